Source: an optimization exercise on an open RTL-to-GDS flow (aim: small area, a short achievable clock period and few clock cycles per item). Production flows keep margins and buffers that such runs may drop.
At most, simulation tests tie the RTL to the original design; equivalence was not proved.
Order is by start time. A run may have started before the one above it ended, and the first run may already hold edits.
Not every run is shown, and edits may drop behaviour that the tests do not exercise.
Function not checked in runs 2 to 4, 12, 13, 15, 19 to 22, 24 to 26, 34 to 37, 39, 41, 49 and 50: the RTL went through the layout flow alone.
Power is estimated from default activity; no workload was simulated.

<file path="flow/run.sh">
#!/bin/bash
# synth_recipe.tcl (not shown) runs the flow's synth.tcl, then flattens the netlist and writes it again
# the make line also repeats each setting of config.mk as NAME=value (left out here)
make -C /OpenROAD-flow-scripts/flow DESIGN_CONFIG=/design/flow/config.mk WORK_HOME=/design/flow/orfs CLKGATE_MAP_FILE= SYNTH_SCRIPT=/design/flow/synth_recipe.tcl finish
</file>
<file path="flow/design.v">
module comparator 
#(
  parameter DATA_WIDTH  = 16,
  parameter BINARY_TREE = 1,
  parameter NUM_INPUTS  = 16
)
(
  input  logic [NUM_INPUTS-1:0][DATA_WIDTH-1 : 0] cmp_ip,
  output logic [$clog2(NUM_INPUTS)-1 :0]  out
);
  generate if (BINARY_TREE == 0) begin
    always_comb begin
      out      = '0;
      for (int i =0; i < NUM_INPUTS; ++i) begin
        if (cmp_ip[i] > cmp_ip[out]) begin
          out      = i;
        end
      end
    end
  end else begin
    logic [$clog2(NUM_INPUTS)-1 : 0] out_stg[$clog2(NUM_INPUTS) + 1][NUM_INPUTS];
    logic [DATA_WIDTH-1 : 0]         cmp_stg[$clog2(NUM_INPUTS) + 1][NUM_INPUTS];
    always_comb begin
      for (int i = 0; i < NUM_INPUTS; i++) begin
        cmp_stg[0][i]  = cmp_ip[i];
        out_stg[0][i]  = i;
      end
      for (int i = 0;i < $clog2(NUM_INPUTS); i++) begin
        for (int j = 0;j < NUM_INPUTS; ++j) begin
          out_stg[i+1][j]    = 'X;
          cmp_stg[i+1][j]    = 'X;
        end
      end
      for (int i = 0;i < $clog2(NUM_INPUTS); i++) begin
        for (int j = 0;j < (NUM_INPUTS/2**i); j= j+2) begin
          if (cmp_stg[i][j] > cmp_stg[i][j+1]) begin
            out_stg[i+1][j/2]    = out_stg[i][j];
            cmp_stg[i+1][j/2]    = cmp_stg[i][j];
          end else begin
            out_stg[i+1][j/2]    = out_stg[i][j+1];
            cmp_stg[i+1][j/2]    = cmp_stg[i][j+1];
          end
        end
      end
      out   = out_stg[$clog2(NUM_INPUTS)][0];
    end
  end
  endgenerate
endmodule
module argmax16 (
  input  logic         clk,
  input  logic         rstn,        
  input  logic         in_valid,
  input  logic [255:0] in_data,     
  output logic         out_valid,
  output logic [3:0]   out_idx
);
  logic [255:0] data_q;
  logic         valid_q;
  logic [3:0]   idx_c;
  always_ff @(posedge clk or negedge rstn) begin
    if (!rstn) begin
      valid_q   <= 1'b0;
      out_valid <= 1'b0;
    end else begin
      valid_q   <= in_valid;
      out_valid <= valid_q;
    end
  end
  always_ff @(posedge clk) begin
    data_q  <= in_data;
    out_idx <= idx_c;
  end
  comparator #(
    .DATA_WIDTH  (16),
    .BINARY_TREE (1),
    .NUM_INPUTS  (16)
  ) u_cmp (
    .cmp_ip (data_q),
    .out    (idx_c)
  );
endmodule
</file>
<file path="flow/config.mk">
export PLATFORM = sky130hd
export DESIGN_NAME = argmax16
export DESIGN_NICKNAME = argmax16
export VERILOG_FILES = /design/flow/design.v
export SDC_FILE = /design/flow/constraint.sdc
export NUM_CORES = 4
export LEC_CHECK = 0
export CAP_MARGIN = 20
export CORE_MARGIN = 2
export CORE_UTILIZATION = 40
export SLEW_MARGIN = 20
</file>
<file path="flow/constraint.sdc">
create_clock -name core_clock -period 8.5 [get_ports {clk}]
set_input_delay 1.7000 -clock core_clock [delete_from_list [all_inputs] [get_ports {clk}]]
set_output_delay 1.7000 -clock core_clock [all_outputs]
set_load 0.01 [all_outputs]
</file>
==> summary.md, run 1 <==
| Metric | Value |
|---|---|
| Status | `complete, no violations` |
| Worst min path class | `reg2reg` |
| Largest net degree at the start of global routing | `36` |
| Worst slew pin tran | `921 ps` |
| #FFs+latches synth | `262` |
| Iteration-0 DRC Markers | `772` |
| DRC viols | `0` |
| Leak pwr | `8.12 nW` |
| Clock period minus worst slack | `7790 ps` |
| Total die area | `0.0361 mm2` |
| Die height | `190 um` |
| Worst-skew pair later-pin latency | `570 ps` |
| DRT antenna net count | `0` |
| DR WL/cell | `18.3 um` |
| Sw frac | `0.353` |
| Final hold vios | `0` |
| Hold Path Cell Cnt | `0` |
| Fin worst setup slack | `706 ps` |
| Worst setup path class | `reg2reg` |
| Yosys cell types | `55` |
| Via density | `5.23` |
| Worst Path Buf+Inv | `4` |
| Worst path arrival time | `8280 ps` |
| Clock Skews | `14.1 ps` |
| Final setup fails | `0` |
| Worst slack at placement | `62.5 ps` |
| Critical Path Sink Type | `register` |
| Final wirelength | `40000 um` |
| Setup TNS | `0 ps` |
| GPL Wtd Cong | `0.962` |
| CTS Root Cell | `clkbuf_16` |
| Worst Path Required | `8980 ps` |
| CP most frequent cell | `a21o_1` |
| Crit Path Max Fanout | `35` |
| Reg2reg path depth | `34` |
| Commonest non-fill, non-tap cell in the layout | `clkdlybuf4s50_1` |
| Max incr delay on CP | `570 ps` |
| Reg clk slew, reported paths | `70 ps` |
| Die W | `190 um` |
| Fin crit share | `0.917` |
| Mapped Cells | `1434` |
| F_max | `128 MHz` |
| Initial Util | `0.403` |
| Hold Path Sink | `out_valid` |
| Slowest CP cell | `a211oi_1` |
| VDD IR-drop max | `0.158 mV` |
| Syn_nets | `1933` |
| Ys async rst share | `0.00763` |
| Worst r2r dst | `out_idx[0]` |
| Final net count | `2213` |
| Slew margin rel. | `0.380` |
| CP top delay family | `compound AO/OA/AOI/OAI gates` |
| Mapped Area | `0.0138 mm2` |
| Num CTS Buffers | `29` |
| Initial antenna violation count | `1` |
| Boundary pin count | `264` |
| Pwr dens | `238 mW/mm2` |
| # diodes | `0` |
| PortBufs | `263` |
| Core Region | `0.0343 mm2` |
| Global-route wire length before repair | `61400 um` |
| Seq pwr share | `0.316` |
| Crit start category | `register` |
| CTS tree | `built` |
| GRT Util Overall | `0.218` |
| Hold_sp | `valid_q` |
| Post-Syn Area per Cell | `9.64 um2` |
| # fillers | `3173` |
| R2r setup slk | `710 ps` |
| Synthesis Warnings | `4` |
| Switching Power | `1.51 mW` |
| CTS HTree Levels | `1` |
| P_int | `2.77 mW` |
| Post-synthesis sequential area ratio | `0.380` |
| FP Rows | `68` |
| Share of cells above drive strength 1 | `0.0986` |
| Congestion Overflow GR | `0` |
| Number of max-slew violations in the final report | `0` |
| Post-synth top flop | `dfxtp_1` |
| EDFF count, synth | `0` |
| Vias in the first global route | `11.5k` |
| Reg2reg start | `data_q[145]` |
| Comb pwr share | `0.397` |
| CTS sink count | `262` |
| Most frequent cells in the layout | `clkdlybuf4s50_1, dfxtp_1, ha_1` |
| Final HPWL DP | `32600 um` |
| Clock power frac | `0.287` |
| Hold Buf Count CTS | `0` |
| Detailed Routing Iterations Pass 1 | `5` |
| Max cap viols | `0` |
| Clock tree buffer depth | `3` |
| Area Growth Syn to Fin | `30.3%` |
| Routed vias | `11.5k` |
| RSZ-0062 raised after global routing | `false` |
==> Yosys cell counts (2+ instances only) <==
cell type,number,area share
buf_6,5,0.0041
a2bb2oi_1,5,0.0032
or2_2,4,0.0018
a2111o_1,2,0.0016
o211ai_1,27,0.015
o21a_1,2,0.0011
o22ai_1,16,0.0072
clkbuf_1,21,0.0057
mux2_2,40,0.033
a22o_1,4,0.0025
nand4_1,54,0.024
buf_2,13,0.0047
nor2b_1,17,0.0077
inv_1,140,0.038
nor2_1,46,0.012
a21oi_1,154,0.056
nor3_1,13,0.0047
or4_1,3,0.0016
mux2_4,9,0.0098
a211oi_1,11,0.0060
a21boi_0,9,0.0049
a221oi_2,6,0.0065
a22oi_1,11,0.0060
a221oi_1,17,0.011
mux2i_1,42,0.030
nand3_1,35,0.013
a21o_1,16,0.0087
nand2b_1,16,0.0072
o31ai_1,7,0.0038
dfxtp_1,260,0.38
nand2_1,82,0.022
a2111oi_0,4,0.0025
and2_1,2,0.00090
a21oi_2,20,0.013
dfrtp_1,2,0.0036
ha_1,240,0.22
o21ai_0,54,0.020
buf_1,3,0.00081
nor4_1,6,0.0027
==> power by group through the flow <==
stage / clock network [mW] / logic (mW) / registers, mW
2_1_floorplan: 0 / 1.12 / 1.37
3_3_place_gp: 0 / 1.62 / 1.38
3_5_place_dp: 0 / 1.65 / 1.38
4_1_cts: 1.26 / 1.66 / 1.35
5_1_grt: 1.31 / 1.89 / 1.36
6_report: 1.23 / 1.70 / 1.35
==> through the flow <==
step / hold WS (ps) / util / cell area [um2] / power (mW) / instances
final: 367 / 0.526 / 18000 / 4.28 / 2190
after global placement: 341 / 0.497 / 17000 / 2.99 / 2137
after global routing: 383 / 0.526 / 18000 / 4.56 / 2190
after detailed placement: 343 / 0.497 / 17000 / 3.03 / 2137
after CTS: 370 / 0.524 / 18000 / 4.28 / 2189
after floorplan: 331 / - / 13800 / 2.48 / 1434
==> cells by family after synthesis <==
kind of cell	after synthesis	synth area share
buf+inv	183	0.0539
simple gates	284	0.102
fa+ha+maj	240	0.217
flops	262	0.380
compound gates	373	0.173
mux	92	0.0738
==> flip-flops by register name (all words and copies together), names as in the netlist <==
name,flops
out_valid,1
valid_q,1
data_q,256
out_idx,4
==> cell type report <==
| cell class | instances | area [um2] | share of cell area |
|---|---|---|---|
| repair buffers | 292 | 2860 | 0.159 |
| multi-input cells | 989 | 7870 | 0.437 |
| clock buffers | 36 | 782 | 0.0434 |
| inverters | 140 | 526 | 0.0292 |
| well taps | 455 | 569 | 0.0316 |
| clock inverters | 16 | 155 | 0.00861 |
| flip-flops and latches | 262 | 5260 | 0.292 |
==> worst max path at each step <==
| stage | slack, ps | startpoint | cells past startpoint | to |
|---|---|---|---|---|
| floorplan | 1310 | data_q[81] | 39 | out_idx[0] |
| global placement | 160 | data_q[49] | 33 | out_idx[0] |
| detailed placement | 60 | data_q[49] | 33 | out_idx[0] |
| CTS | 50 | data_q[49] | 33 | out_idx[0] |
| global route | 10 | data_q[87] | 36 | out_idx[0] |
| finish | 710 | data_q[145] | 34 | out_idx[0] |
==> timing repair <==
| action | CTS | global route |
|---|---|---|
| buffers inserted | 0 | 1 |
| endpoints found under the setup margin | 0 | 4 |
| gates resized for setup | 0 | 10 |
==> routing by layer <==
| metal | wire, um | up-vias | GRT usage |
|---|---|---|---|
| li1 | - | 5774 | - |
| met1 | 19700 | 5241 | 0.314 |
| met2 | 16400 | 380 | 0.330 |
| met3 | 2970 | 56 | 0.0417 |
| met4 | 902 | 2 | 0.0596 |
| met5 | 11 | - | 0 |
Testbench counts, summed over its fixed seeds: cycles 8,208, items 8,192.
==> inputs of run 2 (changes only) <==
==> flow/design.v (replaced) <==
module comparator #(
  parameter int DW = 16
) (
  input  logic [DW-1:0] a_val,
  input  logic [3:0]    a_idx,
  input  logic [DW-1:0] b_val,
  input  logic [3:0]    b_idx,
  output logic [DW-1:0] o_val,
  output logic [3:0]    o_idx
);
  logic a_wins;
  assign a_wins = a_val > b_val;
  assign o_val  = a_wins ? a_val : b_val;
  assign o_idx  = a_wins ? a_idx : b_idx;
endmodule
module argmax16 #(
  parameter int CUT = 2
) (
  input  logic         clk,
  input  logic         rstn,        
  input  logic         in_valid,
  input  logic [255:0] in_data,     
  output logic         out_valid,
  output logic [3:0]   out_idx
);
  logic [15:0] val [5][16];
  logic [3:0]  idx [5][16];
  logic [15:0] val_r [5][16];
  logic [3:0]  idx_r [5][16];
  always_ff @(posedge clk or negedge rstn) begin
    if (!rstn) out_valid <= 1'b0;
    else       out_valid <= in_valid;
  end
  for (genvar i = 0; i < 16; i++) begin : g_in
    assign val_r[0][i] = in_data[16*i +: 16];
    assign idx_r[0][i] = 4'(i);
  end
  for (genvar l = 0; l < 4; l++) begin : g_lvl
    for (genvar j = 0; j < (8 >> l); j++) begin : g_node
      comparator #(.DW(16)) u_node (
        .a_val (val_r[l][2*j]),   .a_idx (idx_r[l][2*j]),
        .b_val (val_r[l][2*j+1]), .b_idx (idx_r[l][2*j+1]),
        .o_val (val[l+1][j]),     .o_idx (idx[l+1][j])
      );
      if (l + 1 == CUT) begin : g_reg
        if (CUT < 4) begin : g_v
          always_ff @(posedge clk) val_r[l+1][j] <= val[l+1][j];
        end
        always_ff @(posedge clk) idx_r[l+1][j] <= idx[l+1][j];
      end else begin : g_wire
        assign val_r[l+1][j] = val[l+1][j];
        assign idx_r[l+1][j] = idx[l+1][j];
      end
    end
  end
  assign out_idx = idx_r[4][0];
endmodule
==> run 2 against run 1 <==
Hold slack better by 1100 ps; worst setup slack better by 630 ps; sequential power down 61%; highest routed layer is now met4; flip-flop and latch count down 189; final area down 18%; critical path depth down 17; clock power down 69%; via count up 3.1%; first-iteration DRC count up 1.0%; combinational power down 5%; sequential share of layout area down 19 points.
==> summary.md, run 2 <==
| Metric | Value |
|---|---|
| Post-synthesis sequential area ratio | `0.126` |
| Most frequent cells in the layout | `clkdlybuf4s50_1, ha_1, inv_1` |
| P_int | `1.43 mW` |
| EDFF count, synth | `0` |
| Seq. cell area | `0.00147 mm2` |
| CP Launch Point | `val_r[33][14]` |
| Max reg flops | `64` |
| Critical Path Sink Type | `output pin` |
| Global-route wire length before repair | `58300 um` |
| GPL Wtd Cong | `0.857` |
| Top-count cell post-synth | `ha_1` |
| Initial Util | `0.405` |
| Syn_nets | `1998` |
| Comb pwr share | `0.640` |
| Worst slew pin tran | `1050 ps` |
| CTS HTree Levels | `3` |
| GRT Util Overall | `0.234` |
| Switching Power | `1.08 mW` |
| Post-Synth Simple-Gate Area | `0.181` |
| Worst path arrival time | `5470 ps` |
| Crit path capture | `out_idx[1]` |
| CTS Root Cell | `clkbuf_16` |
| FP Rows | `62` |
| Worst Path Required | `6800 ps` |
| Mapped Area | `0.0116 mm2` |
| Final HPWL DP | `30100 um` |
| CTS sink count | `73` |
| Largest regs | `val_r (64), idx_r (8), out_valid (1)` |
| Fin util | `0.517` |
| Area Growth Syn to Fin | `27.6%` |
| Final setup fails | `0` |
| Top post-synthesis cells by area | `ha_1, dfxtp_1, mux2i_1, inv_1, nand2_1` |
| Final net count | `2216` |
| Worst min path class | `in2async` |
| Yosys cell types | `68` |
| Fin crit share | `0.843` |
| Synth cell count leaders | `ha_1, inv_1, nand2_1, mux2i_1, a21oi_1` |
| Setup TNS | `0 ps` |
| Max cap viols | `0` |
| Post-Syn Area per Cell | `7.74 um2` |
| Synthesis Warnings | `19` |
| # diodes | `0` |
| Crit start category | `register` |
| Clock power frac | `0.151` |
| Top cell type's share of synthesized area | `0.259` |
| DR WL/cell | `17.2 um` |
| Iteration-0 DRC Markers | `780` |
| Final wirelength | `36300 um` |
| Detailed Routing Iterations Pass 1 | `5` |
| Clock tree buffer depth | `2` |
| DRT antenna net count | `0` |
| PortBufs | `263` |
| Number of max-slew violations in the final report | `0` |
| Pwr dens | `170 mW/mm2` |
| Hold Buf Count CTS | `0` |
| Routed vias | `11.8k` |
| Footprint of the multi-input gates | `0.00898 mm2` |
| Reg clk slew, reported paths | `60 ps` |
| Sw frac | `0.432` |
| Mapped Cells | `1499` |
| Vias in the first global route | `11.5k` |
| Cell taking the most area after synthesis | `ha_1` |
| Post-cts sizing count | `0` |
| Slew margin rel. | `0.298` |
| CTS tree | `built` |
| Mux contribution to synthesized area | `0.103` |
| Via density | `5.61` |
| Clock period minus worst slack | `7170 ps` |
| Total die area | `0.0304 mm2` |
| Synth Area in Compound Gates | `0.227` |
| Top reg by flops | `val_r` |
| Commonest non-fill, non-tap cell in the layout | `clkdlybuf4s50_1` |
| Ys async rst share | `0.0137` |
| Post-synth top flop | `dfxtp_1` |
| Boundary pin count | `264` |
| Largest family of logic cells by synthesized area | `adder cells` |
| Status | `complete, no violations` |
| VDD IR-drop max | `0.129 mV` |
| Leak pwr | `7.14 nW` |
| F_max | `140 MHz` |
| Die W | `174 um` |
| Post-CTS setup buffer count | `0` |
| Fin worst setup slack | `1330 ps` |
| Core Region | `0.0286 mm2` |
| Num CTS Buffers | `9` |
| Share of cells above drive strength 1 | `0.0412` |
| Congestion Overflow GR | `0` |
| Largest net degree at the start of global routing | `36` |
| Initial antenna violation count | `0` |
| Post-Synth Adder-Cell Area | `0.259` |
| Final hold vios | `0` |
| #FFs+latches synth | `73` |
| Die height | `174 um` |
| # fillers | `2729` |
| RSZ-0062 raised after global routing | `false` |
| DRC viols | `0` |
| Worst setup path class | `reg2out` |
| Crit Path Max Fanout | `23` |
| Worst slack at placement | `1520 ps` |
| Seq pwr share | `0.209` |
| Area share of xor/xnor cells in the synthesized design | `0` |
run 2: cell types whose count changed after synthesis, moves of 39 or more:
cell	change
nand2_1	+40
dfxtp_1	-188
mux2_2	-39
a21oi_1	-77
inv_1	+82
mux2i_1	+76
run 2: critical path, stage by stage, from the launching register on:
cell	delay [ps]
dfxtp_1	340
inv_1	80
ha_1	320
nand4_1	160
nor4_1	450
a21boi_0	230
o31a_1	660
buf_4	320
nand2_1	70
o21ai_0	120
ha_1	320
a21oi_1	160
o21ai_0	110
a221o_1	330
nor3_1	330
nor2_1	200
a22oi_1	330
clkdlybuf4s50_1	600
run 2: power groups by stage:
stage | Clock, mW | Combinational, mW | Sequential, mW
6_report | 0.380 | 1.61 | 0.525
5_1_grt | 0.404 | 1.81 | 0.534
4_1_cts | 0.389 | 1.61 | 0.523
3_5_place_dp | 0 | 1.60 | 0.527
3_3_place_gp | 0 | 1.56 | 0.530
2_1_floorplan | 0 | 1.09 | 0.489
run 2: worst min path at each step:
stage / startpoint / to / slack (ps) / depth (start not counted)
finish: rstn / out_valid / 1500 / 1
global route: rstn / out_valid / 1490 / 1
CTS: rstn / out_valid / 1480 / 1
detailed placement: rstn / out_valid / 1850 / 1
global placement: rstn / out_valid / 1850 / 1
floorplan: rstn / out_valid / 1400 / 0
run 2: through the flow:
step / power, mW / instances / hold WS (ps) / cell area (um2)
2_1_floorplan: 1.58 / 1499 / 1400 / 11600
3_3_place_gp: 2.09 / 2090 / 1850 / 14500
3_5_place_dp: 2.13 / 2090 / 1850 / 14500
4_1_cts: 2.52 / 2106 / 1480 / 14800
5_1_grt: 2.74 / 2106 / 1490 / 14800
6_report: 2.51 / 2106 / 1500 / 14800
run 2: final cells by class:
| cell class | count | area share |
|---|---|---|
| clock buffers | 10 | 0.0155 |
| clock inverters | 6 | 0.00439 |
| inverters | 222 | 0.0563 |
| multi-input cells | 1132 | 0.607 |
| flip-flops and latches | 73 | 0.0990 |
| well taps | 384 | 0.0324 |
| repair buffers | 279 | 0.186 |
run 2: routing by layer:
metal / track usage / part of all wire
met5: 0 / 0
met4: 0.0518 / 0.020
met3: 0.0254 / 0.045
met2: 0.393 / 0.46
met1: 0.321 / 0.47
run 2: cells by family (layout without fill, tap and decap cells):
family	Yosys count	in the layout
AO/OA/AOI/OAI	372	372
adder cells (fa/ha/maj)	240	240
buffers and inverters	294	517
flip-flops	73	73
multiplexers	119	119
AND/OR/NAND/NOR	401	401
==> inputs of run 3 (changes only) <==
==> flow/flow/run.sh (new file) <==
#!/bin/bash
# Standard ORFS layout, with the port buffers made of sky130 buf cells
# instead of the delay buffer buffer_ports picks by default.
set -e
export BUFFER_PORTS_ARGS="-buffer_cell sky130_fd_sc_hd__buf_2"
bash standard.sh > standard.log 2>&1
==> flow/standard.sh (new file) <==
#!/bin/bash
# synth_recipe.tcl (not shown) runs the flow's synth.tcl, then flattens the netlist and writes it again
# the make line also repeats each setting of config.mk as NAME=value (left out here)
make -C /OpenROAD-flow-scripts/flow DESIGN_CONFIG=/design/flow/config.mk WORK_HOME=/design/flow/orfs CLKGATE_MAP_FILE= SYNTH_SCRIPT=/design/flow/synth_recipe.tcl "${@:-finish}"
removed: flow/run.sh
==> run 3 against run 2 <==
Final area down 8.8%; synthesized cell count unchanged; core utilization down 4.5 points; highest routed layer unchanged.
==> summary.md, run 3 <==
| Metric | Value |
|---|---|
| GPL Wtd Cong | `0.900` |
| DP Cell Count | `2086` |
| Iteration-0 DRC Markers | `714` |
| Crit start category | `register` |
| F_max | `151 MHz` |
| Core Region | `0.0286 mm2` |
| Worst slew pin tran | `1140 ps` |
| Final HPWL DP | `29100 um` |
| GRT Util Overall | `0.231` |
| Area share of xor/xnor cells in the synthesized design | `0` |
| Vias in the first global route | `11.6k` |
| Most frequent cells in the layout | `buf_2, ha_1, inv_1` |
| Ys async rst share | `0.0137` |
| Number of max-slew violations in the final report | `0` |
| Slowest CP cell | `nor2_2` |
| Max cap viols | `0` |
| Initial antenna violation count | `0` |
| Area Growth Syn to Fin | `16.4%` |
| Detailed Routing Iterations Pass 1 | `5` |
| Synthesis Warnings | `19` |
| Routed vias | `11.8k` |
| Post-Syn Area per Cell | `7.74 um2` |
| Die W | `174 um` |
| Post-CTS setup buffer count | `0` |
| Sw frac | `0.445` |
| CTS Root Cell | `clkbuf_16` |
| Congestion Overflow GR | `0` |
| Global-route wire length before repair | `57900 um` |
| # fillers | `2832` |
| Worst path arrival time | `4940 ps` |
| Boundary pin count | `264` |
| Final wirelength | `35300 um` |
| Synth cell count leaders | `ha_1, inv_1, nand2_1, mux2i_1, a21oi_1` |
| Max reg flops | `64` |
| Largest net degree at the start of global routing | `36` |
| Yosys cell types | `68` |
| Final hold vios | `0` |
| Power Total | `2.47 mW` |
| Reg clk slew, reported paths | `70 ps` |
| Clock tree buffer depth | `2` |
| CTS sink count | `73` |
| Fin util | `0.472` |
| Mapped Cells | `1499` |
| P_int | `1.37 mW` |
| Worst setup path class | `reg2out` |
| Share of cells above drive strength 1 | `0.194` |
| Top post-synthesis cells by area | `ha_1, dfxtp_1, mux2i_1, inv_1, nand2_1` |
| Comb pwr share | `0.614` |
| Top-count cell post-synth | `ha_1` |
| Hold Buf Count CTS | `0` |
| Via density | `5.62` |
| CP Launch Point | `val_r[35][11]` |
| Hold WS | `1120 ps` |
| Post-Synth Adder-Cell Area | `0.259` |
| DRT antenna net count | `0` |
| RSZ-0062 raised after global routing | `false` |
| PortBufs | `263` |
| Initial Util | `0.405` |
| Total die area | `0.0304 mm2` |
| DR WL/cell | `16.8 um` |
| #FFs+latches synth | `73` |
| Leak pwr | `7.15 nW` |
| Crit Path Max Fanout | `17` |
| Post-Synth Simple-Gate Area | `0.181` |
| Pwr dens | `183 mW/mm2` |
| Footprint of the multi-input gates | `0.00898 mm2` |
| Cell taking the most area after synthesis | `ha_1` |
| Final setup fails | `0` |
| CTS tree | `built` |
| Slew margin rel. | `0.242` |
| CP Cell Sequence | `inv_1 -> ha_1 -> and4_1 -> nand3b_1 -> a21o_1 -> o211a_1 -> nor2_2 -> mux2i_1 -> ha_1 -> a21oi_1 -> nand2_1 -> a221o_1 -> nor3_1 -> nor2_1 -> mux2i_1 -> buf_2` |
| Setup TNS | `0 ps` |
| Largest family of logic cells by synthesized area | `adder cells` |
| Worst min path class | `in2async` |
| VDD IR-drop max | `0.102 mV` |
| Status | `complete, no violations` |
| Synth Area in Compound Gates | `0.227` |
| EDFF count, synth | `0` |
| Top reg by flops | `val_r` |
| Num CTS Buffers | `9` |
| Die height | `174 um` |
| Post-route insts no fill | `2103` |
| Clock period minus worst slack | `6640 ps` |
| Switching Power | `1.10 mW` |
| Syn_nets | `1998` |
| Fin crit share | `0.781` |
| Seq. cell area | `0.00147 mm2` |
| DRC viols | `0` |
| Post-synthesis sequential area ratio | `0.126` |
| # diodes | `0` |
| Largest regs | `val_r (64), idx_r (8), out_valid (1)` |
| Worst Path Required | `6800 ps` |
| Max incr delay on CP | `860 ps` |
| Final net count | `2213` |
| Mux contribution to synthesized area | `0.103` |
| Post-cts sizing count | `0` |
| CTS HTree Levels | `3` |
| Critical Path Sink Type | `output pin` |
| Seq pwr share | `0.211` |
| Post-synth top flop | `dfxtp_1` |
| Top cell type's share of synthesized area | `0.259` |
| Mapped Area | `0.0116 mm2` |
| Commonest non-fill, non-tap cell in the layout | `buf_2` |
| FP Rows | `62` |
| Clock power frac | `0.175` |
==> run 3: cell counts after synthesis <==
Identical to the previous run, type by type.
==> run 3: worst max path at each step <==
stage,to,depth (start not counted)
6_report,out_idx[2],16
5_1_grt,val_r[33][13],16
2_1_floorplan,val_r[34][8],18
3_5_place_dp,val_r[33][13],15
3_3_place_gp,val_r[33][13],15
4_1_cts,out_idx[2],14
==> run 3: through the flow <==
stage                     setup slack, ps  instance area [um2]
after floorplan                      3220                11600
after global placement               1720                13200
after detailed placement             1710                13200
after CTS                            1860                13500
after global routing                 1690                13500
final                                1860                13500
==> run 3: power by group through the flow <==
stage	combinational [mW]	sequential, mW	clock (mW)
finish	1.51	0.521	0.432
global route	1.72	0.531	0.457
global placement	1.47	0.529	0
CTS	1.51	0.521	0.445
floorplan	1.09	0.489	0
detailed placement	1.50	0.526	0
==> run 3: layout make-up <==
type	count	area share
multi-input cells	1132	0.665
flip-flops and latches	73	0.109
repair buffers	276	0.105
inverters	222	0.0617
well taps	384	0.0356
clock buffers	10	0.0177
clock inverters	6	0.00704
==> run 3: logic make-up (layout without fill, tap and decap cells) <==
| family | count (synthesis) | after routing |
|---|---|---|
| mux | 119 | 119 |
| buf+inv | 294 | 514 |
| compound gates | 372 | 372 |
| fa+ha+maj | 240 | 240 |
| flops | 73 | 73 |
| simple gates | 401 | 401 |
==> run 3: metal layers <==
metal,track usage,vias to the layer above,part of all wire
met3,0.0232,51,0.049
met2,0.383,353,0.45
met1,0.313,5443,0.47
met4,0.0784,0,0.026
li1,-,5967,-
met5,0,-,0
==> run 3: worst max-delay path, delay by kind of cell, from the launching register on <==
kind / cells / cell delay, ps
buffers and inverters: 2 / 260
multiplexers: 2 / 690
AO/OA/AOI/OAI: 4 / 870
AND/OR/NAND/NOR: 6 / 1740
flip-flops: 1 / 400
adder cells (fa/ha/maj): 2 / 620
==> inputs of run 4 (changes only) <==
--- a/flow/design.v
+++ b/flow/design.v
@@ -10,10 +10,14 @@
 );
   logic a_wins;
-  assign a_wins = a_val > b_val;
+  always_comb begin
+    a_wins = 1'b0;
+    for (int i = 0; i < DW; i++)
+      a_wins = (a_val[i] & ~b_val[i]) | ((a_val[i] | ~b_val[i]) & a_wins);
+  end
   assign o_val  = a_wins ? a_val : b_val;
   assign o_idx  = a_wins ? a_idx : b_idx;
 endmodule
 module argmax16 #(
-  parameter int CUT = 2
+  parameter int CUT = 3
 ) (
   input  logic         clk,
==> flow/run.sh (new file) <==
#!/bin/bash
# synth_recipe.tcl (not shown) runs the flow's synth.tcl, then flattens the netlist and writes it again
# the make line also repeats each setting of config.mk as NAME=value (left out here)
make -C /OpenROAD-flow-scripts/flow DESIGN_CONFIG=/design/flow/config.mk WORK_HOME=/design/flow/orfs CLKGATE_MAP_FILE= SYNTH_SCRIPT=/design/flow/synth_recipe.tcl finish
removed: flow/flow/run.sh
removed: flow/standard.sh
==> run 4 against run 3 <==
Clock power down 52%; via count down 16%; first-iteration DRC count down 15%; die area down 26%; largest power group unchanged; core utilization up 8.6 points; worst setup slack worse by 1300 ps; sequential share of layout area down 4.1 points; final area down 13%; cell count down 18%.
==> summary.md, run 4 <==
| Metric | Value |
|---|---|
| Crit Path Max Fanout | `20` |
| Status | `complete, no violations` |
| Worst Path Required | `8660 ps` |
| Final net count | `1711` |
| Max reg flops | `32` |
| Sw frac | `0.427` |
| # diodes | `0` |
| Via density | `5.73` |
| PortBufs | `263` |
| Synthesis Warnings | `12` |
| DRT antenna net count | `0` |
| Slew margin rel. | `0.351` |
| GPL Wtd Cong | `0.962` |
| Share of cells above drive strength 1 | `0.0923` |
| Hold WS | `1570 ps` |
| Worst setup path class | `in2reg` |
| CTS sink count | `39` |
| Final HPWL DP | `25000 um` |
| Iteration-0 DRC Markers | `608` |
| Max incr delay on CP | `570 ps` |
| Total die area | `0.0226 mm2` |
| Largest regs | `val_r (32), idx_r (6), out_valid (1)` |
| DP Cell Count | `1720` |
| Comb pwr share | `0.726` |
| Commonest non-fill, non-tap cell in the layout | `clkdlybuf4s50_1` |
| Crit start category | `input port` |
| Number of max-slew violations in the final report | `0` |
| Critical Path Sink Type | `register` |
| Final setup fails | `0` |
| Top-count cell post-synth | `inv_1` |
| Largest net degree at the start of global routing | `29` |
| Synth cell count leaders | `inv_1, mux2i_1, nor2_1, nand2_1, a21oi_1` |
| #FFs+latches synth | `39` |
| VDD IR-drop max | `0.121 mV` |
| Vias in the first global route | `9387` |
| Syn_nets | `1452` |
| Leak pwr | `4.99 nW` |
| FP Rows | `53` |
| Initial antenna violation count | `0` |
| Final hold vios | `0` |
| Num CTS Buffers | `5` |
| Post-synth top flop | `dfxtp_1` |
| Post-cts sizing count | `0` |
| Fin crit share | `0.929` |
| Seq pwr share | `0.165` |
| Initial Util | `0.408` |
| Setup TNS | `0 ps` |
| P_int | `1.08 mW` |
| Die W | `150 um` |
| Post-route insts no fill | `1727` |
| Ys async rst share | `0.0256` |
| Post-CTS setup buffer count | `0` |
| DRC viols | `0` |
| Switching Power | `806 uW` |
| DR WL/cell | `17.0 um` |
| GRT Util Overall | `0.249` |
| CTS Root Cell | `clkbuf_16` |
| Global-route wire length before repair | `46200 um` |
| Post-synthesis sequential area ratio | `0.0917` |
| Mapped Cells | `1193` |
| Boundary pin count | `264` |
| Power Total | `1.89 mW` |
| Congestion Overflow GR | `0` |
| Cell taking the most area after synthesis | `mux2i_1` |
| EDFF count, synth | `0` |
| Final wirelength | `29400 um` |
| Clock tree buffer depth | `2` |
| Clock period minus worst slack | `7890 ps` |
| CTS tree | `built` |
| Max cap viols | `0` |
| Top reg by flops | `val_r` |
| RSZ-0062 raised after global routing | `false` |
| Worst path arrival time | `8060 ps` |
| Top post-synthesis cells by area | `mux2i_1, dfxtp_1, inv_1, mux2_2, maj3_1` |
| Area Growth Syn to Fin | `36.7%` |
| Mapped Area | `0.00857 mm2` |
| Worst min path class | `in2async` |
| Top cell type's share of synthesized area | `0.128` |
| Routed vias | `9898` |
| CP Cell Sequence | `clkdlybuf4s50_1 -> nor2b_1 -> or4_1 -> a211oi_1 -> nand2_1 -> o221ai_2 -> buf_4 -> mux2_1 -> a21oi_1 -> a221oi_1 -> a211oi_2 -> o31ai_2 -> o21ai_4 -> buf_4 -> mux2i_1 -> maj3_2 -> and3b_1 -> nand4b_1 -> a31oi_1 -> a211oi_1 -> maj3_2 -> mux2_1` |
| Clock power frac | `0.109` |
| Most frequent cells in the layout | `clkdlybuf4s50_1, inv_1, mux2i_1` |
| Detailed Routing Iterations Pass 1 | `7` |
| Core Region | `0.0210 mm2` |
| F_max | `127 MHz` |
| Post-Syn Area per Cell | `7.19 um2` |
| Hold Buf Count CTS | `0` |
| Worst slew pin tran | `967 ps` |
| CTS HTree Levels | `2` |
| Fin util | `0.558` |
| Yosys cell types | `93` |
| Slowest CP cell | `maj3_2` |
| Reg clk slew, reported paths | `60 ps` |
| Die height | `150 um` |
| Pwr dens | `161 mW/mm2` |
[run 4: cell types whose count changed after synthesis, sizes merged, moves of 43 or more]
cell	change
nand4	-56
nand2	-43
inv	-61
mux2	+56
maj3	+61
ha	-240
nand2b	+43
[run 4: metal layers]
metal	routed length (um)	share of wire	global-route usage
met2	14800	0.50	0.462
met5	0	0	0
met4	454	0.015	0.0443
met3	1470	0.050	0.0191
met1	12700	0.43	0.315
[run 4: cells by family (layout without fill, tap and decap cells)]
logic type | count (synthesis) | count (layout) | share of synthesized area
flip-flops | 39 | 39 | 0.0917
adder cells (fa/ha/maj) | 61 | 61 | 0.0746
AO/OA/AOI/OAI | 361 | 361 | 0.314
buffers and inverters | 192 | 451 | 0.0912
multiplexers | 167 | 167 | 0.205
AND/OR/NAND/NOR | 373 | 373 | 0.224
[run 4: through the flow]
step / area (um2) / setup slack [ps]
floorplan: 8570 / 1510
global placement: 11600 / 411
detailed placement: 11600 / 413
CTS: 11700 / 582
global route: 11700 / 183
finish: 11700 / 605
[run 4: power by group through the flow]
| stage | clock [mW] | combinational, mW | sequential (mW) |
|---|---|---|---|
| after floorplan | 0 | 0.950 | 0.299 |
| after global placement | 0 | 1.36 | 0.314 |
| after detailed placement | 0 | 1.36 | 0.311 |
| after CTS | 0.210 | 1.37 | 0.311 |
| after global routing | 0.217 | 1.50 | 0.318 |
| final | 0.206 | 1.37 | 0.310 |
[run 4: cell type report]
type	count	area, um2
clock buffer	5	125
clock inverter	2	37.5
fill	2066	9300
inverter	161	604
multi-input combinational	962	7040
sequential	39	786
tap	275	344
timing repair buffer	283	2780
[run 4: final timing paths]
path,end,slack [ps],start,cells past startpoint
max,val_r[48][1],610,in_data[125],22
min in group core_clock,out_valid,1870,in_valid,1
max in group asynchronous,out_valid,6840,rstn,1
min,out_valid,1570,rstn,1
[run 4: critical path, delay by kind of cell]
family / cells / cell delay [ps]
mux: 3 / 1120
fa+ha+maj: 2 / 830
simple gates: 5 / 1070
buf+inv: 3 / 1000
compound gates: 9 / 2300
==> inputs of run 5 (changes only) <==
==> flow/design.v (replaced) <==
module comparator #(
  parameter int DW = 16,
  parameter int IW = 2
) (
  input  logic [3:0][DW-1:0] val,
  input  logic [3:0][IW-1:0] idx,
  output logic [DW-1:0]      o_val,
  output logic [IW+1:0]      o_idx
);
  logic gt01, gt02, gt03, gt12, gt13, gt23;
  logic [3:0] win;
  function automatic logic greater(input logic [DW-1:0] a, input logic [DW-1:0] b);
    logic c;
    c = 1'b0;
    for (int k = 0; k < DW; k++) c = (a[k] & ~b[k]) | ((a[k] | ~b[k]) & c);
    greater = c;
  endfunction
  assign gt01 = greater(val[0], val[1]);
  assign gt02 = greater(val[0], val[2]);
  assign gt03 = greater(val[0], val[3]);
  assign gt12 = greater(val[1], val[2]);
  assign gt13 = greater(val[1], val[3]);
  assign gt23 = greater(val[2], val[3]);
  assign win[0] =  gt01 &  gt02 &  gt03;
  assign win[1] = ~gt01 &  gt12 &  gt13;
  assign win[2] = ~gt02 & ~gt12 &  gt23;
  assign win[3] = ~gt03 & ~gt13 & ~gt23;
  always_comb begin
    o_val = '0;
    for (int i = 0; i < 4; i++) o_val |= {DW{win[i]}} & val[i];
  end
  assign o_idx[IW+1] = win[3] | win[2];
  assign o_idx[IW]   = win[3] | win[1];
  always_comb begin
    o_idx[IW-1:0] = '0;
    for (int i = 0; i < 4; i++) o_idx[IW-1:0] |= {IW{win[i]}} & idx[i];
  end
endmodule
module argmax16 #(
  parameter bit REG_MID = 1    
) (
  input  logic         clk,
  input  logic         rstn,        
  input  logic         in_valid,
  input  logic [255:0] in_data,     
  output logic         out_valid,
  output logic [3:0]   out_idx
);
  logic [3:0][15:0] gval, gval_q;    
  logic [3:0][1:0]  gidx, gidx_q;    
  logic [3:0]       idx_c;
  logic [3:0][3:0]  gx;              
  logic [15:0]      unused_val;
  always_ff @(posedge clk or negedge rstn) begin
    if (!rstn) out_valid <= 1'b0;
    else       out_valid <= in_valid;
  end
  for (genvar g = 0; g < 4; g++) begin : g_grp
    comparator #(.DW(16), .IW(1)) u_grp (
      .val   (in_data[64*g +: 64]),
      .idx   ('0),
      .o_val (gval[g]),
      .o_idx (gx[g][2:0])
    );
    assign gx[g][3] = 1'b0;
    assign gidx[g]  = gx[g][2:1];
  end
  comparator #(.DW(16), .IW(2)) u_top (
    .val   (gval_q),
    .idx   (gidx_q),
    .o_val (unused_val),
    .o_idx (idx_c)
  );
  if (REG_MID) begin : g_mid
    always_ff @(posedge clk) begin
      gval_q <= gval;
      gidx_q <= gidx;
    end
    assign out_idx = idx_c;
  end else begin : g_out
    assign gval_q = gval;
    assign gidx_q = gidx;
    always_ff @(posedge clk) out_idx <= idx_c;
  end
endmodule
==> flow/flow/run.sh (new file) <==
#!/bin/bash
# Standard ORFS layout, with the port buffers made of sky130 buf cells
# instead of the delay buffer buffer_ports picks by default.
set -e
export BUFFER_PORTS_ARGS="-buffer_cell sky130_fd_sc_hd__buf_2"
bash standard.sh > standard.log 2>&1
==> flow/standard.sh (new file) <==
#!/bin/bash
# synth_recipe.tcl (not shown) runs the flow's synth.tcl, then flattens the netlist and writes it again
# the make line also repeats each setting of config.mk as NAME=value (left out here)
make -C /OpenROAD-flow-scripts/flow DESIGN_CONFIG=/design/flow/config.mk WORK_HOME=/design/flow/orfs CLKGATE_MAP_FILE= SYNTH_SCRIPT=/design/flow/synth_recipe.tcl "${@:-finish}"
removed: flow/run.sh
==> run 5 against run 4 <==
Cell count rose by 30%; critical path depth fell by 12; final area rose by 14%; sequential share of layout area rose by 4.3 points; combinational power fell by 29%; critical path type is now reg2out; critical endpoint is now out_idx[0]; largest power group unchanged.
==> summary.md, run 5 <==
| Metric | Value |
|---|---|
| Worst slew pin tran | `1070 ps` |
| Pwr dens | `140 mW/mm2` |
| Via density | `6.43` |
| Post-Layout Inst Area | `0.0134 mm2` |
| Crit Path Max Fanout | `4` |
| CP Cell Sequence | `inv_1 -> maj3_1 -> a221o_1 -> a2111oi_1 -> o22ai_1 -> a2111oi_0 -> a211oi_1 -> or3b_1 -> o221ai_1 -> buf_2` |
| Reg clk slew, reported paths | `50 ps` |
| Slew margin rel. | `0.281` |
| Most frequent cells in the layout | `buf_2, inv_1, maj3_1` |
| CTS tree | `built` |
| Final wirelength | `45600 um` |
| Post-synthesis sequential area ratio | `0.128` |
| Hold Buf Count CTS | `0` |
| GPL Wtd Cong | `0.972` |
| Top post-synthesis cells by area | `dfxtp_1, maj3_1, inv_1, nand2b_1, nor2b_1` |
| Post-cts sizing count | `0` |
| EDFF count, synth | `0` |
| Top-count cell post-synth | `inv_1` |
| Initial antenna violation count | `0` |
| Num CTS Buffers | `9` |
| Leak pwr | `5.51 nW` |
| Setup TNS | `0 ps` |
| Syn_nets | `1889` |
| CP top delay family | `compound AO/OA/AOI/OAI gates` |
| Max incr delay on CP | `770 ps` |
| DRT antenna net count | `0` |
| Post-Syn Area per Cell | `7.03 um2` |
| Final hold vios | `0` |
| Seq. cell area | `0.00147 mm2` |
| Met2 usage | `0.473` |
| Clock period minus worst slack | `5370 ps` |
| Ys async rst share | `0.0137` |
| Max reg flops | `64` |
| Largest net degree at the start of global routing | `19` |
| Status | `complete, no violations` |
| PortBufs | `263` |
| Fin crit share | `0.632` |
| Max cap viols | `0` |
| Mapped Area | `0.0115 mm2` |
| Largest regs | `gval_q (64), gidx_q (8), out_valid (1)` |
| Top reg by flops | `gval_q` |
| Detailed Routing Iterations Pass 1 | `8` |
| Routed vias | `14.4k` |
| CTS HTree Levels | `3` |
| Global-route wire length before repair | `71600 um` |
| Die height | `173 um` |
| Crit start category | `register` |
| DRC viols | `0` |
| Placed inst area | `0.0130 mm2` |
| Number of max-slew violations in the final report | `0` |
| Final net count | `2117` |
| Mapped Cells | `1630` |
| Post-CTS setup buffer count | `0` |
| Commonest non-fill, non-tap cell in the layout | `buf_2` |
| Vias in the first global route | `13.4k` |
| Top cell type's share of synthesized area | `0.126` |
| CTS sink count | `73` |
| Top Usage Layer GRT | `met2` |
| CTS Root Cell | `clkbuf_16` |
| Synthesis Warnings | `3` |
| Boundary pin count | `264` |
| # fillers | `2879` |
| Footprint of the multi-input gates | `0.00885 mm2` |
| FP Rows | `61` |
| Met3 usage | `0.0259` |
| Die W | `173 um` |
| Critical Path Sink Type | `output pin` |
| Worst setup path class | `reg2out` |
| Final setup fails | `0` |
| Iteration-0 DRC Markers | `1799` |
| Worst Path Buf+Inv | `2` |
| RSZ-0062 raised after global routing | `false` |
| Yosys cell types | `91` |
| Synth cell count leaders | `inv_1, maj3_1, nand2_1, nand2b_1, nor2_1` |
| VDD IR-drop max | `0.0913 mV` |
| DR WL/cell | `20.3 um` |
| Routing usage on met1 | `0.399` |
| Clock tree buffer depth | `2` |
| Worst min path class | `in2async` |
| # diodes | `0` |
| Worst Path Required | `6800 ps` |
| Final HPWL DP | `36500 um` |
| Share of cells above drive strength 1 | `0.171` |
| Total die area | `0.0300 mm2` |
| Congestion Overflow GR | `0` |
| Cell taking the most area after synthesis | `dfxtp_1` |
| Slowest CP cell | `a2111oi_1` |
| Area Growth Syn to Fin | `16.4%` |
| Worst path arrival time | `3670 ps` |
| #FFs+latches synth | `73` |
| Core Region | `0.0280 mm2` |
| GRT Util Overall | `0.288` |
| F_max | `186 MHz` |
| Post-synth top flop | `dfxtp_1` |
| Initial Util | `0.409` |
[run 5: cell count changes after synthesis, moves of 27 or more]
cell | previous run | this run
nand3_1 | 27 | 66
o2111ai_1 | 2 | 46
mux2i_1 | 110 | 0
inv_1 | 161 | 245
o22ai_1 | 26 | 68
dfxtp_1 | 38 | 72
mux2_2 | 46 | 1
maj3_1 | 38 | 133
nor2b_1 | 45 | 72
nand2_1 | 79 | 117
a221o_1 | 2 | 34
nand2b_1 | 45 | 92
[run 5: cell families after synthesis]
| family | count (synthesis) | share of synthesized area |
|---|---|---|
| AOI/OAI and AO/OA | 578 | 0.388 |
| DFF | 73 | 0.128 |
| and+or+nand+nor | 542 | 0.257 |
| adders and majority gates | 140 | 0.123 |
| muxes | 1 | 0.000982 |
| buffers and inverters | 296 | 0.103 |
[run 5: per-layer routing]
metal | vias to the layer above | wire length, um
met2 | 779 | 20800
met1 | 6796 | 20000
met5 | - | 0
met4 | 0 | 1050
li1 | 6752 | -
met3 | 79 | 3680
[run 5: where the power goes]
group / total (mW) / internal, mW / leakage (nW) / switching, mW
clock: 0.380 / 0.235 / 0.144 / 0.145
sequential: 0.512 / 0.412 / 0.612 / 0.101
combinational: 0.972 / 0.402 / 4.75 / 0.570
[run 5: final cells by class]
class | count | share of cell area
Timing Repair Buffer | 267 | 0.101
Clock buffer | 13 | 0.0187
Tap cell | 378 | 0.0354
Multi-Input combinational cell | 1261 | 0.663
Sequential cell | 73 | 0.110
Inverter | 246 | 0.0692
Clock inverter | 3 | 0.00300
[run 5: how the worst max path moves through the flow]
stage                           start          to  slack (ps)  depth (start not counted)
after detailed placement  in_data[74]  gval_q[31]        3430                         10
after CTS                   gval_q[3]  out_idx[0]        3190                         10
final                       gval_q[3]  out_idx[0]        3130                         10
after global routing       gval_q[12]  out_idx[1]        2940                         10
after floorplan            gval_q[50]  out_idx[0]        4140                          9
after global placement     in_data[9]   gval_q[2]        3420                         10
[run 5: metrics by stage]
stage / cells / total power [mW] / utilization / setup WS, ps / hold slack (ps)
floorplan: 1630 / 1.12 / - / 4140 / 1400
global placement: 2224 / 1.46 / 0.465 / 3420 / 1470
detailed placement: 2225 / 1.47 / 0.466 / 3430 / 1480
CTS: 2241 / 1.85 / 0.476 / 3190 / 1100
global route: 2241 / 1.98 / 0.477 / 2940 / 1110
finish: 2241 / 1.86 / 0.477 / 3130 / 1120
Testbench counts for the RTL of run 5, summed over its fixed seeds: cycles 8,200, items 8,192.
==> inputs of run 6 (changes only) <==
==> flow/flow/run.sh (replaced) <==
#!/bin/bash
# Standard ORFS layout, with the port buffers made of sky130 buf cells
# instead of the delay buffer buffer_ports picks by default.
set -e
export BUFFER_PORTS_ARGS="-buffer_cell sky130_fd_sc_hd__buf_1"
bash standard.sh > standard.log 2>&1
==> run 6 against run 5 <==
Sequential share of layout area increased by 0.24 points; clock power up about 10%; power increased by 1.1%; critical endpoint is now out_idx[1]; cell count unchanged; clock-buffer cell count is 2 lower; hold slack worse by 12 ps; final area shrank 2.1%; non-clock buffer count did not move; die area unchanged; combinational power shrank 2%; critical path type unchanged; sequential power is essentially flat; flip-flop and latch count unchanged.
==> summary.md, run 6 <==
| Metric | Value |
|---|---|
| Synth cell count leaders | `inv_1, maj3_1, nand2_1, nand2b_1, nor2_1` |
| Top post-synthesis cells by area | `dfxtp_1, maj3_1, inv_1, nand2b_1, nor2b_1` |
| Routed vias | `14.4k` |
| Syn_nets | `1889` |
| Reg clk slew, reported paths | `60 ps` |
| Comb pwr share | `0.506` |
| Crit start category | `register` |
| Worst min path class | `in2async` |
| Post-Layout Inst Area | `0.0131 mm2` |
| CTS sink count | `73` |
| Post-synthesis sequential area ratio | `0.128` |
| Initial antenna violation count | `0` |
| Most frequent cells in the layout | `buf_1, inv_1, maj3_1` |
| Seq pwr share | `0.272` |
| Worst path arrival time | `3680 ps` |
| Boundary pin count | `264` |
| Setup TNS | `0 ps` |
| DRT antenna net count | `0` |
| RSZ-0062 raised after global routing | `false` |
| Clock power frac | `0.223` |
| Final wirelength | `45800 um` |
| Top reg by flops | `gval_q` |
| GRT Util Overall | `0.293` |
| Fin crit share | `0.633` |
| Initial Util | `0.409` |
| Post-cts sizing count | `0` |
| Top cell type's share of synthesized area | `0.126` |
| Final setup fails | `0` |
| CTS Root Cell | `clkbuf_16` |
| Max reg flops | `64` |
| Placed inst area | `0.0127 mm2` |
| VDD IR-drop max | `0.0994 mV` |
| PortBufs | `263` |
| Share of cells above drive strength 1 | `0.0306` |
| Area Growth Syn to Fin | `14.0%` |
| Sw frac | `0.436` |
| Crit Path Max Fanout | `4` |
| Ys async rst share | `0.0137` |
| Number of max-slew violations in the final report | `0` |
| Pwr dens | `144 mW/mm2` |
| Largest net degree at the start of global routing | `19` |
| Clock tree buffer depth | `2` |
| GPL Wtd Cong | `0.970` |
| Commonest non-fill, non-tap cell in the layout | `buf_1` |
| Num CTS Buffers | `9` |
| Global-route wire length before repair | `73100 um` |
| P_int | `1.06 mW` |
| Mapped Area | `0.0115 mm2` |
| DR WL/cell | `20.4 um` |
| DRC viols | `0` |
| Congestion Overflow GR | `0` |
| Final net count | `2117` |
| Total die area | `0.0300 mm2` |
| Hold Buf Count CTS | `0` |
| CTS HTree Levels | `3` |
| Detailed Routing Iterations Pass 1 | `6` |
| Post-CTS setup buffer count | `0` |
| F_max | `186 MHz` |
| #FFs+latches synth | `73` |
| Final hold vios | `0` |
| Die W | `173 um` |
| Top-count cell post-synth | `inv_1` |
| Via density | `6.43` |
| Critical Path Sink Type | `output pin` |
| Switching Power | `821 uW` |
| Iteration-0 DRC Markers | `1578` |
| # diodes | `0` |
| Cell taking the most area after synthesis | `dfxtp_1` |
| Status | `complete, no violations` |
| Clock period minus worst slack | `5380 ps` |
| Worst Path Required | `6800 ps` |
| Synthesis Warnings | `3` |
| CTS tree | `built` |
| Worst setup path class | `reg2out` |
| Die height | `173 um` |
| Core Region | `0.0280 mm2` |
| Max cap viols | `0` |
| FP Rows | `61` |
| Slew margin rel. | `0.337` |
| Final HPWL DP | `36500 um` |
| Worst slew pin tran | `987 ps` |
| Largest regs | `gval_q (64), gidx_q (8), out_valid (1)` |
| Mapped Cells | `1630` |
| Vias in the first global route | `13.6k` |
| Leak pwr | `4.80 nW` |
| Power Total | `1.88 mW` |
| Post-Syn Area per Cell | `7.03 um2` |
| EDFF count, synth | `0` |
| Post-synth top flop | `dfxtp_1` |
| Yosys cell types | `91` |
==> run 6: metal layers <==
| metal | wire length [um] | up-vias | GRT usage |
|---|---|---|---|
| met3 | 3530 | 89 | 0.0382 |
| li1 | - | 6749 | - |
| met2 | 20800 | 780 | 0.478 |
| met5 | 0 | - | 0 |
| met1 | 20300 | 6782 | 0.402 |
| met4 | 1170 | 0 | 0.0862 |
==> run 6: area by class of cell <==
| cell class | instances | area (um2) |
|---|---|---|
| clock buffers | 11 | 253 |
| clock inverters | 5 | 77.6 |
| fillers | 3013 | 14900 |
| inverters | 246 | 923 |
| multi-input cells | 1261 | 8860 |
| flip-flops and latches | 73 | 1470 |
| well taps | 378 | 473 |
| repair buffers | 267 | 1020 |
==> run 6: path summary, 6_finish.rpt <==
kind	startpoint	end	slack, ps
setup / recovery	gval_q[3]	out_idx[1]	3120
hold / removal	rstn	out_valid	1110
max in group asynchronous	rstn	out_valid	7300
min in group core_clock	in_valid	out_valid	1450
==> run 6: stage by stage <==
stage	hold slack, ps	cells	worst slack, ps	utilization
2_1_floorplan	1400	1630	4140	-
3_3_place_gp	1460	2225	3280	0.454
3_5_place_dp	1460	2225	3280	0.454
4_1_cts	1090	2241	3120	0.466
5_1_grt	1090	2241	2820	0.466
6_report	1110	2241	3120	0.466
==> run 6: logic make-up (layout without fill, tap and decap cells) <==
family,Yosys count,in the layout,share of synthesized area
AOI/OAI and AO/OA,578,578,0.388
and+or+nand+nor,542,542,0.257
buffers and inverters,296,529,0.103
adders and majority gates,140,140,0.123
DFF,73,73,0.128
muxes,1,1,0.000982
==> run 6: power by group through the flow <==
stage | clock network (mW) | logic, mW | registers, mW
after floorplan | 0 | 0.650 | 0.466
after global placement | 0 | 0.925 | 0.518
after detailed placement | 0 | 0.930 | 0.515
after CTS | 0.428 | 0.936 | 0.510
after global routing | 0.442 | 1.05 | 0.518
final | 0.419 | 0.953 | 0.512
==> run 6: worst max-delay path, stage by stage, from the launching register on <==
cell	delay [ps]
dfxtp_1	380
inv_1	110
maj3_1	360
a221o_1	270
a2111oi_1	730
o22ai_1	190
a2111oi_0	330
a211oi_1	160
or3b_1	420
o221ai_1	190
buf_1	210
==> inputs of run 7 (changes only) <==
==> flow/flow/run.sh (replaced) <==
#!/bin/bash
# Standard ORFS layout, with the port buffers made of sky130 buf cells
# instead of the delay buffer buffer_ports picks by default.
set -e
export BUFFER_PORTS_ARGS="-buffer_cell sky130_fd_sc_hd__buf_2"
bash standard.sh > standard.log 2>&1
--- a/flow/config.mk
+++ b/flow/config.mk
@@ -9,3 +9,4 @@
 export CORE_MARGIN = 2
 export CORE_UTILIZATION = 40
+export SETUP_SLACK_MARGIN = 4
 export SLEW_MARGIN = 20
==> run 7 against run 6 <==
Via count is 0.32% higher; non-clock buffer count grew 11; clock-buffer cell count is 2 higher; critical path type unchanged; largest power group unchanged.
==> summary.md, run 7 <==
| Metric | Value |
|---|---|
| Status | `complete, no violations` |
| Share of cells above drive strength 1 | `0.204` |
| Placed inst area | `0.0130 mm2` |
| CTS tree | `built` |
| Slowest CP cell | `a2111oi_4` |
| DR WL/cell | `20.4 um` |
| Die W | `173 um` |
| EDFF count, synth | `0` |
| Post-synthesis sequential area ratio | `0.128` |
| Post-synth top flop | `dfxtp_1` |
| Boundary pin count | `264` |
| CP Cell Sequence | `nor2b_4 -> maj3_2 -> a221o_1 -> a2111oi_4 -> o22ai_2 -> a2111oi_4 -> a211oi_2 -> or3b_1 -> o221ai_1 -> buf_2` |
| Initial Util | `0.409` |
| DRC viols | `0` |
| Worst setup path class | `reg2out` |
| Setup TNS | `0 ps` |
| RSZ-0062 raised after global routing | `true` |
| DP Cell Count | `2225` |
| Power Total | `1.99 mW` |
| Final net count | `2128` |
| Cell taking the most area after synthesis | `dfxtp_1` |
| Synth cell count leaders | `inv_1, maj3_1, nand2_1, nand2b_1, nor2_1` |
| Max incr delay on CP | `420 ps` |
| CP top delay family | `compound AO/OA/AOI/OAI gates` |
| Max reg flops | `64` |
| Yosys cell types | `91` |
| Synthesis Warnings | `3` |
| Crit start category | `register` |
| Worst path arrival time | `3040 ps` |
| Number of max-slew violations in the final report | `0` |
| # fillers | `2839` |
| Final HPWL DP | `36500 um` |
| Largest regs | `gval_q (64), gidx_q (8), out_valid (1)` |
| Mapped Cells | `1630` |
| Final wirelength | `45900 um` |
| Post-Layout Inst Area | `0.0137 mm2` |
| DRT antenna net count | `0` |
| Iteration-0 DRC Markers | `1893` |
| Num CTS Buffers | `9` |
| Top reg by flops | `gval_q` |
| Ys async rst share | `0.0137` |
| CP most frequent cell | `a2111oi_4` |
| Congestion Overflow GR | `0` |
| Global-route wire length before repair | `72000 um` |
| Die height | `173 um` |
| CTS Root Cell | `clkbuf_16` |
| CTS sink count | `73` |
| Worst slack at placement | `3430 ps` |
| F_max | `211 MHz` |
| Detailed Routing Iterations Pass 1 | `8` |
| Syn_nets | `1889` |
| PortBufs | `263` |
| Worst slew pin tran | `1060 ps` |
| Fin util | `0.489` |
| Fin crit share | `0.557` |
| Hold Buf Count CTS | `0` |
| Mapped Area | `0.0115 mm2` |
| Clock period minus worst slack | `4740 ps` |
| Clock tree buffer depth | `2` |
| Pwr dens | `145 mW/mm2` |
| Routed vias | `14.4k` |
| Final hold vios | `0` |
| Worst Path Required | `6800 ps` |
| Seq. cell area | `0.00150 mm2` |
| Commonest non-fill, non-tap cell in the layout | `buf_2` |
| Final setup fails | `0` |
| Crit Path Max Fanout | `2` |
| Reg clk slew, reported paths | `60 ps` |
| #FFs+latches synth | `73` |
| Initial antenna violation count | `0` |
| Largest net degree at the start of global routing | `19` |
| Total die area | `0.0300 mm2` |
| # diodes | `0` |
| Hold WS | `1120 ps` |
| Top post-synthesis cells by area | `dfxtp_1, maj3_1, inv_1, nand2b_1, nor2b_1` |
| VDD IR-drop max | `0.0950 mV` |
| Top-count cell post-synth | `inv_1` |
| Slew margin rel. | `0.289` |
| Most frequent cells in the layout | `buf_2, inv_1, maj3_1` |
| Via density | `6.41` |
| Leak pwr | `5.63 nW` |
| CTS HTree Levels | `3` |
| Critical Path Sink Type | `output pin` |
| Post-route insts no fill | `2252` |
| Worst Path Buf+Inv | `1` |
| FP Rows | `61` |
| Footprint of the multi-input gates | `0.00904 mm2` |
| Vias in the first global route | `13.5k` |
| Core Region | `0.0280 mm2` |
| Fin worst setup slack | `3760 ps` |
| Area Growth Syn to Fin | `19.5%` |
| Max cap viols | `0` |
| Post-Syn Area per Cell | `7.03 um2` |
| GPL Wtd Cong | `0.972` |
| GRT Util Overall | `0.289` |
| Top cell type's share of synthesized area | `0.126` |
| Worst min path class | `in2async` |
## run 7: cell count changes in the layout (fill, tap and decap cells not counted), moves of 3 or more
cell and delta:
a2111oi_0 -3, buf_1 -263, buf_2 +261, buf_4 +6, buf_6 +5, clkbuf_1 +3, dfxtp_1 -18, dfxtp_2 +14
dfxtp_4 +4, maj3_1 -12, maj3_2 +12, o21ai_0 -3
## run 7: per-layer routing
layer,share of wire,track usage,up-vias
met2,0.46,0.479,759
met5,0,0,-
met4,0.022,0.0823,0
li1,-,-,6773
met3,0.077,0.0261,78
met1,0.44,0.400,6836
## run 7: logic make-up after synthesis
family / synth area share
adders and majority gates: 0.123
AOI/OAI and AO/OA: 0.388
DFF: 0.128
muxes: 0.000982
buffers and inverters: 0.103
and+or+nand+nor: 0.257
## run 7: where the power goes
part           switching [mW]  internal (mW)  total (mW)  leakage, nW
Sequential              0.104          0.416       0.521        0.618
Clock                   0.146          0.235       0.381        0.144
Combinational           0.616          0.469        1.09         4.87
Total                   0.867           1.12        1.99         5.63
## run 7: repair_timing
action                                  4_1_cts  5_1_grt
endpoints found under the setup margin       33       54
setup buffers                                 9        2
resized for setup                            60       21
pin swaps                                    18       15
## run 7: final cells by class
| type | count | share of cell area |
|---|---|---|
| clock buffers | 13 | 0.0183 |
| inverters | 246 | 0.0674 |
| clock inverters | 3 | 0.00292 |
| multi-input cells | 1261 | 0.660 |
| repair buffers | 278 | 0.108 |
| well taps | 378 | 0.0345 |
| flip-flops and latches | 73 | 0.109 |
## run 7: how the worst max path moves through the flow
| stage | startpoint | endpoint | slack [ps] | cells after the start |
|---|---|---|---|---|
| after floorplan | gval_q[50] | out_idx[0] | 4140 | 9 |
| after global placement | in_data[9] | gval_q[2] | 3420 | 10 |
| after detailed placement | in_data[74] | gval_q[31] | 3430 | 10 |
| after CTS | gval_q[50] | out_idx[0] | 3730 | 10 |
| after global routing | gval_q[50] | out_idx[1] | 3670 | 10 |
| final | gval_q[50] | out_idx[0] | 3760 | 10 |
==> inputs of run 8 (changes only) <==
--- a/flow/config.mk
+++ b/flow/config.mk
@@ -9,4 +9,4 @@
 export CORE_MARGIN = 2
 export CORE_UTILIZATION = 40
-export SETUP_SLACK_MARGIN = 4
+export SETUP_SLACK_MARGIN = 5
 export SLEW_MARGIN = 20
==> run 8 against run 7 <==
Die area stayed put; non-clock buffer count is 92 higher; critical path depth is 1 higher; clock-buffer cell count is 3 lower; flip-flop and latch count stayed put; via count is 8.6% higher; combinational power is 25% higher; wire length is 13% higher; critical path type unchanged.
==> summary.md, run 8 <==
| Metric | Value |
|---|---|
| Status | `complete, no violations` |
| Die W | `173 um` |
| #FFs+latches synth | `73` |
| Top post-synthesis cells by area | `dfxtp_1, maj3_1, inv_1, nand2b_1, nor2b_1` |
| Clock period minus worst slack | `4750 ps` |
| Post-synth top flop | `dfxtp_1` |
| Footprint of the multi-input gates | `0.0109 mm2` |
| Initial Util | `0.409` |
| Final net count | `2232` |
| Top cell type's share of synthesized area | `0.126` |
| Share of cells above drive strength 1 | `0.398` |
| Largest net degree at the start of global routing | `21` |
| Critical Path Sink Type | `output pin` |
| Worst slew pin tran | `1040 ps` |
| CP Cell Sequence | `nor2b_4 -> maj3_2 -> a221o_1 -> a2111oi_2 -> buf_4 -> nor2_2 -> a2111oi_4 -> a211oi_2 -> or3b_4 -> o221ai_2 -> buf_2` |
| EDFF count, synth | `0` |
| Yosys cell types | `91` |
| Post-synthesis sequential area ratio | `0.128` |
| CTS tree | `built` |
| Final hold vios | `0` |
| Top reg by flops | `gval_q` |
| DRT antenna net count | `0` |
| Worst Path Required | `6800 ps` |
| Fin crit share | `0.559` |
| Boundary pin count | `264` |
| Via density | `6.66` |
| Reg clk slew, reported paths | `60 ps` |
| Post-Synth Adder-Cell Area | `0.123` |
| Core Region | `0.0280 mm2` |
| Worst min path class | `in2async` |
| CTS Root Cell | `clkbuf_16` |
| Syn_nets | `1889` |
| Synth cell count leaders | `inv_1, maj3_1, nand2_1, nand2b_1, nor2_1` |
| Die height | `173 um` |
| Post-Syn Area per Cell | `7.03 um2` |
| Detailed Routing Iterations Pass 1 | `8` |
| Post-Layout Inst Area | `0.0168 mm2` |
| Max cap viols | `0` |
| Mapped Area | `0.0115 mm2` |
| PortBufs | `263` |
| CTS HTree Levels | `3` |
| Vias in the first global route | `14.8k` |
| # fillers | `2575` |
| Synthesis Warnings | `3` |
| # diodes | `0` |
| Final wirelength | `52000 um` |
| CP Launch Point | `gval_q[50]` |
| Ys async rst share | `0.0137` |
| Num CTS Buffers | `9` |
| Slowest CP cell | `or3b_4` |
| Setup TNS | `0 ps` |
| Seq. cell area | `0.00150 mm2` |
| VDD IR-drop max | `0.109 mV` |
| Max incr delay on CP | `400 ps` |
| Iteration-0 DRC Markers | `1801` |
| Pwr dens | `133 mW/mm2` |
| Crit Path Max Fanout | `2` |
| Number of max-slew violations in the final report | `0` |
| Final setup fails | `0` |
| Commonest non-fill, non-tap cell in the layout | `inv_1` |
| Max reg flops | `64` |
| GPL Wtd Cong | `0.958` |
| Top-count cell post-synth | `inv_1` |
| Clock tree buffer depth | `2` |
| Leak pwr | `6.80 nW` |
| Mapped Cells | `1630` |
| Area Growth Syn to Fin | `46.5%` |
| Crit start category | `register` |
| Post-Synth Simple-Gate Area | `0.257` |
| Slew margin rel. | `0.305` |
| DR WL/cell | `22.1 um` |
| Synth Area in Compound Gates | `0.388` |
| Largest family of logic cells by synthesized area | `compound AO/OA/AOI/OAI gates` |
| Total die area | `0.0300 mm2` |
| F_max | `210 MHz` |
| Mux contribution to synthesized area | `0.000982` |
| CTS sink count | `73` |
| Placed inst area | `0.0135 mm2` |
| DRC viols | `0` |
| Worst path arrival time | `3050 ps` |
| Fin util | `0.600` |
| Area share of xor/xnor cells in the synthesized design | `0` |
| FP Rows | `61` |
| Cell taking the most area after synthesis | `dfxtp_1` |
| Routed vias | `15.7k` |
| GRT Util Overall | `0.321` |
| Worst setup path class | `reg2out` |
| Final HPWL DP | `36800 um` |
| RSZ-0062 raised after global routing | `true` |
| Most frequent cells in the layout | `inv_1, buf_2, nand2_1` |
| Largest regs | `gval_q (64), gidx_q (8), out_valid (1)` |
| Global-route wire length before repair | `80000 um` |
| Initial antenna violation count | `0` |
| Congestion Overflow GR | `0` |
-- run 8: cell counts after synthesis --
No cell type changed its count.
-- run 8: worst max-delay path by stage --
| stage | slack, ps | end |
|---|---|---|
| 2_1_floorplan | 4370 | out_idx[0] |
| 3_3_place_gp | 3760 | gval_q[14] |
| 3_5_place_dp | 3760 | gval_q[14] |
| 4_1_cts | 3750 | out_idx[0] |
| 5_1_grt | 3640 | out_idx[0] |
| 6_report | 3750 | out_idx[0] |
-- run 8: metrics by stage --
step                      setup slack, ps  hold WS, ps  power, mW  instances
final                                3750         1120       2.23       2356
after global placement               3760         1470       1.52       2221
after detailed placement             3760         1480       1.52       2221
after global routing                 3640         1110       2.35       2356
after CTS                            3750         1110       2.13       2334
after floorplan                      4370         1400       1.19       1630
-- run 8: repair_timing --
action,4_1_cts,5_1_grt
setup buffers,80,20
endpoints found under the hold margin,0,0
resized for setup,321,192
gates cloned,17,1
endpoints found under the setup margin,76,76
hold buffers,0,0
pin swaps,200,144
-- run 8: power by group --
part	leakage (nW)	internal (mW)	switching (mW)
Sequential	0.617	0.416	0.102
Clock	0.121	0.198	0.150
Combinational	6.06	0.618	0.746
Total	6.80	1.23	0.999
-- run 8: routing by layer --
metal / routed length (um) / vias to the layer above / global-route usage
met5: 0 / - / 0
met4: 1980 / 0 / 0.128
met3: 4980 / 179 / 0.0454
met2: 23900 / 1019 / 0.519
met1: 21100 / 7470 / 0.429
li1: - / 7027 / -
-- run 8: logic make-up (layout without fill, tap and decap cells) --
family | Yosys count | after routing
compound gates | 578 | 582
mux | 1 | 1
simple gates | 542 | 548
flops | 73 | 73
buf+inv | 296 | 632
fa+ha+maj | 140 | 142
-- run 8: area by class of cell --
class                   instances  area share
multi-input cells            1273       0.648
repair buffers                370       0.162
flip-flops and latches         73      0.0892
inverters                     246      0.0565
clock inverters                 6     0.00261
clock buffers                  10      0.0136
well taps                     378      0.0282
-- run 8: critical path: cells and delay by family, from the launching register on --
family                     cells  cell delay (ps)
AOI/OAI and AO/OA              5             1170
adders and majority gates      1              280
DFF                            1              340
and+or+nand+nor                3              570
buffers and inverters          2              350
==> inputs of run 9 (changes only) <==
==> flow/flow/run.sh (replaced) <==
#!/bin/bash
# Standard ORFS layout, with the port buffers made of sky130 buf cells
# instead of the delay buffer buffer_ports picks by default.
set -e
export BUFFER_PORTS_ARGS="-buffer_cell sky130_fd_sc_hd__buf_1"
bash standard.sh > standard.log 2>&1
==> run 9 against run 8 <==
Worst setup slack better by 18 ps; sequential power hardly changed; non-clock buffer count is 32 higher; via count is 0.34% higher; clock power is 3% higher; largest cell class unchanged; combinational power is 3% higher; area after synthesis stayed put; still clean on timing, DRC and antenna; critical path depth stayed put; die area stayed put; cell count is 1.2% higher.
==> summary.md, run 9 <==
| Metric | Value |
|---|---|
| Status | `complete, no violations` |
| Num CTS Buffers | `9` |
| DR WL/cell | `22.1 um` |
| Commonest non-fill, non-tap cell in the layout | `inv_1` |
| Clock period minus worst slack | `4730 ps` |
| Initial Util | `0.409` |
| Congestion Overflow GR | `0` |
| Max incr delay on CP | `430 ps` |
| Fin worst setup slack | `3770 ps` |
| PortBufs | `263` |
| Largest net degree at the start of global routing | `21` |
| Worst setup path class | `reg2out` |
| GRT Util Overall | `0.326` |
| Iteration-0 DRC Markers | `2037` |
| Clock tree buffer depth | `2` |
| Core Region | `0.0280 mm2` |
| Boundary pin count | `264` |
| CTS tree | `built` |
| CP Cell Sequence | `nor2b_4 -> maj3_2 -> a221o_1 -> a2111oi_2 -> buf_4 -> nor2_4 -> a2111oi_4 -> a211oi_2 -> or3b_4 -> o221ai_2 -> buf_2` |
| Post-synthesis sequential area ratio | `0.128` |
| Worst slew pin tran | `966 ps` |
| CTS sink count | `73` |
| DRC viols | `0` |
| DRT antenna net count | `0` |
| Critical Path Sink Type | `output pin` |
| Yosys cell types | `91` |
| Share of cells above drive strength 1 | `0.342` |
| Routed vias | `15.7k` |
| Mapped Cells | `1630` |
| Top-count cell post-synth | `inv_1` |
| Die W | `173 um` |
| Hold Buf Count CTS | `0` |
| #FFs+latches synth | `73` |
| CTS Root Cell | `clkbuf_16` |
| Synth cell count leaders | `inv_1, maj3_1, nand2_1, nand2b_1, nor2_1` |
| Max cap viols | `0` |
| Post-Syn Area per Cell | `7.03 um2` |
| Leak pwr | `6.66 nW` |
| Die height | `173 um` |
| Largest regs | `gval_q (64), gidx_q (8), out_valid (1)` |
| Initial antenna violation count | `0` |
| Post-synth top flop | `dfxtp_1` |
| Final hold vios | `0` |
| Crit start category | `register` |
| Final wirelength | `52700 um` |
| Max reg flops | `64` |
| F_max | `211 MHz` |
| Synthesis Warnings | `3` |
| Cell taking the most area after synthesis | `dfxtp_1` |
| GPL Wtd Cong | `0.975` |
| Slowest CP cell | `or3b_4` |
| Worst Path Required | `6800 ps` |
| Ys async rst share | `0.0137` |
| Worst path arrival time | `3030 ps` |
| # diodes | `0` |
| FP Rows | `61` |
| Worst min path class | `in2async` |
| RSZ-0062 raised after global routing | `true` |
| Setup TNS | `0 ps` |
| Via density | `6.60` |
| Pwr dens | `134 mW/mm2` |
| Total die area | `0.0300 mm2` |
| Vias in the first global route | `14.8k` |
| Worst slack at placement | `3690 ps` |
| EDFF count, synth | `0` |
| Fin crit share | `0.557` |
| CTS HTree Levels | `3` |
| Top post-synthesis cells by area | `dfxtp_1, maj3_1, inv_1, nand2b_1, nor2b_1` |
| Mapped Area | `0.0115 mm2` |
| Detailed Routing Iterations Pass 1 | `12` |
| Final net count | `2261` |
| Most frequent cells in the layout | `inv_1, buf_1, buf_4` |
| Top reg by flops | `gval_q` |
| Area Growth Syn to Fin | `48.8%` |
| VDD IR-drop max | `0.0968 mV` |
| Global-route wire length before repair | `80700 um` |
| Crit Path Max Fanout | `3` |
| Number of max-slew violations in the final report | `0` |
| Final setup fails | `0` |
| Reg clk slew, reported paths | `60 ps` |
| Top cell type's share of synthesized area | `0.126` |
| Final HPWL DP | `36900 um` |
| Syn_nets | `1889` |
| Slew margin rel. | `0.352` |
-- run 9: layout make-up --
type                            instances  area, um2
Fill cell                            2549      10900
Timing Repair Buffer                  402       3010
Inverter                              246        952
Multi-Input combinational cell       1270      10900
Clock inverter                          3       15.0
Sequential cell                        73       1510
Tap cell                              378        473
Clock buffer                           13        260
-- run 9: per-layer routing --
metal,part of all wire,wire length [um],vias to the layer above,global-route usage
li1,-,-,7074,-
met3,0.10,5410,215,0.0480
met2,0.46,24100,1081,0.537
met5,0,0,-,0
met4,0.041,2180,0,0.133
met1,0.40,21000,7378,0.427
-- run 9: worst paths after layout --
| path | from | to | slack [ps] |
|---|---|---|---|
| max | gval_q[50] | out_idx[1] | 3770 |
| min in group core_clock | in_valid | out_valid | 1450 |
| max in group asynchronous | rstn | out_valid | 7300 |
| min | rstn | out_valid | 1100 |
-- run 9: cells by family after synthesis --
kind of cell,count (synthesis),synth area share
AOI/OAI and AO/OA,578,0.388
and+or+nand+nor,542,0.257
buffers and inverters,296,0.103
adders and majority gates,140,0.123
DFF,73,0.128
muxes,1,0.000982
-- run 9: metrics by stage --
stage	cell area [um2]	hold WS, ps	instances	total power [mW]	util
2_1_floorplan	12100	1400	1630	1.19	-
3_3_place_gp	13200	1460	2221	1.50	0.470
3_5_place_dp	13200	1460	2221	1.50	0.470
4_1_cts	16100	1090	2367	2.17	0.576
5_1_grt	17100	1110	2385	2.40	0.609
6_report	17100	1100	2385	2.28	0.609
-- run 9: power breakdown --
part | internal [mW] | total, mW | leakage [nW] | switching (mW)
clock network | 0.212 | 0.358 | 0.139 | 0.146
logic | 0.649 | 1.40 | 5.90 | 0.751
registers | 0.417 | 0.522 | 0.619 | 0.104
-- run 9: critical path, delay by kind of cell (launching register included) --
family	cells	cell delay, ps
buf+inv	2	370
compound gates	5	1140
simple gates	3	580
fa+ha+maj	1	280
flops	1	320
-- run 9: timing repair --
item | 4_1_cts | 5_1_grt
pin swaps | 200 | 132
setup buffers | 115 | 18
cloned | 15 | 0
gates resized for setup | 466 | 208
endpoints found under the setup margin | 76 | 76
hold endpoints to repair | 0 | 0
==> inputs of run 10 (changes only) <==
--- a/flow/config.mk
+++ b/flow/config.mk
@@ -9,4 +9,4 @@
 export CORE_MARGIN = 2
 export CORE_UTILIZATION = 40
-export SETUP_SLACK_MARGIN = 5
+export SETUP_SLACK_MARGIN = 3.5
 export SLEW_MARGIN = 20
==> run 10 against run 9 <==
Non-clock buffer count fell by 134; sequential share of layout area rose by 2.4 points; area after synthesis did not move; power fell by 15%; flip-flop and latch count did not move; cell count fell by 6.0%; largest cell class unchanged; largest power group unchanged; highest routed layer unchanged.
==> summary.md, run 10 <==
| Metric | Value |
|---|---|
| Status | `complete, no violations` |
| CTS Root Cell | `clkbuf_16` |
| # diodes | `0` |
| Worst path arrival time | `3220 ps` |
| Initial Util | `0.409` |
| Core Region | `0.0280 mm2` |
| FP Rows | `61` |
| Routed vias | `14.4k` |
| DRC viols | `0` |
| Worst min path class | `in2async` |
| Worst setup path class | `reg2out` |
| CTS tree | `built` |
| Slowest CP cell | `o311ai_0` |
| Top-count cell post-synth | `inv_1` |
| CTS sink count | `73` |
| Num CTS Buffers | `9` |
| CP Cell Sequence | `nor2_1 -> maj3_1 -> maj3_1 -> o311ai_0 -> o2111ai_1 -> o211ai_1 -> nand3b_1 -> o221ai_2 -> buf_2` |
| CTS HTree Levels | `3` |
| RSZ-0062 raised after global routing | `false` |
| Post-Layout Inst Area | `0.0132 mm2` |
| Fin crit share | `0.578` |
| Yosys cell types | `91` |
| Clock period minus worst slack | `4920 ps` |
| Largest net degree at the start of global routing | `19` |
| Mapped Area | `0.0115 mm2` |
| Ys async rst share | `0.0137` |
| CP top delay family | `compound AO/OA/AOI/OAI gates` |
| Post-Syn Area per Cell | `7.03 um2` |
| #FFs+latches synth | `73` |
| Top post-synthesis cells by area | `dfxtp_1, maj3_1, inv_1, nand2b_1, nor2b_1` |
| Worst Path Buf+Inv | `1` |
| Detailed Routing Iterations Pass 1 | `8` |
| Power Total | `1.93 mW` |
| Critical Path Sink Type | `output pin` |
| Max incr delay on CP | `670 ps` |
| VDD IR-drop max | `0.102 mV` |
| Total die area | `0.0300 mm2` |
| F_max | `203 MHz` |
| Die height | `173 um` |
| Congestion Overflow GR | `0` |
| Hold WS | `1100 ps` |
| Synthesis Warnings | `3` |
| DRT antenna net count | `0` |
| Syn_nets | `1889` |
| Crit start category | `register` |
| Leak pwr | `4.83 nW` |
| EDFF count, synth | `0` |
| Commonest non-fill, non-tap cell in the layout | `buf_1` |
| GPL Wtd Cong | `0.970` |
| Pwr dens | `146 mW/mm2` |
| Cell taking the most area after synthesis | `dfxtp_1` |
| Final HPWL DP | `36500 um` |
| Slew margin rel. | `0.338` |
| Mapped Cells | `1630` |
| Die W | `173 um` |
| Area Growth Syn to Fin | `14.8%` |
| Max cap viols | `0` |
| Post-synth top flop | `dfxtp_1` |
| Synth cell count leaders | `inv_1, maj3_1, nand2_1, nand2b_1, nor2_1` |
| Max reg flops | `64` |
| Crit Path Max Fanout | `4` |
| Iteration-0 DRC Markers | `1633` |
| Worst Path Required | `6800 ps` |
| DR WL/cell | `20.5 um` |
| Number of max-slew violations in the final report | `0` |
| Hold Buf Count CTS | `0` |
| Most frequent cells in the layout | `buf_1, inv_1, maj3_1` |
| Via density | `6.42` |
| Initial antenna violation count | `0` |
| Vias in the first global route | `13.6k` |
| Final wirelength | `46000 um` |
| Reg clk slew, reported paths | `60 ps` |
| # fillers | `2990` |
| Final net count | `2118` |
| Final setup fails | `0` |
| Global-route wire length before repair | `73100 um` |
| Placed inst area | `0.0127 mm2` |
| Top cell type's share of synthesized area | `0.126` |
| Fin util | `0.470` |
| Final hold vios | `0` |
| Largest regs | `gval_q (64), gidx_q (8), out_valid (1)` |
| Clock tree buffer depth | `2` |
| Worst slew pin tran | `985 ps` |
| Share of cells above drive strength 1 | `0.0413` |
| Post-synthesis sequential area ratio | `0.128` |
| GRT Util Overall | `0.293` |
| PortBufs | `263` |
| Boundary pin count | `264` |
| CP most frequent cell | `maj3_1` |
| Top reg by flops | `gval_q` |
| Setup TNS | `0 ps` |
## run 10: cell counts after synthesis
Identical to the previous run, type by type.
## run 10: cell type report
class	count	area, um2	area share
timing repair buffer	268	1030	0.0780
multi-input combinational	1261	8940	0.679
sequential	73	1470	0.112
tap	378	473	0.0359
clock inverter	5	77.6	0.00589
inverter	246	923	0.0701
clock buffer	11	253	0.0192
## run 10: per-layer routing
| metal | global-route usage | up-vias | wire, um |
|---|---|---|---|
| li1 | - | 6756 | - |
| met1 | 0.402 | 6736 | 20300 |
| met2 | 0.478 | 810 | 20700 |
| met3 | 0.0390 | 98 | 3710 |
| met4 | 0.0862 | 0 | 1220 |
| met5 | 0 | - | 0 |
## run 10: cell families after synthesis
family,share of synthesized area
AOI/OAI and AO/OA,0.388
adders and majority gates,0.123
buffers and inverters,0.103
DFF,0.128
muxes,0.000982
and+or+nand+nor,0.257
## run 10: repair_timing
item / 4_1_cts / 5_1_grt
resized for setup: 5 / 19
setup endpoints to repair: 2 / 2
pin swaps: 1 / 8
buffers inserted: 0 / 1
hold endpoints to repair: 0 / 0
## run 10: metrics by stage
stage | setup slack [ps] | instances
after global placement | 3280 | 2225
after detailed placement | 3280 | 2225
after floorplan | 4140 | 1630
final | 3580 | 2242
after CTS | 3540 | 2241
after global routing | 3390 | 2242
## run 10: power by group
part / internal [mW] / leakage [nW] / total, mW / switching [mW]
sequential: 0.413 / 0.613 / 0.516 / 0.103
combinational: 0.399 / 4.05 / 0.991 / 0.592
clock: 0.272 / 0.162 / 0.420 / 0.148
total: 1.08 / 4.83 / 1.93 / 0.843
## run 10: worst max-delay path by stage
stage          cells after the start   startpoint          to
6_report                           9   gval_q[35]  out_idx[0]
3_3_place_gp                      10  in_data[42]  gval_q[12]
3_5_place_dp                      10  in_data[42]   gval_q[4]
2_1_floorplan                      9   gval_q[50]  out_idx[0]
5_1_grt                           10   gval_q[11]  out_idx[1]
4_1_cts                           10   gval_q[50]  out_idx[1]
==> inputs of run 11 (changes only) <==
--- a/flow/config.mk
+++ b/flow/config.mk
@@ -9,4 +9,4 @@
 export CORE_MARGIN = 2
 export CORE_UTILIZATION = 40
-export SETUP_SLACK_MARGIN = 3.5
+export SETUP_SLACK_MARGIN = 4
 export SLEW_MARGIN = 20
==> run 11 against run 10 <==
Critical path depth up 2; final area rose by 2.8%; worst setup slack improved by 110 ps; still clean on timing, DRC and antenna.
==> summary.md, run 11 <==
| Metric | Value |
|---|---|
| Yosys cell types | `91` |
| Pwr dens | `151 mW/mm2` |
| Top post-synthesis cells by area | `dfxtp_1, maj3_1, inv_1, nand2b_1, nor2b_1` |
| Leak pwr | `4.98 nW` |
| Largest net degree at the start of global routing | `19` |
| Worst setup path class | `reg2out` |
| Top cell type's share of synthesized area | `0.126` |
| Setup TNS | `0 ps` |
| Via density | `6.41` |
| GPL Wtd Cong | `0.970` |
| CTS HTree Levels | `3` |
| DR WL/cell | `20.5 um` |
| VDD IR-drop max | `0.102 mV` |
| Final net count | `2135` |
| # fillers | `2949` |
| Final wirelength | `46300 um` |
| Placed inst area | `0.0127 mm2` |
| Area Growth Syn to Fin | `18.1%` |
| Global-route wire length before repair | `73500 um` |
| Status | `complete, no violations` |
| Switching Power | `890 uW` |
| Most frequent cells in the layout | `buf_1, inv_1, maj3_1` |
| Fin crit share | `0.565` |
| Footprint of the multi-input gates | `0.00910 mm2` |
| Worst slew pin tran | `819 ps` |
| Congestion Overflow GR | `0` |
| GRT Util Overall | `0.295` |
| Top reg by flops | `gval_q` |
| Number of max-slew violations in the final report | `0` |
| Mapped Cells | `1630` |
| Slew margin rel. | `0.454` |
| DRC viols | `0` |
| Post-synth top flop | `dfxtp_1` |
| FP Rows | `61` |
| Ys async rst share | `0.0137` |
| Clock power frac | `0.205` |
| Max reg flops | `64` |
| P_int | `1.15 mW` |
| Reg clk slew, reported paths | `60 ps` |
| PortBufs | `263` |
| Critical Path Sink Type | `output pin` |
| Die height | `173 um` |
| Clock tree buffer depth | `2` |
| Met1 WL | `20500 um` |
| Met3 routed WL | `3530 um` |
| # diodes | `0` |
| Highest metal used | `met4` |
| Post-Syn Area per Cell | `7.03 um2` |
| Final setup fails | `0` |
| Worst Path Required | `6800 ps` |
| Post-Layout Inst Area | `0.0135 mm2` |
| #FFs+latches synth | `73` |
| Share of cells above drive strength 1 | `0.0739` |
| Comb pwr share | `0.540` |
| Cell taking the most area after synthesis | `dfxtp_1` |
| Num CTS Buffers | `9` |
| Core Region | `0.0280 mm2` |
| Seq pwr share | `0.255` |
| Syn_nets | `1889` |
| Iteration-0 DRC Markers | `1558` |
| Synth cell count leaders | `inv_1, maj3_1, nand2_1, nand2b_1, nor2_1` |
| F_max | `208 MHz` |
| RSZ-0062 raised after global routing | `true` |
| Top-count cell post-synth | `inv_1` |
| Initial antenna violation count | `0` |
| Initial Util | `0.409` |
| Crit start category | `register` |
| Clock period minus worst slack | `4800 ps` |
| Commonest non-fill, non-tap cell in the layout | `buf_1` |
| Boundary pin count | `264` |
| Largest regs | `gval_q (64), gidx_q (8), out_valid (1)` |
| Post-synthesis sequential area ratio | `0.128` |
| CTS sink count | `73` |
| Vias in the first global route | `13.7k` |
| EDFF count, synth | `0` |
| Hold Buf Count CTS | `0` |
| Synthesis Warnings | `3` |
| Worst path arrival time | `3100 ps` |
| CTS tree | `built` |
| Die W | `173 um` |
| Sw frac | `0.436` |
| Max cap viols | `0` |
| CTS Root Cell | `clkbuf_16` |
| Met2 WL | `21000 um` |
| Routed vias | `14.5k` |
| Final HPWL DP | `36500 um` |
| Hold WS | `1110 ps` |
| Seq. cell area | `0.00150 mm2` |
| Final hold vios | `0` |
| Worst min path class | `in2async` |
| Detailed Routing Iterations Pass 1 | `7` |
| DRT antenna net count | `0` |
| Total die area | `0.0300 mm2` |
| Fin util | `0.483` |
| Crit Path Max Fanout | `6` |
| Mapped Area | `0.0115 mm2` |
run 11: cell counts after synthesis:
No cell type changed its count.
run 11: power groups by stage:
stage          sequential, mW  clock, mW  combinational (mW)
2_1_floorplan           0.466          0               0.650
5_1_grt                 0.526      0.442                1.19
6_report                0.521      0.418                1.10
3_5_place_dp            0.515          0               0.930
4_1_cts                 0.514      0.428                1.03
3_3_place_gp            0.518          0               0.925
run 11: metal layers:
layer  global-route usage  vias up
li1                     -     6788
met1                0.403     6809
met2                0.480      781
met3               0.0388      101
met4               0.0925        0
met5                    0        -
run 11: worst paths after layout:
kind                             from         end  cells past startpoint
min in group core_clock      in_valid   out_valid                      1
hold / removal                   rstn   out_valid                      1
max in group asynchronous        rstn   out_valid                      1
setup / recovery           gval_q[10]  out_idx[1]                     11
run 11: kinds of logic after synthesis:
logic type | synth area share
multiplexers | 0.000982
adder cells (fa/ha/maj) | 0.123
AND/OR/NAND/NOR | 0.257
buffers and inverters | 0.103
flip-flops | 0.128
AO/OA/AOI/OAI | 0.388
run 11: what timing repair did:
item | CTS | global route
cloned | 0 | 0
pin swaps | 17 | 22
resized for setup | 55 | 37
endpoints found under the setup margin | 37 | 73
setup buffers | 5 | 13
run 11: worst max-delay path, stage by stage, from the launching register on:
cell	delay, ps
dfxtp_1	460
inv_1	60
a222oi_1	350
o21ai_1	200
a2111oi_4	440
nor2_2	110
a2111oi_4	290
a211oi_2	80
buf_4	170
a32oi_1	300
o221ai_2	140
buf_2	170
run 11: cell type report:
cell class	instances	share of cell area
Sequential cell	73	0.111
Clock inverter	5	0.00573
Multi-Input combinational cell	1261	0.672
Inverter	246	0.0682
Clock buffer	11	0.0187
Tap cell	378	0.0349
Timing Repair Buffer	285	0.0892
run 11: stage by stage:
step	setup WS [ps]	power, mW	cells
after floorplan	4140	1.12	1630
after CTS	3740	1.97	2246
after global routing	3450	2.16	2259
final	3700	2.04	2259
after global placement	3280	1.44	2225
after detailed placement	3280	1.44	2225
==> inputs of run 12 (changes only) <==
==> flow/design.v (replaced) <==
module comparator #(
  parameter int DW = 16
) (
  input  logic [DW-1:0] a,
  input  logic [DW-1:0] b,
  output logic          gt
);
  always_comb begin
    gt = 1'b0;
    for (int k = 0; k < DW; k++) gt = (a[k] & ~b[k]) | ((a[k] | ~b[k]) & gt);
  end
endmodule
module argmax4_tree #(
  parameter int DW = 16
) (
  input  logic [3:0][DW-1:0] val,
  output logic [DW-1:0]      o_val,
  output logic [1:0]         o_idx
);
  logic          lo_a, hi_a, top_a;    
  logic [DW-1:0] lo_v, hi_v;
  comparator #(.DW(DW)) u_lo  (.a(val[0]), .b(val[1]), .gt(lo_a));
  comparator #(.DW(DW)) u_hi  (.a(val[2]), .b(val[3]), .gt(hi_a));
  assign lo_v = lo_a ? val[0] : val[1];
  assign hi_v = hi_a ? val[2] : val[3];
  comparator #(.DW(DW)) u_top (.a(lo_v), .b(hi_v), .gt(top_a));
  assign o_val = top_a ? lo_v : hi_v;
  assign o_idx = top_a ? {1'b0, ~lo_a} : {1'b1, ~hi_a};
endmodule
module argmax4_flat #(
  parameter int DW = 16
) (
  input  logic [3:0][DW-1:0] val,
  output logic [3:0]         win
);
  logic gt01, gt02, gt03, gt12, gt13, gt23;    
  comparator #(.DW(DW)) u01 (.a(val[0]), .b(val[1]), .gt(gt01));
  comparator #(.DW(DW)) u02 (.a(val[0]), .b(val[2]), .gt(gt02));
  comparator #(.DW(DW)) u03 (.a(val[0]), .b(val[3]), .gt(gt03));
  comparator #(.DW(DW)) u12 (.a(val[1]), .b(val[2]), .gt(gt12));
  comparator #(.DW(DW)) u13 (.a(val[1]), .b(val[3]), .gt(gt13));
  comparator #(.DW(DW)) u23 (.a(val[2]), .b(val[3]), .gt(gt23));
  assign win[0] =  gt01 &  gt02 &  gt03;
  assign win[1] = ~gt01 &  gt12 &  gt13;
  assign win[2] = ~gt02 & ~gt12 &  gt23;
  assign win[3] = ~gt03 & ~gt13 & ~gt23;
endmodule
module argmax16 (
  input  logic         clk,
  input  logic         rstn,        
  input  logic         in_valid,
  input  logic [255:0] in_data,     
  output logic         out_valid,
  output logic [3:0]   out_idx
);
  logic [3:0][15:0] gval, gval_q;    
  logic [3:0][1:0]  gidx, gidx_q;    
  logic [3:0]       win;             
  always_ff @(posedge clk or negedge rstn) begin
    if (!rstn) out_valid <= 1'b0;
    else       out_valid <= in_valid;
  end
  for (genvar g = 0; g < 4; g++) begin : g_grp
    argmax4_tree #(.DW(16)) u_grp (
      .val   (in_data[64*g +: 64]),
      .o_val (gval[g]),
      .o_idx (gidx[g])
    );
  end
  always_ff @(posedge clk) begin
    gval_q <= gval;
    gidx_q <= gidx;
  end
  argmax4_flat #(.DW(16)) u_top (
    .val (gval_q),
    .win (win)
  );
  always_comb begin
    out_idx[3] = win[3] | win[2];
    out_idx[2] = win[3] | win[1];
    out_idx[1:0] = '0;
    for (int g = 0; g < 4; g++) out_idx[1:0] |= {2{win[g]}} & gidx_q[g];
  end
endmodule
==> run 12 against run 11 <==
Still clean; sequential share of layout area increased by 0.45 points; global-route usage shrank 4.6 points; area after synthesis down 21%; maximum frequency is 15% lower; flip-flop and latch count stayed put; clock power shrank about 10%; critical path depth up 5; worst setup slack worse by 830 ps; combinational power is 21% higher; critical path type unchanged.
==> summary.md, run 12 <==
| Metric | Value |
|---|---|
| Final setup fails | `0` |
| Mapped Cells | `1244` |
| Yosys cell types | `83` |
| # fillers | `2032` |
| Cell taking the most area after synthesis | `dfxtp_1` |
| Clock tree buffer depth | `2` |
| Post-Syn Area per Cell | `7.26 um2` |
| Boundary pin count | `264` |
| Clock period minus worst slack | `5630 ps` |
| Post-synth top flop | `dfxtp_1` |
| Core Region | `0.0220 mm2` |
| Footprint of the multi-input gates | `0.00785 mm2` |
| Worst Path Required | `6800 ps` |
| Vias in the first global route | `10.0k` |
| Leak pwr | `5.51 nW` |
| CP Cell Sequence | `o21ai_1 -> a222oi_1 -> a221oi_1 -> a211o_1 -> a221oi_2 -> nor2_1 -> maj3_2 -> maj3_2 -> o2111a_1 -> nor4_2 -> o221ai_1 -> maj3_2 -> nor3b_4 -> a22oi_2 -> o211ai_1 -> buf_2` |
| Top cell type's share of synthesized area | `0.160` |
| Final wirelength | `31700 um` |
| Placed inst area | `0.0105 mm2` |
| Worst path arrival time | `3930 ps` |
| Congestion Overflow GR | `0` |
| Largest regs | `gval_q (64), gidx_q (8), out_valid (1)` |
| DP Cell Count | `1768` |
| CTS sink count | `73` |
| Final hold vios | `0` |
| Worst slew pin tran | `929 ps` |
| CTS HTree Levels | `3` |
| GPL Wtd Cong | `0.905` |
| #FFs+latches synth | `73` |
| Most frequent cells in the layout | `buf_1, inv_1, nand2_1` |
| Num CTS Buffers | `9` |
| Post-route insts no fill | `1894` |
| Worst min path class | `in2async` |
| Die height | `154 um` |
| Largest net degree at the start of global routing | `18` |
| Crit Path Max Fanout | `4` |
| Critical Path Sink Type | `output pin` |
| Area Growth Syn to Fin | `42.9%` |
| Synthesis Warnings | `2` |
| Post-synthesis sequential area ratio | `0.162` |
| Commonest non-fill, non-tap cell in the layout | `buf_1` |
| Max cap viols | `0` |
| Reg clk slew, reported paths | `60 ps` |
| Final net count | `1868` |
| Initial antenna violation count | `0` |
| Mapped Area | `0.00903 mm2` |
| DRT antenna net count | `0` |
| VDD IR-drop max | `0.130 mV` |
| Worst setup path class | `reg2out` |
| CTS Root Cell | `clkbuf_16` |
| Number of max-slew violations in the final report | `0` |
| # diodes | `0` |
| Final HPWL DP | `23900 um` |
| Post-Layout Inst Area | `0.0129 mm2` |
| Syn_nets | `1503` |
| DRC viols | `0` |
| Fin util | `0.587` |
| Crit start category | `register` |
| Iteration-0 DRC Markers | `607` |
| Slew margin rel. | `0.381` |
| F_max | `178 MHz` |
| Share of cells above drive strength 1 | `0.244` |
| Fin crit share | `0.662` |
| CTS tree | `built` |
| Top post-synthesis cells by area | `dfxtp_1, mux2i_1, inv_1, maj3_1, o21ai_0` |
| EDFF count, synth | `0` |
| RSZ-0062 raised after global routing | `true` |
| DR WL/cell | `16.8 um` |
| Total die area | `0.0238 mm2` |
| Hold Buf Count CTS | `0` |
| Max incr delay on CP | `400 ps` |
| Initial Util | `0.411` |
| PortBufs | `263` |
| GRT Util Overall | `0.249` |
| Setup TNS | `0 ps` |
| Via density | `5.58` |
| Ys async rst share | `0.0137` |
| Detailed Routing Iterations Pass 1 | `8` |
| Seq. cell area | `0.00149 mm2` |
| Synth cell count leaders | `inv_1, mux2i_1, nand2_1, nor2_1, o21ai_0` |
| Top-count cell post-synth | `inv_1` |
| Hold WS | `1110 ps` |
| Slowest CP cell | `dfxtp_4` |
| Max reg flops | `64` |
| FP Rows | `54` |
| Die W | `154 um` |
| Pwr dens | `174 mW/mm2` |
| CP most frequent cell | `maj3_2` |
| Routed vias | `10.6k` |
| Top reg by flops | `gval_q` |
| Global-route wire length before repair | `48800 um` |
| Status | `complete, no violations` |
[run 12: logic make-up (layout without fill, tap and decap cells)]
logic type | after synthesis | after routing | share of synthesized area
AOI/OAI and AO/OA | 386 | 386 | 0.309
muxes | 128 | 128 | 0.146
buffers and inverters | 211 | 579 | 0.0940
adders and majority gates | 73 | 75 | 0.0815
and+or+nand+nor | 373 | 373 | 0.208
DFF | 73 | 73 | 0.162
[run 12: per-stage QoR]
stage	total power, mW	setup slack, ps
2_1_floorplan	1.26	2960
4_1_cts	2.15	2860
3_5_place_dp	1.52	2000
6_report	2.25	2870
5_1_grt	2.39	2590
3_3_place_gp	1.51	2060
[run 12: final timing paths]
kind / startpoint / to / slack (ps) / cells past startpoint
worst min-delay path: rstn / out_valid / 1110 / 1
max in group asynchronous: rstn / out_valid / 7280 / 1
min in group core_clock: in_valid / out_valid / 1460 / 1
worst max-delay path: gval_q[33] / out_idx[0] / 2870 / 16
[run 12: where the power goes]
part | switching, mW | internal [mW] | total [mW]
Clock | 0.145 | 0.230 | 0.375
Sequential | 0.105 | 0.432 | 0.537
Combinational | 0.668 | 0.666 | 1.33
[run 12: per-layer routing]
metal,vias to the layer above,share of wire,global-route usage
li1,5291,-,-
met1,4921,0.44,0.314
met2,323,0.49,0.440
met3,39,0.053,0.0319
met4,0,0.019,0.0819
met5,-,0,0
[run 12: area by class of cell]
type | instances | share of cell area
multi-input combinational | 962 | 0.608
timing repair buffer | 373 | 0.171
sequential | 73 | 0.115
inverter | 190 | 0.0553
tap | 280 | 0.0272
clock buffer | 13 | 0.0217
clock inverter | 3 | 0.00165
[run 12: timing repair]
item                       in CTS  in global routing
pin swaps                      91                 68
setup endpoints to repair      70                 70
gates cloned                    7                  0
hold endpoints to repair        0                  0
gates resized for setup       193                107
buffers inserted               82                 21
[run 12: worst max-delay path: cells and delay by family (launching register included)]
| kind | cells | cell delay, ps |
|---|---|---|
| adders and majority gates | 3 | 990 |
| AOI/OAI and AO/OA | 9 | 1560 |
| DFF | 1 | 400 |
| and+or+nand+nor | 3 | 470 |
| buffers and inverters | 1 | 170 |
==> inputs of run 13 (changes only) <==
--- a/flow/config.mk
+++ b/flow/config.mk
@@ -9,4 +9,4 @@
 export CORE_MARGIN = 2
 export CORE_UTILIZATION = 40
-export SETUP_SLACK_MARGIN = 4
+export SETUP_SLACK_MARGIN = 2
 export SLEW_MARGIN = 20
==> run 13 against run 12 <==
Global-route usage decreased by 2.5 points; highest routed layer unchanged; via count decreased by 5.1%; final area decreased by 17%; synthesized cell count unchanged.
==> summary.md, run 13 <==
| Metric | Value |
|---|---|
| Clock period minus worst slack | `6220 ps` |
| Footprint of the multi-input gates | `0.00676 mm2` |
| Post-Syn Area per Cell | `7.26 um2` |
| GPL Wtd Cong | `0.939` |
| Ys async rst share | `0.0137` |
| Slew margin rel. | `0.464` |
| Top post-synthesis cells by area | `dfxtp_1, mux2i_1, inv_1, maj3_1, o21ai_0` |
| Most frequent cells in the layout | `buf_1, inv_1, mux2i_1` |
| Critical Path Sink Type | `register` |
| Syn_nets | `1503` |
| Vias in the first global route | `9423` |
| # fillers | `2216` |
| Post-Layout Inst Area | `0.0108 mm2` |
| Detailed Routing Iterations Pass 1 | `7` |
| Final net count | `1779` |
| Die W | `154 um` |
| Post-synth top flop | `dfxtp_1` |
| Routed vias | `10.0k` |
| Worst min path class | `in2async` |
| Worst path arrival time | `6470 ps` |
| CTS HTree Levels | `3` |
| Setup TNS | `0 ps` |
| Cell taking the most area after synthesis | `dfxtp_1` |
| Largest net degree at the start of global routing | `22` |
| Leak pwr | `4.64 nW` |
| GRT Util Overall | `0.224` |
| Number of max-slew violations in the final report | `0` |
| DRC viols | `0` |
| #FFs+latches synth | `73` |
| Area Growth Syn to Fin | `19.3%` |
| Global-route wire length before repair | `44700 um` |
| Die height | `154 um` |
| Reg clk slew, reported paths | `60 ps` |
| Final setup fails | `0` |
| Num CTS Buffers | `9` |
| Max incr delay on CP | `590 ps` |
| Top reg by flops | `gval_q` |
| CTS sink count | `73` |
| Commonest non-fill, non-tap cell in the layout | `buf_1` |
| Placed inst area | `0.0103 mm2` |
| # diodes | `0` |
| CTS tree | `built` |
| Crit start category | `input port` |
| Slowest CP cell | `maj3_2` |
| Via density | `5.56` |
| Mapped Area | `0.00903 mm2` |
| Fin crit share | `0.731` |
| Seq. cell area | `0.00147 mm2` |
| Congestion Overflow GR | `0` |
| Top cell type's share of synthesized area | `0.160` |
| Final hold vios | `0` |
| Iteration-0 DRC Markers | `626` |
| CTS Root Cell | `clkbuf_16` |
| Post-synthesis sequential area ratio | `0.162` |
| DRT antenna net count | `0` |
| Max cap viols | `0` |
| Worst slew pin tran | `804 ps` |
| Yosys cell types | `83` |
| CP Cell Sequence | `buf_1 -> nand2b_1 -> maj3_1 -> a21oi_1 -> o32ai_2 -> o31ai_1 -> maj3_2 -> mux2_4 -> a31o_1 -> a31oi_1 -> o221a_2 -> o31ai_2 -> maj3_1 -> a222oi_1 -> nor3_2 -> o211ai_4 -> mux2i_1` |
| Share of cells above drive strength 1 | `0.0591` |
| CP most frequent cell | `maj3_1` |
| Worst Path Required | `8750 ps` |
| VDD IR-drop max | `0.122 mV` |
| Worst setup path class | `in2reg` |
| Initial Util | `0.411` |
| Core Region | `0.0220 mm2` |
| Largest regs | `gval_q (64), gidx_q (8), out_valid (1)` |
| Final HPWL DP | `23300 um` |
| Synthesis Warnings | `2` |
| DR WL/cell | `15.3 um` |
| EDFF count, synth | `0` |
| RSZ-0062 raised after global routing | `false` |
| PortBufs | `263` |
| F_max | `161 MHz` |
| CP Launch Point | `in_data[208]` |
| Power Total | `1.90 mW` |
| Status | `complete, no violations` |
| Pwr dens | `177 mW/mm2` |
| Mapped Cells | `1244` |
| Crit Path Max Fanout | `20` |
| Boundary pin count | `264` |
| Synth cell count leaders | `inv_1, mux2i_1, nand2_1, nor2_1, o21ai_0` |
| Initial antenna violation count | `0` |
| Final wirelength | `27600 um` |
| FP Rows | `54` |
| Top-count cell post-synth | `inv_1` |
| Clock tree buffer depth | `2` |
| Total die area | `0.0238 mm2` |
| Max reg flops | `64` |
[run 13: changes by cell type in the layout (fill, tap and decap cells not counted), sizes merged]
cell      change
buf          -74
clkinvlp      -1
bufinv        +2
maj3          -2
clkbuf       -14
inv           -1
[run 13: worst paths after layout]
kind,end,cells after the start
setup / recovery,gval_q[57],17
hold / removal,out_valid,1
max in group asynchronous,out_valid,1
min in group core_clock,out_valid,1
[run 13: metrics by stage]
stage	hold slack, ps	setup WS, ps	utilization	instances
5_1_grt	1100	2000	0.490	1804
6_report	1120	2280	0.490	1804
4_1_cts	1100	2060	0.482	1784
3_5_place_dp	1460	1590	0.468	1769
2_1_floorplan	1400	2770	-	1244
3_3_place_gp	1460	1640	0.468	1769
[run 13: area by class of cell]
cell class | count | share of cell area
Multi-Input combinational cell | 960 | 0.627
Sequential cell | 73 | 0.136
Timing Repair Buffer | 286 | 0.109
Inverter | 190 | 0.0662
Tap cell | 280 | 0.0325
Clock buffer | 12 | 0.0229
Clock inverter | 3 | 0.00604
[run 13: cell families (layout without fill, tap and decap cells)]
logic type | Yosys count | in the layout | share of synthesized area
AOI/OAI and AO/OA | 386 | 386 | 0.309
and+or+nand+nor | 373 | 373 | 0.208
buffers and inverters | 211 | 491 | 0.0940
muxes | 128 | 128 | 0.146
adders and majority gates | 73 | 73 | 0.0815
DFF | 73 | 73 | 0.162
[run 13: worst max-delay path, delay by kind of cell]
kind | cells | cell delay (ps)
compound gates | 9 | 2440
fa+ha+maj | 3 | 1290
mux | 2 | 630
simple gates | 2 | 270
buf+inv | 1 | 110
[run 13: power breakdown]
part	internal (mW)	leakage (nW)	total, mW	switching, mW
Clock	0.263	0.153	0.399	0.136
Sequential	0.428	0.618	0.527	0.0987
Combinational	0.442	3.87	0.978	0.536
[run 13: timing repair]
item	CTS	global route
gates resized for setup	2	6
endpoints found under the setup margin	3	36
pin swaps	0	4
setup buffers	0	20
hold buffers	0	0
[run 13: per-layer routing]
layer  part of all wire  global-route usage
met1               0.46               0.294
met2               0.47               0.393
met3              0.053              0.0263
met4              0.014              0.0525
met5                  0                   0
==> inputs of run 14 (changes only) <==
==> flow/design.v (replaced) <==
module comparator #(
  parameter int DW = 16,
  parameter int IW = 2
) (
  input  logic [3:0][DW-1:0] val,
  input  logic [3:0][IW-1:0] idx,
  output logic [DW-1:0]      o_val,
  output logic [IW+1:0]      o_idx
);
  logic gt01, gt02, gt03, gt12, gt13, gt23;
  logic [3:0] win;
  function automatic logic greater(input logic [DW-1:0] a, input logic [DW-1:0] b);
    logic c;
    c = 1'b0;
    for (int k = 0; k < DW; k++) c = (a[k] & ~b[k]) | ((a[k] | ~b[k]) & c);
    greater = c;
  endfunction
  assign gt01 = greater(val[0], val[1]);
  assign gt02 = greater(val[0], val[2]);
  assign gt03 = greater(val[0], val[3]);
  assign gt12 = greater(val[1], val[2]);
  assign gt13 = greater(val[1], val[3]);
  assign gt23 = greater(val[2], val[3]);
  assign win[0] =  gt01 &  gt02 &  gt03;
  assign win[1] = ~gt01 &  gt12 &  gt13;
  assign win[2] = ~gt02 & ~gt12 &  gt23;
  assign win[3] = ~gt03 & ~gt13 & ~gt23;
  always_comb begin
    o_val = '0;
    for (int i = 0; i < 4; i++) o_val |= {DW{win[i]}} & val[i];
  end
  assign o_idx[IW+1] = win[3] | win[2];
  assign o_idx[IW]   = win[3] | win[1];
  always_comb begin
    o_idx[IW-1:0] = '0;
    for (int i = 0; i < 4; i++) o_idx[IW-1:0] |= {IW{win[i]}} & idx[i];
  end
endmodule
module argmax16 #(
  parameter bit REG_MID = 1    
) (
  input  logic         clk,
  input  logic         rstn,        
  input  logic         in_valid,
  input  logic [255:0] in_data,     
  output logic         out_valid,
  output logic [3:0]   out_idx
);
  logic [3:0][15:0] gval, gval_q;    
  logic [3:0][1:0]  gidx, gidx_q;    
  logic [3:0]       idx_c;
  logic [3:0][3:0]  gx;              
  logic [15:0]      unused_val;
  always_ff @(posedge clk or negedge rstn) begin
    if (!rstn) out_valid <= 1'b0;
    else       out_valid <= in_valid;
  end
  for (genvar g = 0; g < 4; g++) begin : g_grp
    comparator #(.DW(16), .IW(1)) u_grp (
      .val   (in_data[64*g +: 64]),
      .idx   ('0),
      .o_val (gval[g]),
      .o_idx (gx[g][2:0])
    );
    assign gx[g][3] = 1'b0;
    assign gidx[g]  = gx[g][2:1];
  end
  comparator #(.DW(16), .IW(2)) u_top (
    .val   (gval_q),
    .idx   (gidx_q),
    .o_val (unused_val),
    .o_idx (idx_c)
  );
  if (REG_MID) begin : g_mid
    always_ff @(posedge clk) begin
      gval_q <= gval;
      gidx_q <= gidx;
    end
    assign out_idx = idx_c;
  end else begin : g_out
    assign gval_q = gval;
    assign gidx_q = gidx;
    always_ff @(posedge clk) out_idx <= idx_c;
  end
endmodule
--- a/flow/config.mk
+++ b/flow/config.mk
@@ -9,4 +9,4 @@
 export CORE_MARGIN = 2
 export CORE_UTILIZATION = 40
-export SETUP_SLACK_MARGIN = 2
+export SETUP_SLACK_MARGIN = 3
 export SLEW_MARGIN = 20
==> run 14 against run 13 <==
Maximum frequency increased by 23%; worst setup slack better by 1100 ps; core utilization shrank 2.3 points; clock-buffer cell count shrank 1; critical path depth shrank 7; first-iteration DRC count is 150% higher; critical endpoint is now out_idx[1]; via count increased by 43%; largest power group unchanged; synthesized cell count up 31%; area after synthesis grew 27%; largest cell class unchanged; hold slack worse by 9.8 ps; final area rose by 21%; die area increased by 26%.
==> summary.md, run 14 <==
| Metric | Value |
|---|---|
| Synth cell count leaders | `inv_1, maj3_1, nand2_1, nand2b_1, nor2_1` |
| Post-Layout Inst Area | `0.0131 mm2` |
| Worst slack at placement | `3280 ps` |
| DRC viols | `0` |
| Hold WS | `1110 ps` |
| Mapped Cells | `1630` |
| Final hold vios | `0` |
| Total die area | `0.0300 mm2` |
| Hold Buf Count CTS | `0` |
| Worst setup path class | `reg2out` |
| Num CTS Buffers | `9` |
| Iteration-0 DRC Markers | `1557` |
| Top reg by flops | `gval_q` |
| PortBufs | `263` |
| Post-cts sizing count | `0` |
| Worst slew pin tran | `978 ps` |
| Post-Syn Area per Cell | `7.03 um2` |
| Number of max-slew violations in the final report | `0` |
| GRT Util Overall | `0.293` |
| Post-route insts no fill | `2241` |
| Global-route wire length before repair | `73100 um` |
| Boundary pin count | `264` |
| Crit start category | `register` |
| Crit Path Max Fanout | `4` |
| Fin crit share | `0.596` |
| F_max | `197 MHz` |
| Initial antenna violation count | `0` |
| Setup TNS | `0 ps` |
| CP top delay family | `compound AO/OA/AOI/OAI gates` |
| VDD IR-drop max | `0.0991 mV` |
| Worst path arrival time | `3370 ps` |
| Power Total | `1.89 mW` |
| Reg clk slew, reported paths | `60 ps` |
| Pwr dens | `144 mW/mm2` |
| Vias in the first global route | `13.6k` |
| Initial Util | `0.409` |
| Most frequent cells in the layout | `buf_1, inv_1, maj3_1` |
| DRT antenna net count | `0` |
| Worst Path Required | `6800 ps` |
| RSZ-0062 raised after global routing | `false` |
| Ys async rst share | `0.0137` |
| Synthesis Warnings | `3` |
| GPL Wtd Cong | `0.970` |
| Placed inst area | `0.0127 mm2` |
| Slew margin rel. | `0.343` |
| Commonest non-fill, non-tap cell in the layout | `buf_1` |
| #FFs+latches synth | `73` |
| Largest net degree at the start of global routing | `19` |
| Top-count cell post-synth | `inv_1` |
| Worst min path class | `in2async` |
| Critical Path Sink Type | `output pin` |
| Final wirelength | `45700 um` |
| FP Rows | `61` |
| Top post-synthesis cells by area | `dfxtp_1, maj3_1, inv_1, nand2b_1, nor2b_1` |
| Clock tree buffer depth | `2` |
| EDFF count, synth | `0` |
| Worst Path Buf+Inv | `2` |
| Die height | `173 um` |
| Fin util | `0.467` |
| Fin worst setup slack | `3430 ps` |
| CTS tree | `built` |
| CP Cell Sequence | `inv_1 -> maj3_1 -> a221o_1 -> a2111oi_4 -> o22ai_1 -> a2111oi_0 -> a211oi_1 -> or3b_1 -> o221ai_1 -> buf_1` |
| Max cap viols | `0` |
| Detailed Routing Iterations Pass 1 | `8` |
| Leak pwr | `4.80 nW` |
| # diodes | `0` |
| Congestion Overflow GR | `0` |
| Syn_nets | `1889` |
| Largest regs | `gval_q (64), gidx_q (8), out_valid (1)` |
| Die W | `173 um` |
| CTS HTree Levels | `3` |
| Status | `complete, no violations` |
| Cell taking the most area after synthesis | `dfxtp_1` |
| Final setup fails | `0` |
| Clock period minus worst slack | `5070 ps` |
| Max reg flops | `64` |
| Yosys cell types | `91` |
| Via density | `6.41` |
| Slowest CP cell | `a2111oi_4` |
| Routed vias | `14.4k` |
| Post-synthesis sequential area ratio | `0.128` |
| Post-CTS setup buffer count | `0` |
| DR WL/cell | `20.4 um` |
| Max incr delay on CP | `440 ps` |
| Share of cells above drive strength 1 | `0.0311` |
| DP Cell Count | `2225` |
| Final net count | `2117` |
| Final HPWL DP | `36500 um` |
| Top cell type's share of synthesized area | `0.126` |
| CTS Root Cell | `clkbuf_16` |
| # fillers | `3010` |
| Post-synth top flop | `dfxtp_1` |
| CTS sink count | `73` |
| Mapped Area | `0.0115 mm2` |
| Core Region | `0.0280 mm2` |
| Area Growth Syn to Fin | `14.1%` |
[run 14: how the worst max path moves through the flow]
stage	from	cells after the start	slack, ps	endpoint
detailed placement	in_data[42]	10	3280	gval_q[4]
floorplan	gval_q[50]	9	4140	out_idx[0]
CTS	gval_q[50]	10	3120	out_idx[1]
finish	gval_q[3]	10	3430	out_idx[1]
global route	gval_q[12]	10	3060	out_idx[1]
global placement	in_data[42]	10	3280	gval_q[12]
[run 14: power breakdown]
part | switching (mW) | internal, mW | total, mW
clock network | 0.146 | 0.272 | 0.418
registers | 0.100 | 0.412 | 0.512
logic | 0.577 | 0.383 | 0.960
total | 0.824 | 1.07 | 1.89
[run 14: cell type report]
type	instances	area, um2	share of cell area
multi-input cells	1261	8870	0.678
flip-flops and latches	73	1470	0.112
inverters	246	923	0.0706
clock inverters	5	77.6	0.00593
well taps	378	473	0.0361
repair buffers	267	1020	0.0777
clock buffers	11	253	0.0193
[run 14: cell families (layout without fill, tap and decap cells)]
| group | count (synthesis) | count (layout) | share of synthesized area |
|---|---|---|---|
| AND/OR/NAND/NOR | 542 | 542 | 0.257 |
| AO/OA/AOI/OAI | 578 | 578 | 0.388 |
| buffers and inverters | 296 | 529 | 0.103 |
| adder cells (fa/ha/maj) | 140 | 140 | 0.123 |
| multiplexers | 1 | 1 | 0.000982 |
| flip-flops | 73 | 73 | 0.128 |
[run 14: metal layers]
metal / GRT usage / wire [um] / vias to the layer above
met1: 0.402 / 20400 / 6776
met5: 0 / 0 / -
met4: 0.0862 / 1130 / 0
met3: 0.0382 / 3420 / 84
li1: - / - / 6752
met2: 0.478 / 20700 / 758
Testbench counts for the RTL of run 14, summed over its fixed seeds: cycles 8,200, items 8,192.
==> inputs of run 15 (changes only) <==
==> flow/design.v (replaced) <==
module comparator #(
  parameter int LB = 12
) (
  input  logic [3:0][LB-1:0] val,
  input  logic [3:0]         cand,
  output logic [3:0]         win,
  output logic [LB-1:0]      o_val
);
  function automatic logic greater(input logic [LB-1:0] a, input logic [LB-1:0] b);
    logic c;
    c = 1'b0;
    for (int k = 0; k < LB; k++) c = (a[k] & ~b[k]) | ((a[k] | ~b[k]) & c);
    greater = c;
  endfunction
  logic [3:0][3:0] beats;        
  always_comb begin
    beats = '0;
    for (int i = 0; i < 4; i++)
      for (int j = i + 1; j < 4; j++) begin
        beats[i][j] = greater(val[i], val[j]);
        beats[j][i] = ~beats[i][j];
      end
    for (int i = 0; i < 4; i++) begin
      win[i] = cand[i];
      for (int j = 0; j < 4; j++)
        if (j != i) win[i] = win[i] & (~cand[j] | beats[i][j]);
    end
    o_val = '0;
    for (int i = 0; i < 4; i++) o_val |= {LB{win[i]}} & val[i];
  end
endmodule
module argmax16 #(
  parameter int HB = 4
) (
  input  logic         clk,
  input  logic         rstn,        
  input  logic         in_valid,
  input  logic [255:0] in_data,     
  output logic         out_valid,
  output logic [3:0]   out_idx
);
  localparam int LB = 16 - HB;
  logic [15:0]         cand;             
  logic [15:0]         hbit;
  logic                any;
  logic [3:0][LB-1:0]  glow, glow_q;     
  logic [3:0][1:0]     gidx, gidx_q;     
  logic [3:0]          gc, gc_q;         
  logic [3:0][3:0]     gwin;
  logic [3:0]          win;
  logic [LB-1:0]       unused_val;
  always_ff @(posedge clk or negedge rstn) begin
    if (!rstn) out_valid <= 1'b0;
    else       out_valid <= in_valid;
  end
  always_comb begin
    cand = '1;
    for (int k = 15; k >= LB; k--) begin
      for (int i = 0; i < 16; i++) hbit[i] = in_data[16*i + k];
      any  = |(cand & hbit);
      cand = cand & (hbit | {16{~any}});
    end
  end
  for (genvar g = 0; g < 4; g++) begin : g_grp
    comparator #(.LB(LB)) u_grp (
      .val   ({in_data[64*g+48 +: LB], in_data[64*g+32 +: LB],
               in_data[64*g+16 +: LB], in_data[64*g +: LB]}),
      .cand  (cand[4*g +: 4]),
      .win   (gwin[g]),
      .o_val (glow[g])
    );
    assign gc[g]      = |cand[4*g +: 4];
    assign gidx[g][1] = gwin[g][3] | gwin[g][2];
    assign gidx[g][0] = gwin[g][3] | gwin[g][1];
  end
  always_ff @(posedge clk) begin
    glow_q <= glow;
    gidx_q <= gidx;
    gc_q   <= gc;
  end
  comparator #(.LB(LB)) u_top (
    .val   (glow_q),
    .cand  (gc_q),
    .win   (win),
    .o_val (unused_val)
  );
  always_comb begin
    out_idx[3] = win[3] | win[2];
    out_idx[2] = win[3] | win[1];
    out_idx[1:0] = '0;
    for (int g = 0; g < 4; g++) out_idx[1:0] |= {2{win[g]}} & gidx_q[g];
  end
endmodule
--- a/flow/config.mk
+++ b/flow/config.mk
@@ -8,5 +8,5 @@
 export CAP_MARGIN = 20
 export CORE_MARGIN = 2
-export CORE_UTILIZATION = 40
-export SETUP_SLACK_MARGIN = 3
+export CORE_UTILIZATION = 55
+export SETUP_SLACK_MARGIN = 4
 export SLEW_MARGIN = 20
==> run 15 against run 14 <==
Still clean; worst setup slack lost 1900 ps; sequential share of layout area is 1.5 points lower; global-route usage up 12 points; highest routed layer is now met5.
==> summary.md, run 15 <==
| Metric | Value |
|---|---|
| Vias in the first global route | `10.8k` |
| Max cap viols | `0` |
| Fin worst setup slack | `1490 ps` |
| Final wirelength | `41400 um` |
| Die W | `130 um` |
| Synth cell count leaders | `inv_1, maj3_1, o21ai_0, nand2_1, nor2_1` |
| Synthesis Warnings | `2` |
| Initial antenna violation count | `1` |
| DRT antenna net count | `0` |
| Clock power frac | `0.218` |
| Post-synth top flop | `dfxtp_1` |
| #FFs+latches synth | `61` |
| Crit Path Max Fanout | `7` |
| Switching Power | `652 uW` |
| Most frequent cells in the layout | `buf_1, inv_1, maj3_1` |
| Via density | `6.86` |
| VDD IR-drop max | `0.116 mV` |
| Largest regs | `glow_q (48), gidx_q (8), gc_q (4)` |
| Share of cells above drive strength 1 | `0.228` |
| Clock period minus worst slack | `7010 ps` |
| Top-count cell post-synth | `inv_1` |
| Global-route wire length before repair | `55200 um` |
| Final HPWL DP | `24500 um` |
| Leak pwr | `4.84 nW` |
| Area Growth Syn to Fin | `45.7%` |
| Post-synthesis sequential area ratio | `0.141` |
| Slew margin rel. | `0.433` |
| Top post-synthesis cells by area | `maj3_1, dfxtp_1, inv_1, o21ai_0, a221o_1` |
| Top cell type's share of synthesized area | `0.180` |
| Clock tree buffer depth | `2` |
| CTS HTree Levels | `3` |
| # fillers | `1035` |
| EDFF count, synth | `0` |
| Seq pwr share | `0.235` |
| Final hold vios | `0` |
| Hold Buf Count CTS | `0` |
| DRC viols | `0` |
| Detailed Routing Iterations Pass 1 | `9` |
| CTS Root Cell | `clkbuf_16` |
| Num CTS Buffers | `9` |
| Status | `complete, no violations` |
| Core Region | `0.0157 mm2` |
| Cell taking the most area after synthesis | `maj3_1` |
| CTS sink count | `61` |
| Routed vias | `12.4k` |
| Max reg flops | `48` |
| Reg clk slew, reported paths | `60 ps` |
| Boundary pin count | `264` |
| PortBufs | `263` |
| Largest net degree at the start of global routing | `15` |
| GRT Util Overall | `0.410` |
| Syn_nets | `1479` |
| RSZ-0062 raised after global routing | `true` |
| Critical Path Sink Type | `register` |
| Worst setup path class | `in2reg` |
| Pwr dens | `123 mW/mm2` |
| FP Rows | `46` |
| Initial Util | `0.555` |
| Iteration-0 DRC Markers | `1902` |
| Final setup fails | `0` |
| Total die area | `0.0169 mm2` |
| Footprint of the multi-input gates | `0.00777 mm2` |
| Seq. cell area | `0.00124 mm2` |
| Worst min path class | `in2async` |
| Sw frac | `0.417` |
| Mapped Cells | `1220` |
| DR WL/cell | `22.9 um` |
| Worst slack at placement | `1220 ps` |
| Final net count | `1845` |
| Mapped Area | `0.00872 mm2` |
| P_int | `912 uW` |
| GPL Wtd Cong | `0.984` |
| Number of max-slew violations in the final report | `0` |
| Worst Path Required | `8720 ps` |
| Crit start category | `input port` |
| Worst path arrival time | `7230 ps` |
| Ys async rst share | `0.0164` |
| Worst slew pin tran | `841 ps` |
| Die height | `130 um` |
| CTS tree | `built` |
| Commonest non-fill, non-tap cell in the layout | `buf_1` |
| Congestion Overflow GR | `0` |
| Comb pwr share | `0.547` |
| Fin crit share | `0.824` |
| Post-Syn Area per Cell | `7.15 um2` |
| F_max | `143 MHz` |
| Top reg by flops | `glow_q` |
| Setup TNS | `0 ps` |
| Yosys cell types | `69` |
[run 15: cell types whose count changed after synthesis, moves of 24 or more]
cell / change
nand2_1: -41
o2111ai_1: -36
nand3_1: -55
maj3_1: +24
nand2b_1: -60
inv_1: -40
nor2b_1: -41
[run 15: repair_timing]
item,CTS,global route
pin swaps,130,44
resized for setup,271,77
cloned,17,1
buffers inserted,77,16
endpoints found under the setup margin,64,64
[run 15: cells by family (layout without fill, tap and decap cells)]
logic type | after synthesis | count (layout) | synth area share
fa+ha+maj | 173 | 173 | 0.201
other cells | 0 | 1 | 0
simple gates | 279 | 282 | 0.159
compound gates | 468 | 469 | 0.390
flops | 61 | 61 | 0.141
buf+inv | 239 | 606 | 0.109
[run 15: metal layers]
layer,track usage,wire length (um),up-vias
met3,0.0947,5280,340
met1,0.497,14900,5611
li1,-,-,5407
met5,0,14,-
met4,0.279,3630,2
met2,0.647,17600,1045
[run 15: worst max-delay path by stage]
stage,end,start,depth (start not counted)
after global placement,glow_q[35],in_data[63],19
after detailed placement,glow_q[30],in_data[15],19
final,glow_q[35],in_data[127],24
after floorplan,out_idx[0],glow_q[24],14
after CTS,out_idx[0],glow_q[0],15
after global routing,glow_q[11],in_data[127],21
[run 15: through the flow]
step                power [mW]  area (um2)  cells  hold WS, ps   util
global placement         0.964       10100   1680         1460  0.645
global route              1.62       12700   1807         1110  0.808
floorplan                0.771        8960   1220         1400      -
CTS                       1.45       12200   1790         1100  0.775
detailed placement       0.968       10100   1680         1470  0.645
finish                    1.56       12700   1808         1110  0.808
[run 15: worst max-delay path: stages]
cell and delay, ps:
buf_8 100, nor4_4 50, and4_4 240, buf_8 140
o21ai_2 160, nand4_1 200, nor4_4 460, buf_6 240
buf_4 150, o221ai_4 120, o2111ai_4 120, nor4_4 80
buf_4 170, buf_6 120, o211ai_1 600, o2111ai_2 470
buf_4 290, or4_4 620, buf_12 180, a21oi_4 150
nor2b_2 260, a2111oi_4 70, buf_4 210, a211o_1 300
[run 15: area by class of cell]
class | instances | area share
clock buffer | 11 | 0.0191
clock inverter | 5 | 0.00217
inverter | 205 | 0.0606
antenna | 1 | 0.000197
timing repair buffer | 385 | 0.187
tap | 216 | 0.0213
sequential | 61 | 0.0975
multi-input combinational | 924 | 0.612
[run 15: power groups by stage]
stage	logic, mW	clock network [mW]	registers [mW]
6_report	0.856	0.340	0.368
4_1_cts	0.750	0.339	0.362
3_3_place_gp	0.597	0	0.367
5_1_grt	0.901	0.347	0.369
2_1_floorplan	0.422	0	0.349
3_5_place_dp	0.601	0	0.367
==> inputs of run 16 (changes only) <==
==> flow/design.v (replaced) <==
module comparator #(
  parameter int DW = 16,
  parameter int IW = 2
) (
  input  logic [3:0][DW-1:0] val,
  input  logic [3:0][IW-1:0] idx,
  output logic [DW-1:0]      o_val,
  output logic [IW+1:0]      o_idx
);
  logic gt01, gt02, gt03, gt12, gt13, gt23;
  logic [3:0] win;
  function automatic logic greater(input logic [DW-1:0] a, input logic [DW-1:0] b);
    logic c;
    c = 1'b0;
    for (int k = 0; k < DW; k++) c = (a[k] & ~b[k]) | ((a[k] | ~b[k]) & c);
    greater = c;
  endfunction
  assign gt01 = greater(val[0], val[1]);
  assign gt02 = greater(val[0], val[2]);
  assign gt03 = greater(val[0], val[3]);
  assign gt12 = greater(val[1], val[2]);
  assign gt13 = greater(val[1], val[3]);
  assign gt23 = greater(val[2], val[3]);
  assign win[0] =  gt01 &  gt02 &  gt03;
  assign win[1] = ~gt01 &  gt12 &  gt13;
  assign win[2] = ~gt02 & ~gt12 &  gt23;
  assign win[3] = ~gt03 & ~gt13 & ~gt23;
  always_comb begin
    o_val = '0;
    for (int i = 0; i < 4; i++) o_val |= {DW{win[i]}} & val[i];
  end
  assign o_idx[IW+1] = win[3] | win[2];
  assign o_idx[IW]   = win[3] | win[1];
  always_comb begin
    o_idx[IW-1:0] = '0;
    for (int i = 0; i < 4; i++) o_idx[IW-1:0] |= {IW{win[i]}} & idx[i];
  end
endmodule
module argmax16 #(
  parameter bit REG_MID = 1    
) (
  input  logic         clk,
  input  logic         rstn,        
  input  logic         in_valid,
  input  logic [255:0] in_data,     
  output logic         out_valid,
  output logic [3:0]   out_idx
);
  logic [3:0][15:0] gval, gval_q;    
  logic [3:0][1:0]  gidx, gidx_q;    
  logic [3:0]       idx_c;
  logic [3:0][3:0]  gx;              
  logic [15:0]      unused_val;
  always_ff @(posedge clk or negedge rstn) begin
    if (!rstn) out_valid <= 1'b0;
    else       out_valid <= in_valid;
  end
  for (genvar g = 0; g < 4; g++) begin : g_grp
    comparator #(.DW(16), .IW(1)) u_grp (
      .val   (in_data[64*g +: 64]),
      .idx   ('0),
      .o_val (gval[g]),
      .o_idx (gx[g][2:0])
    );
    assign gx[g][3] = 1'b0;
    assign gidx[g]  = gx[g][2:1];
  end
  comparator #(.DW(16), .IW(2)) u_top (
    .val   (gval_q),
    .idx   (gidx_q),
    .o_val (unused_val),
    .o_idx (idx_c)
  );
  if (REG_MID) begin : g_mid
    always_ff @(posedge clk) begin
      gval_q <= gval;
      gidx_q <= gidx;
    end
    assign out_idx = idx_c;
  end else begin : g_out
    assign gval_q = gval;
    assign gidx_q = gidx;
    always_ff @(posedge clk) out_idx <= idx_c;
  end
endmodule
==> run 16 against run 15 <==
Still clean; global-route usage fell by 3.9 points; synthesized cell count grew 34%; worst setup slack improved by 2300 ps; hold slack better by 15 ps; clock power increased by 21%; final area is 4.2% higher; wire length rose by 4.3%; non-clock buffer count down 111; combinational power rose by 23%; area after synthesis rose by 32%; via count grew 18%; critical endpoint is now out_idx[0].
==> summary.md, run 16 <==
| Metric | Value |
|---|---|
| Largest net degree at the start of global routing | `19` |
| Post-synth top flop | `dfxtp_1` |
| F_max | `210 MHz` |
| FP Rows | `52` |
| VDD IR-drop max | `0.0763 mV` |
| CTS tree | `built` |
| Final setup fails | `0` |
| Worst path arrival time | `3050 ps` |
| Max cap viols | `0` |
| Synthesis Warnings | `3` |
| P_int | `1.12 mW` |
| Congestion Overflow GR | `0` |
| Fin util | `0.650` |
| Post-Syn Area per Cell | `7.03 um2` |
| Worst min path class | `in2async` |
| Post-route insts no fill | `2139` |
| Reg clk slew, reported paths | `50 ps` |
| Final wirelength | `43200 um` |
| Final net count | `2124` |
| Iteration-0 DRC Markers | `1899` |
| Final hold vios | `0` |
| Top-count cell post-synth | `inv_1` |
| Total die area | `0.0220 mm2` |
| Setup TNS | `0 ps` |
| Initial Util | `0.563` |
| Top reg by flops | `gval_q` |
| DRT antenna net count | `0` |
| DP Cell Count | `2117` |
| CTS sink count | `73` |
| Fin crit share | `0.559` |
| Clock period minus worst slack | `4750 ps` |
| Max reg flops | `64` |
| Worst slack at placement | `3490 ps` |
| RSZ-0062 raised after global routing | `true` |
| Seq pwr share | `0.262` |
| Die height | `148 um` |
| Critical Path Sink Type | `output pin` |
| Fin worst setup slack | `3750 ps` |
| Crit start category | `register` |
| Vias in the first global route | `13.1k` |
| Final HPWL DP | `34000 um` |
| Detailed Routing Iterations Pass 1 | `8` |
| Status | `complete, no violations` |
| Worst Path Required | `6800 ps` |
| Most frequent cells in the layout | `buf_1, inv_1, maj3_1` |
| Crit Path Max Fanout | `2` |
| Pwr dens | `149 mW/mm2` |
| # fillers | `1934` |
| # diodes | `0` |
| GPL Wtd Cong | `0.994` |
| Post-synthesis sequential area ratio | `0.128` |
| CTS Root Cell | `clkbuf_16` |
| Largest regs | `gval_q (64), gidx_q (8), out_valid (1)` |
| Share of cells above drive strength 1 | `0.0674` |
| Mapped Cells | `1630` |
| #FFs+latches synth | `73` |
| Leak pwr | `4.91 nW` |
| DR WL/cell | `20.2 um` |
| Hold Buf Count CTS | `0` |
| Top cell type's share of synthesized area | `0.126` |
| Boundary pin count | `264` |
| Syn_nets | `1889` |
| Worst slew pin tran | `800 ps` |
| Core Region | `0.0204 mm2` |
| Number of max-slew violations in the final report | `0` |
| Slew margin rel. | `0.466` |
| Commonest non-fill, non-tap cell in the layout | `buf_1` |
| CTS HTree Levels | `3` |
| Routed vias | `14.6k` |
| Footprint of the multi-input gates | `0.00904 mm2` |
| EDFF count, synth | `0` |
| Synth cell count leaders | `inv_1, maj3_1, nand2_1, nand2b_1, nor2_1` |
| Switching Power | `856 uW` |
| Clock tree buffer depth | `2` |
| PortBufs | `263` |
| GRT Util Overall | `0.371` |
| Top post-synthesis cells by area | `dfxtp_1, maj3_1, inv_1, nand2b_1, nor2b_1` |
| Num CTS Buffers | `9` |
| Yosys cell types | `91` |
| Cell taking the most area after synthesis | `dfxtp_1` |
| Initial antenna violation count | `0` |
| Ys async rst share | `0.0137` |
| Worst setup path class | `reg2out` |
| Hold WS | `1120 ps` |
| Area Growth Syn to Fin | `15.4%` |
| Comb pwr share | `0.530` |
| Via density | `6.82` |
| Seq. cell area | `0.00150 mm2` |
| Mapped Area | `0.0115 mm2` |
| Sw frac | `0.433` |
| Clock power frac | `0.208` |
| Die W | `148 um` |
| DRC viols | `0` |
| Global-route wire length before repair | `67500 um` |
## run 16: cell count changes after synthesis, moves of 14 or more
cell       delta
a32oi_1      +18
a222oi_1     +18
inv_1        +40
o21ai_0      -23
nand2_1      +41
a211oi_1     +14
nor2b_1      +41
maj3_1       -24
nand3_1      +55
o2111ai_1    +36
nand2b_1     +60
## run 16: area by class of cell
class,instances,share of cell area
multi-input combinational,1261,0.683
sequential,73,0.113
timing repair buffer,274,0.0836
inverter,246,0.0698
tap,270,0.0255
clock buffer,11,0.0191
clock inverter,4,0.00577
## run 16: through the flow
step	cell area (um2)	total power [mW]
3_3_place_gp	12600	1.42
2_1_floorplan	11500	1.12
5_1_grt	13200	2.08
4_1_cts	13000	1.90
6_report	13200	1.97
3_5_place_dp	12600	1.43
## run 16: worst max-delay path by stage
stage / startpoint / to / slack [ps] / depth (start not counted)
after global routing: gval_q[50] / out_idx[0] / 3670 / 11
after detailed placement: in_data[74] / gval_q[31] / 3490 / 10
after CTS: gval_q[50] / out_idx[0] / 3780 / 10
final: gval_q[50] / out_idx[0] / 3750 / 10
after global placement: in_data[107] / gval_q[20] / 3530 / 10
after floorplan: gval_q[50] / out_idx[0] / 4140 / 9
## run 16: worst max-delay path, stage by stage, from the launching register on
cell       delay, ps
dfxtp_2          330
nor2b_4          120
maj3_2           290
a221o_1          310
a2111oi_4        440
nor2_1            90
a2111oi_2        320
a211oi_2          90
or3b_4           410
o221ai_2         150
buf_2            160
## run 16: power by group through the flow
stage	Combinational [mW]	Sequential (mW)	Clock, mW
2_1_floorplan	0.650	0.466	0
3_3_place_gp	0.910	0.510	0
3_5_place_dp	0.918	0.511	0
4_1_cts	0.977	0.510	0.415
5_1_grt	1.13	0.522	0.431
6_report	1.05	0.518	0.410
## run 16: logic make-up after synthesis
logic type | Yosys count | share of synthesized area
adders and majority gates | 140 | 0.123
muxes | 1 | 0.000982
AOI/OAI and AO/OA | 578 | 0.388
buffers and inverters | 296 | 0.103
and+or+nand+nor | 542 | 0.257
DFF | 73 | 0.128
## run 16: routing by layer
metal,global-route usage,vias up,part of all wire
li1,-,6762,-
met1,0.508,6758,0.41
met2,0.611,940,0.45
met3,0.0497,121,0.11
met4,0.102,0,0.030
met5,0,-,0
## run 16: repair_timing
action                                  CTS  global route
buffers inserted                          1             6
endpoints found under the setup margin   36            73
gates resized for setup                  42            41
pin swaps                                16            23
Testbench counts for the RTL of run 16, summed over its fixed seeds: cycles 8,200, items 8,192.
==> inputs of run 17 (changes only) <==
--- a/flow/config.mk
+++ b/flow/config.mk
@@ -8,5 +8,5 @@
 export CAP_MARGIN = 20
 export CORE_MARGIN = 2
-export CORE_UTILIZATION = 55
+export CORE_UTILIZATION = 62
 export SETUP_SLACK_MARGIN = 4
 export SLEW_MARGIN = 20
==> run 17 against run 16 <==
Wire length shrank 1.4%; via count is 2.7% higher; hold slack worse by 7.0 ps; critical endpoint is now out_idx[1]; non-clock buffer count is 2 higher; first-iteration DRC count grew 24%; power decreased by 0.13%; final area about the same; cell count is 1.8% lower; die area down 11%; clock power down 6.1%.
==> summary.md, run 17 <==
| Metric | Value |
|---|---|
| Worst min path class | `in2async` |
| Routed vias | `15.0k` |
| Ys async rst share | `0.0137` |
| DRC viols | `0` |
| EDFF count, synth | `0` |
| Final net count | `2126` |
| Critical Path Sink Type | `output pin` |
| Largest regs | `gval_q (64), gidx_q (8), out_valid (1)` |
| Worst setup path class | `reg2out` |
| Yosys cell types | `91` |
| VDD IR-drop max | `0.126 mV` |
| Crit Path Max Fanout | `6` |
| Max cap viols | `0` |
| GRT Util Overall | `0.408` |
| Final setup fails | `0` |
| Synthesis Warnings | `3` |
| Via density | `7.13` |
| Detailed Routing Iterations Pass 1 | `9` |
| Worst Path Required | `6800 ps` |
| DR WL/cell | `20.3 um` |
| FP Rows | `49` |
| Final HPWL DP | `32900 um` |
| Setup TNS | `0 ps` |
| #FFs+latches synth | `73` |
| Reg clk slew, reported paths | `60 ps` |
| Fin worst setup slack | `3800 ps` |
| CTS sink count | `73` |
| Boundary pin count | `264` |
| Worst path arrival time | `3000 ps` |
| Slew margin rel. | `0.319` |
| Cell taking the most area after synthesis | `dfxtp_1` |
| Leak pwr | `4.91 nW` |
| Clock tree buffer depth | `2` |
| Num CTS Buffers | `9` |
| Die W | `140 um` |
| CTS tree | `built` |
| # diodes | `0` |
| F_max | `213 MHz` |
| Worst slack at placement | `3220 ps` |
| Top post-synthesis cells by area | `dfxtp_1, maj3_1, inv_1, nand2b_1, nor2b_1` |
| Worst slew pin tran | `1010 ps` |
| Post-Layout Inst Area | `0.0132 mm2` |
| Mapped Area | `0.0115 mm2` |
| Crit start category | `register` |
| Post-synthesis sequential area ratio | `0.128` |
| Initial antenna violation count | `1` |
| Initial Util | `0.636` |
| Seq. cell area | `0.00150 mm2` |
| DRT antenna net count | `0` |
| Syn_nets | `1889` |
| Most frequent cells in the layout | `buf_1, inv_1, maj3_1` |
| Post-Syn Area per Cell | `7.03 um2` |
| Top reg by flops | `gval_q` |
| Final wirelength | `42600 um` |
| Vias in the first global route | `13.5k` |
| PortBufs | `263` |
| # fillers | `1532` |
| Number of max-slew violations in the final report | `0` |
| Share of cells above drive strength 1 | `0.0673` |
| Hold Buf Count CTS | `0` |
| Status | `complete, no violations` |
| RSZ-0062 raised after global routing | `true` |
| Total die area | `0.0196 mm2` |
| CTS HTree Levels | `3` |
| Clock period minus worst slack | `4700 ps` |
| Max reg flops | `64` |
| CTS Root Cell | `clkbuf_16` |
| Commonest non-fill, non-tap cell in the layout | `buf_1` |
| Top-count cell post-synth | `inv_1` |
| Congestion Overflow GR | `0` |
| Placed inst area | `0.0125 mm2` |
| Area Growth Syn to Fin | `15.4%` |
| Die height | `140 um` |
| Largest net degree at the start of global routing | `19` |
| Synth cell count leaders | `inv_1, maj3_1, nand2_1, nand2b_1, nor2_1` |
| GPL Wtd Cong | `1.02` |
| Global-route wire length before repair | `67600 um` |
| Top cell type's share of synthesized area | `0.126` |
| Core Region | `0.0180 mm2` |
| Footprint of the multi-input gates | `0.00911 mm2` |
| Final hold vios | `0` |
| Post-synth top flop | `dfxtp_1` |
| Pwr dens | `149 mW/mm2` |
| Fin crit share | `0.553` |
| Mapped Cells | `1630` |
| Iteration-0 DRC Markers | `2351` |
## run 17: cell counts after synthesis
Identical to the previous run, type by type.
## run 17: final timing paths
| path | from | end | slack [ps] | cells past startpoint |
|---|---|---|---|---|
| max | gval_q[10] | out_idx[1] | 3800 | 10 |
| min | rstn | out_valid | 1110 | 1 |
| max in group asynchronous | rstn | out_valid | 7290 | 1 |
| min in group core_clock | in_valid | out_valid | 1460 | 1 |
## run 17: final cells by class
| class | instances | area share |
|---|---|---|
| flip-flops and latches | 73 | 0.113 |
| well taps | 229 | 0.0217 |
| multi-input cells | 1261 | 0.688 |
| inverters | 246 | 0.0698 |
| clock inverters | 6 | 0.00492 |
| clock buffers | 10 | 0.0181 |
| repair buffers | 276 | 0.0838 |
## run 17: power by group
| part | leakage, nW | internal [mW] | switching, mW |
|---|---|---|---|
| combinational | 4.15 | 0.444 | 0.625 |
| sequential | 0.618 | 0.416 | 0.102 |
| clock | 0.149 | 0.235 | 0.149 |
## run 17: critical path, cell delays in order, from the launching register on
cell       delay [ps]
dfxtp_1           460
inv_1              70
a222oi_1          320
o21ai_1           210
a2111oi_4         390
nor2_2            100
a2111oi_4         300
a211oi_2           80
or3b_4            400
o221ai_2          170
buf_2             170
## run 17: metrics by stage
stage | std cells | hold WS [ps] | total power, mW | util
floorplan | 1630 | 1400 | 1.12 | -
global placement | 2075 | 1460 | 1.41 | 0.694
detailed placement | 2075 | 1470 | 1.42 | 0.694
CTS | 2094 | 1110 | 1.88 | 0.721
global route | 2101 | 1120 | 2.07 | 0.734
finish | 2101 | 1110 | 1.97 | 0.734
## run 17: logic make-up (layout without fill, tap and decap cells)
group	Yosys count	after routing	share of synthesized area
compound gates	578	578	0.388
flops	73	73	0.128
fa+ha+maj	140	140	0.123
buf+inv	296	538	0.103
simple gates	542	542	0.257
mux	1	1	0.000982
## run 17: repair_timing
action | CTS | global route
gates resized for setup | 46 | 39
pin swaps | 16 | 18
endpoints found under the hold margin | 0 | 0
buffers inserted | 3 | 7
setup endpoints to repair | 35 | 71
## run 17: metal layers
| metal | up-vias | wire, um | GRT usage |
|---|---|---|---|
| li1 | 6763 | - | - |
| met1 | 6793 | 16600 | 0.546 |
| met2 | 1211 | 19000 | 0.650 |
| met3 | 208 | 5280 | 0.0735 |
| met4 | 2 | 1760 | 0.164 |
| met5 | - | 11 | 0 |
==> inputs of run 18 (changes only) <==
--- a/flow/config.mk
+++ b/flow/config.mk
@@ -8,5 +8,6 @@
 export CAP_MARGIN = 20
 export CORE_MARGIN = 2
-export CORE_UTILIZATION = 62
+export CORE_UTILIZATION = 55
+export CTS_BUF_LIST = sky130_fd_sc_hd__clkbuf_4 sky130_fd_sc_hd__clkbuf_8
 export SETUP_SLACK_MARGIN = 4
 export SLEW_MARGIN = 20
==> run 18 against run 17 <==
Clock power decreased by about 20%; wire length increased by 1.4%; sequential power barely moved; critical path type unchanged; largest cell class unchanged.
==> summary.md, run 18 <==
| Metric | Value |
|---|---|
| Worst setup path class | `reg2out` |
| Post-Synth Adder-Cell Area | `0.123` |
| PortBufs | `263` |
| DRC viols | `0` |
| Top-count cell post-synth | `inv_1` |
| Worst min path class | `in2async` |
| Critical Path Sink Type | `output pin` |
| Vias in the first global route | `13.2k` |
| Die height | `148 um` |
| Routed vias | `14.6k` |
| F_max | `210 MHz` |
| RSZ-0062 raised after global routing | `true` |
| Largest regs | `gval_q (64), gidx_q (8), out_valid (1)` |
| Post-synthesis sequential area ratio | `0.128` |
| # diodes | `0` |
| Area share of xor/xnor cells in the synthesized design | `0` |
| Boundary pin count | `264` |
| Worst Path Required | `6800 ps` |
| Largest net degree at the start of global routing | `19` |
| CTS tree | `built` |
| Mapped Area | `0.0115 mm2` |
| Post-Syn Area per Cell | `7.03 um2` |
| CTS HTree Levels | `3` |
| Crit Path Max Fanout | `2` |
| Post-Synth Simple-Gate Area | `0.257` |
| Most frequent cells in the layout | `buf_1, inv_1, maj3_1` |
| Status | `complete, no violations` |
| Initial Util | `0.563` |
| CP Cell Sequence | `nor2b_4 -> maj3_2 -> a221o_1 -> a2111oi_4 -> nor2_1 -> a2111oi_2 -> a211oi_2 -> or3b_4 -> o221ai_2 -> buf_2` |
| Max incr delay on CP | `430 ps` |
| Syn_nets | `1889` |
| Initial antenna violation count | `0` |
| Synthesis Warnings | `3` |
| Slew margin rel. | `0.473` |
| Iteration-0 DRC Markers | `1814` |
| Final setup fails | `0` |
| FP Rows | `52` |
| Worst slack at placement | `3490 ps` |
| CTS sink count | `73` |
| Top reg by flops | `gval_q` |
| Top cell type's share of synthesized area | `0.126` |
| GRT Util Overall | `0.372` |
| Clock tree buffer depth | `2` |
| Global-route wire length before repair | `67600 um` |
| Synth cell count leaders | `inv_1, maj3_1, nand2_1, nand2b_1, nor2_1` |
| Total die area | `0.0220 mm2` |
| Fin crit share | `0.561` |
| # fillers | `1946` |
| Commonest non-fill, non-tap cell in the layout | `buf_1` |
| Post-synth top flop | `dfxtp_1` |
| Area Growth Syn to Fin | `14.4%` |
| Final HPWL DP | `34000 um` |
| Max reg flops | `64` |
| Die W | `148 um` |
| Worst slew pin tran | `790 ps` |
| Num CTS Buffers | `9` |
| Clock period minus worst slack | `4770 ps` |
| Setup TNS | `0 ps` |
| Final net count | `2124` |
| Leak pwr | `4.85 nW` |
| Mapped Cells | `1630` |
| Slowest CP cell | `a2111oi_4` |
| DRT antenna net count | `0` |
| Fin util | `0.644` |
| Crit start category | `register` |
| Share of cells above drive strength 1 | `0.0615` |
| Top post-synthesis cells by area | `dfxtp_1, maj3_1, inv_1, nand2b_1, nor2b_1` |
| Via density | `6.81` |
| Ys async rst share | `0.0137` |
| Congestion Overflow GR | `0` |
| GPL Wtd Cong | `0.994` |
| Mux contribution to synthesized area | `0.000982` |
| Core Region | `0.0204 mm2` |
| Worst path arrival time | `3070 ps` |
| VDD IR-drop max | `0.0758 mV` |
| Fin worst setup slack | `3730 ps` |
| Detailed Routing Iterations Pass 1 | `8` |
| Max cap viols | `0` |
| EDFF count, synth | `0` |
| Final hold vios | `0` |
| Synth Area in Compound Gates | `0.388` |
| Yosys cell types | `91` |
| Cell taking the most area after synthesis | `dfxtp_1` |
| Final wirelength | `43200 um` |
| CTS Root Cell | `clkbuf_8` |
| #FFs+latches synth | `73` |
| DR WL/cell | `20.2 um` |
| Number of max-slew violations in the final report | `0` |
| Pwr dens | `142 mW/mm2` |
| Reg clk slew, reported paths | `70 ps` |
| Largest family of logic cells by synthesized area | `compound AO/OA/AOI/OAI gates` |
-- run 18: layout make-up --
type	count	area [um2]	area share
inverters	246	923	0.0704
clock buffers	11	151	0.0115
clock inverters	4	76.3	0.00582
well taps	270	338	0.0258
multi-input cells	1261	9030	0.689
flip-flops and latches	73	1490	0.114
repair buffers	274	1100	0.0839
-- run 18: critical path: cells and delay by family, from the launching register on --
family	cells	cell delay (ps)
AOI/OAI and AO/OA	5	1290
adders and majority gates	1	280
buffers and inverters	1	160
DFF	1	340
and+or+nand+nor	3	620
-- run 18: what timing repair did --
action / CTS / global route
setup endpoints to repair: 36 / 72
hold buffers: 0 / 0
pin swaps: 16 / 13
cloned: 0 / 0
setup buffers: 5 / 2
gates resized for setup: 45 / 26
-- run 18: through the flow --
| stage | area, um2 | instances | hold slack, ps | power, mW |
|---|---|---|---|---|
| 3_3_place_gp | 12600 | 2117 | 1460 | 1.42 |
| 2_1_floorplan | 11500 | 1630 | 1400 | 1.12 |
| 4_1_cts | 13000 | 2137 | 1090 | 1.81 |
| 3_5_place_dp | 12600 | 2117 | 1470 | 1.43 |
| 6_report | 13100 | 2139 | 1100 | 1.87 |
| 5_1_grt | 13100 | 2139 | 1080 | 1.98 |
-- run 18: power breakdown --
part	internal (mW)	switching [mW]	leakage (nW)
Combinational	0.426	0.616	4.12
Clock	0.180	0.128	0.112
Sequential	0.415	0.101	0.617
-- run 18: logic make-up (layout without fill, tap and decap cells) --
logic type	Yosys count	in the layout
buffers and inverters	296	535
DFF	73	73
and+or+nand+nor	542	542
adders and majority gates	140	140
muxes	1	1
AOI/OAI and AO/OA	578	578
-- run 18: worst paths after layout --
path,end,slack (ps),startpoint,depth (start not counted)
min,out_valid,1100,rstn,1
max,out_idx[0],3730,gval_q[50],10
max in group asynchronous,out_valid,7300,rstn,1
min in group core_clock,out_valid,1450,in_valid,1
-- run 18: per-layer routing --
metal / vias up / part of all wire / routed length, um / global-route usage
met3: 99 / 0.11 / 4710 / 0.0567
met1: 6732 / 0.41 / 17600 / 0.506
met5: - / 0 / 0 / 0
met4: 0 / 0.030 / 1300 / 0.117
li1: 6761 / - / - / -
met2: 974 / 0.45 / 19600 / 0.606
==> inputs of run 19 (changes only) <==
--- a/flow/design.v
+++ b/flow/design.v
@@ -1,5 +1,6 @@
 module comparator #(
   parameter int DW = 16,
-  parameter int IW = 2
+  parameter int IW = 2,
+  parameter int HB = 2
 ) (
   input  logic [3:0][DW-1:0] val,
@@ -8,22 +9,37 @@
   output logic [IW+1:0]      o_idx
 );
-  logic gt01, gt02, gt03, gt12, gt13, gt23;
-  logic [3:0] win;
-  function automatic logic greater(input logic [DW-1:0] a, input logic [DW-1:0] b);
+  localparam int LB = DW - HB;
+  function automatic logic greater(input logic [LB-1:0] a, input logic [LB-1:0] b);
     logic c;
     c = 1'b0;
-    for (int k = 0; k < DW; k++) c = (a[k] & ~b[k]) | ((a[k] | ~b[k]) & c);
+    for (int k = 0; k < LB; k++) c = (a[k] & ~b[k]) | ((a[k] | ~b[k]) & c);
     greater = c;
   endfunction
-  assign gt01 = greater(val[0], val[1]);
-  assign gt02 = greater(val[0], val[2]);
-  assign gt03 = greater(val[0], val[3]);
-  assign gt12 = greater(val[1], val[2]);
-  assign gt13 = greater(val[1], val[3]);
-  assign gt23 = greater(val[2], val[3]);
-  assign win[0] =  gt01 &  gt02 &  gt03;
-  assign win[1] = ~gt01 &  gt12 &  gt13;
-  assign win[2] = ~gt02 & ~gt12 &  gt23;
-  assign win[3] = ~gt03 & ~gt13 & ~gt23;
+  logic [3:0] cand;              
+  logic       any;
+  logic [3:0] bits;
+  logic [3:0][3:0] beats;        
+  logic [3:0] win;
+  always_comb begin
+    cand = 4'b1111;
+    for (int k = DW - 1; k >= LB; k--) begin
+      for (int i = 0; i < 4; i++) bits[i] = val[i][k];
+      any  = |(cand & bits);
+      cand = cand & (bits | {4{~any}});
+    end
+  end
+  always_comb begin
+    beats = '0;
+    for (int i = 0; i < 4; i++)
+      for (int j = i + 1; j < 4; j++) begin
+        beats[i][j] = greater(val[i][LB-1:0], val[j][LB-1:0]);
+        beats[j][i] = ~beats[i][j];
+      end
+    for (int i = 0; i < 4; i++) begin
+      win[i] = cand[i];
+      for (int j = 0; j < 4; j++)
+        if (j != i) win[i] = win[i] & (~cand[j] | beats[i][j]);
+    end
+  end
   always_comb begin
     o_val = '0;
--- a/flow/config.mk
+++ b/flow/config.mk
@@ -9,5 +9,4 @@
 export CORE_MARGIN = 2
 export CORE_UTILIZATION = 55
-export CTS_BUF_LIST = sky130_fd_sc_hd__clkbuf_4 sky130_fd_sc_hd__clkbuf_8
 export SETUP_SLACK_MARGIN = 4
 export SLEW_MARGIN = 20
==> run 19 against run 18 <==
Flip-flop and latch count unchanged; first-iteration DRC count fell by 30%; power rose by 1.9%; clock-buffer cell count is 1 lower; combinational power shrank 9%; clock power rose by 43%; cell count decreased by 5.8%; die area fell by 8.7%; area after synthesis fell by 8.9%; largest cell class unchanged; highest routed layer unchanged.
==> summary.md, run 19 <==
| Metric | Value |
|---|---|
| Status | `complete, no violations` |
| Final HPWL DP | `28700 um` |
| Top post-synthesis cells by area | `dfxtp_1, maj3_1, inv_1, nand2_1, a222oi_1` |
| Met3 usage | `0.0432` |
| Congestion Overflow GR | `0` |
| Mapped Area | `0.0104 mm2` |
| F_max | `203 MHz` |
| Largest net degree at the start of global routing | `18` |
| Detailed Routing Iterations Pass 1 | `7` |
| Area Growth Syn to Fin | `18.9%` |
| DP Cell Count | `1983` |
| DR WL/cell | `18.1 um` |
| Clock period minus worst slack | `4920 ps` |
| PortBufs | `263` |
| Max cap viols | `0` |
| Post-Layout Inst Area | `0.0124 mm2` |
| Total die area | `0.0201 mm2` |
| Die W | `142 um` |
| Number of max-slew violations in the final report | `0` |
| Final setup fails | `0` |
| Met2 WL | `17300 um` |
| Crit Path Max Fanout | `3` |
| Sw frac | `0.412` |
| Top Usage Layer GRT | `met2` |
| Fin crit share | `0.579` |
| RSZ-0062 raised after global routing | `true` |
| # diodes | `0` |
| Slew margin rel. | `0.405` |
| Routed vias | `13.2k` |
| Iteration-0 DRC Markers | `1261` |
| VDD IR-drop max | `0.112 mV` |
| Most frequent cells in the layout | `buf_1, inv_1, nand2_1` |
| Clock power frac | `0.232` |
| Fin util | `0.666` |
| Critical Path Sink Type | `output pin` |
| FP Rows | `50` |
| CP Cell Sequence | `nor2b_4 -> maj3_2 -> maj3_2 -> maj3_2 -> maj3_2 -> a21oi_2 -> o21ai_1 -> maj3_2 -> a221oi_4 -> nand4_1 -> nand3_2 -> buf_6` |
| Core Region | `0.0186 mm2` |
| Global-route wire length before repair | `57200 um` |
| CP most frequent cell | `maj3_2` |
| Switching Power | `783 uW` |
| Initial antenna violation count | `0` |
| EDFF count, synth | `0` |
| Post-Syn Area per Cell | `6.91 um2` |
| CTS Root Cell | `clkbuf_16` |
| Worst slack at placement | `3270 ps` |
| Slowest CP cell | `maj3_2` |
| Fin worst setup slack | `3580 ps` |
| Max reg flops | `64` |
| Largest regs | `gval_q (64), gidx_q (8), out_valid (1)` |
| Pwr dens | `153 mW/mm2` |
| Vias in the first global route | `11.6k` |
| #FFs+latches synth | `73` |
| Post-synth top flop | `dfxtp_1` |
| Crit start category | `register` |
| CTS sink count | `73` |
| Worst min path class | `in2async` |
| Highest metal used | `met4` |
| Yosys cell types | `84` |
| Worst Path Required | `6800 ps` |
| Clock tree buffer depth | `2` |
| GPL Wtd Cong | `0.966` |
| Synthesis Warnings | `3` |
| Num CTS Buffers | `9` |
| DRC viols | `0` |
| DRT antenna net count | `0` |
| Top reg by flops | `gval_q` |
| GRT Util Overall | `0.340` |
| Top cell type's share of synthesized area | `0.138` |
| Post-route insts no fill | `2014` |
| Met1 WL | `15600 um` |
| Mapped Cells | `1511` |
| Boundary pin count | `264` |
| Post-synthesis sequential area ratio | `0.140` |
| Met2 usage | `0.587` |
| Share of cells above drive strength 1 | `0.0719` |
| Ys async rst share | `0.0137` |
| Hold Buf Count CTS | `0` |
| Comb pwr share | `0.500` |
| Final hold vios | `0` |
| Initial Util | `0.560` |
| Setup TNS | `0 ps` |
| Final wirelength | `36500 um` |
| CTS HTree Levels | `3` |
| Routing usage on met1 | `0.445` |
| P_int | `1.12 mW` |
| Worst path arrival time | `3220 ps` |
| Via density | `6.57` |
| Die height | `142 um` |
| CTS tree | `built` |
| Top-count cell post-synth | `inv_1` |
| Max incr delay on CP | `340 ps` |
| Leak pwr | `4.90 nW` |
| Final net count | `2034` |
| Cell taking the most area after synthesis | `dfxtp_1` |
| Placed inst area | `0.0116 mm2` |
| Commonest non-fill, non-tap cell in the layout | `buf_1` |
| Synth cell count leaders | `inv_1, nand2_1, maj3_1, nor2_1, o21ai_0` |
| Reg clk slew, reported paths | `60 ps` |
| Worst slew pin tran | `870 ps` |
| Seq pwr share | `0.268` |
| Worst setup path class | `reg2out` |
| Met3 routed WL | `2770 um` |
| Syn_nets | `1770` |
-- run 19: cell types whose count changed in the layout (fill, tap and decap cells not counted), moves of 19 or more --
cell and change:
o2111ai_1 -35, o21ai_0 +24, nor2b_1 -37, a222oi_1 +19
nand2b_1 -51, nor2_1 +33, nand3_1 -49
-- run 19: timing repair --
item	in CTS	in global routing
gates cloned	0	2
endpoints found under the setup margin	52	66
gates resized for setup	29	43
pin swaps	21	27
buffers inserted	5	8
-- run 19: stage by stage --
step / hold slack (ps) / power (mW)
after floorplan: 1400 / 1.07
after global placement: 1460 / 1.34
after detailed placement: 1460 / 1.35
after CTS: 1110 / 1.83
after global routing: 1120 / 2.01
final: 1120 / 1.90
-- run 19: cells by family after synthesis --
| family | count (synthesis) | synth area share |
|---|---|---|
| simple gates | 420 | 0.192 |
| compound gates | 605 | 0.436 |
| flops | 73 | 0.140 |
| buf+inv | 281 | 0.104 |
| fa+ha+maj | 132 | 0.128 |
-- run 19: layout make-up --
| type | count | area, um2 |
|---|---|---|
| fill | 1781 | 6220 |
| clock buffer | 10 | 239 |
| timing repair buffer | 279 | 1170 |
| multi-input combinational | 1159 | 8180 |
| tap | 234 | 293 |
| inverter | 253 | 950 |
| clock inverter | 6 | 113 |
| sequential | 73 | 1470 |
-- run 19: how the worst max path moves through the flow --
stage,start,end,slack [ps],cells after the start
floorplan,gval_q[32],out_idx[0],4030,11
global placement,in_data[239],gval_q[59],3410,12
detailed placement,in_data[240],gval_q[59],3270,12
CTS,gval_q[0],out_idx[1],3560,12
global route,gval_q[0],out_idx[1],3460,12
finish,gval_q[0],out_idx[1],3580,12
-- run 19: worst max-delay path: cells and delay by family, from the launching register on --
| family | cells | cell delay [ps] |
|---|---|---|
| adder cells (fa/ha/maj) | 5 | 1530 |
| AND/OR/NAND/NOR | 3 | 390 |
| AO/OA/AOI/OAI | 3 | 530 |
| flip-flops | 1 | 330 |
| buffers and inverters | 1 | 100 |
-- run 19: power by group through the flow --
stage / Sequential, mW / Combinational, mW / Clock [mW]
3_3_place_gp: 0.509 / 0.833 / 0
2_1_floorplan: 0.464 / 0.604 / 0
5_1_grt: 0.515 / 1.04 / 0.460
3_5_place_dp: 0.506 / 0.843 / 0
4_1_cts: 0.503 / 0.888 / 0.444
6_report: 0.509 / 0.951 / 0.441
==> inputs of run 20 (changes only) <==
--- a/flow/design.v
+++ b/flow/design.v
@@ -2,5 +2,5 @@
   parameter int DW = 16,
   parameter int IW = 2,
-  parameter int HB = 2
+  parameter int HB = 1
 ) (
   input  logic [3:0][DW-1:0] val,
==> run 20 against run 19 <==
Largest power group unchanged; non-clock buffer count increased by 7; area after synthesis increased by 7.4%; core utilization decreased by 0.48 points; maximum frequency increased by 3.6%; critical path depth decreased by 2; via count increased by 4.9%.
==> summary.md, run 20 <==
| Metric | Value |
|---|---|
| Status | `complete, no violations` |
| Final HPWL DP | `31600 um` |
| Detailed Routing Iterations Pass 1 | `7` |
| Power Total | `1.99 mW` |
| Die height | `147 um` |
| Clock tree buffer depth | `2` |
| Worst setup path class | `reg2out` |
| DR WL/cell | `18.8 um` |
| Post-Synth Simple-Gate Area | `0.242` |
| Crit start category | `register` |
| Clock power frac | `0.192` |
| GPL Wtd Cong | `1.06` |
| Final wirelength | `40000 um` |
| Placed inst area | `0.0124 mm2` |
| Switching Power | `858 uW` |
| # fillers | `1840` |
| Crit Path Max Fanout | `4` |
| RSZ-0062 raised after global routing | `true` |
| Largest family of logic cells by synthesized area | `compound AO/OA/AOI/OAI gates` |
| Total die area | `0.0216 mm2` |
| Final hold vios | `0` |
| Post-synth top flop | `dfxtp_1` |
| Mapped Area | `0.0112 mm2` |
| Top-count cell post-synth | `inv_1` |
| Setup TNS | `0 ps` |
| Worst Path Required | `6800 ps` |
| Vias in the first global route | `12.7k` |
| Seq. cell area | `0.00150 mm2` |
| Max incr delay on CP | `400 ps` |
| Critical Path Sink Type | `output pin` |
| Global-route wire length before repair | `63900 um` |
| Largest net degree at the start of global routing | `18` |
| Synth Area in Compound Gates | `0.401` |
| Fin crit share | `0.559` |
| Clock period minus worst slack | `4750 ps` |
| Via density | `6.52` |
| Yosys cell types | `88` |
| Fin util | `0.662` |
| GRT Util Overall | `0.356` |
| Iteration-0 DRC Markers | `1456` |
| F_max | `211 MHz` |
| #FFs+latches synth | `73` |
| Worst min path class | `in2async` |
| Area share of xor/xnor cells in the synthesized design | `0` |
| Initial antenna violation count | `1` |
| Worst path arrival time | `3050 ps` |
| Top post-synthesis cells by area | `dfxtp_1, maj3_1, inv_1, nand2b_1, a221o_1` |
| Final net count | `2112` |
| Sw frac | `0.432` |
| Initial Util | `0.558` |
| Synth cell count leaders | `inv_1, maj3_1, nand2_1, nor2_1, nand2b_1` |
| CP Cell Sequence | `nand2b_1 -> maj3_1 -> a221oi_4 -> nor4_4 -> nor4_1 -> nor3_2 -> o21a_1 -> o311a_4 -> a221o_1 -> buf_2` |
| Final setup fails | `0` |
| Top cell type's share of synthesized area | `0.128` |
| Top reg by flops | `gval_q` |
| FP Rows | `52` |
| Commonest non-fill, non-tap cell in the layout | `buf_1` |
| Routed vias | `13.9k` |
| EDFF count, synth | `0` |
| Post-Layout Inst Area | `0.0133 mm2` |
| DRT antenna net count | `0` |
| P_int | `1.13 mW` |
| Max cap viols | `0` |
| VDD IR-drop max | `0.111 mV` |
| Post-synthesis sequential area ratio | `0.131` |
| Number of max-slew violations in the final report | `0` |
| Seq pwr share | `0.267` |
| Num CTS Buffers | `9` |
| Max reg flops | `64` |
| Ys async rst share | `0.0137` |
| Largest regs | `gval_q (64), gidx_q (8), out_valid (1)` |
| Die W | `147 um` |
| CTS sink count | `73` |
| Hold Buf Count CTS | `0` |
| Cell taking the most area after synthesis | `dfxtp_1` |
| Reg clk slew, reported paths | `60 ps` |
| CTS tree | `built` |
| Congestion Overflow GR | `0` |
| Boundary pin count | `264` |
| Worst slew pin tran | `753 ps` |
| Mapped Cells | `1590` |
| Most frequent cells in the layout | `buf_1, inv_1, maj3_1` |
| Comb pwr share | `0.541` |
| Post-Syn Area per Cell | `7.06 um2` |
| CTS Root Cell | `clkbuf_16` |
| Share of cells above drive strength 1 | `0.0829` |
| Area Growth Syn to Fin | `18.5%` |
| Footprint of the multi-input gates | `0.00899 mm2` |
| Syn_nets | `1849` |
| Synthesis Warnings | `3` |
| Slew margin rel. | `0.494` |
| Pwr dens | `149 mW/mm2` |
| PortBufs | `263` |
| Mux contribution to synthesized area | `0` |
| DRC viols | `0` |
| Post-Synth Adder-Cell Area | `0.133` |
| Slowest CP cell | `nor4_1` |
| Leak pwr | `5.12 nW` |
| Core Region | `0.0201 mm2` |
| CTS HTree Levels | `3` |
==> run 20: worst max-delay path: cells and delay by family, from the launching register on <==
kind	cells	cell delay, ps
compound gates	4	1030
simple gates	4	760
fa+ha+maj	1	390
flops	1	360
buf+inv	1	140
==> run 20: cell families after synthesis <==
kind of cell / count (synthesis)
AOI/OAI and AO/OA: 582
and+or+nand+nor: 518
buffers and inverters: 270
adders and majority gates: 147
DFF: 73
==> run 20: layout make-up <==
type,instances,area share
Sequential cell,73,0.113
Clock buffer,9,0.0169
Antenna cell,1,0.000188
Inverter,236,0.0666
Timing Repair Buffer,286,0.0964
Multi-Input combinational cell,1247,0.676
Tap cell,270,0.0254
Clock inverter,6,0.00527
==> run 20: worst max-delay path by stage <==
stage | startpoint | endpoint | slack [ps]
after floorplan | gval_q[40] | out_idx[0] | 4030
after global placement | in_data[88] | gval_q[31] | 3470
after detailed placement | in_data[166] | gval_q[44] | 3380
after CTS | gval_q[16] | out_idx[0] | 3800
after global routing | gval_q[6] | out_idx[0] | 3680
final | gval_q[16] | out_idx[0] | 3750
==> run 20: power by group through the flow <==
stage	Clock [mW]	Sequential (mW)	Combinational, mW
2_1_floorplan	0	0.473	0.662
3_3_place_gp	0	0.524	0.904
3_5_place_dp	0	0.523	0.918
4_1_cts	0.384	0.523	0.993
5_1_grt	0.397	0.537	1.17
6_report	0.381	0.531	1.08
==> run 20: layer usage <==
metal	GRT usage	wire [um]
met2	0.608	18900
met4	0.104	961
met5	0	0
met3	0.0528	3220
met1	0.467	16900
==> run 20: what timing repair did <==
item                                    in CTS  in global routing
gates resized for setup                     61                 42
buffers inserted                             9                  8
gates cloned                                 0                  0
endpoints found under the setup margin      69                 67
pin swaps                                   28                 20
==> run 20: metrics by stage <==
| stage | setup WS, ps | std cells | hold slack, ps |
|---|---|---|---|
| 2_1_floorplan | 4030 | 1590 | 1400 |
| 3_3_place_gp | 3470 | 2095 | 1460 |
| 3_5_place_dp | 3380 | 2095 | 1470 |
| 4_1_cts | 3800 | 2119 | 1100 |
| 5_1_grt | 3680 | 2127 | 1100 |
| 6_report | 3750 | 2128 | 1110 |
==> inputs of run 21 (changes only) <==
--- a/flow/design.v
+++ b/flow/design.v
@@ -2,5 +2,5 @@
   parameter int DW = 16,
   parameter int IW = 2,
-  parameter int HB = 1
+  parameter int HB = 4
 ) (
   input  logic [3:0][DW-1:0] val,
==> run 21 against run 20 <==
Flip-flop and latch count is the same; via count shrank 1.0%; combinational power grew 11%; maximum frequency shrank 4.8%; critical endpoint unchanged.
==> summary.md, run 21 <==
| Metric | Value |
|---|---|
| GPL Wtd Cong | `0.938` |
| Congestion Overflow GR | `0` |
| EDFF count, synth | `0` |
| Worst Path Required | `6800 ps` |
| Top cell type's share of synthesized area | `0.129` |
| FP Rows | `52` |
| DR WL/cell | `18.2 um` |
| Largest regs | `gval_q (64), gidx_q (8), out_valid (1)` |
| Die height | `146 um` |
| CTS HTree Levels | `3` |
| Via density | `6.48` |
| Most frequent cells in the layout | `buf_1, inv_1, nand2_1` |
| # diodes | `0` |
| Seq pwr share | `0.254` |
| Yosys cell types | `102` |
| Number of max-slew violations in the final report | `0` |
| Area Growth Syn to Fin | `22.7%` |
| Commonest non-fill, non-tap cell in the layout | `buf_1` |
| CTS sink count | `73` |
| Routed vias | `13.7k` |
| Synthesis Warnings | `3` |
| Top reg by flops | `gval_q` |
| Mapped Area | `0.0111 mm2` |
| Routing usage on met1 | `0.442` |
| Detailed Routing Iterations Pass 1 | `6` |
| Clock tree buffer depth | `2` |
| Sw frac | `0.433` |
| Ys async rst share | `0.0137` |
| Comb pwr share | `0.554` |
| Hold WS | `1100 ps` |
| Top-count cell post-synth | `inv_1` |
| Initial antenna violation count | `0` |
| Critical Path Sink Type | `output pin` |
| RSZ-0062 raised after global routing | `true` |
| Post-synth top flop | `dfxtp_1` |
| Crit start category | `register` |
| GRT Util Overall | `0.331` |
| Hold Buf Count CTS | `0` |
| Power Total | `2.17 mW` |
| Post-Layout Inst Area | `0.0137 mm2` |
| Core Region | `0.0200 mm2` |
| F_max | `200 MHz` |
| Iteration-0 DRC Markers | `1003` |
| #FFs+latches synth | `73` |
| Total die area | `0.0214 mm2` |
| Vias in the first global route | `12.2k` |
| CTS tree | `built` |
| Fin util | `0.682` |
| Top post-synthesis cells by area | `dfxtp_1, maj3_1, inv_1, nand2_1, nor2_1` |
| DRC viols | `0` |
| # fillers | `1810` |
| Clock period minus worst slack | `4990 ps` |
| Boundary pin count | `264` |
| VDD IR-drop max | `0.143 mV` |
| Met2 usage | `0.572` |
| Num CTS Buffers | `9` |
| Final HPWL DP | `29400 um` |
| Mapped Cells | `1566` |
| Final wirelength | `38600 um` |
| Clock power frac | `0.192` |
| PortBufs | `263` |
| Seq. cell area | `0.00151 mm2` |
| Pwr dens | `158 mW/mm2` |
| Switching Power | `938 uW` |
| Met3 usage | `0.0309` |
| Post-synthesis sequential area ratio | `0.132` |
| CTS Root Cell | `clkbuf_16` |
| Fin crit share | `0.587` |
| Max reg flops | `64` |
| Syn_nets | `1825` |
| Status | `complete, no violations` |
| Leak pwr | `5.34 nW` |
| DRT antenna net count | `0` |
| Final net count | `2104` |
| Crit Path Max Fanout | `7` |
| Footprint of the multi-input gates | `0.00936 mm2` |
| Worst setup path class | `reg2out` |
| Placed inst area | `0.0123 mm2` |
| Setup TNS | `0 ps` |
| Max cap viols | `0` |
| Global-route wire length before repair | `59500 um` |
| Worst min path class | `in2async` |
| Die W | `146 um` |
| Reg clk slew, reported paths | `60 ps` |
| Final setup fails | `0` |
| Largest net degree at the start of global routing | `15` |
| Share of cells above drive strength 1 | `0.141` |
| Worst path arrival time | `3290 ps` |
| Synth cell count leaders | `inv_1, nand2_1, nor2_1, maj3_1, a21oi_1` |
| Initial Util | `0.556` |
| P_int | `1.23 mW` |
| Top Usage Layer GRT | `met2` |
| Slew margin rel. | `0.481` |
| Cell taking the most area after synthesis | `dfxtp_1` |
| Post-Syn Area per Cell | `7.12 um2` |
| Final hold vios | `0` |
| Worst slew pin tran | `759 ps` |
==> run 21: cell count changes after synthesis, sizes merged, moves of 23 or more <==
cell and delta:
nand2b -37, a22o -23, o22ai -23, a221o -23
nor2b -32, inv -29
==> run 21: layout make-up <==
type | instances | area share
clock buffers | 11 | 0.0178
clock inverters | 5 | 0.00576
inverters | 206 | 0.0565
multi-input cells | 1251 | 0.684
flip-flops and latches | 73 | 0.110
well taps | 270 | 0.0247
repair buffers | 304 | 0.100
==> run 21: stage by stage <==
stage               cells  worst slack (ps)
global route         2120              3410
global placement     2065              3200
CTS                  2103              3480
detailed placement   2065              3090
floorplan            1566              4020
finish               2120              3510
==> run 21: worst max-delay path, cell delays in order, from the launching register on <==
cell and delay, ps:
dfxtp_4 370, nor3_1 190, o22ai_1 120, a2111o_1 490, buf_4 170, a31o_4 220
a31o_4 260, a21oi_2 120, o21ai_2 90, or2_4 250, a32o_1 250, a221o_1 270
buf_6 140
==> run 21: worst max path at each step <==
| stage | cells after the start | end | start | slack (ps) |
|---|---|---|---|---|
| floorplan | 10 | out_idx[0] | gval_q[5] | 4020 |
| global placement | 12 | gval_q[0] | in_data[47] | 3200 |
| detailed placement | 12 | gval_q[3] | in_data[47] | 3090 |
| CTS | 11 | out_idx[0] | gval_q[15] | 3480 |
| global route | 13 | out_idx[0] | gval_q[15] | 3410 |
| finish | 12 | out_idx[0] | gval_q[31] | 3510 |
==> run 21: cell families after synthesis <==
family / after synthesis / synth area share
fa+ha+maj: 127 / 0.115
compound gates: 612 / 0.437
buf+inv: 242 / 0.0883
flops: 73 / 0.132
simple gates: 512 / 0.228
==> run 21: power groups by stage <==
stage,clock network (mW),logic [mW],registers [mW]
global route,0.431,1.30,0.553
CTS,0.418,1.09,0.541
detailed placement,0,1.01,0.541
global placement,0,1.00,0.544
floorplan,0,0.755,0.487
finish,0.416,1.20,0.550
==> run 21: timing repair <==
| action | in CTS | in global routing |
|---|---|---|
| pin swaps | 24 | 45 |
| gates resized for setup | 78 | 119 |
| setup endpoints to repair | 58 | 60 |
| buffers inserted | 22 | 17 |
==> run 21: per-layer routing <==
| metal | share of wire | wire, um |
|---|---|---|
| met3 | 0.072 | 2770 |
| met2 | 0.48 | 18400 |
| met1 | 0.43 | 16500 |
| met4 | 0.024 | 939 |
| met5 | 0 | 0 |
==> inputs of run 22 (changes only) <==
--- a/flow/design.v
+++ b/flow/design.v
@@ -2,5 +2,5 @@
   parameter int DW = 16,
   parameter int IW = 2,
-  parameter int HB = 4
+  parameter int HB = 2
 ) (
   input  logic [3:0][DW-1:0] val,
@@ -16,15 +16,14 @@
     greater = c;
   endfunction
-  logic [3:0] cand;              
-  logic       any;
-  logic [3:0] bits;
+  logic [3:0]      cand;         
+  logic [3:0]      bits;
   logic [3:0][3:0] beats;        
-  logic [3:0] win;
+  logic [3:0]      win;
   always_comb begin
     cand = 4'b1111;
     for (int k = DW - 1; k >= LB; k--) begin
       for (int i = 0; i < 4; i++) bits[i] = val[i][k];
-      any  = |(cand & bits);
-      cand = cand & (bits | {4{~any}});
+      o_val[k] = |(cand & bits);
+      cand = cand & (bits | {4{~o_val[k]}});
     end
   end
@@ -43,6 +42,6 @@
   end
   always_comb begin
-    o_val = '0;
-    for (int i = 0; i < 4; i++) o_val |= {DW{win[i]}} & val[i];
+    o_val[LB-1:0] = '0;
+    for (int i = 0; i < 4; i++) o_val[LB-1:0] |= {LB{win[i]}} & val[i][LB-1:0];
   end
   assign o_idx[IW+1] = win[3] | win[2];
@@ -54,5 +53,7 @@
 endmodule
 module argmax16 #(
-  parameter bit REG_MID = 1    
+  parameter bit REG_MID = 1,   
+  parameter int HBG     = 3,   
+  parameter int HBT     = 3    
 ) (
   input  logic         clk,
@@ -73,5 +74,5 @@
   end
   for (genvar g = 0; g < 4; g++) begin : g_grp
-    comparator #(.DW(16), .IW(1)) u_grp (
+    comparator #(.DW(16), .IW(1), .HB(HBG)) u_grp (
       .val   (in_data[64*g +: 64]),
       .idx   ('0),
@@ -82,5 +83,5 @@
     assign gidx[g]  = gx[g][2:1];
   end
-  comparator #(.DW(16), .IW(2)) u_top (
+  comparator #(.DW(16), .IW(2), .HB(HBT)) u_top (
     .val   (gval_q),
     .idx   (gidx_q),
==> run 22 against run 21 <==
Die area fell by 0.26%; maximum frequency grew 2.7%; clock-buffer cell count decreased by 1; critical endpoint unchanged; largest cell class unchanged.
==> summary.md, run 22 <==
| Metric | Value |
|---|---|
| Yosys cell types | `90` |
| CP Cell Sequence | `inv_1 -> maj3_2 -> nor4b_2 -> a31oi_1 -> and3_1 -> maj3_2 -> nor3_1 -> nor2_1 -> a22oi_2 -> o211ai_1 -> buf_2` |
| Synthesis Warnings | `3` |
| Max reg flops | `64` |
| VDD IR-drop max | `0.115 mV` |
| Final hold vios | `0` |
| Mapped Area | `0.0111 mm2` |
| Placed inst area | `0.0123 mm2` |
| Mapped Cells | `1585` |
| Share of cells above drive strength 1 | `0.0959` |
| Core Region | `0.0200 mm2` |
| EDFF count, synth | `0` |
| #FFs+latches synth | `73` |
| Boundary pin count | `264` |
| Largest net degree at the start of global routing | `16` |
| Setup TNS | `0 ps` |
| Post-route insts no fill | `2116` |
| CTS tree | `built` |
| Clock period minus worst slack | `4860 ps` |
| Worst min path class | `in2async` |
| Hold Buf Count CTS | `0` |
| Reg clk slew, reported paths | `60 ps` |
| Post-Layout Inst Area | `0.0132 mm2` |
| Commonest non-fill, non-tap cell in the layout | `buf_1` |
| Pwr dens | `151 mW/mm2` |
| Fin util | `0.659` |
| Crit Path Max Fanout | `6` |
| F_max | `206 MHz` |
| GRT Util Overall | `0.350` |
| Critical Path Sink Type | `output pin` |
| Number of max-slew violations in the final report | `0` |
| Final net count | `2100` |
| DRC viols | `0` |
| Worst Path Buf+Inv | `2` |
| Post-Syn Area per Cell | `7.01 um2` |
| # diodes | `0` |
| Most frequent cells in the layout | `buf_1, inv_1, nor2_1` |
| Final wirelength | `39600 um` |
| Final HPWL DP | `30600 um` |
| Total die area | `0.0214 mm2` |
| GPL Wtd Cong | `1.00` |
| CTS sink count | `73` |
| PortBufs | `263` |
| DP Cell Count | `2081` |
| Status | `complete, no violations` |
| CP most frequent cell | `maj3_2` |
| Via density | `6.64` |
| CP top delay family | `simple AND/OR/NAND/NOR gates` |
| CTS HTree Levels | `3` |
| Top cell type's share of synthesized area | `0.130` |
| Num CTS Buffers | `9` |
| Congestion Overflow GR | `0` |
| Max cap viols | `0` |
| Die height | `146 um` |
| Final setup fails | `0` |
| Area Growth Syn to Fin | `18.8%` |
| Power Total | `1.99 mW` |
| Vias in the first global route | `12.6k` |
| Crit start category | `register` |
| Post-synthesis sequential area ratio | `0.132` |
| Ys async rst share | `0.0137` |
| Top-count cell post-synth | `inv_1` |
| Global-route wire length before repair | `63000 um` |
| Slew margin rel. | `0.272` |
| Initial Util | `0.555` |
| DRT antenna net count | `0` |
| Worst slew pin tran | `1090 ps` |
| Top post-synthesis cells by area | `dfxtp_1, maj3_1, inv_1, nand2b_1, nor2b_1` |
| Syn_nets | `1844` |
| Fin crit share | `0.572` |
| Top reg by flops | `gval_q` |
| Iteration-0 DRC Markers | `1155` |
| Routed vias | `14.0k` |
| Die W | `146 um` |
| FP Rows | `52` |
| Worst Path Required | `6800 ps` |
| Detailed Routing Iterations Pass 1 | `9` |
| RSZ-0062 raised after global routing | `true` |
| Worst setup path class | `reg2out` |
| Worst path arrival time | `3160 ps` |
| Cell taking the most area after synthesis | `dfxtp_1` |
| Max incr delay on CP | `390 ps` |
| Clock tree buffer depth | `2` |
| CTS Root Cell | `clkbuf_16` |
| Largest regs | `gval_q (64), gidx_q (8), out_valid (1)` |
| Post-synth top flop | `dfxtp_1` |
| DR WL/cell | `18.7 um` |
| Slowest CP cell | `dfxtp_2` |
| Synth cell count leaders | `inv_1, maj3_1, nor2_1, nand2_1, o21ai_0` |
| Initial antenna violation count | `0` |
| Leak pwr | `5.01 nW` |
## run 22: stage by stage
| stage | hold WS [ps] | worst slack [ps] |
|---|---|---|
| 4_1_cts | 1100 | 3740 |
| 3_5_place_dp | 1460 | 3600 |
| 5_1_grt | 1100 | 3550 |
| 3_3_place_gp | 1460 | 3650 |
| 6_report | 1110 | 3640 |
| 2_1_floorplan | 1400 | 4210 |
## run 22: cell families after synthesis
family	count (synthesis)	synth area share
compound gates	610	0.418
fa+ha+maj	132	0.120
buf+inv	247	0.0871
flops	73	0.132
simple gates	523	0.243
## run 22: final cells by class
class / instances / area, um2
Clock buffer: 10 / 239
Clock inverter: 6 / 50.0
Fill cell: 1951 / 6830
Inverter: 207 / 777
Multi-Input combinational cell: 1265 / 9070
Sequential cell: 73 / 1530
Tap cell: 270 / 338
Timing Repair Buffer: 285 / 1200
## run 22: worst max path at each step
stage | from | end | slack [ps] | cells past startpoint
3_5_place_dp | in_data[207] | gval_q[48] | 3600 | 11
4_1_cts | gval_q[57] | out_idx[0] | 3740 | 10
5_1_grt | gval_q[27] | out_idx[0] | 3550 | 11
2_1_floorplan | gval_q[16] | out_idx[0] | 4210 | 10
3_3_place_gp | in_data[207] | gval_q[53] | 3650 | 10
6_report | gval_q[27] | out_idx[0] | 3640 | 11
## run 22: power by group
part / switching, mW / internal, mW / total [mW]
clock: 0.158 / 0.208 / 0.367
sequential: 0.107 / 0.419 / 0.526
combinational: 0.626 / 0.471 / 1.10
total: 0.891 / 1.10 / 1.99
## run 22: per-layer routing
| metal | track usage | part of all wire | wire length, um | vias up |
|---|---|---|---|---|
| met3 | 0.0397 | 0.081 | 3210 | 100 |
| li1 | - | - | - | 6621 |
| met5 | 0 | 0 | 0 | - |
| met1 | 0.464 | 0.42 | 16600 | 6589 |
| met4 | 0.105 | 0.028 | 1130 | 0 |
| met2 | 0.598 | 0.47 | 18700 | 732 |
## run 22: timing repair
action	CTS	global route
buffers inserted	9	10
endpoints found under the setup margin	18	59
gates resized for setup	81	44
pin swaps	27	30
hold endpoints to repair	0	0
==> inputs of run 23 (changes only) <==
--- a/flow/design.v
+++ b/flow/design.v
@@ -2,5 +2,5 @@
   parameter int DW = 16,
   parameter int IW = 2,
-  parameter int HB = 2
+  parameter int HB = 3
 ) (
   input  logic [3:0][DW-1:0] val,
@@ -16,14 +16,15 @@
     greater = c;
   endfunction
-  logic [3:0]      cand;         
-  logic [3:0]      bits;
+  logic [3:0] cand;              
+  logic       any;
+  logic [3:0] bits;
   logic [3:0][3:0] beats;        
-  logic [3:0]      win;
+  logic [3:0] win;
   always_comb begin
     cand = 4'b1111;
     for (int k = DW - 1; k >= LB; k--) begin
       for (int i = 0; i < 4; i++) bits[i] = val[i][k];
-      o_val[k] = |(cand & bits);
-      cand = cand & (bits | {4{~o_val[k]}});
+      any  = |(cand & bits);
+      cand = cand & (bits | {4{~any}});
     end
   end
@@ -42,6 +43,6 @@
   end
   always_comb begin
-    o_val[LB-1:0] = '0;
-    for (int i = 0; i < 4; i++) o_val[LB-1:0] |= {LB{win[i]}} & val[i][LB-1:0];
+    o_val = '0;
+    for (int i = 0; i < 4; i++) o_val |= {DW{win[i]}} & val[i];
   end
   assign o_idx[IW+1] = win[3] | win[2];
@@ -53,7 +54,5 @@
 endmodule
 module argmax16 #(
-  parameter bit REG_MID = 1,   
-  parameter int HBG     = 3,   
-  parameter int HBT     = 3    
+  parameter bit REG_MID = 1    
 ) (
   input  logic         clk,
@@ -74,5 +73,5 @@
   end
   for (genvar g = 0; g < 4; g++) begin : g_grp
-    comparator #(.DW(16), .IW(1), .HB(HBG)) u_grp (
+    comparator #(.DW(16), .IW(1)) u_grp (
       .val   (in_data[64*g +: 64]),
       .idx   ('0),
@@ -83,5 +82,5 @@
     assign gidx[g]  = gx[g][2:1];
   end
-  comparator #(.DW(16), .IW(2), .HB(HBT)) u_top (
+  comparator #(.DW(16), .IW(2)) u_top (
     .val   (gval_q),
     .idx   (gidx_q),
==> run 23 against run 22 <==
Wire length down 9.5%; maximum frequency up 2.8%; die area down 5.7%; combinational power down 13%; final area down 7.2%; first-iteration DRC count down 4.6%; area after synthesis down 5.9%; power down 6.4%; highest routed layer unchanged; hold slack worse by 2.1 ps; critical path type unchanged; sequential share of layout area up 0.61 points; via count down 6.5%; worst setup slack better by 130 ps.
==> summary.md, run 23 <==
| Metric | Value |
|---|---|
| Clock period minus worst slack | `4730 ps` |
| FP Rows | `50` |
| Vias in the first global route | `11.7k` |
| Final setup fails | `0` |
| Top reg by flops | `gval_q` |
| CP Cell Sequence | `nor2b_4 -> maj3_2 -> maj3_2 -> maj3_2 -> maj3_2 -> a2111oi_4 -> a211oi_2 -> nor2_1 -> nor2_2 -> a221o_1 -> buf_6` |
| CTS tree | `built` |
| Mapped Area | `0.0105 mm2` |
| # fillers | `1770` |
| DRC viols | `0` |
| Detailed Routing Iterations Pass 1 | `7` |
| Num CTS Buffers | `9` |
| Crit start category | `register` |
| Ys async rst share | `0.0137` |
| Max cap viols | `0` |
| #FFs+latches synth | `73` |
| Routed vias | `13.1k` |
| Largest net degree at the start of global routing | `16` |
| Max reg flops | `64` |
| RSZ-0062 raised after global routing | `true` |
| Yosys cell types | `75` |
| Top cell type's share of synthesized area | `0.138` |
| PortBufs | `263` |
| Boundary pin count | `264` |
| Congestion Overflow GR | `0` |
| Status | `complete, no violations` |
| Initial antenna violation count | `0` |
| Mapped Cells | `1492` |
| Setup TNS | `0 ps` |
| Die height | `142 um` |
| Worst slew pin tran | `641 ps` |
| Footprint of the multi-input gates | `0.00825 mm2` |
| Final wirelength | `35900 um` |
| Cell taking the most area after synthesis | `dfxtp_1` |
| # diodes | `0` |
| CTS Root Cell | `clkbuf_16` |
| Worst setup path class | `reg2out` |
| Fin util | `0.655` |
| Die W | `142 um` |
| Share of cells above drive strength 1 | `0.0650` |
| Pwr dens | `152 mW/mm2` |
| Fin crit share | `0.556` |
| Clock tree buffer depth | `2` |
| Commonest non-fill, non-tap cell in the layout | `buf_1` |
| Post-Syn Area per Cell | `7.01 um2` |
| DRT antenna net count | `0` |
| Slew margin rel. | `0.571` |
| GRT Util Overall | `0.340` |
| Largest regs | `gval_q (64), gidx_q (8), out_valid (1)` |
| Final hold vios | `0` |
| DR WL/cell | `18.0 um` |
| Final net count | `2007` |
| CP most frequent cell | `maj3_2` |
| Reg clk slew, reported paths | `60 ps` |
| CTS sink count | `73` |
| Syn_nets | `1751` |
| Core Region | `0.0187 mm2` |
| Seq. cell area | `0.00149 mm2` |
| Area Growth Syn to Fin | `17.1%` |
| GPL Wtd Cong | `0.972` |
| Top post-synthesis cells by area | `dfxtp_1, maj3_1, inv_1, o21ai_0, a221o_1` |
| Post-synthesis sequential area ratio | `0.140` |
| Max incr delay on CP | `360 ps` |
| Initial Util | `0.559` |
| Top-count cell post-synth | `inv_1` |
| Slowest CP cell | `dfxtp_4` |
| EDFF count, synth | `0` |
| Critical Path Sink Type | `output pin` |
| Synth cell count leaders | `inv_1, maj3_1, nand2_1, nor2_1, o21ai_0` |
| Crit Path Max Fanout | `4` |
| CTS HTree Levels | `3` |
| Worst min path class | `in2async` |
| Final HPWL DP | `28700 um` |
| Post-synth top flop | `dfxtp_1` |
| Worst Path Required | `6800 ps` |
| Worst path arrival time | `3030 ps` |
| Total die area | `0.0201 mm2` |
| Iteration-0 DRC Markers | `1102` |
| Synthesis Warnings | `3` |
| Global-route wire length before repair | `57400 um` |
| Leak pwr | `4.71 nW` |
| F_max | `211 MHz` |
| Number of max-slew violations in the final report | `0` |
| VDD IR-drop max | `0.0986 mV` |
| Via density | `6.61` |
| Most frequent cells in the layout | `buf_1, inv_1, maj3_1` |
[run 23: changes by cell type after synthesis, sizes merged, moves of 12 or more]
| cell | previous run | this run |
|---|---|---|
| o211ai | 37 | 13 |
| a2bb2o | 12 | 0 |
| nor2 | 117 | 99 |
| nand3 | 25 | 49 |
| nand2b | 79 | 53 |
| nor3 | 52 | 34 |
| nand4 | 25 | 5 |
| a22oi | 34 | 16 |
| buf | 19 | 6 |
[run 23: area by class of cell]
class / instances / share of cell area
clock buffers: 10 / 0.0195
inverters: 208 / 0.0637
flip-flops and latches: 73 / 0.122
repair buffers: 277 / 0.0929
multi-input cells: 1179 / 0.673
clock inverters: 6 / 0.00551
well taps: 234 / 0.0239
[run 23: worst max-delay path by stage]
| stage | startpoint | endpoint | slack, ps |
|---|---|---|---|
| after CTS | gval_q[54] | out_idx[1] | 3660 |
| after global routing | gval_q[54] | out_idx[0] | 3650 |
| after floorplan | in_data[48] | gval_q[10] | 4020 |
| after global placement | in_data[102] | gval_q[23] | 3450 |
| final | gval_q[54] | out_idx[1] | 3770 |
| after detailed placement | in_data[67] | gval_q[20] | 3430 |
[run 23: routing by layer]
metal  wire length (um)  up-vias  global-route usage
li1                   -     6279                   -
met1              15400     6153               0.450
met2              17000      631               0.583
met3               2580       70              0.0333
met4                807        0               0.107
met5                  0        -                   0
[run 23: where the power goes]
group          internal (mW)  leakage (nW)  switching, mW
Sequential             0.415         0.617         0.0994
Clock                  0.235         0.145          0.152
Combinational          0.420          3.95          0.540
Total                   1.07          4.71          0.792
[run 23: critical path, delay by kind of cell (launching register included)]
kind	cells	cell delay (ps)
buffers and inverters	1	140
and+or+nand+nor	3	330
DFF	1	360
AOI/OAI and AO/OA	3	620
adders and majority gates	4	1230
[run 23: what timing repair did]
item,in CTS,in global routing
resized for setup,41,33
setup endpoints to repair,39,59
hold buffers,0,0
setup buffers,4,3
pin swaps,14,16
[run 23: through the flow]
stage                     total power [mW]  cell area [um2]  cells  setup slack (ps)  hold slack, ps
after floorplan                       1.09            10500   1492              4020            1400
after global placement                1.37            11700   1964              3450            1460
after detailed placement              1.38            11700   1964              3430            1470
after CTS                             1.82            12100   1984              3660            1100
after global routing                  1.97            12300   1987              3650            1100
final                                 1.86            12300   1987              3770            1100
[run 23: cells by family after synthesis]
| family | synth area share |
|---|---|
| AO/OA/AOI/OAI | 0.426 |
| AND/OR/NAND/NOR | 0.214 |
| flip-flops | 0.140 |
| buffers and inverters | 0.0876 |
| adder cells (fa/ha/maj) | 0.132 |
Testbench counts for the RTL of run 23, summed over its fixed seeds: cycles 8,200, items 8,192.
==> inputs of run 24 (changes only) <==
==> flow/design.v (replaced) <==
module comparator #(
  parameter int LB = 12
) (
  input  logic [3:0][LB-1:0] val,
  input  logic [3:0]         cand,
  output logic [3:0]         win,
  output logic [LB-1:0]      o_val
);
  function automatic logic greater(input logic [LB-1:0] a, input logic [LB-1:0] b);
    logic c;
    c = 1'b0;
    for (int k = 0; k < LB; k++) c = (a[k] & ~b[k]) | ((a[k] | ~b[k]) & c);
    greater = c;
  endfunction
  logic [3:0][3:0] beats;        
  always_comb begin
    beats = '0;
    for (int i = 0; i < 4; i++)
      for (int j = i + 1; j < 4; j++) begin
        beats[i][j] = greater(val[i], val[j]);
        beats[j][i] = ~beats[i][j];
      end
    for (int i = 0; i < 4; i++) begin
      win[i] = cand[i];
      for (int j = 0; j < 4; j++)
        if (j != i) win[i] = win[i] & (~cand[j] | beats[i][j]);
    end
    o_val = '0;
    for (int i = 0; i < 4; i++) o_val |= {LB{win[i]}} & val[i];
  end
endmodule
module argmax16 #(
  parameter int HB = 3
) (
  input  logic         clk,
  input  logic         rstn,        
  input  logic         in_valid,
  input  logic [255:0] in_data,     
  output logic         out_valid,
  output logic [3:0]   out_idx
);
  localparam int LB = 16 - HB;
  logic [15:0]         cand;             
  logic [15:0]         hbit;
  logic                any;
  logic [3:0][LB-1:0]  glow, glow_q;     
  logic [3:0][1:0]     gidx, gidx_q;     
  logic [3:0]          gc, gc_q;         
  logic [3:0][3:0]     gwin;
  logic [3:0]          win;
  logic [LB-1:0]       unused_val;
  always_ff @(posedge clk or negedge rstn) begin
    if (!rstn) out_valid <= 1'b0;
    else       out_valid <= in_valid;
  end
  always_comb begin
    cand = '1;
    for (int k = 15; k >= LB; k--) begin
      for (int i = 0; i < 16; i++) hbit[i] = in_data[16*i + k];
      any  = |(cand & hbit);
      cand = cand & (hbit | {16{~any}});
    end
  end
  for (genvar g = 0; g < 4; g++) begin : g_grp
    comparator #(.LB(LB)) u_grp (
      .val   ({in_data[64*g+48 +: LB], in_data[64*g+32 +: LB],
               in_data[64*g+16 +: LB], in_data[64*g +: LB]}),
      .cand  (cand[4*g +: 4]),
      .win   (gwin[g]),
      .o_val (glow[g])
    );
    assign gc[g]      = |cand[4*g +: 4];
    assign gidx[g][1] = gwin[g][3] | gwin[g][2];
    assign gidx[g][0] = gwin[g][3] | gwin[g][1];
  end
  always_ff @(posedge clk) begin
    glow_q <= glow;
    gidx_q <= gidx;
    gc_q   <= gc;
  end
  comparator #(.LB(LB)) u_top (
    .val   (glow_q),
    .cand  (gc_q),
    .win   (win),
    .o_val (unused_val)
  );
  always_comb begin
    out_idx[3] = win[3] | win[2];
    out_idx[2] = win[3] | win[1];
    out_idx[1:0] = '0;
    for (int g = 0; g < 4; g++) out_idx[1:0] |= {2{win[g]}} & gidx_q[g];
  end
endmodule
==> run 24 against run 23 <==
Worst setup slack worse by 1000 ps; non-clock buffer count increased by 101; synthesized cell count rose by 2.0%; power down 6.0%; via count is 15% higher; sequential share of layout area fell by 2.9 points; wire length increased by 33%; die area shrank 0.29%; critical endpoint is now glow_q[31].
==> summary.md, run 24 <==
| Metric | Value |
|---|---|
| Detailed Routing Iterations Pass 1 | `8` |
| Synth cell count leaders | `inv_1, nand2_1, nor2_1, maj3_1, o21ai_0` |
| Final hold vios | `0` |
| Clock tree buffer depth | `2` |
| Setup TNS | `0 ps` |
| CTS HTree Levels | `3` |
| CTS tree | `built` |
| Ys async rst share | `0.0154` |
| Worst slew pin tran | `934 ps` |
| Top-count cell post-synth | `inv_1` |
| DRT antenna net count | `0` |
| Die height | `142 um` |
| Leak pwr | `5.44 nW` |
| DRC viols | `0` |
| Worst min path class | `in2async` |
| Initial antenna violation count | `0` |
| F_max | `174 MHz` |
| Final HPWL DP | `31000 um` |
| Crit Path Max Fanout | `7` |
| CTS sink count | `65` |
| Worst Path Buf+Inv | `7` |
| Vias in the first global route | `13.1k` |
| Congestion Overflow GR | `0` |
| Num CTS Buffers | `9` |
| Status | `complete, no violations` |
| Slew margin rel. | `0.371` |
| Post-synthesis sequential area ratio | `0.125` |
| Top cell type's share of synthesized area | `0.123` |
| Cell taking the most area after synthesis | `dfxtp_1` |
| FP Rows | `50` |
| GPL Wtd Cong | `0.975` |
| Post-route insts no fill | `2110` |
| Hold Buf Count CTS | `0` |
| Top reg by flops | `glow_q` |
| Core Region | `0.0186 mm2` |
| #FFs+latches synth | `65` |
| # fillers | `1401` |
| Via density | `7.17` |
| Syn_nets | `1781` |
| Final net count | `2130` |
| CTS Root Cell | `clkbuf_16` |
| CP Cell Sequence | `buf_1 -> or4_4 -> buf_6 -> o41ai_4 -> a22oi_2 -> and4_4 -> buf_4 -> a31oi_4 -> o22ai_2 -> nor4_4 -> buf_4 -> a21oi_2 -> nor3_4 -> buf_12 -> a2111oi_4 -> buf_4 -> buf_6 -> a32oi_2 -> o211ai_1` |
| Max cap viols | `0` |
| Total die area | `0.0201 mm2` |
| Clock period minus worst slack | `5740 ps` |
| Die W | `142 um` |
| CP top delay family | `simple AND/OR/NAND/NOR gates` |
| Reg clk slew, reported paths | `50 ps` |
| Pwr dens | `123 mW/mm2` |
| Worst Path Required | `8710 ps` |
| # diodes | `0` |
| Synthesis Warnings | `2` |
| Post-synth top flop | `dfxtp_1` |
| RSZ-0062 raised after global routing | `true` |
| Mapped Cells | `1522` |
| Crit start category | `input port` |
| Share of cells above drive strength 1 | `0.174` |
| Iteration-0 DRC Markers | `1800` |
| Most frequent cells in the layout | `buf_1, inv_1, nand2_1` |
| PortBufs | `263` |
| Critical Path Sink Type | `register` |
| Final wirelength | `47700 um` |
| GRT Util Overall | `0.406` |
| Routed vias | `15.1k` |
| Largest net degree at the start of global routing | `17` |
| Initial Util | `0.560` |
| Number of max-slew violations in the final report | `0` |
| Slowest CP cell | `or4_4` |
| Largest regs | `glow_q (52), gidx_q (8), gc_q (4)` |
| Worst path arrival time | `5950 ps` |
| CP most frequent cell | `buf_4` |
| Mapped Area | `0.0104 mm2` |
| Post-Syn Area per Cell | `6.85 um2` |
| Commonest non-fill, non-tap cell in the layout | `buf_1` |
| EDFF count, synth | `0` |
| Area Growth Syn to Fin | `36.1%` |
| Yosys cell types | `80` |
| Max incr delay on CP | `610 ps` |
| Final setup fails | `0` |
| VDD IR-drop max | `0.0931 mV` |
| Worst setup path class | `in2reg` |
| Fin crit share | `0.676` |
| DR WL/cell | `22.6 um` |
| Max reg flops | `52` |
| Global-route wire length before repair | `67000 um` |
| Top post-synthesis cells by area | `dfxtp_1, maj3_1, inv_1, nand2_1, o21ai_0` |
| DP Cell Count | `1971` |
| Boundary pin count | `264` |
-- run 24: cell count changes after synthesis, moves of 14 or more --
| cell | previous run | this run |
|---|---|---|
| a22o_1 | 41 | 15 |
| nor2b_1 | 61 | 47 |
| a221o_1 | 44 | 16 |
| a22oi_1 | 16 | 31 |
| a31oi_1 | 21 | 40 |
| a32oi_1 | 4 | 30 |
| maj3_1 | 134 | 90 |
| a222oi_1 | 27 | 8 |
| o21ai_0 | 98 | 80 |
| nand2_1 | 102 | 172 |
| o211ai_1 | 13 | 38 |
-- run 24: what timing repair did --
action / in CTS / in global routing
gates cloned: 8 / 5
resized for setup: 121 / 116
pin swaps: 88 / 62
endpoints found under the setup margin: 68 / 68
buffers inserted: 58 / 52
-- run 24: per-stage QoR --
step                      hold slack (ps)  total power [mW]  utilization  worst slack (ps)  instance area, um2
after detailed placement             1470              1.07        0.627              1030               11700
after global routing                 1110              1.82        0.761              2760               14200
after global placement               1460              1.07        0.627              1290               11700
final                                1110              1.75        0.761              2760               14200
after CTS                            1110              1.62        0.709              3350               13200
after floorplan                      1400             0.852            -              3100               10700
-- run 24: how the worst max path moves through the flow --
| stage | end | from | slack, ps | depth (start not counted) |
|---|---|---|---|---|
| 4_1_cts | glow_q[40] | in_data[239] | 3350 | 16 |
| 2_1_floorplan | glow_q[49] | in_data[63] | 3100 | 17 |
| 3_5_place_dp | glow_q[8] | in_data[143] | 1030 | 12 |
| 3_3_place_gp | glow_q[37] | in_data[143] | 1290 | 13 |
| 6_report | glow_q[31] | in_data[95] | 2760 | 19 |
| 5_1_grt | glow_q[31] | in_data[111] | 2760 | 19 |
-- run 24: cell families (layout without fill, tap and decap cells) --
kind of cell,count (synthesis),after routing,share of synthesized area
flops,65,65,0.125
compound gates,603,607,0.444
fa+ha+maj,90,90,0.0864
simple gates,514,519,0.247
buf+inv,250,595,0.0977
-- run 24: final cells by class --
class	count	area, um2	share of cell area
multi-input cells	1216	9270	0.653
repair buffers	378	2200	0.155
flip-flops and latches	65	1320	0.0932
inverters	201	754	0.0532
well taps	234	293	0.0206
clock buffers	10	229	0.0161
clock inverters	6	130	0.00917
-- run 24: where the power goes --
part	switching, mW	internal (mW)
logic	0.516	0.367
clock network	0.145	0.315
registers	0.0636	0.344
-- run 24: metal layers --
metal	wire length (um)	vias to the layer above	track usage
met1	16900	6865	0.502
li1	-	6639	-
met4	3360	0	0.161
met2	21400	1266	0.683
met5	0	-	0
met3	6040	354	0.0965
==> inputs of run 25 (changes only) <==
==> flow/design.v (replaced) <==
module comparator #(
  parameter int DW = 16,
  parameter int IW = 2,
  parameter int HB = 3
) (
  input  logic [3:0][DW-1:0] val,
  input  logic [3:0][IW-1:0] idx,
  output logic [DW-1:0]      o_val,
  output logic [IW+1:0]      o_idx
);
  localparam int LB = DW - HB;
  function automatic logic greater(input logic [LB-1:0] a, input logic [LB-1:0] b);
    logic c;
    c = 1'b0;
    for (int k = 0; k < LB; k++) c = (a[k] & ~b[k]) | ((a[k] | ~b[k]) & c);
    greater = c;
  endfunction
  logic [3:0] cand;              
  logic       any;
  logic [3:0] bits;
  logic [3:0][3:0] beats;        
  logic [3:0] win;
  always_comb begin
    cand = 4'b1111;
    for (int k = DW - 1; k >= LB; k--) begin
      for (int i = 0; i < 4; i++) bits[i] = val[i][k];
      any  = |(cand & bits);
      cand = cand & (bits | {4{~any}});
    end
  end
  always_comb begin
    beats = '0;
    for (int i = 0; i < 4; i++)
      for (int j = i + 1; j < 4; j++) begin
        beats[i][j] = greater(val[i][LB-1:0], val[j][LB-1:0]);
        beats[j][i] = ~beats[i][j];
      end
    for (int i = 0; i < 4; i++) begin
      win[i] = cand[i];
      for (int j = 0; j < 4; j++)
        if (j != i) win[i] = win[i] & (~cand[j] | beats[i][j]);
    end
  end
  always_comb begin
    o_val = '0;
    for (int i = 0; i < 4; i++) o_val |= {DW{win[i]}} & val[i];
  end
  assign o_idx[IW+1] = win[3] | win[2];
  assign o_idx[IW]   = win[3] | win[1];
  always_comb begin
    o_idx[IW-1:0] = '0;
    for (int i = 0; i < 4; i++) o_idx[IW-1:0] |= {IW{win[i]}} & idx[i];
  end
endmodule
module argmax16 #(
  parameter bit REG_MID = 1,   
  parameter int HBG     = 3,   
  parameter int HBT     = 2    
) (
  input  logic         clk,
  input  logic         rstn,        
  input  logic         in_valid,
  input  logic [255:0] in_data,     
  output logic         out_valid,
  output logic [3:0]   out_idx
);
  logic [3:0][15:0] gval, gval_q;    
  logic [3:0][1:0]  gidx, gidx_q;    
  logic [3:0]       idx_c;
  logic [3:0][3:0]  gx;              
  logic [15:0]      unused_val;
  always_ff @(posedge clk or negedge rstn) begin
    if (!rstn) out_valid <= 1'b0;
    else       out_valid <= in_valid;
  end
  for (genvar g = 0; g < 4; g++) begin : g_grp
    comparator #(.DW(16), .IW(1), .HB(HBG)) u_grp (
      .val   (in_data[64*g +: 64]),
      .idx   ('0),
      .o_val (gval[g]),
      .o_idx (gx[g][2:0])
    );
    assign gx[g][3] = 1'b0;
    assign gidx[g]  = gx[g][2:1];
  end
  comparator #(.DW(16), .IW(2), .HB(HBT)) u_top (
    .val   (gval_q),
    .idx   (gidx_q),
    .o_val (unused_val),
    .o_idx (idx_c)
  );
  if (REG_MID) begin : g_mid
    always_ff @(posedge clk) begin
      gval_q <= gval;
      gidx_q <= gidx;
    end
    assign out_idx = idx_c;
  end else begin : g_out
    assign gval_q = gval;
    assign gidx_q = gidx;
    always_ff @(posedge clk) out_idx <= idx_c;
  end
endmodule
==> run 25 against run 24 <==
Cell count decreased by 0.47%; core utilization is 11 points lower; maximum frequency up 26%; largest power group unchanged.
==> summary.md, run 25 <==
| Metric | Value |
|---|---|
| Area Growth Syn to Fin | `16.4%` |
| Top post-synthesis cells by area | `dfxtp_1, maj3_1, inv_1, o21ai_0, a221o_1` |
| Worst min path class | `in2async` |
| Final wirelength | `40900 um` |
| Top-count cell post-synth | `inv_1` |
| Slowest CP cell | `maj3_2` |
| Levels on crit path | `10` |
| Leak pwr | `4.73 nW` |
| Post-route insts no fill | `2100` |
| DRT antenna net count | `0` |
| GRT Util Overall | `0.364` |
| EDFF count, synth | `0` |
| Detailed Routing Iterations Pass 1 | `6` |
| Number of max-slew violations in the final report | `0` |
| PortBufs | `263` |
| Final net count | `2089` |
| Largest regs | `gval_q (64), gidx_q (8), out_valid (1)` |
| Initial Util | `0.563` |
| Share of cells above drive strength 1 | `0.0714` |
| Post-Syn Area per Cell | `6.96 um2` |
| Vias in the first global route | `13.0k` |
| Synth cell count leaders | `inv_1, maj3_1, nor2_1, o21ai_0, nand2_1` |
| DR WL/cell | `19.5 um` |
| Synthesis Warnings | `3` |
| Met2 usage | `0.601` |
| Max cap viols | `0` |
| Top reg by flops | `gval_q` |
| Final setup fails | `0` |
| Crit start category | `register` |
| Fin worst setup slack | `3950 ps` |
| Congestion Overflow GR | `0` |
| Slew margin rel. | `0.392` |
| Ys async rst share | `0.0137` |
| F_max | `220 MHz` |
| Reg clk slew, reported paths | `60 ps` |
| Mapped Cells | `1586` |
| Mux contribution to synthesized area | `0` |
| Final hold vios | `0` |
| Routing usage on met1 | `0.486` |
| DRC viols | `0` |
| Max incr delay on CP | `340 ps` |
| Syn_nets | `1845` |
| Area share of xor/xnor cells in the synthesized design | `0` |
| CP top delay family | `adder cells` |
| Cell taking the most area after synthesis | `dfxtp_1` |
| Largest net degree at the start of global routing | `21` |
| Pwr dens | `153 mW/mm2` |
| CTS HTree Levels | `3` |
| Most frequent cells in the layout | `buf_1, inv_1, maj3_1` |
| Hold WS | `1110 ps` |
| Core Region | `0.0196 mm2` |
| Yosys cell types | `82` |
| RSZ-0062 raised after global routing | `true` |
| Post-Synth Simple-Gate Area | `0.215` |
| Fin util | `0.656` |
| Num CTS Buffers | `9` |
| Commonest non-fill, non-tap cell in the layout | `buf_1` |
| Crit Path Max Fanout | `3` |
| Post-synthesis sequential area ratio | `0.133` |
| Top cell type's share of synthesized area | `0.131` |
| FP Rows | `51` |
| Iteration-0 DRC Markers | `1632` |
| DP Cell Count | `2078` |
| Clock period minus worst slack | `4550 ps` |
| Worst slack at placement | `3560 ps` |
| Largest family of logic cells by synthesized area | `compound AO/OA/AOI/OAI gates` |
| Setup TNS | `0 ps` |
| VDD IR-drop max | `0.100 mV` |
| GPL Wtd Cong | `0.978` |
| Worst setup path class | `reg2out` |
| Global-route wire length before repair | `65500 um` |
| #FFs+latches synth | `73` |
| Worst slew pin tran | `908 ps` |
| Max reg flops | `64` |
| Status | `complete, no violations` |
| Top Usage Layer GRT | `met2` |
| Synth Area in Compound Gates | `0.448` |
| Fin crit share | `0.536` |
| Die W | `146 um` |
| CTS tree | `built` |
| Post-Synth Adder-Cell Area | `0.110` |
| CTS Root Cell | `clkbuf_16` |
| CP Cell Sequence | `nand2b_4 -> maj3_2 -> maj3_2 -> maj3_2 -> a21oi_4 -> o32ai_2 -> o21ai_2 -> a32oi_2 -> o211ai_1 -> buf_2` |
| Via density | `6.80` |
| Worst Path Required | `6800 ps` |
| Hold Buf Count CTS | `0` |
| CTS sink count | `73` |
| Clock tree buffer depth | `2` |
| Routed vias | `14.3k` |
| Boundary pin count | `264` |
| Mapped Area | `0.0110 mm2` |
| CP most frequent cell | `maj3_2` |
| Initial antenna violation count | `0` |
| Critical Path Sink Type | `output pin` |
| Post-synth top flop | `dfxtp_1` |
| Worst path arrival time | `2850 ps` |
| # diodes | `0` |
| Total die area | `0.0212 mm2` |
| Worst Path Buf+Inv | `1` |
| Met3 usage | `0.0586` |
| Final HPWL DP | `32000 um` |
| Die height | `146 um` |
[run 25: layer usage]
metal | share of wire | wire length (um)
met5 | 0 | 0
met4 | 0.030 | 1240
met3 | 0.10 | 4280
met2 | 0.46 | 18700
met1 | 0.41 | 16600
[run 25: cell type report]
type                            instances  area (um2)
Tap cell                              265         332
Fill cell                            1910        6750
Inverter                              224         841
Multi-Input combinational cell       1247        8800
Sequential cell                        73        1500
Timing Repair Buffer                  275        1090
Clock buffer                           10         239
Clock inverter                          6        40.0
[run 25: per-stage QoR]
step	cell area, um2	total power [mW]
3_5_place_dp	12200	1.47
4_1_cts	12700	1.89
6_report	12800	1.97
3_3_place_gp	12200	1.46
2_1_floorplan	11000	1.15
5_1_grt	12800	2.09
[run 25: cells by family after synthesis]
logic type      after synthesis
buf+inv                     266
simple gates                465
fa+ha+maj                   121
compound gates              661
flops                        73
[run 25: worst paths after layout]
check                           start         end  slack, ps
max                        gval_q[32]  out_idx[0]       3950
min                              rstn   out_valid       1110
max in group asynchronous        rstn   out_valid       7290
min in group core_clock      in_valid   out_valid       1460
[run 25: power breakdown]
group	leakage [nW]	total, mW	switching, mW	internal (mW)
combinational	3.97	1.07	0.637	0.437
clock	0.139	0.359	0.154	0.206
sequential	0.618	0.537	0.116	0.422
[run 25: what timing repair did]
| item | in CTS | in global routing |
|---|---|---|
| pin swaps | 16 | 20 |
| setup buffers | 1 | 5 |
| cloned | 0 | 0 |
| setup endpoints to repair | 20 | 58 |
| gates resized for setup | 47 | 40 |
==> inputs of run 26 (changes only) <==
--- a/flow/design.v
+++ b/flow/design.v
@@ -56,5 +56,5 @@
   parameter bit REG_MID = 1,   
   parameter int HBG     = 3,   
-  parameter int HBT     = 2    
+  parameter int HBT     = 4    
 ) (
   input  logic         clk,
==> run 26 against run 25 <==
Wire length is 13% lower; area after synthesis shrank 6.7%; critical path depth up 1; highest routed layer unchanged; flip-flop and latch count did not move; die area fell by 6.6%; critical path type unchanged; clock power is 9.7% higher.
==> summary.md, run 26 <==
| Metric | Value |
|---|---|
| Total die area | `0.0198 mm2` |
| Max incr delay on CP | `570 ps` |
| Iteration-0 DRC Markers | `1128` |
| Core Region | `0.0185 mm2` |
| Hold WS | `1110 ps` |
| Most frequent cells in the layout | `buf_1, inv_1, maj3_1` |
| Die height | `141 um` |
| Largest net degree at the start of global routing | `16` |
| Synthesis Warnings | `3` |
| Via density | `6.49` |
| RSZ-0062 raised after global routing | `true` |
| Synth cell count leaders | `inv_1, maj3_1, nor2_1, nand2_1, o21ai_0` |
| Crit Path Max Fanout | `3` |
| Slowest CP cell | `or4b_4` |
| Critical Path Sink Type | `output pin` |
| Max reg flops | `64` |
| Share of cells above drive strength 1 | `0.102` |
| Area Growth Syn to Fin | `21.7%` |
| Final wirelength | `35500 um` |
| Final setup fails | `0` |
| Top-count cell post-synth | `inv_1` |
| CTS sink count | `73` |
| Slew margin rel. | `0.619` |
| Top post-synthesis cells by area | `dfxtp_1, maj3_1, inv_1, nor2_1, o21ai_0` |
| Initial Util | `0.556` |
| Leak pwr | `4.74 nW` |
| Ys async rst share | `0.0137` |
| Max cap viols | `0` |
| Post-synth top flop | `dfxtp_1` |
| VDD IR-drop max | `0.135 mV` |
| Yosys cell types | `95` |
| Syn_nets | `1732` |
| Final hold vios | `0` |
| Die W | `141 um` |
| Post-Syn Area per Cell | `6.98 um2` |
| #FFs+latches synth | `73` |
| Worst Path Buf+Inv | `1` |
| Crit start category | `register` |
| FP Rows | `50` |
| Worst min path class | `in2async` |
| Initial antenna violation count | `0` |
| Clock tree buffer depth | `2` |
| CTS tree | `built` |
| Mapped Cells | `1473` |
| Number of max-slew violations in the final report | `0` |
| Routed vias | `12.9k` |
| DRT antenna net count | `0` |
| Worst slew pin tran | `571 ps` |
| Setup TNS | `0 ps` |
| Worst setup path class | `reg2out` |
| Cell taking the most area after synthesis | `dfxtp_1` |
| CP most frequent cell | `o41ai_4` |
| Vias in the first global route | `11.8k` |
| # diodes | `0` |
| CP Cell Sequence | `nor2b_4 -> o21a_1 -> or4b_4 -> o32a_1 -> o2111a_2 -> o41ai_4 -> o41ai_4 -> o2111a_1 -> a22oi_2 -> o221ai_1 -> buf_2` |
| CTS Root Cell | `clkbuf_16` |
| Post-route insts no fill | `1992` |
| CP top delay family | `compound AO/OA/AOI/OAI gates` |
| Final net count | `2012` |
| Top reg by flops | `gval_q` |
| Worst path arrival time | `3270 ps` |
| PortBufs | `263` |
| Fin crit share | `0.585` |
| Post-synthesis sequential area ratio | `0.143` |
| DP Cell Count | `1950` |
| DRC viols | `0` |
| Clock period minus worst slack | `4970 ps` |
| Boundary pin count | `264` |
| Worst Path Required | `6800 ps` |
| Pwr dens | `150 mW/mm2` |
| Congestion Overflow GR | `0` |
| CTS HTree Levels | `3` |
| Fin util | `0.676` |
| Hold Buf Count CTS | `0` |
| EDFF count, synth | `0` |
| Power Total | `1.88 mW` |
| Mapped Area | `0.0103 mm2` |
| Status | `complete, no violations` |
| Top cell type's share of synthesized area | `0.140` |
| Reg clk slew, reported paths | `60 ps` |
| F_max | `201 MHz` |
| Detailed Routing Iterations Pass 1 | `6` |
| GRT Util Overall | `0.342` |
| Largest regs | `gval_q (64), gidx_q (8), out_valid (1)` |
| Final HPWL DP | `27700 um` |
| Global-route wire length before repair | `57300 um` |
| GPL Wtd Cong | `0.956` |
| DR WL/cell | `17.8 um` |
| Commonest non-fill, non-tap cell in the layout | `buf_1` |
| Num CTS Buffers | `9` |
-- run 26: final cells by class --
cell class / instances / area, um2
Multi-Input combinational cell: 1166 / 8300
Fill cell: 1700 / 6000
Sequential cell: 73 / 1520
Timing Repair Buffer: 290 / 1290
Inverter: 213 / 800
Tap cell: 234 / 293
Clock buffer: 10 / 239
Clock inverter: 6 / 72.6
-- run 26: final timing paths --
kind                             from          to  slack, ps  cells past startpoint
worst max-delay path       gval_q[46]  out_idx[1]       3530                     11
max in group asynchronous        rstn   out_valid       7300                      1
worst min-delay path             rstn   out_valid       1110                      1
min in group core_clock      in_valid   out_valid       1450                      1
-- run 26: per-layer routing --
layer	vias to the layer above	global-route usage	share of wire
li1	6195	-	-
met5	-	0	0
met4	0	0.0705	0.017
met3	53	0.0445	0.085
met2	684	0.577	0.46
met1	6002	0.468	0.44
-- run 26: where the power goes --
part / internal, mW / leakage, nW / switching [mW]
registers: 0.414 / 0.619 / 0.0843
logic: 0.435 / 3.97 / 0.555
clock network: 0.239 / 0.150 / 0.155
-- run 26: per-stage QoR --
| stage | cell area (um2) | setup WS (ps) |
|---|---|---|
| floorplan | 10300 | 4020 |
| global placement | 11500 | 3280 |
| detailed placement | 11500 | 3170 |
| CTS | 12300 | 3610 |
| global route | 12500 | 3390 |
| finish | 12500 | 3530 |
-- run 26: timing repair --
action,4_1_cts,5_1_grt
setup buffers,19,7
endpoints found under the setup margin,44,65
gates resized for setup,90,42
pin swaps,34,13
-- run 26: kinds of logic after synthesis --
kind of cell | count (synthesis) | synth area share
AO/OA/AOI/OAI | 557 | 0.404
AND/OR/NAND/NOR | 464 | 0.223
buffers and inverters | 234 | 0.0884
adder cells (fa/ha/maj) | 145 | 0.143
flip-flops | 73 | 0.143
==> inputs of run 27 (changes only) <==
--- a/flow/design.v
+++ b/flow/design.v
@@ -54,7 +54,5 @@
 endmodule
 module argmax16 #(
-  parameter bit REG_MID = 1,   
-  parameter int HBG     = 3,   
-  parameter int HBT     = 4    
+  parameter bit REG_MID = 1    
 ) (
   input  logic         clk,
@@ -75,5 +73,5 @@
   end
   for (genvar g = 0; g < 4; g++) begin : g_grp
-    comparator #(.DW(16), .IW(1), .HB(HBG)) u_grp (
+    comparator #(.DW(16), .IW(1)) u_grp (
       .val   (in_data[64*g +: 64]),
       .idx   ('0),
@@ -84,5 +82,5 @@
     assign gidx[g]  = gx[g][2:1];
   end
-  comparator #(.DW(16), .IW(2), .HB(HBT)) u_top (
+  comparator #(.DW(16), .IW(2)) u_top (
     .val   (gval_q),
     .idx   (gidx_q),
--- a/flow/config.mk
+++ b/flow/config.mk
@@ -9,4 +9,5 @@
 export CORE_MARGIN = 2
 export CORE_UTILIZATION = 55
+export CTS_BUF_LIST = sky130_fd_sc_hd__clkbuf_4 sky130_fd_sc_hd__clkbuf_8
 export SETUP_SLACK_MARGIN = 4
 export SLEW_MARGIN = 20
==> run 27 against run 26 <==
Still clean on timing, DRC and antenna; hold slack got worse by 34 ps; sequential power grew 3%; flip-flop and latch count unchanged; first-iteration DRC count grew 6.8%; non-clock buffer count decreased by 13; global-route usage shrank 0.39 points; sequential share of layout area increased by 0.18 points; combinational power shrank 2.7%; clock power fell by 29%; via count is 1.4% higher; largest cell class unchanged.
==> summary.md, run 27 <==
| Metric | Value |
|---|---|
| Final HPWL DP | `28700 um` |
| Yosys cell types | `75` |
| Worst min path class | `in2async` |
| Worst path arrival time | `3040 ps` |
| Clock tree buffer depth | `2` |
| Number of max-slew violations in the final report | `0` |
| Crit Path Max Fanout | `4` |
| Final net count | `2007` |
| # diodes | `0` |
| Initial Util | `0.559` |
| Slowest CP cell | `dfxtp_4` |
| CTS Root Cell | `clkbuf_8` |
| Area Growth Syn to Fin | `16.3%` |
| Post-route insts no fill | `1987` |
| Post-CTS setup buffer count | `2` |
| Cell taking the most area after synthesis | `dfxtp_1` |
| Fin crit share | `0.557` |
| Mapped Area | `0.0105 mm2` |
| Hold WS | `1070 ps` |
| Worst setup path class | `reg2out` |
| Syn_nets | `1751` |
| Met2 usage | `0.581` |
| EDFF count, synth | `0` |
| P_int | `982 uW` |
| Final setup fails | `0` |
| Sw frac | `0.441` |
| Global-route wire length before repair | `57100 um` |
| CP Cell Sequence | `nor2b_4 -> maj3_2 -> maj3_2 -> maj3_2 -> maj3_2 -> a2111oi_4 -> a211oi_2 -> nor2_1 -> nor2_2 -> a221o_1 -> buf_6` |
| Boundary pin count | `264` |
| Status | `complete, no violations` |
| Iteration-0 DRC Markers | `1205` |
| DRT antenna net count | `0` |
| Switching Power | `776 uW` |
| Clock period minus worst slack | `4740 ps` |
| Post-cts sizing count | `41` |
| Slew margin rel. | `0.464` |
| DRC viols | `0` |
| PortBufs | `263` |
| Share of cells above drive strength 1 | `0.0650` |
| Top reg by flops | `gval_q` |
| Largest net degree at the start of global routing | `16` |
| FP Rows | `50` |
| CTS tree | `built` |
| DP Cell Count | `1964` |
| GPL Wtd Cong | `0.972` |
| Pwr dens | `144 mW/mm2` |
| CTS HTree Levels | `3` |
| RSZ-0062 raised after global routing | `true` |
| Reg clk slew, reported paths | `80 ps` |
| Worst Path Required | `6800 ps` |
| Post-synthesis sequential area ratio | `0.140` |
| # fillers | `1787` |
| Max cap viols | `0` |
| Top Usage Layer GRT | `met2` |
| Die W | `142 um` |
| Max reg flops | `64` |
| Post-Syn Area per Cell | `7.01 um2` |
| Seq. cell area | `0.00150 mm2` |
| Clock power frac | `0.160` |
| Most frequent cells in the layout | `buf_1, inv_1, maj3_1` |
| Leak pwr | `4.66 nW` |
| Num CTS Buffers | `9` |
| Critical Path Sink Type | `output pin` |
| CP top delay family | `adder cells` |
| Top-count cell post-synth | `inv_1` |
| Met3 usage | `0.0347` |
| F_max | `211 MHz` |
| Total die area | `0.0201 mm2` |
| Final wirelength | `35800 um` |
| Mapped Cells | `1492` |
| GRT Util Overall | `0.338` |
| Seq pwr share | `0.292` |
| Comb pwr share | `0.548` |
| Routed vias | `13.1k` |
| Top post-synthesis cells by area | `dfxtp_1, maj3_1, inv_1, o21ai_0, a221o_1` |
| Worst slew pin tran | `783 ps` |
| Largest regs | `gval_q (64), gidx_q (8), out_valid (1)` |
| Initial antenna violation count | `0` |
| Post-synth top flop | `dfxtp_1` |
| Detailed Routing Iterations Pass 1 | `8` |
| Ys async rst share | `0.0137` |
| Final hold vios | `0` |
| Synthesis Warnings | `3` |
| CP most frequent cell | `maj3_2` |
| #FFs+latches synth | `73` |
| Worst Path Buf+Inv | `1` |
| Via density | `6.60` |
| CTS sink count | `73` |
| VDD IR-drop max | `0.0962 mV` |
| Setup TNS | `0 ps` |
| Congestion Overflow GR | `0` |
| Hold Buf Count CTS | `0` |
| Crit start category | `register` |
| Synth cell count leaders | `inv_1, maj3_1, nand2_1, nor2_1, o21ai_0` |
| Routing usage on met1 | `0.448` |
| Footprint of the multi-input gates | `0.00825 mm2` |
| Top cell type's share of synthesized area | `0.138` |
| DR WL/cell | `18.0 um` |
| Die height | `142 um` |
| Core Region | `0.0187 mm2` |
| Max incr delay on CP | `360 ps` |
| Vias in the first global route | `11.7k` |
| Commonest non-fill, non-tap cell in the layout | `buf_1` |
[run 27: cell count changes after synthesis, sizes merged, moves of 10 or more]
cell / before / now
a22oi: 47 / 16
nor2: 129 / 99
nand3: 20 / 49
a221o: 17 / 44
a22o: 14 / 41
o221ai: 47 / 22
clkbuf: 8 / 26
o2111ai: 14 / 24
[run 27: power by group through the flow]
| stage | clock network [mW] | logic [mW] | registers, mW |
|---|---|---|---|
| finish | 0.281 | 0.963 | 0.514 |
| global route | 0.301 | 1.06 | 0.520 |
| CTS | 0.287 | 0.925 | 0.508 |
| detailed placement | 0 | 0.871 | 0.512 |
| global placement | 0 | 0.861 | 0.514 |
| floorplan | 0 | 0.623 | 0.464 |
[run 27: layout make-up]
type / instances / area share
clock buffers: 10 / 0.0113
clock inverters: 6 / 0.00555
well taps: 234 / 0.0241
multi-input cells: 1179 / 0.678
repair buffers: 277 / 0.0943
flip-flops and latches: 73 / 0.123
inverters: 208 / 0.0644
[run 27: routing by layer]
layer | part of all wire | vias up | wire (um)
li1 | - | 6273 | -
met1 | 0.43 | 6123 | 15200
met2 | 0.48 | 640 | 17000
met3 | 0.076 | 85 | 2720
met4 | 0.023 | 0 | 826
met5 | 0 | - | 0
[run 27: stage by stage]
| step | power (mW) | util | setup WS, ps | instance area, um2 |
|---|---|---|---|---|
| 3_5_place_dp | 1.38 | 0.623 | 3430 | 11700 |
| 2_1_floorplan | 1.09 | - | 4020 | 10500 |
| 3_3_place_gp | 1.37 | 0.623 | 3450 | 11700 |
| 6_report | 1.76 | 0.651 | 3760 | 12200 |
| 4_1_cts | 1.72 | 0.643 | 3620 | 12000 |
| 5_1_grt | 1.88 | 0.651 | 3620 | 12200 |
[run 27: cell families after synthesis]
group | after synthesis | share of synthesized area
AOI/OAI and AO/OA | 592 | 0.426
and+or+nand+nor | 449 | 0.214
buffers and inverters | 240 | 0.0876
adders and majority gates | 138 | 0.132
DFF | 73 | 0.140
[run 27: how the worst max path moves through the flow]
| stage | end | cells past startpoint | slack, ps | from |
|---|---|---|---|---|
| 2_1_floorplan | gval_q[10] | 11 | 4020 | in_data[48] |
| 3_3_place_gp | gval_q[23] | 11 | 3450 | in_data[102] |
| 3_5_place_dp | gval_q[20] | 11 | 3430 | in_data[67] |
| 4_1_cts | out_idx[1] | 11 | 3620 | gval_q[54] |
| 5_1_grt | out_idx[0] | 11 | 3620 | gval_q[31] |
| 6_report | out_idx[1] | 11 | 3760 | gval_q[54] |
Testbench counts for the RTL of run 27, summed over its fixed seeds: cycles 8,200, items 8,192.
==> inputs of run 28 (changes only) <==
--- a/flow/config.mk
+++ b/flow/config.mk
@@ -9,5 +9,7 @@
 export CORE_MARGIN = 2
 export CORE_UTILIZATION = 55
-export CTS_BUF_LIST = sky130_fd_sc_hd__clkbuf_4 sky130_fd_sc_hd__clkbuf_8
+export CTS_BUF_LIST = sky130_fd_sc_hd__clkbuf_8 sky130_fd_sc_hd__clkbuf_16
+export CTS_CLUSTER_DIAMETER = 150
+export CTS_CLUSTER_SIZE = 40
 export SETUP_SLACK_MARGIN = 4
 export SLEW_MARGIN = 20
==> run 28 against run 27 <==
Maximum frequency increased by 0.13%; via count about the same; power increased by 5.9%; area after synthesis unchanged; core utilization increased by 0.45 points; largest power group unchanged; die area unchanged; sequential power about the same; clock power increased by 38%.
==> summary.md, run 28 <==
| Metric | Value |
|---|---|
| Status | `complete, no violations` |
| Setup TNS | `0 ps` |
| Worst min path class | `in2async` |
| FP Rows | `50` |
| CP Cell Sequence | `nor2b_4 -> maj3_2 -> maj3_2 -> maj3_2 -> maj3_2 -> a2111oi_4 -> a211oi_2 -> nor2_1 -> nor2_2 -> a221o_1 -> buf_6` |
| EDFF count, synth | `0` |
| Clock period minus worst slack | `4730 ps` |
| Mapped Area | `0.0105 mm2` |
| Seq. cell area | `0.00149 mm2` |
| Fin crit share | `0.556` |
| Post-synth top flop | `dfxtp_1` |
| Die W | `142 um` |
| Top post-synthesis cells by area | `dfxtp_1, maj3_1, inv_1, o21ai_0, a221o_1` |
| Post-synthesis sequential area ratio | `0.140` |
| DR WL/cell | `18.0 um` |
| CTS HTree Levels | `3` |
| Ys async rst share | `0.0137` |
| # fillers | `1770` |
| Die height | `142 um` |
| Largest regs | `gval_q (64), gidx_q (8), out_valid (1)` |
| Worst Path Buf+Inv | `1` |
| Initial Util | `0.559` |
| Synthesis Warnings | `3` |
| RSZ-0062 raised after global routing | `true` |
| Final hold vios | `0` |
| Commonest non-fill, non-tap cell in the layout | `buf_1` |
| Final net count | `2007` |
| Area Growth Syn to Fin | `17.1%` |
| #FFs+latches synth | `73` |
| CP most frequent cell | `maj3_2` |
| Critical Path Sink Type | `output pin` |
| Via density | `6.61` |
| Most frequent cells in the layout | `buf_1, inv_1, maj3_1` |
| Cell taking the most area after synthesis | `dfxtp_1` |
| Worst path arrival time | `3030 ps` |
| Boundary pin count | `264` |
| Footprint of the multi-input gates | `0.00825 mm2` |
| Crit start category | `register` |
| Max reg flops | `64` |
| Max cap viols | `0` |
| Top cell type's share of synthesized area | `0.138` |
| Iteration-0 DRC Markers | `1102` |
| Mapped Cells | `1492` |
| Worst Path Required | `6800 ps` |
| Post-Syn Area per Cell | `7.01 um2` |
| Crit Path Max Fanout | `4` |
| DRC viols | `0` |
| Worst slew pin tran | `641 ps` |
| Power Total | `1.86 mW` |
| Number of max-slew violations in the final report | `0` |
| Slowest CP cell | `dfxtp_4` |
| Reg clk slew, reported paths | `60 ps` |
| DRT antenna net count | `0` |
| Final setup fails | `0` |
| Largest net degree at the start of global routing | `16` |
| Final HPWL DP | `28700 um` |
| Num CTS Buffers | `9` |
| DP Cell Count | `1964` |
| Yosys cell types | `75` |
| Syn_nets | `1751` |
| Congestion Overflow GR | `0` |
| Core Region | `0.0187 mm2` |
| Top-count cell post-synth | `inv_1` |
| CTS tree | `built` |
| GPL Wtd Cong | `0.972` |
| CP Launch Point | `gval_q[54]` |
| Max incr delay on CP | `360 ps` |
| Final wirelength | `35900 um` |
| Post-route insts no fill | `1987` |
| PortBufs | `263` |
| Total die area | `0.0201 mm2` |
| F_max | `211 MHz` |
| VDD IR-drop max | `0.0986 mV` |
| CTS Root Cell | `clkbuf_16` |
| CP top delay family | `adder cells` |
| Top reg by flops | `gval_q` |
| Detailed Routing Iterations Pass 1 | `7` |
| GRT Util Overall | `0.340` |
| Pwr dens | `152 mW/mm2` |
| Leak pwr | `4.71 nW` |
| Routed vias | `13.1k` |
| Clock tree buffer depth | `2` |
| Global-route wire length before repair | `57400 um` |
| Vias in the first global route | `11.7k` |
| Synth cell count leaders | `inv_1, maj3_1, nand2_1, nor2_1, o21ai_0` |
| CTS sink count | `73` |
| Share of cells above drive strength 1 | `0.0650` |
| # diodes | `0` |
| Slew margin rel. | `0.571` |
| Initial antenna violation count | `0` |
| Worst setup path class | `reg2out` |
-- run 28: cell counts after synthesis --
No cell type changed its count.
-- run 28: kinds of logic after synthesis --
group           share of synthesized area
fa+ha+maj                           0.132
buf+inv                            0.0876
flops                               0.140
simple gates                        0.214
compound gates                      0.426
-- run 28: metrics by stage --
stage / area [um2] / util / setup slack, ps / hold slack, ps
floorplan: 10500 / - / 4020 / 1400
global placement: 11700 / 0.623 / 3450 / 1460
detailed placement: 11700 / 0.623 / 3430 / 1470
global route: 12300 / 0.655 / 3650 / 1100
finish: 12300 / 0.655 / 3770 / 1100
CTS: 12100 / 0.649 / 3660 / 1100
-- run 28: where the power goes --
group	switching [mW]	internal (mW)	total (mW)
Combinational	0.540	0.420	0.960
Clock	0.152	0.235	0.388
Sequential	0.0994	0.415	0.514
-- run 28: worst paths after layout --
check                              to  cells after the start
hold / removal              out_valid                      1
max in group asynchronous   out_valid                      1
setup / recovery           out_idx[1]                     11
min in group core_clock     out_valid                      1
-- run 28: cell type report --
class / instances / area share
clock buffers: 10 / 0.0195
clock inverters: 6 / 0.00551
inverters: 208 / 0.0637
multi-input cells: 1179 / 0.673
flip-flops and latches: 73 / 0.122
well taps: 234 / 0.0239
repair buffers: 277 / 0.0929
-- run 28: per-layer routing --
layer	track usage	wire length, um	vias up
li1	-	-	6279
met1	0.450	15400	6153
met2	0.583	17000	631
met3	0.0333	2580	70
met4	0.107	807	0
met5	0	0	-
-- run 28: repair_timing --
item                                   CTS  global route
setup buffers                            4             3
setup endpoints to repair               39            59
resized for setup                       41            33
hold buffers                             0             0
pin swaps                               14            16
endpoints found under the hold margin    0             0
==> inputs of run 29 (changes only) <==
--- a/flow/config.mk
+++ b/flow/config.mk
@@ -9,7 +9,5 @@
 export CORE_MARGIN = 2
 export CORE_UTILIZATION = 55
-export CTS_BUF_LIST = sky130_fd_sc_hd__clkbuf_8 sky130_fd_sc_hd__clkbuf_16
-export CTS_CLUSTER_DIAMETER = 150
-export CTS_CLUSTER_SIZE = 40
-export SETUP_SLACK_MARGIN = 4
+export SETUP_SLACK_MARGIN = 5
 export SLEW_MARGIN = 20
+export TNS_END_PERCENT = 10
==> run 29 against run 28 <==
Die area is the same; sequential share of layout area shrank 0.66 points; non-clock buffer count grew 20; worst setup slack gained 0.68 ps; largest cell class unchanged; clock power is essentially flat; combinational power grew 8%; via count grew 2.1%.
==> summary.md, run 29 <==
| Metric | Value |
|---|---|
| Status | `complete, no violations` |
| FP Rows | `50` |
| Worst min path class | `in2async` |
| Congestion Overflow GR | `0` |
| Synthesis Warnings | `3` |
| Worst setup path class | `reg2out` |
| Initial Util | `0.559` |
| Mapped Area | `0.0105 mm2` |
| Reg clk slew, reported paths | `60 ps` |
| Max cap viols | `0` |
| Final wirelength | `37500 um` |
| Detailed Routing Iterations Pass 1 | `9` |
| Post-Syn Area per Cell | `7.01 um2` |
| Worst Path Required | `6800 ps` |
| Commonest non-fill, non-tap cell in the layout | `buf_1` |
| CTS Root Cell | `clkbuf_16` |
| Final hold vios | `0` |
| GPL Wtd Cong | `0.977` |
| Routed vias | `13.4k` |
| Final setup fails | `0` |
| Synth cell count leaders | `inv_1, maj3_1, nand2_1, nor2_1, o21ai_0` |
| Die W | `142 um` |
| Initial antenna violation count | `0` |
| Iteration-0 DRC Markers | `1115` |
| Fin crit share | `0.556` |
| #FFs+latches synth | `73` |
| CTS sink count | `73` |
| Crit Path Max Fanout | `4` |
| Clock period minus worst slack | `4730 ps` |
| Largest regs | `gval_q (64), gidx_q (8), out_valid (1)` |
| Final net count | `2028` |
| Yosys cell types | `75` |
| Mapped Cells | `1492` |
| Number of max-slew violations in the final report | `0` |
| Slew margin rel. | `0.348` |
| Top reg by flops | `gval_q` |
| Setup TNS | `0 ps` |
| CTS tree | `built` |
| Crit start category | `register` |
| Global-route wire length before repair | `57700 um` |
| Ys async rst share | `0.0137` |
| Top-count cell post-synth | `inv_1` |
| Area Growth Syn to Fin | `23.9%` |
| Post-route insts no fill | `2008` |
| Num CTS Buffers | `9` |
| RSZ-0062 raised after global routing | `true` |
| Critical Path Sink Type | `output pin` |
| Post-synthesis sequential area ratio | `0.140` |
| Worst path arrival time | `3030 ps` |
| Core Region | `0.0187 mm2` |
| DRT antenna net count | `0` |
| DP Cell Count | `1964` |
| Cell taking the most area after synthesis | `dfxtp_1` |
| DR WL/cell | `18.7 um` |
| Die height | `142 um` |
| Pwr dens | `150 mW/mm2` |
| Most frequent cells in the layout | `buf_1, inv_1, maj3_1` |
| Clock tree buffer depth | `2` |
| Vias in the first global route | `12.0k` |
| # fillers | `1664` |
| CTS HTree Levels | `3` |
| Top post-synthesis cells by area | `dfxtp_1, maj3_1, inv_1, o21ai_0, a221o_1` |
| Final HPWL DP | `28600 um` |
| Hold Buf Count CTS | `0` |
| DRC viols | `0` |
| Boundary pin count | `264` |
| Max reg flops | `64` |
| # diodes | `0` |
| Via density | `6.68` |
| Leak pwr | `5.04 nW` |
| Top cell type's share of synthesized area | `0.138` |
| VDD IR-drop max | `0.0930 mV` |
| Total die area | `0.0201 mm2` |
| Share of cells above drive strength 1 | `0.129` |
| Largest net degree at the start of global routing | `16` |
| F_max | `211 MHz` |
| Syn_nets | `1751` |
| PortBufs | `263` |
| Post-synth top flop | `dfxtp_1` |
| EDFF count, synth | `0` |
| GRT Util Overall | `0.344` |
| Worst slew pin tran | `978 ps` |
run 29: final timing paths:
check / start / end / slack (ps) / cells past startpoint
setup / recovery: gval_q[9] / out_idx[1] / 3770 / 11
hold / removal: rstn / out_valid / 1120 / 1
max in group asynchronous: rstn / out_valid / 7290 / 1
min in group core_clock: in_valid / out_valid / 1470 / 1
run 29: critical path, stage by stage (launching register included):
cell and delay (ps):
dfxtp_4 370, inv_4 40, a222oi_1 410, o211ai_1 150
o31a_1 290, a21o_1 190, maj3_2 330, o2111ai_2 180
a31oi_2 70, a22o_1 250, a221o_1 270, buf_6 130
run 29: per-layer routing:
| layer | up-vias | share of wire | global-route usage |
|---|---|---|---|
| li1 | 6335 | - | - |
| met1 | 6236 | 0.42 | 0.446 |
| met2 | 727 | 0.48 | 0.595 |
| met3 | 107 | 0.080 | 0.0397 |
| met4 | 0 | 0.028 | 0.112 |
| met5 | - | 0 | 0 |
run 29: layout make-up:
class | instances | area (um2) | share of cell area
multi-input combinational | 1180 | 8660 | 0.668
clock buffer | 10 | 239 | 0.0184
sequential | 73 | 1490 | 0.115
inverter | 208 | 783 | 0.0604
clock inverter | 6 | 72.6 | 0.00560
tap | 234 | 293 | 0.0226
timing repair buffer | 297 | 1430 | 0.110
run 29: power by group:
| group | switching [mW] | internal, mW |
|---|---|---|
| Sequential | 0.103 | 0.415 |
| Combinational | 0.571 | 0.466 |
| Clock | 0.148 | 0.238 |
run 29: through the flow:
| step | hold WS, ps | util | power (mW) | setup WS [ps] | instance area, um2 |
|---|---|---|---|---|---|
| floorplan | 1400 | - | 1.09 | 4110 | 10500 |
| global placement | 1460 | 0.624 | 1.37 | 3460 | 11700 |
| detailed placement | 1470 | 0.624 | 1.38 | 3370 | 11700 |
| CTS | 1110 | 0.658 | 1.84 | 3690 | 12300 |
| global route | 1110 | 0.693 | 2.06 | 3600 | 13000 |
| finish | 1120 | 0.693 | 1.94 | 3770 | 13000 |
run 29: logic make-up after synthesis:
logic type	count (synthesis)	synth area share
flip-flops	73	0.140
buffers and inverters	240	0.0876
AND/OR/NAND/NOR	449	0.214
AO/OA/AOI/OAI	592	0.426
adder cells (fa/ha/maj)	138	0.132
run 29: what timing repair did:
item | in CTS | in global routing
cloned | 1 | 3
setup endpoints to repair | 64 | 64
gates resized for setup | 72 | 145
pin swaps | 29 | 49
setup buffers | 8 | 16
==> inputs of run 30 (changes only) <==
--- a/flow/config.mk
+++ b/flow/config.mk
@@ -9,5 +9,5 @@
 export CORE_MARGIN = 2
 export CORE_UTILIZATION = 55
-export SETUP_SLACK_MARGIN = 5
+export SETUP_SLACK_MARGIN = 4.5
 export SLEW_MARGIN = 20
 export TNS_END_PERCENT = 10
==> run 30 against run 29 <==
Area after synthesis did not move; maximum frequency about the same; largest power group unchanged; first-iteration DRC count decreased by 2.4%; clock power hardly changed; flip-flop and latch count unchanged; clock-buffer cell count unchanged; wire length is 2.0% lower; hold slack got worse by 0.72 ps; critical path depth did not move; power shrank 1.1%.
==> summary.md, run 30 <==
| Metric | Value |
|---|---|
| P_int | `1.11 mW` |
| Final hold vios | `0` |
| EDFF count, synth | `0` |
| Comb pwr share | `0.529` |
| Status | `complete, no violations` |
| Post-Syn Area per Cell | `7.01 um2` |
| Crit Path Max Fanout | `4` |
| Sw frac | `0.423` |
| Clock period minus worst slack | `4730 ps` |
| # diodes | `0` |
| Worst Path Required | `6800 ps` |
| DRC viols | `0` |
| Top reg by flops | `gval_q` |
| Mapped Area | `0.0105 mm2` |
| Max cap viols | `0` |
| Synth Area in Compound Gates | `0.426` |
| Top cell type's share of synthesized area | `0.138` |
| FP Rows | `50` |
| Power Total | `1.92 mW` |
| Post-Layout Inst Area | `0.0127 mm2` |
| Total die area | `0.0201 mm2` |
| Fin crit share | `0.556` |
| Synth cell count leaders | `inv_1, maj3_1, nand2_1, nor2_1, o21ai_0` |
| Vias in the first global route | `12.0k` |
| Initial antenna violation count | `0` |
| Reg clk slew, reported paths | `60 ps` |
| Global-route wire length before repair | `57700 um` |
| Mux contribution to synthesized area | `0` |
| Clock tree buffer depth | `2` |
| Synthesis Warnings | `3` |
| Leak pwr | `4.94 nW` |
| Congestion Overflow GR | `0` |
| Final net count | `2020` |
| Yosys cell types | `75` |
| Initial Util | `0.559` |
| Pwr dens | `151 mW/mm2` |
| Ys async rst share | `0.0137` |
| PortBufs | `263` |
| Clock power frac | `0.201` |
| Post-Synth Simple-Gate Area | `0.214` |
| Final setup fails | `0` |
| Top-count cell post-synth | `inv_1` |
| GRT Util Overall | `0.344` |
| Worst path arrival time | `3030 ps` |
| Mapped Cells | `1492` |
| Share of cells above drive strength 1 | `0.112` |
| Core Region | `0.0187 mm2` |
| DP Cell Count | `1964` |
| Area Growth Syn to Fin | `21.8%` |
| Detailed Routing Iterations Pass 1 | `8` |
| Post-synthesis sequential area ratio | `0.140` |
| Hold Buf Count CTS | `0` |
| Slew margin rel. | `0.352` |
| Setup TNS | `0 ps` |
| RSZ-0062 raised after global routing | `true` |
| Worst slack at placement | `3370 ps` |
| Iteration-0 DRC Markers | `1088` |
| Worst min path class | `in2async` |
| Seq pwr share | `0.269` |
| Crit start category | `register` |
| Switching Power | `812 uW` |
| Largest net degree at the start of global routing | `16` |
| Most frequent cells in the layout | `buf_1, inv_1, maj3_1` |
| Final HPWL DP | `28600 um` |
| Num CTS Buffers | `9` |
| Placed inst area | `0.0117 mm2` |
| Worst setup path class | `reg2out` |
| Critical Path Sink Type | `output pin` |
| DR WL/cell | `18.4 um` |
| F_max | `212 MHz` |
| Die W | `142 um` |
| Area share of xor/xnor cells in the synthesized design | `0` |
| Number of max-slew violations in the final report | `0` |
| Hold WS | `1120 ps` |
| CTS HTree Levels | `3` |
| DRT antenna net count | `0` |
| Final wirelength | `36800 um` |
| Cell taking the most area after synthesis | `dfxtp_1` |
| Post-route insts no fill | `2000` |
| Largest family of logic cells by synthesized area | `compound AO/OA/AOI/OAI gates` |
| CTS sink count | `73` |
| Commonest non-fill, non-tap cell in the layout | `buf_1` |
| Boundary pin count | `264` |
| #FFs+latches synth | `73` |
| Post-synth top flop | `dfxtp_1` |
| Top post-synthesis cells by area | `dfxtp_1, maj3_1, inv_1, o21ai_0, a221o_1` |
| # fillers | `1716` |
| Die height | `142 um` |
| CTS Root Cell | `clkbuf_16` |
| Fin util | `0.681` |
| VDD IR-drop max | `0.0926 mV` |
| Post-Synth Adder-Cell Area | `0.132` |
| Syn_nets | `1751` |
| Worst slew pin tran | `971 ps` |
| Max reg flops | `64` |
| Largest regs | `gval_q (64), gidx_q (8), out_valid (1)` |
| Routed vias | `13.2k` |
| CTS tree | `built` |
| Via density | `6.60` |
| GPL Wtd Cong | `0.977` |
| Fin worst setup slack | `3770 ps` |
-- run 30: cell counts after synthesis --
No cell type changed its count.
-- run 30: area by class of cell --
type / count / area (um2) / share of cell area
clock inverters: 6 / 72.6 / 0.00570
clock buffers: 10 / 239 / 0.0188
flip-flops and latches: 73 / 1490 / 0.117
inverters: 208 / 783 / 0.0615
repair buffers: 289 / 1330 / 0.105
well taps: 234 / 293 / 0.0230
multi-input cells: 1180 / 8530 / 0.669
-- run 30: critical path, stage by stage (launching register included) --
cell,delay (ps)
dfxtp_4,370
inv_4,40
a222oi_1,420
o211ai_1,150
o31a_1,300
a21o_1,190
maj3_2,330
o2111ai_2,180
a31oi_2,70
a22o_1,250
a221o_1,270
buf_6,130
-- run 30: worst paths after layout --
path,from,endpoint,cells past startpoint
max,gval_q[9],out_idx[1],11
max in group asynchronous,rstn,out_valid,1
min,rstn,out_valid,1
min in group core_clock,in_valid,out_valid,1
-- run 30: repair_timing --
| action | in CTS | in global routing |
|---|---|---|
| resized for setup | 72 | 93 |
| setup buffers | 8 | 8 |
| endpoints found under the setup margin | 64 | 64 |
| pin swaps | 29 | 34 |
| gates cloned | 1 | 3 |
-- run 30: power by group through the flow --
stage          sequential, mW  clock (mW)  combinational [mW]
3_3_place_gp            0.515           0               0.860
5_1_grt                 0.523       0.405                1.11
3_5_place_dp            0.513           0               0.870
6_report                0.517       0.387                1.02
4_1_cts                 0.509       0.393               0.941
2_1_floorplan           0.464           0               0.624
-- run 30: routing by layer --
metal	GRT usage	part of all wire	up-vias	routed length (um)
li1	-	-	6320	-
met1	0.446	0.43	6146	15700
met2	0.595	0.47	639	17400
met3	0.0397	0.074	95	2720
met4	0.112	0.026	0	946
met5	0	0	-	0
-- run 30: kinds of logic (layout without fill, tap and decap cells) --
kind of cell | count (synthesis) | in the layout
adder cells (fa/ha/maj) | 138 | 138
buffers and inverters | 240 | 513
AO/OA/AOI/OAI | 592 | 592
AND/OR/NAND/NOR | 449 | 450
flip-flops | 73 | 73
==> inputs of run 31 (changes only) <==
==> flow/design.v (replaced) <==
module comparator #(
  parameter int DW = 16,
  parameter int HB = 3
) (
  input  logic [3:0][DW-1:0] val,
  output logic [3:0]         win,
  output logic [DW-1:0]      o_val
);
  localparam int LB = DW - HB;
  function automatic logic greater(input logic [LB-1:0] a, input logic [LB-1:0] b);
    logic c;
    c = 1'b0;
    for (int k = 0; k < LB; k++) c = (a[k] & ~b[k]) | ((a[k] | ~b[k]) & c);
    greater = c;
  endfunction
  logic [3:0]      cand;         
  logic            any;
  logic [3:0]      bits;
  logic [3:0][3:0] beats;        
  always_comb begin
    cand = 4'b1111;
    for (int k = DW - 1; k >= LB; k--) begin
      for (int i = 0; i < 4; i++) bits[i] = val[i][k];
      any  = |(cand & bits);
      cand = cand & (bits | {4{~any}});
    end
  end
  always_comb begin
    beats = '0;
    for (int i = 0; i < 4; i++)
      for (int j = i + 1; j < 4; j++) begin
        beats[i][j] = greater(val[i][LB-1:0], val[j][LB-1:0]);
        beats[j][i] = ~beats[i][j];
      end
    for (int i = 0; i < 4; i++) begin
      win[i] = cand[i];
      for (int j = 0; j < 4; j++)
        if (j != i) win[i] = win[i] & (~cand[j] | beats[i][j]);
    end
  end
  always_comb begin
    o_val = '0;
    for (int i = 0; i < 4; i++) o_val |= {DW{win[i]}} & val[i];
  end
endmodule
module argmax16 #(
  parameter int HBG = 3,    
  parameter int HBT = 3     
) (
  input  logic         clk,
  input  logic         rstn,        
  input  logic         in_valid,
  input  logic [255:0] in_data,     
  output logic         out_valid,
  output logic [3:0]   out_idx
);
  logic             valid_q;
  logic [3:0][15:0] gval, gval_q;    
  logic [3:0][3:0]  gwin;            
  logic [3:0][1:0]  gidx, gidx_q;    
  logic [3:0]       win;             
  logic [15:0]      unused_val;
  logic [3:0]       idx_c;
  always_ff @(posedge clk or negedge rstn) begin
    if (!rstn) begin
      valid_q   <= 1'b0;
      out_valid <= 1'b0;
    end else begin
      valid_q   <= in_valid;
      out_valid <= valid_q;
    end
  end
  for (genvar g = 0; g < 4; g++) begin : g_grp
    comparator #(.DW(16), .HB(HBG)) u_grp (
      .val   (in_data[64*g +: 64]),
      .win   (gwin[g]),
      .o_val (gval[g])
    );
    assign gidx[g][1] = gwin[g][3] | gwin[g][2];
    assign gidx[g][0] = gwin[g][3] | gwin[g][1];
  end
  always_ff @(posedge clk) begin
    gval_q <= gval;
    gidx_q <= gidx;
  end
  comparator #(.DW(16), .HB(HBT)) u_top (
    .val   (gval_q),
    .win   (win),
    .o_val (unused_val)
  );
  always_comb begin
    idx_c[3] = win[3] | win[2];
    idx_c[2] = win[3] | win[1];
    idx_c[1:0] = '0;
    for (int g = 0; g < 4; g++) idx_c[1:0] |= {2{win[g]}} & gidx_q[g];
  end
  always_ff @(posedge clk) out_idx <= idx_c;
endmodule
--- a/flow/config.mk
+++ b/flow/config.mk
@@ -9,5 +9,5 @@
 export CORE_MARGIN = 2
 export CORE_UTILIZATION = 55
-export SETUP_SLACK_MARGIN = 4.5
+export CTS_BUF_LIST = sky130_fd_sc_hd__clkbuf_4 sky130_fd_sc_hd__clkbuf_8
+export SETUP_SLACK_MARGIN = 4
 export SLEW_MARGIN = 20
-export TNS_END_PERCENT = 10
==> run 31 against run 30 <==
Critical path depth unchanged; combinational power decreased by 12%; sequential power increased by 5.2%; worst setup slack improved by 330 ps; flip-flop and latch count increased by 5; final area decreased by 5.1%; area after synthesis increased by 1.0%; cell count decreased by 0.65%; wire length decreased by 1.6%; synthesized cell count increased by 0.34%; first-iteration DRC count decreased by 8.5%; clock-buffer cell count unchanged.
==> summary.md, run 31 <==
| Metric | Value |
|---|---|
| DR WL/cell | `18.2 um` |
| CP Cell Sequence | `buf_1 -> inv_1 -> a222oi_1 -> a21boi_0 -> a2111oi_0 -> a2111oi_0 -> o21ai_0 -> o211ai_1 -> o21ba_2 -> a22o_1 -> a221o_1` |
| Detailed Routing Iterations Pass 1 | `6` |
| Iteration-0 DRC Markers | `995` |
| Global-route wire length before repair | `57100 um` |
| Congestion Overflow GR | `0` |
| FP Rows | `50` |
| Fin crit share | `0.517` |
| Pwr dens | `144 mW/mm2` |
| Worst min path class | `reg2reg` |
| Core Region | `0.0188 mm2` |
| Reg clk slew, reported paths | `90 ps` |
| F_max | `227 MHz` |
| Fin worst setup slack | `4100 ps` |
| Die W | `143 um` |
| Slew margin rel. | `0.402` |
| Commonest non-fill, non-tap cell in the layout | `buf_1` |
| R2r setup slk | `5400 ps` |
| EDFF count, synth | `0` |
| Clock tree buffer depth | `2` |
| Crit start category | `input port` |
| Routed vias | `13.1k` |
| Num CTS Buffers | `9` |
| CTS HTree Levels | `3` |
| Die height | `143 um` |
| Worst slew pin tran | `874 ps` |
| Crit Path Max Fanout | `14` |
| Mapped Area | `0.0106 mm2` |
| Status | `complete, no violations` |
| Worst Path Required | `8750 ps` |
| Synthesis Warnings | `2` |
| Most frequent cells in the layout | `buf_1, inv_1, maj3_1` |
| Share of cells above drive strength 1 | `0.0405` |
| Syn_nets | `1756` |
| Max cap viols | `0` |
| Total die area | `0.0203 mm2` |
| Ys async rst share | `0.0256` |
| DRC viols | `0` |
| Worst-skew pair later-pin latency | `380 ps` |
| Worst setup path class | `in2reg` |
| CP most frequent cell | `a2111oi_0` |
| Worst slack at placement | `3390 ps` |
| Final hold vios | `0` |
| Top cell type's share of synthesized area | `0.144` |
| Post-route insts no fill | `1987` |
| Clock period minus worst slack | `4400 ps` |
| CTS sink count | `78` |
| GRT Util Overall | `0.339` |
| Top reg by flops | `gval_q` |
| Initial antenna violation count | `0` |
| Synth cell count leaders | `inv_1, maj3_1, nand2_1, nor2_1, o21ai_0` |
| Via density | `6.60` |
| Clock Skews | `8.40 ps` |
| # fillers | `1881` |
| Largest net degree at the start of global routing | `16` |
| Leak pwr | `4.63 nW` |
| CTS Root Cell | `clkbuf_8` |
| # diodes | `0` |
| Hold Buf Count CTS | `0` |
| Critical Path Sink Type | `register` |
| Final wirelength | `36200 um` |
| Setup TNS | `0 ps` |
| Final net count | `2007` |
| Post-synth top flop | `dfxtp_1` |
| PortBufs | `263` |
| RSZ-0062 raised after global routing | `false` |
| Yosys cell types | `75` |
| Area Growth Syn to Fin | `14.3%` |
| Top post-synthesis cells by area | `dfxtp_1, maj3_1, inv_1, o21ai_0, a221o_1` |
| Initial Util | `0.563` |
| DRT antenna net count | `0` |
| Final HPWL DP | `29200 um` |
| Hold WS | `369 ps` |
| Final setup fails | `0` |
| Post-Syn Area per Cell | `7.06 um2` |
| #FFs+latches synth | `78` |
| Worst path arrival time | `4640 ps` |
| CTS tree | `built` |
| Post-synthesis sequential area ratio | `0.149` |
| Max reg flops | `64` |
| VDD IR-drop max | `0.0780 mV` |
| Top-count cell post-synth | `inv_1` |
| DP Cell Count | `1969` |
| Number of max-slew violations in the final report | `0` |
| Largest regs | `gval_q (64), gidx_q (8), out_idx (4)` |
| Vias in the first global route | `11.9k` |
| GPL Wtd Cong | `0.991` |
| Mapped Cells | `1497` |
| Boundary pin count | `264` |
| Slowest CP cell | `a2111oi_0` |
| Max incr delay on CP | `780 ps` |
| Cell taking the most area after synthesis | `dfxtp_1` |
| Power Total | `1.74 mW` |
run 31: cell count changes after synthesis:
| cell | change |
|---|---|
| dfxtp_1 | +4 |
| dfrtp_1 | +1 |
run 31: cells by family after synthesis:
group,share of synthesized area
compound gates,0.422
simple gates,0.212
fa+ha+maj,0.131
buf+inv,0.0868
flops,0.149
run 31: metrics by stage:
step	area, um2	utilization
finish	12100	0.644
CTS	12000	0.639
floorplan	10600	-
detailed placement	11800	0.627
global placement	11800	0.627
global route	12100	0.644
run 31: per-layer routing:
layer | track usage | share of wire | wire length [um] | vias to the layer above
met2 | 0.586 | 0.47 | 17100 | 675
li1 | - | - | - | 6279
met5 | 0 | 0 | 0 | -
met4 | 0.109 | 0.027 | 969 | 0
met1 | 0.433 | 0.42 | 15400 | 6063
met3 | 0.0503 | 0.075 | 2720 | 90
run 31: repair_timing:
item,in CTS,in global routing
resized for setup,2,14
pin swaps,1,3
buffers inserted,0,2
endpoints found under the setup margin,25,54
run 31: where the power goes:
part           internal [mW]  switching (mW)
clock network          0.145           0.147
registers              0.443           0.101
logic                  0.385           0.515
total                  0.973           0.763
run 31: cell type report:
type,instances,area (um2),area share
well taps,234,293,0.0242
repair buffers,272,1080,0.0893
clock buffers,10,138,0.0114
flip-flops and latches,78,1570,0.130
clock inverters,6,70.1,0.00580
inverters,208,781,0.0646
multi-input cells,1179,8150,0.675
run 31: critical path, delay by kind of cell:
kind / cells / cell delay, ps
compound gates: 9 / 2600
buf+inv: 2 / 330
run 31: worst paths after layout:
| path | endpoint | from | depth (start not counted) |
|---|---|---|---|
| setup / recovery | gval_q[36] | in_data[163] | 11 |
| hold / removal | out_valid | valid_q | 0 |
| setup reg to reg | out_idx[1] | gval_q[23] | 10 |
| hold reg to reg | out_valid | valid_q | 0 |
| max in group asynchronous | valid_q | rstn | 1 |
| min in group asynchronous | out_valid | rstn | 1 |
Testbench counts for the RTL of run 31, summed over its fixed seeds: cycles 8,208, items 8,192.
==> inputs of run 32 (changes only) <==
--- a/flow/config.mk
+++ b/flow/config.mk
@@ -10,4 +10,4 @@
 export CORE_UTILIZATION = 55
 export CTS_BUF_LIST = sky130_fd_sc_hd__clkbuf_4 sky130_fd_sc_hd__clkbuf_8
-export SETUP_SLACK_MARGIN = 4
+export SETUP_SLACK_MARGIN = 4.6
 export SLEW_MARGIN = 20
==> run 32 against run 31 <==
Non-clock buffer count is 41 higher; sequential share of layout area fell by 1.4 points; combinational power rose by 18%; clock-buffer cell count is 1 lower; critical path depth did not move; register-to-register slack worse by 40 ps; via count up 4.0%; critical path type unchanged; synthesized cell count unchanged; clock power shrank 7.5%.
==> summary.md, run 32 <==
| Metric | Value |
|---|---|
| Crit start category | `input port` |
| DRT antenna net count | `0` |
| Final hold vios | `0` |
| Largest net degree at the start of global routing | `17` |
| Top cell type's share of synthesized area | `0.144` |
| Num CTS Buffers | `9` |
| Final setup fails | `0` |
| DR WL/cell | `19.1 um` |
| Cell taking the most area after synthesis | `dfxtp_1` |
| Synth Area in Compound Gates | `0.422` |
| Hold_sp | `valid_q` |
| Hold WS | `360 ps` |
| CP most frequent cell | `maj3_2` |
| Top post-synthesis cells by area | `dfxtp_1, maj3_1, inv_1, o21ai_0, a221o_1` |
| Final wirelength | `38900 um` |
| F_max | `240 MHz` |
| Via density | `6.71` |
| Reg2reg path depth | `10` |
| R2r setup slk | `5360 ps` |
| GRT Util Overall | `0.356` |
| Most frequent cells in the layout | `inv_1, buf_1, maj3_1` |
| Placed inst area | `0.0120 mm2` |
| Post-synthesis sequential area ratio | `0.149` |
| Post-synth top flop | `dfxtp_1` |
| Top-count cell post-synth | `inv_1` |
| Core Region | `0.0188 mm2` |
| Hold Path Sink | `out_valid` |
| Post-Syn Area per Cell | `7.06 um2` |
| Max reg flops | `64` |
| Fin crit share | `0.491` |
| RSZ-0062 raised after global routing | `true` |
| DRC viols | `0` |
| Area Growth Syn to Fin | `27.9%` |
| CP Cell Sequence | `buf_1 -> nor2b_1 -> maj3_2 -> a21oi_1 -> a221oi_1 -> or4_1 -> maj3_2 -> maj3_2 -> o211a_4 -> a22o_1 -> a221o_1` |
| Final net count | `2051` |
| CTS sink count | `78` |
| Boundary pin count | `264` |
| Iteration-0 DRC Markers | `1152` |
| GPL Wtd Cong | `0.952` |
| Slew margin rel. | `0.613` |
| Global-route wire length before repair | `60200 um` |
| Post-Layout Inst Area | `0.0135 mm2` |
| Pwr dens | `138 mW/mm2` |
| CTS Root Cell | `clkbuf_8` |
| CTS tree | `built` |
| Largest regs | `gval_q (64), gidx_q (8), out_idx (4)` |
| Post-Synth Adder-Cell Area | `0.131` |
| Initial antenna violation count | `0` |
| Worst path arrival time | `4450 ps` |
| PortBufs | `263` |
| #FFs+latches synth | `78` |
| Mapped Area | `0.0106 mm2` |
| CTS HTree Levels | `3` |
| Syn_nets | `1756` |
| Max incr delay on CP | `530 ps` |
| Share of cells above drive strength 1 | `0.174` |
| Status | `complete, no violations` |
| Critical Path Sink Type | `register` |
| Worst slew pin tran | `580 ps` |
| Ys async rst share | `0.0256` |
| Hold Path Cell Cnt | `0` |
| Setup TNS | `0 ps` |
| EDFF count, synth | `0` |
| Congestion Overflow GR | `0` |
| Power Total | `1.87 mW` |
| CP Launch Point | `in_data[55]` |
| Mapped Cells | `1497` |
| Reg clk slew, reported paths | `100 ps` |
| Vias in the first global route | `12.6k` |
| Worst Path Required | `8770 ps` |
| Clock Skews | `17.8 ps` |
| Worst-skew pair later-pin latency | `390 ps` |
| Post-Synth Simple-Gate Area | `0.212` |
| Synthesis Warnings | `2` |
| Area share of xor/xnor cells in the synthesized design | `0` |
| Worst setup path class | `in2reg` |
| FP Rows | `50` |
| Max cap viols | `0` |
| Reg2reg start | `gval_q[23]` |
| Largest family of logic cells by synthesized area | `compound AO/OA/AOI/OAI gates` |
| Detailed Routing Iterations Pass 1 | `6` |
| Mux contribution to synthesized area | `0` |
| # diodes | `0` |
| Crit Path Max Fanout | `7` |
| Clock period minus worst slack | `4180 ps` |
| Top reg by flops | `gval_q` |
| Die W | `143 um` |
| Number of max-slew violations in the final report | `0` |
| Slowest CP cell | `or4_1` |
| Leak pwr | `5.29 nW` |
| Yosys cell types | `75` |
| Die height | `143 um` |
| Worst r2r dst | `out_idx[1]` |
| Synth cell count leaders | `inv_1, maj3_1, nand2_1, nor2_1, o21ai_0` |
| Routed vias | `13.6k` |
| Worst min path class | `reg2reg` |
| Initial Util | `0.563` |
| Clock tree buffer depth | `2` |
| Final HPWL DP | `29000 um` |
| VDD IR-drop max | `0.0807 mV` |
| Total die area | `0.0203 mm2` |
[run 32: cell counts after synthesis]
No cell type changed its count.
[run 32: worst max-delay path by stage]
| stage | cells after the start | to | slack [ps] |
|---|---|---|---|
| finish | 11 | gval_q[0] | 4320 |
| global route | 10 | gval_q[4] | 4230 |
| CTS | 11 | gval_q[0] | 4360 |
| detailed placement | 11 | gval_q[10] | 3520 |
| global placement | 11 | gval_q[5] | 3560 |
| floorplan | 11 | gval_q[10] | 4110 |
[run 32: metal layers]
| layer | routed length, um | share of wire | up-vias | GRT usage |
|---|---|---|---|---|
| li1 | - | - | 6402 | - |
| met5 | 0 | 0 | - | 0 |
| met4 | 1400 | 0.036 | 0 | 0.132 |
| met1 | 16000 | 0.41 | 6323 | 0.449 |
| met2 | 18300 | 0.47 | 765 | 0.614 |
| met3 | 3180 | 0.082 | 143 | 0.0526 |
[run 32: through the flow]
stage,util,std cells,worst slack (ps)
after floorplan,-,1497,4110
after detailed placement,0.638,1964,3520
after global placement,0.638,1964,3560
after global routing,0.720,2031,4230
final,0.720,2031,4320
after CTS,0.685,2005,4360
[run 32: cell families (layout without fill, tap and decap cells)]
| kind of cell | after synthesis | count (layout) |
|---|---|---|
| AO/OA/AOI/OAI | 592 | 594 |
| AND/OR/NAND/NOR | 449 | 450 |
| buffers and inverters | 240 | 537 |
| adder cells (fa/ha/maj) | 138 | 138 |
| flip-flops | 78 | 78 |
[run 32: what timing repair did]
item,4_1_cts,5_1_grt
setup buffers,22,23
hold buffers,0,0
gates cloned,3,3
setup endpoints to repair,59,58
gates resized for setup,123,124
endpoints found under the hold margin,0,0
pin swaps,28,63
[run 32: report_power, final]
group | internal (mW) | leakage, nW | switching [mW] | total, mW
Sequential | 0.443 | 0.660 | 0.101 | 0.544
Combinational | 0.474 | 4.53 | 0.583 | 1.06
Clock | 0.112 | 0.0927 | 0.158 | 0.270
[run 32: layout make-up]
cell class                 instances  area [um2]
clock buffer                       9         124
inverter                         208         781
fill                            1593        5250
timing repair buffer             313        1700
sequential                        78        1570
multi-input combinational       1182        8990
clock inverter                     7        62.6
tap                              234         293
[run 32: worst max-delay path: cells and delay by family]
kind,cells,cell delay (ps)
compound gates,5,960
simple gates,2,680
fa+ha+maj,3,1000
buf+inv,1,110
==> inputs of run 33 (changes only) <==
--- a/flow/config.mk
+++ b/flow/config.mk
@@ -10,4 +10,4 @@
 export CORE_UTILIZATION = 55
 export CTS_BUF_LIST = sky130_fd_sc_hd__clkbuf_4 sky130_fd_sc_hd__clkbuf_8
-export SETUP_SLACK_MARGIN = 4.6
+export SETUP_SLACK_MARGIN = 4.3
 export SLEW_MARGIN = 20
==> run 33 against run 32 <==
Critical path depth unchanged; register-to-register slack improved by 20 ps; wire length down 5.7%; clock power increased by 28%; global-route usage shrank 1.8 points; first-iteration DRC count decreased by 6.3%; non-clock buffer count is 33 lower; area after synthesis did not move; combinational power is 12% lower; synthesized cell count did not move; final area down 7.5%; largest power group unchanged.
==> summary.md, run 33 <==
| Metric | Value |
|---|---|
| RSZ-0062 raised after global routing | `true` |
| Total die area | `0.0203 mm2` |
| Area share of xor/xnor cells in the synthesized design | `0` |
| CTS Root Cell | `clkbuf_8` |
| Clock period minus worst slack | `4230 ps` |
| Largest net degree at the start of global routing | `16` |
| # diodes | `0` |
| Top reg by flops | `gval_q` |
| Area Growth Syn to Fin | `18.3%` |
| Worst-skew pair later-pin latency | `380 ps` |
| Switching Power | `783 uW` |
| Top post-synthesis cells by area | `dfxtp_1, maj3_1, inv_1, o21ai_0, a221o_1` |
| Largest family of logic cells by synthesized area | `compound AO/OA/AOI/OAI gates` |
| Max reg flops | `64` |
| FP Rows | `50` |
| Pwr dens | `146 mW/mm2` |
| #FFs+latches synth | `78` |
| Post-Synth Simple-Gate Area | `0.212` |
| Syn_nets | `1756` |
| Crit Path Max Fanout | `7` |
| Boundary pin count | `264` |
| Status | `complete, no violations` |
| DR WL/cell | `18.3 um` |
| Die W | `143 um` |
| Post-synthesis sequential area ratio | `0.149` |
| Ys async rst share | `0.0256` |
| Worst Path Required | `8760 ps` |
| Post-Synth Adder-Cell Area | `0.131` |
| Vias in the first global route | `11.8k` |
| Mapped Area | `0.0106 mm2` |
| Final net count | `2017` |
| Top cell type's share of synthesized area | `0.144` |
| Congestion Overflow GR | `0` |
| CTS tree | `built` |
| Initial antenna violation count | `0` |
| # fillers | `1767` |
| Reg clk slew, reported paths | `90 ps` |
| Synth Area in Compound Gates | `0.422` |
| Clock Skews | `11.2 ps` |
| Setup TNS | `0 ps` |
| Max cap viols | `0` |
| Fin crit share | `0.498` |
| Most frequent cells in the layout | `buf_1, inv_1, maj3_1` |
| Worst slew pin tran | `627 ps` |
| GPL Wtd Cong | `0.969` |
| PortBufs | `263` |
| Synth cell count leaders | `inv_1, maj3_1, nand2_1, nor2_1, o21ai_0` |
| Comb pwr share | `0.511` |
| Seq pwr share | `0.299` |
| GRT Util Overall | `0.338` |
| Initial Util | `0.563` |
| Detailed Routing Iterations Pass 1 | `7` |
| Routed vias | `13.3k` |
| Die height | `143 um` |
| Largest regs | `gval_q (64), gidx_q (8), out_idx (4)` |
| Synthesis Warnings | `2` |
| Commonest non-fill, non-tap cell in the layout | `buf_1` |
| Sw frac | `0.429` |
| Clock tree buffer depth | `2` |
| Worst min path class | `reg2reg` |
| Final wirelength | `36600 um` |
| DRC viols | `0` |
| Cell taking the most area after synthesis | `dfxtp_1` |
| Share of cells above drive strength 1 | `0.0834` |
| Top-count cell post-synth | `inv_1` |
| P_int | `1.04 mW` |
| Post-Syn Area per Cell | `7.06 um2` |
| Fin worst setup slack | `4270 ps` |
| Global-route wire length before repair | `56900 um` |
| CTS HTree Levels | `3` |
| Worst slack at placement | `3550 ps` |
| Crit start category | `input port` |
| Clock power frac | `0.189` |
| F_max | `236 MHz` |
| EDFF count, synth | `0` |
| Post-synth top flop | `dfxtp_1` |
| Num CTS Buffers | `9` |
| Worst path arrival time | `4490 ps` |
| Final setup fails | `0` |
| Number of max-slew violations in the final report | `0` |
| Final hold vios | `0` |
| Leak pwr | `4.84 nW` |
| Mapped Cells | `1497` |
| VDD IR-drop max | `0.0953 mV` |
| Final HPWL DP | `28900 um` |
| Yosys cell types | `75` |
| CTS sink count | `78` |
| Slew margin rel. | `0.571` |
| Via density | `6.65` |
| Critical Path Sink Type | `register` |
| Mux contribution to synthesized area | `0` |
| Worst setup path class | `in2reg` |
| Core Region | `0.0188 mm2` |
| Iteration-0 DRC Markers | `1079` |
| DRT antenna net count | `0` |
run 33: cell counts after synthesis:
Identical to the previous run, type by type.
run 33: path summary, 6_finish.rpt:
check,startpoint,to,slack [ps],depth (start not counted)
max,in_data[48],gval_q[4],4270,11
min,valid_q,out_valid,370,0
max reg2reg,gval_q[23],out_idx[1],5380,10
min reg2reg,valid_q,out_valid,370,0
max in group asynchronous,rstn,out_valid,7300,1
min in group asynchronous,rstn,out_valid,1080,1
run 33: timing repair:
item | CTS | global route
setup endpoints to repair | 50 | 57
pin swaps | 5 | 16
gates cloned | 1 | 2
hold buffers | 0 | 0
setup buffers | 4 | 5
gates resized for setup | 18 | 86
run 33: power groups by stage:
stage          Clock, mW  Sequential, mW  Combinational, mW
3_3_place_gp           0           0.551              0.852
4_1_cts            0.349           0.542              0.885
3_5_place_dp           0           0.548              0.863
2_1_floorplan          0           0.504              0.617
6_report           0.346           0.547              0.934
5_1_grt            0.364           0.554               1.02
run 33: final cells by class:
class                      instances  area (um2)  share of cell area
clock inverter                     7         121             0.00970
timing repair buffer             280        1190              0.0951
sequential                        78        1570               0.126
inverter                         208         781              0.0624
clock buffer                       9         124             0.00990
multi-input combinational       1181        8430               0.674
tap                              234         293              0.0234
run 33: worst max-delay path, cell delays in order:
cell	delay, ps
buf_8	100
nand2b_4	120
a221o_1	300
o221ai_2	160
a21oi_1	100
or4_1	490
maj3_2	320
maj3_2	370
o211a_4	310
a22o_1	240
a221o_1	260
run 33: logic make-up after synthesis:
group,Yosys count
AO/OA/AOI/OAI,592
adder cells (fa/ha/maj),138
buffers and inverters,240
flip-flops,78
AND/OR/NAND/NOR,449
run 33: metal layers:
| layer | GRT usage | vias to the layer above | part of all wire |
|---|---|---|---|
| li1 | - | 6334 | - |
| met1 | 0.435 | 6140 | 0.42 |
| met2 | 0.572 | 696 | 0.47 |
| met3 | 0.0456 | 112 | 0.083 |
| met4 | 0.133 | 0 | 0.033 |
| met5 | 0 | - | 0 |
run 33: stage by stage:
step | hold slack (ps) | cell area (um2) | utilization | total power [mW] | std cells
detailed placement | 351 | 11800 | 0.629 | 1.41 | 1969
global route | 384 | 12500 | 0.666 | 1.94 | 1997
CTS | 371 | 12200 | 0.649 | 1.78 | 1990
finish | 369 | 12500 | 0.666 | 1.83 | 1997
floorplan | 331 | 10600 | - | 1.12 | 1497
global placement | 345 | 11800 | 0.629 | 1.40 | 1969
==> inputs of run 34 (changes only) <==
--- a/flow/design.v
+++ b/flow/design.v
@@ -45,5 +45,5 @@
 endmodule
 module argmax16 #(
-  parameter int HBG = 3,    
+  parameter int HBG = 2,    
   parameter int HBT = 3     
 ) (
==> run 34 against run 33 <==
Highest routed layer is now met5; hold slack worse by 8.2 ps; sequential power down 3%; global-route usage decreased by 1.8 points; still clean; non-clock buffer count shrank 13; via count is 0.86% lower; clock power down about 20%; synthesized cell count is 3.1% higher.
==> summary.md, run 34 <==
| Metric | Value |
|---|---|
| Boundary pin count | `264` |
| Max reg flops | `64` |
| FP Rows | `51` |
| Hold Path Cell Cnt | `0` |
| Post-Syn Area per Cell | `7.08 um2` |
| # diodes | `0` |
| DR WL/cell | `17.6 um` |
| Mapped Cells | `1544` |
| VDD IR-drop max | `0.0715 mV` |
| Leak pwr | `4.90 nW` |
| Iteration-0 DRC Markers | `1117` |
| Top reg by flops | `gval_q` |
| Worst path arrival time | `4410 ps` |
| EDFF count, synth | `0` |
| Syn_nets | `1803` |
| Worst min path class | `reg2reg` |
| Crit Path Max Fanout | `8` |
| Number of max-slew violations in the final report | `0` |
| Num CTS Buffers | `9` |
| Setup TNS | `0 ps` |
| Top-count cell post-synth | `inv_1` |
| Fin crit share | `0.491` |
| Final HPWL DP | `28900 um` |
| Crit start category | `input port` |
| Worst Path Required | `8740 ps` |
| Top Usage Layer GRT | `met2` |
| Congestion Overflow GR | `0` |
| Top post-synthesis cells by area | `dfxtp_1, maj3_1, inv_1, nand2b_1, nand2_1` |
| Cell taking the most area after synthesis | `dfxtp_1` |
| CP top delay family | `compound AO/OA/AOI/OAI gates` |
| Synthesis Warnings | `3` |
| GRT Util Overall | `0.320` |
| CTS HTree Levels | `3` |
| Reg clk slew, reported paths | `70 ps` |
| Slowest CP cell | `maj3_1` |
| Ys async rst share | `0.0256` |
| CTS Root Cell | `clkbuf_8` |
| Area Growth Syn to Fin | `15.3%` |
| Post-synth top flop | `dfxtp_1` |
| Final wirelength | `36200 um` |
| Most frequent cells in the layout | `buf_1, inv_1, maj3_1` |
| Critical Path Sink Type | `register` |
| Worst-skew pair later-pin latency | `370 ps` |
| F_max | `240 MHz` |
| Detailed Routing Iterations Pass 1 | `9` |
| CP most frequent cell | `o21ai_1` |
| Routed vias | `13.2k` |
| Reg2reg path depth | `10` |
| Slew margin rel. | `0.404` |
| Die W | `145 um` |
| Share of cells above drive strength 1 | `0.0563` |
| Met3 usage | `0.0393` |
| Levels on crit path | `11` |
| Mapped Area | `0.0109 mm2` |
| Initial antenna violation count | `1` |
| Synth cell count leaders | `inv_1, maj3_1, nand2_1, nor2_1, nand2b_1` |
| Vias in the first global route | `11.9k` |
| Initial Util | `0.562` |
| Top cell type's share of synthesized area | `0.139` |
| DRC viols | `0` |
| #FFs+latches synth | `78` |
| Worst Path Buf+Inv | `1` |
| Max cap viols | `0` |
| Pwr dens | `136 mW/mm2` |
| Status | `complete, no violations` |
| Total die area | `0.0210 mm2` |
| RSZ-0062 raised after global routing | `false` |
| Clock period minus worst slack | `4170 ps` |
| Max incr delay on CP | `360 ps` |
| CTS sink count | `78` |
| Final setup fails | `0` |
| DRT antenna net count | `0` |
| Fin util | `0.648` |
| Commonest non-fill, non-tap cell in the layout | `buf_1` |
| Via density | `6.40` |
| Routing usage on met1 | `0.422` |
| Core Region | `0.0195 mm2` |
| Clock tree buffer depth | `2` |
| CTS tree | `built` |
| Global-route wire length before repair | `57700 um` |
| Largest net degree at the start of global routing | `18` |
| Post-synthesis sequential area ratio | `0.144` |
| Die height | `145 um` |
| PortBufs | `263` |
| GPL Wtd Cong | `0.955` |
| Largest regs | `gval_q (64), gidx_q (8), out_idx (4)` |
| Yosys cell types | `87` |
| Clock Skews | `14.6 ps` |
| Met2 usage | `0.561` |
| Final hold vios | `0` |
| Worst setup path class | `in2reg` |
| Worst slew pin tran | `884 ps` |
| Final net count | `2047` |
| CP Cell Sequence | `buf_1 -> nand2b_1 -> maj3_2 -> maj3_1 -> a222oi_1 -> a2bb2oi_1 -> o21ai_1 -> o21ai_1 -> a221o_2 -> o32ai_2 -> a211o_1` |
## run 34: report_power, final
group | internal, mW | switching (mW)
Sequential | 0.442 | 0.0886
Combinational | 0.390 | 0.514
Clock | 0.147 | 0.131
## run 34: final timing paths
check	from	end	slack [ps]
hold reg to reg	valid_q	out_valid	360
min in group asynchronous	rstn	valid_q	1110
max in group asynchronous	rstn	out_valid	7260
setup reg to reg	gval_q[49]	out_idx[0]	5460
setup / recovery	in_data[228]	gval_q[48]	4330
hold / removal	valid_q	out_valid	360
## run 34: timing repair
| item | CTS | global route |
|---|---|---|
| hold buffers | 0 | 0 |
| gates resized for setup | 5 | 50 |
| buffers inserted | 1 | 2 |
| gates cloned | 0 | 4 |
| endpoints found under the setup margin | 40 | 65 |
| pin swaps | 1 | 9 |
## run 34: metrics by stage
stage / cell area, um2 / total power, mW / cells / hold slack (ps) / setup WS (ps)
after floorplan: 10900 / 1.11 / 1544 / 331 / 4310
after global placement: 12100 / 1.37 / 2035 / 343 / 3830
after detailed placement: 12100 / 1.39 / 2035 / 340 / 3830
after CTS: 12300 / 1.67 / 2052 / 363 / 4300
after global routing: 12600 / 1.84 / 2058 / 383 / 4280
final: 12600 / 1.71 / 2058 / 361 / 4330
## run 34: layout make-up
cell class	instances	area, um2
clock buffer	11	145
clock inverter	5	58.8
fill	1914	6860
inverter	221	830
multi-input combinational	1211	8630
sequential	78	1570
tap	265	332
timing repair buffer	267	1030
## run 34: cells by family after synthesis
kind of cell,after synthesis,synth area share
compound gates,597,0.412
simple gates,461,0.213
buf+inv,259,0.0921
fa+ha+maj,149,0.139
flops,78,0.144
## run 34: worst register-to-register path: cells and delay by family (launching register included)
family | cells | cell delay (ps)
AND/OR/NAND/NOR | 1 | 110
flip-flops | 1 | 410
adder cells (fa/ha/maj) | 4 | 1380
buffers and inverters | 1 | 70
AO/OA/AOI/OAI | 4 | 1000
## run 34: layer usage
metal	up-vias	share of wire
li1	6398	-
met1	6097	0.44
met2	611	0.47
met3	60	0.073
met4	2	0.014
met5	-	0.00036
==> inputs of run 35 (changes only) <==
--- a/flow/design.v
+++ b/flow/design.v
@@ -44,7 +44,27 @@
   end
 endmodule
+module argmax4_tree #(
+  parameter int DW = 16
+) (
+  input  logic [3:0][DW-1:0] val,
+  output logic [1:0]         pos
+);
+  function automatic logic greater(input logic [DW-1:0] a, input logic [DW-1:0] b);
+    logic c;
+    c = 1'b0;
+    for (int k = 0; k < DW; k++) c = (a[k] & ~b[k]) | ((a[k] | ~b[k]) & c);
+    greater = c;
+  endfunction
+  logic          lo_a, hi_a, top_a;    
+  logic [DW-1:0] lo_v, hi_v;
+  assign lo_a  = greater(val[0], val[1]);
+  assign hi_a  = greater(val[2], val[3]);
+  assign lo_v  = lo_a ? val[0] : val[1];
+  assign hi_v  = hi_a ? val[2] : val[3];
+  assign top_a = greater(lo_v, hi_v);
+  assign pos   = top_a ? {1'b0, ~lo_a} : {1'b1, ~hi_a};
+endmodule
 module argmax16 #(
-  parameter int HBG = 2,    
-  parameter int HBT = 3     
+  parameter int HBG = 3     
 ) (
   input  logic         clk,
@@ -59,6 +79,5 @@
   logic [3:0][3:0]  gwin;            
   logic [3:0][1:0]  gidx, gidx_q;    
-  logic [3:0]       win;             
-  logic [15:0]      unused_val;
+  logic [1:0]       gpos;            
   logic [3:0]       idx_c;
   always_ff @(posedge clk or negedge rstn) begin
@@ -84,15 +103,9 @@
     gidx_q <= gidx;
   end
-  comparator #(.DW(16), .HB(HBT)) u_top (
-    .val   (gval_q),
-    .win   (win),
-    .o_val (unused_val)
+  argmax4_tree #(.DW(16)) u_top (
+    .val (gval_q),
+    .pos (gpos)
   );
-  always_comb begin
-    idx_c[3] = win[3] | win[2];
-    idx_c[2] = win[3] | win[1];
-    idx_c[1:0] = '0;
-    for (int g = 0; g < 4; g++) idx_c[1:0] |= {2{win[g]}} & gidx_q[g];
-  end
+  assign idx_c = {gpos, gidx_q[gpos]};
   always_ff @(posedge clk) out_idx <= idx_c;
 endmodule
==> run 35 against run 34 <==
Still clean on timing, DRC and antenna; via count increased by 1.7%; area after synthesis down 5.9%; non-clock buffer count grew 69; global-route usage rose by 2.3 points; flip-flop and latch count is the same; combinational power increased by 27%; clock skew grew 2.9 ps; largest cell class unchanged; highest routed layer is now met4.
==> summary.md, run 35 <==
| Metric | Value |
|---|---|
| Hold_sp | `valid_q` |
| Hold Buf Count CTS | `0` |
| #FFs+latches synth | `78` |
| Num CTS Buffers | `9` |
| Detailed Routing Iterations Pass 1 | `8` |
| Vias in the first global route | `11.9k` |
| Top-count cell post-synth | `inv_1` |
| Area share of xor/xnor cells in the synthesized design | `0` |
| DRC viols | `0` |
| Clock period minus worst slack | `4720 ps` |
| Worst slack at placement | `3190 ps` |
| Via density | `6.49` |
| DR WL/cell | `18.5 um` |
| Top post-synthesis cells by area | `dfxtp_1, maj3_1, inv_1, nand2_1, nor2_1` |
| Worst slew pin tran | `874 ps` |
| Mapped Cells | `1509` |
| Clock tree buffer depth | `2` |
| CP top delay family | `adder cells` |
| Clock Skews | `17.5 ps` |
| Crit Path Max Fanout | `6` |
| Footprint of the multi-input gates | `0.00909 mm2` |
| Seq. cell area | `0.00157 mm2` |
| Post-Layout Inst Area | `0.0138 mm2` |
| Post-Synth Adder-Cell Area | `0.127` |
| Final wirelength | `38100 um` |
| CP Cell Sequence | `buf_8 -> nor2b_4 -> maj3_2 -> maj3_2 -> maj3_2 -> a221o_1 -> maj3_2 -> maj3_2 -> maj3_2 -> o21bai_4 -> a2111o_1 -> a31oi_4 -> a222oi_1 -> nand2_1` |
| Post-synth top flop | `dfxtp_1` |
| Reg2reg path depth | `13` |
| Iteration-0 DRC Markers | `1247` |
| GRT Util Overall | `0.343` |
| Post-route insts no fill | `2063` |
| Slew margin rel. | `0.410` |
| Setup TNS | `0 ps` |
| R2r setup slk | `4550 ps` |
| EDFF count, synth | `0` |
| Commonest non-fill, non-tap cell in the layout | `buf_1` |
| Final setup fails | `0` |
| Largest family of logic cells by synthesized area | `compound AO/OA/AOI/OAI gates` |
| Routed vias | `13.4k` |
| Largest net degree at the start of global routing | `20` |
| Die W | `141 um` |
| Slowest CP cell | `a222oi_1` |
| Top cell type's share of synthesized area | `0.148` |
| Ys async rst share | `0.0256` |
| CP Launch Point | `in_data[0]` |
| CTS tree | `built` |
| GPL Wtd Cong | `0.957` |
| Synthesis Warnings | `3` |
| Worst r2r dst | `out_idx[2]` |
| Total die area | `0.0198 mm2` |
| Yosys cell types | `79` |
| FP Rows | `50` |
| Final net count | `2083` |
| Largest regs | `gval_q (64), gidx_q (8), out_idx (4)` |
| DP Cell Count | `1973` |
| Reg2reg start | `gval_q[40]` |
| Worst path arrival time | `5000 ps` |
| Post-synthesis sequential area ratio | `0.153` |
| F_max | `212 MHz` |
| Synth Area in Compound Gates | `0.367` |
| Fin worst setup slack | `3780 ps` |
| Global-route wire length before repair | `57400 um` |
| Initial Util | `0.556` |
| VDD IR-drop max | `0.0876 mV` |
| Initial antenna violation count | `0` |
| Placed inst area | `0.0116 mm2` |
| Post-Syn Area per Cell | `6.82 um2` |
| CTS sink count | `78` |
| PortBufs | `263` |
| Worst min path class | `reg2reg` |
| CTS Root Cell | `clkbuf_8` |
| Synth cell count leaders | `inv_1, nand2_1, nor2_1, maj3_1, a21oi_1` |
| Critical Path Sink Type | `register` |
| Worst-skew pair later-pin latency | `390 ps` |
| RSZ-0062 raised after global routing | `true` |
| Final HPWL DP | `26500 um` |
| Max incr delay on CP | `390 ps` |
| Area Growth Syn to Fin | `34.4%` |
| Number of max-slew violations in the final report | `0` |
| # fillers | `1467` |
| Pwr dens | `143 mW/mm2` |
| CP most frequent cell | `maj3_2` |
| Worst setup path class | `in2reg` |
| Congestion Overflow GR | `0` |
| Hold Path Sink | `out_valid` |
| Crit start category | `input port` |
| CTS HTree Levels | `3` |
| Worst Path Buf+Inv | `1` |
| Top reg by flops | `gval_q` |
| Reg clk slew, reported paths | `100 ps` |
| Max reg flops | `64` |
| Mapped Area | `0.0103 mm2` |
| Hold Path Cell Cnt | `0` |
| Post-Synth Simple-Gate Area | `0.230` |
| Status | `complete, no violations` |
| DRT antenna net count | `0` |
| Power Total | `1.98 mW` |
| Syn_nets | `1768` |
| Most frequent cells in the layout | `buf_1, inv_1, nand2_1` |
| Cell taking the most area after synthesis | `dfxtp_1` |
| Max cap viols | `0` |
| Final hold vios | `0` |
| Worst Path Required | `8780 ps` |
| Mux contribution to synthesized area | `0.0304` |
| Core Region | `0.0185 mm2` |
| Fin crit share | `0.555` |
| Die height | `141 um` |
| Share of cells above drive strength 1 | `0.226` |
| Boundary pin count | `264` |
| # diodes | `0` |
| Leak pwr | `5.52 nW` |
## run 35: worst max-delay path by stage
stage / slack (ps) / depth (start not counted) / end
after floorplan: 3630 / 14 / gval_q[10]
after detailed placement: 3190 / 14 / gval_q[2]
after CTS: 3820 / 14 / gval_q[11]
after global routing: 3670 / 14 / gval_q[2]
after global placement: 3250 / 14 / gval_q[0]
final: 3780 / 14 / gval_q[10]
## run 35: area by class of cell
class / count / share of cell area
Timing Repair Buffer: 336 / 0.135
Inverter: 210 / 0.0581
Clock buffer: 9 / 0.00895
Clock inverter: 7 / 0.00579
Multi-Input combinational cell: 1189 / 0.657
Sequential cell: 78 / 0.114
Tap cell: 234 / 0.0212
## run 35: logic make-up (layout without fill, tap and decap cells)
group | count (synthesis) | in the layout
AOI/OAI and AO/OA | 516 | 521
muxes | 30 | 30
DFF | 78 | 78
and+or+nand+nor | 509 | 509
adders and majority gates | 129 | 129
buffers and inverters | 247 | 562
## run 35: through the flow
stage	hold WS, ps	utilization
floorplan	331	-
global placement	342	0.629
detailed placement	353	0.629
CTS	377	0.687
global route	384	0.747
finish	370	0.747
## run 35: power breakdown
part | switching (mW) | internal, mW | leakage (nW) | total [mW]
combinational | 0.644 | 0.510 | 4.77 | 1.15
clock | 0.163 | 0.139 | 0.0968 | 0.302
sequential | 0.0715 | 0.448 | 0.659 | 0.520
total | 0.878 | 1.10 | 5.52 | 1.98
## run 35: worst register-to-register path: stages, from the launching register on
cell and delay [ps]:
dfxtp_1 440, nor2b_1 80, maj3_1 350, and2_1 170, nor4_2 390, a211o_1 230
and3_4 380, mux2_1 390, nor3_1 210, o21ai_1 80, a211o_1 300, a211o_1 300
maj3_2 360, a22oi_1 190
## run 35: what timing repair did
action                     CTS  global route
setup buffers               28            36
cloned                       5             5
gates resized for setup    133           230
setup endpoints to repair   66            65
hold endpoints to repair     0             0
pin swaps                   67           120
## run 35: metal layers
layer,global-route usage,routed length (um),vias to the layer above
li1,-,-,6300
met1,0.468,16200,6233
met2,0.563,17500,740
met3,0.0581,3440,113
met4,0.0884,1020,0
met5,0,0,-
==> inputs of run 36 (changes only) <==
--- a/flow/design.v
+++ b/flow/design.v
@@ -44,27 +44,7 @@
   end
 endmodule
-module argmax4_tree #(
-  parameter int DW = 16
-) (
-  input  logic [3:0][DW-1:0] val,
-  output logic [1:0]         pos
-);
-  function automatic logic greater(input logic [DW-1:0] a, input logic [DW-1:0] b);
-    logic c;
-    c = 1'b0;
-    for (int k = 0; k < DW; k++) c = (a[k] & ~b[k]) | ((a[k] | ~b[k]) & c);
-    greater = c;
-  endfunction
-  logic          lo_a, hi_a, top_a;    
-  logic [DW-1:0] lo_v, hi_v;
-  assign lo_a  = greater(val[0], val[1]);
-  assign hi_a  = greater(val[2], val[3]);
-  assign lo_v  = lo_a ? val[0] : val[1];
-  assign hi_v  = hi_a ? val[2] : val[3];
-  assign top_a = greater(lo_v, hi_v);
-  assign pos   = top_a ? {1'b0, ~lo_a} : {1'b1, ~hi_a};
-endmodule
 module argmax16 #(
-  parameter int HBG = 3     
+  parameter int HBG = 4,    
+  parameter int HBT = 3     
 ) (
   input  logic         clk,
@@ -79,5 +59,6 @@
   logic [3:0][3:0]  gwin;            
   logic [3:0][1:0]  gidx, gidx_q;    
-  logic [1:0]       gpos;            
+  logic [3:0]       win;             
+  logic [15:0]      unused_val;
   logic [3:0]       idx_c;
   always_ff @(posedge clk or negedge rstn) begin
@@ -103,9 +84,15 @@
     gidx_q <= gidx;
   end
-  argmax4_tree #(.DW(16)) u_top (
-    .val (gval_q),
-    .pos (gpos)
+  comparator #(.DW(16), .HB(HBT)) u_top (
+    .val   (gval_q),
+    .win   (win),
+    .o_val (unused_val)
   );
-  assign idx_c = {gpos, gidx_q[gpos]};
+  always_comb begin
+    idx_c[3] = win[3] | win[2];
+    idx_c[2] = win[3] | win[1];
+    idx_c[1:0] = '0;
+    for (int g = 0; g < 4; g++) idx_c[1:0] |= {2{win[g]}} & gidx_q[g];
+  end
   always_ff @(posedge clk) out_idx <= idx_c;
 endmodule
==> run 36 against run 35 <==
Still clean; power is 1.2% higher; cell count up 3.1%; maximum frequency grew 5.9%; die area increased by 3.9%; sequential power rose by 9.2%; final area is 1.7% higher; via count rose by 6.3%; worst setup slack improved by 260 ps; first-iteration DRC count increased by 14%; critical path type unchanged; critical endpoint is now gval_q[37]; largest cell class unchanged; highest routed layer unchanged.
==> summary.md, run 36 <==
| Metric | Value |
|---|---|
| Status | `complete, no violations` |
| Synth cell count leaders | `inv_1, nand2_1, nor2_1, maj3_1, a21oi_1` |
| Synthesis Warnings | `3` |
| Largest net degree at the start of global routing | `16` |
| Clock period minus worst slack | `4460 ps` |
| Hold Buf Count CTS | `0` |
| Total die area | `0.0206 mm2` |
| Commonest non-fill, non-tap cell in the layout | `buf_1` |
| Reg clk slew, reported paths | `90 ps` |
| CTS Root Cell | `clkbuf_8` |
| Global-route wire length before repair | `59100 um` |
| CTS tree | `built` |
| Mapped Cells | `1538` |
| Max cap viols | `0` |
| DRC viols | `0` |
| Most frequent cells in the layout | `buf_1, inv_1, nand2_1` |
| VDD IR-drop max | `0.0683 mV` |
| Area Growth Syn to Fin | `31.4%` |
| Pwr dens | `142 mW/mm2` |
| Switching Power | `901 uW` |
| PortBufs | `263` |
| Final hold vios | `0` |
| Post-Layout Inst Area | `0.0141 mm2` |
| Slew margin rel. | `0.596` |
| Initial Util | `0.556` |
| Comb pwr share | `0.584` |
| Worst path arrival time | `4770 ps` |
| Top cell type's share of synthesized area | `0.142` |
| Seq pwr share | `0.284` |
| DR WL/cell | `19.2 um` |
| CTS sink count | `78` |
| Leak pwr | `5.53 nW` |
| Cell taking the most area after synthesis | `dfxtp_1` |
| GRT Util Overall | `0.347` |
| # fillers | `1616` |
| RSZ-0062 raised after global routing | `true` |
| Crit start category | `input port` |
| Worst slack at placement | `3210 ps` |
| Via density | `6.69` |
| Crit Path Max Fanout | `6` |
| Worst Path Required | `8810 ps` |
| Boundary pin count | `264` |
| Post-Syn Area per Cell | `6.96 um2` |
| Fin crit share | `0.524` |
| Placed inst area | `0.0120 mm2` |
| Top-count cell post-synth | `inv_1` |
| Setup TNS | `0 ps` |
| Post-synthesis sequential area ratio | `0.147` |
| Clock tree buffer depth | `2` |
| Worst slew pin tran | `591 ps` |
| Critical Path Sink Type | `register` |
| P_int | `1.10 mW` |
| Final net count | `2116` |
| Clock power frac | `0.132` |
| Die W | `144 um` |
| Num CTS Buffers | `9` |
| Die height | `144 um` |
| Initial antenna violation count | `0` |
| Syn_nets | `1797` |
| Mapped Area | `0.0107 mm2` |
| GPL Wtd Cong | `1.04` |
| Detailed Routing Iterations Pass 1 | `6` |
| Fin util | `0.730` |
| Routed vias | `14.2k` |
| Ys async rst share | `0.0256` |
| DP Cell Count | `2040` |
| #FFs+latches synth | `78` |
| Top reg by flops | `gval_q` |
| Hold WS | `365 ps` |
| Power Total | `2.00 mW` |
| Final HPWL DP | `29000 um` |
| Worst min path class | `reg2reg` |
| FP Rows | `51` |
| Core Region | `0.0193 mm2` |
| Yosys cell types | `83` |
| Final wirelength | `40900 um` |
| Post-route insts no fill | `2127` |
| Largest regs | `gval_q (64), gidx_q (8), out_idx (4)` |
| Share of cells above drive strength 1 | `0.173` |
| Post-synth top flop | `dfxtp_1` |
| Worst-skew pair later-pin latency | `370 ps` |
| Clock Skews | `9.95 ps` |
| Max reg flops | `64` |
| Fin worst setup slack | `4040 ps` |
| Iteration-0 DRC Markers | `1420` |
| CTS HTree Levels | `3` |
| Vias in the first global route | `12.4k` |
| Sw frac | `0.451` |
| Congestion Overflow GR | `0` |
| DRT antenna net count | `0` |
| Top post-synthesis cells by area | `dfxtp_1, maj3_1, inv_1, nand2b_1, a221o_1` |
| Worst setup path class | `in2reg` |
| Number of max-slew violations in the final report | `0` |
| EDFF count, synth | `0` |
| Final setup fails | `0` |
| # diodes | `0` |
| F_max | `224 MHz` |
run 36: cell types whose count changed after synthesis, moves of 12 or more:
cell | before | now
nand2_1 | 192 | 115
mux2i_1 | 20 | 0
o2111ai_1 | 27 | 12
a221o_1 | 18 | 44
a22o_1 | 6 | 32
o32ai_1 | 0 | 12
maj3_1 | 116 | 99
nand2b_1 | 53 | 74
run 36: routing by layer:
layer	routed length, um	track usage	share of wire
met1	16400	0.446	0.40
met5	0	0	0
met2	19400	0.591	0.47
met3	3550	0.0447	0.087
met4	1560	0.128	0.038
run 36: kinds of logic after synthesis:
| group | share of synthesized area |
|---|---|
| AOI/OAI and AO/OA | 0.433 |
| buffers and inverters | 0.0854 |
| and+or+nand+nor | 0.237 |
| DFF | 0.147 |
| adders and majority gates | 0.0978 |
run 36: power groups by stage:
| stage | combinational (mW) | clock [mW] | sequential, mW |
|---|---|---|---|
| final | 1.17 | 0.264 | 0.568 |
| after global routing | 1.26 | 0.288 | 0.573 |
| after CTS | 1.02 | 0.268 | 0.562 |
| after detailed placement | 0.946 | 0 | 0.568 |
| after global placement | 0.936 | 0 | 0.569 |
| after floorplan | 0.691 | 0 | 0.519 |
run 36: what timing repair did:
action	CTS	global route
gates resized for setup	104	215
setup endpoints to repair	55	55
pin swaps	41	86
setup buffers	27	41
cloned	1	2
run 36: worst max-delay path, cell delays in order:
cell	delay, ps
buf_8	90
nor2b_4	110
maj3_2	300
a221oi_2	250
nor2_1	90
maj3_2	320
maj3_2	310
maj3_2	310
a211o_1	310
a221o_2	440
buf_6	160
o32ai_2	210
a221o_1	160
run 36: final timing paths:
kind,from,end,slack [ps],cells after the start
worst max-delay path,in_data[160],gval_q[37],4040,13
worst min-delay path,valid_q,out_valid,360,0
worst max register to register,gval_q[32],out_idx[1],5090,11
worst min register to register,valid_q,out_valid,360,0
max in group asynchronous,rstn,out_valid,7280,1
min in group asynchronous,rstn,valid_q,1100,1
run 36: area by class of cell:
| type | instances | area (um2) | share of cell area |
|---|---|---|---|
| Clock buffer | 12 | 159 | 0.0113 |
| Timing Repair Buffer | 334 | 1810 | 0.129 |
| Inverter | 211 | 796 | 0.0566 |
| Tap cell | 265 | 332 | 0.0236 |
| Multi-Input combinational cell | 1223 | 9370 | 0.666 |
| Clock inverter | 4 | 30.0 | 0.00213 |
| Sequential cell | 78 | 1570 | 0.112 |
==> inputs of run 37 (changes only) <==
==> flow/design.v (replaced) <==
module comparator #(
  parameter int DW = 16,
  parameter int HB = 3
) (
  input  logic [3:0][DW-1:0]  val,
  output logic [3:0]          win,
  output logic [HB-1:0]       o_high,
  output logic [DW-HB-1:0]    o_low
);
  localparam int LB = DW - HB;
  function automatic logic greater(input logic [LB-1:0] a, input logic [LB-1:0] b);
    logic c;
    c = 1'b0;
    for (int k = 0; k < LB; k++) c = (a[k] & ~b[k]) | ((a[k] | ~b[k]) & c);
    greater = c;
  endfunction
  logic [3:0]      cand;         
  logic [3:0]      bits;
  logic [3:0][3:0] beats;        
  always_comb begin
    cand = 4'b1111;
    for (int k = HB - 1; k >= 0; k--) begin
      for (int i = 0; i < 4; i++) bits[i] = val[i][LB + k];
      o_high[k] = |(cand & bits);
      cand = cand & (bits | {4{~o_high[k]}});
    end
  end
  always_comb begin
    beats = '0;
    for (int i = 0; i < 4; i++)
      for (int j = i + 1; j < 4; j++) begin
        beats[i][j] = greater(val[i][LB-1:0], val[j][LB-1:0]);
        beats[j][i] = ~beats[i][j];
      end
    for (int i = 0; i < 4; i++) begin
      win[i] = cand[i];
      for (int j = 0; j < 4; j++)
        if (j != i) win[i] = win[i] & (~cand[j] | beats[i][j]);
    end
  end
  always_comb begin
    o_low = '0;
    for (int i = 0; i < 4; i++) o_low |= {LB{win[i]}} & val[i][LB-1:0];
  end
endmodule
module argmax4_tree #(
  parameter int DW = 13
) (
  input  logic [3:0][DW-1:0] val,
  input  logic [3:0]         flag,
  output logic [1:0]         pos
);
  function automatic logic greater(input logic [DW-1:0] a, input logic [DW-1:0] b);
    logic c;
    c = 1'b0;
    for (int k = 0; k < DW; k++) c = (a[k] & ~b[k]) | ((a[k] | ~b[k]) & c);
    greater = c;
  endfunction
  logic          lo_a, hi_a, top_a;    
  logic [DW-1:0] lo_v, hi_v;
  logic          lo_f, hi_f;
  assign lo_a  = flag[0] & (~flag[1] | greater(val[0], val[1]));
  assign hi_a  = flag[2] & (~flag[3] | greater(val[2], val[3]));
  assign lo_v  = lo_a ? val[0] : val[1];
  assign hi_v  = hi_a ? val[2] : val[3];
  assign lo_f  = flag[0] | flag[1];
  assign hi_f  = flag[2] | flag[3];
  assign top_a = lo_f & (~hi_f | greater(lo_v, hi_v));
  assign pos   = top_a ? {1'b0, ~lo_a} : {1'b1, ~hi_a};
endmodule
module argmax16 #(
  parameter int HB = 3      
) (
  input  logic         clk,
  input  logic         rstn,        
  input  logic         in_valid,
  input  logic [255:0] in_data,     
  output logic         out_valid,
  output logic [3:0]   out_idx
);
  localparam int LB = 16 - HB;
  logic                valid_q;
  logic [3:0][HB-1:0]  ghigh;             
  logic [3:0][LB-1:0]  glow, glow_q;      
  logic [3:0][3:0]     gwin;              
  logic [3:0][1:0]     gidx, gidx_q;      
  logic [3:0]          gflag, gflag_q;    
  logic [3:0]          hbits;
  logic                hany;
  logic [1:0]          gpos;              
  always_ff @(posedge clk or negedge rstn) begin
    if (!rstn) begin
      valid_q   <= 1'b0;
      out_valid <= 1'b0;
    end else begin
      valid_q   <= in_valid;
      out_valid <= valid_q;
    end
  end
  for (genvar g = 0; g < 4; g++) begin : g_grp
    comparator #(.DW(16), .HB(HB)) u_grp (
      .val    (in_data[64*g +: 64]),
      .win    (gwin[g]),
      .o_high (ghigh[g]),
      .o_low  (glow[g])
    );
    assign gidx[g][1] = gwin[g][3] | gwin[g][2];
    assign gidx[g][0] = gwin[g][3] | gwin[g][1];
  end
  always_comb begin
    gflag = 4'b1111;
    for (int k = HB - 1; k >= 0; k--) begin
      for (int g = 0; g < 4; g++) hbits[g] = ghigh[g][k];
      hany  = |(gflag & hbits);
      gflag = gflag & (hbits | {4{~hany}});
    end
  end
  always_ff @(posedge clk) begin
    glow_q  <= glow;
    gidx_q  <= gidx;
    gflag_q <= gflag;
  end
  argmax4_tree #(.DW(LB)) u_top (
    .val  (glow_q),
    .flag (gflag_q),
    .pos  (gpos)
  );
  always_ff @(posedge clk) out_idx <= {gpos, gidx_q[gpos]};
endmodule
==> run 37 against run 36 <==
Hold slack better by 0.97 ps; power decreased by 6.9%; highest routed layer unchanged; via count down 0.13%; largest power group unchanged; flip-flop and latch count fell by 8; sequential power down 17%; die area rose by 3.1%; critical endpoint is now glow_q[4].
==> summary.md, run 37 <==
| Metric | Value |
|---|---|
| Met2 usage | `0.595` |
| Met2 WL | `18600 um` |
| CTS sink count | `70` |
| Num CTS Buffers | `9` |
| Max cap viols | `0` |
| Top cell type's share of synthesized area | `0.123` |
| Final setup fails | `0` |
| Cell taking the most area after synthesis | `dfxtp_1` |
| Final hold vios | `0` |
| Slew margin rel. | `0.494` |
| Reg2reg start | `glow_q[10]` |
| Initial Util | `0.564` |
| CTS HTree Levels | `3` |
| Congestion Overflow GR | `0` |
| Core Region | `0.0196 mm2` |
| DP Cell Count | `2117` |
| Initial antenna violation count | `0` |
| Met1 WL | `16200 um` |
| GPL Wtd Cong | `0.975` |
| VDD IR-drop max | `0.0916 mV` |
| Largest regs | `glow_q (52), gidx_q (8)` |
| Slowest CP cell | `maj3_2` |
| Post-route insts no fill | `2167` |
| Post-Syn Area per Cell | `6.78 um2` |
| Worst setup path class | `in2reg` |
| Crit Path Max Fanout | `11` |
| Met3 usage | `0.0420` |
| Critical Path Sink Type | `register` |
| PortBufs | `263` |
| Hold Path Cell Cnt | `0` |
| Reg clk slew, reported paths | `80 ps` |
| Detailed Routing Iterations Pass 1 | `6` |
| GRT Util Overall | `0.342` |
| Post-Layout Inst Area | `0.0136 mm2` |
| Yosys cell types | `93` |
| Post-synth top flop | `dfxtp_1` |
| Hold_sp | `valid_q` |
| Routing usage on met1 | `0.444` |
| Top reg by flops | `glow_q` |
| Mapped Area | `0.0111 mm2` |
| Worst Path Required | `8730 ps` |
| Reg2reg path depth | `11` |
| Max reg flops | `52` |
| Worst slew pin tran | `752 ps` |
| Die W | `146 um` |
| Final wirelength | `38800 um` |
| Top post-synthesis cells by area | `dfxtp_1, maj3_1, inv_1, a21oi_1, nand2_1` |
| Clock period minus worst slack | `4410 ps` |
| # fillers | `1775` |
| #FFs+latches synth | `70` |
| DRC viols | `0` |
| Most frequent cells in the layout | `buf_1, inv_1, nand2_1` |
| Mapped Cells | `1629` |
| Sw frac | `0.454` |
| Hold Path Sink | `out_valid` |
| CTS Root Cell | `clkbuf_8` |
| Syn_nets | `1888` |
| F_max | `227 MHz` |
| Comb pwr share | `0.610` |
| Fin crit share | `0.519` |
| DRT antenna net count | `0` |
| P_int | `1.02 mW` |
| Die height | `146 um` |
| R2r setup slk | `4810 ps` |
| Clock tree buffer depth | `2` |
| Synth cell count leaders | `inv_1, nand2_1, nor2_1, a21oi_1, maj3_1` |
| Number of max-slew violations in the final report | `0` |
| Area Growth Syn to Fin | `22.7%` |
| Worst path arrival time | `4640 ps` |
| Boundary pin count | `264` |
| Leak pwr | `5.22 nW` |
| Top-count cell post-synth | `inv_1` |
| Iteration-0 DRC Markers | `1232` |
| EDFF count, synth | `0` |
| Power Total | `1.86 mW` |
| Total die area | `0.0212 mm2` |
| Clock power frac | `0.137` |
| Global-route wire length before repair | `62600 um` |
| CTS tree | `built` |
| Status | `complete, no violations` |
| Met3 routed WL | `2790 um` |
| Switching Power | `845 uW` |
| Setup TNS | `0 ps` |
| Commonest non-fill, non-tap cell in the layout | `buf_1` |
| Top Usage Layer GRT | `met2` |
| Worst r2r dst | `out_idx[0]` |
| Placed inst area | `0.0124 mm2` |
| Seq pwr share | `0.253` |
| Clock Skews | `7.65 ps` |
| Max incr delay on CP | `340 ps` |
| Final HPWL DP | `30100 um` |
| Pwr dens | `137 mW/mm2` |
| Largest net degree at the start of global routing | `25` |
| Hold Buf Count CTS | `0` |
| Synthesis Warnings | `3` |
| Post-synthesis sequential area ratio | `0.128` |
| Share of cells above drive strength 1 | `0.128` |
| Highest metal used | `met4` |
| DR WL/cell | `17.9 um` |
| CP Cell Sequence | `buf_8 -> nand2b_4 -> maj3_2 -> maj3_2 -> maj3_2 -> a211o_1 -> maj3_2 -> a2111oi_4 -> or4b_4 -> nor3b_4 -> buf_12 -> a22o_1 -> a221o_1` |
| # diodes | `0` |
| CP most frequent cell | `maj3_2` |
| Hold WS | `366 ps` |
| FP Rows | `51` |
| Crit start category | `input port` |
| Ys async rst share | `0.0286` |
| Routed vias | `14.2k` |
| Worst-skew pair later-pin latency | `350 ps` |
| RSZ-0062 raised after global routing | `true` |
| Vias in the first global route | `12.9k` |
| Via density | `6.56` |
| Worst min path class | `reg2reg` |
| Final net count | `2156` |
## run 37: cell types whose count changed after synthesis, moves of 11 or more
| cell | change |
|---|---|
| o21ai_1 | +14 |
| a22o_1 | -14 |
| o21ai_0 | +15 |
| nand2_1 | +17 |
| o22ai_1 | -18 |
| nand3_1 | +17 |
| a2bb2oi_1 | +11 |
| o211ai_1 | +26 |
| a2bb2o_1 | +11 |
| a22oi_1 | -18 |
| clkbuf_1 | +16 |
| a221o_1 | -18 |
| a21oi_1 | +29 |
## run 37: worst max-delay path, delay by kind of cell
kind,cells,cell delay (ps)
and+or+nand+nor,3,370
AOI/OAI and AO/OA,4,1090
adders and majority gates,4,1250
buffers and inverters,2,240
## run 37: how the worst max path moves through the flow
stage / cells after the start / startpoint / end
after detailed placement: 12 / in_data[15] / glow_q[11]
after global routing: 13 / in_data[48] / glow_q[4]
after CTS: 13 / in_data[48] / glow_q[4]
final: 13 / in_data[48] / glow_q[4]
after floorplan: 12 / in_data[48] / glow_q[11]
after global placement: 12 / in_data[143] / glow_q[36]
## run 37: cell type report
class	count	area (um2)	share of cell area
clock buffers	13	173	0.0127
clock inverters	3	17.5	0.00129
inverters	203	762	0.0562
multi-input cells	1310	9390	0.692
flip-flops and latches	70	1410	0.104
well taps	265	332	0.0244
repair buffers	303	1480	0.109
## run 37: power by group through the flow
stage               logic, mW  registers, mW  clock network, mW
floorplan               0.742          0.451                  0
global placement        0.996          0.476                  0
detailed placement       1.01          0.476                  0
CTS                      1.06          0.470              0.259
global route             1.24          0.476              0.274
finish                   1.14          0.472              0.255
## run 37: logic make-up after synthesis
| group | Yosys count | share of synthesized area |
|---|---|---|
| AND/OR/NAND/NOR | 542 | 0.250 |
| multiplexers | 8 | 0.00781 |
| adder cells (fa/ha/maj) | 104 | 0.0951 |
| buffers and inverters | 249 | 0.0876 |
| AO/OA/AOI/OAI | 656 | 0.431 |
| flip-flops | 70 | 0.128 |
## run 37: through the flow
| stage | worst slack (ps) | util |
|---|---|---|
| final | 4090 | 0.692 |
| after global routing | 4030 | 0.692 |
| after CTS | 4130 | 0.668 |
| after detailed placement | 3370 | 0.635 |
| after global placement | 3460 | 0.635 |
| after floorplan | 3980 | - |
## run 37: repair_timing
action                     CTS  global route
setup buffers               24             6
setup endpoints to repair   60            63
pin swaps                   19            31
gates resized for setup     52           105
cloned                       2             2
==> inputs of run 38 (changes only) <==
--- a/flow/design.v
+++ b/flow/design.v
@@ -44,10 +44,10 @@
   end
 endmodule
-module argmax4_tree #(
+module argmax4_flat #(
   parameter int DW = 13
 ) (
   input  logic [3:0][DW-1:0] val,
   input  logic [3:0]         flag,
-  output logic [1:0]         pos
+  output logic [3:0]         win
 );
   function automatic logic greater(input logic [DW-1:0] a, input logic [DW-1:0] b);
@@ -57,15 +57,18 @@
     greater = c;
   endfunction
-  logic          lo_a, hi_a, top_a;    
-  logic [DW-1:0] lo_v, hi_v;
-  logic          lo_f, hi_f;
-  assign lo_a  = flag[0] & (~flag[1] | greater(val[0], val[1]));
-  assign hi_a  = flag[2] & (~flag[3] | greater(val[2], val[3]));
-  assign lo_v  = lo_a ? val[0] : val[1];
-  assign hi_v  = hi_a ? val[2] : val[3];
-  assign lo_f  = flag[0] | flag[1];
-  assign hi_f  = flag[2] | flag[3];
-  assign top_a = lo_f & (~hi_f | greater(lo_v, hi_v));
-  assign pos   = top_a ? {1'b0, ~lo_a} : {1'b1, ~hi_a};
+  logic [3:0][3:0] beats;        
+  always_comb begin
+    beats = '0;
+    for (int i = 0; i < 4; i++)
+      for (int j = i + 1; j < 4; j++) begin
+        beats[i][j] = greater(val[i], val[j]);
+        beats[j][i] = ~beats[i][j];
+      end
+    for (int i = 0; i < 4; i++) begin
+      win[i] = flag[i];
+      for (int j = 0; j < 4; j++)
+        if (j != i) win[i] = win[i] & (~flag[j] | beats[i][j]);
+    end
+  end
 endmodule
 module argmax16 #(
@@ -88,5 +91,6 @@
   logic [3:0]          hbits;
   logic                hany;
-  logic [1:0]          gpos;              
+  logic [3:0]          win;               
+  logic [3:0]          idx_c;
   always_ff @(posedge clk or negedge rstn) begin
     if (!rstn) begin
@@ -121,9 +125,15 @@
     gflag_q <= gflag;
   end
-  argmax4_tree #(.DW(LB)) u_top (
+  argmax4_flat #(.DW(LB)) u_top (
     .val  (glow_q),
     .flag (gflag_q),
-    .pos  (gpos)
+    .win  (win)
   );
-  always_ff @(posedge clk) out_idx <= {gpos, gidx_q[gpos]};
+  always_comb begin
+    idx_c[3] = win[3] | win[2];
+    idx_c[2] = win[3] | win[1];
+    idx_c[1:0] = '0;
+    for (int g = 0; g < 4; g++) idx_c[1:0] |= {2{win[g]}} & gidx_q[g];
+  end
+  always_ff @(posedge clk) out_idx <= idx_c;
 endmodule
==> run 38 against run 37 <==
Critical path depth decreased by 2; cell count decreased by 9.2%; sequential share of layout area increased by 1.3 points; register-to-register slack improved by 610 ps; worst setup slack improved by 250 ps; sequential power increased by 8.1%; final area decreased by 11%; clock skew increased by 1.1 ps; area after synthesis decreased by 6.2%; clock power decreased by 2%; die area decreased by 6.1%; critical endpoint is now glow_q[19]; largest cell class unchanged.
==> summary.md, run 38 <==
| Metric | Value |
|---|---|
| Cell taking the most area after synthesis | `dfxtp_1` |
| Crit path capture | `glow_q[19]` |
| Clock tree buffer depth | `2` |
| Top reg by flops | `glow_q` |
| DRT antenna net count | `0` |
| Crit start category | `input port` |
| DRC viols | `0` |
| Mapped Cells | `1480` |
| Slowest CP cell | `o41a_1` |
| Iteration-0 DRC Markers | `1082` |
| Hold Buf Count CTS | `0` |
| Synth cell count leaders | `inv_1, maj3_1, nand2_1, nor2_1, a21oi_1` |
| Top post-synthesis cells by area | `dfxtp_1, maj3_1, inv_1, nand2b_1, a221o_1` |
| CTS tree | `built` |
| Largest net degree at the start of global routing | `16` |
| Reg2reg path depth | `10` |
| Routed vias | `12.9k` |
| Seq. cell area | `0.00141 mm2` |
| Initial antenna violation count | `0` |
| F_max | `241 MHz` |
| Worst slew pin tran | `685 ps` |
| GPL Wtd Cong | `1.01` |
| Post-synth top flop | `dfxtp_1` |
| Worst slack at placement | `3400 ps` |
| R2r setup slk | `5420 ps` |
| CP top delay family | `compound AO/OA/AOI/OAI gates` |
| Max incr delay on CP | `420 ps` |
| Total die area | `0.0200 mm2` |
| Critical Path Sink Type | `register` |
| Reg clk slew, reported paths | `80 ps` |
| Top-count cell post-synth | `inv_1` |
| Synthesis Warnings | `3` |
| CTS HTree Levels | `3` |
| Slew margin rel. | `0.542` |
| GRT Util Overall | `0.342` |
| Largest regs | `glow_q (52), gidx_q (8)` |
| Global-route wire length before repair | `56400 um` |
| Detailed Routing Iterations Pass 1 | `7` |
| Die height | `141 um` |
| Max reg flops | `52` |
| # fillers | `1792` |
| Area Growth Syn to Fin | `16.3%` |
| Number of max-slew violations in the final report | `0` |
| Reg2reg start | `glow_q[26]` |
| Footprint of the multi-input gates | `0.00826 mm2` |
| Worst Path Buf+Inv | `3` |
| Worst min path class | `reg2reg` |
| Worst Path Required | `8770 ps` |
| Yosys cell types | `86` |
| CTS sink count | `70` |
| RSZ-0062 raised after global routing | `true` |
| Mapped Area | `0.0104 mm2` |
| Final HPWL DP | `28400 um` |
| FP Rows | `50` |
| Worst r2r dst | `out_idx[0]` |
| Vias in the first global route | `11.5k` |
| Commonest non-fill, non-tap cell in the layout | `buf_1` |
| Crit Path Max Fanout | `15` |
| Initial Util | `0.558` |
| Levels on crit path | `11` |
| Share of cells above drive strength 1 | `0.0692` |
| Clock period minus worst slack | `4160 ps` |
| Top cell type's share of synthesized area | `0.131` |
| Boundary pin count | `264` |
| Clock Skews | `8.75 ps` |
| Final wirelength | `36400 um` |
| Syn_nets | `1739` |
| Most frequent cells in the layout | `buf_1, inv_1, maj3_1` |
| Core Region | `0.0186 mm2` |
| Max cap viols | `0` |
| Worst-skew pair later-pin latency | `390 ps` |
| CP Launch Point | `in_data[106]` |
| Final hold vios | `0` |
| Congestion Overflow GR | `0` |
| CP most frequent cell | `maj3_2` |
| CTS Root Cell | `clkbuf_8` |
| PortBufs | `263` |
| Final setup fails | `0` |
| Die W | `141 um` |
| Worst setup path class | `in2reg` |
| Pwr dens | `140 mW/mm2` |
| DR WL/cell | `18.5 um` |
| # diodes | `0` |
| EDFF count, synth | `0` |
| Num CTS Buffers | `9` |
| Status | `complete, no violations` |
| Via density | `6.54` |
| Fin crit share | `0.489` |
| Worst path arrival time | `4430 ps` |
| VDD IR-drop max | `0.0830 mV` |
| Leak pwr | `4.58 nW` |
| CP Cell Sequence | `buf_1 -> inv_2 -> maj3_1 -> maj3_2 -> a211o_1 -> o41a_1 -> maj3_2 -> nor2_4 -> a211oi_4 -> buf_12 -> a221o_1` |
| #FFs+latches synth | `70` |
| Post-Syn Area per Cell | `7.00 um2` |
| Fin util | `0.649` |
| Post-synthesis sequential area ratio | `0.136` |
| Ys async rst share | `0.0286` |
| Fin worst setup slack | `4340 ps` |
| Final net count | `1988` |
| Setup TNS | `0 ps` |
## run 38: cell count changes after synthesis, moves of 12 or more
cell      change
a21o_1       -12
a21oi_1      -31
a221o_1      +19
a22o_1       +23
a2bb2o_1     -12
clkbuf_1     -12
maj3_1       +23
nand2_1      -22
nand3_1      -23
nor2_1       -34
nor2b_1      +24
o211ai_1     -24
o21ai_0      -35
## run 38: how the worst min path moves through the flow
stage,slack (ps),start,depth (start not counted),end
4_1_cts,370,valid_q,0,out_valid
6_report,360,valid_q,0,out_valid
3_5_place_dp,340,valid_q,0,out_valid
5_1_grt,370,valid_q,0,out_valid
2_1_floorplan,330,valid_q,0,out_valid
3_3_place_gp,340,valid_q,0,out_valid
## run 38: metrics by stage
stage | instance area, um2 | instances | hold slack, ps | power (mW)
3_5_place_dp | 11500 | 1939 | 338 | 1.36
3_3_place_gp | 11500 | 1939 | 340 | 1.36
5_1_grt | 12100 | 1968 | 371 | 1.79
2_1_floorplan | 10400 | 1480 | 331 | 1.08
6_report | 12100 | 1968 | 365 | 1.68
4_1_cts | 11800 | 1958 | 366 | 1.64
## run 38: cell type report
cell class                 count  area share
tap                          234      0.0243
clock buffer                  11      0.0120
inverter                     209      0.0651
sequential                    70       0.117
timing repair buffer         275      0.0940
multi-input combinational   1164       0.685
clock inverter                 5     0.00208
## run 38: cells by family after synthesis
logic type               count (synthesis)  synth area share
buffers and inverters                  249            0.0939
AO/OA/AOI/OAI                          580             0.420
adder cells (fa/ha/maj)                133             0.130
flip-flops                              70             0.136
AND/OR/NAND/NOR                        448             0.220
## run 38: what timing repair did
action | 4_1_cts | 5_1_grt
resized for setup | 20 | 41
setup endpoints to repair | 56 | 63
pin swaps | 9 | 15
cloned | 1 | 2
buffers inserted | 2 | 8
## run 38: worst register-to-register path: stages, from the launching register on
cell	delay [ps]
dfxtp_1	390
nand2b_1	180
maj3_1	370
o221ai_1	160
o311ai_0	170
maj3_1	390
o21ai_0	340
a21oi_1	120
a211oi_1	490
a22oi_1	230
o211ai_1	150
## run 38: report_power, final
part / switching, mW / leakage (nW) / total, mW / internal, mW
clock network: 0.136 / 0.0961 / 0.250 / 0.114
logic: 0.527 / 3.89 / 0.922 / 0.395
registers: 0.103 / 0.594 / 0.510 / 0.407
total: 0.765 / 4.58 / 1.68 / 0.916
## run 38: per-layer routing
layer	up-vias	routed length [um]	global-route usage
met5	-	0	0
met3	81	3520	0.0692
met2	679	16500	0.562
met1	5955	15400	0.449
li1	6147	-	-
met4	0	977	0.112
Testbench counts for the RTL of run 38, summed over its fixed seeds: cycles 8,208, items 8,192.
==> inputs of run 39 (changes only) <==
--- a/flow/design.v
+++ b/flow/design.v
@@ -73,5 +73,5 @@
 endmodule
 module argmax16 #(
-  parameter int HB = 3      
+  parameter int HB = 2      
 ) (
   input  logic         clk,
==> run 39 against run 38 <==
Still clean on timing, DRC and antenna; clock skew decreased by 1.8 ps; critical path type unchanged; clock power increased by 5%; first-iteration DRC count increased by 89%.
==> summary.md, run 39 <==
| Metric | Value |
|---|---|
| Status | `complete, no violations` |
| Die W | `146 um` |
| Routing usage on met1 | `0.491` |
| Boundary pin count | `264` |
| Top reg by flops | `glow_q` |
| Leak pwr | `4.91 nW` |
| Worst slew pin tran | `799 ps` |
| Detailed Routing Iterations Pass 1 | `11` |
| Via density | `6.73` |
| Worst Path Required | `8840 ps` |
| Worst setup path class | `in2reg` |
| Worst path arrival time | `4540 ps` |
| Top-count cell post-synth | `inv_1` |
| Final HPWL DP | `32300 um` |
| Critical Path Sink Type | `register` |
| Post-cts sizing count | `18` |
| Most frequent cells in the layout | `buf_1, inv_1, maj3_1` |
| Congestion Overflow GR | `0` |
| Num CTS Buffers | `9` |
| Area Growth Syn to Fin | `16.5%` |
| Worst r2r dst | `out_idx[0]` |
| Largest regs | `glow_q (56), gidx_q (8)` |
| Top cell type's share of synthesized area | `0.130` |
| DRT antenna net count | `0` |
| Total die area | `0.0212 mm2` |
| Iteration-0 DRC Markers | `2050` |
| VDD IR-drop max | `0.0874 mV` |
| Mapped Cells | `1617` |
| Met2 usage | `0.583` |
| Post-synthesis sequential area ratio | `0.135` |
| Initial antenna violation count | `0` |
| Worst min path class | `reg2reg` |
| F_max | `238 MHz` |
| Initial Util | `0.564` |
| DP Cell Count | `2108` |
| CTS Root Cell | `clkbuf_8` |
| Fin crit share | `0.494` |
| Global-route wire length before repair | `65200 um` |
| PortBufs | `263` |
| Synth cell count leaders | `inv_1, maj3_1, nand2_1, nor2_1, o21ai_0` |
| GPL Wtd Cong | `1.02` |
| Largest net degree at the start of global routing | `17` |
| Syn_nets | `1876` |
| Final hold vios | `0` |
| Final net count | `2126` |
| Cell taking the most area after synthesis | `dfxtp_1` |
| CTS HTree Levels | `3` |
| Commonest non-fill, non-tap cell in the layout | `buf_1` |
| Reg2reg path depth | `9` |
| Max reg flops | `56` |
| Worst-skew pair later-pin latency | `380 ps` |
| Top post-synthesis cells by area | `dfxtp_1, maj3_1, inv_1, o21ai_0, nand2_1` |
| Reg2reg start | `glow_q[42]` |
| Hold_sp | `valid_q` |
| Hold Path Sink | `out_valid` |
| Final setup fails | `0` |
| Max cap viols | `0` |
| Setup TNS | `0 ps` |
| Crit start category | `input port` |
| # diodes | `0` |
| Top Usage Layer GRT | `met2` |
| Crit Path Max Fanout | `7` |
| Post-route insts no fill | `2137` |
| Hold Path Cell Cnt | `0` |
| Reg clk slew, reported paths | `90 ps` |
| Pwr dens | `136 mW/mm2` |
| Number of max-slew violations in the final report | `0` |
| DR WL/cell | `19.4 um` |
| Yosys cell types | `75` |
| CP Launch Point | `in_data[0]` |
| Clock Skews | `6.92 ps` |
| Slew margin rel. | `0.453` |
| DRC viols | `0` |
| Share of cells above drive strength 1 | `0.0620` |
| EDFF count, synth | `0` |
| CTS tree | `built` |
| Synthesis Warnings | `3` |
| Hold Buf Count CTS | `0` |
| Final wirelength | `41400 um` |
| Vias in the first global route | `13.1k` |
| Die height | `146 um` |
| Ys async rst share | `0.0270` |
| Post-Syn Area per Cell | `6.83 um2` |
| R2r setup slk | `5490 ps` |
| RSZ-0062 raised after global routing | `true` |
| Routed vias | `14.4k` |
| FP Rows | `51` |
| Clock period minus worst slack | `4200 ps` |
| Clock tree buffer depth | `2` |
| Met3 usage | `0.0708` |
| Power Total | `1.75 mW` |
| Mapped Area | `0.0111 mm2` |
| CTS sink count | `74` |
| Post-CTS setup buffer count | `2` |
| GRT Util Overall | `0.365` |
| Post-synth top flop | `dfxtp_1` |
| Core Region | `0.0196 mm2` |
| #FFs+latches synth | `74` |
-- run 39: changes by cell type in the layout (fill, tap and decap cells not counted), moves of 19 or more --
| cell | before | now |
|---|---|---|
| a221o_1 | 45 | 10 |
| a222oi_1 | 21 | 44 |
| a22o_1 | 41 | 9 |
| inv_1 | 205 | 239 |
| nor2_1 | 87 | 109 |
| o21ai_0 | 49 | 92 |
| o21ai_1 | 27 | 8 |
-- run 39: metrics by stage --
| step | setup slack [ps] | hold WS [ps] | util | instance area (um2) |
|---|---|---|---|---|
| detailed placement | 3470 | 341 | 0.626 | 12300 |
| global route | 4240 | 376 | 0.657 | 12900 |
| global placement | 3450 | 341 | 0.625 | 12200 |
| CTS | 4310 | 373 | 0.641 | 12600 |
| floorplan | 4300 | 331 | - | 11100 |
| finish | 4300 | 374 | 0.657 | 12900 |
-- run 39: worst max-delay path by stage --
stage	slack, ps	end	cells past startpoint
2_1_floorplan	4300	glow_q[35]	11
3_3_place_gp	3450	glow_q[22]	10
3_5_place_dp	3470	glow_q[24]	10
4_1_cts	4310	glow_q[40]	11
5_1_grt	4240	glow_q[7]	10
6_report	4300	glow_q[1]	10
-- run 39: routing by layer --
metal	part of all wire	vias up	wire length (um)
met2	0.45	967	18600
li1	-	6713	-
met5	0	-	0
met4	0.031	0	1270
met1	0.41	6567	16900
met3	0.11	130	4690
-- run 39: where the power goes --
| part | internal (mW) | total [mW] | switching [mW] |
|---|---|---|---|
| clock | 0.114 | 0.263 | 0.148 |
| sequential | 0.425 | 0.533 | 0.108 |
| combinational | 0.393 | 0.958 | 0.565 |
-- run 39: layout make-up --
class | count | area, um2
timing repair buffer | 282 | 1160
tap | 265 | 332
sequential | 74 | 1490
fill | 1910 | 6720
multi-input combinational | 1261 | 8810
clock buffer | 10 | 138
clock inverter | 6 | 41.3
inverter | 239 | 897
-- run 39: cell families (layout without fill, tap and decap cells) --
kind of cell | after synthesis | after routing | share of synthesized area
buffers and inverters | 283 | 537 | 0.0979
AOI/OAI and AO/OA | 609 | 610 | 0.408
adders and majority gates | 140 | 140 | 0.127
and+or+nand+nor | 511 | 511 | 0.231
DFF | 74 | 74 | 0.135
-- run 39: worst max-delay path, stage by stage --
cell and delay, ps:
clkbuf_2 120, nor2b_4 130, maj3_2 310, maj3_2 310, maj3_2 340, a211o_1 370
maj3_2 330, a2111o_2 610, o32ai_2 170, a221o_1 140
==> inputs of run 40 (changes only) <==
--- a/flow/design.v
+++ b/flow/design.v
@@ -73,5 +73,5 @@
 endmodule
 module argmax16 #(
-  parameter int HB = 2      
+  parameter int HB = 3      
 ) (
   input  logic         clk,
--- a/flow/config.mk
+++ b/flow/config.mk
@@ -10,4 +10,4 @@
 export CORE_UTILIZATION = 55
 export CTS_BUF_LIST = sky130_fd_sc_hd__clkbuf_4 sky130_fd_sc_hd__clkbuf_8
-export SETUP_SLACK_MARGIN = 4.3
+export SETUP_SLACK_MARGIN = 4.6
 export SLEW_MARGIN = 20
==> run 40 against run 39 <==
Hold slack worse by 2.7 ps; worst setup slack better by 170 ps; clock-buffer cell count increased by 1; combinational power is 9% higher; synthesized cell count fell by 8.5%; global-route usage down 0.74 points; clock skew rose by 6.9 ps; area after synthesis down 6.2%; register-to-register slack improved by 60 ps; critical path depth rose by 1; core utilization rose by 6.1 points; largest power group unchanged.
==> summary.md, run 40 <==
| Metric | Value |
|---|---|
| Final hold vios | `0` |
| # diodes | `0` |
| Number of max-slew violations in the final report | `0` |
| Synthesis Warnings | `3` |
| Die height | `141 um` |
| Syn_nets | `1739` |
| EDFF count, synth | `0` |
| Total die area | `0.0200 mm2` |
| Hold Path Sink | `out_valid` |
| Pwr dens | `142 mW/mm2` |
| Final setup fails | `0` |
| Die W | `141 um` |
| # fillers | `1624` |
| GRT Util Overall | `0.357` |
| Iteration-0 DRC Markers | `1257` |
| VDD IR-drop max | `0.0800 mV` |
| GPL Wtd Cong | `0.975` |
| Post-synth top flop | `dfxtp_1` |
| Final net count | `2025` |
| Clock tree buffer depth | `2` |
| Clock Skews | `13.8 ps` |
| Hold WS | `372 ps` |
| Worst-skew pair later-pin latency | `380 ps` |
| Vias in the first global route | `12.0k` |
| Max reg flops | `52` |
| Post-synthesis sequential area ratio | `0.136` |
| Final HPWL DP | `28200 um` |
| Initial antenna violation count | `0` |
| Yosys cell types | `86` |
| Boundary pin count | `264` |
| #FFs+latches synth | `70` |
| Congestion Overflow GR | `0` |
| Cell taking the most area after synthesis | `dfxtp_1` |
| PortBufs | `263` |
| Initial Util | `0.558` |
| Core Region | `0.0186 mm2` |
| Status | `complete, no violations` |
| CTS tree | `built` |
| Reg clk slew, reported paths | `80 ps` |
| Power Total | `1.89 mW` |
| Reg2reg start | `glow_q[0]` |
| DRC viols | `0` |
| Post-Layout Inst Area | `0.0133 mm2` |
| Top post-synthesis cells by area | `dfxtp_1, maj3_1, inv_1, nand2b_1, a221o_1` |
| Worst setup path class | `in2reg` |
| Final wirelength | `38400 um` |
| Hold_sp | `valid_q` |
| Worst slew pin tran | `690 ps` |
| F_max | `248 MHz` |
| Max cap viols | `0` |
| DRT antenna net count | `0` |
| Footprint of the multi-input gates | `0.00901 mm2` |
| Commonest non-fill, non-tap cell in the layout | `inv_1` |
| Most frequent cells in the layout | `inv_1, buf_1, nand2_1` |
| Crit Path Max Fanout | `7` |
| Top cell type's share of synthesized area | `0.131` |
| Placed inst area | `0.0116 mm2` |
| Share of cells above drive strength 1 | `0.190` |
| Fin crit share | `0.474` |
| Global-route wire length before repair | `59000 um` |
| RSZ-0062 raised after global routing | `true` |
| Top reg by flops | `glow_q` |
| Mapped Cells | `1480` |
| Routed vias | `13.3k` |
| Mapped Area | `0.0104 mm2` |
| Num CTS Buffers | `9` |
| Detailed Routing Iterations Pass 1 | `8` |
| Ys async rst share | `0.0286` |
| Critical Path Sink Type | `register` |
| Via density | `6.62` |
| R2r setup slk | `5550 ps` |
| Post-Syn Area per Cell | `7.00 um2` |
| Seq. cell area | `0.00141 mm2` |
| Worst min path class | `reg2reg` |
| Area Growth Syn to Fin | `28.7%` |
| DR WL/cell | `19.2 um` |
| FP Rows | `50` |
| Hold Path Cell Cnt | `0` |
| Worst Path Required | `8750 ps` |
| Worst path arrival time | `4280 ps` |
| Clock period minus worst slack | `4030 ps` |
| CTS sink count | `70` |
| CTS Root Cell | `clkbuf_8` |
| Top-count cell post-synth | `inv_1` |
| Synth cell count leaders | `inv_1, maj3_1, nand2_1, nor2_1, a21oi_1` |
| Worst r2r dst | `out_idx[0]` |
| Setup TNS | `0 ps` |
| Reg2reg path depth | `10` |
| Largest regs | `glow_q (52), gidx_q (8)` |
| Slew margin rel. | `0.536` |
| CTS HTree Levels | `3` |
| Largest net degree at the start of global routing | `15` |
| Leak pwr | `5.21 nW` |
| Crit start category | `input port` |
run 40: changes by cell type after synthesis, sizes merged, moves of 14 or more:
| cell | previous run | this run |
|---|---|---|
| a22o | 9 | 41 |
| a222oi | 44 | 21 |
| o221ai | 47 | 32 |
| a32oi | 18 | 4 |
| inv | 239 | 209 |
| nand2 | 125 | 110 |
| nor2 | 110 | 89 |
| a221o | 18 | 45 |
| o21ai | 101 | 79 |
| o32ai | 15 | 1 |
| nand3 | 38 | 21 |
run 40: kinds of logic (layout without fill, tap and decap cells):
logic type,after synthesis,in the layout,synth area share
compound gates,580,585,0.420
fa+ha+maj,133,133,0.130
buf+inv,249,534,0.0939
flops,70,70,0.136
simple gates,448,449,0.220
run 40: worst max-delay path: stages:
cell and delay [ps]:
buf_8 100, nor2b_4 110, maj3_2 290, maj3_2 290, maj3_2 330, o41ai_4 240
maj3_2 280, a21oi_4 90, o2111a_2 330, a22o_1 230, a221o_1 280
run 40: cell type report:
type / instances / area share
inverters: 209 / 0.0590
multi-input cells: 1167 / 0.675
well taps: 234 / 0.0219
flip-flops and latches: 70 / 0.106
clock inverters: 5 / 0.00788
repair buffers: 309 / 0.119
clock buffers: 11 / 0.0113
run 40: how the worst max path moves through the flow:
stage | from | to | slack [ps] | depth (start not counted)
floorplan | in_data[247] | glow_q[48] | 4360 | 12
global placement | in_data[7] | glow_q[12] | 3790 | 11
detailed placement | in_data[7] | glow_q[10] | 3760 | 11
CTS | in_data[64] | glow_q[15] | 4500 | 11
global route | in_data[95] | glow_q[15] | 4450 | 11
finish | in_data[64] | glow_q[18] | 4470 | 11
run 40: timing repair:
action                                  in CTS  in global routing
hold buffers                                 0                  0
endpoints found under the setup margin      64                 61
buffers inserted                            19                 23
gates cloned                                 7                  2
pin swaps                                   33                 70
gates resized for setup                    106                156
run 40: metal layers:
layer  up-vias  GRT usage  share of wire
li1       6255          -              -
met1      6166      0.477           0.42
met2       752      0.566           0.45
met3       103     0.0742          0.097
met4         0      0.139          0.034
met5         -          0              0
run 40: through the flow:
stage	std cells	util	setup WS, ps
after global placement	1938	0.627	3790
after CTS	1980	0.677	4500
after detailed placement	1938	0.627	3760
after floorplan	1480	-	4360
after global routing	2005	0.718	4450
final	2005	0.718	4470
run 40: power breakdown:
| group | internal [mW] | switching, mW | total (mW) |
|---|---|---|---|
| Sequential | 0.407 | 0.0976 | 0.505 |
| Clock | 0.211 | 0.133 | 0.344 |
| Combinational | 0.462 | 0.582 | 1.04 |
Testbench counts for the RTL of run 40, summed over its fixed seeds: cycles 8,208, items 8,192.
==> inputs of run 41 (changes only) <==
--- a/flow/design.v
+++ b/flow/design.v
@@ -73,5 +73,5 @@
 endmodule
 module argmax16 #(
-  parameter int HB = 3      
+  parameter int HB = 4      
 ) (
   input  logic         clk,
--- a/flow/config.mk
+++ b/flow/config.mk
@@ -10,4 +10,4 @@
 export CORE_UTILIZATION = 55
 export CTS_BUF_LIST = sky130_fd_sc_hd__clkbuf_4 sky130_fd_sc_hd__clkbuf_8
-export SETUP_SLACK_MARGIN = 4.6
+export SETUP_SLACK_MARGIN = 4.3
 export SLEW_MARGIN = 20
==> run 41 against run 40 <==
Flip-flop and latch count fell by 4; final area is 7.6% higher; sequential share of layout area down 1.3 points; area after synthesis grew 1.9%; highest routed layer unchanged; sequential power decreased by 1%.
==> summary.md, run 41 <==
| Metric | Value |
|---|---|
| Status | `complete, no violations` |
| Num CTS Buffers | `9` |
| Pwr dens | `141 mW/mm2` |
| Critical Path Sink Type | `register` |
| # diodes | `0` |
| Via density | `6.84` |
| CTS tree | `built` |
| Leak pwr | `5.49 nW` |
| Clock tree buffer depth | `2` |
| Congestion Overflow GR | `0` |
| Commonest non-fill, non-tap cell in the layout | `buf_1` |
| Final net count | `2070` |
| # fillers | `1474` |
| Crit start category | `input port` |
| Mapped Area | `0.0106 mm2` |
| F_max | `222 MHz` |
| Synthesis Warnings | `3` |
| Clock Skews | `7.46 ps` |
| Crit Path Max Fanout | `5` |
| CTS HTree Levels | `3` |
| Setup TNS | `0 ps` |
| Slew margin rel. | `0.482` |
| Worst-skew pair later-pin latency | `350 ps` |
| Worst path arrival time | `4780 ps` |
| Post-Syn Area per Cell | `7.16 um2` |
| Clock period minus worst slack | `4500 ps` |
| Top post-synthesis cells by area | `dfxtp_1, maj3_1, inv_1, nand2_1, nor2_1` |
| Area Growth Syn to Fin | `36.0%` |
| Post-synth top flop | `dfxtp_1` |
| Met2 WL | `19700 um` |
| DRC viols | `0` |
| Iteration-0 DRC Markers | `1697` |
| Top cell type's share of synthesized area | `0.121` |
| Initial Util | `0.563` |
| Cell taking the most area after synthesis | `dfxtp_1` |
| Max reg flops | `48` |
| Worst min path class | `reg2reg` |
| Final hold vios | `0` |
| Max incr delay on CP | `570 ps` |
| Post-synthesis sequential area ratio | `0.126` |
| GPL Wtd Cong | `0.991` |
| CP most frequent cell | `buf_4` |
| Most frequent cells in the layout | `buf_1, inv_1, nand2_1` |
| Core Region | `0.0188 mm2` |
| Met1 WL | `16000 um` |
| DR WL/cell | `20.1 um` |
| Met3 routed WL | `3860 um` |
| Die height | `143 um` |
| Reg clk slew, reported paths | `70 ps` |
| Slowest CP cell | `or4b_4` |
| DRT antenna net count | `0` |
| Mapped Cells | `1474` |
| RSZ-0062 raised after global routing | `true` |
| Syn_nets | `1733` |
| Highest metal used | `met4` |
| GRT Util Overall | `0.356` |
| Initial antenna violation count | `0` |
| Top-count cell post-synth | `inv_1` |
| Post-Layout Inst Area | `0.0144 mm2` |
| Fin crit share | `0.529` |
| Final setup fails | `0` |
| Die W | `143 um` |
| Yosys cell types | `97` |
| Ys async rst share | `0.0303` |
| #FFs+latches synth | `66` |
| Final HPWL DP | `28400 um` |
| Synth cell count leaders | `inv_1, nand2_1, maj3_1, nor2_1, o21ai_0` |
| FP Rows | `50` |
| Final wirelength | `41200 um` |
| Largest net degree at the start of global routing | `14` |
| Number of max-slew violations in the final report | `0` |
| Top reg by flops | `glow_q` |
| Largest regs | `glow_q (48), gidx_q (8)` |
| CTS Root Cell | `clkbuf_8` |
| Global-route wire length before repair | `59900 um` |
| CP Cell Sequence | `buf_12 -> or4b_4 -> nand2_4 -> a211oi_4 -> a21o_1 -> buf_6 -> a21boi_4 -> a32oi_1 -> a41oi_2 -> buf_4 -> o32ai_4 -> buf_4 -> a2111oi_0 -> or3_1` |
| Max cap viols | `0` |
| Routed vias | `14.0k` |
| Worst Path Required | `8790 ps` |
| VDD IR-drop max | `0.0875 mV` |
| Fin util | `0.765` |
| Boundary pin count | `264` |
| Worst slew pin tran | `758 ps` |
| EDFF count, synth | `0` |
| Vias in the first global route | `12.2k` |
| CTS sink count | `66` |
| Placed inst area | `0.0119 mm2` |
| Share of cells above drive strength 1 | `0.223` |
| Total die area | `0.0203 mm2` |
| Worst setup path class | `in2reg` |
| Detailed Routing Iterations Pass 1 | `9` |
| PortBufs | `263` |
==> run 41: path summary, 6_finish.rpt <==
| kind | startpoint | end | slack, ps | cells past startpoint |
|---|---|---|---|---|
| max | in_data[95] | glow_q[23] | 4000 | 14 |
| min | valid_q | out_valid | 350 | 0 |
| max reg2reg | glow_q[36] | out_idx[0] | 5300 | 11 |
| min reg2reg | valid_q | out_valid | 350 | 0 |
| max in group asynchronous | rstn | valid_q | 7200 | 1 |
| min in group asynchronous | rstn | out_valid | 1140 | 1 |
==> run 41: logic make-up after synthesis <==
group,synth area share
AOI/OAI and AO/OA,0.454
and+or+nand+nor,0.220
buffers and inverters,0.0891
adders and majority gates,0.111
DFF,0.126
==> run 41: per-stage QoR <==
| step | setup WS (ps) | std cells | power, mW | hold slack (ps) |
|---|---|---|---|---|
| floorplan | 4040 | 1474 | 1.18 | 331 |
| global placement | 3200 | 1936 | 1.45 | 335 |
| detailed placement | 3180 | 1936 | 1.46 | 340 |
| CTS | 4230 | 2012 | 1.87 | 355 |
| global route | 3940 | 2050 | 2.13 | 382 |
| finish | 4000 | 2050 | 2.02 | 354 |
==> run 41: critical path, delay by kind of cell <==
family	cells	cell delay, ps
AOI/OAI and AO/OA	7	1590
buffers and inverters	4	620
and+or+nand+nor	3	870
==> run 41: metal layers <==
metal  GRT usage  up-vias
met5           0        -
li1            -     6406
met2       0.608      933
met4       0.108        0
met1       0.472     6517
met3      0.0387      160
==> run 41: power breakdown <==
part | switching [mW] | total [mW] | internal (mW)
clock | 0.113 | 0.278 | 0.166
combinational | 0.675 | 1.24 | 0.568
sequential | 0.103 | 0.498 | 0.395
==> run 41: final cells by class <==
class / count / area, um2 / area share
repair buffers: 359 / 2110 / 0.147
multi-input cells: 1177 / 9670 / 0.673
well taps: 234 / 293 / 0.0204
flip-flops and latches: 66 / 1330 / 0.0927
inverters: 198 / 743 / 0.0518
clock inverters: 2 / 35.0 / 0.00244
clock buffers: 14 / 180 / 0.0125
==> run 41: what timing repair did <==
action                     in CTS  in global routing
hold buffers                    0                  0
setup buffers                  56                 32
gates resized for setup       154                192
gates cloned                    4                  6
pin swaps                      84                 90
setup endpoints to repair      60                 60
==> inputs of run 42 (changes only) <==
--- a/flow/design.v
+++ b/flow/design.v
@@ -73,5 +73,5 @@
 endmodule
 module argmax16 #(
-  parameter int HB = 4      
+  parameter int HB = 3      
 ) (
   input  logic         clk,
--- a/flow/config.mk
+++ b/flow/config.mk
@@ -10,4 +10,4 @@
 export CORE_UTILIZATION = 55
 export CTS_BUF_LIST = sky130_fd_sc_hd__clkbuf_4 sky130_fd_sc_hd__clkbuf_8
-export SETUP_SLACK_MARGIN = 4.3
+export SETUP_SLACK_MARGIN = 4.15
 export SLEW_MARGIN = 20
==> run 42 against run 41 <==
Still clean; first-iteration DRC count fell by 24%; worst setup slack improved by 220 ps; register-to-register slack gained 130 ps; clock power shrank 5%; critical path type unchanged; critical endpoint is now glow_q[16].
==> summary.md, run 42 <==
| Metric | Value |
|---|---|
| Status | `complete, no violations` |
| Die height | `141 um` |
| Reg2reg start | `glow_q[26]` |
| Vias in the first global route | `11.5k` |
| VDD IR-drop max | `0.0677 mV` |
| Synth Area in Compound Gates | `0.420` |
| Mapped Area | `0.0104 mm2` |
| GPL Wtd Cong | `1.03` |
| Synthesis Warnings | `3` |
| P_int | `934 uW` |
| Pwr dens | `141 mW/mm2` |
| Hold Path Cell Cnt | `0` |
| Worst slew pin tran | `1020 ps` |
| Slew margin rel. | `0.313` |
| Worst-skew pair later-pin latency | `360 ps` |
| Hold Path Sink | `out_valid` |
| Core Region | `0.0186 mm2` |
| Hold_sp | `valid_q` |
| CTS HTree Levels | `3` |
| Seq pwr share | `0.304` |
| #FFs+latches synth | `70` |
| Leak pwr | `4.51 nW` |
| Worst r2r dst | `out_idx[0]` |
| Boundary pin count | `264` |
| Iteration-0 DRC Markers | `1293` |
| Clock period minus worst slack | `4280 ps` |
| Final hold vios | `0` |
| EDFF count, synth | `0` |
| Top reg by flops | `glow_q` |
| Top cell type's share of synthesized area | `0.131` |
| Largest regs | `glow_q (52), gidx_q (8)` |
| Clock power frac | `0.158` |
| Largest net degree at the start of global routing | `16` |
| F_max | `234 MHz` |
| Final wirelength | `35700 um` |
| Clock tree buffer depth | `2` |
| Crit start category | `input port` |
| Max reg flops | `52` |
| Area share of xor/xnor cells in the synthesized design | `0` |
| Final net count | `1983` |
| Worst min path class | `reg2reg` |
| Power Total | `1.67 mW` |
| Area Growth Syn to Fin | `14.7%` |
| # fillers | `1778` |
| Mux contribution to synthesized area | `0` |
| Comb pwr share | `0.538` |
| RSZ-0062 raised after global routing | `true` |
| Critical Path Sink Type | `register` |
| Top-count cell post-synth | `inv_1` |
| Final setup fails | `0` |
| Post-Synth Simple-Gate Area | `0.220` |
| DRT antenna net count | `0` |
| PortBufs | `263` |
| Via density | `6.55` |
| Post-route insts no fill | `1963` |
| Reg2reg path depth | `10` |
| Global-route wire length before repair | `56500 um` |
| Sw frac | `0.441` |
| Yosys cell types | `86` |
| Post-Synth Adder-Cell Area | `0.130` |
| # diodes | `0` |
| CTS tree | `built` |
| Post-synth top flop | `dfxtp_1` |
| Share of cells above drive strength 1 | `0.0486` |
| Initial antenna violation count | `0` |
| Post-synthesis sequential area ratio | `0.136` |
| CTS Root Cell | `clkbuf_8` |
| Largest family of logic cells by synthesized area | `compound AO/OA/AOI/OAI gates` |
| Setup TNS | `0 ps` |
| Die W | `141 um` |
| FP Rows | `50` |
| Syn_nets | `1739` |
| Post-Syn Area per Cell | `7.00 um2` |
| Detailed Routing Iterations Pass 1 | `10` |
| Reg clk slew, reported paths | `70 ps` |
| Max cap viols | `0` |
| Commonest non-fill, non-tap cell in the layout | `buf_1` |
| Num CTS Buffers | `9` |
| Mapped Cells | `1480` |
| Initial Util | `0.558` |
| DR WL/cell | `18.2 um` |
| Final HPWL DP | `28500 um` |
| Worst setup path class | `in2reg` |
| Fin crit share | `0.503` |
| Hold Buf Count CTS | `0` |
| CTS sink count | `70` |
| Cell taking the most area after synthesis | `dfxtp_1` |
| Total die area | `0.0200 mm2` |
| DP Cell Count | `1939` |
| Routed vias | `12.9k` |
| Synth cell count leaders | `inv_1, maj3_1, nand2_1, nor2_1, a21oi_1` |
| DRC viols | `0` |
| Crit Path Max Fanout | `6` |
| Clock Skews | `10.9 ps` |
| Number of max-slew violations in the final report | `0` |
| Congestion Overflow GR | `0` |
| GRT Util Overall | `0.339` |
| R2r setup slk | `5430 ps` |
| Top post-synthesis cells by area | `dfxtp_1, maj3_1, inv_1, nand2b_1, a221o_1` |
| Ys async rst share | `0.0286` |
| Fin util | `0.640` |
| Switching Power | `737 uW` |
| Worst path arrival time | `4530 ps` |
| Worst Path Required | `8750 ps` |
| Most frequent cells in the layout | `buf_1, inv_1, maj3_1` |
==> run 42: cell types whose count changed in the layout (fill, tap and decap cells not counted), moves of 17 or more <==
cell	before	now
buf_1	220	261
buf_6	18	0
a22o_1	16	41
nand2b_1	47	73
a32oi_1	21	4
buf_4	75	8
a21oi_1	57	80
o21ai_0	69	51
o21ai_1	8	27
maj3_1	100	118
nor2b_1	43	67
==> run 42: power by group through the flow <==
stage	Combinational [mW]	Clock (mW)	Sequential (mW)
final	0.899	0.264	0.509
after global routing	0.985	0.282	0.515
after CTS	0.866	0.270	0.505
after detailed placement	0.851	0	0.510
after global placement	0.842	0	0.514
after floorplan	0.612	0	0.467
==> run 42: area by class of cell <==
cell class                      count  area, um2  area share
Tap cell                          234        293      0.0246
Multi-Input combinational cell   1162       8130       0.684
Clock buffer                       16        195      0.0164
Sequential cell                    70       1410       0.119
Timing Repair Buffer              272       1070      0.0900
Inverter                          209        785      0.0660
==> run 42: worst max-delay path: stages <==
cell      delay, ps
clkbuf_2        130
nor2b_1         150
maj3_2          320
maj3_2          320
maj3_2          350
o41ai_4         320
maj3_2          250
a21oi_2          90
o2111a_1        360
a22o_1          280
a221o_1         250
==> run 42: worst max-delay path by stage <==
stage	slack [ps]	cells past startpoint	end	startpoint
after floorplan	4230	11	glow_q[23]	in_data[64]
after global placement	3350	11	glow_q[28]	in_data[191]
after detailed placement	3380	11	glow_q[28]	in_data[191]
after CTS	4160	11	glow_q[17]	in_data[64]
after global routing	4150	11	glow_q[12]	in_data[31]
final	4220	11	glow_q[16]	in_data[64]
==> run 42: stage by stage <==
stage,worst slack [ps],hold slack [ps],cell area (um2)
after floorplan,4230,331,10400
after global placement,3350,342,11500
after detailed placement,3380,342,11500
after CTS,4160,371,11700
after global routing,4150,375,11900
final,4220,367,11900
==> run 42: layer usage <==
metal / part of all wire / routed length (um) / up-vias / GRT usage
met5: 0 / 0 / - / 0
met4: 0.023 / 818 / 0 / 0.0979
met3: 0.091 / 3250 / 78 / 0.0449
met2: 0.46 / 16300 / 699 / 0.561
met1: 0.43 / 15300 / 5952 / 0.462
li1: - / - / 6138 / -
==> run 42: cells by family after synthesis <==
kind of cell | Yosys count
buf+inv | 249
compound gates | 580
flops | 70
fa+ha+maj | 133
simple gates | 448
==> run 42: repair_timing <==
item / CTS / global route
setup endpoints to repair: 56 / 57
hold endpoints to repair: 0 / 0
buffers inserted: 3 / 4
pin swaps: 2 / 5
cloned: 0 / 1
gates resized for setup: 9 / 20
Testbench counts for the RTL of run 42, summed over its fixed seeds: cycles 8,208, items 8,192.
==> inputs of run 43 (changes only) <==
--- a/flow/config.mk
+++ b/flow/config.mk
@@ -8,6 +8,6 @@
 export CAP_MARGIN = 20
 export CORE_MARGIN = 2
-export CORE_UTILIZATION = 55
+export CORE_UTILIZATION = 62
 export CTS_BUF_LIST = sky130_fd_sc_hd__clkbuf_4 sky130_fd_sc_hd__clkbuf_8
-export SETUP_SLACK_MARGIN = 4.15
+export SETUP_SLACK_MARGIN = 4.3
 export SLEW_MARGIN = 20
==> run 43 against run 42 <==
Hold slack lost 9.4 ps; core utilization up 9.8 points; sequential share of layout area fell by 0.25 points; non-clock buffer count grew 10; still clean; via count grew 3.9%.
==> summary.md, run 43 <==
| Metric | Value |
|---|---|
| Hold Buf Count CTS | `0` |
| Worst min path class | `reg2reg` |
| P_int | `946 uW` |
| CTS HTree Levels | `3` |
| VDD IR-drop max | `0.0865 mV` |
| Largest net degree at the start of global routing | `16` |
| Leak pwr | `4.62 nW` |
| Reg2reg start | `glow_q[32]` |
| Area Growth Syn to Fin | `17.2%` |
| Seq. cell area | `0.00141 mm2` |
| Mapped Cells | `1480` |
| Crit start category | `input port` |
| F_max | `236 MHz` |
| CTS tree | `built` |
| Hold_sp | `valid_q` |
| Footprint of the multi-input gates | `0.00829 mm2` |
| Setup TNS | `0 ps` |
| Commonest non-fill, non-tap cell in the layout | `buf_1` |
| Seq pwr share | `0.298` |
| Comb pwr share | `0.549` |
| Final net count | `1995` |
| Iteration-0 DRC Markers | `1591` |
| Share of cells above drive strength 1 | `0.0724` |
| GRT Util Overall | `0.387` |
| Top reg by flops | `glow_q` |
| Pwr dens | `141 mW/mm2` |
| Routed vias | `13.4k` |
| RSZ-0062 raised after global routing | `true` |
| CP Launch Point | `in_data[137]` |
| Status | `complete, no violations` |
| Max reg flops | `52` |
| Post-Syn Area per Cell | `7.00 um2` |
| Fin worst setup slack | `4270 ps` |
| PortBufs | `263` |
| EDFF count, synth | `0` |
| Worst setup path class | `in2reg` |
| Syn_nets | `1739` |
| CTS Root Cell | `clkbuf_8` |
| Worst slew pin tran | `710 ps` |
| Detailed Routing Iterations Pass 1 | `7` |
| Via density | `6.82` |
| Critical Path Sink Type | `register` |
| Number of max-slew violations in the final report | `0` |
| Max cap viols | `0` |
| Post-synth top flop | `dfxtp_1` |
| CP Cell Sequence | `buf_1 -> nor2b_1 -> maj3_1 -> maj3_1 -> maj3_1 -> o21bai_1 -> a221oi_1 -> nand2_1 -> a31oi_1 -> a2bb2oi_1 -> a221o_1` |
| Yosys cell types | `86` |
| DRC viols | `0` |
| Core Region | `0.0165 mm2` |
| FP Rows | `47` |
| Met3 usage | `0.0837` |
| Max incr delay on CP | `450 ps` |
| CP most frequent cell | `maj3_1` |
| GPL Wtd Cong | `0.989` |
| Slowest CP cell | `a221oi_1` |
| # diodes | `0` |
| Crit Path Max Fanout | `7` |
| Clock period minus worst slack | `4230 ps` |
| Final HPWL DP | `28000 um` |
| Final setup fails | `0` |
| Ys async rst share | `0.0286` |
| Congestion Overflow GR | `0` |
| Clock tree buffer depth | `2` |
| Met2 usage | `0.637` |
| Worst Path Required | `8830 ps` |
| Slew margin rel. | `0.522` |
| Initial antenna violation count | `1` |
| Worst path arrival time | `4560 ps` |
| Top-count cell post-synth | `inv_1` |
| Mapped Area | `0.0104 mm2` |
| Num CTS Buffers | `9` |
| Most frequent cells in the layout | `buf_1, inv_1, maj3_1` |
| Global-route wire length before repair | `57500 um` |
| Final hold vios | `0` |
| Post-synthesis sequential area ratio | `0.136` |
| Reg clk slew, reported paths | `80 ps` |
| Final wirelength | `36900 um` |
| Clock Skews | `12.5 ps` |
| Vias in the first global route | `11.9k` |
| Switching Power | `769 uW` |
| Top post-synthesis cells by area | `dfxtp_1, maj3_1, inv_1, nand2b_1, a221o_1` |
| Die W | `133 um` |
| Top Usage Layer GRT | `met2` |
| Initial Util | `0.629` |
| Sw frac | `0.448` |
| Cell taking the most area after synthesis | `dfxtp_1` |
| #FFs+latches synth | `70` |
| DRT antenna net count | `0` |
| Worst slack at placement | `3390 ps` |
| Largest regs | `glow_q (52), gidx_q (8)` |
| # fillers | `1461` |
| Synth cell count leaders | `inv_1, maj3_1, nand2_1, nor2_1, a21oi_1` |
| Synthesis Warnings | `3` |
| CTS sink count | `70` |
| Boundary pin count | `264` |
| Fin crit share | `0.498` |
| Total die area | `0.0178 mm2` |
| Clock power frac | `0.153` |
| Worst-skew pair later-pin latency | `380 ps` |
| DR WL/cell | `18.8 um` |
| Top cell type's share of synthesized area | `0.131` |
| Die height | `133 um` |
| Routing usage on met1 | `0.501` |
[run 43: cells by family after synthesis]
group / after synthesis / synth area share
adders and majority gates: 133 / 0.130
DFF: 70 / 0.136
and+or+nand+nor: 448 / 0.220
buffers and inverters: 249 / 0.0939
AOI/OAI and AO/OA: 580 / 0.420
[run 43: worst paths after layout]
kind                       slack, ps  depth (start not counted)          to
setup reg to reg                5420                         10  out_idx[1]
min in group asynchronous       1080                          1     valid_q
max in group asynchronous       7300                          1   out_valid
hold / removal                   360                          0   out_valid
setup / recovery                4270                         11  glow_q[38]
hold reg to reg                  360                          0   out_valid
[run 43: what timing repair did]
action / in CTS / in global routing
pin swaps: 3 / 11
resized for setup: 16 / 45
cloned: 1 / 4
buffers inserted: 4 / 11
endpoints found under the setup margin: 58 / 63
[run 43: power by group through the flow]
stage / Combinational (mW) / Clock [mW] / Sequential, mW
5_1_grt: 1.02 / 0.279 / 0.514
4_1_cts: 0.878 / 0.261 / 0.503
2_1_floorplan: 0.617 / 0 / 0.467
3_5_place_dp: 0.854 / 0 / 0.508
6_report: 0.941 / 0.262 / 0.511
3_3_place_gp: 0.837 / 0 / 0.510
[run 43: area by class of cell]
| cell class | instances | area share |
|---|---|---|
| clock buffer | 15 | 0.0149 |
| clock inverter | 1 | 0.000412 |
| timing repair buffer | 282 | 0.0988 |
| multi-input combinational | 1164 | 0.682 |
| tap | 220 | 0.0227 |
| inverter | 209 | 0.0646 |
| sequential | 70 | 0.116 |
[run 43: routing by layer]
layer / vias up / wire (um)
met5: - / 16
met4: 2 / 1370
met3: 152 / 4360
met1: 6130 / 14500
met2: 913 / 16700
li1: 6172 / -
[run 43: worst max-delay path, delay by kind of cell]
family	cells	cell delay (ps)
buffers and inverters	1	180
AOI/OAI and AO/OA	5	1190
adders and majority gates	3	1120
and+or+nand+nor	2	350
[run 43: metrics by stage]
step / hold slack, ps / cell area, um2 / total power [mW] / utilization / instances
6_report: 358 / 12100 / 1.71 / 0.737 / 1961
5_1_grt: 372 / 12100 / 1.82 / 0.737 / 1961
4_1_cts: 358 / 11800 / 1.64 / 0.718 / 1946
3_5_place_dp: 340 / 11500 / 1.36 / 0.697 / 1925
3_3_place_gp: 339 / 11500 / 1.35 / 0.697 / 1925
2_1_floorplan: 331 / 10400 / 1.08 / - / 1480
==> inputs of run 44 (changes only) <==
--- a/flow/config.mk
+++ b/flow/config.mk
@@ -8,6 +8,7 @@
 export CAP_MARGIN = 20
 export CORE_MARGIN = 2
-export CORE_UTILIZATION = 62
+export CORE_UTILIZATION = 55
 export CTS_BUF_LIST = sky130_fd_sc_hd__clkbuf_4 sky130_fd_sc_hd__clkbuf_8
 export SETUP_SLACK_MARGIN = 4.3
 export SLEW_MARGIN = 20
+export TNS_END_PERCENT = 50
==> run 44 against run 43 <==
Maximum frequency up 1.4%; sequential power is essentially flat; first-iteration DRC count decreased by 30%; final area fell by 0.43%.
==> summary.md, run 44 <==
| Metric | Value |
|---|---|
| Status | `complete, no violations` |
| Reg clk slew, reported paths | `80 ps` |
| Max cap viols | `0` |
| CTS Root Cell | `clkbuf_8` |
| Congestion Overflow GR | `0` |
| Fin util | `0.651` |
| CTS HTree Levels | `3` |
| Detailed Routing Iterations Pass 1 | `8` |
| Final setup fails | `0` |
| Worst slack at placement | `3400 ps` |
| Slowest CP cell | `maj3_2` |
| DR WL/cell | `18.5 um` |
| P_int | `920 uW` |
| Switching Power | `764 uW` |
| Clock Skews | `8.05 ps` |
| Final HPWL DP | `28400 um` |
| Vias in the first global route | `11.5k` |
| Worst setup path class | `in2reg` |
| Seq pwr share | `0.302` |
| Cell taking the most area after synthesis | `dfxtp_1` |
| Initial Util | `0.558` |
| Crit Path Max Fanout | `7` |
| Post-synth top flop | `dfxtp_1` |
| Global-route wire length before repair | `56200 um` |
| Power Total | `1.68 mW` |
| Clock period minus worst slack | `4180 ps` |
| FP Rows | `50` |
| Iteration-0 DRC Markers | `1113` |
| Share of cells above drive strength 1 | `0.0702` |
| CP top delay family | `adder cells` |
| Die height | `141 um` |
| GPL Wtd Cong | `1.01` |
| Via density | `6.51` |
| GRT Util Overall | `0.340` |
| CP most frequent cell | `maj3_2` |
| Syn_nets | `1739` |
| Critical Path Sink Type | `register` |
| Setup TNS | `0 ps` |
| Max incr delay on CP | `350 ps` |
| Final net count | `1991` |
| DP Cell Count | `1939` |
| Initial antenna violation count | `0` |
| Ys async rst share | `0.0286` |
| CTS tree | `built` |
| Max reg flops | `52` |
| Top-count cell post-synth | `inv_1` |
| Crit start category | `input port` |
| Synthesis Warnings | `3` |
| Total die area | `0.0200 mm2` |
| Mapped Area | `0.0104 mm2` |
| # diodes | `0` |
| Boundary pin count | `264` |
| Leak pwr | `4.60 nW` |
| Comb pwr share | `0.549` |
| Worst min path class | `reg2reg` |
| Slew margin rel. | `0.527` |
| Worst Path Buf+Inv | `1` |
| # fillers | `1786` |
| Die W | `141 um` |
| Worst slew pin tran | `708 ps` |
| Area Growth Syn to Fin | `16.7%` |
| Clock power frac | `0.149` |
| VDD IR-drop max | `0.0830 mV` |
| Yosys cell types | `86` |
| Post-Syn Area per Cell | `7.00 um2` |
| DRC viols | `0` |
| Num CTS Buffers | `9` |
| Final wirelength | `36400 um` |
| Most frequent cells in the layout | `buf_1, inv_1, maj3_1` |
| Sw frac | `0.454` |
| PortBufs | `263` |
| Largest regs | `glow_q (52), gidx_q (8)` |
| CP Cell Sequence | `buf_8 -> nor2b_4 -> maj3_2 -> maj3_2 -> maj3_2 -> o41ai_4 -> maj3_2 -> a21oi_4 -> o2111a_2 -> a22o_1 -> a221o_1` |
| Post-route insts no fill | `1971` |
| DRT antenna net count | `0` |
| Post-synthesis sequential area ratio | `0.136` |
| Fin worst setup slack | `4320 ps` |
| Top reg by flops | `glow_q` |
| Final hold vios | `0` |
| Core Region | `0.0186 mm2` |
| Worst path arrival time | `4440 ps` |
| Mapped Cells | `1480` |
| F_max | `239 MHz` |
| Worst-skew pair later-pin latency | `390 ps` |
| Routed vias | `12.8k` |
| Commonest non-fill, non-tap cell in the layout | `buf_1` |
| Seq. cell area | `0.00141 mm2` |
| CTS sink count | `70` |
| Synth cell count leaders | `inv_1, maj3_1, nand2_1, nor2_1, a21oi_1` |
| Largest net degree at the start of global routing | `16` |
| #FFs+latches synth | `70` |
| Worst Path Required | `8770 ps` |
| Pwr dens | `139 mW/mm2` |
| Top post-synthesis cells by area | `dfxtp_1, maj3_1, inv_1, nand2b_1, a221o_1` |
| Fin crit share | `0.491` |
| RSZ-0062 raised after global routing | `true` |
| Footprint of the multi-input gates | `0.00825 mm2` |
| Number of max-slew violations in the final report | `0` |
| Top cell type's share of synthesized area | `0.131` |
| Clock tree buffer depth | `2` |
| EDFF count, synth | `0` |
==> run 44: cell counts after synthesis <==
Identical to the previous run, type by type.
==> run 44: final timing paths <==
path / from / to / slack (ps) / depth (start not counted)
max in group asynchronous: rstn / out_valid / 7300 / 1
max: in_data[64] / glow_q[19] / 4320 / 11
max reg2reg: glow_q[26] / out_idx[0] / 5420 / 10
min in group asynchronous: rstn / valid_q / 1070 / 1
min: valid_q / out_valid / 370 / 0
min reg2reg: valid_q / out_valid / 370 / 0
==> run 44: per-layer routing <==
layer | GRT usage | vias to the layer above | routed length (um)
met4 | 0.111 | 0 | 1090
li1 | - | 6151 | -
met2 | 0.558 | 663 | 16400
met5 | 0 | - | 0
met1 | 0.449 | 5921 | 15400
met3 | 0.0692 | 93 | 3580
==> run 44: area by class of cell <==
cell class                      instances  share of cell area
Clock buffer                           11              0.0120
Clock inverter                          5             0.00207
Inverter                              209              0.0649
Multi-Input combinational cell       1163               0.682
Sequential cell                        70               0.117
Tap cell                              234              0.0242
Timing Repair Buffer                  279              0.0979
==> run 44: power groups by stage <==
stage               logic, mW  registers, mW  clock network (mW)
global route             1.01          0.515               0.265
floorplan               0.617          0.467                   0
global placement        0.845          0.511                   0
finish                  0.924          0.509               0.251
detailed placement      0.856          0.509                   0
CTS                     0.873          0.503               0.255
==> run 44: metrics by stage <==
stage	instance area, um2	hold slack [ps]
2_1_floorplan	10400	331
3_3_place_gp	11500	340
3_5_place_dp	11500	338
4_1_cts	11800	366
5_1_grt	12100	371
6_report	12100	365
==> run 44: cell families (layout without fill, tap and decap cells) <==
logic type / Yosys count / in the layout / synth area share
simple gates: 448 / 449 / 0.220
fa+ha+maj: 133 / 133 / 0.130
flops: 70 / 70 / 0.136
buf+inv: 249 / 504 / 0.0939
compound gates: 580 / 581 / 0.420
==> run 44: repair_timing <==
| item | in CTS | in global routing |
|---|---|---|
| resized for setup | 11 | 53 |
| endpoints found under the setup margin | 56 | 63 |
| endpoints found under the hold margin | 0 | 0 |
| buffers inserted | 2 | 12 |
| pin swaps | 2 | 24 |
| hold buffers | 0 | 0 |
| gates cloned | 0 | 2 |
==> inputs of run 45 (changes only) <==
--- a/flow/config.mk
+++ b/flow/config.mk
@@ -10,5 +10,5 @@
 export CORE_UTILIZATION = 55
 export CTS_BUF_LIST = sky130_fd_sc_hd__clkbuf_4 sky130_fd_sc_hd__clkbuf_8
+export GPL_ROUTABILITY_DRIVEN = 0
 export SETUP_SLACK_MARGIN = 4.3
 export SLEW_MARGIN = 20
-export TNS_END_PERCENT = 50
==> run 45 against run 44 <==
Sequential share of layout area is 0.12 points lower; flip-flop and latch count is the same; clock skew is 9.6 ps higher; clock-buffer cell count is 1 lower; core utilization is 0.67 points higher; maximum frequency is essentially flat; non-clock buffer count rose by 5; largest cell class unchanged.
==> summary.md, run 45 <==
| Metric | Value |
|---|---|
| Status | `complete, no violations` |
| Top-count cell post-synth | `inv_1` |
| Reg clk slew, reported paths | `90 ps` |
| Max reg flops | `52` |
| Routed vias | `13.1k` |
| VDD IR-drop max | `0.0821 mV` |
| Num CTS Buffers | `9` |
| Worst Path Required | `8740 ps` |
| Synth cell count leaders | `inv_1, maj3_1, nand2_1, nor2_1, a21oi_1` |
| Initial antenna violation count | `0` |
| Commonest non-fill, non-tap cell in the layout | `buf_1` |
| Via density | `6.61` |
| Yosys cell types | `86` |
| Reg2reg start | `glow_q[0]` |
| Final HPWL DP | `28300 um` |
| Synth Area in Compound Gates | `0.420` |
| Final net count | `1996` |
| Hold_sp | `valid_q` |
| PortBufs | `263` |
| Core Region | `0.0186 mm2` |
| Clock period minus worst slack | `4170 ps` |
| RSZ-0062 raised after global routing | `true` |
| Die height | `141 um` |
| Post-synthesis sequential area ratio | `0.136` |
| #FFs+latches synth | `70` |
| CTS HTree Levels | `3` |
| Share of cells above drive strength 1 | `0.0792` |
| Worst-skew pair later-pin latency | `380 ps` |
| Worst min path class | `reg2reg` |
| Worst setup path class | `in2reg` |
| EDFF count, synth | `0` |
| Reg2reg path depth | `10` |
| CP Cell Sequence | `buf_8 -> nor2b_4 -> maj3_2 -> maj3_2 -> maj3_2 -> o41ai_4 -> maj3_2 -> a21oi_4 -> o2111a_2 -> a22o_1 -> a221o_1` |
| Hold Path Sink | `out_valid` |
| Max cap viols | `0` |
| CTS tree | `built` |
| Post-Layout Inst Area | `0.0122 mm2` |
| Hold Path Cell Cnt | `0` |
| R2r setup slk | `5430 ps` |
| Global-route wire length before repair | `56800 um` |
| Power Total | `1.69 mW` |
| GRT Util Overall | `0.341` |
| Area Growth Syn to Fin | `17.9%` |
| Critical Path Sink Type | `register` |
| Clock Skews | `17.6 ps` |
| Initial Util | `0.558` |
| Total die area | `0.0200 mm2` |
| Clock tree buffer depth | `2` |
| Leak pwr | `4.67 nW` |
| DRC viols | `0` |
| Cell taking the most area after synthesis | `dfxtp_1` |
| Most frequent cells in the layout | `buf_1, inv_1, maj3_1` |
| Final hold vios | `0` |
| Final wirelength | `36200 um` |
| Fin crit share | `0.491` |
| Max incr delay on CP | `350 ps` |
| Worst slack at placement | `3430 ps` |
| Number of max-slew violations in the final report | `0` |
| CTS sink count | `70` |
| Crit Path Max Fanout | `7` |
| Fin worst setup slack | `4330 ps` |
| Post-Synth Simple-Gate Area | `0.220` |
| Area share of xor/xnor cells in the synthesized design | `0` |
| Post-synth top flop | `dfxtp_1` |
| F_max | `240 MHz` |
| Slew margin rel. | `0.526` |
| Placed inst area | `0.0115 mm2` |
| Top cell type's share of synthesized area | `0.131` |
| Post-Synth Adder-Cell Area | `0.130` |
| Largest family of logic cells by synthesized area | `compound AO/OA/AOI/OAI gates` |
| Iteration-0 DRC Markers | `1329` |
| Pwr dens | `139 mW/mm2` |
| Mapped Cells | `1480` |
| DP Cell Count | `1939` |
| Worst r2r dst | `out_idx[1]` |
| Detailed Routing Iterations Pass 1 | `7` |
| Hold Buf Count CTS | `0` |
| Syn_nets | `1739` |
| DR WL/cell | `18.3 um` |
| DRT antenna net count | `0` |
| FP Rows | `50` |
| # diodes | `0` |
| Setup TNS | `0 ps` |
| Ys async rst share | `0.0286` |
| # fillers | `1810` |
| Worst slew pin tran | `705 ps` |
| Largest net degree at the start of global routing | `16` |
| Vias in the first global route | `11.6k` |
| Top post-synthesis cells by area | `dfxtp_1, maj3_1, inv_1, nand2b_1, a221o_1` |
| Final setup fails | `0` |
| Crit start category | `input port` |
| Mux contribution to synthesized area | `0` |
| Slowest CP cell | `maj3_2` |
| Worst path arrival time | `4420 ps` |
| Mapped Area | `0.0104 mm2` |
| Largest regs | `glow_q (52), gidx_q (8)` |
| Post-route insts no fill | `1976` |
| CTS Root Cell | `clkbuf_8` |
| Top reg by flops | `glow_q` |
| Boundary pin count | `264` |
| Fin util | `0.657` |
| Synthesis Warnings | `3` |
| CP most frequent cell | `maj3_2` |
| Post-Syn Area per Cell | `7.00 um2` |
| Die W | `141 um` |
| Hold WS | `362 ps` |
| Congestion Overflow GR | `0` |
## run 45: cell count changes in the layout (fill, tap and decap cells not counted), moves of 2 or more
cell      change
buf_1         -6
clkinv_4      +2
buf_12        +2
clkbuf_2      +6
## run 45: worst max path at each step
stage	start	end	cells past startpoint
after global placement	in_data[191]	glow_q[28]	11
after global routing	in_data[31]	glow_q[12]	11
after floorplan	in_data[247]	glow_q[48]	12
final	in_data[64]	glow_q[18]	11
after CTS	in_data[32]	glow_q[3]	11
after detailed placement	in_data[191]	glow_q[37]	11
## run 45: final cells by class
type / count / area [um2] / share of cell area
sequential: 70 / 1410 / 0.116
inverter: 209 / 785 / 0.0642
clock buffer: 10 / 138 / 0.0113
timing repair buffer: 284 / 1250 / 0.103
tap: 234 / 293 / 0.0240
multi-input combinational: 1163 / 8300 / 0.679
clock inverter: 6 / 37.5 / 0.00307
## run 45: logic make-up after synthesis
group,count (synthesis)
DFF,70
adders and majority gates,133
and+or+nand+nor,448
buffers and inverters,249
AOI/OAI and AO/OA,580
## run 45: report_power, final
part | leakage, nW | internal, mW | total, mW | switching (mW)
Clock | 0.0958 | 0.113 | 0.245 | 0.133
Combinational | 3.98 | 0.408 | 0.941 | 0.533
Sequential | 0.594 | 0.407 | 0.508 | 0.101
Total | 4.67 | 0.928 | 1.69 | 0.766
## run 45: routing by layer
layer,GRT usage,vias up,wire length [um]
li1,-,6167,-
met1,0.467,6077,15700
met2,0.557,715,16400
met3,0.0483,94,3170
met4,0.105,0,991
met5,0,-,0
## run 45: timing repair
| item | 4_1_cts | 5_1_grt |
|---|---|---|
| setup buffers | 5 | 13 |
| resized for setup | 20 | 60 |
| cloned | 2 | 1 |
| pin swaps | 4 | 26 |
| endpoints found under the setup margin | 57 | 63 |
## run 45: critical path: cells and delay by family
family	cells	cell delay, ps
compound gates	5	1250
fa+ha+maj	4	1240
buf+inv	1	100
simple gates	1	110
==> inputs of run 46 (changes only) <==
--- a/flow/config.mk
+++ b/flow/config.mk
@@ -8,7 +8,6 @@
 export CAP_MARGIN = 20
 export CORE_MARGIN = 2
-export CORE_UTILIZATION = 55
+export CORE_UTILIZATION = 48
 export CTS_BUF_LIST = sky130_fd_sc_hd__clkbuf_4 sky130_fd_sc_hd__clkbuf_8
-export GPL_ROUTABILITY_DRIVEN = 0
 export SETUP_SLACK_MARGIN = 4.3
 export SLEW_MARGIN = 20
==> run 46 against run 45 <==
Area after synthesis stayed put; wire length is 4.3% higher; highest routed layer unchanged; core utilization is 7.4 points lower; hold slack better by 13 ps.
==> summary.md, run 46 <==
| Metric | Value |
|---|---|
| Hold WS | `375 ps` |
| Worst min path class | `reg2reg` |
| Leak pwr | `4.68 nW` |
| Worst path arrival time | `4410 ps` |
| CTS Root Cell | `clkbuf_8` |
| Die W | `151 um` |
| Yosys cell types | `86` |
| DP Cell Count | `1980` |
| Routed vias | `12.9k` |
| EDFF count, synth | `0` |
| Area Growth Syn to Fin | `18.8%` |
| Initial antenna violation count | `0` |
| Clock tree buffer depth | `2` |
| DR WL/cell | `18.7 um` |
| Final setup fails | `0` |
| Num CTS Buffers | `9` |
| Number of max-slew violations in the final report | `0` |
| Die height | `151 um` |
| Post-route insts no fill | `2017` |
| DRT antenna net count | `0` |
| Post-Layout Inst Area | `0.0123 mm2` |
| Met2 usage | `0.513` |
| Mapped Area | `0.0104 mm2` |
| Met3 usage | `0.0425` |
| Max reg flops | `52` |
| DRC viols | `0` |
| Largest net degree at the start of global routing | `16` |
| Post-Syn Area per Cell | `7.00 um2` |
| RSZ-0062 raised after global routing | `true` |
| Synth cell count leaders | `inv_1, maj3_1, nand2_1, nor2_1, a21oi_1` |
| Worst Path Required | `8750 ps` |
| CTS sink count | `70` |
| Share of cells above drive strength 1 | `0.0804` |
| Top post-synthesis cells by area | `dfxtp_1, maj3_1, inv_1, nand2b_1, a221o_1` |
| Final HPWL DP | `29600 um` |
| Boundary pin count | `264` |
| #FFs+latches synth | `70` |
| Core Region | `0.0211 mm2` |
| Crit start category | `input port` |
| Final wirelength | `37800 um` |
| Commonest non-fill, non-tap cell in the layout | `buf_1` |
| Setup TNS | `0 ps` |
| Syn_nets | `1739` |
| # diodes | `0` |
| Critical Path Sink Type | `register` |
| Top-count cell post-synth | `inv_1` |
| # fillers | `2139` |
| Synthesis Warnings | `3` |
| Slew margin rel. | `0.506` |
| Top cell type's share of synthesized area | `0.131` |
| Placed inst area | `0.0116 mm2` |
| GRT Util Overall | `0.312` |
| GPL Wtd Cong | `1.02` |
| Final hold vios | `0` |
| VDD IR-drop max | `0.116 mV` |
| PortBufs | `263` |
| Global-route wire length before repair | `58000 um` |
| Fin crit share | `0.490` |
| Clock period minus worst slack | `4160 ps` |
| Cell taking the most area after synthesis | `dfxtp_1` |
| CTS HTree Levels | `3` |
| Congestion Overflow GR | `0` |
| Worst setup path class | `in2reg` |
| Total die area | `0.0228 mm2` |
| Final net count | `1996` |
| Status | `complete, no violations` |
| Largest regs | `glow_q (52), gidx_q (8)` |
| FP Rows | `53` |
| Initial Util | `0.491` |
| Iteration-0 DRC Markers | `1021` |
| F_max | `240 MHz` |
| Post-synthesis sequential area ratio | `0.136` |
| Worst-skew pair later-pin latency | `370 ps` |
| Post-synth top flop | `dfxtp_1` |
| Via density | `6.37` |
| Pwr dens | `146 mW/mm2` |
| Top reg by flops | `glow_q` |
| Crit Path Max Fanout | `7` |
| Reg clk slew, reported paths | `90 ps` |
| Detailed Routing Iterations Pass 1 | `6` |
| Worst slew pin tran | `734 ps` |
| Clock Skews | `11.4 ps` |
| Routing usage on met1 | `0.432` |
| Ys async rst share | `0.0286` |
| Top Usage Layer GRT | `met2` |
| Mapped Cells | `1480` |
| Vias in the first global route | `11.5k` |
| Most frequent cells in the layout | `buf_1, inv_1, maj3_1` |
| Max cap viols | `0` |
| CTS tree | `built` |
==> run 46: cell counts after synthesis <==
Identical to the previous run, type by type.
==> run 46: where the power goes <==
part / leakage [nW] / internal, mW / switching [mW]
sequential: 0.594 / 0.407 / 0.104
clock: 0.122 / 0.211 / 0.135
combinational: 3.96 / 0.406 / 0.533
==> run 46: repair_timing <==
action	CTS	global route
gates resized for setup	14	54
buffers inserted	6	13
gates cloned	0	2
hold buffers	0	0
pin swaps	4	11
setup endpoints to repair	57	62
==> run 46: through the flow <==
step / power [mW] / setup slack [ps] / util
global placement: 1.37 / 3440 / 0.548
global route: 1.91 / 4200 / 0.584
CTS: 1.74 / 4290 / 0.567
finish: 1.80 / 4340 / 0.584
floorplan: 1.08 / 4300 / -
detailed placement: 1.37 / 3450 / 0.548
==> run 46: cell type report <==
cell class                      instances  area [um2]  area share
Tap cell                              275         344      0.0279
Inverter                              209         785      0.0637
Clock inverter                          5         105     0.00854
Clock buffer                           11         151      0.0123
Timing Repair Buffer                  284        1240       0.101
Multi-Input combinational cell       1163        8270       0.672
Sequential cell                        70        1410       0.115
==> run 46: cell families after synthesis <==
group | after synthesis | share of synthesized area
fa+ha+maj | 133 | 0.130
flops | 70 | 0.136
compound gates | 580 | 0.420
simple gates | 448 | 0.220
buf+inv | 249 | 0.0939
==> run 46: final timing paths <==
check                            startpoint  cells after the start         end  slack, ps
worst max-delay path            in_data[64]                     11  glow_q[17]       4340
worst min-delay path                valid_q                      0   out_valid        370
worst max register to register   glow_q[32]                     10  out_idx[1]       5440
worst min register to register      valid_q                      0   out_valid        370
max in group asynchronous              rstn                      1     valid_q       7270
min in group asynchronous              rstn                      1   out_valid       1100
==> run 46: metal layers <==
layer  share of wire  vias up
li1                -     6158
met1            0.44     5980
met2            0.45      651
met3           0.086       65
met4           0.022        0
met5               0        -
==> run 46: critical path: stages <==
cell and delay, ps:
clkbuf_2 120, nor2b_1 150, maj3_2 310, maj3_2 310
maj3_2 330, o41ai_4 240, maj3_2 270, a21oi_2 100
o2111a_2 340, a22o_1 280, a221o_1 260
==> inputs of run 47 (changes only) <==
--- a/flow/config.mk
+++ b/flow/config.mk
@@ -8,6 +8,6 @@
 export CAP_MARGIN = 20
 export CORE_MARGIN = 2
-export CORE_UTILIZATION = 48
+export CORE_UTILIZATION = 55
 export CTS_BUF_LIST = sky130_fd_sc_hd__clkbuf_4 sky130_fd_sc_hd__clkbuf_8
-export SETUP_SLACK_MARGIN = 4.3
+export SETUP_SLACK_MARGIN = 4.4
 export SLEW_MARGIN = 20
==> run 47 against run 46 <==
Register-to-register slack improved by 50 ps; worst setup slack improved by 90 ps; hold slack got worse by 15 ps; clock-buffer cell count rose by 3; wire length fell by 3.7%; combinational power rose by 1%; largest cell class unchanged.
==> summary.md, run 47 <==
| Metric | Value |
|---|---|
| Most frequent cells in the layout | `buf_1, inv_1, maj3_1` |
| Clock period minus worst slack | `4070 ps` |
| CTS HTree Levels | `3` |
| Critical Path Sink Type | `register` |
| Worst min path class | `reg2reg` |
| Worst slew pin tran | `660 ps` |
| Status | `complete, no violations` |
| Hold WS | `359 ps` |
| Met3 routed WL | `3260 um` |
| Met1 WL | `15500 um` |
| Core Region | `0.0186 mm2` |
| Worst Path Buf+Inv | `3` |
| Ys async rst share | `0.0286` |
| Pwr dens | `138 mW/mm2` |
| Placed inst area | `0.0116 mm2` |
| Vias in the first global route | `11.5k` |
| Die W | `141 um` |
| Total die area | `0.0200 mm2` |
| Worst setup path class | `in2reg` |
| Die height | `141 um` |
| Synthesis Warnings | `3` |
| Number of max-slew violations in the final report | `0` |
| Final HPWL DP | `28400 um` |
| F_max | `246 MHz` |
| Worst-skew pair later-pin latency | `370 ps` |
| RSZ-0062 raised after global routing | `true` |
| DRC viols | `0` |
| DRT antenna net count | `0` |
| Final setup fails | `0` |
| VDD IR-drop max | `0.0761 mV` |
| Num CTS Buffers | `9` |
| Highest metal used | `met4` |
| CTS sink count | `70` |
| Hold Buf Count CTS | `0` |
| Clock tree buffer depth | `2` |
| Clock Skews | `14.0 ps` |
| Worst path arrival time | `4300 ps` |
| Boundary pin count | `264` |
| Top post-synthesis cells by area | `dfxtp_1, maj3_1, inv_1, nand2b_1, a221o_1` |
| Post-Syn Area per Cell | `7.00 um2` |
| Top-count cell post-synth | `inv_1` |
| Post-synth top flop | `dfxtp_1` |
| Commonest non-fill, non-tap cell in the layout | `buf_1` |
| Leak pwr | `4.75 nW` |
| Final wirelength | `36400 um` |
| #FFs+latches synth | `70` |
| Crit Path Max Fanout | `5` |
| Worst slack at placement | `3640 ps` |
| Synth cell count leaders | `inv_1, maj3_1, nand2_1, nor2_1, a21oi_1` |
| Final net count | `2000` |
| Reg clk slew, reported paths | `70 ps` |
| Routed vias | `12.9k` |
| Fin util | `0.666` |
| Share of cells above drive strength 1 | `0.102` |
| # fillers | `1738` |
| Syn_nets | `1739` |
| Detailed Routing Iterations Pass 1 | `6` |
| Yosys cell types | `86` |
| Slew margin rel. | `0.556` |
| Global-route wire length before repair | `56700 um` |
| Mapped Area | `0.0104 mm2` |
| Slowest CP cell | `maj3_1` |
| Mapped Cells | `1480` |
| Fin crit share | `0.479` |
| CTS tree | `built` |
| Iteration-0 DRC Markers | `1380` |
| CTS Root Cell | `clkbuf_8` |
| Congestion Overflow GR | `0` |
| Largest net degree at the start of global routing | `16` |
| Via density | `6.53` |
| # diodes | `0` |
| Fin worst setup slack | `4430 ps` |
| Initial Util | `0.558` |
| DR WL/cell | `18.4 um` |
| Top cell type's share of synthesized area | `0.131` |
| Met2 WL | `16400 um` |
| Worst Path Required | `8730 ps` |
| Post-synthesis sequential area ratio | `0.136` |
| Max incr delay on CP | `370 ps` |
| FP Rows | `50` |
| EDFF count, synth | `0` |
| Post-Layout Inst Area | `0.0124 mm2` |
| Crit start category | `input port` |
| R2r setup slk | `5490 ps` |
| Setup TNS | `0 ps` |
| Final hold vios | `0` |
| Max cap viols | `0` |
| Area Growth Syn to Fin | `19.4%` |
| Top reg by flops | `glow_q` |
| CP top delay family | `compound AO/OA/AOI/OAI gates` |
| Largest regs | `glow_q (52), gidx_q (8)` |
| GRT Util Overall | `0.343` |
| Initial antenna violation count | `0` |
| Max reg flops | `52` |
| Cell taking the most area after synthesis | `dfxtp_1` |
| CP Cell Sequence | `buf_2 -> inv_2 -> nand2_1 -> maj3_1 -> maj3_1 -> a41o_1 -> maj3_2 -> o221a_1 -> a21boi_4 -> buf_6 -> a22o_1 -> a221o_1` |
| PortBufs | `263` |
| CP most frequent cell | `maj3_1` |
| GPL Wtd Cong | `1.01` |
## run 47: cell type report
cell class	count	area (um2)	area share
Inverter	209	785	0.0634
Multi-Input combinational cell	1164	8420	0.681
Tap cell	234	293	0.0237
Sequential cell	70	1410	0.114
Timing Repair Buffer	287	1280	0.104
Clock inverter	1	5.00	0.000405
Clock buffer	14	174	0.0141
## run 47: worst reg2reg max path, cell delays in order, from the launching register on
cell      delay [ps]
dfxtp_1          360
nor2b_1          150
maj3_1           390
a221oi_1         380
a211oi_1         140
o22ai_1          180
nand3_1          100
maj3_1           360
maj3_1           400
a21o_1           230
o221ai_1         200
## run 47: path summary, 6_finish.rpt
check                             startpoint  depth (start not counted)    endpoint
worst max-delay path            in_data[229]                         12  glow_q[47]
worst min-delay path                 valid_q                          0   out_valid
worst max register to register     glow_q[0]                         10  out_idx[1]
worst min register to register       valid_q                          0   out_valid
max in group asynchronous               rstn                          1     valid_q
min in group asynchronous               rstn                          1   out_valid
## run 47: routing by layer
| metal | vias to the layer above | track usage |
|---|---|---|
| met2 | 674 | 0.546 |
| met1 | 5961 | 0.463 |
| met5 | - | 0 |
| met3 | 105 | 0.0621 |
| met4 | 0 | 0.132 |
| li1 | 6178 | - |
## run 47: per-stage QoR
step                      std cells  power, mW
after floorplan                1480       1.09
after detailed placement       1938       1.37
after global routing           1979       1.82
after global placement         1938       1.36
after CTS                      1966       1.66
final                          1979       1.71
## run 47: cell families after synthesis
family	count (synthesis)	synth area share
buffers and inverters	249	0.0939
AND/OR/NAND/NOR	448	0.220
adder cells (fa/ha/maj)	133	0.130
flip-flops	70	0.136
AO/OA/AOI/OAI	580	0.420
## run 47: timing repair
item                                    4_1_cts  5_1_grt
buffers inserted                             12       10
cloned                                        1        3
endpoints found under the setup margin       60       62
pin swaps                                     6       18
gates resized for setup                      27       77
hold endpoints to repair                      0        0
## run 47: power breakdown
group | switching, mW | total, mW | internal, mW
combinational | 0.539 | 0.953 | 0.414
clock | 0.122 | 0.252 | 0.130
sequential | 0.100 | 0.508 | 0.407
total | 0.761 | 1.71 | 0.951
==> inputs of run 48 (changes only) <==
==> flow/flow/run.sh (replaced) <==
#!/bin/bash
# Standard ORFS layout, with the port buffers made of sky130 buf cells
# instead of the delay buffer buffer_ports picks by default.
set -e
export BUFFER_PORTS_ARGS="-buffer_cell sky130_fd_sc_hd__buf_2"
bash standard.sh > standard.log 2>&1
--- a/flow/config.mk
+++ b/flow/config.mk
@@ -10,4 +10,4 @@
 export CORE_UTILIZATION = 55
 export CTS_BUF_LIST = sky130_fd_sc_hd__clkbuf_4 sky130_fd_sc_hd__clkbuf_8
-export SETUP_SLACK_MARGIN = 4.4
+export SETUP_SLACK_MARGIN = 4.3
 export SLEW_MARGIN = 20
==> run 48 against run 47 <==
Flip-flop and latch count unchanged; wire length down 0.12%; cell count down 0.25%; clock skew down 0.91 ps; highest routed layer unchanged; area after synthesis unchanged; core utilization up 0.57 points; largest power group unchanged; largest cell class unchanged; sequential share of layout area down 0.097 points; final area up 0.86%; global-route usage down 0.54 points; worst setup slack worse by 110 ps; combinational power down 0.5%; still clean.
==> summary.md, run 48 <==
| Metric | Value |
|---|---|
| Status | `complete, no violations` |
| Post-Synth Adder-Cell Area | `0.130` |
| Post-synthesis sequential area ratio | `0.136` |
| Met3 routed WL | `3270 um` |
| Clock period minus worst slack | `4180 ps` |
| Largest family of logic cells by synthesized area | `compound AO/OA/AOI/OAI gates` |
| VDD IR-drop max | `0.0842 mV` |
| Number of max-slew violations in the final report | `0` |
| Setup TNS | `0 ps` |
| Reg2reg start | `glow_q[26]` |
| Footprint of the multi-input gates | `0.00825 mm2` |
| Total die area | `0.0200 mm2` |
| Slew margin rel. | `0.501` |
| Initial Util | `0.558` |
| CP Cell Sequence | `buf_2 -> nand2b_1 -> maj3_1 -> a21boi_0 -> a221oi_1 -> a21oi_1 -> maj3_2 -> o221a_1 -> nor2b_4 -> buf_12 -> a22o_1 -> a221o_1` |
| Met1 WL | `15600 um` |
| Synthesis Warnings | `3` |
| CTS sink count | `70` |
| Detailed Routing Iterations Pass 1 | `6` |
| Largest net degree at the start of global routing | `16` |
| Worst-skew pair later-pin latency | `360 ps` |
| Final setup fails | `0` |
| PortBufs | `263` |
| DR WL/cell | `18.4 um` |
| Boundary pin count | `264` |
| Top reg by flops | `glow_q` |
| CTS HTree Levels | `3` |
| Final HPWL DP | `28200 um` |
| Top post-synthesis cells by area | `dfxtp_1, maj3_1, inv_1, nand2b_1, a221o_1` |
| Met2 WL | `16700 um` |
| Num CTS Buffers | `9` |
| Max incr delay on CP | `380 ps` |
| Max cap viols | `0` |
| Synth Area in Compound Gates | `0.420` |
| Most frequent cells in the layout | `buf_2, inv_1, maj3_1` |
| #FFs+latches synth | `70` |
| RSZ-0062 raised after global routing | `true` |
| Worst Path Required | `8750 ps` |
| Leak pwr | `5.33 nW` |
| Global-route wire length before repair | `56400 um` |
| Power Total | `1.78 mW` |
| Critical Path Sink Type | `register` |
| EDFF count, synth | `0` |
| Cell taking the most area after synthesis | `dfxtp_1` |
| Top-count cell post-synth | `inv_1` |
| Final net count | `1994` |
| Post-Synth Simple-Gate Area | `0.220` |
| Ys async rst share | `0.0286` |
| Final hold vios | `0` |
| Core Region | `0.0186 mm2` |
| Post-synth top flop | `dfxtp_1` |
| DRT antenna net count | `0` |
| # diodes | `0` |
| Worst slew pin tran | `748 ps` |
| Yosys cell types | `86` |
| Iteration-0 DRC Markers | `1330` |
| Crit start category | `input port` |
| CTS tree | `built` |
| Commonest non-fill, non-tap cell in the layout | `buf_2` |
| Fin util | `0.671` |
| Worst setup path class | `in2reg` |
| Worst path arrival time | `4420 ps` |
| Vias in the first global route | `11.4k` |
| FP Rows | `50` |
| F_max | `239 MHz` |
| Area Growth Syn to Fin | `20.4%` |
| Share of cells above drive strength 1 | `0.213` |
| Mux contribution to synthesized area | `0` |
| DRC viols | `0` |
| Seq. cell area | `0.00141 mm2` |
| Synth cell count leaders | `inv_1, maj3_1, nand2_1, nor2_1, a21oi_1` |
| Congestion Overflow GR | `0` |
| Mapped Area | `0.0104 mm2` |
| Slowest CP cell | `maj3_1` |
| Post-Syn Area per Cell | `7.00 um2` |
| Area share of xor/xnor cells in the synthesized design | `0` |
| Die W | `141 um` |
| Via density | `6.56` |
| Crit Path Max Fanout | `14` |
| Largest regs | `glow_q (52), gidx_q (8)` |
| CP Launch Point | `in_data[183]` |
| Clock tree buffer depth | `2` |
| Hold_sp | `valid_q` |
| Initial antenna violation count | `0` |
| Mapped Cells | `1480` |
| Hold Buf Count CTS | `0` |
| GRT Util Overall | `0.338` |
| GPL Wtd Cong | `1.01` |
| Max reg flops | `52` |
| Routed vias | `13.0k` |
| Syn_nets | `1739` |
| CTS Root Cell | `clkbuf_8` |
| Die height | `141 um` |
| # fillers | `1731` |
| Pwr dens | `143 mW/mm2` |
| Worst min path class | `reg2reg` |
| Top cell type's share of synthesized area | `0.131` |
| Highest metal used | `met4` |
| Reg clk slew, reported paths | `80 ps` |
| Clock Skews | `13.1 ps` |
| Final wirelength | `36300 um` |
| Hold WS | `362 ps` |
| Fin crit share | `0.491` |
## run 48: cell counts after synthesis
Identical to the previous run, type by type.
## run 48: where the power goes
part | switching (mW) | leakage [nW] | internal, mW
Combinational | 0.528 | 4.61 | 0.420
Clock | 0.128 | 0.123 | 0.192
Sequential | 0.102 | 0.594 | 0.407
Total | 0.759 | 5.33 | 1.02
## run 48: per-stage QoR
stage | cells | area [um2] | setup slack, ps
after floorplan | 1480 | 10400 | 4300
after global placement | 1939 | 11800 | 3520
after detailed placement | 1939 | 11800 | 3480
after CTS | 1963 | 12200 | 4300
final | 1974 | 12500 | 4320
after global routing | 1974 | 12500 | 4280
## run 48: final timing paths
| kind | end | slack (ps) | cells after the start |
|---|---|---|---|
| setup reg to reg | out_idx[0] | 5450 | 10 |
| max in group asynchronous | out_valid | 7300 | 1 |
| setup / recovery | glow_q[32] | 4320 | 12 |
| min in group asynchronous | valid_q | 1110 | 1 |
| hold reg to reg | out_valid | 360 | 0 |
| hold / removal | out_valid | 360 | 0 |
## run 48: critical path: cells and delay by family
family / cells / cell delay, ps
compound gates: 6 / 1400
fa+ha+maj: 2 / 740
buf+inv: 2 / 290
simple gates: 2 / 300
## run 48: metal layers
metal	GRT usage	vias up
met3	0.0459	72
met2	0.561	683
li1	-	6168
met4	0.0889	0
met1	0.462	6027
met5	0	-
## run 48: repair_timing
item,4_1_cts,5_1_grt
gates resized for setup,9,35
buffers inserted,8,9
setup endpoints to repair,56,61
pin swaps,3,18
cloned,0,2
## run 48: final cells by class
cell class                 instances  share of cell area
multi-input combinational       1163               0.661
timing repair buffer             282               0.120
sequential                        70               0.113
inverter                         209              0.0629
tap                              234              0.0235
clock buffer                      13              0.0138
clock inverter                     3             0.00522
## run 48: cells by family (layout without fill, tap and decap cells)
family / count (synthesis) / in the layout
simple gates: 448 / 448
compound gates: 580 / 582
fa+ha+maj: 133 / 133
buf+inv: 249 / 507
flops: 70 / 70
==> inputs of run 49 (changes only) <==
--- a/flow/design.v
+++ b/flow/design.v
@@ -45,5 +45,6 @@
 endmodule
 module argmax4_flat #(
-  parameter int DW = 13
+  parameter int DW = 13,
+  parameter int HB = 3
 ) (
   input  logic [3:0][DW-1:0] val,
@@ -51,22 +52,34 @@
   output logic [3:0]         win
 );
-  function automatic logic greater(input logic [DW-1:0] a, input logic [DW-1:0] b);
+  localparam int LB = DW - HB;
+  function automatic logic greater(input logic [LB-1:0] a, input logic [LB-1:0] b);
     logic c;
     c = 1'b0;
-    for (int k = 0; k < DW; k++) c = (a[k] & ~b[k]) | ((a[k] | ~b[k]) & c);
+    for (int k = 0; k < LB; k++) c = (a[k] & ~b[k]) | ((a[k] | ~b[k]) & c);
     greater = c;
   endfunction
+  logic [3:0]      cand;         
+  logic            any;
+  logic [3:0]      bits;
   logic [3:0][3:0] beats;        
+  always_comb begin
+    cand = flag;
+    for (int k = DW - 1; k >= LB; k--) begin
+      for (int i = 0; i < 4; i++) bits[i] = val[i][k];
+      any  = |(cand & bits);
+      cand = cand & (bits | {4{~any}});
+    end
+  end
   always_comb begin
     beats = '0;
     for (int i = 0; i < 4; i++)
       for (int j = i + 1; j < 4; j++) begin
-        beats[i][j] = greater(val[i], val[j]);
+        beats[i][j] = greater(val[i][LB-1:0], val[j][LB-1:0]);
         beats[j][i] = ~beats[i][j];
       end
     for (int i = 0; i < 4; i++) begin
-      win[i] = flag[i];
+      win[i] = cand[i];
       for (int j = 0; j < 4; j++)
-        if (j != i) win[i] = win[i] & (~flag[j] | beats[i][j]);
+        if (j != i) win[i] = win[i] & (~cand[j] | beats[i][j]);
     end
   end
==> flow/flow/run.sh (replaced) <==
#!/bin/bash
# Standard ORFS layout, with the port buffers made of sky130 buf cells
# instead of the delay buffer buffer_ports picks by default.
set -e
export BUFFER_PORTS_ARGS="-buffer_cell sky130_fd_sc_hd__buf_1"
bash standard.sh > standard.log 2>&1
==> run 49 against run 48 <==
Non-clock buffer count rose by 10; clock skew barely moved; global-route usage rose by 1.8 points; maximum frequency rose by 0.55%; flip-flop and latch count did not move; sequential share of layout area barely moved; first-iteration DRC count rose by 19%; final area fell by 0.16%; via count rose by 2.6%; worst setup slack improved by 23 ps; critical path type unchanged; area after synthesis fell by 0.83%; critical path depth did not move; largest cell class unchanged.
==> summary.md, run 49 <==
| Metric | Value |
|---|---|
| Fin crit share | `0.489` |
| Reg clk slew, reported paths | `70 ps` |
| Boundary pin count | `264` |
| Seq pwr share | `0.269` |
| Status | `complete, no violations` |
| Syn_nets | `1737` |
| Worst slack at placement | `3370 ps` |
| CTS tree | `built` |
| Post-Layout Inst Area | `0.0125 mm2` |
| Setup TNS | `0 ps` |
| Largest net degree at the start of global routing | `16` |
| FP Rows | `49` |
| Mux contribution to synthesized area | `0` |
| Top post-synthesis cells by area | `dfxtp_1, maj3_1, inv_1, nand2_1, o21ai_0` |
| Final hold vios | `0` |
| Clock period minus worst slack | `4150 ps` |
| Synth Area in Compound Gates | `0.436` |
| #FFs+latches synth | `70` |
| RSZ-0062 raised after global routing | `true` |
| CTS Root Cell | `clkbuf_8` |
| EDFF count, synth | `0` |
| Initial Util | `0.566` |
| Final net count | `2005` |
| Slew margin rel. | `0.539` |
| Mapped Area | `0.0103 mm2` |
| Top reg by flops | `glow_q` |
| Via density | `6.71` |
| CTS sink count | `70` |
| VDD IR-drop max | `0.0877 mV` |
| Critical Path Sink Type | `register` |
| Routed vias | `13.3k` |
| Global-route wire length before repair | `59200 um` |
| Iteration-0 DRC Markers | `1578` |
| Clock power frac | `0.202` |
| Worst min path class | `reg2reg` |
| Worst path arrival time | `4390 ps` |
| Hold Path Cell Cnt | `0` |
| Post-synthesis sequential area ratio | `0.137` |
| F_max | `241 MHz` |
| Reg2reg path depth | `10` |
| Largest regs | `glow_q (52), gidx_q (8)` |
| Clock Skews | `13.2 ps` |
| Post-Syn Area per Cell | `6.95 um2` |
| Worst-skew pair later-pin latency | `370 ps` |
| Pwr dens | `147 mW/mm2` |
| Final wirelength | `38100 um` |
| Synthesis Warnings | `3` |
| Mapped Cells | `1478` |
| Comb pwr share | `0.528` |
| Cell taking the most area after synthesis | `dfxtp_1` |
| Num CTS Buffers | `9` |
| Top cell type's share of synthesized area | `0.132` |
| Synth cell count leaders | `inv_1, maj3_1, nand2_1, nor2_1, o21ai_0` |
| Worst Path Required | `8740 ps` |
| Crit start category | `input port` |
| Yosys cell types | `80` |
| Post-synth top flop | `dfxtp_1` |
| Crit Path Max Fanout | `7` |
| Core Region | `0.0181 mm2` |
| Fin util | `0.686` |
| Area Growth Syn to Fin | `21.2%` |
| DRC viols | `0` |
| CTS HTree Levels | `3` |
| Final setup fails | `0` |
| Ys async rst share | `0.0286` |
| Share of cells above drive strength 1 | `0.102` |
| Largest family of logic cells by synthesized area | `compound AO/OA/AOI/OAI gates` |
| Sw frac | `0.432` |
| Top-count cell post-synth | `inv_1` |
| Switching Power | `790 uW` |
| Worst slew pin tran | `686 ps` |
| Initial antenna violation count | `0` |
| Hold Buf Count CTS | `0` |
| DRT antenna net count | `0` |
| P_int | `1.04 mW` |
| Placed inst area | `0.0114 mm2` |
| DR WL/cell | `19.3 um` |
| Post-Synth Adder-Cell Area | `0.117` |
| Max cap viols | `0` |
| Final HPWL DP | `29300 um` |
| PortBufs | `263` |
| Most frequent cells in the layout | `buf_1, inv_1, nand2_1` |
| Leak pwr | `4.60 nW` |
| GRT Util Overall | `0.355` |
| Vias in the first global route | `12.0k` |
| Post-Synth Simple-Gate Area | `0.218` |
| Die W | `141 um` |
| Area share of xor/xnor cells in the synthesized design | `0` |
| Congestion Overflow GR | `0` |
| Fin worst setup slack | `4350 ps` |
| Clock tree buffer depth | `2` |
| GPL Wtd Cong | `1.01` |
| Commonest non-fill, non-tap cell in the layout | `buf_1` |
| Die height | `141 um` |
| Detailed Routing Iterations Pass 1 | `6` |
| Max reg flops | `52` |
| Number of max-slew violations in the final report | `0` |
| Total die area | `0.0198 mm2` |
| Worst setup path class | `in2reg` |
| # diodes | `0` |
[run 49: worst paths after layout]
kind | start | end | slack [ps]
min in group asynchronous | rstn | out_valid | 1120
worst min-delay path | valid_q | out_valid | 360
max in group asynchronous | rstn | out_valid | 7260
worst max-delay path | in_data[176] | glow_q[37] | 4350
worst max register to register | gflag_q[0] | out_idx[1] | 5200
worst min register to register | valid_q | out_valid | 360
[run 49: logic make-up (layout without fill, tap and decap cells)]
kind of cell,Yosys count,count (layout)
compound gates,593,596
fa+ha+maj,119,119
buf+inv,242,512
flops,70,70
simple gates,454,454
[run 49: area by class of cell]
type	count	area, um2
repair buffers	292	1300
multi-input cells	1169	8410
flip-flops and latches	70	1410
well taps	229	287
clock buffers	11	151
inverters	204	766
fillers	1661	5690
clock inverters	5	129
[run 49: critical path, stage by stage]
cell	delay, ps
buf_1	150
nor3b_2	200
o22ai_1	110
maj3_2	320
maj3_2	310
maj3_2	330
a21o_1	210
a211oi_2	290
a2111oi_4	90
buf_4	190
a22o_1	220
a221o_1	260
[run 49: power groups by stage]
stage	clock network [mW]	logic, mW	registers [mW]
2_1_floorplan	0	0.606	0.458
3_3_place_gp	0	0.844	0.495
3_5_place_dp	0	0.855	0.494
4_1_cts	0.372	0.893	0.488
5_1_grt	0.387	1.05	0.499
6_report	0.370	0.967	0.493
[run 49: what timing repair did]
action	in CTS	in global routing
gates cloned	0	4
endpoints found under the setup margin	58	62
pin swaps	15	36
buffers inserted	13	11
gates resized for setup	26	91
[run 49: metal layers]
metal | GRT usage | share of wire
met1 | 0.478 | 0.42
met2 | 0.598 | 0.47
met3 | 0.0557 | 0.096
met4 | 0.0874 | 0.020
met5 | 0 | 0
[run 49: stage by stage]
stage	hold slack [ps]	power (mW)	instances
3_5_place_dp	338	1.35	1936
5_1_grt	384	1.94	1980
4_1_cts	363	1.75	1965
6_report	362	1.83	1980
3_3_place_gp	344	1.34	1936
2_1_floorplan	331	1.06	1478
==> inputs of run 50 (changes only) <==
--- a/flow/config.mk
+++ b/flow/config.mk
@@ -10,4 +10,4 @@
 export CORE_UTILIZATION = 55
 export CTS_BUF_LIST = sky130_fd_sc_hd__clkbuf_4 sky130_fd_sc_hd__clkbuf_8
-export SETUP_SLACK_MARGIN = 4.3
+export SETUP_SLACK_MARGIN = 4.4
 export SLEW_MARGIN = 20
==> run 50 against run 49 <==
Still clean; wire length is 2.3% higher; cell count is 0.45% higher; maximum frequency is 1.5% higher; area after synthesis stayed put; critical path type unchanged; highest routed layer unchanged.
==> summary.md, run 50 <==
| Metric | Value |
|---|---|
| R2r setup slk | `5300 ps` |
| Num CTS Buffers | `9` |
| Crit start category | `input port` |
| CP Cell Sequence | `buf_1 -> nor2b_1 -> maj3_1 -> maj3_1 -> maj3_2 -> o31ai_4 -> o2111ai_2 -> a21oi_2 -> nor3_2 -> buf_4 -> a22oi_1 -> o211ai_1` |
| GRT Util Overall | `0.357` |
| Mapped Area | `0.0103 mm2` |
| Clock tree buffer depth | `2` |
| Commonest non-fill, non-tap cell in the layout | `buf_1` |
| Reg2reg start | `gflag_q[0]` |
| Mapped Cells | `1478` |
| Initial Util | `0.566` |
| RSZ-0062 raised after global routing | `true` |
| Top cell type's share of synthesized area | `0.132` |
| Vias in the first global route | `12.0k` |
| Top Usage Layer GRT | `met2` |
| Synth cell count leaders | `inv_1, maj3_1, nand2_1, nor2_1, o21ai_0` |
| Boundary pin count | `264` |
| Synthesis Warnings | `3` |
| Fin crit share | `0.481` |
| Reg clk slew, reported paths | `70 ps` |
| Final wirelength | `39000 um` |
| Clock Skews | `14.2 ps` |
| Routed vias | `13.5k` |
| F_max | `244 MHz` |
| EDFF count, synth | `0` |
| Largest net degree at the start of global routing | `16` |
| Congestion Overflow GR | `0` |
| Final HPWL DP | `29200 um` |
| GPL Wtd Cong | `1.03` |
| Top-count cell post-synth | `inv_1` |
| Die W | `141 um` |
| # fillers | `1623` |
| Worst Path Buf+Inv | `2` |
| Detailed Routing Iterations Pass 1 | `7` |
| Die height | `141 um` |
| Worst Path Required | `8730 ps` |
| Post-Layout Inst Area | `0.0128 mm2` |
| CTS Root Cell | `clkbuf_8` |
| Largest regs | `glow_q (52), gidx_q (8)` |
| PortBufs | `263` |
| Top post-synthesis cells by area | `dfxtp_1, maj3_1, inv_1, nand2_1, o21ai_0` |
| Post-route insts no fill | `1989` |
| Critical Path Sink Type | `register` |
| Worst-skew pair later-pin latency | `370 ps` |
| Worst r2r dst | `out_idx[1]` |
| Hold WS | `360 ps` |
| Fin worst setup slack | `4410 ps` |
| Post-synth top flop | `dfxtp_1` |
| Top reg by flops | `glow_q` |
| Worst slew pin tran | `723 ps` |
| Hold Path Cell Cnt | `0` |
| Pwr dens | `139 mW/mm2` |
| Power Total | `1.78 mW` |
| FP Rows | `49` |
| DR WL/cell | `19.6 um` |
| DRC viols | `0` |
| Leak pwr | `4.74 nW` |
| Clock period minus worst slack | `4090 ps` |
| Post-Syn Area per Cell | `6.95 um2` |
| CP most frequent cell | `maj3_1` |
| Yosys cell types | `80` |
| Max incr delay on CP | `370 ps` |
| Reg2reg path depth | `10` |
| Most frequent cells in the layout | `buf_1, inv_1, nand2_1` |
| Hold_sp | `valid_q` |
| Share of cells above drive strength 1 | `0.135` |
| Max cap viols | `0` |
| Ys async rst share | `0.0286` |
| CTS tree | `built` |
| Total die area | `0.0198 mm2` |
| Met2 usage | `0.595` |
| Final net count | `2012` |
| Core Region | `0.0181 mm2` |
| Setup TNS | `0 ps` |
| Post-synthesis sequential area ratio | `0.137` |
| VDD IR-drop max | `0.0801 mV` |
| DP Cell Count | `1936` |
| Met3 usage | `0.0605` |
| Worst slack at placement | `3530 ps` |
| Area Growth Syn to Fin | `24.2%` |
| Worst min path class | `reg2reg` |
| Initial antenna violation count | `1` |
| Hold Path Sink | `out_valid` |
| CP top delay family | `adder cells` |
| CP Launch Point | `in_data[208]` |
| Slowest CP cell | `maj3_1` |
| #FFs+latches synth | `70` |
| Worst setup path class | `in2reg` |
| Routing usage on met1 | `0.477` |
| CTS sink count | `70` |
| Max reg flops | `52` |
| Crit Path Max Fanout | `6` |
| Placed inst area | `0.0115 mm2` |
| Worst path arrival time | `4320 ps` |
| CTS HTree Levels | `3` |
| Number of max-slew violations in the final report | `0` |
| Cell taking the most area after synthesis | `dfxtp_1` |
| Syn_nets | `1737` |
| Final setup fails | `0` |
| Slew margin rel. | `0.512` |
| DRT antenna net count | `0` |
| Via density | `6.77` |
| Global-route wire length before repair | `59300 um` |
| Status | `complete, no violations` |
| Iteration-0 DRC Markers | `1514` |
| Final hold vios | `0` |
| Fin util | `0.703` |
==> run 50: cell counts after synthesis <==
Identical to the previous run, type by type.
==> run 50: worst max-delay path by stage <==
stage / slack (ps) / cells past startpoint / endpoint
final: 4410 / 12 / glow_q[49]
after global routing: 4350 / 12 / glow_q[34]
after CTS: 4380 / 12 / glow_q[40]
after detailed placement: 3530 / 11 / glow_q[34]
after global placement: 3630 / 11 / glow_q[18]
after floorplan: 4400 / 11 / glow_q[33]
==> run 50: cells by family (layout without fill, tap and decap cells) <==
kind of cell	after synthesis	after routing	synth area share
AO/OA/AOI/OAI	593	596	0.436
AND/OR/NAND/NOR	454	454	0.218
buffers and inverters	242	519	0.0913
adder cells (fa/ha/maj)	119	119	0.117
flip-flops	70	70	0.137
other	0	2	0
==> run 50: metal layers <==
layer  share of wire  vias to the layer above
met4           0.029                        0
met1            0.41                     6244
met3           0.099                      125
li1                -                     6256
met5               0                        -
met2            0.46                      840
==> run 50: layout make-up <==
type | instances | area [um2] | area share
multi-input cells | 1169 | 8650 | 0.678
repair buffers | 299 | 1430 | 0.112
flip-flops and latches | 70 | 1410 | 0.111
inverters | 204 | 766 | 0.0600
well taps | 229 | 287 | 0.0225
clock buffers | 13 | 166 | 0.0130
clock inverters | 3 | 42.5 | 0.00333
diodes | 2 | 5.00 | 0.000392
==> run 50: timing repair <==
item | 4_1_cts | 5_1_grt
pin swaps | 15 | 63
hold buffers | 0 | 0
cloned | 2 | 4
gates resized for setup | 42 | 149
endpoints found under the setup margin | 61 | 64
buffers inserted | 15 | 14
==> run 50: power by group <==
group	switching [mW]	internal [mW]
clock	0.127	0.158
sequential	0.0914	0.405
combinational	0.585	0.412
==> run 50: worst reg2reg max path, cell delays in order, from the launching register on <==
cell and delay (ps):
dfxtp_1 340, a222oi_1 620, a21oi_1 240, a311o_1 410, nor3b_2 240, nor3_1 80
o21ai_0 280, inv_1 100, a221oi_1 460, a22o_1 260, a221o_1 110
==> inputs of run 51 (changes only) <==
--- a/flow/design.v
+++ b/flow/design.v
@@ -45,6 +45,5 @@
 endmodule
 module argmax4_flat #(
-  parameter int DW = 13,
-  parameter int HB = 3
+  parameter int DW = 13
 ) (
   input  logic [3:0][DW-1:0] val,
@@ -52,34 +51,22 @@
   output logic [3:0]         win
 );
-  localparam int LB = DW - HB;
-  function automatic logic greater(input logic [LB-1:0] a, input logic [LB-1:0] b);
+  function automatic logic greater(input logic [DW-1:0] a, input logic [DW-1:0] b);
     logic c;
     c = 1'b0;
-    for (int k = 0; k < LB; k++) c = (a[k] & ~b[k]) | ((a[k] | ~b[k]) & c);
+    for (int k = 0; k < DW; k++) c = (a[k] & ~b[k]) | ((a[k] | ~b[k]) & c);
     greater = c;
   endfunction
-  logic [3:0]      cand;         
-  logic            any;
-  logic [3:0]      bits;
   logic [3:0][3:0] beats;        
-  always_comb begin
-    cand = flag;
-    for (int k = DW - 1; k >= LB; k--) begin
-      for (int i = 0; i < 4; i++) bits[i] = val[i][k];
-      any  = |(cand & bits);
-      cand = cand & (bits | {4{~any}});
-    end
-  end
   always_comb begin
     beats = '0;
     for (int i = 0; i < 4; i++)
       for (int j = i + 1; j < 4; j++) begin
-        beats[i][j] = greater(val[i][LB-1:0], val[j][LB-1:0]);
+        beats[i][j] = greater(val[i], val[j]);
         beats[j][i] = ~beats[i][j];
       end
     for (int i = 0; i < 4; i++) begin
-      win[i] = cand[i];
+      win[i] = flag[i];
       for (int j = 0; j < 4; j++)
-        if (j != i) win[i] = win[i] & (~cand[j] | beats[i][j]);
+        if (j != i) win[i] = win[i] & (~flag[j] | beats[i][j]);
     end
   end
--- a/flow/config.mk
+++ b/flow/config.mk
@@ -10,4 +10,5 @@
 export CORE_UTILIZATION = 55
 export CTS_BUF_LIST = sky130_fd_sc_hd__clkbuf_4 sky130_fd_sc_hd__clkbuf_8
-export SETUP_SLACK_MARGIN = 4.4
+export PLACE_DENSITY = 0.75
+export SETUP_SLACK_MARGIN = 4.3
 export SLEW_MARGIN = 20
==> run 51 against run 50 <==
Die area rose by 0.82%; wire length fell by 7.0%; largest cell class unchanged; area after synthesis rose by 0.84%; maximum frequency fell by 2.2%; hold slack improved by 14 ps; sequential share of layout area rose by 0.44 points; largest power group unchanged; clock-buffer cell count fell by 2.
==> summary.md, run 51 <==
| Metric | Value |
|---|---|
| GRT Util Overall | `0.339` |
| Hold_sp | `valid_q` |
| Post-route insts no fill | `1976` |
| Post-Synth Simple-Gate Area | `0.220` |
| FP Rows | `50` |
| Syn_nets | `1739` |
| Crit Path Max Fanout | `7` |
| Num CTS Buffers | `9` |
| Critical Path Sink Type | `register` |
| Footprint of the multi-input gates | `0.00833 mm2` |
| Fin crit share | `0.492` |
| Synthesis Warnings | `3` |
| RSZ-0062 raised after global routing | `true` |
| Final hold vios | `0` |
| Routed vias | `12.9k` |
| Iteration-0 DRC Markers | `1278` |
| Synth cell count leaders | `inv_1, maj3_1, nand2_1, nor2_1, a21oi_1` |
| Post-Synth Adder-Cell Area | `0.130` |
| # fillers | `1754` |
| Worst path arrival time | `4420 ps` |
| Die height | `141 um` |
| Core Region | `0.0186 mm2` |
| Hold Buf Count CTS | `0` |
| Initial Util | `0.558` |
| CTS tree | `built` |
| Top cell type's share of synthesized area | `0.131` |
| Commonest non-fill, non-tap cell in the layout | `buf_1` |
| Detailed Routing Iterations Pass 1 | `6` |
| Worst Path Required | `8740 ps` |
| Clock Skews | `7.45 ps` |
| # diodes | `0` |
| Final setup fails | `0` |
| Yosys cell types | `86` |
| Max cap viols | `0` |
| Final HPWL DP | `28400 um` |
| CTS HTree Levels | `3` |
| Reg clk slew, reported paths | `80 ps` |
| Mux contribution to synthesized area | `0` |
| EDFF count, synth | `0` |
| DP Cell Count | `1939` |
| Worst slack at placement | `3410 ps` |
| CTS sink count | `70` |
| Area Growth Syn to Fin | `18.4%` |
| Largest family of logic cells by synthesized area | `compound AO/OA/AOI/OAI gates` |
| Clock period minus worst slack | `4180 ps` |
| Worst-skew pair later-pin latency | `370 ps` |
| Synth Area in Compound Gates | `0.420` |
| CP Launch Point | `in_data[197]` |
| Seq. cell area | `0.00141 mm2` |
| Initial antenna violation count | `0` |
| Setup TNS | `0 ps` |
| DR WL/cell | `18.4 um` |
| Max incr delay on CP | `420 ps` |
| Max reg flops | `52` |
| Mapped Area | `0.0104 mm2` |
| Largest regs | `glow_q (52), gidx_q (8)` |
| #FFs+latches synth | `70` |
| Top reg by flops | `glow_q` |
| Worst slew pin tran | `736 ps` |
| Die W | `141 um` |
| Post-synth top flop | `dfxtp_1` |
| Most frequent cells in the layout | `buf_1, inv_1, maj3_1` |
| Area share of xor/xnor cells in the synthesized design | `0` |
| Boundary pin count | `264` |
| Slowest CP cell | `maj3_1` |
| Global-route wire length before repair | `56500 um` |
| Vias in the first global route | `11.4k` |
| Reg2reg start | `glow_q[0]` |
| Total die area | `0.0200 mm2` |
| Worst min path class | `reg2reg` |
| CP Cell Sequence | `buf_1 -> nor2b_1 -> maj3_1 -> a221oi_1 -> o221ai_1 -> a21oi_1 -> inv_1 -> maj3_1 -> nor2b_1 -> nor4b_4 -> buf_4 -> a221o_1` |
| Share of cells above drive strength 1 | `0.0821` |
| Fin util | `0.660` |
| Worst setup path class | `in2reg` |
| GPL Wtd Cong | `1.01` |
| Ys async rst share | `0.0286` |
| Post-synthesis sequential area ratio | `0.136` |
| Mapped Cells | `1480` |
| Congestion Overflow GR | `0` |
| Top-count cell post-synth | `inv_1` |
| Cell taking the most area after synthesis | `dfxtp_1` |
| PortBufs | `263` |
| Crit start category | `input port` |
| Slew margin rel. | `0.506` |
| CTS Root Cell | `clkbuf_8` |
| Top post-synthesis cells by area | `dfxtp_1, maj3_1, inv_1, nand2b_1, a221o_1` |
| Final net count | `1996` |
| DRT antenna net count | `0` |
| Fin worst setup slack | `4320 ps` |
| Largest net degree at the start of global routing | `16` |
| Pwr dens | `141 mW/mm2` |
| VDD IR-drop max | `0.0664 mV` |
| DRC viols | `0` |
| Clock tree buffer depth | `2` |
| Via density | `6.52` |
| Status | `complete, no violations` |
| Post-Syn Area per Cell | `7.00 um2` |
| Number of max-slew violations in the final report | `0` |
| F_max | `239 MHz` |
| Leak pwr | `4.68 nW` |
| Final wirelength | `36300 um` |
[run 51: cell count changes after synthesis, sizes merged, moves of 11 or more]
| cell | change |
|---|---|
| o211ai | -28 |
| a221o | +27 |
| nand3 | -26 |
| a22o | +25 |
| a21oi | +18 |
| maj3 | +14 |
| o221ai | -14 |
| a22oi | -12 |
| nand2b | +11 |
[run 51: power by group]
part	internal (mW)	switching, mW
sequential	0.407	0.104
combinational	0.409	0.528
clock	0.147	0.134
[run 51: cell families after synthesis]
logic type	after synthesis
AO/OA/AOI/OAI	580
adder cells (fa/ha/maj)	133
buffers and inverters	249
flip-flops	70
AND/OR/NAND/NOR	448
[run 51: path summary, 6_finish.rpt]
check	endpoint	slack, ps	cells after the start
worst max-delay path	glow_q[47]	4320	12
worst min-delay path	out_valid	370	0
worst max register to register	out_idx[1]	5520	10
worst min register to register	out_valid	370	0
max in group asynchronous	out_valid	7270	1
min in group asynchronous	valid_q	1100	1
[run 51: critical path, delay by kind of cell]
kind	cells	cell delay, ps
AOI/OAI and AO/OA	4	1030
and+or+nand+nor	3	520
adders and majority gates	2	780
buffers and inverters	3	400
[run 51: layout make-up]
type,instances,area share
Tap cell,234,0.0239
Multi-Input combinational cell,1163,0.679
Timing Repair Buffer,284,0.102
Clock buffer,11,0.0118
Inverter,209,0.0639
Sequential cell,70,0.115
Clock inverter,5,0.00479
[run 51: stage by stage]
| step | power (mW) | instance area [um2] | hold WS (ps) |
|---|---|---|---|
| after floorplan | 1.08 | 10400 | 331 |
| after global placement | 1.36 | 11500 | 342 |
| after detailed placement | 1.36 | 11500 | 354 |
| after CTS | 1.67 | 11900 | 374 |
| after global routing | 1.84 | 12300 | 376 |
| final | 1.73 | 12300 | 373 |
[run 51: repair_timing]
item | CTS | global route
gates resized for setup | 12 | 71
endpoints found under the setup margin | 56 | 63
cloned | 1 | 2
pin swaps | 4 | 27
buffers inserted | 9 | 9
[run 51: layer usage]
metal | vias up | routed length [um] | global-route usage
met3 | 95 | 3310 | 0.0479
met5 | - | 0 | 0
met1 | 5939 | 15400 | 0.462
met2 | 684 | 16600 | 0.555
met4 | 0 | 1020 | 0.106
li1 | 6173 | - | -
Testbench counts for the RTL of run 51, summed over its fixed seeds: cycles 8,208, items 8,192.
==> inputs of run 52 (changes only) <==
--- a/flow/config.mk
+++ b/flow/config.mk
@@ -10,5 +10,5 @@
 export CORE_UTILIZATION = 55
 export CTS_BUF_LIST = sky130_fd_sc_hd__clkbuf_4 sky130_fd_sc_hd__clkbuf_8
-export PLACE_DENSITY = 0.75
+export GPL_TIMING_DRIVEN = 0
 export SETUP_SLACK_MARGIN = 4.3
 export SLEW_MARGIN = 20
==> run 52 against run 51 <==
Still clean; combinational power is 2.9% higher; via count rose by 0.15%; final area up 1.6%; largest cell class unchanged.
==> summary.md, run 52 <==
| Metric | Value |
|---|---|
| Final setup fails | `0` |
| Worst r2r dst | `out_idx[0]` |
| Routed vias | `12.9k` |
| Hold Path Cell Cnt | `0` |
| Cell taking the most area after synthesis | `dfxtp_1` |
| CTS tree | `built` |
| Top-count cell post-synth | `inv_1` |
| Slew margin rel. | `0.520` |
| Post-synth top flop | `dfxtp_1` |
| Die height | `141 um` |
| Total die area | `0.0200 mm2` |
| Leak pwr | `4.85 nW` |
| Worst Path Buf+Inv | `3` |
| R2r setup slk | `5540 ps` |
| Largest net degree at the start of global routing | `11` |
| Synthesis Warnings | `3` |
| Top cell type's share of synthesized area | `0.131` |
| Global-route wire length before repair | `55400 um` |
| Share of cells above drive strength 1 | `0.113` |
| Critical Path Sink Type | `register` |
| CP top delay family | `adder cells` |
| Crit Path Max Fanout | `10` |
| CTS Root Cell | `clkbuf_8` |
| #FFs+latches synth | `70` |
| Largest regs | `glow_q (52), gidx_q (8)` |
| Crit start category | `input port` |
| Max reg flops | `52` |
| Reg2reg path depth | `10` |
| Worst slack at placement | `3590 ps` |
| Max incr delay on CP | `350 ps` |
| Post-Syn Area per Cell | `7.00 um2` |
| Congestion Overflow GR | `0` |
| Clock period minus worst slack | `4190 ps` |
| Number of max-slew violations in the final report | `0` |
| DRC viols | `0` |
| Worst min path class | `reg2reg` |
| CTS HTree Levels | `3` |
| Hold Path Sink | `out_valid` |
| EDFF count, synth | `0` |
| Syn_nets | `1739` |
| Mapped Cells | `1480` |
| Worst Path Required | `8710 ps` |
| Status | `complete, no violations` |
| DR WL/cell | `17.8 um` |
| VDD IR-drop max | `0.0867 mV` |
| Mapped Area | `0.0104 mm2` |
| # fillers | `1744` |
| Top post-synthesis cells by area | `dfxtp_1, maj3_1, inv_1, nand2b_1, a221o_1` |
| Final wirelength | `35600 um` |
| Top reg by flops | `glow_q` |
| RSZ-0062 raised after global routing | `true` |
| Vias in the first global route | `11.4k` |
| CP Cell Sequence | `buf_2 -> nand2b_4 -> maj3_2 -> maj3_2 -> maj3_2 -> maj3_2 -> o311ai_4 -> maj3_2 -> nand2_1 -> and3_4 -> buf_6 -> buf_8 -> a221o_1` |
| Initial Util | `0.558` |
| Hold Buf Count CTS | `0` |
| DRT antenna net count | `0` |
| Slowest CP cell | `maj3_2` |
| CTS sink count | `70` |
| Hold_sp | `valid_q` |
| FP Rows | `50` |
| Commonest non-fill, non-tap cell in the layout | `buf_1` |
| Synth cell count leaders | `inv_1, maj3_1, nand2_1, nor2_1, a21oi_1` |
| Fin crit share | `0.493` |
| Die W | `141 um` |
| Final HPWL DP | `28100 um` |
| Yosys cell types | `86` |
| Setup TNS | `0 ps` |
| Post-synthesis sequential area ratio | `0.136` |
| F_max | `239 MHz` |
| Fin worst setup slack | `4310 ps` |
| GRT Util Overall | `0.333` |
| Reg2reg start | `glow_q[0]` |
| Initial antenna violation count | `2` |
| Iteration-0 DRC Markers | `1205` |
| Clock Skews | `6.66 ps` |
| Most frequent cells in the layout | `buf_1, inv_1, maj3_1` |
| GPL Wtd Cong | `1.00` |
| Worst slew pin tran | `719 ps` |
| Final net count | `2020` |
| Detailed Routing Iterations Pass 1 | `6` |
| Worst path arrival time | `4400 ps` |
| Reg clk slew, reported paths | `70 ps` |
| Core Region | `0.0186 mm2` |
| Final hold vios | `0` |
| Worst-skew pair later-pin latency | `350 ps` |
| Area Growth Syn to Fin | `20.3%` |
| Num CTS Buffers | `9` |
| Ys async rst share | `0.0286` |
| Pwr dens | `137 mW/mm2` |
| Via density | `6.46` |
| PortBufs | `242` |
| Worst setup path class | `in2reg` |
| Power Total | `1.71 mW` |
| Max cap viols | `0` |
| Boundary pin count | `264` |
| Clock tree buffer depth | `2` |
| CP most frequent cell | `maj3_2` |
run 52: worst max-delay path by stage:
stage                 start         end  cells after the start
3_5_place_dp   in_data[191]  glow_q[31]                     13
5_1_grt        in_data[191]  glow_q[31]                     12
2_1_floorplan  in_data[247]  glow_q[48]                     12
4_1_cts         in_data[32]  glow_q[12]                     12
6_report       in_data[247]  glow_q[47]                     13
3_3_place_gp   in_data[217]  glow_q[49]                     12
run 52: cell type report:
cell class              instances  area (um2)  share of cell area
diodes                          1        2.50            0.000201
plain buffers                  40         265              0.0213
clock buffers                  14         174              0.0140
clock inverters                 1        5.00            0.000401
inverters                     209         785              0.0629
multi-input cells            1161        8380               0.672
flip-flops and latches         70        1410               0.113
well taps                     234         293              0.0235
repair buffers                270        1150              0.0924
run 52: power by group:
group | internal (mW) | switching (mW)
sequential | 0.408 | 0.0950
combinational | 0.424 | 0.539
clock | 0.130 | 0.113
total | 0.962 | 0.748
run 52: through the flow:
step	instance area [um2]	utilization	instances	hold WS (ps)
final	12500	0.671	2000	357
after global routing	12500	0.671	1999	369
after CTS	12100	0.650	1980	360
after detailed placement	11600	0.624	1956	343
after global placement	11600	0.624	1956	343
after floorplan	10400	-	1480	331
run 52: kinds of logic (layout without fill, tap and decap cells):
group,count (synthesis),after routing,share of synthesized area
other,0,1,0
buffers and inverters,249,534,0.0939
adder cells (fa/ha/maj),133,133,0.130
AND/OR/NAND/NOR,448,448,0.220
flip-flops,70,70,0.136
AO/OA/AOI/OAI,580,580,0.420
run 52: what timing repair did:
action | CTS | global route
endpoints found under the hold margin | 0 | 0
pin swaps | 27 | 38
cloned | 3 | 2
gates resized for setup | 59 | 82
endpoints found under the setup margin | 53 | 62
buffers inserted | 6 | 17
run 52: routing by layer:
layer	vias to the layer above	wire length, um	GRT usage
met1	5955	15200	0.447
met4	2	809	0.0947
li1	6225	-	-
met5	-	13	0
met2	653	16400	0.550
met3	75	3160	0.0580

[static timing again, ports no longer ideal]
Ports are ideal in the flow. The routed layouts listed here were re-timed in OpenROAD.
Step 1: set_driving_cell puts a clkbuf_16 on clk and a buf_2 on each other input, an assumption about the parent block.
Step 2 adds t to the input delays and takes it off the output delays; t is the mean of the earliest and latest rising clock arrival at the registers after step 1. Input paths then give back, and output paths get back, about the clock's delay inside the block.
Three values: ideal, step 1, step 2; two values: the first two.
| run | t (ns) | setup WS [ns] | latest minus earliest clock arrival (ns) | worst slew at a driven data input, ns |
|---|---|---|---|---|
| run 1 | 0.610 | 0.706 / 0.706 / 0.706 | 0.014 / 0.014 | 0.07 |
| run 2 | 0.373 | 1.334 / 1.296 / 1.636 | 0.007 / 0.007 | 0.06 |
| run 3 | 0.383 | 1.862 / 1.820 / 1.696 | 0.010 / 0.011 | 0.05 |
| run 4 | 0.305 | 0.605 / 0.598 / 0.304 | 0.007 / 0.007 | 0.06 |
| run 5 | 0.390 | 3.130 / 3.086 / 3.289 | 0.013 / 0.013 | 0.05 |
| run 6 | 0.387 | 3.115 / 3.068 / 3.313 | 0.007 / 0.008 | 0.05 |
| run 7 | 0.392 | 3.764 / 3.717 / 3.675 | 0.013 / 0.014 | 0.05 |
| run 8 | 0.384 | 3.749 / 3.708 / 4.092 | 0.007 / 0.006 | 0.07 |
| run 9 | 0.385 | 3.767 / 3.724 / 4.109 | 0.012 / 0.013 | 0.07 |
| run 10 | 0.387 | 3.583 / 3.536 / 3.294 | 0.007 / 0.007 | 0.05 |
| run 11 | 0.385 | 3.696 / 3.649 / 3.757 | 0.006 / 0.006 | 0.04 |
| run 12 | 0.385 | 2.869 / 2.824 / 2.521 | 0.007 / 0.008 | 0.07 |
| run 13 | 0.372 | 2.283 / 2.303 / 1.931 | 0.010 / 0.009 | 0.06 |
| run 14 | 0.386 | 3.433 / 3.385 / 3.314 | 0.006 / 0.006 | 0.05 |
| run 15 | 0.389 | 1.492 / 1.471 / 1.083 | 0.008 / 0.009 | 0.09 |
| run 16 | 0.368 | 3.749 / 3.714 / 3.790 | 0.005 / 0.005 | 0.04 |
| run 17 | 0.377 | 3.799 / 3.761 / 3.610 | 0.011 / 0.011 | 0.05 |
| run 18 | 0.392 | 3.733 / 3.700 / 3.758 | 0.010 / 0.010 | 0.04 |
| run 19 | 0.376 | 3.580 / 3.540 / 3.653 | 0.006 / 0.007 | 0.03 |
| run 20 | 0.388 | 3.749 / 3.706 / 3.799 | 0.007 / 0.007 | 0.05 |
| run 21 | 0.385 | 3.508 / 3.469 / 3.721 | 0.009 / 0.010 | 0.04 |
| run 22 | 0.381 | 3.638 / 3.600 / 3.738 | 0.013 / 0.013 | 0.04 |
| run 23 | 0.390 | 3.770 / 3.726 / 3.738 | 0.015 / 0.016 | 0.04 |
| run 24 | 0.389 | 2.758 / 2.784 / 2.396 | 0.007 / 0.007 | 0.09 |
| run 25 | 0.385 | 3.947 / 3.902 / 3.758 | 0.008 / 0.009 | 0.04 |
| run 26 | 0.386 | 3.531 / 3.489 / 3.719 | 0.006 / 0.007 | 0.06 |
| run 27 | 0.412 | 3.764 / 3.726 / 3.705 | 0.022 / 0.022 | 0.04 |
| run 28 | 0.390 | 3.770 / 3.726 / 3.738 | 0.015 / 0.016 | 0.04 |
| run 29 | 0.381 | 3.771 / 3.727 / 3.475 | 0.012 / 0.013 | 0.06 |
| run 30 | 0.380 | 3.772 / 3.729 / 3.485 | 0.011 / 0.012 | 0.05 |
| run 31 | 0.411 | 4.103 / 4.122 / 3.710 | 0.015 / 0.015 | 0.04 |
| run 32 | 0.426 | 4.325 / 4.341 / 3.915 | 0.018 / 0.018 | 0.06 |
| run 33 | 0.412 | 4.267 / 4.269 / 3.857 | 0.014 / 0.014 | 0.05 |
| run 34 | 0.394 | 4.329 / 4.342 / 3.949 | 0.015 / 0.015 | 0.04 |
| run 35 | 0.419 | 3.779 / 3.778 / 3.359 | 0.018 / 0.018 | 0.06 |
| run 36 | 0.400 | 4.043 / 4.033 / 3.634 | 0.013 / 0.013 | 0.07 |
| run 37 | 0.376 | 4.091 / 4.075 / 3.700 | 0.011 / 0.011 | 0.06 |
| run 38 | 0.421 | 4.342 / 4.354 / 3.933 | 0.011 / 0.010 | 0.05 |
| run 39 | 0.409 | 4.300 / 4.307 / 3.898 | 0.013 / 0.013 | 0.05 |
| run 40 | 0.408 | 4.470 / 4.467 / 4.059 | 0.016 / 0.016 | 0.05 |
| run 41 | 0.387 | 4.002 / 3.971 / 3.585 | 0.009 / 0.009 | 0.11 |
| run 42 | 0.398 | 4.224 / 4.242 / 3.844 | 0.012 / 0.011 | 0.04 |
| run 43 | 0.417 | 4.267 / 4.287 / 3.870 | 0.014 / 0.014 | 0.04 |
| run 44 | 0.423 | 4.324 / 4.326 / 3.903 | 0.010 / 0.010 | 0.05 |
| run 45 | 0.408 | 4.328 / 4.333 / 3.925 | 0.020 / 0.020 | 0.05 |
| run 46 | 0.404 | 4.339 / 4.357 / 3.952 | 0.015 / 0.015 | 0.04 |
| run 47 | 0.404 | 4.429 / 4.451 / 4.047 | 0.014 / 0.014 | 0.04 |
| run 48 | 0.396 | 4.323 / 4.346 / 3.950 | 0.013 / 0.014 | 0.05 |
| run 49 | 0.397 | 4.346 / 4.353 / 3.956 | 0.018 / 0.019 | 0.06 |
| run 50 | 0.395 | 4.409 / 4.410 / 4.014 | 0.024 / 0.023 | 0.06 |
| run 51 | 0.401 | 4.316 / 4.333 / 3.932 | 0.008 / 0.008 | 0.06 |
| run 52 | 0.385 | 4.310 / 4.329 / 3.944 | 0.008 / 0.008 | 0.05 |
After both steps setup and hold are still met in every run listed. The setup slack of run 44, which loses most, moves by +0.002 ns with the drivers and by -0.421 ns with both steps.
